What follows belongs to an exercise in optimizing a design on an open flow for small area and a short achievable clock period; a production flow would make more cautious choices. In this exercise RTL edits were held to simulation tests only and were not proved equivalent to the original. The runs stand in the order in which they began. Some may have run side by side, so a run need not build on the results above it, and the first need not be the original design. Not every run is shown, and edits may drop behaviour that the tests do not exercise.

==> flow/design.v <==
module resampler_q15 #(
    parameter TAP_COUNT = 9,
    parameter DATA_WIDTH = 16
)(
    input  logic                  clk,
    input  logic                  rst_n,
    input  logic signed [31:0]    ppm_in,        
    input  logic [TAP_COUNT*DATA_WIDTH-1:0] coeffs,  
    input  logic [DATA_WIDTH-1:0] data_in,
    input  logic                  data_in_valid,
    output logic                  data_in_ready,
    output logic [DATA_WIDTH-1:0] data_out,
    output logic                  data_out_valid
);
    logic signed [31:0] ppm_accum;
    logic overflow;
    logic signed [DATA_WIDTH-1:0] shift_reg [TAP_COUNT];
    logic signed [2*DATA_WIDTH-1:0] products [TAP_COUNT];
    logic signed [31:0] acc_sum;
    assign data_in_ready = 1'b1;  
    always_ff @(posedge clk or negedge rst_n) begin
        if (!rst_n) begin
            ppm_accum <= 32'sd0;
        end else begin
            ppm_accum <= ppm_accum + ppm_in;
        end
    end
    assign overflow = (ppm_accum[31] == 1'b0 && ppm_accum[30] == 1'b1) ||
                      (ppm_accum[31] == 1'b1 && ppm_accum[30] == 1'b0);
    always_ff @(posedge clk or negedge rst_n) begin
        if (!rst_n) begin
            for (int i = 0; i < TAP_COUNT; i++) begin
                shift_reg[i] <= '0;
            end
        end else if (overflow && data_in_valid) begin
            shift_reg[0] <= data_in;
            for (int i = 1; i < TAP_COUNT; i++) begin
                shift_reg[i] <= shift_reg[i-1];
            end
        end
    end
    always_comb begin
        for (int i = 0; i < TAP_COUNT; i++) begin
            products[i] = $signed(shift_reg[i]) * $signed(coeffs[i*DATA_WIDTH +: DATA_WIDTH]);
        end
    end
    always_comb begin
        acc_sum = 0;
        for (int i = 0; i < TAP_COUNT; i++) begin
            acc_sum += $signed(products[i]) >>> 15;  
        end
    end
    assign data_out       = $signed(acc_sum[DATA_WIDTH-1:0]);
    assign data_out_valid = overflow;
endmodule
==> flow/run.sh <==
#!/bin/bash
# synth_recipe.tcl (not shown) runs the flow's synth.tcl, then flattens the netlist and writes it again
# the make line also repeats each setting of config.mk as NAME=value (left out here)
make -C /OpenROAD-flow-scripts/flow DESIGN_CONFIG=/design/flow/config.mk WORK_HOME=/design/flow/orfs CLKGATE_MAP_FILE= SYNTH_SCRIPT=/design/flow/synth_recipe.tcl finish
==> flow/config.mk <==
export PLATFORM = sky130hd
export DESIGN_NAME = resampler_q15
export DESIGN_NICKNAME = resampler_q15
export VERILOG_FILES = /design/flow/design.v
export SDC_FILE = /design/flow/constraint.sdc
export NUM_CORES = 4
export LEC_CHECK = 0
export CAP_MARGIN = 20
export CORE_MARGIN = 2
export CORE_UTILIZATION = 40
export SLEW_MARGIN = 20
==> flow/constraint.sdc <==
create_clock -name core_clock -period 19.0 [get_ports {clk}]
set_input_delay 3.8000 -clock core_clock [delete_from_list [all_inputs] [get_ports {clk}]]
set_output_delay 3.8000 -clock core_clock [all_outputs]
set_load 0.01 [all_outputs]
==> impl_metrics.tcl, run 1 <==
set metrics [dict create \
    min_period_ps 18670 \
    vias 63976 \
    grt_overflow 0 \
    nNetsFinal 13332 \
    crit_end "data_out[15]" \
    place_hpwl_um 207000 \
    start_util_pct 40.1 \
    cts_root_buf "clkbuf_16" \
    cts_sinks 176 \
    die_w_um 486 \
    drv_cap 0 \
    regToRegSetupSlack_ps 15310 \
    dr.pass1.iters 7 \
    reg2reg_from "ppm_accum[8]" \
    yosysWarnings 3 \
    holdWs_ps 474 \
    place_area_um2 99500 \
    crit_path_start "coeffs[53]" \
    hold_viol_final 0 \
    grt_util_all_layers_pct 21.7 \
    clkTransAtPathRegs_ps 80 \
    stdcell_area_um2 101000 \
    crit_path_end_kind "output port" \
    route.detailed.drc 0 \
    ant_nets 0 \
    cts_tree "yes" \
    critical-path-slowest-cell "clkdlybuf4s50_1" \
    clock_latency_ps 590 \
    period_share_pct 98.2 \
    antenna_found_initial 23 \
    wirelength_um 244000 \
    hold-path-cell-count 1 \
    fmax_mhz 53.6 \
    die_y_um 486 \
    numCtsBuffers 17 \
    clock_tree.buffer_depth 2 \
    r2r_cells 14 \
    cp.arrival_ps 14870 \
    grt_start_max_net_pins 73 \
    placementRows 177 \
    grt_first_pass_wirelength_um 402000 \
    dominantRegCellSynth "dfrtp_1" \
    wl_per_cell_um 18.7 \
    timing.slew.headroom_pct 31.4 \
    largest_register_ffs 144 \
    path_max_fanout 11 \
    syn_area_um2 93000 \
    cp-start-kind "input port" \
    status "timing/DRC/antenna clean" \
    cpPeakStageDelay_ps 810 \
    synth_edf_count 0 \
    worst_pin_slew_ps 1020 \
    htreeDepth 4 \
    path_common_cell "fa_1" \
    die-area_um2 236000 \
    synth_cells 9844 \
    worst_clock_skew_ps 23.9 \
    port_buffers 211 \
    yosysSeqAreaShare_pct 4.73 \
    hp-class "register to register" \
    ioPinCount 213 \
    slew_violations 0 \
    fillerInstances 22435 \
    yosysUniqueCellTypes 74 \
    core_um2 232000 \
    syn_area_per_cell_um2 9.45 \
    critical_path_class "input port to output port" \
    rsz0062_at_grt "true" \
    grt_pass1_vias 72165 \
    setup_viol 0 \
    synth-seq-cells 176 \
    drt_iter0_drc 3471 \
    area_growth_syn_to_layout_pct 8.06 \
    finalNonFillerCells 13061 \
    place_inst 13009 \
    gp_congestion 0.907 \
    async_reset_ff_share_pct 100 \
    timing.rr.end "ppm_accum[31]" \
    vias_per_cell 4.90 \
    drive_gt1_share_pct 5.02 \
    cp_data_required_time_ps 15200 \
]
[synthesized netlist by cell type (all sizes together), types with 5 or more instances]
cell | instances | area [um^2]
inv | 2807 | 10500
fa | 2397 | 48000
nand2 | 1183 | 4440
and2 | 1014 | 6340
ha | 740 | 9260
clkbuf | 316 | 1190
xnor2 | 230 | 2010
dfrtp | 176 | 4400
nor2 | 152 | 576
mux2 | 144 | 1620
nand2b | 115 | 719
a21oi | 108 | 563
o21ai | 73 | 373
xor2 | 62 | 543
a21o | 50 | 375
nor3 | 37 | 185
o21a | 33 | 248
nor2b | 26 | 163
nand4 | 22 | 138
nand3 | 20 | 100
a31oi | 14 | 109
o21bai | 12 | 90.1
a211oi | 11 | 103
or2 | 10 | 62.6
or3 | 8 | 55.1
o211ai | 7 | 57.6
and4 | 6 | 52.6
a2111oi | 5 | 75.1
a211o | 5 | 43.8
a21boi | 5 | 37.5
[area by class of cell]
cell class | instances | area (um^2) | share of cell area, %
Antenna cell | 5 | 12.5 | 0.0124
Clock buffer | 18 | 429 | 0.427
Clock inverter | 14 | 158 | 0.157
Inverter | 2807 | 10500 | 10.5
Multi-Input combinational cell | 6542 | 77100 | 76.7
Sequential cell | 176 | 4400 | 4.38
Tap cell | 3043 | 3810 | 3.79
Timing Repair Buffer | 456 | 4100 | 4.08
[metrics by stage]
step	worst slack, ps	TNS [ps]	util, %
floorplan	1400	0	-
global placement	-25.5	-25.5	42.9
detailed placement	-57.6	-57.6	42.9
CTS	25.2	0	43.2
global route	-42.7	-42.7	43.3
finish	334	0	43.4
[timing repair]
action,4_1_cts,5_1_grt
hold buffers,0,0
setup buffers,0,15
resized for setup,2,79
pin swaps,0,28
endpoints found under the setup margin,1,5
[worst min-delay path by stage]
stage | startpoint | end | slack [ps]
after floorplan | ppm_accum[0] | ppm_accum[0] | 440
after global placement | ppm_accum[0] | ppm_accum[0] | 450
after detailed placement | ppm_accum[0] | ppm_accum[0] | 460
after CTS | ppm_accum[0] | ppm_accum[0] | 480
after global routing | ppm_accum[0] | ppm_accum[0] | 490
final | ppm_accum[0] | ppm_accum[0] | 470
[worst max-delay path: cells and delay by family]
kind / cells / cell delay (ps)
adders and majority gates: 12 / 5460
AOI/OAI and AO/OA: 10 / 1890
buffers and inverters: 10 / 1440
xor gates and xnor gates: 6 / 1140
and+or+nand+nor: 5 / 1100
[logic make-up after synthesis]
family	count (synthesis)	synth area share, %
other	1	0.00403
muxes	144	1.74
xor gates and xnor gates	294	2.80
buffers and inverters	3126	12.6
adders and majority gates	3137	61.5
DFF	176	4.73
AOI/OAI and AO/OA	363	2.68
and+or+nand+nor	2603	13.9
[layer usage]
| layer | vias up | part of all wire (%) | GRT usage [%] |
|---|---|---|---|
| li1 | 28343 | - | - |
| met1 | 33883 | 44 | 29.7 |
| met2 | 1453 | 49 | 36.6 |
| met3 | 273 | 4.5 | 2.51 |
| met4 | 24 | 2.9 | 6.09 |
| met5 | - | 0.069 | 0 |
[cells in the final DEF (no fill, tap or decap), types with 22 or more instances in the layout]
cell             synthesis  routed
nand2b_1               115     115
buf_4                    1     238
a21o_1                  50      50
xnor2_1                230     228
clkdlybuf4s50_1          0     177
fa_1                  2397    2393
ha_1                   740     740
nor2_1                 150     147
nor2b_1                 26      26
a21oi_1                102      94
nand4_1                 22      22
mux2_2                 144     144
dfrtp_1                176     176
o21ai_1                 25      22
o21a_1                  33      33
inv_1                 2807    2805
xor2_1                  62      60
and2_1                1014    1014
nand2_1               1183    1182
o21ai_0                 46      44
dlymetal6s2s_1           0      29
nor3_1                  37      37
Power of run 1 is left out: the tool's default activity adds up to more than one toggle a clock period on the data nets, which glitch-free logic cannot reach.
## Run 2: large edit since run 1, in outline
flow/design.v: 55 -> 8408 lines; modules unchanged: 0
  resampler_q15: edited, 55 -> 8404 lines, shown in part
  fa_cell: new, 4 lines
==> module resampler_q15, changes in run 2, first 57 of 8433 lines <==
@@ -6,4 +6,4 @@
     input  logic                  rst_n,
-    input  logic signed [31:0]    ppm_in,        
-    input  logic [TAP_COUNT*DATA_WIDTH-1:0] coeffs,  
+    input  logic signed [31:0]    ppm_in,
+    input  logic [TAP_COUNT*DATA_WIDTH-1:0] coeffs,
     input  logic [DATA_WIDTH-1:0] data_in,
@@ -15,40 +15,8389 @@
     logic signed [31:0] ppm_accum;
-    logic overflow;
-    logic signed [DATA_WIDTH-1:0] shift_reg [TAP_COUNT];
-    logic signed [2*DATA_WIDTH-1:0] products [TAP_COUNT];
-    logic signed [31:0] acc_sum;
-    assign data_in_ready = 1'b1;  
-    always_ff @(posedge clk or negedge rst_n) begin
+    logic overflow, shift;
+    logic [TAP_COUNT*DATA_WIDTH-1:0] creg;
+    logic [15:0] x;
+    logic [15:0] w0, w1, w2, w3, w4, w5, w6;
+    logic [15:0] q;
+    logic [19:0] ya, yb;
+    logic yc;
+    assign data_in_ready = 1'b1;
+    assign overflow = ppm_accum[31] ^ ppm_accum[30];
+    assign shift = overflow & data_in_valid;
+    always_ff @(posedge clk or negedge rst_n)
+        if (!rst_n) ppm_accum <= '0;
+        else ppm_accum <= ppm_accum + ppm_in;
+    always_ff @(posedge clk)
+        creg <= coeffs;
+    logic bxo0, bxt0, bxn0;
+    logic bxo1, bxt1, bxn1;
+    logic bxo2, bxt2, bxn2;
+    logic bxo3, bxt3, bxn3;
+    logic bxo4, bxt4, bxn4;
+    logic bxo5, bxt5, bxn5;
+    logic bxo6, bxt6, bxn6;
+    logic bxo7, bxt7, bxn7;
+    logic bqo0, bqt0, bqn0;
+    logic bqo1, bqt1, bqn1;
+    logic bqo2, bqt2, bqn2;
+    logic bqo3, bqt3, bqn3;
+    logic bqo4, bqt4, bqn4;
+    logic bqo5, bqt5, bqn5;
+    logic bqo6, bqt6, bqn6;
+    logic bqo7, bqt7, bqn7;
+    logic p1_1;
+    logic p1_2;
+    logic p1_3;
+    logic p1_4;
+    logic p1_5;
+    logic p1_6;
+    logic p1_7;
+    logic p1_8;
+    logic p1_9;
+    logic p1_10;
+    logic p1_11;
==> module fa_cell as of run 2 <==
module fa_cell (input logic a, b, c, output logic s, co);
    assign s = a ^ b ^ c;
    assign co = (a & b) | (c & (a ^ b));
endmodule
--- a/flow/config.mk
+++ b/flow/config.mk
@@ -7,5 +7,8 @@
 export LEC_CHECK = 0
+export ABC_AREA = 1
 export CAP_MARGIN = 20
 export CORE_MARGIN = 2
-export CORE_UTILIZATION = 40
+export CORE_UTILIZATION = 55
 export SLEW_MARGIN = 20
+export SYNTH_HIERARCHICAL = 1
+export SYNTH_MINIMUM_KEEP_SIZE = 0
==> run 2 against run 1 <==
Against the previous run: still clean on timing, DRC and antenna; global-route usage up 14 points; core utilization up 16 points; clock skew up 9.4 ps; critical endpoint is now yb[7].
==> impl_metrics.tcl, run 2 <==
set metrics [dict create \
    wl_met1_um 88200 \
    grt_overflow 0 \
    ys_top_cells_by_area "fa_1 (28%), xor2_1 (16%), o22ai_1 (11%)" \
    slew_violations 0 \
    cts_root_buf "clkbuf_16" \
    fillerInstances 10011 \
    cp.arrival_ps 8960 \
    synth_edf_count 0 \
    synth_top_cell_by_area "fa_1" \
    cts_sinks 345 \
    path_max_fanout 41 \
    synth.top_cell.area_share_pct 28.4 \
    core_um2 112000 \
    wirelength_um 206000 \
    numCtsBuffers 50 \
    place_hpwl_um 140000 \
    cp-start-kind "register" \
    critical_path_class "register to register" \
    crit_path_end_kind "register" \
    route.detailed.drc 0 \
    synth_cells 7265 \
    vias_per_cell 6.25 \
    async_reset_ff_share_pct 58.3 \
    hold-path-cell-count 2 \
    grt_util_all_layers_pct 35.9 \
    dr.pass1.iters 7 \
    met2WireLength_um 91500 \
    syn_area_um2 62000 \
    htreeDepth 2 \
    yosysUniqueCellTypes 46 \
    grt_first_pass_wirelength_um 325000 \
    clock_tree.buffer_depth 3 \
    grt_pass1_vias 55123 \
    die-area_um2 115000 \
    period_share_pct 44.3 \
    ioPinCount 213 \
    yosys-top-cells-count "xor2_1 (1167), o22ai_1 (1064), nand2_1 (1045), fa_1 (879), inv_1 (489)" \
    r2r_cells 24 \
    vias 53680 \
    die_w_um 340 \
    worst_clock_skew_ps 33.3 \
    worst_pin_slew_ps 1020 \
    synth-seq-cells 345 \
    clkTransAtPathRegs_ps 70 \
    dominantRegCellSynth "dfxtp_1" \
    fmax_mhz 119 \
    wl_met3_um 19300 \
    ant_nets 0 \
    postCtsResizedCells 0 \
    yosysWarnings 7 \
    yosysSeqAreaShare_pct 12.9 \
    drt_iter0_drc 4960 \
    maxUsedRoutingLayer "met4" \
    drive_gt1_share_pct 4.82 \
    status "timing/DRC/antenna clean" \
    post-cts-setup-buffer-count 0 \
    die_y_um 340 \
    hold_viol_final 0 \
    cts_hold_buf 0 \
    setup_tns_ps 0 \
    timing.slew.headroom_pct 32.3 \
    hp-class "register to register" \
    final_cell_mix "xor2_1 (1167), o22ai_1 (1064), nand2_1 (1036)" \
    clock_latency_ps 670 \
    wl_per_cell_um 24.0 \
    cp_data_required_time_ps 19530 \
    antenna_found_initial 2 \
    port_buffers 211 \
    drv_cap 0 \
    gp_congestion 0.912 \
    n_antenna_cell 0 \
    start_util_pct 55.3 \
    placementRows 123 \
    grt_start_max_net_pins 106 \
    rsz0062_at_grt "false" \
    cts_tree "yes" \
    final_common_cell "xor2_1" \
    nNetsFinal 8474 \
    post-synth-top-count-cell "xor2_1" \
    area_growth_syn_to_layout_pct 6.87 \
    min_period_ps 8420 \
    largest_register_ffs 144 \
    syn_area_per_cell_um2 8.53 \
    setup_viol 0 \
]
-- run 2: cell types whose count changed after synthesis, sizes merged, moves of 91 or more --
cell and change:
inv -2312, nor2 +217, o22ai +1061, ha -391
and2 -1014, xor2 +1105, nand2b -115, buf +215
fa -1518, nand2 -91, mux2 -144, dfxtp +144
xnor2 -210, nand3 +267
-- run 2: cells by family after synthesis --
kind of cell    synth area share [%]
compound gates                  15.8
xor+xnor                        16.8
fa+ha+maj                       35.4
buf+inv                         7.00
flops                           12.9
other cells                  0.00605
simple gates                    12.1
-- run 2: area by class of cell --
cell class	count	area (um^2)	area share (%)
clock buffers	66	1430	2.16
clock inverters	26	300	0.453
inverters	517	1950	2.94
multi-input cells	5834	49800	75.2
flip-flops and latches	345	8030	12.1
well taps	1500	1880	2.83
repair buffers	303	2870	4.34
-- run 2: path summary, 6_finish.rpt --
| path | from | slack [ps] | end |
|---|---|---|---|
| max in group asynchronous | rst_n | 14400 | ya[3] |
| max | x[7] | 10580 | yb[7] |
| min | w3[13] | 470 | w3[13] |
| max reg2reg | x[7] | 10580 | yb[7] |
| min reg2reg | w3[13] | 470 | w3[13] |
| min in group asynchronous | rst_n | 3090 | w6[0] |
-- run 2: worst max-delay path: stages, from the launching register on --
cell and delay, ps:
dfrtp_4 940, clkinv_1 850, o22ai_1 420, xor2_1 190, ha_1 270, fa_1 450, fa_1 460, fa_1 520
inv_1 60, a21oi_1 180, o21a_1 160, nand2_1 70, a21oi_1 140, nor2_1 70, nand2_1 460, inv_1 120
fa_1 400, xor2_1 350, inv_1 130, fa_1 520, fa_1 450, fa_1 540, fa_1 410, nand2_1 70
nand2_1 60
-- run 2: stage by stage --
stage | hold WS, ps | setup WS [ps] | instance area, um^2 | std cells | utilization (%)
4_1_cts | 471 | 10610 | 66200 | 8591 | 59.1
3_3_place_gp | 453 | 10810 | 64500 | 8499 | 57.5
6_report | 471 | 10580 | 66300 | 8591 | 59.1
5_1_grt | 488 | 10060 | 66300 | 8591 | 59.1
2_1_floorplan | 443 | 11940 | 62000 | 7265 | -
3_5_place_dp | 461 | 10660 | 64500 | 8499 | 57.5
-- run 2: modules after synthesis, one instance, submodules excluded --
module,copies in the design,flip-flops and latches,cells inside
fa_cell,870,0,1
resampler_q15,1,345,6395
-- run 2: layer usage --
layer / vias up / track usage [%]
met5: - / 0
met4: 0 / 12.9
met3: 422 / 7.21
met2: 2674 / 55.1
met1: 26598 / 50.4
li1: 23986 / -
Power of run 2 is left out for the same reason.
==> inputs of run 3 (changes only) <==
==> flow/flow/run.sh (new file) <==
#!/bin/bash
# The standard layout (standard.sh, ORFS synthesis to final), with the
# resizer's setup repair aimed below the clock period so that it buffers and
# sizes the design's long paths. The SDC and every other setting are the standard flow's.
set -euo pipefail
bash standard.sh SETUP_SLACK_MARGIN=11.5 finish > standard_make.log 2>&1
==> flow/standard.sh (new file) <==
#!/bin/bash
# synth_recipe.tcl (not shown) runs the flow's synth.tcl, then flattens the netlist and writes it again
# the make line also repeats each setting of config.mk as NAME=value (left out here)
make -C /OpenROAD-flow-scripts/flow DESIGN_CONFIG=/design/flow/config.mk WORK_HOME=/design/flow/orfs CLKGATE_MAP_FILE= SYNTH_SCRIPT=/design/flow/synth_recipe.tcl "${@:-finish}"
removed: flow/run.sh
==> run 3 against run 2 <==
Against the previous run: critical path type unchanged; core utilization up 0.59 points; non-clock buffer count up 47; via count up 0.99%; synthesized cell count unchanged; die area unchanged; global-route usage up 0.30 points; worst setup slack better by 1200 ps; routed wire length up 1.3%; clock-buffer cell count unchanged; first-iteration DRC count up 4.6%; register-to-register slack better by 1200 ps; sequential share of layout area down 0.11 points.
==> impl_metrics.tcl, run 3 <==
set metrics [dict create \
    dominantRegCellSynth "dfxtp_1" \
    grt_busiest_layer "met2" \
    grtUsageMet1_pct 50.7 \
    setup_viol 0 \
    worst_pin_slew_ps 1020 \
    numCtsBuffers 50 \
    cp_data_required_time_ps 19530 \
    syn_area_um2 62000 \
    hold_viol_final 0 \
    period_share_pct 38.3 \
    clock_tree.buffer_depth 3 \
    grt_first_pass_wirelength_um 327000 \
    start_util_pct 55.3 \
    post-synth-top-count-cell "xor2_1" \
    grt_util_all_layers_pct 36.2 \
    port_buffers 211 \
    synth_edf_count 0 \
    final_common_cell "xor2_1" \
    setup_tns_ps 0 \
    ys_top_cells_by_area "fa_1 (28%), xor2_1 (16%), o22ai_1 (11%)" \
    route.detailed.drc 0 \
    status "timing/DRC/antenna clean" \
    crit_path_end_kind "register" \
    slew_violations 0 \
    synth_cells 7265 \
    path_common_cell "fa_1" \
    yosysUniqueCellTypes 46 \
    path_max_fanout 26 \
    ioPinCount 213 \
    grt_start_max_net_pins 106 \
    die-area_um2 115000 \
    critical-path-slowest-cell "dfrtp_4" \
    min_period_ps 7270 \
    fmax_mhz 138 \
    n_antenna_cell 0 \
    hp-class "register to register" \
    die_w_um 340 \
    synth-seq-cells 345 \
    cp.arrival_ps 7800 \
    cp_top_family "adder cells" \
    rsz0062_at_grt "true" \
    place_area_um2 64500 \
    timing.slew.headroom_pct 32.0 \
    async_reset_ff_share_pct 58.3 \
    yosysWarnings 7 \
    clkTransAtPathRegs_ps 60 \
    cts_tree "yes" \
    cts_sinks 345 \
    vias_per_cell 6.28 \
    die_y_um 340 \
    drive_gt1_share_pct 5.77 \
    drt_iter0_drc 5186 \
    ant_nets 0 \
    drv_cap 0 \
    place_hpwl_um 140000 \
    syn_area_per_cell_um2 8.53 \
    largest_register_ffs 144 \
    area_growth_syn_to_layout_pct 7.93 \
    yosysSeqAreaShare_pct 12.9 \
    placementRows 123 \
    core_um2 112000 \
    cp-start-kind "register" \
    met3_usage_pct 7.47 \
    worst_clock_skew_ps 34.6 \
    wirelength_um 209000 \
    cpPeakStageDelay_ps 710 \
    wl_per_cell_um 24.2 \
    vias 54213 \
    dr.pass1.iters 7 \
    synth.top_cell.area_share_pct 28.4 \
    cts_root_buf "clkbuf_16" \
    final_cell_mix "xor2_1 (1166), o22ai_1 (1063), nand2_1 (1028)" \
    gp_congestion 0.912 \
    antenna_found_initial 2 \
    grtUsageMet2_pct 55.6 \
    stdcell_area_um2 66900 \
    cp_num_buf_inv 3 \
    grt_overflow 0 \
    htreeDepth 2 \
    synth_top_cell_by_area "fa_1" \
    clock_latency_ps 670 \
    nNetsFinal 8521 \
    grt_pass1_vias 55123 \
    path_cells "inv_4 > buf_6 > o22ai_1 > xor2_1 > fa_1 > fa_1 > fa_1 > fa_1 > ha_1 > inv_1 > o21bai_1 > a21oi_1 > a21o_1 > nand2_1 > fa_1 > fa_1 > fa_1 > fa_1 > nand2_1 > nand2_1" \
    yosys-top-cells-count "xor2_1 (1167), o22ai_1 (1064), nand2_1 (1045), fa_1 (879), inv_1 (489)" \
    critical_path_class "register to register" \
]
[run 3: cell count changes in the layout (fill, tap and decap cells not counted), sizes merged]
cell,delta
clkinvlp,+7
buf,+46
inv,-6
clkinv,-1
clkbuf,+1
[run 3: per-stage QoR]
step / cells / hold WS, ps / utilization (%) / worst slack [ps]
floorplan: 7265 / 443 / - / 11940
global placement: 8499 / 453 / 57.5 / 10810
detailed placement: 8499 / 461 / 57.5 / 10660
CTS: 8599 / 471 / 59.2 / 11500
global route: 8638 / 488 / 59.6 / 11450
finish: 8638 / 471 / 59.6 / 11730
[run 3: cell families (layout without fill, tap and decap cells)]
group	Yosys count	after routing	synth area share (%)
AND/OR/NAND/NOR	1821	1821	12.1
AO/OA/AOI/OAI	1596	1596	15.8
adder cells (fa/ha/maj)	1229	1229	35.4
XOR/XNOR	1187	1187	16.8
buffers and inverters	1086	959	7.00
flip-flops	345	345	12.9
other	1	1	0.00605
[run 3: modules after synthesis, one instance, submodules excluded]
module / copies in the design / flip-flops and latches / cells / area [um^2]
fa_cell: 870 / 0 / 1 / 20.0
resampler_q15: 1 / 345 / 6395 / 44600
[run 3: final cells by class]
class | instances | area (um^2)
Multi-Input combinational cell | 5834 | 49900
Fill cell | 9963 | 45300
Sequential cell | 345 | 8030
Timing Repair Buffer | 350 | 3440
Inverter | 517 | 1980
Tap cell | 1500 | 1880
Clock buffer | 66 | 1430
Clock inverter | 26 | 300
[run 3: final timing paths]
path | from | to | slack, ps | cells past startpoint
worst max-delay path | x[15] | yb[10] | 11730 | 20
max in group asynchronous | rst_n | ya[3] | 14400 | 2
worst min-delay path | w3[13] | w3[13] | 470 | 2
worst max register to register | x[15] | yb[10] | 11730 | 20
worst min register to register | w3[13] | w3[13] | 470 | 2
min in group asynchronous | rst_n | w6[0] | 3100 | 1
[run 3: routing by layer]
metal,wire length [um],vias up
li1,-,24084
met1,88300,26917
met2,92600,2803
met3,20600,407
met4,7440,2
met5,13,-
[run 3: worst reg2reg max path, cell delays in order, from the launching register on]
cell,delay [ps]
dfrtp_4,710
inv_4,400
buf_6,360
o22ai_1,190
xor2_1,180
fa_1,570
fa_1,470
fa_1,550
fa_1,460
ha_1,340
inv_1,80
o21bai_1,380
a21oi_1,150
a21o_1,200
nand2_1,190
fa_1,460
fa_1,400
fa_1,530
fa_1,420
nand2_1,90
nand2_1,70
[run 3: timing repair]
action / 4_1_cts / 5_1_grt
setup buffers: 8 / 39
hold buffers: 0 / 0
pin swaps: 0 / 3
setup endpoints to repair: 116 / 83
resized for setup: 14 / 44
Power of run 3 is left out for the same reason.
==> inputs of run 4 (changes only) <==
--- a/flow/design.v
+++ b/flow/design.v
@@ -20,3 +20,3 @@
     logic [15:0] q;
-    logic [19:0] ya, yb;
+    logic [73:0] yr;
     logic yc;
@@ -3893,4 +3893,4 @@
     logic s3839, c3839;
-    logic s3840, c3840;
-    logic s3841, c3841;
+    logic h3840;
+    logic q3841;
     logic s3842, c3842;
@@ -3921,4 +3921,4 @@
     logic s3867, c3867;
-    logic h3868;
-    logic q3869;
+    logic s3868, c3868;
+    logic s3869, c3869;
     logic s3870, c3870;
@@ -3926,9 +3926,9 @@
     logic q3872;
-    logic h3873;
-    logic q3874;
-    logic h3875;
-    logic q3876;
-    logic s3877, c3877;
-    logic s3878, c3878;
-    logic s3879, c3879;
+    logic s3873, c3873;
+    logic h3874;
+    logic q3875;
+    logic h3876;
+    logic q3877;
+    logic h3878;
+    logic q3879;
     logic s3880, c3880;
@@ -3952,31 +3952,31 @@
     logic s3898, c3898;
-    logic h3899;
-    logic q3900;
-    logic h3901;
-    logic q3902;
-    logic h3903;
-    logic q3904;
-    logic s3905, c3905;
-    logic s3906, c3906;
-    logic s3907, c3907;
-    logic s3908, c3908;
-    logic s3909, c3909;
-    logic s3910, c3910;
-    logic s3911, c3911;
-    logic s3912, c3912;
-    logic s3913, c3913;
-    logic s3914, c3914;
-    logic s3915, c3915;
-    logic s3916, c3916;
-    logic s3917, c3917;
-    logic s3918, c3918;
-    logic s3919, c3919;
-    logic s3920, c3920;
-    logic s3921, c3921;
-    logic s3922, c3922;
-    logic s3923, c3923;
-    logic s3924, c3924;
-    logic s3925, c3925;
-    logic s3926, c3926;
-    logic s3927, c3927;
+    logic s3899, c3899;
+    logic s3900, c3900;
+    logic s3901, c3901;
+    logic s3902, c3902;
+    logic s3903, c3903;
+    logic h3904;
+    logic q3905;
+    logic g3906;
+    logic t3907;
+    logic g3908;
+    logic t3909;
+    logic g3910;
+    logic t3911;
+    logic g3912;
+    logic t3913;
+    logic g3914;
+    logic t3915;
+    logic g3916;
+    logic t3917;
+    logic g3918;
+    logic t3919;
+    logic g3920;
+    logic t3921;
+    logic g3922;
+    logic t3923;
+    logic g3924;
+    logic t3925;
+    logic h3926;
+    logic q3927;
     logic s3928, c3928;
@@ -3984,44 +3984,44 @@
     logic s3930, c3930;
-    logic h3931;
-    logic q3932;
-    logic g3933;
-    logic t3934;
-    logic g3935;
-    logic t3936;
-    logic g3937;
-    logic t3938;
-    logic g3939;
-    logic t3940;
-    logic g3941;
-    logic t3942;
-    logic g3943;
-    logic t3944;
-    logic g3945;
-    logic t3946;
-    logic g3947;
-    logic t3948;
-    logic g3949;
-    logic t3950;
-    logic g3951;
-    logic t3952;
+    logic s3931, c3931;
+    logic s3932, c3932;
+    logic s3933, c3933;
+    logic s3934, c3934;
+    logic s3935, c3935;
+    logic s3936, c3936;
+    logic s3937, c3937;
+    logic s3938, c3938;
+    logic s3939, c3939;
+    logic s3940, c3940;
+    logic s3941, c3941;
+    logic s3942, c3942;
+    logic s3943, c3943;
+    logic s3944, c3944;
+    logic s3945, c3945;
+    logic s3946, c3946;
+    logic s3947, c3947;
+    logic s3948, c3948;
+    logic s3949, c3949;
+    logic s3950, c3950;
+    logic h3951;
+    logic q3952;
     logic g3953;
-    logic t3954;
+    logic x3954;
     logic g3955;
-    logic t3956;
+    logic x3956;
     logic g3957;
-    logic t3958;
+    logic x3958;
     logic g3959;
-    logic t3960;
+    logic x3960;
     logic g3961;
-    logic t3962;
+    logic x3962;
     logic g3963;
-    logic t3964;
+    logic x3964;
     logic g3965;
-    logic t3966;
+    logic x3966;
     logic g3967;
-    logic t3968;
+    logic x3968;
     logic g3969;
-    logic t3970;
+    logic x3970;
     logic g3971;
-    logic t3972;
+    logic x3972;
     logic g3973;
@@ -4057,11 +4057,11 @@
     logic g4003;
-    logic x4004;
+    logic t4004;
     logic g4005;
-    logic x4006;
+    logic t4006;
     logic g4007;
-    logic x4008;
+    logic t4008;
     logic g4009;
-    logic x4010;
+    logic t4010;
     logic g4011;
-    logic x4012;
+    logic t4012;
     logic g4013;
@@ -4146,20 +4146,20 @@
     logic t4092;
-    logic k4093;
-    logic o4094;
-    logic k4095;
-    logic o4096;
-    logic k4097;
-    logic o4098;
-    logic k4099;
-    logic o4100;
-    logic k4101;
-    logic o4102;
-    logic k4103;
-    logic o4104;
-    logic k4105;
-    logic o4106;
-    logic k4107;
-    logic o4108;
-    logic k4109;
-    logic o4110;
+    logic g4093;
+    logic t4094;
+    logic g4095;
+    logic t4096;
+    logic g4097;
+    logic t4098;
+    logic g4099;
+    logic t4100;
+    logic g4101;
+    logic t4102;
+    logic g4103;
+    logic t4104;
+    logic g4105;
+    logic t4106;
+    logic g4107;
+    logic t4108;
+    logic g4109;
+    logic t4110;
     logic k4111;
@@ -4178,2 +4178,20 @@
     logic o4124;
+    logic k4125;
+    logic o4126;
+    logic k4127;
+    logic o4128;
+    logic k4129;
+    logic o4130;
+    logic k4131;
+    logic o4132;
+    logic k4133;
+    logic o4134;
+    logic k4135;
+    logic o4136;
+    logic k4137;
+    logic o4138;
+    logic k4139;
+    logic o4140;
+    logic k4141;
+    logic o4142;
     assign bxo0 = x[0] ^ 1'b0;
@@ -8078,186 +8096,186 @@
     assign q3828 = q[7] & p0_3724;
-    assign h3829 = bcn3 ^ p0_3663;
-    assign q3830 = bcn3 & p0_3663;
-    assign h3831 = p0_3664 ^ p0_3679;
-    assign q3832 = p0_3664 & p0_3679;
-    fa_cell u3833 (.a(bcn4), .b(p0_3665), .c(p0_3680), .s(s3833), .co(c3833));
-    assign h3834 = p0_3695 ^ p0_3710;
-    assign q3835 = p0_3695 & p0_3710;
-    fa_cell u3836 (.a(p0_3666), .b(p0_3681), .c(p0_3696), .s(s3836), .co(c3836));
-    assign h3837 = p0_3711 ^ p0_3726;
-    assign q3838 = p0_3711 & p0_3726;
-    fa_cell u3839 (.a(p0_3682), .b(p0_3697), .c(p0_3712), .s(s3839), .co(c3839));
-    fa_cell u3840 (.a(p0_3727), .b(p0_3742), .c(h3795), .s(s3840), .co(c3840));
-    fa_cell u3841 (.a(p0_3698), .b(p0_3713), .c(p0_3728), .s(s3841), .co(c3841));
-    fa_cell u3842 (.a(p0_3743), .b(q3796), .c(h3797), .s(s3842), .co(c3842));
-    fa_cell u3843 (.a(p0_3729), .b(p0_3744), .c(p0_3759), .s(s3843), .co(c3843));
-    fa_cell u3844 (.a(q3798), .b(h3800), .c(s3799), .s(s3844), .co(c3844));
-    fa_cell u3845 (.a(p0_3745), .b(p0_3760), .c(q3801), .s(s3845), .co(c3845));
-    fa_cell u3846 (.a(h3803), .b(c3799), .c(s3802), .s(s3846), .co(c3846));
-    fa_cell u3847 (.a(p0_3776), .b(q3804), .c(h3807), .s(s3847), .co(c3847));
-    fa_cell u3848 (.a(c3802), .b(s3805), .c(s3806), .s(s3848), .co(c3848));
-    fa_cell u3849 (.a(q3808), .b(c3805), .c(c3806), .s(s3849), .co(c3849));
-    fa_cell u3850 (.a(s3809), .b(s3810), .c(s3811), .s(s3850), .co(c3850));
-    fa_cell u3851 (.a(c3809), .b(c3810), .c(c3811), .s(s3851), .co(c3851));
-    fa_cell u3852 (.a(s3812), .b(s3813), .c(s3814), .s(s3852), .co(c3852));
-    fa_cell u3853 (.a(c3812), .b(c3813), .c(c3814), .s(s3853), .co(c3853));
-    fa_cell u3854 (.a(s3815), .b(s3816), .c(s3817), .s(s3854), .co(c3854));
-    fa_cell u3855 (.a(c3815), .b(c3816), .c(c3817), .s(s3855), .co(c3855));
-    fa_cell u3856 (.a(s3818), .b(s3819), .c(s3820), .s(s3856), .co(c3856));
-    fa_cell u3857 (.a(p0_3781), .b(c3818), .c(c3819), .s(s3857), .co(c3857));
-    fa_cell u3858 (.a(c3820), .b(s3821), .c(s3822), .s(s3858), .co(c3858));
-    fa_cell u3859 (.a(p0_3767), .b(p0_3782), .c(h3824), .s(s3859), .co(c3859));
-    fa_cell u3860 (.a(c3821), .b(c3822), .c(s3823), .s(s3860), .co(c3860));
-    fa_cell u3861 (.a(p0_3753), .b(p0_3768), .c(p0_3783), .s(s3861), .co(c3861));
-    fa_cell u3862 (.a(q3825), .b(c3823), .c(s3826), .s(s3862), .co(c3862));
-    fa_cell u3863 (.a(p0_3739), .b(p0_3754), .c(p0_3769), .s(s3863), .co(c3863));
-    fa_cell u3864 (.a(p0_3784), .b(h3827), .c(c3826), .s(s3864), .co(c3864));
-    fa_cell u3865 (.a(q[8]), .b(p0_3740), .c(p0_3755), .s(s3865), .co(c3865));
-    fa_cell u3866 (.a(p0_3770), .b(p0_3785), .c(q3828), .s(s3866), .co(c3866));
-    fa_cell u3867 (.a(q[9]), .b(p0_3741), .c(p0_3756), .s(s3867), .co(c3867));
-    assign h3868 = p0_3771 ^ p0_3786;
-    assign q3869 = p0_3771 & p0_3786;
-    fa_cell u3870 (.a(q[10]), .b(p0_3757), .c(p0_3772), .s(s3870), .co(c3870));
-    assign h3871 = q[11] ^ p0_3758;
-    assign q3872 = q[11] & p0_3758;
-    assign h3873 = bcn2 ^ p0_3661;
-    assign q3874 = bcn2 & p0_3661;
-    assign h3875 = p0_3662 ^ p0_3677;
-    assign q3876 = p0_3662 & p0_3677;
-    fa_cell u3877 (.a(p0_3678), .b(p0_3693), .c(p0_3708), .s(s3877), .co(c3877));
-    fa_cell u3878 (.a(p0_3694), .b(p0_3709), .c(q3830), .s(s3878), .co(c3878));
-    fa_cell u3879 (.a(p0_3725), .b(q3832), .c(h3834), .s(s3879), .co(c3879));
-    fa_cell u3880 (.a(q3835), .b(h3837), .c(c3833), .s(s3880), .co(c3880));
-    fa_cell u3881 (.a(q3838), .b(c3836), .c(s3839), .s(s3881), .co(c3881));
-    fa_cell u3882 (.a(c3839), .b(s3841), .c(c3840), .s(s3882), .co(c3882));
-    fa_cell u3883 (.a(c3841), .b(s3843), .c(c3842), .s(s3883), .co(c3883));
-    fa_cell u3884 (.a(c3843), .b(s3845), .c(c3844), .s(s3884), .co(c3884));
-    fa_cell u3885 (.a(c3845), .b(s3847), .c(c3846), .s(s3885), .co(c3885));
-    fa_cell u3886 (.a(c3847), .b(c3848), .c(s3849), .s(s3886), .co(c3886));
-    fa_cell u3887 (.a(c3849), .b(c3850), .c(s3851), .s(s3887), .co(c3887));
-    fa_cell u3888 (.a(c3851), .b(c3852), .c(s3853), .s(s3888), .co(c3888));
-    fa_cell u3889 (.a(c3853), .b(c3854), .c(s3855), .s(s3889), .co(c3889));
-    fa_cell u3890 (.a(c3855), .b(c3856), .c(s3857), .s(s3890), .co(c3890));
-    fa_cell u3891 (.a(s3859), .b(c3857), .c(c3858), .s(s3891), .co(c3891));
-    fa_cell u3892 (.a(s3861), .b(c3859), .c(c3860), .s(s3892), .co(c3892));
-    fa_cell u3893 (.a(c3861), .b(s3863), .c(c3862), .s(s3893), .co(c3893));
-    fa_cell u3894 (.a(c3863), .b(s3865), .c(s3866), .s(s3894), .co(c3894));
-    fa_cell u3895 (.a(h3868), .b(c3865), .c(s3867), .s(s3895), .co(c3895));
-    fa_cell u3896 (.a(p0_3787), .b(q3869), .c(c3867), .s(s3896), .co(c3896));
-    fa_cell u3897 (.a(p0_3773), .b(p0_3788), .c(h3871), .s(s3897), .co(c3897));
-    fa_cell u3898 (.a(q[12]), .b(p0_3774), .c(p0_3789), .s(s3898), .co(c3898));
-    assign h3899 = q[13] ^ p0_3775;
-    assign q3900 = q[13] & p0_3775;
-    assign h3901 = bcn1 ^ p0_3659;
-    assign q3902 = bcn1 & p0_3659;
-    assign h3903 = p0_3660 ^ p0_3675;
-    assign q3904 = p0_3660 & p0_3675;
-    fa_cell u3905 (.a(p0_3676), .b(p0_3691), .c(h3873), .s(s3905), .co(c3905));
-    fa_cell u3906 (.a(p0_3692), .b(q3874), .c(h3875), .s(s3906), .co(c3906));
-    fa_cell u3907 (.a(q3876), .b(h3829), .c(s3877), .s(s3907), .co(c3907));
-    fa_cell u3908 (.a(h3831), .b(c3877), .c(s3878), .s(s3908), .co(c3908));
-    fa_cell u3909 (.a(s3833), .b(c3878), .c(s3879), .s(s3909), .co(c3909));
-    fa_cell u3910 (.a(s3836), .b(c3879), .c(s3880), .s(s3910), .co(c3910));
-    fa_cell u3911 (.a(s3840), .b(c3880), .c(s3881), .s(s3911), .co(c3911));
-    fa_cell u3912 (.a(s3842), .b(c3881), .c(s3882), .s(s3912), .co(c3912));
-    fa_cell u3913 (.a(s3844), .b(c3882), .c(s3883), .s(s3913), .co(c3913));
-    fa_cell u3914 (.a(s3846), .b(c3883), .c(s3884), .s(s3914), .co(c3914));
-    fa_cell u3915 (.a(s3848), .b(c3884), .c(s3885), .s(s3915), .co(c3915));
-    fa_cell u3916 (.a(s3850), .b(c3885), .c(s3886), .s(s3916), .co(c3916));
-    fa_cell u3917 (.a(s3852), .b(c3886), .c(s3887), .s(s3917), .co(c3917));
-    fa_cell u3918 (.a(s3854), .b(c3887), .c(s3888), .s(s3918), .co(c3918));
-    fa_cell u3919 (.a(s3856), .b(c3888), .c(s3889), .s(s3919), .co(c3919));
-    fa_cell u3920 (.a(s3858), .b(c3889), .c(s3890), .s(s3920), .co(c3920));
-    fa_cell u3921 (.a(s3860), .b(c3890), .c(s3891), .s(s3921), .co(c3921));
-    fa_cell u3922 (.a(s3862), .b(c3891), .c(s3892), .s(s3922), .co(c3922));
-    fa_cell u3923 (.a(s3864), .b(c3892), .c(s3893), .s(s3923), .co(c3923));
-    fa_cell u3924 (.a(c3864), .b(s3894), .c(c3893), .s(s3924), .co(c3924));
-    fa_cell u3925 (.a(c3866), .b(s3895), .c(c3894), .s(s3925), .co(c3925));
-    fa_cell u3926 (.a(s3870), .b(c3895), .c(s3896), .s(s3926), .co(c3926));
-    fa_cell u3927 (.a(c3870), .b(s3897), .c(c3896), .s(s3927), .co(c3927));
-    fa_cell u3928 (.a(q3872), .b(s3898), .c(c3897), .s(s3928), .co(c3928));
-    fa_cell u3929 (.a(p0_3790), .b(h3899), .c(c3898), .s(s3929), .co(c3929));
-    fa_cell u3930 (.a(q[14]), .b(p0_3791), .c(q3900), .s(s3930), .co(c3930));
-    assign h3931 = q[15] ^ p0_3792;
-    assign q3932 = q[15] & p0_3792;
-    assign g3933 = bcn0 & p0_3657;
-    assign t3934 = bcn0 | p0_3657;
-    assign g3935 = h3901 & p0_3674;
-    assign t3936 = h3901 | p0_3674;
-    assign g3937 = q3902 & h3903;
-    assign t3938 = q3902 | h3903;
-    assign g3939 = q3904 & s3905;
-    assign t3940 = q3904 | s3905;
-    assign g3941 = c3905 & s3906;
-    assign t3942 = c3905 | s3906;
-    assign g3943 = c3906 & s3907;
-    assign t3944 = c3906 | s3907;
-    assign g3945 = c3907 & s3908;
-    assign t3946 = c3907 | s3908;
-    assign g3947 = c3908 & s3909;
-    assign t3948 = c3908 | s3909;
-    assign g3949 = c3909 & s3910;
-    assign t3950 = c3909 | s3910;
-    assign g3951 = c3910 & s3911;
-    assign t3952 = c3910 | s3911;
-    assign g3953 = 1'b0 | (p0_3658 & g3933);
-    assign t3954 = p0_3658 & t3934;
-    assign g3955 = g3937 | (t3938 & g3935);
-    assign t3956 = t3938 & t3936;
-    assign g3957 = g3941 | (t3942 & g3939);
-    assign t3958 = t3942 & t3940;
-    assign g3959 = g3945 | (t3946 & g3943);
-    assign t3960 = t3946 & t3944;
-    assign g3961 = g3949 | (t3950 & g3947);
-    assign t3962 = t3950 & t3948;
-    assign g3963 = g3955 | (t3956 & g3953);
-    assign t3964 = t3956 & t3954;
-    assign g3965 = g3959 | (t3960 & g3957);
-    assign t3966 = t3960 & t3958;
-    assign g3967 = g3951 | (t3952 & g3961);
-    assign t3968 = t3952 & t3962;
-    assign g3969 = g3965 | (t3966 & g3963);
-    assign t3970 = t3966 & t3964;
-    assign g3971 = g3967 | (t3968 & g3969);
-    assign t3972 = t3968 & t3970;
-    assign g3973 = ya[0] & yb[0];
-    assign x3974 = ya[0] ^ yb[0];
-    assign g3975 = ya[1] & yb[1];
-    assign x3976 = ya[1] ^ yb[1];
-    assign g3977 = ya[2] & yb[2];
-    assign x3978 = ya[2] ^ yb[2];
-    assign g3979 = ya[3] & yb[3];
-    assign x3980 = ya[3] ^ yb[3];
-    assign g3981 = ya[4] & yb[4];
-    assign x3982 = ya[4] ^ yb[4];
-    assign g3983 = ya[5] & yb[5];
-    assign x3984 = ya[5] ^ yb[5];
-    assign g3985 = ya[6] & yb[6];
-    assign x3986 = ya[6] ^ yb[6];
-    assign g3987 = ya[7] & yb[7];
-    assign x3988 = ya[7] ^ yb[7];
-    assign g3989 = ya[8] & yb[8];
-    assign x3990 = ya[8] ^ yb[8];
-    assign g3991 = ya[9] & yb[9];
-    assign x3992 = ya[9] ^ yb[9];
-    assign g3993 = ya[10] & yb[10];
-    assign x3994 = ya[10] ^ yb[10];
-    assign g3995 = ya[11] & yb[11];
-    assign x3996 = ya[11] ^ yb[11];
-    assign g3997 = ya[12] & yb[12];
-    assign x3998 = ya[12] ^ yb[12];
-    assign g3999 = ya[13] & yb[13];
-    assign x4000 = ya[13] ^ yb[13];
-    assign g4001 = ya[14] & yb[14];
-    assign x4002 = ya[14] ^ yb[14];
-    assign g4003 = ya[15] & yb[15];
-    assign x4004 = ya[15] ^ yb[15];
-    assign g4005 = ya[16] & yb[16];
-    assign x4006 = ya[16] ^ yb[16];
-    assign g4007 = ya[17] & yb[17];
-    assign x4008 = ya[17] ^ yb[17];
-    assign g4009 = ya[18] & yb[18];
-    assign x4010 = ya[18] ^ yb[18];
-    assign g4011 = ya[19] & yb[19];
-    assign x4012 = ya[19] ^ yb[19];
+    assign h3829 = bcn2 ^ p0_3661;
+    assign q3830 = bcn2 & p0_3661;
+    assign h3831 = p0_3662 ^ p0_3677;
+    assign q3832 = p0_3662 & p0_3677;
+    fa_cell u3833 (.a(bcn3), .b(p0_3663), .c(p0_3678), .s(s3833), .co(c3833));
+    assign h3834 = p0_3664 ^ p0_3679;
+    assign q3835 = p0_3664 & p0_3679;
+    fa_cell u3836 (.a(bcn4), .b(p0_3665), .c(p0_3680), .s(s3836), .co(c3836));
+    assign h3837 = p0_3695 ^ p0_3710;
+    assign q3838 = p0_3695 & p0_3710;
+    fa_cell u3839 (.a(p0_3666), .b(p0_3681), .c(p0_3696), .s(s3839), .co(c3839));
+    assign h3840 = p0_3711 ^ p0_3726;
+    assign q3841 = p0_3711 & p0_3726;
+    fa_cell u3842 (.a(p0_3682), .b(p0_3697), .c(p0_3712), .s(s3842), .co(c3842));
+    fa_cell u3843 (.a(p0_3727), .b(p0_3742), .c(h3795), .s(s3843), .co(c3843));
+    fa_cell u3844 (.a(p0_3698), .b(p0_3713), .c(p0_3728), .s(s3844), .co(c3844));
+    fa_cell u3845 (.a(p0_3743), .b(q3796), .c(h3797), .s(s3845), .co(c3845));
+    fa_cell u3846 (.a(p0_3729), .b(p0_3744), .c(p0_3759), .s(s3846), .co(c3846));
+    fa_cell u3847 (.a(q3798), .b(h3800), .c(s3799), .s(s3847), .co(c3847));
+    fa_cell u3848 (.a(p0_3745), .b(p0_3760), .c(q3801), .s(s3848), .co(c3848));
+    fa_cell u3849 (.a(h3803), .b(c3799), .c(s3802), .s(s3849), .co(c3849));
+    fa_cell u3850 (.a(p0_3776), .b(q3804), .c(h3807), .s(s3850), .co(c3850));
+    fa_cell u3851 (.a(c3802), .b(s3805), .c(s3806), .s(s3851), .co(c3851));
+    fa_cell u3852 (.a(q3808), .b(c3805), .c(c3806), .s(s3852), .co(c3852));
+    fa_cell u3853 (.a(s3809), .b(s3810), .c(s3811), .s(s3853), .co(c3853));
+    fa_cell u3854 (.a(c3809), .b(c3810), .c(c3811), .s(s3854), .co(c3854));
+    fa_cell u3855 (.a(s3812), .b(s3813), .c(s3814), .s(s3855), .co(c3855));
+    fa_cell u3856 (.a(c3812), .b(c3813), .c(c3814), .s(s3856), .co(c3856));
+    fa_cell u3857 (.a(s3815), .b(s3816), .c(s3817), .s(s3857), .co(c3857));
+    fa_cell u3858 (.a(c3815), .b(c3816), .c(c3817), .s(s3858), .co(c3858));
+    fa_cell u3859 (.a(s3818), .b(s3819), .c(s3820), .s(s3859), .co(c3859));
+    fa_cell u3860 (.a(p0_3781), .b(c3818), .c(c3819), .s(s3860), .co(c3860));
+    fa_cell u3861 (.a(c3820), .b(s3821), .c(s3822), .s(s3861), .co(c3861));
+    fa_cell u3862 (.a(p0_3767), .b(p0_3782), .c(h3824), .s(s3862), .co(c3862));
+    fa_cell u3863 (.a(c3821), .b(c3822), .c(s3823), .s(s3863), .co(c3863));
+    fa_cell u3864 (.a(p0_3753), .b(p0_3768), .c(p0_3783), .s(s3864), .co(c3864));
+    fa_cell u3865 (.a(q3825), .b(c3823), .c(s3826), .s(s3865), .co(c3865));
+    fa_cell u3866 (.a(p0_3739), .b(p0_3754), .c(p0_3769), .s(s3866), .co(c3866));
+    fa_cell u3867 (.a(p0_3784), .b(h3827), .c(c3826), .s(s3867), .co(c3867));
+    fa_cell u3868 (.a(q[8]), .b(p0_3740), .c(p0_3755), .s(s3868), .co(c3868));
+    fa_cell u3869 (.a(p0_3770), .b(p0_3785), .c(q3828), .s(s3869), .co(c3869));
+    fa_cell u3870 (.a(q[9]), .b(p0_3741), .c(p0_3756), .s(s3870), .co(c3870));
+    assign h3871 = p0_3771 ^ p0_3786;
+    assign q3872 = p0_3771 & p0_3786;
+    fa_cell u3873 (.a(q[10]), .b(p0_3757), .c(p0_3772), .s(s3873), .co(c3873));
+    assign h3874 = q[11] ^ p0_3758;
+    assign q3875 = q[11] & p0_3758;
+    assign h3876 = bcn1 ^ p0_3659;
+    assign q3877 = bcn1 & p0_3659;
+    assign h3878 = p0_3660 ^ p0_3675;
+    assign q3879 = p0_3660 & p0_3675;
+    fa_cell u3880 (.a(p0_3676), .b(p0_3691), .c(h3829), .s(s3880), .co(c3880));
+    fa_cell u3881 (.a(p0_3692), .b(q3830), .c(h3831), .s(s3881), .co(c3881));
+    fa_cell u3882 (.a(p0_3693), .b(p0_3708), .c(q3832), .s(s3882), .co(c3882));
+    fa_cell u3883 (.a(p0_3694), .b(p0_3709), .c(h3834), .s(s3883), .co(c3883));
+    fa_cell u3884 (.a(p0_3725), .b(q3835), .c(h3837), .s(s3884), .co(c3884));
+    fa_cell u3885 (.a(q3838), .b(h3840), .c(c3836), .s(s3885), .co(c3885));
+    fa_cell u3886 (.a(q3841), .b(c3839), .c(s3842), .s(s3886), .co(c3886));
+    fa_cell u3887 (.a(c3842), .b(s3844), .c(c3843), .s(s3887), .co(c3887));
+    fa_cell u3888 (.a(c3844), .b(s3846), .c(c3845), .s(s3888), .co(c3888));
+    fa_cell u3889 (.a(c3846), .b(s3848), .c(c3847), .s(s3889), .co(c3889));
+    fa_cell u3890 (.a(c3848), .b(s3850), .c(c3849), .s(s3890), .co(c3890));
+    fa_cell u3891 (.a(c3850), .b(c3851), .c(s3852), .s(s3891), .co(c3891));
+    fa_cell u3892 (.a(c3852), .b(c3853), .c(s3854), .s(s3892), .co(c3892));
+    fa_cell u3893 (.a(c3854), .b(c3855), .c(s3856), .s(s3893), .co(c3893));
+    fa_cell u3894 (.a(c3856), .b(c3857), .c(s3858), .s(s3894), .co(c3894));
+    fa_cell u3895 (.a(c3858), .b(c3859), .c(s3860), .s(s3895), .co(c3895));
+    fa_cell u3896 (.a(s3862), .b(c3860), .c(c3861), .s(s3896), .co(c3896));
+    fa_cell u3897 (.a(s3864), .b(c3862), .c(c3863), .s(s3897), .co(c3897));
+    fa_cell u3898 (.a(c3864), .b(s3866), .c(c3865), .s(s3898), .co(c3898));
+    fa_cell u3899 (.a(c3866), .b(s3868), .c(s3869), .s(s3899), .co(c3899));
+    fa_cell u3900 (.a(h3871), .b(c3868), .c(s3870), .s(s3900), .co(c3900));
+    fa_cell u3901 (.a(p0_3787), .b(q3872), .c(c3870), .s(s3901), .co(c3901));
+    fa_cell u3902 (.a(p0_3773), .b(p0_3788), .c(h3874), .s(s3902), .co(c3902));
+    fa_cell u3903 (.a(q[12]), .b(p0_3774), .c(p0_3789), .s(s3903), .co(c3903));
+    assign h3904 = q[13] ^ p0_3775;
+    assign q3905 = q[13] & p0_3775;
+    assign g3906 = bcn0 & p0_3657;
+    assign t3907 = bcn0 | p0_3657;
+    assign g3908 = h3876 & p0_3674;
+    assign t3909 = h3876 | p0_3674;
+    assign g3910 = q3877 & h3878;
+    assign t3911 = q3877 | h3878;
+    assign g3912 = q3879 & s3880;
+    assign t3913 = q3879 | s3880;
+    assign g3914 = c3880 & s3881;
+    assign t3915 = c3880 | s3881;
+    assign g3916 = 1'b0 | (p0_3658 & g3906);
+    assign t3917 = p0_3658 & t3907;
+    assign g3918 = g3910 | (t3911 & g3908);
+    assign t3919 = t3911 & t3909;
+    assign g3920 = g3914 | (t3915 & g3912);
+    assign t3921 = t3915 & t3913;
+    assign g3922 = g3918 | (t3919 & g3916);
+    assign t3923 = t3919 & t3917;
+    assign g3924 = g3920 | (t3921 & g3922);
+    assign t3925 = t3921 & t3923;
+    assign h3926 = yr[0] ^ yr[1];
+    assign q3927 = yr[0] & yr[1];
+    fa_cell u3928 (.a(yr[3]), .b(yr[4]), .c(yr[5]), .s(s3928), .co(c3928));
+    fa_cell u3929 (.a(yr[6]), .b(yr[7]), .c(yr[8]), .s(s3929), .co(c3929));
+    fa_cell u3930 (.a(yr[9]), .b(yr[10]), .c(yr[11]), .s(s3930), .co(c3930));
+    fa_cell u3931 (.a(yr[12]), .b(yr[13]), .c(yr[14]), .s(s3931), .co(c3931));
+    fa_cell u3932 (.a(yr[15]), .b(yr[16]), .c(yr[17]), .s(s3932), .co(c3932));
+    fa_cell u3933 (.a(yr[18]), .b(yr[19]), .c(yr[20]), .s(s3933), .co(c3933));
+    fa_cell u3934 (.a(yr[21]), .b(yr[22]), .c(yr[23]), .s(s3934), .co(c3934));
+    fa_cell u3935 (.a(yr[24]), .b(yr[25]), .c(yr[26]), .s(s3935), .co(c3935));
+    fa_cell u3936 (.a(yr[27]), .b(yr[28]), .c(yr[29]), .s(s3936), .co(c3936));
+    fa_cell u3937 (.a(yr[30]), .b(yr[31]), .c(yr[32]), .s(s3937), .co(c3937));
+    fa_cell u3938 (.a(yr[33]), .b(yr[34]), .c(yr[35]), .s(s3938), .co(c3938));
+    fa_cell u3939 (.a(yr[36]), .b(yr[37]), .c(yr[38]), .s(s3939), .co(c3939));
+    fa_cell u3940 (.a(yr[39]), .b(yr[40]), .c(yr[41]), .s(s3940), .co(c3940));
+    fa_cell u3941 (.a(yr[42]), .b(yr[43]), .c(yr[44]), .s(s3941), .co(c3941));
+    fa_cell u3942 (.a(yr[45]), .b(yr[46]), .c(yr[47]), .s(s3942), .co(c3942));
+    fa_cell u3943 (.a(yr[48]), .b(yr[49]), .c(yr[50]), .s(s3943), .co(c3943));
+    fa_cell u3944 (.a(yr[51]), .b(yr[52]), .c(yr[53]), .s(s3944), .co(c3944));
+    fa_cell u3945 (.a(yr[54]), .b(yr[55]), .c(yr[56]), .s(s3945), .co(c3945));
+    fa_cell u3946 (.a(yr[57]), .b(yr[58]), .c(yr[59]), .s(s3946), .co(c3946));
+    fa_cell u3947 (.a(yr[60]), .b(yr[61]), .c(yr[62]), .s(s3947), .co(c3947));
+    fa_cell u3948 (.a(yr[63]), .b(yr[64]), .c(yr[65]), .s(s3948), .co(c3948));
+    fa_cell u3949 (.a(yr[66]), .b(yr[67]), .c(yr[68]), .s(s3949), .co(c3949));
+    fa_cell u3950 (.a(yr[69]), .b(yr[70]), .c(yr[71]), .s(s3950), .co(c3950));
+    assign h3951 = yr[72] ^ yr[73];
+    assign q3952 = yr[72] & yr[73];
+    assign g3953 = h3926 & yr[2];
+    assign x3954 = h3926 ^ yr[2];
+    assign g3955 = q3927 & s3928;
+    assign x3956 = q3927 ^ s3928;
+    assign g3957 = c3928 & s3929;
+    assign x3958 = c3928 ^ s3929;
+    assign g3959 = c3929 & s3930;
+    assign x3960 = c3929 ^ s3930;
+    assign g3961 = c3930 & s3931;
+    assign x3962 = c3930 ^ s3931;
+    assign g3963 = c3931 & s3932;
+    assign x3964 = c3931 ^ s3932;
+    assign g3965 = c3932 & s3933;
+    assign x3966 = c3932 ^ s3933;
+    assign g3967 = c3933 & s3934;
+    assign x3968 = c3933 ^ s3934;
+    assign g3969 = c3934 & s3935;
+    assign x3970 = c3934 ^ s3935;
+    assign g3971 = c3935 & s3936;
+    assign x3972 = c3935 ^ s3936;
+    assign g3973 = c3936 & s3937;
+    assign x3974 = c3936 ^ s3937;
+    assign g3975 = c3937 & s3938;
+    assign x3976 = c3937 ^ s3938;
+    assign g3977 = c3938 & s3939;
+    assign x3978 = c3938 ^ s3939;
+    assign g3979 = c3939 & s3940;
+    assign x3980 = c3939 ^ s3940;
+    assign g3981 = c3940 & s3941;
+    assign x3982 = c3940 ^ s3941;
+    assign g3983 = c3941 & s3942;
+    assign x3984 = c3941 ^ s3942;
+    assign g3985 = c3942 & s3943;
+    assign x3986 = c3942 ^ s3943;
+    assign g3987 = c3943 & s3944;
+    assign x3988 = c3943 ^ s3944;
+    assign g3989 = c3944 & s3945;
+    assign x3990 = c3944 ^ s3945;
+    assign g3991 = c3945 & s3946;
+    assign x3992 = c3945 ^ s3946;
+    assign g3993 = c3946 & s3947;
+    assign x3994 = c3946 ^ s3947;
+    assign g3995 = c3947 & s3948;
+    assign x3996 = c3947 ^ s3948;
+    assign g3997 = c3948 & s3949;
+    assign x3998 = c3948 ^ s3949;
+    assign g3999 = c3949 & s3950;
+    assign x4000 = c3949 ^ s3950;
+    assign g4001 = c3950 & h3951;
+    assign x4002 = c3950 ^ h3951;
+    assign g4003 = g3955 | (x3956 & g3953);
+    assign t4004 = x3956 & x3954;
+    assign g4005 = g3959 | (x3960 & g3957);
+    assign t4006 = x3960 & x3958;
+    assign g4007 = g3963 | (x3964 & g3961);
+    assign t4008 = x3964 & x3962;
+    assign g4009 = g3967 | (x3968 & g3965);
+    assign t4010 = x3968 & x3966;
+    assign g4011 = g3971 | (x3972 & g3969);
+    assign t4012 = x3972 & x3970;
     assign g4013 = g3975 | (x3976 & g3973);
@@ -8276,100 +8294,118 @@
     assign t4026 = x4000 & x3998;
-    assign g4027 = g4003 | (x4004 & g4001);
-    assign t4028 = x4004 & x4002;
-    assign g4029 = g4007 | (x4008 & g4005);
-    assign t4030 = x4008 & x4006;
-    assign g4031 = g4011 | (x4012 & g4009);
-    assign t4032 = x4012 & x4010;
-    assign g4033 = g3977 | (x3978 & g4013);
-    assign t4034 = x3978 & t4014;
-    assign g4035 = g4015 | (t4016 & g4013);
-    assign t4036 = t4016 & t4014;
-    assign g4037 = g3985 | (x3986 & g4017);
-    assign t4038 = x3986 & t4018;
-    assign g4039 = g4019 | (t4020 & g4017);
-    assign t4040 = t4020 & t4018;
-    assign g4041 = g3993 | (x3994 & g4021);
-    assign t4042 = x3994 & t4022;
-    assign g4043 = g4023 | (t4024 & g4021);
-    assign t4044 = t4024 & t4022;
-    assign g4045 = g4001 | (x4002 & g4025);
-    assign t4046 = x4002 & t4026;
-    assign g4047 = g4027 | (t4028 & g4025);
-    assign t4048 = t4028 & t4026;
-    assign g4049 = g4009 | (x4010 & g4029);
-    assign t4050 = x4010 & t4030;
-    assign g4051 = g4031 | (t4032 & g4029);
-    assign t4052 = t4032 & t4030;
-    assign g4053 = g3981 | (x3982 & g4035);
-    assign t4054 = x3982 & t4036;
-    assign g4055 = g4017 | (t4018 & g4035);
-    assign t4056 = t4018 & t4036;
-    assign g4057 = g4037 | (t4038 & g4035);
-    assign t4058 = t4038 & t4036;
-    assign g4059 = g4039 | (t4040 & g4035);
-    assign t4060 = t4040 & t4036;
-    assign g4061 = g3997 | (x3998 & g4043);
-    assign t4062 = x3998 & t4044;
-    assign g4063 = g4025 | (t4026 & g4043);
-    assign t4064 = t4026 & t4044;
-    assign g4065 = g4045 | (t4046 & g4043);
-    assign t4066 = t4046 & t4044;
-    assign g4067 = g4047 | (t4048 & g4043);
-    assign t4068 = t4048 & t4044;
-    assign g4069 = g3989 | (x3990 & g4059);
-    assign t4070 = x3990 & t4060;
-    assign g4071 = g4021 | (t4022 & g4059);
-    assign t4072 = t4022 & t4060;
-    assign g4073 = g4041 | (t4042 & g4059);
-    assign t4074 = t4042 & t4060;
-    assign g4075 = g4043 | (t4044 & g4059);
-    assign t4076 = t4044 & t4060;
-    assign g4077 = g4061 | (t4062 & g4059);
-    assign t4078 = t4062 & t4060;
-    assign g4079 = g4063 | (t4064 & g4059);
-    assign t4080 = t4064 & t4060;
-    assign g4081 = g4065 | (t4066 & g4059);
-    assign t4082 = t4066 & t4060;
-    assign g4083 = g4067 | (t4068 & g4059);
-    assign t4084 = t4068 & t4060;
-    assign g4085 = g4005 | (x4006 & g4083);
-    assign t4086 = x4006 & t4084;
-    assign g4087 = g4029 | (t4030 & g4083);
-    assign t4088 = t4030 & t4084;
-    assign g4089 = g4049 | (t4050 & g4083);
-    assign t4090 = t4050 & t4084;
-    assign g4091 = g4051 | (t4052 & g4083);
-    assign t4092 = t4052 & t4084;
-    assign k4093 = g4035 | (t4036 & yc);
-    assign o4094 = x3982 ^ k4093;
-    assign k4095 = g4053 | (t4054 & yc);
-    assign o4096 = x3984 ^ k4095;
-    assign k4097 = g4055 | (t4056 & yc);
-    assign o4098 = x3986 ^ k4097;
-    assign k4099 = g4057 | (t4058 & yc);
-    assign o4100 = x3988 ^ k4099;
-    assign k4101 = g4059 | (t4060 & yc);
-    assign o4102 = x3990 ^ k4101;
-    assign k4103 = g4069 | (t4070 & yc);
-    assign o4104 = x3992 ^ k4103;
-    assign k4105 = g4071 | (t4072 & yc);
-    assign o4106 = x3994 ^ k4105;
-    assign k4107 = g4073 | (t4074 & yc);
-    assign o4108 = x3996 ^ k4107;
-    assign k4109 = g4075 | (t4076 & yc);
-    assign o4110 = x3998 ^ k4109;
-    assign k4111 = g4077 | (t4078 & yc);
-    assign o4112 = x4000 ^ k4111;
-    assign k4113 = g4079 | (t4080 & yc);
-    assign o4114 = x4002 ^ k4113;
-    assign k4115 = g4081 | (t4082 & yc);
-    assign o4116 = x4004 ^ k4115;
-    assign k4117 = g4083 | (t4084 & yc);
-    assign o4118 = x4006 ^ k4117;
-    assign k4119 = g4085 | (t4086 & yc);
-    assign o4120 = x4008 ^ k4119;
-    assign k4121 = g4087 | (t4088 & yc);
-    assign o4122 = x4010 ^ k4121;
-    assign k4123 = g4089 | (t4090 & yc);
-    assign o4124 = x4012 ^ k4123;
+    assign g4027 = g3957 | (x3958 & g4003);
+    assign t4028 = x3958 & t4004;
+    assign g4029 = g4005 | (t4006 & g4003);
+    assign t4030 = t4006 & t4004;
+    assign g4031 = g3965 | (x3966 & g4007);
+    assign t4032 = x3966 & t4008;
+    assign g4033 = g4009 | (t4010 & g4007);
+    assign t4034 = t4010 & t4008;
+    assign g4035 = g3973 | (x3974 & g4011);
+    assign t4036 = x3974 & t4012;
+    assign g4037 = g4013 | (t4014 & g4011);
+    assign t4038 = t4014 & t4012;
+    assign g4039 = g3981 | (x3982 & g4015);
+    assign t4040 = x3982 & t4016;
+    assign g4041 = g4017 | (t4018 & g4015);
+    assign t4042 = t4018 & t4016;
+    assign g4043 = g3989 | (x3990 & g4019);
+    assign t4044 = x3990 & t4020;
+    assign g4045 = g4021 | (t4022 & g4019);
+    assign t4046 = t4022 & t4020;
+    assign g4047 = g3997 | (x3998 & g4023);
+    assign t4048 = x3998 & t4024;
+    assign g4049 = g4025 | (t4026 & g4023);
+    assign t4050 = t4026 & t4024;
+    assign g4051 = g3961 | (x3962 & g4029);
+    assign t4052 = x3962 & t4030;
+    assign g4053 = g4007 | (t4008 & g4029);
+    assign t4054 = t4008 & t4030;
+    assign g4055 = g4031 | (t4032 & g4029);
+    assign t4056 = t4032 & t4030;
+    assign g4057 = g4033 | (t4034 & g4029);
+    assign t4058 = t4034 & t4030;
+    assign g4059 = g3977 | (x3978 & g4037);
+    assign t4060 = x3978 & t4038;
+    assign g4061 = g4015 | (t4016 & g4037);
+    assign t4062 = t4016 & t4038;
+    assign g4063 = g4039 | (t4040 & g4037);
+    assign t4064 = t4040 & t4038;
+    assign g4065 = g4041 | (t4042 & g4037);
+    assign t4066 = t4042 & t4038;
+    assign g4067 = g3993 | (x3994 & g4045);
+    assign t4068 = x3994 & t4046;
+    assign g4069 = g4023 | (t4024 & g4045);
+    assign t4070 = t4024 & t4046;
+    assign g4071 = g4047 | (t4048 & g4045);
+    assign t4072 = t4048 & t4046;
+    assign g4073 = g4049 | (t4050 & g4045);
+    assign t4074 = t4050 & t4046;
+    assign g4075 = g3969 | (x3970 & g4057);
+    assign t4076 = x3970 & t4058;
+    assign g4077 = g4011 | (t4012 & g4057);
+    assign t4078 = t4012 & t4058;
+    assign g4079 = g4035 | (t4036 & g4057);
+    assign t4080 = t4036 & t4058;
+    assign g4081 = g4037 | (t4038 & g4057);
+    assign t4082 = t4038 & t4058;
+    assign g4083 = g4059 | (t4060 & g4057);
+    assign t4084 = t4060 & t4058;
+    assign g4085 = g4061 | (t4062 & g4057);
+    assign t4086 = t4062 & t4058;
+    assign g4087 = g4063 | (t4064 & g4057);
+    assign t4088 = t4064 & t4058;
+    assign g4089 = g4065 | (t4066 & g4057);
+    assign t4090 = t4066 & t4058;
+    assign g4091 = g4001 | (x4002 & g4073);
+    assign t4092 = x4002 & t4074;
+    assign g4093 = g3985 | (x3986 & g4089);
+    assign t4094 = x3986 & t4090;
+    assign g4095 = g4019 | (t4020 & g4089);
+    assign t4096 = t4020 & t4090;
+    assign g4097 = g4043 | (t4044 & g4089);
+    assign t4098 = t4044 & t4090;
+    assign g4099 = g4045 | (t4046 & g4089);
+    assign t4100 = t4046 & t4090;
+    assign g4101 = g4067 | (t4068 & g4089);
+    assign t4102 = t4068 & t4090;
+    assign g4103 = g4069 | (t4070 & g4089);
+    assign t4104 = t4070 & t4090;
+    assign g4105 = g4071 | (t4072 & g4089);
+    assign t4106 = t4072 & t4090;
+    assign g4107 = g4073 | (t4074 & g4089);
+    assign t4108 = t4074 & t4090;
+    assign g4109 = g4091 | (t4092 & g4089);
+    assign t4110 = t4092 & t4090;
+    assign k4111 = g4075 | (t4076 & yc);
+    assign o4112 = x3972 ^ k4111;
+    assign k4113 = g4077 | (t4078 & yc);
+    assign o4114 = x3974 ^ k4113;
+    assign k4115 = g4079 | (t4080 & yc);
+    assign o4116 = x3976 ^ k4115;
+    assign k4117 = g4081 | (t4082 & yc);
+    assign o4118 = x3978 ^ k4117;
+    assign k4119 = g4083 | (t4084 & yc);
+    assign o4120 = x3980 ^ k4119;
+    assign k4121 = g4085 | (t4086 & yc);
+    assign o4122 = x3982 ^ k4121;
+    assign k4123 = g4087 | (t4088 & yc);
+    assign o4124 = x3984 ^ k4123;
+    assign k4125 = g4089 | (t4090 & yc);
+    assign o4126 = x3986 ^ k4125;
+    assign k4127 = g4093 | (t4094 & yc);
+    assign o4128 = x3988 ^ k4127;
+    assign k4129 = g4095 | (t4096 & yc);
+    assign o4130 = x3990 ^ k4129;
+    assign k4131 = g4097 | (t4098 & yc);
+    assign o4132 = x3992 ^ k4131;
+    assign k4133 = g4099 | (t4100 & yc);
+    assign o4134 = x3994 ^ k4133;
+    assign k4135 = g4101 | (t4102 & yc);
+    assign o4136 = x3996 ^ k4135;
+    assign k4137 = g4103 | (t4104 & yc);
+    assign o4138 = x3998 ^ k4137;
+    assign k4139 = g4105 | (t4106 & yc);
+    assign o4140 = x4000 ^ k4139;
+    assign k4141 = g4107 | (t4108 & yc);
+    assign o4142 = x4002 ^ k4141;
     assign q = {o459, o457, o455, o453, o451, o449, o447, o445, o443, o441, o439, o437, o435, o433, o431, o429};
@@ -8385,4 +8421,3 @@
             w6 <= 16'haaaa;
-            ya <= '0;
-            yb <= '0;
+            yr <= '0;
             yc <= 1'b0;
@@ -8397,7 +8432,6 @@
             w6 <= {o3656, o3654, o3652, o3650, o3648, o3646, o3644, o3642, o3640, o3638, o3636, o3634, o3632, o3630, o3628, o3626};
-            ya <= {c3930, c3929, c3928, c3927, c3926, c3925, c3924, c3923, c3922, c3921, c3920, c3919, c3918, c3917, c3916, c3915, c3914, c3913, c3912, c3911};
-            yb <= {h3931, s3930, s3929, s3928, s3927, s3926, s3925, s3924, s3923, s3922, s3921, s3920, s3919, s3918, s3917, s3916, s3915, s3914, s3913, s3912};
-            yc <= g3971;
+            yr <= {p0_3792, q[15], p0_3791, q[14], q3905, p0_3790, h3904, c3903, q3875, s3903, c3902, c3873, s3902, c3901, s3873, s3901, c3900, c3869, s3900, c3899, c3867, s3899, c3898, s3867, s3898, c3897, s3865, s3897, c3896, s3863, s3896, c3895, s3861, s3895, c3894, s3859, s3894, c3893, s3857, s3893, c3892, s3855, s3892, c3891, s3853, s3891, c3890, s3851, s3890, c3889, s3849, s3889, c3888, s3847, s3888, c3887, s3845, s3887, c3886, s3843, s3886, c3885, s3839, s3885, c3884, s3836, s3884, c3883, c3833, s3883, c3882, s3833, s3882, c3881};
+            yc <= g3924;
         end
-    assign data_out = {o4124, o4122, o4120, o4118, o4116, o4114, o4112, o4110, o4108, o4106, o4104, o4102, o4100, o4098, o4096, o4094};
+    assign data_out = {o4142, o4140, o4138, o4136, o4134, o4132, o4130, o4128, o4126, o4124, o4122, o4120, o4118, o4116, o4114, o4112};
     assign data_out_valid = overflow;
==> run 4 against run 3 <==
Against the previous run: register-to-register slack better by 120 ps; highest routed layer unchanged; synthesized area up 2.1%; clock-buffer cell count up 5; first-iteration DRC count up 4.1%; still clean; final area up 1.8%.
==> impl_metrics.tcl, run 4 <==
set metrics [dict create \
    status "timing/DRC/antenna clean" \
    placementRows 124 \
    nNetsFinal 8662 \
    vias_per_cell 6.25 \
    synth_edf_count 0 \
    path_cells "fa_1 > ha_4 > inv_1 > nor4_2 > nand3_1 > nand3_4 > a21o_2 > nand2_1 > nand2_1 > xor2_1 > dlygate4sd2_1" \
    largest_register_ffs 144 \
    area_growth_syn_to_layout_pct 7.60 \
    synth-seq-cells 379 \
    multi_input_area_um2 50400 \
    fmax_mhz 137 \
    port_buffers 211 \
    start_util_pct 55.4 \
    yosysSeqAreaShare_pct 14.0 \
    cp_num_buf_inv 2 \
    yosys-top-cells-count "nand2_1 (1224), xor2_1 (1160), o22ai_1 (1065), fa_1 (879), inv_1 (500)" \
    wl_per_cell_um 23.9 \
    final_cell_mix "nand2_1 (1210), xor2_1 (1159), o22ai_1 (1065)" \
    cts_hold_buf 0 \
    cp.arrival_ps 3510 \
    die-area_um2 118000 \
    min_period_ps 7310 \
    syn_area_per_cell_um2 8.51 \
    grt_overflow 0 \
    synth.top_cell.area_share_pct 27.8 \
    ioPinCount 213 \
    cp_data_required_time_ps 15200 \
    setup_tns_ps 0 \
    period_share_pct 38.5 \
    cts_tree "yes" \
    seq_area_um2 8880 \
    worst_clock_skew_ps 69.5 \
    cp_top_family "adder cells" \
    drive_gt1_share_pct 5.01 \
    crit_cells 11 \
    antenna_found_initial 5 \
    place_hpwl_um 141000 \
    cpPeakStageDelay_ps 600 \
    critical_path_class "register to output port" \
    cts_sinks 379 \
    clock_latency_ps 720 \
    clock_tree.buffer_depth 3 \
    slew_violations 0 \
    vias 55006 \
    final_common_cell "nand2_1" \
    dominantRegCellSynth "dfrtp_1" \
    hold_viol_final 0 \
    setup_viol 0 \
    wirelength_um 210000 \
    yosysUniqueCellTypes 50 \
    synth_cells 7439 \
    hold-path-cell-count 1 \
    grt_start_max_net_pins 106 \
    syn_area_um2 63300 \
    die_w_um 343 \
    cp-start-kind "register" \
    grt_pass1_vias 55848 \
    cts_root_buf "clkbuf_16" \
    path_max_fanout 4 \
    critical-path-slowest-cell "fa_1" \
    grt_first_pass_wirelength_um 328000 \
    r2r_cells 25 \
    yosysWarnings 7 \
    drt_iter0_drc 5400 \
    timing.slew.headroom_pct 29.5 \
    numCtsBuffers 54 \
    core_um2 114000 \
    dr.pass1.iters 8 \
    die_y_um 343 \
    synth_top_cell_by_area "fa_1" \
    post-synth-top-count-cell "nand2_1" \
    gp_congestion 0.897 \
    ys_top_cells_by_area "fa_1 (28%), xor2_1 (16%), o22ai_1 (11%)" \
    crit_path_end_kind "output port" \
    fillerInstances 10341 \
    route.detailed.drc 0 \
    rsz0062_at_grt "false" \
    clkTransAtPathRegs_ps 60 \
    async_reset_ff_share_pct 62.0 \
    ant_nets 0 \
    path_common_cell "nand2_1" \
    worst_pin_slew_ps 1060 \
    grt_util_all_layers_pct 35.8 \
    hp-class "register to register" \
    drv_cap 0 \
    htreeDepth 2 \
]
## run 4: worst paths after layout
| path | endpoint | slack, ps | startpoint |
|---|---|---|---|
| max in group asynchronous | x[5] | 13930 | rst_n |
| min reg2reg | ppm_accum[0] | 470 | ppm_accum[0] |
| max reg2reg | w6[10] | 11850 | x[1] |
| min | ppm_accum[0] | 470 | ppm_accum[0] |
| max | data_out[12] | 11690 | yr[42] |
| min in group asynchronous | w6[0] | 3090 | rst_n |
## run 4: stage by stage
| step | util (%) | instance area (um^2) | std cells | setup slack (ps) | hold slack (ps) |
|---|---|---|---|---|---|
| after floorplan | - | 63300 | 7439 | 12430 | 443 |
| after global placement | 57.6 | 65800 | 8682 | 11150 | 453 |
| after detailed placement | 57.6 | 65800 | 8682 | 11100 | 461 |
| after CTS | 59.4 | 67900 | 8785 | 11500 | 475 |
| after global routing | 59.6 | 68100 | 8795 | 11480 | 489 |
| final | 59.6 | 68100 | 8795 | 11690 | 470 |
## run 4: logic make-up (layout without fill, tap and decap cells)
| family | count (synthesis) | after routing | synth area share (%) |
|---|---|---|---|
| simple gates | 1925 | 1925 | 12.3 |
| compound gates | 1608 | 1609 | 15.5 |
| other cells | 1 | 4 | 0.00593 |
| buf+inv | 1107 | 947 | 6.99 |
| flops | 379 | 379 | 14.0 |
| xor+xnor | 1184 | 1184 | 16.4 |
| fa+ha+maj | 1235 | 1235 | 34.8 |
## run 4: final cells by class
cell class	instances	share of cell area, %
multi-input cells	5954	73.9
flip-flops and latches	379	13.0
repair buffers	315	4.40
inverters	530	2.95
well taps	1512	2.78
clock buffers	71	2.24
clock inverters	31	0.628
diodes	3	0.0110
## run 4: repair_timing
item | in CTS | in global routing
gates resized for setup | 35 | 42
buffers inserted | 0 | 7
gates cloned | 1 | 0
pin swaps | 3 | 2
setup endpoints to repair | 99 | 97
## run 4: routing by layer
| layer | global-route usage [%] | routed length, um | share of wire, % | vias to the layer above |
|---|---|---|---|---|
| li1 | - | - | - | 24525 |
| met1 | 49.3 | 88300 | 42 | 27251 |
| met5 | 0.681 | 126 | 0.060 | - |
| met4 | 13.3 | 7870 | 3.7 | 4 |
| met2 | 55.9 | 94500 | 45 | 2747 |
| met3 | 7.03 | 19500 | 9.3 | 479 |
## run 4: per-module statistics from Yosys, one instance, submodules excluded
module,cell area [um^2],cells inside,times used,flops+latches
fa_cell,20.0,1,870,0
resampler_q15,45900,6569,1,379
Power of run 4 is left out for the same reason.
==> inputs of run 5 (changes only) <==
==> flow/design.v: back to that of run 2 <==
--- a/flow/flow/run.sh
+++ b/flow/flow/run.sh
@@ -5,2 +5,2 @@
 set -euo pipefail
-bash standard.sh SETUP_SLACK_MARGIN=11.5 finish > standard_make.log 2>&1
+bash standard.sh SETUP_SLACK_MARGIN=12.5 finish > standard_make.log 2>&1
==> run 5 against run 4 <==
Against the previous run: synthesized cell count is 2.3% lower; worst setup slack gained 730 ps; cell count hardly changed; still clean on timing, DRC and antenna.
==> impl_metrics.tcl, run 5 <==
set metrics [dict create \
    drt_iter0_drc 5287 \
    ioPinCount 213 \
    synth.top_cell.area_share_pct 28.4 \
    cp_data_required_time_ps 15200 \
    htreeDepth 2 \
    route.detailed.drc 0 \
    vias_per_cell 6.30 \
    utilization_pct 62.5 \
    die_w_um 340 \
    async_reset_ff_share_pct 58.3 \
    period_share_pct 34.6 \
    hp-class "register to register" \
    cts_sinks 345 \
    antenna_found_initial 0 \
    synth-seq-cells 345 \
    grt_first_pass_wirelength_um 335000 \
    cts_root_buf "clkbuf_16" \
    grt_util_all_layers_pct 37.3 \
    port_buffers 211 \
    wirelength_um 221000 \
    largest_register_ffs 144 \
    yosysWarnings 7 \
    nNetsFinal 8674 \
    final_cell_mix "xor2_1 (1152), o22ai_1 (1039), nand2_1 (1000)" \
    rsz0062_at_grt "true" \
    core_um2 112000 \
    hold_viol_final 0 \
    vias 55353 \
    yosys-top-cells-count "xor2_1 (1167), o22ai_1 (1064), nand2_1 (1045), fa_1 (879), inv_1 (489)" \
    post-synth-top-count-cell "xor2_1" \
    numCtsBuffers 50 \
    syn_area_per_cell_um2 8.53 \
    setup_viol 0 \
    r2r_cells 26 \
    ant_nets 0 \
    place_hpwl_um 141000 \
    gp_congestion 0.929 \
    cp-start-kind "register" \
    cts_tree "yes" \
    placementRows 123 \
    synth_cells 7265 \
    synth_edf_count 0 \
    fillerInstances 9691 \
    drv_cap 0 \
    cp.arrival_ps 2780 \
    wl_per_cell_um 25.1 \
    die_y_um 340 \
    ys_top_cells_by_area "fa_1 (28%), xor2_1 (16%), o22ai_1 (11%)" \
    worst_pin_slew_ps 1030 \
    die-area_um2 115000 \
    start_util_pct 55.3 \
    worst_clock_skew_ps 23.3 \
    synth_top_cell_by_area "fa_1" \
    grt_pass1_vias 55530 \
    grt_overflow 0 \
    status "timing/DRC/antenna clean" \
    setup_tns_ps 0 \
    clock_tree.buffer_depth 3 \
    grt_busiest_layer "met2" \
    min_period_ps 6580 \
    hold-path-cell-count 2 \
    fmax_mhz 152 \
    crit_path_end_kind "output port" \
    path_max_fanout 3 \
    dominantRegCellSynth "dfxtp_1" \
    grt_start_max_net_pins 107 \
    final_common_cell "xor2_1" \
    slew_violations 0 \
    met3_usage_pct 8.74 \
    timing.slew.headroom_pct 31.3 \
    clkTransAtPathRegs_ps 60 \
    critical_path_class "register to output port" \
    yosysUniqueCellTypes 46 \
    clock_latency_ps 660 \
    grtUsageMet1_pct 52.4 \
    yosysSeqAreaShare_pct 12.9 \
    syn_area_um2 62000 \
    area_growth_syn_to_layout_pct 13.0 \
    grtUsageMet2_pct 56.9 \
    dr.pass1.iters 8 \
    drive_gt1_share_pct 11.2 \
]
==> run 5: cell count changes in the layout (fill, tap and decap cells not counted), moves of 34 or more <==
| cell | before | now |
|---|---|---|
| nand2_1 | 1210 | 1000 |
| buf_4 | 86 | 208 |
| inv_1 | 498 | 464 |
| fa_1 | 879 | 837 |
| nand2_2 | 20 | 61 |
| dfrtp_1 | 160 | 119 |
| fa_2 | 0 | 42 |
==> run 5: final timing paths <==
path | end | start | slack [ps]
setup / recovery | data_out[11] | yb[3] | 12420
hold / removal | w1[7] | w1[7] | 470
setup reg to reg | yb[6] | creg[21] | 12450
hold reg to reg | w1[7] | w1[7] | 470
max in group asynchronous | x[9] | rst_n | 14280
min in group asynchronous | w6[0] | rst_n | 3090
==> run 5: per-module statistics from Yosys (local to each module, per instance) <==
module,cells inside,flops+latches,cell area (um^2),copies in the design
resampler_q15,6395,345,44600,1
fa_cell,1,0,20.0,870
==> run 5: critical path: stages (launching register included) <==
cell           delay [ps]
dfrtp_1               410
ha_4                  280
nand2_1                60
inv_2                  90
nand3_4               110
nor2_4                190
buf_6                 130
nand3_1                70
nand2_2               120
a21oi_2                80
o21bai_1              150
xor2_1                160
dlygate4sd2_1         280
==> run 5: cell type report <==
type | instances | area, um^2 | area share [%]
Antenna cell | 1 | 2.50 | 0.00357
Sequential cell | 345 | 8070 | 11.5
Multi-Input combinational cell | 5840 | 51200 | 73.0
Clock inverter | 26 | 387 | 0.552
Tap cell | 1500 | 1880 | 2.68
Clock buffer | 67 | 1400 | 1.99
Inverter | 517 | 2090 | 2.99
Timing Repair Buffer | 493 | 5050 | 7.21
Timing Repair inverter | 4 | 23.8 | 0.0339
==> run 5: repair_timing <==
action	CTS	global route
hold buffers	0	0
endpoints found under the setup margin	165	114
gates resized for setup	233	276
setup buffers	92	96
gates cloned	10	11
pin swaps	31	132
==> run 5: through the flow <==
step | cell area [um^2] | hold WS [ps] | std cells | worst slack, ps
2_1_floorplan | 62200 | 443 | 7265 | 12450
3_3_place_gp | 64500 | 453 | 8490 | 11000
3_5_place_dp | 64500 | 461 | 8490 | 10870
4_1_cts | 68100 | 472 | 8685 | 12310
5_1_grt | 70100 | 482 | 8792 | 12250
6_report | 70100 | 471 | 8793 | 12420
==> run 5: per-layer routing <==
layer	up-vias	routed length, um
li1	24409	-
met1	27373	91500
met2	3116	96900
met3	455	24600
met4	0	7620
met5	-	0
==> run 5: kinds of logic (layout without fill, tap and decap cells) <==
group                      count (synthesis)  in the layout  share of synthesized area [%]
DFF                                      345            345                           12.9
other                                      1              2                        0.00605
AOI/OAI and AO/OA                       1596           1597                           15.8
xor gates and xnor gates                1187           1187                           16.8
buffers and inverters                   1086           1107                           7.00
and+or+nand+nor                         1821           1826                           12.1
adders and majority gates               1229           1229                           35.4
Power of run 5 is left out for the same reason.
## Run 6: large edit since run 5, in outline
flow/design.v: 8408 -> 8439 lines; modules unchanged: 1
  resampler_q15: edited, 8404 -> 8435 lines, shown in part
==> module resampler_q15 as of run 6, first 70 of 8435 lines <==
module resampler_q15 #(
    parameter TAP_COUNT = 9,
    parameter DATA_WIDTH = 16
)(
    input  logic                  clk,
    input  logic                  rst_n,
    input  logic signed [31:0]    ppm_in,
    input  logic [TAP_COUNT*DATA_WIDTH-1:0] coeffs,
    input  logic [DATA_WIDTH-1:0] data_in,
    input  logic                  data_in_valid,
    output logic                  data_in_ready,
    output logic [DATA_WIDTH-1:0] data_out,
    output logic                  data_out_valid
);
    logic signed [31:0] ppm_accum;
    logic overflow, shift;
    logic [TAP_COUNT*DATA_WIDTH-1:0] creg;
    logic [15:0] x;
    logic [15:0] w0, w1, w2, w3, w4, w5, w6;
    logic [61:0] p1;
    logic [15:0] q;
    logic [39:0] yr;
    logic yc;
    assign data_in_ready = 1'b1;
    assign overflow = ppm_accum[31] ^ ppm_accum[30];
    assign shift = overflow & data_in_valid;
    always_ff @(posedge clk or negedge rst_n)
        if (!rst_n) ppm_accum <= '0;
        else ppm_accum <= ppm_accum + ppm_in;
    always_ff @(posedge clk)
        creg <= coeffs;
    logic bxo0, bxt0, bxn0;
    logic bxo1, bxt1, bxn1;
    logic bxo2, bxt2, bxn2;
    logic bxo3, bxt3, bxn3;
    logic bxo4, bxt4, bxn4;
    logic bxo5, bxt5, bxn5;
    logic bxo6, bxt6, bxn6;
    logic bxo7, bxt7, bxn7;
    logic p2_1;
    logic p2_2;
    logic p2_3;
    logic p2_4;
    logic p2_5;
    logic p2_6;
    logic p2_7;
    logic p2_8;
    logic p2_9;
    logic p2_10;
    logic p2_11;
    logic p2_12;
    logic p2_13;
    logic p2_14;
    logic p2_15;
    logic p2_16;
    logic p2_17;
    logic p2_18;
    logic p2_19;
    logic p2_20;
    logic p2_21;
    logic p2_22;
    logic p2_23;
    logic p2_24;
    logic p2_25;
    logic p2_26;
    logic p2_27;
    logic p2_28;
    logic p2_29;
    logic p2_30;
    logic p2_31;
==> run 6 against run 5 <==
Against the previous run: critical path type unchanged; still clean; cell count up 1.8%; sequential share of layout area increased by 2.1 points; core utilization is 1.6 points lower; synthesized area rose by 3.7%; critical path depth is 3 lower; synthesized cell count rose by 3.8%; maximum frequency rose by 1.0%; clock skew up 28 ps.
==> impl_metrics.tcl, run 6 <==
set metrics [dict create \
    holdCritStartpoint "ppm_accum[0]" \
    synth-seq-cells 407 \
    cp_num_buf_inv 1 \
    cts_root_buf "clkbuf_16" \
    fmax_mhz 154 \
    ys_top_cells_by_area "fa_1 (27%), xor2_1 (16%), o22ai_1 (10%)" \
    place_hpwl_um 140000 \
    cp_top_family "compound AO/OA/AOI/OAI gates" \
    nNetsFinal 8809 \
    wirelength_um 216000 \
    synth_cells 7538 \
    rsz0062_at_grt "true" \
    post-synth-top-count-cell "nand2_1" \
    antenna_found_initial 2 \
    cts_tree "yes" \
    cp-start-kind "register" \
    cpPeakStageDelay_ps 460 \
    gp_congestion 0.906 \
    hold_viol_final 0 \
    synth_top_cell_by_area "fa_1" \
    timing.slew.headroom_pct 36.3 \
    vias 56157 \
    worst_clock_skew_ps 51.1 \
    die-area_um2 120000 \
    syn_area_um2 64300 \
    yosysSeqAreaShare_pct 14.9 \
    slew_violations 0 \
    wl_per_cell_um 24.2 \
    crit_path_end_kind "output port" \
    final_cell_mix "nand2_1 (1267), xor2_1 (1166), o22ai_1 (1057)" \
    clock_latency_ps 720 \
    clock_tree.buffer_depth 3 \
    ioPinCount 213 \
    fillerInstances 10305 \
    hp-class "register to register" \
    path_common_cell "a21oi_2" \
    route.detailed.drc 0 \
    worst_pin_slew_ps 956 \
    drive_gt1_share_pct 6.83 \
    reg2reg_from "x[1]" \
    clkTransAtPathRegs_ps 70 \
    critical-path-slowest-cell "dfrtp_2" \
    status "timing/DRC/antenna clean" \
    area_growth_syn_to_layout_pct 9.86 \
    period_share_pct 34.3 \
    setup_viol 0 \
    yosysWarnings 7 \
    drt_iter0_drc 5706 \
    setup_tns_ps 0 \
    htreeDepth 2 \
    synth_edf_count 0 \
    grt_start_max_net_pins 106 \
    yosys-top-cells-count "nand2_1 (1288), xor2_1 (1168), o22ai_1 (1064), fa_1 (880), inv_1 (519)" \
    die_w_um 346 \
    place_area_um2 66900 \
    grt_util_all_layers_pct 35.5 \
    start_util_pct 55.4 \
    final_common_cell "nand2_1" \
    grt_first_pass_wirelength_um 334000 \
    grt_overflow 0 \
    multi_input_area_um2 51000 \
    path_max_fanout 4 \
    crit_path_start "yr[18]" \
    core_um2 116000 \
    async_reset_ff_share_pct 64.6 \
    largest_register_ffs 144 \
    die_y_um 346 \
    placementRows 125 \
    cp_data_required_time_ps 15200 \
    grt_pass1_vias 57065 \
    cp.arrival_ps 2710 \
    port_buffers 211 \
    drv_cap 0 \
    vias_per_cell 6.28 \
    numCtsBuffers 54 \
    min_period_ps 6510 \
    ant_nets 0 \
    stdcell_area_um2 70600 \
    dr.pass1.iters 6 \
    syn_area_per_cell_um2 8.53 \
    critical_path_class "register to output port" \
    yosysUniqueCellTypes 48 \
    synth.top_cell.area_share_pct 27.4 \
    seq_area_um2 9590 \
    cts_sinks 407 \
    dominantRegCellSynth "dfrtp_1" \
    path_cells "ha_4 > a21oi_2 > o21ai_2 > a21oi_2 > nand3_4 > a21o_4 > a21oi_2 > xnor2_1 > buf_2" \
]
[run 6: cell types whose count changed after synthesis, sizes merged, moves of 8 or more]
cell    change
a31oi      +13
buf        -15
clkbuf     +36
clkinv     -17
dfrtp      +54
dfstp       +8
ha          +8
inv        +34
nand2     +215
nand3      -47
o21ai      +23
o21bai     -13
[run 6: repair_timing]
item,4_1_cts,5_1_grt
resized for setup,167,133
cloned,1,16
hold buffers,0,0
buffers inserted,14,22
pin swaps,23,31
endpoints found under the setup margin,146,105
[run 6: cells by family after synthesis]
group                      Yosys count  synth area share, %
and+or+nand+nor                   1969                 12.3
AOI/OAI and AO/OA                 1607                 15.2
adders and majority gates         1238                 34.4
xor gates and xnor gates          1192                 16.2
buffers and inverters             1124                 6.99
DFF                                407                 14.9
other                                1              0.00583
[run 6: metal layers]
layer / GRT usage [%] / wire length (um) / vias to the layer above
li1: - / - / 24899
met1: 49.2 / 89400 / 27893
met2: 55.2 / 97000 / 2888
met3: 7.01 / 21600 / 477
met4: 13.1 / 8330 / 0
met5: 0 / 0 / -
[run 6: cell type report]
| type | instances | area share [%] |
|---|---|---|
| Antenna cell | 1 | 0.00354 |
| Clock buffer | 71 | 2.19 |
| Clock inverter | 31 | 0.618 |
| Inverter | 534 | 2.91 |
| Multi-Input combinational cell | 6011 | 72.2 |
| Sequential cell | 407 | 13.6 |
| Tap cell | 1524 | 2.70 |
| Timing Repair Buffer | 369 | 5.80 |
[run 6: per-stage QoR]
| stage | hold slack, ps | setup slack [ps] | util (%) | cells |
|---|---|---|---|---|
| after global routing | 489 | 12390 | 60.8 | 8947 |
| after floorplan | 443 | 12500 | - | 7538 |
| after global placement | 453 | 11430 | 57.7 | 8792 |
| after CTS | 472 | 12450 | 60.0 | 8909 |
| after detailed placement | 461 | 11390 | 57.7 | 8792 |
| final | 471 | 12490 | 60.8 | 8948 |
[run 6: worst reg2reg max path, stage by stage, from the launching register on]
cell	delay, ps
dfrtp_4	600
nand2_4	370
nand2_1	250
nand2_8	350
buf_16	380
o22ai_1	200
xor2_1	200
fa_1	510
fa_1	420
fa_1	470
fa_1	520
inv_1	60
nand2_1	90
nand2_1	60
nand2_1	80
o21a_1	140
nand2_1	70
nor2_1	140
nand2_2	80
nand2_4	180
inv_1	100
fa_1	720
o21ai_0	140
[run 6: path summary, 6_finish.rpt]
check	cells after the start	endpoint	slack, ps
min in group asynchronous	1	ppm_accum[25]	3030
hold / removal	1	ppm_accum[0]	470
hold reg to reg	1	ppm_accum[0]	470
max in group asynchronous	3	w0[4]	13690
setup reg to reg	22	w3[0]	12730
setup / recovery	9	data_out[13]	12490
[run 6: Yosys stat by module, one instance, submodules excluded]
module	cells	area (um^2)	flops+latches
fa_cell	1	20.0	0
resampler_q15	6667	46800	407
Power of run 6 is left out for the same reason.
==> inputs of run 7 (changes only) <==
==> flow/design.v: back to that of run 2 <==
==> flow/flow/run.sh (replaced) <==
#!/bin/bash
# The standard layout (standard.sh, ORFS synthesis to final), with the
# resizer's setup repair aimed below the clock period so that it buffers and
# sizes the design's long paths, and with the synthesis buffers removed at
# floorplan so that the resizer buffers those nets itself. The SDC and every
# other setting are the standard flow's.
set -euo pipefail
bash standard.sh SETUP_SLACK_MARGIN=12.5 REMOVE_ABC_BUFFERS=1 finish > standard_make.log 2>&1
--- a/flow/config.mk
+++ b/flow/config.mk
@@ -10,3 +10,3 @@
 export CORE_MARGIN = 2
-export CORE_UTILIZATION = 55
+export CORE_UTILIZATION = 65
 export SLEW_MARGIN = 20
==> run 7 against run 6 <==
Against the previous run: maximum frequency down 2.6%; routed wire length down 6.1%; non-clock buffer count up 88; flip-flop and latch count down 62; synthesized cell count down 3.6%; core utilization up 12 points; first-iteration DRC count up 10%; cell count down 4.9%; largest cell class unchanged.
==> impl_metrics.tcl, run 7 <==
set metrics [dict create \
    status "timing/DRC/antenna clean" \
    holdWs_ps 469 \
    htreeDepth 2 \
    path_max_fanout 3 \
    clock_tree.buffer_depth 3 \
    grt_first_pass_wirelength_um 316000 \
    syn_area_per_cell_um2 8.53 \
    gp_congestion 0.931 \
    synth.top_cell.area_share_pct 28.4 \
    setup_viol 0 \
    critical_path_class "register to register" \
    post-synth-top-count-cell "xor2_1" \
    drt_iter0_drc 6293 \
    cp_data_required_time_ps 19610 \
    period_share_pct 35.2 \
    grt_overflow 0 \
    numCtsBuffers 48 \
    die-area_um2 97900 \
    crit_path_end_kind "register" \
    drv_cap 0 \
    port_buffers 211 \
    placementRows 113 \
    min_period_ps 6690 \
    cp-start-kind "register" \
    antenna_found_initial 1 \
    hold_viol_final 0 \
    drive_gt1_share_pct 9.91 \
    wl_met1_um 76400 \
    utilization_pct 72.8 \
    cts_root_buf "clkbuf_16" \
    clock_latency_ps 670 \
    r2r_cells 26 \
    yosysUniqueCellTypes 46 \
    dominantRegCellSynth "dfxtp_1" \
    core_um2 94700 \
    ys_top_cells_by_area "fa_1 (28%), xor2_1 (16%), o22ai_1 (11%)" \
    fmax_mhz 150 \
    setup_tns_ps 0 \
    vias_per_cell 6.56 \
    place_hpwl_um 127000 \
    clkTransAtPathRegs_ps 60 \
    nNetsFinal 8632 \
    die_w_um 313 \
    final_common_cell "xor2_1" \
    syn_area_um2 62000 \
    route.detailed.drc 0 \
    yosys-top-cells-count "xor2_1 (1167), o22ai_1 (1064), nand2_1 (1045), fa_1 (879), inv_1 (489)" \
    async_reset_ff_share_pct 58.3 \
    hold-path-cell-count 2 \
    cts_sinks 345 \
    die_y_um 313 \
    synth_top_cell_by_area "fa_1" \
    yosysSeqAreaShare_pct 12.9 \
    dr.pass1.iters 8 \
    rsz0062_at_grt "true" \
    worst_pin_slew_ps 995 \
    slew_violations 0 \
    vias 55826 \
    grt_start_max_net_pins 97 \
    stdcell_area_um2 69000 \
    synth-seq-cells 345 \
    cts_tree "yes" \
    timing.slew.headroom_pct 33.7 \
    synth_cells 7265 \
    start_util_pct 65.4 \
    ant_nets 0 \
    synth_edf_count 0 \
    final_cell_mix "xor2_1 (1160), o22ai_1 (1042), nand2_1 (1004)" \
    wl_met3_um 24300 \
    maxUsedRoutingLayer "met5" \
    area_growth_syn_to_layout_pct 11.3 \
    largest_register_ffs 144 \
    grt_util_all_layers_pct 40.6 \
    hp-class "register to register" \
    cts_hold_buf 0 \
    yosysWarnings 7 \
    wirelength_um 203000 \
    cp.arrival_ps 7300 \
    place_area_um2 64200 \
    grt_pass1_vias 56815 \
    ioPinCount 213 \
    wl_per_cell_um 23.9 \
    n_antenna_cell 0 \
    worst_clock_skew_ps 18.9 \
    met2WireLength_um 92400 \
]
[run 7: path summary, 6_finish.rpt]
check                           startpoint    end  slack (ps)
worst min register to register       w4[7]  w4[7]         470
worst max-delay path                  x[9]  yb[6]       12310
min in group asynchronous            rst_n  w2[0]        3110
worst min-delay path                 w4[7]  w4[7]         470
worst max register to register        x[9]  yb[6]       12310
max in group asynchronous            rst_n  x[11]       13560
[run 7: routing by layer]
metal / GRT usage, % / vias to the layer above
li1: - / 24324
met1: 53.0 / 27225
met2: 64.2 / 3593
met3: 10.3 / 682
met4: 18.2 / 2
met5: 0 / -
[run 7: logic make-up after synthesis]
kind of cell,after synthesis,synth area share [%]
other,1,0.00605
DFF,345,12.9
xor gates and xnor gates,1187,16.8
AOI/OAI and AO/OA,1596,15.8
adders and majority gates,1229,35.4
buffers and inverters,1086,7.00
and+or+nand+nor,1821,12.1
[run 7: per-module statistics from Yosys (local to each module, per instance)]
module,times used,flops+latches
fa_cell,870,0
resampler_q15,1,345
[run 7: metrics by stage]
step	setup WS, ps	std cells
6_report	12310	8513
5_1_grt	12170	8513
4_1_cts	12320	8452
3_5_place_dp	10730	8266
3_3_place_gp	10850	8266
2_1_floorplan	5100	6696
[run 7: layout make-up]
type,count,area [um^2]
clock buffers,65,1390
flip-flops and latches,345,8060
repair inverters,1,5.00
well taps,1265,1580
fillers,7353,25700
repair buffers,457,4670
clock inverters,24,422
inverters,517,2060
multi-input cells,5839,50800
[run 7: worst max-delay path: stages (launching register included)]
cell and delay (ps):
dfrtp_4 440, buf_6 120, inv_8 30, buf_12 120, o22ai_2 190, xor2_1 220, fa_1 490, fa_2 370
fa_1 470, fa_1 570, inv_2 60, a21oi_2 150, o21a_1 180, nand2_2 70, nor2_1 90, nand2_1 100
nand2_4 110, inv_2 40, fa_2 380, xor2_4 210, buf_4 150, fa_2 340, fa_2 550, fa_2 460
fa_2 570, nand2_1 50, nand2_1 100
[run 7: timing repair]
| action | 4_1_cts | 5_1_grt |
|---|---|---|
| setup buffers | 87 | 55 |
| endpoints found under the setup margin | 163 | 109 |
| pin swaps | 60 | 74 |
| resized for setup | 252 | 192 |
| cloned | 10 | 6 |
Power of run 7 is left out for the same reason.
==> inputs of run 8 (changes only) <==
--- a/flow/design.v
+++ b/flow/design.v
@@ -15,2 +15,3 @@
     logic signed [31:0] ppm_accum;
+    logic [31:0] acc_next;       
     logic overflow, shift;
@@ -27,3 +28,3 @@
         if (!rst_n) ppm_accum <= '0;
-        else ppm_accum <= ppm_accum + ppm_in;
+        else ppm_accum <= acc_next;
     always_ff @(posedge clk)
@@ -4178,2 +4179,211 @@
     logic o4124;
+    logic g4125;
+    logic g4126;
+    logic g4127;
+    logic g4128;
+    logic g4129;
+    logic g4130;
+    logic g4131;
+    logic g4132;
+    logic g4133;
+    logic g4134;
+    logic g4135;
+    logic g4136;
+    logic g4137;
+    logic g4138;
+    logic g4139;
+    logic g4140;
+    logic g4141;
+    logic g4142;
+    logic g4143;
+    logic g4144;
+    logic g4145;
+    logic g4146;
+    logic g4147;
+    logic g4148;
+    logic g4149;
+    logic g4150;
+    logic g4151;
+    logic g4152;
+    logic g4153;
+    logic g4154;
+    logic g4155;
+    logic g4156;
+    logic x4157;
+    logic x4158;
+    logic x4159;
+    logic x4160;
+    logic x4161;
+    logic x4162;
+    logic x4163;
+    logic x4164;
+    logic x4165;
+    logic x4166;
+    logic x4167;
+    logic x4168;
+    logic x4169;
+    logic x4170;
+    logic x4171;
+    logic x4172;
+    logic x4173;
+    logic x4174;
+    logic x4175;
+    logic x4176;
+    logic x4177;
+    logic x4178;
+    logic x4179;
+    logic x4180;
+    logic x4181;
+    logic x4182;
+    logic x4183;
+    logic x4184;
+    logic x4185;
+    logic x4186;
+    logic x4187;
+    logic x4188;
+    logic g4189;
+    logic t4190;
+    logic g4191;
+    logic t4192;
+    logic g4193;
+    logic t4194;
+    logic g4195;
+    logic t4196;
+    logic g4197;
+    logic t4198;
+    logic g4199;
+    logic t4200;
+    logic g4201;
+    logic t4202;
+    logic g4203;
+    logic t4204;
+    logic g4205;
+    logic t4206;
+    logic g4207;
+    logic t4208;
+    logic g4209;
+    logic t4210;
+    logic g4211;
+    logic t4212;
+    logic g4213;
+    logic t4214;
+    logic g4215;
+    logic t4216;
+    logic g4217;
+    logic t4218;
+    logic g4219;
+    logic t4220;
+    logic g4221;
+    logic t4222;
+    logic g4223;
+    logic t4224;
+    logic g4225;
+    logic t4226;
+    logic g4227;
+    logic t4228;
+    logic g4229;
+    logic t4230;
+    logic g4231;
+    logic t4232;
+    logic g4233;
+    logic t4234;
+    logic g4235;
+    logic t4236;
+    logic g4237;
+    logic t4238;
+    logic g4239;
+    logic t4240;
+    logic g4241;
+    logic t4242;
+    logic g4243;
+    logic t4244;
+    logic g4245;
+    logic t4246;
+    logic g4247;
+    logic t4248;
+    logic g4249;
+    logic t4250;
+    logic g4251;
+    logic t4252;
+    logic g4253;
+    logic t4254;
+    logic g4255;
+    logic t4256;
+    logic g4257;
+    logic t4258;
+    logic g4259;
+    logic t4260;
+    logic g4261;
+    logic t4262;
+    logic g4263;
+    logic t4264;
+    logic g4265;
+    logic t4266;
+    logic g4267;
+    logic t4268;
+    logic g4269;
+    logic t4270;
+    logic g4271;
+    logic t4272;
+    logic g4273;
+    logic t4274;
+    logic g4275;
+    logic t4276;
+    logic g4277;
+    logic t4278;
+    logic g4279;
+    logic t4280;
+    logic g4281;
+    logic t4282;
+    logic g4283;
+    logic t4284;
+    logic g4285;
+    logic t4286;
+    logic g4287;
+    logic t4288;
+    logic g4289;
+    logic t4290;
+    logic g4291;
+    logic t4292;
+    logic g4293;
+    logic t4294;
+    logic g4295;
+    logic t4296;
+    logic g4297;
+    logic t4298;
+    logic g4299;
+    logic t4300;
+    logic g4301;
+    logic t4302;
+    logic o4303;
+    logic o4304;
+    logic o4305;
+    logic o4306;
+    logic o4307;
+    logic o4308;
+    logic o4309;
+    logic o4310;
+    logic o4311;
+    logic o4312;
+    logic o4313;
+    logic o4314;
+    logic o4315;
+    logic o4316;
+    logic o4317;
+    logic o4318;
+    logic o4319;
+    logic o4320;
+    logic o4321;
+    logic o4322;
+    logic o4323;
+    logic o4324;
+    logic o4325;
+    logic o4326;
+    logic o4327;
+    logic o4328;
+    logic o4329;
+    logic o4330;
+    logic o4331;
+    logic o4332;
+    logic o4333;
     assign bxo0 = x[0] ^ 1'b0;
@@ -8374,3 +8584,213 @@
     assign o4124 = x4012 ^ k4123;
+    assign g4125 = ppm_accum[0] & ppm_in[0];
+    assign g4126 = ppm_accum[1] & ppm_in[1];
+    assign g4127 = ppm_accum[2] & ppm_in[2];
+    assign g4128 = ppm_accum[3] & ppm_in[3];
+    assign g4129 = ppm_accum[4] & ppm_in[4];
+    assign g4130 = ppm_accum[5] & ppm_in[5];
+    assign g4131 = ppm_accum[6] & ppm_in[6];
+    assign g4132 = ppm_accum[7] & ppm_in[7];
+    assign g4133 = ppm_accum[8] & ppm_in[8];
+    assign g4134 = ppm_accum[9] & ppm_in[9];
+    assign g4135 = ppm_accum[10] & ppm_in[10];
+    assign g4136 = ppm_accum[11] & ppm_in[11];
+    assign g4137 = ppm_accum[12] & ppm_in[12];
+    assign g4138 = ppm_accum[13] & ppm_in[13];
+    assign g4139 = ppm_accum[14] & ppm_in[14];
+    assign g4140 = ppm_accum[15] & ppm_in[15];
+    assign g4141 = ppm_accum[16] & ppm_in[16];
+    assign g4142 = ppm_accum[17] & ppm_in[17];
+    assign g4143 = ppm_accum[18] & ppm_in[18];
+    assign g4144 = ppm_accum[19] & ppm_in[19];
+    assign g4145 = ppm_accum[20] & ppm_in[20];
+    assign g4146 = ppm_accum[21] & ppm_in[21];
+    assign g4147 = ppm_accum[22] & ppm_in[22];
+    assign g4148 = ppm_accum[23] & ppm_in[23];
+    assign g4149 = ppm_accum[24] & ppm_in[24];
+    assign g4150 = ppm_accum[25] & ppm_in[25];
+    assign g4151 = ppm_accum[26] & ppm_in[26];
+    assign g4152 = ppm_accum[27] & ppm_in[27];
+    assign g4153 = ppm_accum[28] & ppm_in[28];
+    assign g4154 = ppm_accum[29] & ppm_in[29];
+    assign g4155 = ppm_accum[30] & ppm_in[30];
+    assign g4156 = ppm_accum[31] & ppm_in[31];
+    assign x4157 = ppm_accum[0] ^ ppm_in[0];
+    assign x4158 = ppm_accum[1] ^ ppm_in[1];
+    assign x4159 = ppm_accum[2] ^ ppm_in[2];
+    assign x4160 = ppm_accum[3] ^ ppm_in[3];
+    assign x4161 = ppm_accum[4] ^ ppm_in[4];
+    assign x4162 = ppm_accum[5] ^ ppm_in[5];
+    assign x4163 = ppm_accum[6] ^ ppm_in[6];
+    assign x4164 = ppm_accum[7] ^ ppm_in[7];
+    assign x4165 = ppm_accum[8] ^ ppm_in[8];
+    assign x4166 = ppm_accum[9] ^ ppm_in[9];
+    assign x4167 = ppm_accum[10] ^ ppm_in[10];
+    assign x4168 = ppm_accum[11] ^ ppm_in[11];
+    assign x4169 = ppm_accum[12] ^ ppm_in[12];
+    assign x4170 = ppm_accum[13] ^ ppm_in[13];
+    assign x4171 = ppm_accum[14] ^ ppm_in[14];
+    assign x4172 = ppm_accum[15] ^ ppm_in[15];
+    assign x4173 = ppm_accum[16] ^ ppm_in[16];
+    assign x4174 = ppm_accum[17] ^ ppm_in[17];
+    assign x4175 = ppm_accum[18] ^ ppm_in[18];
+    assign x4176 = ppm_accum[19] ^ ppm_in[19];
+    assign x4177 = ppm_accum[20] ^ ppm_in[20];
+    assign x4178 = ppm_accum[21] ^ ppm_in[21];
+    assign x4179 = ppm_accum[22] ^ ppm_in[22];
+    assign x4180 = ppm_accum[23] ^ ppm_in[23];
+    assign x4181 = ppm_accum[24] ^ ppm_in[24];
+    assign x4182 = ppm_accum[25] ^ ppm_in[25];
+    assign x4183 = ppm_accum[26] ^ ppm_in[26];
+    assign x4184 = ppm_accum[27] ^ ppm_in[27];
+    assign x4185 = ppm_accum[28] ^ ppm_in[28];
+    assign x4186 = ppm_accum[29] ^ ppm_in[29];
+    assign x4187 = ppm_accum[30] ^ ppm_in[30];
+    assign x4188 = ppm_accum[31] ^ ppm_in[31];
+    assign g4189 = g4126 | (x4158 & g4125);
+    assign t4190 = x4158 & x4157;
+    assign g4191 = g4128 | (x4160 & g4127);
+    assign t4192 = x4160 & x4159;
+    assign g4193 = g4130 | (x4162 & g4129);
+    assign t4194 = x4162 & x4161;
+    assign g4195 = g4132 | (x4164 & g4131);
+    assign t4196 = x4164 & x4163;
+    assign g4197 = g4134 | (x4166 & g4133);
+    assign t4198 = x4166 & x4165;
+    assign g4199 = g4136 | (x4168 & g4135);
+    assign t4200 = x4168 & x4167;
+    assign g4201 = g4138 | (x4170 & g4137);
+    assign t4202 = x4170 & x4169;
+    assign g4203 = g4140 | (x4172 & g4139);
+    assign t4204 = x4172 & x4171;
+    assign g4205 = g4142 | (x4174 & g4141);
+    assign t4206 = x4174 & x4173;
+    assign g4207 = g4144 | (x4176 & g4143);
+    assign t4208 = x4176 & x4175;
+    assign g4209 = g4146 | (x4178 & g4145);
+    assign t4210 = x4178 & x4177;
+    assign g4211 = g4148 | (x4180 & g4147);
+    assign t4212 = x4180 & x4179;
+    assign g4213 = g4150 | (x4182 & g4149);
+    assign t4214 = x4182 & x4181;
+    assign g4215 = g4152 | (x4184 & g4151);
+    assign t4216 = x4184 & x4183;
+    assign g4217 = g4154 | (x4186 & g4153);
+    assign t4218 = x4186 & x4185;
+    assign g4219 = g4156 | (x4188 & g4155);
+    assign t4220 = x4188 & x4187;
+    assign g4221 = g4191 | (t4192 & g4189);
+    assign t4222 = t4192 & t4190;
+    assign g4223 = g4195 | (t4196 & g4193);
+    assign t4224 = t4196 & t4194;
+    assign g4225 = g4199 | (t4200 & g4197);
+    assign t4226 = t4200 & t4198;
+    assign g4227 = g4203 | (t4204 & g4201);
+    assign t4228 = t4204 & t4202;
+    assign g4229 = g4207 | (t4208 & g4205);
+    assign t4230 = t4208 & t4206;
+    assign g4231 = g4211 | (t4212 & g4209);
+    assign t4232 = t4212 & t4210;
+    assign g4233 = g4215 | (t4216 & g4213);
+    assign t4234 = t4216 & t4214;
+    assign g4235 = g4219 | (t4220 & g4217);
+    assign t4236 = t4220 & t4218;
+    assign g4237 = g4223 | (t4224 & g4221);
+    assign t4238 = t4224 & t4222;
+    assign g4239 = g4227 | (t4228 & g4225);
+    assign t4240 = t4228 & t4226;
+    assign g4241 = g4231 | (t4232 & g4229);
+    assign t4242 = t4232 & t4230;
+    assign g4243 = g4235 | (t4236 & g4233);
+    assign t4244 = t4236 & t4234;
+    assign g4245 = g4239 | (t4240 & g4237);
+    assign t4246 = t4240 & t4238;
+    assign g4247 = g4243 | (t4244 & g4241);
+    assign t4248 = t4244 & t4242;
+    assign g4249 = g4247 | (t4248 & g4245);
+    assign t4250 = t4248 & t4246;
+    assign g4251 = g4241 | (t4242 & g4245);
+    assign t4252 = t4242 & t4246;
+    assign g4253 = g4225 | (t4226 & g4237);
+    assign t4254 = t4226 & t4238;
+    assign g4255 = g4229 | (t4230 & g4245);
+    assign t4256 = t4230 & t4246;
+    assign g4257 = g4233 | (t4234 & g4251);
+    assign t4258 = t4234 & t4252;
+    assign g4259 = g4193 | (t4194 & g4221);
+    assign t4260 = t4194 & t4222;
+    assign g4261 = g4197 | (t4198 & g4237);
+    assign t4262 = t4198 & t4238;
+    assign g4263 = g4201 | (t4202 & g4253);
+    assign t4264 = t4202 & t4254;
+    assign g4265 = g4205 | (t4206 & g4245);
+    assign t4266 = t4206 & t4246;
+    assign g4267 = g4209 | (t4210 & g4255);
+    assign t4268 = t4210 & t4256;
+    assign g4269 = g4213 | (t4214 & g4251);
+    assign t4270 = t4214 & t4252;
+    assign g4271 = g4217 | (t4218 & g4257);
+    assign t4272 = t4218 & t4258;
+    assign g4273 = g4127 | (x4159 & g4189);
+    assign t4274 = x4159 & t4190;
+    assign g4275 = g4129 | (x4161 & g4221);
+    assign t4276 = x4161 & t4222;
+    assign g4277 = g4131 | (x4163 & g4259);
+    assign t4278 = x4163 & t4260;
+    assign g4279 = g4133 | (x4165 & g4237);
+    assign t4280 = x4165 & t4238;
+    assign g4281 = g4135 | (x4167 & g4261);
+    assign t4282 = x4167 & t4262;
+    assign g4283 = g4137 | (x4169 & g4253);
+    assign t4284 = x4169 & t4254;
+    assign g4285 = g4139 | (x4171 & g4263);
+    assign t4286 = x4171 & t4264;
+    assign g4287 = g4141 | (x4173 & g4245);
+    assign t4288 = x4173 & t4246;
+    assign g4289 = g4143 | (x4175 & g4265);
+    assign t4290 = x4175 & t4266;
+    assign g4291 = g4145 | (x4177 & g4255);
+    assign t4292 = x4177 & t4256;
+    assign g4293 = g4147 | (x4179 & g4267);
+    assign t4294 = x4179 & t4268;
+    assign g4295 = g4149 | (x4181 & g4251);
+    assign t4296 = x4181 & t4252;
+    assign g4297 = g4151 | (x4183 & g4269);
+    assign t4298 = x4183 & t4270;
+    assign g4299 = g4153 | (x4185 & g4257);
+    assign t4300 = x4185 & t4258;
+    assign g4301 = g4155 | (x4187 & g4271);
+    assign t4302 = x4187 & t4272;
+    assign o4303 = x4158 ^ g4125;
+    assign o4304 = x4159 ^ g4189;
+    assign o4305 = x4160 ^ g4273;
+    assign o4306 = x4161 ^ g4221;
+    assign o4307 = x4162 ^ g4275;
+    assign o4308 = x4163 ^ g4259;
+    assign o4309 = x4164 ^ g4277;
+    assign o4310 = x4165 ^ g4237;
+    assign o4311 = x4166 ^ g4279;
+    assign o4312 = x4167 ^ g4261;
+    assign o4313 = x4168 ^ g4281;
+    assign o4314 = x4169 ^ g4253;
+    assign o4315 = x4170 ^ g4283;
+    assign o4316 = x4171 ^ g4263;
+    assign o4317 = x4172 ^ g4285;
+    assign o4318 = x4173 ^ g4245;
+    assign o4319 = x4174 ^ g4287;
+    assign o4320 = x4175 ^ g4265;
+    assign o4321 = x4176 ^ g4289;
+    assign o4322 = x4177 ^ g4255;
+    assign o4323 = x4178 ^ g4291;
+    assign o4324 = x4179 ^ g4267;
+    assign o4325 = x4180 ^ g4293;
+    assign o4326 = x4181 ^ g4251;
+    assign o4327 = x4182 ^ g4295;
+    assign o4328 = x4183 ^ g4269;
+    assign o4329 = x4184 ^ g4297;
+    assign o4330 = x4185 ^ g4257;
+    assign o4331 = x4186 ^ g4299;
+    assign o4332 = x4187 ^ g4271;
+    assign o4333 = x4188 ^ g4301;
     assign q = {o459, o457, o455, o453, o451, o449, o447, o445, o443, o441, o439, o437, o435, o433, o431, o429};
+    assign acc_next = {o4333, o4332, o4331, o4330, o4329, o4328, o4327, o4326, o4325, o4324, o4323, o4322, o4321, o4320, o4319, o4318, o4317, o4316, o4315, o4314, o4313, o4312, o4311, o4310, o4309, o4308, o4307, o4306, o4305, o4304, o4303, x4157};
     always_ff @(posedge clk or negedge rst_n)
==> flow/flow/run.sh (replaced) <==
#!/bin/bash
# The standard layout (standard.sh, ORFS synthesis to final), with:
# - the resizer's setup repair aimed below the clock period, so that it buffers
#   and sizes the design's long paths;
# - the synthesis buffers removed at floorplan, so that the resizer buffers
#   those nets itself;
# - the port buffers made as sky130_fd_sc_hd__buf_1 (the resizer sizes them up
#   where a path needs it).
# The SDC and every other setting are the standard flow's.
set -euo pipefail
bash standard.sh SETUP_SLACK_MARGIN=12.5 REMOVE_ABC_BUFFERS=1 \
  "BUFFER_PORTS_ARGS=-buffer_cell sky130_fd_sc_hd__buf_1" finish > standard_make.log 2>&1
==> run 8 against run 7 <==
Against the previous run: register-to-register slack gained 90 ps; worst setup slack gained 89 ps; clock skew grew 2.8 ps; via count shrank 1.9%; critical path type unchanged; highest routed layer unchanged.
==> impl_metrics.tcl, run 8 <==
set metrics [dict create \
    hp-class "register to register" \
    timing.slew.headroom_pct 31.5 \
    dr.pass1.iters 8 \
    met2WireLength_um 89900 \
    grt_first_pass_wirelength_um 312000 \
    synthMuxAreaShare_pct 0 \
    syn_area_per_cell_um2 8.63 \
    maxUsedRoutingLayer "met5" \
    start_util_pct 65.6 \
    numCtsBuffers 46 \
    cts_tree "yes" \
    ant_nets 0 \
    drive_gt1_share_pct 9.57 \
    regToRegSetupSlack_ps 12400 \
    critical_path_class "register to register" \
    synth_top_cell_by_area "fa_1" \
    slew_violations 0 \
    hold-path-cell-count 2 \
    worst_pin_slew_ps 1030 \
    htreeDepth 2 \
    core_um2 93300 \
    drt_iter0_drc 6008 \
    synth-seq-cells 345 \
    grt_start_max_net_pins 92 \
    wl_met1_um 77300 \
    min_period_ps 6600 \
    wl_met3_um 24000 \
    largest_register_ffs 144 \
    synth_xor_xnor_area_share_pct 16.8 \
    grt_pass1_vias 55709 \
    hold_viol_final 0 \
    synth_top_family_by_area "adder cells" \
    cts_root_buf "clkbuf_16" \
    area_growth_syn_to_layout_pct 9.43 \
    vias_per_cell 6.58 \
    place_hpwl_um 126000 \
    post-synth-top-count-cell "xor2_1" \
    fillerInstances 7321 \
    dominantRegCellSynth "dfxtp_1" \
    setup_viol 0 \
    async_reset_ff_share_pct 58.3 \
    port_buffers 211 \
    status "timing/DRC/antenna clean" \
    synth.top_cell.area_share_pct 29.2 \
    synth_cells 7099 \
    final_common_cell "xor2_1" \
    syn_area_um2 61300 \
    vias 54779 \
    seq_area_um2 8060 \
    holdWs_ps 469 \
    period_share_pct 34.7 \
    crit_path_end_kind "register" \
    yosysWarnings 7 \
    multi_input_area_um2 50100 \
    reg2reg_from "x[3]" \
    nNetsFinal 8475 \
    ioPinCount 213 \
    die-area_um2 96700 \
    drv_cap 0 \
    yosysUniqueCellTypes 46 \
    synth_compound_area_share_pct 15.5 \
    clock_latency_ps 660 \
    r2r_cells 27 \
    grt_overflow 0 \
    worst_clock_skew_ps 21.7 \
    timing.rr.end "yb[7]" \
    rsz0062_at_grt "true" \
    cp-start-kind "register" \
    die_w_um 311 \
    synth_fa_ha_area_share_pct 36.3 \
    wirelength_um 200000 \
    synth_edf_count 0 \
    gp_congestion 0.902 \
    wl_per_cell_um 24.1 \
    holdCritStartpoint "w6[13]" \
    ys_top_cells_by_area "fa_1 (29%), xor2_1 (17%), o22ai_1 (11%)" \
    fmax_mhz 152 \
    place_ws_ps 11010 \
    yosys.area_share.simple_pct 11.3 \
    cp.arrival_ps 7210 \
    clock_tree.buffer_depth 3 \
    yosysSeqAreaShare_pct 13.0 \
    grt_util_all_layers_pct 40.7 \
    n_antenna_cell 0 \
    die_y_um 311 \
    route.detailed.drc 0 \
    antenna_found_initial 2 \
    placementRows 112 \
    yosys-top-cells-count "xor2_1 (1158), o22ai_1 (1066), nand2_1 (1030), fa_1 (894), inv_1 (477)" \
    cts_hold_buf 0 \
    final_cell_mix "xor2_1 (1151), o22ai_1 (1050), nand2_1 (992)" \
    cp_data_required_time_ps 19610 \
    path_max_fanout 21 \
    min_to "w6[13]" \
    setup_tns_ps 0 \
    clkTransAtPathRegs_ps 70 \
    worst_slack_ps 12400 \
    cts_sinks 345 \
]
-- run 8: metrics by stage --
stage                     cell area, um^2  instances  util, %
final                               67000       8331     71.8
after global routing                67000       8331     71.8
after CTS                           65400       8264     70.1
after detailed placement            62200       8094     66.6
after global placement              62200       8094     66.6
after floorplan                     58900       6531        -
-- run 8: logic make-up (layout without fill, tap and decap cells) --
kind of cell               count (synthesis)  in the layout
DFF                                      345            345
xor gates and xnor gates                1176           1176
adders and majority gates               1244           1244
other                                      1              1
and+or+nand+nor                         1715           1717
buffers and inverters                   1074           1050
AOI/OAI and AO/OA                       1544           1544
-- run 8: cell type report --
cell class                 instances  share of cell area [%]
sequential                       345                    12.0
timing repair buffer             457                    5.41
tap                             1254                    2.34
clock buffer                      56                    1.88
inverter                         506                    3.00
timing repair inverter             1                 0.00747
multi-input combinational       5682                    74.7
clock inverter                    30                   0.612
-- run 8: metal layers --
layer  GRT usage (%)  up-vias
met4            18.3        4
li1                -    23759
met2            63.3     3557
met5               0        -
met1            54.3    26826
met3            9.78      633
-- run 8: worst max-delay path by stage --
stage / startpoint / end / slack [ps] / cells past startpoint
4_1_cts: creg[19] / yb[7] / 12460 / 29
3_5_place_dp: creg[17] / yb[7] / 11010 / 29
5_1_grt: creg[17] / yb[7] / 12160 / 30
2_1_floorplan: x[15] / w5[12] / 5080 / 20
3_3_place_gp: creg[17] / yb[7] / 11060 / 29
6_report: x[3] / yb[7] / 12400 / 27
-- run 8: repair_timing --
item,in CTS,in global routing
buffers inserted,74,59
hold endpoints to repair,0,0
gates cloned,10,8
pin swaps,31,102
gates resized for setup,166,274
setup endpoints to repair,154,114
-- run 8: worst max-delay path, cell delays in order (launching register included) --
cell        delay [ps]
dfrtp_4            520
clkinvlp_4         150
buf_12             200
o22ai_1            130
xor2_1             160
ha_1               320
fa_1               520
fa_1               430
fa_1               510
inv_2               50
nand2_2             70
o21a_1             150
o21ai_1             70
inv_1               80
nand2_2             70
nor2_1              90
nand2_1            100
nand2_4            110
inv_2               40
fa_2               370
xor2_4             170
inv_2               60
fa_2               390
fa_2               590
fa_2               450
fa_2               530
nand2_1             60
nand2_1            110
-- run 8: Yosys stat by module, one instance, submodules excluded --
module | cell area [um^2] | copies in the design | cells inside
resampler_q15 | 43800 | 1 | 6229
fa_cell | 20.0 | 870 | 1
Power of run 8 is left out for the same reason.
==> inputs of run 9 (changes only) <==
--- a/flow/config.mk
+++ b/flow/config.mk
@@ -10,3 +10,4 @@
 export CORE_MARGIN = 2
-export CORE_UTILIZATION = 65
+export CORE_UTILIZATION = 68
+export CTS_BUF_LIST = sky130_fd_sc_hd__clkbuf_4 sky130_fd_sc_hd__clkbuf_8
 export SLEW_MARGIN = 20
==> run 9 against run 8 <==
Against the previous run: clock skew is 21 ps higher; core utilization is 3.6 points higher; clock-buffer cell count is 55 higher; register-to-register slack worse by 120 ps; hold slack better by 3.5 ps; non-clock buffer count is 22 higher; flip-flop and latch count stayed put.
==> impl_metrics.tcl, run 9 <==
set metrics [dict create \
    status "timing/DRC/antenna clean" \
    utilization_pct 75.4 \
    cpPeakStageDelay_ps 540 \
    area_growth_syn_to_layout_pct 10.3 \
    clkTransAtPathRegs_ps 60 \
    setup_viol 0 \
    die_w_um 304 \
    grt_pass1_vias 56169 \
    placementRows 110 \
    nNetsFinal 8527 \
    die_y_um 304 \
    setup_tns_ps 0 \
    cts_hold_buf 0 \
    numCtsBuffers 74 \
    port_buffers 211 \
    vias 55960 \
    ys_top_cells_by_area "fa_1 (29%), xor2_1 (17%), o22ai_1 (11%)" \
    place_hpwl_um 123000 \
    timing.rr.end "yb[5]" \
    clock_latency_ps 790 \
    worst_clock_skew_ps 43.1 \
    hold-path-cell-count 1 \
    timing.slew.headroom_pct 28.9 \
    yosysWarnings 7 \
    wirelength_um 205000 \
    synth.top_cell.area_share_pct 29.2 \
    die-area_um2 92500 \
    worst_pin_slew_ps 1070 \
    path_max_fanout 6 \
    final_cell_mix "xor2_1 (1146), o22ai_1 (1040), nand2_1 (980)" \
    grtUsageMet2_pct 66.4 \
    min_to "ppm_accum[0]" \
    core_um2 89600 \
    yosys-top-cells-count "xor2_1 (1158), o22ai_1 (1066), nand2_1 (1030), fa_1 (894), inv_1 (477)" \
    syn_area_per_cell_um2 8.63 \
    grt_util_all_layers_pct 42.4 \
    antenna_found_initial 6 \
    route.detailed.drc 0 \
    critical_path_class "register to register" \
    clock_tree.buffer_depth 3 \
    cts_tree "yes" \
    ant_nets 0 \
    reg2reg_from "creg[19]" \
    stdcell_area_um2 67600 \
    drive_gt1_share_pct 11.3 \
    seq_area_um2 8070 \
    largest_register_ffs 144 \
    regToRegSetupSlack_ps 12280 \
    grt_start_max_net_pins 107 \
    synth_cells 7099 \
    drt_iter0_drc 6715 \
    hp-class "register to register" \
    multi_input_area_um2 50500 \
    cp_data_required_time_ps 19720 \
    drv_cap 0 \
    dr.pass1.iters 7 \
    wl_per_cell_um 24.5 \
    cp.arrival_ps 7440 \
    holdCritStartpoint "ppm_accum[0]" \
    min_period_ps 6720 \
    rsz0062_at_grt "true" \
    cts_root_buf "clkbuf_8" \
    ioPinCount 213 \
    yosysSeqAreaShare_pct 13.0 \
    synth_edf_count 0 \
    grt_first_pass_wirelength_um 310000 \
    fmax_mhz 149 \
    hold_viol_final 0 \
    fillerInstances 6615 \
    post-synth-top-count-cell "xor2_1" \
    gp_congestion 0.925 \
    met3_usage_pct 11.0 \
    critical-path-slowest-cell "fa_2" \
    period_share_pct 35.4 \
    grt_busiest_layer "met2" \
    dominantRegCellSynth "dfxtp_1" \
    vias_per_cell 6.71 \
    place_area_um2 62100 \
    yosysUniqueCellTypes 46 \
    start_util_pct 68.4 \
    async_reset_ff_share_pct 58.3 \
    grtUsageMet1_pct 55.1 \
    cts_sinks 345 \
    r2r_cells 29 \
    synth-seq-cells 345 \
    path_common_cell "fa_2" \
    syn_area_um2 61300 \
    synth_top_cell_by_area "fa_1" \
    cp-start-kind "register" \
    slew_violations 0 \
    crit_path_end_kind "register" \
    final_common_cell "xor2_1" \
    htreeDepth 3 \
    grt_overflow 0 \
]
-- run 9: changes by cell type in the layout (fill, tap and decap cells not counted), sizes merged --
cell	change
clkinv	+10
diode	+6
clkbuf	+50
inv	-10
bufinv	-3
nand2	+2
buf	+27
clkinvlp	-1
-- run 9: cell families (layout without fill, tap and decap cells) --
family,Yosys count,after routing,share of synthesized area (%)
buffers and inverters,1074,1123,6.99
AO/OA/AOI/OAI,1544,1544,15.5
XOR/XNOR,1176,1176,16.8
adder cells (fa/ha/maj),1244,1244,36.3
AND/OR/NAND/NOR,1715,1719,11.3
flip-flops,345,345,13.0
other,1,7,0.00612
-- run 9: worst max-delay path by stage --
| stage | endpoint | start |
|---|---|---|
| floorplan | w5[12] | x[15] |
| global placement | yb[7] | x[5] |
| detailed placement | yb[7] | x[5] |
| CTS | yb[7] | creg[17] |
| global route | yb[8] | creg[27] |
| finish | yb[5] | creg[19] |
-- run 9: layer usage --
metal / vias up / share of wire (%)
li1: 23864 / -
met2: 4025 / 45
met1: 27192 / 37
met4: 2 / 5.7
met3: 877 / 12
met5: - / 0.0088
-- run 9: per-module statistics from Yosys (local to each module, per instance) --
module | flip-flops and latches | copies in the design
fa_cell | 0 | 870
resampler_q15 | 345 | 1
-- run 9: layout make-up --
class	instances	share of cell area (%)
multi-input cells	5684	74.8
flip-flops and latches	345	11.9
repair buffers	479	5.59
inverters	506	2.98
well taps	1176	2.18
clock buffers	111	2.10
clock inverters	26	0.409
diodes	6	0.0222
repair inverters	1	0.00741
-- run 9: critical path, delay by kind of cell (launching register included) --
kind	cells	cell delay (ps)
buffers and inverters	6	500
AO/OA/AOI/OAI	5	540
flip-flops	1	370
adder cells (fa/ha/maj)	9	4300
XOR/XNOR	1	220
AND/OR/NAND/NOR	8	680
-- run 9: timing repair --
item | in CTS | in global routing
buffers inserted | 93 | 69
setup endpoints to repair | 154 | 112
gates resized for setup | 223 | 278
pin swaps | 63 | 133
gates cloned | 8 | 9
endpoints found under the hold margin | 0 | 0
-- run 9: stage by stage --
stage	std cells	worst slack [ps]	hold slack, ps
after floorplan	6531	5080	443
after global placement	8011	11290	454
after detailed placement	8011	11140	461
after CTS	8249	12410	475
after global routing	8331	12090	485
final	8334	12280	472
Power of run 9 is left out for the same reason.
==> inputs of run 10 (changes only) <==
--- a/flow/flow/run.sh
+++ b/flow/flow/run.sh
@@ -10,3 +10,3 @@
 set -euo pipefail
-bash standard.sh SETUP_SLACK_MARGIN=12.5 REMOVE_ABC_BUFFERS=1 \
+bash standard.sh SETUP_SLACK_MARGIN=12.8 REMOVE_ABC_BUFFERS=1 \
   "BUFFER_PORTS_ARGS=-buffer_cell sky130_fd_sc_hd__buf_1" finish > standard_make.log 2>&1
--- a/flow/config.mk
+++ b/flow/config.mk
@@ -10,4 +10,3 @@
 export CORE_MARGIN = 2
-export CORE_UTILIZATION = 68
-export CTS_BUF_LIST = sky130_fd_sc_hd__clkbuf_4 sky130_fd_sc_hd__clkbuf_8
+export CORE_UTILIZATION = 65
 export SLEW_MARGIN = 20
==> run 10 against run 9 <==
Against the previous run: critical path depth down 7; flip-flop and latch count unchanged; maximum frequency increased by 2.9%; synthesized area is the same; still clean on timing, DRC and antenna; register-to-register slack improved by 190 ps; final area rose by 1.5%; critical endpoint is now yb[10]; via count down 0.32%; clock skew fell by 19 ps; largest cell class unchanged.
==> impl_metrics.tcl, run 10 <==
set metrics [dict create \
    yosysWarnings 7 \
    path_max_fanout 12 \
    hold_viol_final 0 \
    cp_data_required_time_ps 19540 \
    multi_input_area_um2 50800 \
    period_share_pct 34.4 \
    wirelength_um 209000 \
    cp-start-kind "register" \
    synth_edf_count 0 \
    nNetsFinal 8534 \
    die-area_um2 96700 \
    grt_pass1_vias 56192 \
    drt_iter0_drc 6123 \
    slew_violations 0 \
    cpPeakStageDelay_ps 540 \
    clock_latency_ps 670 \
    antenna_found_initial 4 \
    synth_compound_area_share_pct 15.5 \
    grt_util_all_layers_pct 41.2 \
    area_growth_syn_to_layout_pct 11.9 \
    async_reset_ff_share_pct 58.3 \
    yosys-top-cells-count "xor2_1 (1158), o22ai_1 (1066), nand2_1 (1030), fa_1 (894), inv_1 (477)" \
    yosysSeqAreaShare_pct 13.0 \
    route.detailed.drc 0 \
    cp_num_buf_inv 4 \
    start_util_pct 65.6 \
    syn_area_per_cell_um2 8.63 \
    setup_tns_ps 0 \
    path_cells "clkinvlp_4 > buf_4 > o22ai_2 > xor2_1 > fa_2 > fa_2 > fa_1 > fa_1 > ha_4 > inv_1 > o21bai_4 > a21oi_4 > inv_4 > a21oi_4 > a21o_1 > nand2_2 > fa_2 > fa_2 > fa_2 > fa_2 > nand2_1 > nand2_1" \
    final_cell_mix "xor2_1 (1148), o22ai_1 (1041), nand2_1 (973)" \
    cts_root_buf "clkbuf_16" \
    worst_pin_slew_ps 1050 \
    status "timing/DRC/antenna clean" \
    post-synth-top-count-cell "xor2_1" \
    clkTransAtPathRegs_ps 60 \
    min_period_ps 6530 \
    vias 55779 \
    place_inst 8094 \
    ys_top_cells_by_area "fa_1 (29%), xor2_1 (17%), o22ai_1 (11%)" \
    finalNonFillerCells 8395 \
    syn_area_um2 61300 \
    htreeDepth 2 \
    wl_per_cell_um 24.9 \
    synth_cells 7099 \
    synth_xor_xnor_area_share_pct 16.8 \
    yosysUniqueCellTypes 46 \
    grt_overflow 0 \
    fmax_mhz 153 \
    place_ws_ps 11010 \
    cp_top_family "adder cells" \
    timing.slew.headroom_pct 30.2 \
    seq_area_um2 8070 \
    placementRows 112 \
    ioPinCount 213 \
    worst_slack_ps 12470 \
    clock_tree.buffer_depth 3 \
    synth_fa_ha_area_share_pct 36.3 \
    grt_first_pass_wirelength_um 316000 \
    core_um2 93300 \
    ant_nets 0 \
    cts_tree "yes" \
    dr.pass1.iters 8 \
    grt_start_max_net_pins 92 \
    place_hpwl_um 126000 \
    die_y_um 311 \
    rsz0062_at_grt "true" \
    critical-path-slowest-cell "fa_2" \
    die_w_um 311 \
    synth_top_cell_by_area "fa_1" \
    dominantRegCellSynth "dfxtp_1" \
    cts_hold_buf 0 \
    synthMuxAreaShare_pct 0 \
    numCtsBuffers 46 \
    path_common_cell "fa_2" \
    largest_register_ffs 144 \
    crit_path_end_kind "register" \
    cp.arrival_ps 7070 \
    worst_clock_skew_ps 23.9 \
    drive_gt1_share_pct 11.7 \
    yosys.area_share.simple_pct 11.3 \
    synth.top_cell.area_share_pct 29.2 \
    setup_viol 0 \
    synth-seq-cells 345 \
    fillerInstances 7078 \
    cts_sinks 345 \
    synth_top_family_by_area "adder cells" \
    hp-class "register to register" \
    critical_path_class "register to register" \
    gp_congestion 0.902 \
    final_common_cell "xor2_1" \
    drv_cap 0 \
    port_buffers 211 \
    vias_per_cell 6.64 \
]
-- run 10: cell types whose count changed in the layout (fill, tap and decap cells not counted), moves of 9 or more --
cell	previous run	this run
buf_16	5	16
buf_4	181	190
buf_6	24	34
clkbuf_16	4	60
clkbuf_4	18	1
clkbuf_8	95	3
fa_1	855	837
fa_2	39	57
inv_4	4	16
nand2_4	23	37
-- run 10: cell families (layout without fill, tap and decap cells) --
family / after synthesis / count (layout)
fa+ha+maj: 1244 / 1244
xor+xnor: 1176 / 1176
compound gates: 1544 / 1544
other cells: 1 / 6
flops: 345 / 345
simple gates: 1715 / 1721
buf+inv: 1074 / 1105
-- run 10: path summary, 6_finish.rpt --
check	start	endpoint	slack, ps	depth (start not counted)
min in group asynchronous	rst_n	ppm_accum[16]	3060	1
max reg2reg	x[12]	yb[10]	12470	22
min reg2reg	w4[7]	w4[7]	470	2
min	w4[7]	w4[7]	470	2
max	x[12]	yb[10]	12470	22
max in group asynchronous	rst_n	x[13]	13890	3
-- run 10: modules after synthesis, one instance, submodules excluded --
module | times used | cells | flops+latches
fa_cell | 870 | 1 | 0
resampler_q15 | 1 | 6229 | 345
-- run 10: worst register-to-register path, cell delays in order, from the launching register on --
cell        delay (ps)
dfrtp_2            500
clkinvlp_4         250
buf_4              260
o22ai_2            200
xor2_1             220
fa_2               490
fa_2               400
fa_1               520
fa_1               460
ha_4               260
inv_1              160
o21bai_4           100
a21oi_4            190
inv_4               90
a21oi_4            130
a21o_1             130
nand2_2             80
fa_2               480
fa_2               360
fa_2               540
fa_2               420
nand2_1            100
nand2_1             70
-- run 10: layout make-up --
| cell class | count | share of cell area (%) |
|---|---|---|
| Tap cell | 1254 | 2.29 |
| Multi-Input combinational cell | 5686 | 74.1 |
| Timing Repair Buffer | 510 | 6.37 |
| Inverter | 506 | 3.02 |
| Clock buffer | 56 | 1.84 |
| Sequential cell | 345 | 11.8 |
| Clock inverter | 30 | 0.598 |
| Antenna cell | 5 | 0.0182 |
| Timing Repair inverter | 3 | 0.0219 |
-- run 10: repair_timing --
item / in CTS / in global routing
resized for setup: 325 / 300
setup endpoints to repair: 163 / 127
cloned: 12 / 19
pin swaps: 97 / 153
buffers inserted: 105 / 74
-- run 10: through the flow --
step                      cell area [um^2]  hold slack (ps)  util (%)
after floorplan                      58900              443         -
after global placement               62200              453      66.6
after detailed placement             62200              461      66.6
after CTS                            66300              471      71.1
after global routing                 68600              488      73.5
final                                68600              471      73.5
-- run 10: per-layer routing --
metal / track usage, % / part of all wire [%]
met5: 0 / 0.017
met2: 63.7 / 44
met3: 10.9 / 13
met1: 54.2 / 38
met4: 19.6 / 5.3
Power of run 10 is left out for the same reason.
==> run 11: too many edits to list; what changed since run 10 <==
flow/design.v: 8828 -> 8879 lines; modules unchanged: 1
  resampler_q15: edited, 8824 -> 8875 lines, shown in part
==> module resampler_q15 as of run 11, first 69 of 8875 lines <==
module resampler_q15 #(
    parameter TAP_COUNT = 9,
    parameter DATA_WIDTH = 16
)(
    input  logic                  clk,
    input  logic                  rst_n,
    input  logic signed [31:0]    ppm_in,
    input  logic [TAP_COUNT*DATA_WIDTH-1:0] coeffs,
    input  logic [DATA_WIDTH-1:0] data_in,
    input  logic                  data_in_valid,
    output logic                  data_in_ready,
    output logic [DATA_WIDTH-1:0] data_out,
    output logic                  data_out_valid
);
    logic signed [31:0] ppm_accum;
    logic [31:0] acc_next;       
    logic overflow, shift;
    logic [TAP_COUNT*DATA_WIDTH-1:0] creg;
    logic [15:0] x;
    logic [15:0] w0, w1, w2, w3, w4, w5, w6;
    logic [61:0] p1;
    logic [15:0] q;
    logic [45:0] yr;
    logic yc;
    assign data_in_ready = 1'b1;
    assign overflow = ppm_accum[31] ^ ppm_accum[30];
    assign shift = overflow & data_in_valid;
    always_ff @(posedge clk or negedge rst_n)
        if (!rst_n) ppm_accum <= '0;
        else ppm_accum <= acc_next;
    always_ff @(posedge clk)
        creg <= coeffs;
    logic bxo0, bxt0, bxn0;
    logic bxo1, bxt1, bxn1;
    logic bxo2, bxt2, bxn2;
    logic bxo3, bxt3, bxn3;
    logic bxo4, bxt4, bxn4;
    logic bxo5, bxt5, bxn5;
    logic bxo6, bxt6, bxn6;
    logic bxo7, bxt7, bxn7;
    logic p2_1;
    logic p2_2;
    logic p2_3;
    logic p2_4;
    logic p2_5;
    logic p2_6;
    logic p2_7;
    logic p2_8;
    logic p2_9;
    logic p2_10;
    logic p2_11;
    logic p2_12;
    logic p2_13;
    logic p2_14;
    logic p2_15;
    logic p2_16;
    logic p2_17;
    logic p2_18;
    logic p2_19;
    logic p2_20;
    logic p2_21;
    logic p2_22;
    logic p2_23;
    logic p2_24;
    logic p2_25;
    logic p2_26;
    logic p2_27;
    logic p2_28;
    logic p2_29;
--- a/flow/flow/run.sh
+++ b/flow/flow/run.sh
@@ -10,3 +10,3 @@
 set -euo pipefail
-bash standard.sh SETUP_SLACK_MARGIN=12.8 REMOVE_ABC_BUFFERS=1 \
+bash standard.sh SETUP_SLACK_MARGIN=12.5 REMOVE_ABC_BUFFERS=1 \
   "BUFFER_PORTS_ARGS=-buffer_cell sky130_fd_sc_hd__buf_1" finish > standard_make.log 2>&1
==> run 11 against run 10 <==
Against the previous run: clock skew is 4.7 ps lower; maximum frequency decreased by 0.27%; first-iteration DRC count fell by 3.9%; register-to-register slack better by 270 ps; via count barely moved; critical path depth down 10; final area fell by 0.72%; non-clock buffer count shrank 170; largest cell class unchanged; highest routed layer unchanged.
==> impl_metrics.tcl, run 11 <==
set metrics [dict create \
    r2r_cells 23 \
    rsz0062_at_grt "true" \
    wirelength_um 200000 \
    clkTransAtPathRegs_ps 60 \
    synth.top_cell.area_share_pct 27.8 \
    clock_tree.buffer_depth 3 \
    worst_slack_ps 12450 \
    status "timing/DRC/antenna clean" \
    timing.slew.headroom_pct 27.3 \
    die_y_um 319 \
    htreeDepth 2 \
    vias 55739 \
    n_antenna_cell 0 \
    dominantRegCellSynth "dfrtp_1" \
    antenna_found_initial 3 \
    cp_data_required_time_ps 15200 \
    ant_nets 0 \
    yosysUniqueCellTypes 51 \
    cts_root_buf "clkbuf_16" \
    grt_pass1_vias 56381 \
    place_ws_ps 11330 \
    synth-seq-cells 413 \
    drv_cap 0 \
    fmax_mhz 153 \
    cp_top_family "simple AND/OR/NAND/NOR gates" \
    met2WireLength_um 90800 \
    min_period_ps 6550 \
    drive_gt1_share_pct 6.41 \
    numCtsBuffers 52 \
    die_w_um 319 \
    final_cell_mix "nand2_1 (1248), xor2_1 (1159), o22ai_1 (1062)" \
    placementRows 115 \
    synth_cells 7454 \
    ys_top_cells_by_area "fa_1 (28%), xor2_1 (16%), o22ai_1 (10%)" \
    nNetsFinal 8709 \
    start_util_pct 65.6 \
    setup_tns_ps 0 \
    vias_per_cell 6.49 \
    grt_util_all_layers_pct 38.7 \
    final_common_cell "nand2_1" \
    cts_tree "yes" \
    fillerInstances 8162 \
    regToRegSetupSlack_ps 12740 \
    grt_first_pass_wirelength_um 313000 \
    post-synth-top-count-cell "nand2_1" \
    wl_per_cell_um 23.3 \
    critical_path_class "register to output port" \
    largest_register_ffs 144 \
    cts_sinks 413 \
    clock_latency_ps 680 \
    period_share_pct 34.5 \
    slew_violations 0 \
    cpPeakStageDelay_ps 420 \
    worst_pin_slew_ps 1090 \
    worst_clock_skew_ps 19.2 \
    yosys-top-cells-count "nand2_1 (1268), xor2_1 (1159), o22ai_1 (1062), fa_1 (895), inv_1 (505)" \
    crit_path_end_kind "output port" \
    area_growth_syn_to_layout_pct 5.66 \
    setup_viol 0 \
    yosysSeqAreaShare_pct 15.1 \
    ioPinCount 213 \
    die-area_um2 102000 \
    hold-path-cell-count 2 \
    cp_num_buf_inv 2 \
    gp_congestion 0.918 \
    core_um2 98300 \
    hp-class "register to register" \
    syn_area_per_cell_um2 8.64 \
    port_buffers 211 \
    path_cells "ha_4 > nand2_2 > inv_2 > nand2_4 > nor3_4 > nand3_2 > nand3_4 > a21o_4 > nand2_4 > nand2_2 > xor2_1 > buf_2" \
    crit_cells 12 \
    maxUsedRoutingLayer "met5" \
    grt_start_max_net_pins 91 \
    hold_viol_final 0 \
    cp.arrival_ps 2750 \
    grt_overflow 0 \
    wl_met1_um 78700 \
    synth_edf_count 0 \
    wl_met3_um 21300 \
    dr.pass1.iters 7 \
    critical-path-slowest-cell "dfrtp_1" \
    drt_iter0_drc 5885 \
    place_hpwl_um 127000 \
    synth_top_cell_by_area "fa_1" \
    yosysWarnings 7 \
    syn_area_um2 64400 \
    route.detailed.drc 0 \
    async_reset_ff_share_pct 65.1 \
    path_max_fanout 7 \
    cp-start-kind "register" \
]
==> run 11: logic make-up after synthesis <==
logic type               share of synthesized area (%)
AO/OA/AOI/OAI                                     14.8
XOR/XNOR                                          16.0
adder cells (fa/ha/maj)                           34.8
buffers and inverters                             6.97
flip-flops                                        15.1
other                                          0.00582
AND/OR/NAND/NOR                                   12.4
==> run 11: layout make-up <==
cell class	count	area, um^2	area share [%]
Inverter	524	2000	2.94
Clock buffer	69	1480	2.17
Clock inverter	28	275	0.404
Timing Repair Buffer	340	2230	3.28
Sequential cell	413	9740	14.3
Tap cell	1287	1610	2.37
Timing Repair inverter	1	5.00	0.00735
Multi-Input combinational cell	5929	50700	74.5
==> run 11: path summary, 6_finish.rpt <==
kind,startpoint,end
worst min register to register,w4[13],w4[13]
min in group asynchronous,rst_n,ppm_accum[6]
worst max register to register,x[7],w6[13]
worst max-delay path,yr[20],data_out[15]
worst min-delay path,w4[13],w4[13]
max in group asynchronous,rst_n,x[15]
==> run 11: worst reg2reg max path: stages (launching register included) <==
cell and delay (ps):
dfrtp_4 600, clkinvlp_4 310, o21ai_4 240, buf_12 350, buf_8 540, o22ai_1 170, xor2_1 290, fa_1 500
fa_1 420, fa_1 540, fa_1 450, ha_1 300, nand2_1 80, nor3_2 260, nand2_1 150, nor2_1 220
nand2_1 140, nor3_2 150, nand2_1 70, nor2_1 80, nand2_1 70, nand3_1 90, nand3_1 80, nand2_1 100
==> run 11: per-stage QoR <==
step	hold WS [ps]	utilization, %	instance area [um^2]	instances
finish	473	69.3	68100	8591
global route	488	69.3	68100	8591
CTS	476	68.6	67400	8566
detailed placement	462	66.4	65200	8460
global placement	453	66.4	65200	8460
floorplan	443	-	61900	6865
==> run 11: modules after synthesis (local to each module, per instance) <==
| module | cell area [um^2] | times used | flops+latches |
|---|---|---|---|
| fa_cell | 20.0 | 871 | 0 |
| resampler_q15 | 47000 | 1 | 413 |
==> run 11: repair_timing <==
action,in CTS,in global routing
buffers inserted,8,20
resized for setup,43,110
setup endpoints to repair,118,96
gates cloned,1,4
pin swaps,3,16
hold buffers,0,0
==> run 11: per-layer routing <==
layer	GRT usage, %	vias to the layer above
li1	-	24541
met1	51.9	27203
met2	61.6	3360
met3	8.19	629
met4	15.7	6
met5	0	-
Power of run 11 is left out for the same reason.
==> inputs of run 12 (changes only) <==
==> flow/design.v: back to that of run 8 <==
--- a/flow/config.mk
+++ b/flow/config.mk
@@ -11,2 +11,4 @@
 export CORE_UTILIZATION = 65
+export CTS_CLUSTER_DIAMETER = 100
+export CTS_CLUSTER_SIZE = 24
 export SLEW_MARGIN = 20
==> run 12 against run 11 <==
Against the previous run: critical path depth fell by 1; synthesized cell count fell by 4.8%; flip-flop and latch count shrank 68; global-route usage up 1.6 points; first-iteration DRC count down 5.3%; cell count is 3.6% lower; sequential share of layout area is 2.2 points lower; via count decreased by 2.4%; worst setup slack lost 18 ps; synthesized area decreased by 4.9%; critical path type is now input port to register; largest cell class unchanged.
==> impl_metrics.tcl, run 12 <==
set metrics [dict create \
    yosysSeqAreaShare_pct 13.0 \
    antenna_found_initial 1 \
    cts_tree "yes" \
    rsz0062_at_grt "true" \
    holdCritStartpoint "w4[7]" \
    cp_data_required_time_ps 19580 \
    met3_usage_pct 9.46 \
    yosys-top-cells-count "xor2_1 (1158), o22ai_1 (1066), nand2_1 (1030), fa_1 (894), inv_1 (477)" \
    clock_tree.buffer_depth 3 \
    timing.slew.headroom_pct 33.3 \
    grt_first_pass_wirelength_um 311000 \
    numCtsBuffers 31 \
    ioPinCount 213 \
    place_ws_ps 11010 \
    min_period_ps 6560 \
    grt_start_max_net_pins 92 \
    vias 54408 \
    nNetsFinal 8443 \
    wl_per_cell_um 24.0 \
    critical_path_class "input port to register" \
    crit_path_start "data_in[15]" \
    timing.rr.end "yb[7]" \
    synth_cells 7099 \
    clkTransAtPathRegs_ps 90 \
    grtUsageMet2_pct 63.2 \
    area_growth_syn_to_layout_pct 8.35 \
    n_antenna_cell 0 \
    worst_clock_skew_ps 25.7 \
    crit_path_end_kind "register" \
    hp-class "register to register" \
    largest_register_ffs 144 \
    cp.arrival_ps 7150 \
    r2r_cells 27 \
    worst_pin_slew_ps 999 \
    fillerInstances 7446 \
    cts_root_buf "clkbuf_16" \
    vias_per_cell 6.57 \
    dr.pass1.iters 8 \
    start_util_pct 65.6 \
    drive_gt1_share_pct 9.31 \
    reg2reg_from "x[3]" \
    grt_busiest_layer "met2" \
    ant_nets 0 \
    place_hpwl_um 126000 \
    clock_latency_ps 690 \
    core_um2 93300 \
    hold_viol_final 0 \
    route.detailed.drc 0 \
    status "timing/DRC/antenna clean" \
    die_y_um 311 \
    wirelength_um 199000 \
    dominantRegCellSynth "dfxtp_1" \
    ys_top_cells_by_area "fa_1 (29%), xor2_1 (17%), o22ai_1 (11%)" \
    cp-start-kind "input port" \
    async_reset_ff_share_pct 58.3 \
    cts_hold_buf 0 \
    synth_edf_count 0 \
    regToRegSetupSlack_ps 12450 \
    synth.top_cell.area_share_pct 29.2 \
    syn_area_um2 61300 \
    grt_overflow 0 \
    hold-path-cell-count 2 \
    syn_area_per_cell_um2 8.63 \
    worst_slack_ps 12440 \
    drv_cap 0 \
    yosysUniqueCellTypes 46 \
    grt_pass1_vias 55380 \
    gp_congestion 0.902 \
    path_max_fanout 10 \
    yosysWarnings 7 \
    final_cell_mix "xor2_1 (1150), o22ai_1 (1048), nand2_1 (988)" \
    cts_sinks 345 \
    synth-seq-cells 345 \
    die-area_um2 96700 \
    drt_iter0_drc 5573 \
    htreeDepth 1 \
    placementRows 112 \
    port_buffers 211 \
    die_w_um 311 \
    period_share_pct 34.5 \
    post-synth-top-count-cell "xor2_1" \
    final_common_cell "xor2_1" \
    grtUsageMet1_pct 54.2 \
    setup_tns_ps 0 \
    min_to "w4[7]" \
    grt_util_all_layers_pct 40.3 \
    slew_violations 0 \
    synth_top_cell_by_area "fa_1" \
    fmax_mhz 152 \
    setup_viol 0 \
]
==> run 12: layer usage <==
metal,vias to the layer above,share of wire [%]
li1,23658,-
met1,26673,39
met2,3458,45
met3,619,12
met4,0,4.4
met5,-,0
==> run 12: worst max-delay path by stage <==
| stage | to | slack (ps) | depth (start not counted) |
|---|---|---|---|
| floorplan | w5[12] | 5080 | 20 |
| global placement | yb[7] | 11060 | 29 |
| detailed placement | yb[7] | 11010 | 29 |
| CTS | yb[7] | 12430 | 30 |
| global route | yb[7] | 12180 | 30 |
| finish | yb[7] | 12440 | 11 |
==> run 12: cell families after synthesis <==
family                   after synthesis  synth area share [%]
buffers and inverters               1074                  6.99
AND/OR/NAND/NOR                     1715                  11.3
XOR/XNOR                            1176                  16.8
other                                  1               0.00612
adder cells (fa/ha/maj)             1244                  36.3
AO/OA/AOI/OAI                       1544                  15.5
flip-flops                           345                  13.0
==> run 12: worst max-delay path, cell delays in order <==
cell        delay [ps]
buf_1              460
clkinvlp_4         170
buf_4              210
o22ai_1            210
xor2_1             280
fa_2               510
fa_2               390
fa_2               560
fa_2               430
nand2_1             70
nand2_1             60
==> run 12: per-stage QoR <==
step | cells | hold WS, ps | instance area, um^2 | util (%)
CTS | 8229 | 475 | 64900 | 69.5
global placement | 8094 | 453 | 62200 | 66.6
global route | 8286 | 490 | 66400 | 71.1
detailed placement | 8094 | 461 | 62200 | 66.6
finish | 8286 | 473 | 66400 | 71.1
floorplan | 6531 | 443 | 58900 | -
==> run 12: per-module statistics from Yosys (local to each module, per instance) <==
module | copies in the design | flops+latches
fa_cell | 870 | 0
resampler_q15 | 1 | 345
==> run 12: area by class of cell <==
cell class	count	area (um^2)	area share, %
Clock inverter	24	314	0.473
Timing Repair Buffer	440	3390	5.11
Inverter	506	1990	3.00
Multi-Input combinational cell	5682	50200	75.6
Clock buffer	34	840	1.26
Tap cell	1254	1570	2.36
Timing Repair inverter	1	7.51	0.0113
Sequential cell	345	8060	12.1
==> run 12: what timing repair did <==
item	CTS	global route
pin swaps	27	82
buffers inserted	69	50
gates resized for setup	168	267
setup endpoints to repair	153	116
gates cloned	8	7
Power of run 12 is left out for the same reason.
==> inputs of run 13 (changes only) <==
--- a/flow/design.v
+++ b/flow/design.v
@@ -16,3 +16,3 @@
     logic [31:0] acc_next;       
-    logic overflow, shift;
+    logic overflow, shift, clr;
     logic [TAP_COUNT*DATA_WIDTH-1:0] creg;
@@ -8796,3 +8796,6 @@
     always_ff @(posedge clk or negedge rst_n)
-        if (!rst_n) begin
+        if (!rst_n) clr <= 1'b1;
+        else clr <= 1'b0;
+    always_ff @(posedge clk)
+        if (clr) begin
             x <= '0;
@@ -8805,5 +8808,2 @@
             w6 <= 16'haaaa;
-            ya <= '0;
-            yb <= '0;
-            yc <= 1'b0;
         end else if (shift) begin
@@ -8817,2 +8817,9 @@
             w6 <= {o3656, o3654, o3652, o3650, o3648, o3646, o3644, o3642, o3640, o3638, o3636, o3634, o3632, o3630, o3628, o3626};
+        end
+    always_ff @(posedge clk or negedge rst_n)
+        if (!rst_n) begin
+            ya <= '0;
+            yb <= '0;
+            yc <= 1'b0;
+        end else if (shift) begin
             ya <= {c3930, c3929, c3928, c3927, c3926, c3925, c3924, c3923, c3922, c3921, c3920, c3919, c3918, c3917, c3916, c3915, c3914, c3913, c3912, c3911};
==> run 13 against run 12 <==
Against the previous run: synthesized area shrank 0.50%; synthesized cell count is 0.17% higher; maximum frequency shrank 2.0%; non-clock buffer count increased by 9; die area down 0.49%; hold slack better by 16 ps; routed wire length is 3.7% higher; flip-flop and latch count up 1; sequential share of layout area decreased by 0.99 points; critical path type is now register to output port.
==> impl_metrics.tcl, run 13 <==
set metrics [dict create \
    nNetsFinal 8451 \
    cts_root_buf "clkbuf_16" \
    ant_nets 0 \
    slew_violations 0 \
    wirelength_um 206000 \
    setup_tns_ps 0 \
    status "timing/DRC/antenna clean" \
    grt_util_all_layers_pct 41.4 \
    place_ws_ps 10700 \
    place_hpwl_um 129000 \
    numCtsBuffers 29 \
    largest_register_ffs 144 \
    path_cells "ha_4 > nand2_4 > inv_2 > nand3_4 > nor3_4 > buf_6 > nand2_4 > nand3_4 > a21o_1 > nand3_1 > nand2_1 > xor2_1 > buf_2" \
    clock_tree.buffer_depth 3 \
    route.detailed.drc 0 \
    placementRows 112 \
    core_um2 93200 \
    die_w_um 310 \
    port_buffers 211 \
    htreeDepth 1 \
    syn_area_per_cell_um2 8.57 \
    reg2reg_from "x[12]" \
    final_cell_mix "xor2_1 (1149), o22ai_1 (1053), fa_1 (855)" \
    hold_viol_final 0 \
    min_to "w3[13]" \
    wl_per_cell_um 24.8 \
    final_common_cell "xor2_1" \
    clkTransAtPathRegs_ps 100 \
    critical_path_class "register to output port" \
    min_period_ps 6690 \
    dominantRegCellSynth "dfxtp_1" \
    critical-path-slowest-cell "dfrtp_1" \
    period_share_pct 35.2 \
    rsz0062_at_grt "true" \
    finalNonFillerCells 8293 \
    drt_iter0_drc 6261 \
    area_growth_syn_to_layout_pct 8.42 \
    grt_overflow 0 \
    yosysSeqAreaShare_pct 12.0 \
    dr.pass1.iters 8 \
    synth_edf_count 0 \
    ioPinCount 213 \
    grt_pass1_vias 54460 \
    synth_cells 7111 \
    path_max_fanout 3 \
    r2r_cells 26 \
    timing.rr.end "yb[6]" \
    vias 55112 \
    setup_viol 0 \
    grt_start_max_net_pins 106 \
    place_inst 8078 \
    cp_data_required_time_ps 15200 \
    fillerInstances 7491 \
    start_util_pct 65.4 \
    holdCritStartpoint "w3[13]" \
    post-synth-top-count-cell "xor2_1" \
    die_y_um 310 \
    place_area_um2 61700 \
    vias_per_cell 6.65 \
    drv_cap 0 \
    cts_hold_buf 0 \
    stdcell_area_um2 66100 \
    timing.slew.headroom_pct 31.5 \
    gp_congestion 0.944 \
    yosysUniqueCellTypes 49 \
    hp-class "register to register" \
    synth.top_cell.area_share_pct 29.4 \
    cts_tree "yes" \
    fmax_mhz 149 \
    cts_sinks 346 \
    worst_slack_ps 12310 \
    ys_top_cells_by_area "fa_1 (29%), xor2_1 (17%), o22ai_1 (11%)" \
    yosys-top-cells-count "xor2_1 (1162), o22ai_1 (1067), fa_1 (894), nand2_1 (858), inv_1 (496)" \
    synth_top_cell_by_area "fa_1" \
    die-area_um2 96200 \
    regToRegSetupSlack_ps 12370 \
    yosysWarnings 7 \
    worst_pin_slew_ps 1030 \
    synth-seq-cells 346 \
    drive_gt1_share_pct 8.38 \
    syn_area_um2 61000 \
    clock_latency_ps 700 \
    async_reset_ff_share_pct 21.4 \
    worst_clock_skew_ps 35.9 \
    cpPeakStageDelay_ps 440 \
    cp.arrival_ps 2890 \
    crit_path_end_kind "output port" \
    cp-start-kind "register" \
    antenna_found_initial 3 \
    grt_first_pass_wirelength_um 310000 \
    hold-path-cell-count 2 \
]
-- run 13: changes by cell type after synthesis, sizes merged, moves of 51 or more --
cell | previous run | this run
dfxtp | 144 | 272
nand3 | 276 | 225
nand2 | 1040 | 870
dfrtp | 135 | 73
dfstp | 66 | 1
a21oi | 176 | 285
-- run 13: cell families after synthesis --
| logic type | synth area share, % |
|---|---|
| AO/OA/AOI/OAI | 17.2 |
| buffers and inverters | 7.20 |
| flip-flops | 12.0 |
| other | 0.0123 |
| AND/OR/NAND/NOR | 10.2 |
| XOR/XNOR | 17.0 |
| adder cells (fa/ha/maj) | 36.5 |
-- run 13: cell type report --
class	instances	area, um^2	area share (%)
multi-input combinational	5668	50500	76.4
sequential	346	7370	11.2
clock inverter	24	408	0.617
timing repair inverter	2	12.5	0.0189
antenna	1	2.50	0.00379
inverter	519	2050	3.10
timing repair buffer	449	3430	5.19
clock buffer	30	729	1.10
tap	1254	1570	2.37
-- run 13: stage by stage --
| stage | utilization [%] | hold WS, ps |
|---|---|---|
| after floorplan | - | 443 |
| after global placement | 66.2 | 453 |
| after detailed placement | 66.2 | 470 |
| after CTS | 69.4 | 492 |
| after global routing | 70.9 | 511 |
| final | 70.9 | 489 |
-- run 13: how the worst max path moves through the flow --
stage / startpoint / end
6_report: yb[11] / data_out[14]
5_1_grt: x[12] / yb[6]
4_1_cts: yb[2] / data_out[14]
3_5_place_dp: x[9] / yb[7]
3_3_place_gp: x[9] / yb[7]
2_1_floorplan: x[9] / w5[15]
-- run 13: worst max-delay path, delay by kind of cell, from the launching register on --
family / cells / cell delay [ps]
fa+ha+maj: 1 / 310
buf+inv: 3 / 370
simple gates: 7 / 710
xor+xnor: 1 / 190
flops: 1 / 440
compound gates: 1 / 190
-- run 13: repair_timing --
item                       in CTS  in global routing
buffers inserted               89                 54
gates cloned                    5                 12
setup endpoints to repair     159                102
gates resized for setup       202                216
pin swaps                      40                 92
-- run 13: Yosys stat by module (local to each module, per instance) --
module,copies in the design,area (um^2)
resampler_q15,1,43500
fa_cell,870,20.0
-- run 13: metal layers --
layer  up-vias  wire [um]  global-route usage, %
li1      23845          -                      -
met1     26976      79800                   55.8
met2      3613      91600                   64.1
met3       672      25400                   10.6
met4         6       8930                   16.1
met5         -         51                      0
Power of run 13 is left out for the same reason.
==> run 14: too many edits to list; what changed since run 13 <==
flow/design.v: 8835 -> 8886 lines; modules unchanged: 1
  resampler_q15: edited, 8831 -> 8882 lines, shown in part
==> module resampler_q15 as of run 14, first 69 of 8882 lines <==
module resampler_q15 #(
    parameter TAP_COUNT = 9,
    parameter DATA_WIDTH = 16
)(
    input  logic                  clk,
    input  logic                  rst_n,
    input  logic signed [31:0]    ppm_in,
    input  logic [TAP_COUNT*DATA_WIDTH-1:0] coeffs,
    input  logic [DATA_WIDTH-1:0] data_in,
    input  logic                  data_in_valid,
    output logic                  data_in_ready,
    output logic [DATA_WIDTH-1:0] data_out,
    output logic                  data_out_valid
);
    logic signed [31:0] ppm_accum;
    logic [31:0] acc_next;       
    logic overflow, shift, clr;
    logic [TAP_COUNT*DATA_WIDTH-1:0] creg;
    logic [15:0] x;
    logic [15:0] w0, w1, w2, w3, w4, w5, w6;
    logic [61:0] p1;
    logic [15:0] q;
    logic [45:0] yr;
    logic yc;
    assign data_in_ready = 1'b1;
    assign overflow = ppm_accum[31] ^ ppm_accum[30];
    assign shift = overflow & data_in_valid;
    always_ff @(posedge clk or negedge rst_n)
        if (!rst_n) ppm_accum <= '0;
        else ppm_accum <= acc_next;
    always_ff @(posedge clk)
        creg <= coeffs;
    logic bxo0, bxt0, bxn0;
    logic bxo1, bxt1, bxn1;
    logic bxo2, bxt2, bxn2;
    logic bxo3, bxt3, bxn3;
    logic bxo4, bxt4, bxn4;
    logic bxo5, bxt5, bxn5;
    logic bxo6, bxt6, bxn6;
    logic bxo7, bxt7, bxn7;
    logic p2_1;
    logic p2_2;
    logic p2_3;
    logic p2_4;
    logic p2_5;
    logic p2_6;
    logic p2_7;
    logic p2_8;
    logic p2_9;
    logic p2_10;
    logic p2_11;
    logic p2_12;
    logic p2_13;
    logic p2_14;
    logic p2_15;
    logic p2_16;
    logic p2_17;
    logic p2_18;
    logic p2_19;
    logic p2_20;
    logic p2_21;
    logic p2_22;
    logic p2_23;
    logic p2_24;
    logic p2_25;
    logic p2_26;
    logic p2_27;
    logic p2_28;
    logic p2_29;
==> run 14 against run 13 <==
Against the previous run: still clean; synthesized cell count up 4.4%; first-iteration DRC count up 1.4%; cell count rose by 2.7%; flip-flop and latch count grew 68.
==> impl_metrics.tcl, run 14 <==
set metrics [dict create \
    critical_path_class "register to output port" \
    fmax_mhz 154 \
    yosysWarnings 7 \
    syn_area_per_cell_um2 8.55 \
    cts_hold_buf 0 \
    dr.pass1.iters 6 \
    final_common_cell "xor2_1" \
    gp_congestion 0.883 \
    vias 55724 \
    wl_per_cell_um 23.0 \
    cts_root_buf "clkbuf_16" \
    grt_pass1_vias 55317 \
    nNetsFinal 8662 \
    die_w_um 316 \
    clock_latency_ps 710 \
    clock_tree.buffer_depth 3 \
    syn_area_um2 63400 \
    critical-path-slowest-cell "dfrtp_1" \
    ys_top_cells_by_area "fa_1 (28%), xor2_1 (16%), dfxtp_1 (11%)" \
    yosys-top-cells-count "xor2_1 (1162), o22ai_1 (1064), nand2_1 (991), fa_1 (895), inv_1 (502)" \
    grt_util_all_layers_pct 38.5 \
    die_y_um 316 \
    die-area_um2 100000 \
    timing.slew.headroom_pct 31.1 \
    dominantRegCellSynth "dfxtp_1" \
    vias_per_cell 6.54 \
    cts_tree "yes" \
    grt_first_pass_wirelength_um 307000 \
    cts_sinks 414 \
    min_period_ps 6490 \
    path_cells "ha_4 > nand4_1 > buf_4 > nor2_4 > nand3_2 > nand3_4 > nand2_2 > nand3_2 > xor2_1 > buf_2" \
    post-synth-top-count-cell "xor2_1" \
    ant_nets 0 \
    path_max_fanout 7 \
    setup_viol 0 \
    core_um2 96700 \
    synth.top_cell.area_share_pct 28.2 \
    synth_cells 7424 \
    port_buffers 211 \
    start_util_pct 65.6 \
    placementRows 114 \
    setup_tns_ps 0 \
    route.detailed.drc 0 \
    n_antenna_cell 0 \
    worst_pin_slew_ps 1030 \
    wirelength_um 196000 \
    stdcell_area_um2 66600 \
    cp_num_buf_inv 2 \
    drt_iter0_drc 6347 \
    htreeDepth 1 \
    cp_top_family "simple AND/OR/NAND/NOR gates" \
    slew_violations 0 \
    crit_path_end_kind "output port" \
    ioPinCount 213 \
    clkTransAtPathRegs_ps 100 \
    antenna_found_initial 3 \
    period_share_pct 34.2 \
    grt_overflow 0 \
    worst_clock_skew_ps 44.7 \
    async_reset_ff_share_pct 19.3 \
    yosysUniqueCellTypes 54 \
    place_inst 8402 \
    cp_data_required_time_ps 15200 \
    rsz0062_at_grt "true" \
    cpPeakStageDelay_ps 420 \
    synth_edf_count 0 \
    drv_cap 0 \
    yosysSeqAreaShare_pct 13.7 \
    synth_top_cell_by_area "fa_1" \
    path_common_cell "nand3_2" \
    area_growth_syn_to_layout_pct 4.93 \
    cp.arrival_ps 2690 \
    hp-class "register to register" \
    synth-seq-cells 414 \
    hold_viol_final 0 \
    drive_gt1_share_pct 4.85 \
    finalNonFillerCells 8515 \
    place_area_um2 64300 \
    numCtsBuffers 31 \
    status "timing/DRC/antenna clean" \
    place_hpwl_um 126000 \
    grt_start_max_net_pins 203 \
    cp-start-kind "register" \
    largest_register_ffs 144 \
    final_cell_mix "xor2_1 (1161), o22ai_1 (1064), nand2_1 (975)" \
]
run 14: cell types whose count changed after synthesis, sizes merged, moves of 7 or more:
| cell | before | now |
|---|---|---|
| inv | 505 | 513 |
| nand2 | 870 | 1008 |
| ha | 347 | 358 |
| nor2 | 329 | 354 |
| a31oi | 67 | 49 |
| dfxtp | 272 | 334 |
| o211ai | 0 | 7 |
| clkbuf | 407 | 428 |
| a21o | 29 | 20 |
| a21oi | 285 | 342 |
run 14: repair_timing:
item	CTS	global route
resized for setup	68	85
endpoints found under the setup margin	133	100
gates cloned	2	2
buffers inserted	23	28
pin swaps	15	27
run 14: path summary, 6_finish.rpt:
check	startpoint	to	slack (ps)	cells after the start
setup / recovery	yr[15]	data_out[14]	12510	10
hold / removal	p1[0]	p1[0]	470	2
setup reg to reg	x[1]	w5[10]	12670	26
hold reg to reg	p1[0]	p1[0]	470	2
max in group asynchronous	rst_n	yr[2]	14850	2
min in group asynchronous	rst_n	ppm_accum[14]	3020	1
run 14: cell type report:
cell class | instances | area (um^2)
repair inverters | 2 | 10.0
multi-input cells | 5880 | 50700
clock buffers | 35 | 801
clock inverters | 23 | 339
well taps | 1276 | 1600
fillers | 8020 | 30100
inverters | 521 | 2010
flip-flops and latches | 414 | 8720
repair buffers | 364 | 2390
run 14: layer usage:
layer	vias up	track usage, %	part of all wire [%]
met2	3418	59.8	44
li1	24595	-	-
met5	-	0	0.0066
met4	2	14.2	4.0
met3	606	7.93	11
met1	27103	53.5	40
run 14: logic make-up after synthesis:
logic type | count (synthesis) | synth area share [%]
fa+ha+maj | 1253 | 35.3
other cells | 2 | 0.0118
flops | 414 | 13.7
compound gates | 1761 | 16.7
buf+inv | 1131 | 7.11
xor+xnor | 1181 | 16.3
simple gates | 1682 | 10.9
run 14: per-module statistics from Yosys, one instance, submodules excluded:
module,copies in the design,flip-flops and latches
fa_cell,871,0
resampler_q15,1,414
run 14: metrics by stage:
step / setup slack (ps) / hold slack (ps) / util (%)
finish: 12510 / 474 / 68.8
detailed placement: 11260 / 460 / 66.5
CTS: 12480 / 476 / 68.2
floorplan: 5330 / 443 / -
global route: 12410 / 492 / 68.8
global placement: 11410 / 454 / 66.5
run 14: tightest hold or removal path: stages, from the launching register on:
cell     delay [ps]
dfxtp_1         320
nand2_1          60
a21oi_1          50
Power of run 14 is left out for the same reason.
==> inputs of run 15 (changes only) <==
--- a/flow/flow/run.sh
+++ b/flow/flow/run.sh
@@ -10,3 +10,3 @@
 set -euo pipefail
-bash standard.sh SETUP_SLACK_MARGIN=12.5 REMOVE_ABC_BUFFERS=1 \
+bash standard.sh SETUP_SLACK_MARGIN=12.8 REMOVE_ABC_BUFFERS=1 \
   "BUFFER_PORTS_ARGS=-buffer_cell sky130_fd_sc_hd__buf_1" finish > standard_make.log 2>&1
==> run 15 against run 14 <==
Against the previous run: still clean on timing, DRC and antenna; synthesized area unchanged; critical path depth decreased by 1; flip-flop and latch count unchanged; maximum frequency decreased by 1.4%; global-route usage increased by 0.24 points; die area unchanged; largest cell class unchanged.
==> impl_metrics.tcl, run 15 <==
set metrics [dict create \
    start_util_pct 65.6 \
    hp-class "register to register" \
    fmax_mhz 152 \
    timing.slew.headroom_pct 29.6 \
    synth_compound_area_share_pct 16.7 \
    ioPinCount 213 \
    drive_gt1_share_pct 5.76 \
    synth-seq-cells 414 \
    drt_iter0_drc 6676 \
    grt_pass1_vias 55559 \
    cts_tree "yes" \
    route.detailed.drc 0 \
    cp_data_required_time_ps 15200 \
    wl_per_cell_um 23.3 \
    die-area_um2 100000 \
    status "timing/DRC/antenna clean" \
    antenna_found_initial 2 \
    path_max_fanout 3 \
    clock_latency_ps 710 \
    gp_congestion 0.883 \
    crit_path_end_kind "output port" \
    n_antenna_cell 0 \
    grt_util_all_layers_pct 38.8 \
    core_um2 96700 \
    drv_cap 0 \
    grt_overflow 0 \
    largest_register_ffs 144 \
    numCtsBuffers 31 \
    cp.arrival_ps 2790 \
    wirelength_um 199000 \
    port_buffers 211 \
    cts_sinks 414 \
    critical_path_class "register to output port" \
    vias 55857 \
    synth_xor_xnor_area_share_pct 16.3 \
    worst_clock_skew_ps 44.1 \
    slew_violations 0 \
    final_common_cell "xor2_1" \
    cts_root_buf "clkbuf_16" \
    placementRows 114 \
    yosysWarnings 7 \
    hold-path-cell-count 2 \
    min_period_ps 6590 \
    dr.pass1.iters 9 \
    synth_top_cell_by_area "fa_1" \
    yosysUniqueCellTypes 54 \
    worst_pin_slew_ps 1060 \
    cp-start-kind "register" \
    grt_start_max_net_pins 203 \
    syn_area_um2 63400 \
    synth_top_family_by_area "adder cells" \
    hold_viol_final 0 \
    period_share_pct 34.7 \
    dominantRegCellSynth "dfxtp_1" \
    ys_top_cells_by_area "fa_1 (28%), xor2_1 (16%), dfxtp_1 (11%)" \
    synthMuxAreaShare_pct 0 \
    setup_viol 0 \
    r2r_cells 23 \
    synth_edf_count 0 \
    die_w_um 316 \
    synth.top_cell.area_share_pct 28.2 \
    grt_first_pass_wirelength_um 308000 \
    die_y_um 316 \
    post-synth-top-count-cell "xor2_1" \
    rsz0062_at_grt "true" \
    setup_tns_ps 0 \
    htreeDepth 1 \
    async_reset_ff_share_pct 19.3 \
    vias_per_cell 6.54 \
    yosys-top-cells-count "xor2_1 (1162), o22ai_1 (1064), nand2_1 (991), fa_1 (895), inv_1 (502)" \
    syn_area_per_cell_um2 8.55 \
    clkTransAtPathRegs_ps 90 \
    area_growth_syn_to_layout_pct 6.12 \
    clock_tree.buffer_depth 3 \
    final_cell_mix "xor2_1 (1157), o22ai_1 (1057), nand2_1 (975)" \
    yosysSeqAreaShare_pct 13.7 \
    synth_fa_ha_area_share_pct 35.3 \
    synth_cells 7424 \
    ant_nets 0 \
    place_hpwl_um 126000 \
    yosys.area_share.simple_pct 10.9 \
    nNetsFinal 8683 \
]
## run 15: changes by cell type in the layout (fill, tap and decap cells not counted), sizes merged
cell	before	now
buf	355	373
clkbuf	44	46
clkinv	8	7
clkinvlp	11	9
inv	526	529
nand2	1009	1010
## run 15: cell families (layout without fill, tap and decap cells)
group | count (synthesis) | in the layout
XOR/XNOR | 1181 | 1181
flip-flops | 414 | 414
buffers and inverters | 1131 | 965
other | 2 | 2
AO/OA/AOI/OAI | 1761 | 1761
AND/OR/NAND/NOR | 1682 | 1684
adder cells (fa/ha/maj) | 1253 | 1253
## run 15: layout make-up
type	count	area, um^2
inverters	521	2010
clock inverters	23	339
flip-flops and latches	414	8720
repair inverters	2	10.0
fillers	7905	29400
clock buffers	35	801
well taps	1276	1600
multi-input cells	5881	51000
repair buffers	384	2890
## run 15: metal layers
layer / part of all wire [%] / wire length, um / track usage [%]
met2: 44 / 88300 / 60.1
met5: 0.042 / 84 / 0
met1: 40 / 80200 / 53.5
met4: 3.8 / 7650 / 14.3
met3: 11 / 22600 / 8.48
## run 15: worst paths after layout
path / start / end / slack [ps]
max: yr[6] / data_out[6] / 12410
min: p1[0] / p1[0] / 480
max reg2reg: x[1] / w5[12] / 12980
min reg2reg: p1[0] / p1[0] / 480
max in group asynchronous: rst_n / yr[2] / 14840
min in group asynchronous: rst_n / ppm_accum[14] / 3030
## run 15: critical path: stages, from the launching register on
cell and delay [ps]:
dfrtp_1 420, ha_4 290, nand4_1 220, nor2_4 290, buf_6 140, buf_4 100
nand4_1 150, nand3_1 150, xor2_1 160, buf_2 170
## run 15: repair_timing
| action | in CTS | in global routing |
|---|---|---|
| pin swaps | 29 | 30 |
| setup buffers | 35 | 30 |
| gates resized for setup | 142 | 131 |
| gates cloned | 2 | 9 |
| hold buffers | 0 | 0 |
| endpoints found under the setup margin | 157 | 118 |
## run 15: stage by stage
step	setup slack (ps)	hold slack [ps]	cell area (um^2)	utilization, %	std cells
after detailed placement	11260	460	64300	66.5	8402
final	12410	477	67300	69.6	8536
after CTS	12550	476	66400	68.6	8497
after global placement	11410	454	64300	66.5	8402
after global routing	12380	492	67300	69.6	8536
after floorplan	5330	443	60900	-	6814
## run 15: Yosys stat by module (local to each module, per instance)
| module | cells inside | area, um^2 | copies in the design | flip-flops and latches |
|---|---|---|---|---|
| fa_cell | 1 | 20.0 | 871 | 0 |
| resampler_q15 | 6553 | 46000 | 1 | 414 |
Power of run 15 is left out for the same reason.
==> inputs of run 16 (changes only) <==
--- a/flow/design.v
+++ b/flow/design.v
@@ -22,3 +22,3 @@
     logic [15:0] q;
-    logic [45:0] yr;
+    logic [37:0] yr;
     logic yc;
@@ -4032,17 +4032,17 @@
     logic g3976;
-    logic x3977;
+    logic t3977;
     logic g3978;
-    logic x3979;
+    logic t3979;
     logic g3980;
-    logic x3981;
+    logic t3981;
     logic g3982;
-    logic x3983;
+    logic t3983;
     logic g3984;
-    logic x3985;
+    logic t3985;
     logic g3986;
-    logic x3987;
+    logic t3987;
     logic g3988;
-    logic x3989;
+    logic t3989;
     logic g3990;
-    logic x3991;
+    logic t3991;
     logic g3992;
@@ -4078,9 +4078,9 @@
     logic g4022;
-    logic t4023;
+    logic x4023;
     logic g4024;
-    logic t4025;
+    logic x4025;
     logic g4026;
-    logic t4027;
+    logic x4027;
     logic g4028;
-    logic t4029;
+    logic x4029;
     logic g4030;
@@ -4159,16 +4159,16 @@
     logic t4103;
-    logic g4104;
-    logic t4105;
-    logic g4106;
-    logic t4107;
-    logic g4108;
-    logic t4109;
-    logic g4110;
-    logic t4111;
-    logic g4112;
-    logic t4113;
-    logic g4114;
-    logic t4115;
-    logic g4116;
-    logic t4117;
+    logic k4104;
+    logic o4105;
+    logic k4106;
+    logic o4107;
+    logic k4108;
+    logic o4109;
+    logic k4110;
+    logic o4111;
+    logic k4112;
+    logic o4113;
+    logic k4114;
+    logic o4115;
+    logic k4116;
+    logic o4117;
     logic k4118;
@@ -4191,16 +4191,16 @@
     logic o4135;
-    logic k4136;
-    logic o4137;
-    logic k4138;
-    logic o4139;
-    logic k4140;
-    logic o4141;
-    logic k4142;
-    logic o4143;
-    logic k4144;
-    logic o4145;
-    logic k4146;
-    logic o4147;
-    logic k4148;
-    logic o4149;
+    logic g4136;
+    logic g4137;
+    logic g4138;
+    logic g4139;
+    logic g4140;
+    logic g4141;
+    logic g4142;
+    logic g4143;
+    logic g4144;
+    logic g4145;
+    logic g4146;
+    logic g4147;
+    logic g4148;
+    logic g4149;
     logic g4150;
@@ -4223,16 +4223,16 @@
     logic g4167;
-    logic g4168;
-    logic g4169;
-    logic g4170;
-    logic g4171;
-    logic g4172;
-    logic g4173;
-    logic g4174;
-    logic g4175;
-    logic g4176;
-    logic g4177;
-    logic g4178;
-    logic g4179;
-    logic g4180;
-    logic g4181;
+    logic x4168;
+    logic x4169;
+    logic x4170;
+    logic x4171;
+    logic x4172;
+    logic x4173;
+    logic x4174;
+    logic x4175;
+    logic x4176;
+    logic x4177;
+    logic x4178;
+    logic x4179;
+    logic x4180;
+    logic x4181;
     logic x4182;
@@ -4255,16 +4255,16 @@
     logic x4199;
-    logic x4200;
-    logic x4201;
-    logic x4202;
-    logic x4203;
-    logic x4204;
-    logic x4205;
-    logic x4206;
-    logic x4207;
-    logic x4208;
-    logic x4209;
-    logic x4210;
-    logic x4211;
-    logic x4212;
-    logic x4213;
+    logic g4200;
+    logic t4201;
+    logic g4202;
+    logic t4203;
+    logic g4204;
+    logic t4205;
+    logic g4206;
+    logic t4207;
+    logic g4208;
+    logic t4209;
+    logic g4210;
+    logic t4211;
+    logic g4212;
+    logic t4213;
     logic g4214;
@@ -4369,16 +4369,16 @@
     logic t4313;
-    logic g4314;
-    logic t4315;
-    logic g4316;
-    logic t4317;
-    logic g4318;
-    logic t4319;
-    logic g4320;
-    logic t4321;
-    logic g4322;
-    logic t4323;
-    logic g4324;
-    logic t4325;
-    logic g4326;
-    logic t4327;
+    logic o4314;
+    logic o4315;
+    logic o4316;
+    logic o4317;
+    logic o4318;
+    logic o4319;
+    logic o4320;
+    logic o4321;
+    logic o4322;
+    logic o4323;
+    logic o4324;
+    logic o4325;
+    logic o4326;
+    logic o4327;
     logic o4328;
@@ -4400,16 +4400,2 @@
     logic o4344;
-    logic o4345;
-    logic o4346;
-    logic o4347;
-    logic o4348;
-    logic o4349;
-    logic o4350;
-    logic o4351;
-    logic o4352;
-    logic o4353;
-    logic o4354;
-    logic o4355;
-    logic o4356;
-    logic o4357;
-    logic o4358;
     assign bxo0 = x[0] ^ 1'b0;
@@ -8447,70 +8433,70 @@
     assign t3961 = c3922 | s3923;
-    assign g3962 = 1'b0 | (p0_3673 & g3948);
-    assign t3963 = p0_3673 & t3949;
-    assign g3964 = g3952 | (t3953 & g3950);
-    assign t3965 = t3953 & t3951;
-    assign g3966 = g3956 | (t3957 & g3954);
-    assign t3967 = t3957 & t3955;
-    assign g3968 = g3960 | (t3961 & g3958);
-    assign t3969 = t3961 & t3959;
-    assign g3970 = g3964 | (t3965 & g3962);
-    assign t3971 = t3965 & t3963;
-    assign g3972 = g3968 | (t3969 & g3966);
-    assign t3973 = t3969 & t3967;
-    assign g3974 = g3972 | (t3973 & g3970);
-    assign t3975 = t3973 & t3971;
-    assign g3976 = yr[0] & yr[1];
-    assign x3977 = yr[0] ^ yr[1];
-    assign g3978 = yr[2] & yr[3];
-    assign x3979 = yr[2] ^ yr[3];
-    assign g3980 = yr[4] & yr[5];
-    assign x3981 = yr[4] ^ yr[5];
-    assign g3982 = yr[6] & yr[7];
-    assign x3983 = yr[6] ^ yr[7];
-    assign g3984 = yr[8] & yr[9];
-    assign x3985 = yr[8] ^ yr[9];
-    assign g3986 = yr[10] & yr[11];
-    assign x3987 = yr[10] ^ yr[11];
-    assign g3988 = yr[12] & yr[13];
-    assign x3989 = yr[12] ^ yr[13];
-    assign g3990 = yr[14] & yr[15];
-    assign x3991 = yr[14] ^ yr[15];
-    assign g3992 = yr[16] & yr[17];
-    assign x3993 = yr[16] ^ yr[17];
-    assign g3994 = yr[18] & yr[19];
-    assign x3995 = yr[18] ^ yr[19];
-    assign g3996 = yr[20] & yr[21];
-    assign x3997 = yr[20] ^ yr[21];
-    assign g3998 = yr[22] & yr[23];
-    assign x3999 = yr[22] ^ yr[23];
-    assign g4000 = yr[24] & yr[25];
-    assign x4001 = yr[24] ^ yr[25];
-    assign g4002 = yr[26] & yr[27];
-    assign x4003 = yr[26] ^ yr[27];
-    assign g4004 = yr[28] & yr[29];
-    assign x4005 = yr[28] ^ yr[29];
-    assign g4006 = yr[30] & yr[31];
-    assign x4007 = yr[30] ^ yr[31];
-    assign g4008 = yr[32] & yr[33];
-    assign x4009 = yr[32] ^ yr[33];
-    assign g4010 = yr[34] & yr[35];
-    assign x4011 = yr[34] ^ yr[35];
-    assign g4012 = yr[36] & yr[37];
-    assign x4013 = yr[36] ^ yr[37];
-    assign g4014 = yr[38] & yr[39];
-    assign x4015 = yr[38] ^ yr[39];
-    assign g4016 = yr[40] & yr[41];
-    assign x4017 = yr[40] ^ yr[41];
-    assign g4018 = yr[42] & yr[43];
-    assign x4019 = yr[42] ^ yr[43];
-    assign g4020 = yr[44] & yr[45];
-    assign x4021 = yr[44] ^ yr[45];
-    assign g4022 = g3978 | (x3979 & g3976);
-    assign t4023 = x3979 & x3977;
-    assign g4024 = g3982 | (x3983 & g3980);
-    assign t4025 = x3983 & x3981;
-    assign g4026 = g3986 | (x3987 & g3984);
-    assign t4027 = x3987 & x3985;
-    assign g4028 = g3990 | (x3991 & g3988);
-    assign t4029 = x3991 & x3989;
+    assign g3962 = c3923 & s3924;
+    assign t3963 = c3923 | s3924;
+    assign g3964 = c3924 & s3925;
+    assign t3965 = c3924 | s3925;
+    assign g3966 = c3925 & s3926;
+    assign t3967 = c3925 | s3926;
+    assign g3968 = c3926 & s3927;
+    assign t3969 = c3926 | s3927;
+    assign g3970 = 1'b0 | (p0_3673 & g3948);
+    assign t3971 = p0_3673 & t3949;
+    assign g3972 = g3952 | (t3953 & g3950);
+    assign t3973 = t3953 & t3951;
+    assign g3974 = g3956 | (t3957 & g3954);
+    assign t3975 = t3957 & t3955;
+    assign g3976 = g3960 | (t3961 & g3958);
+    assign t3977 = t3961 & t3959;
+    assign g3978 = g3964 | (t3965 & g3962);
+    assign t3979 = t3965 & t3963;
+    assign g3980 = g3968 | (t3969 & g3966);
+    assign t3981 = t3969 & t3967;
+    assign g3982 = g3972 | (t3973 & g3970);
+    assign t3983 = t3973 & t3971;
+    assign g3984 = g3976 | (t3977 & g3974);
+    assign t3985 = t3977 & t3975;
+    assign g3986 = g3980 | (t3981 & g3978);
+    assign t3987 = t3981 & t3979;
+    assign g3988 = g3984 | (t3985 & g3982);
+    assign t3989 = t3985 & t3983;
+    assign g3990 = g3986 | (t3987 & g3988);
+    assign t3991 = t3987 & t3989;
+    assign g3992 = yr[0] & yr[1];
+    assign x3993 = yr[0] ^ yr[1];
+    assign g3994 = yr[2] & yr[3];
+    assign x3995 = yr[2] ^ yr[3];
+    assign g3996 = yr[4] & yr[5];
+    assign x3997 = yr[4] ^ yr[5];
+    assign g3998 = yr[6] & yr[7];
+    assign x3999 = yr[6] ^ yr[7];
+    assign g4000 = yr[8] & yr[9];
+    assign x4001 = yr[8] ^ yr[9];
+    assign g4002 = yr[10] & yr[11];
+    assign x4003 = yr[10] ^ yr[11];
+    assign g4004 = yr[12] & yr[13];
+    assign x4005 = yr[12] ^ yr[13];
+    assign g4006 = yr[14] & yr[15];
+    assign x4007 = yr[14] ^ yr[15];
+    assign g4008 = yr[16] & yr[17];
+    assign x4009 = yr[16] ^ yr[17];
+    assign g4010 = yr[18] & yr[19];
+    assign x4011 = yr[18] ^ yr[19];
+    assign g4012 = yr[20] & yr[21];
+    assign x4013 = yr[20] ^ yr[21];
+    assign g4014 = yr[22] & yr[23];
+    assign x4015 = yr[22] ^ yr[23];
+    assign g4016 = yr[24] & yr[25];
+    assign x4017 = yr[24] ^ yr[25];
+    assign g4018 = yr[26] & yr[27];
+    assign x4019 = yr[26] ^ yr[27];
+    assign g4020 = yr[28] & yr[29];
+    assign x4021 = yr[28] ^ yr[29];
+    assign g4022 = yr[30] & yr[31];
+    assign x4023 = yr[30] ^ yr[31];
+    assign g4024 = yr[32] & yr[33];
+    assign x4025 = yr[32] ^ yr[33];
+    assign g4026 = yr[34] & yr[35];
+    assign x4027 = yr[34] ^ yr[35];
+    assign g4028 = yr[36] & yr[37];
+    assign x4029 = yr[36] ^ yr[37];
     assign g4030 = g3994 | (x3995 & g3992);
@@ -8529,172 +8515,172 @@
     assign t4043 = x4019 & x4017;
-    assign g4044 = g3980 | (x3981 & g4022);
-    assign t4045 = x3981 & t4023;
-    assign g4046 = g4024 | (t4025 & g4022);
-    assign t4047 = t4025 & t4023;
-    assign g4048 = g3988 | (x3989 & g4026);
-    assign t4049 = x3989 & t4027;
-    assign g4050 = g4028 | (t4029 & g4026);
-    assign t4051 = t4029 & t4027;
-    assign g4052 = g3996 | (x3997 & g4030);
-    assign t4053 = x3997 & t4031;
-    assign g4054 = g4032 | (t4033 & g4030);
-    assign t4055 = t4033 & t4031;
-    assign g4056 = g4004 | (x4005 & g4034);
-    assign t4057 = x4005 & t4035;
-    assign g4058 = g4036 | (t4037 & g4034);
-    assign t4059 = t4037 & t4035;
-    assign g4060 = g4012 | (x4013 & g4038);
-    assign t4061 = x4013 & t4039;
-    assign g4062 = g4040 | (t4041 & g4038);
-    assign t4063 = t4041 & t4039;
-    assign g4064 = g4020 | (x4021 & g4042);
-    assign t4065 = x4021 & t4043;
-    assign g4066 = g3984 | (x3985 & g4046);
-    assign t4067 = x3985 & t4047;
-    assign g4068 = g4026 | (t4027 & g4046);
-    assign t4069 = t4027 & t4047;
-    assign g4070 = g4048 | (t4049 & g4046);
-    assign t4071 = t4049 & t4047;
-    assign g4072 = g4050 | (t4051 & g4046);
-    assign t4073 = t4051 & t4047;
-    assign g4074 = g4000 | (x4001 & g4054);
-    assign t4075 = x4001 & t4055;
-    assign g4076 = g4034 | (t4035 & g4054);
-    assign t4077 = t4035 & t4055;
-    assign g4078 = g4056 | (t4057 & g4054);
-    assign t4079 = t4057 & t4055;
-    assign g4080 = g4058 | (t4059 & g4054);
-    assign t4081 = t4059 & t4055;
-    assign g4082 = g4016 | (x4017 & g4062);
-    assign t4083 = x4017 & t4063;
-    assign g4084 = g4042 | (t4043 & g4062);
-    assign t4085 = t4043 & t4063;
-    assign g4086 = g4064 | (t4065 & g4062);
-    assign t4087 = t4065 & t4063;
-    assign g4088 = g3992 | (x3993 & g4072);
-    assign t4089 = x3993 & t4073;
-    assign g4090 = g4030 | (t4031 & g4072);
-    assign t4091 = t4031 & t4073;
-    assign g4092 = g4052 | (t4053 & g4072);
-    assign t4093 = t4053 & t4073;
-    assign g4094 = g4054 | (t4055 & g4072);
-    assign t4095 = t4055 & t4073;
-    assign g4096 = g4074 | (t4075 & g4072);
-    assign t4097 = t4075 & t4073;
-    assign g4098 = g4076 | (t4077 & g4072);
-    assign t4099 = t4077 & t4073;
-    assign g4100 = g4078 | (t4079 & g4072);
-    assign t4101 = t4079 & t4073;
-    assign g4102 = g4080 | (t4081 & g4072);
-    assign t4103 = t4081 & t4073;
-    assign g4104 = g4008 | (x4009 & g4102);
-    assign t4105 = x4009 & t4103;
-    assign g4106 = g4038 | (t4039 & g4102);
-    assign t4107 = t4039 & t4103;
-    assign g4108 = g4060 | (t4061 & g4102);
-    assign t4109 = t4061 & t4103;
-    assign g4110 = g4062 | (t4063 & g4102);
-    assign t4111 = t4063 & t4103;
-    assign g4112 = g4082 | (t4083 & g4102);
-    assign t4113 = t4083 & t4103;
-    assign g4114 = g4084 | (t4085 & g4102);
-    assign t4115 = t4085 & t4103;
-    assign g4116 = g4086 | (t4087 & g4102);
-    assign t4117 = t4087 & t4103;
-    assign k4118 = g4070 | (t4071 & yc);
-    assign o4119 = x3991 ^ k4118;
-    assign k4120 = g4072 | (t4073 & yc);
-    assign o4121 = x3993 ^ k4120;
+    assign g4044 = g4022 | (x4023 & g4020);
+    assign t4045 = x4023 & x4021;
+    assign g4046 = g4026 | (x4027 & g4024);
+    assign t4047 = x4027 & x4025;
+    assign g4048 = g3996 | (x3997 & g4030);
+    assign t4049 = x3997 & t4031;
+    assign g4050 = g4032 | (t4033 & g4030);
+    assign t4051 = t4033 & t4031;
+    assign g4052 = g4004 | (x4005 & g4034);
+    assign t4053 = x4005 & t4035;
+    assign g4054 = g4036 | (t4037 & g4034);
+    assign t4055 = t4037 & t4035;
+    assign g4056 = g4012 | (x4013 & g4038);
+    assign t4057 = x4013 & t4039;
+    assign g4058 = g4040 | (t4041 & g4038);
+    assign t4059 = t4041 & t4039;
+    assign g4060 = g4020 | (x4021 & g4042);
+    assign t4061 = x4021 & t4043;
+    assign g4062 = g4044 | (t4045 & g4042);
+    assign t4063 = t4045 & t4043;
+    assign g4064 = g4028 | (x4029 & g4046);
+    assign t4065 = x4029 & t4047;
+    assign g4066 = g4000 | (x4001 & g4050);
+    assign t4067 = x4001 & t4051;
+    assign g4068 = g4034 | (t4035 & g4050);
+    assign t4069 = t4035 & t4051;
+    assign g4070 = g4052 | (t4053 & g4050);
+    assign t4071 = t4053 & t4051;
+    assign g4072 = g4054 | (t4055 & g4050);
+    assign t4073 = t4055 & t4051;
+    assign g4074 = g4016 | (x4017 & g4058);
+    assign t4075 = x4017 & t4059;
+    assign g4076 = g4042 | (t4043 & g4058);
+    assign t4077 = t4043 & t4059;
+    assign g4078 = g4060 | (t4061 & g4058);
+    assign t4079 = t4061 & t4059;
+    assign g4080 = g4062 | (t4063 & g4058);
+    assign t4081 = t4063 & t4059;
+    assign g4082 = g4008 | (x4009 & g4072);
+    assign t4083 = x4009 & t4073;
+    assign g4084 = g4038 | (t4039 & g4072);
+    assign t4085 = t4039 & t4073;
+    assign g4086 = g4056 | (t4057 & g4072);
+    assign t4087 = t4057 & t4073;
+    assign g4088 = g4058 | (t4059 & g4072);
+    assign t4089 = t4059 & t4073;
+    assign g4090 = g4074 | (t4075 & g4072);
+    assign t4091 = t4075 & t4073;
+    assign g4092 = g4076 | (t4077 & g4072);
+    assign t4093 = t4077 & t4073;
+    assign g4094 = g4078 | (t4079 & g4072);
+    assign t4095 = t4079 & t4073;
+    assign g4096 = g4080 | (t4081 & g4072);
+    assign t4097 = t4081 & t4073;
+    assign g4098 = g4024 | (x4025 & g4096);
+    assign t4099 = x4025 & t4097;
+    assign g4100 = g4046 | (t4047 & g4096);
+    assign t4101 = t4047 & t4097;
+    assign g4102 = g4064 | (t4065 & g4096);
+    assign t4103 = t4065 & t4097;
+    assign k4104 = g4048 | (t4049 & yc);
+    assign o4105 = x3999 ^ k4104;
+    assign k4106 = g4050 | (t4051 & yc);
+    assign o4107 = x4001 ^ k4106;
+    assign k4108 = g4066 | (t4067 & yc);
+    assign o4109 = x4003 ^ k4108;
+    assign k4110 = g4068 | (t4069 & yc);
+    assign o4111 = x4005 ^ k4110;
+    assign k4112 = g4070 | (t4071 & yc);
+    assign o4113 = x4007 ^ k4112;
+    assign k4114 = g4072 | (t4073 & yc);
+    assign o4115 = x4009 ^ k4114;
+    assign k4116 = g4082 | (t4083 & yc);
+    assign o4117 = x4011 ^ k4116;
+    assign k4118 = g4084 | (t4085 & yc);
+    assign o4119 = x4013 ^ k4118;
+    assign k4120 = g4086 | (t4087 & yc);
+    assign o4121 = x4015 ^ k4120;
     assign k4122 = g4088 | (t4089 & yc);
-    assign o4123 = x3995 ^ k4122;
+    assign o4123 = x4017 ^ k4122;
     assign k4124 = g4090 | (t4091 & yc);
-    assign o4125 = x3997 ^ k4124;
+    assign o4125 = x4019 ^ k4124;
     assign k4126 = g4092 | (t4093 & yc);
-    assign o4127 = x3999 ^ k4126;
+    assign o4127 = x4021 ^ k4126;
     assign k4128 = g4094 | (t4095 & yc);
-    assign o4129 = x4001 ^ k4128;
+    assign o4129 = x4023 ^ k4128;
     assign k4130 = g4096 | (t4097 & yc);
-    assign o4131 = x4003 ^ k4130;
+    assign o4131 = x4025 ^ k4130;
     assign k4132 = g4098 | (t4099 & yc);
-    assign o4133 = x4005 ^ k4132;
+    assign o4133 = x4027 ^ k4132;
     assign k4134 = g4100 | (t4101 & yc);
-    assign o4135 = x4007 ^ k4134;
-    assign k4136 = g4102 | (t4103 & yc);
-    assign o4137 = x4009 ^ k4136;
-    assign k4138 = g4104 | (t4105 & yc);
-    assign o4139 = x4011 ^ k4138;
-    assign k4140 = g4106 | (t4107 & yc);
-    assign o4141 = x4013 ^ k4140;
-    assign k4142 = g4108 | (t4109 & yc);
-    assign o4143 = x4015 ^ k4142;
-    assign k4144 = g4110 | (t4111 & yc);
-    assign o4145 = x4017 ^ k4144;
-    assign k4146 = g4112 | (t4113 & yc);
-    assign o4147 = x4019 ^ k4146;
-    assign k4148 = g4114 | (t4115 & yc);
-    assign o4149 = x4021 ^ k4148;
-    assign g4150 = ppm_accum[0] & ppm_in[0];
-    assign g4151 = ppm_accum[1] & ppm_in[1];
-    assign g4152 = ppm_accum[2] & ppm_in[2];
-    assign g4153 = ppm_accum[3] & ppm_in[3];
-    assign g4154 = ppm_accum[4] & ppm_in[4];
-    assign g4155 = ppm_accum[5] & ppm_in[5];
-    assign g4156 = ppm_accum[6] & ppm_in[6];
-    assign g4157 = ppm_accum[7] & ppm_in[7];
-    assign g4158 = ppm_accum[8] & ppm_in[8];
-    assign g4159 = ppm_accum[9] & ppm_in[9];
-    assign g4160 = ppm_accum[10] & ppm_in[10];
-    assign g4161 = ppm_accum[11] & ppm_in[11];
-    assign g4162 = ppm_accum[12] & ppm_in[12];
-    assign g4163 = ppm_accum[13] & ppm_in[13];
-    assign g4164 = ppm_accum[14] & ppm_in[14];
-    assign g4165 = ppm_accum[15] & ppm_in[15];
-    assign g4166 = ppm_accum[16] & ppm_in[16];
-    assign g4167 = ppm_accum[17] & ppm_in[17];
-    assign g4168 = ppm_accum[18] & ppm_in[18];
-    assign g4169 = ppm_accum[19] & ppm_in[19];
-    assign g4170 = ppm_accum[20] & ppm_in[20];
-    assign g4171 = ppm_accum[21] & ppm_in[21];
-    assign g4172 = ppm_accum[22] & ppm_in[22];
-    assign g4173 = ppm_accum[23] & ppm_in[23];
-    assign g4174 = ppm_accum[24] & ppm_in[24];
-    assign g4175 = ppm_accum[25] & ppm_in[25];
-    assign g4176 = ppm_accum[26] & ppm_in[26];
-    assign g4177 = ppm_accum[27] & ppm_in[27];
-    assign g4178 = ppm_accum[28] & ppm_in[28];
-    assign g4179 = ppm_accum[29] & ppm_in[29];
-    assign g4180 = ppm_accum[30] & ppm_in[30];
-    assign g4181 = ppm_accum[31] & ppm_in[31];
-    assign x4182 = ppm_accum[0] ^ ppm_in[0];
-    assign x4183 = ppm_accum[1] ^ ppm_in[1];
-    assign x4184 = ppm_accum[2] ^ ppm_in[2];
-    assign x4185 = ppm_accum[3] ^ ppm_in[3];
-    assign x4186 = ppm_accum[4] ^ ppm_in[4];
-    assign x4187 = ppm_accum[5] ^ ppm_in[5];
-    assign x4188 = ppm_accum[6] ^ ppm_in[6];
-    assign x4189 = ppm_accum[7] ^ ppm_in[7];
-    assign x4190 = ppm_accum[8] ^ ppm_in[8];
-    assign x4191 = ppm_accum[9] ^ ppm_in[9];
-    assign x4192 = ppm_accum[10] ^ ppm_in[10];
-    assign x4193 = ppm_accum[11] ^ ppm_in[11];
-    assign x4194 = ppm_accum[12] ^ ppm_in[12];
-    assign x4195 = ppm_accum[13] ^ ppm_in[13];
-    assign x4196 = ppm_accum[14] ^ ppm_in[14];
-    assign x4197 = ppm_accum[15] ^ ppm_in[15];
-    assign x4198 = ppm_accum[16] ^ ppm_in[16];
-    assign x4199 = ppm_accum[17] ^ ppm_in[17];
-    assign x4200 = ppm_accum[18] ^ ppm_in[18];
-    assign x4201 = ppm_accum[19] ^ ppm_in[19];
-    assign x4202 = ppm_accum[20] ^ ppm_in[20];
-    assign x4203 = ppm_accum[21] ^ ppm_in[21];
-    assign x4204 = ppm_accum[22] ^ ppm_in[22];
-    assign x4205 = ppm_accum[23] ^ ppm_in[23];
-    assign x4206 = ppm_accum[24] ^ ppm_in[24];
-    assign x4207 = ppm_accum[25] ^ ppm_in[25];
-    assign x4208 = ppm_accum[26] ^ ppm_in[26];
-    assign x4209 = ppm_accum[27] ^ ppm_in[27];
-    assign x4210 = ppm_accum[28] ^ ppm_in[28];
-    assign x4211 = ppm_accum[29] ^ ppm_in[29];
-    assign x4212 = ppm_accum[30] ^ ppm_in[30];
-    assign x4213 = ppm_accum[31] ^ ppm_in[31];
+    assign o4135 = x4029 ^ k4134;
+    assign g4136 = ppm_accum[0] & ppm_in[0];
+    assign g4137 = ppm_accum[1] & ppm_in[1];
+    assign g4138 = ppm_accum[2] & ppm_in[2];
+    assign g4139 = ppm_accum[3] & ppm_in[3];
+    assign g4140 = ppm_accum[4] & ppm_in[4];
+    assign g4141 = ppm_accum[5] & ppm_in[5];
+    assign g4142 = ppm_accum[6] & ppm_in[6];
+    assign g4143 = ppm_accum[7] & ppm_in[7];
+    assign g4144 = ppm_accum[8] & ppm_in[8];
+    assign g4145 = ppm_accum[9] & ppm_in[9];
+    assign g4146 = ppm_accum[10] & ppm_in[10];
+    assign g4147 = ppm_accum[11] & ppm_in[11];
+    assign g4148 = ppm_accum[12] & ppm_in[12];
+    assign g4149 = ppm_accum[13] & ppm_in[13];
+    assign g4150 = ppm_accum[14] & ppm_in[14];
+    assign g4151 = ppm_accum[15] & ppm_in[15];
+    assign g4152 = ppm_accum[16] & ppm_in[16];
+    assign g4153 = ppm_accum[17] & ppm_in[17];
+    assign g4154 = ppm_accum[18] & ppm_in[18];
+    assign g4155 = ppm_accum[19] & ppm_in[19];
+    assign g4156 = ppm_accum[20] & ppm_in[20];
+    assign g4157 = ppm_accum[21] & ppm_in[21];
+    assign g4158 = ppm_accum[22] & ppm_in[22];
+    assign g4159 = ppm_accum[23] & ppm_in[23];
+    assign g4160 = ppm_accum[24] & ppm_in[24];
+    assign g4161 = ppm_accum[25] & ppm_in[25];
+    assign g4162 = ppm_accum[26] & ppm_in[26];
+    assign g4163 = ppm_accum[27] & ppm_in[27];
+    assign g4164 = ppm_accum[28] & ppm_in[28];
+    assign g4165 = ppm_accum[29] & ppm_in[29];
+    assign g4166 = ppm_accum[30] & ppm_in[30];
+    assign g4167 = ppm_accum[31] & ppm_in[31];
+    assign x4168 = ppm_accum[0] ^ ppm_in[0];
+    assign x4169 = ppm_accum[1] ^ ppm_in[1];
+    assign x4170 = ppm_accum[2] ^ ppm_in[2];
+    assign x4171 = ppm_accum[3] ^ ppm_in[3];
+    assign x4172 = ppm_accum[4] ^ ppm_in[4];
+    assign x4173 = ppm_accum[5] ^ ppm_in[5];
+    assign x4174 = ppm_accum[6] ^ ppm_in[6];
+    assign x4175 = ppm_accum[7] ^ ppm_in[7];
+    assign x4176 = ppm_accum[8] ^ ppm_in[8];
+    assign x4177 = ppm_accum[9] ^ ppm_in[9];
+    assign x4178 = ppm_accum[10] ^ ppm_in[10];
+    assign x4179 = ppm_accum[11] ^ ppm_in[11];
+    assign x4180 = ppm_accum[12] ^ ppm_in[12];
+    assign x4181 = ppm_accum[13] ^ ppm_in[13];
+    assign x4182 = ppm_accum[14] ^ ppm_in[14];
+    assign x4183 = ppm_accum[15] ^ ppm_in[15];
+    assign x4184 = ppm_accum[16] ^ ppm_in[16];
+    assign x4185 = ppm_accum[17] ^ ppm_in[17];
+    assign x4186 = ppm_accum[18] ^ ppm_in[18];
+    assign x4187 = ppm_accum[19] ^ ppm_in[19];
+    assign x4188 = ppm_accum[20] ^ ppm_in[20];
+    assign x4189 = ppm_accum[21] ^ ppm_in[21];
+    assign x4190 = ppm_accum[22] ^ ppm_in[22];
+    assign x4191 = ppm_accum[23] ^ ppm_in[23];
+    assign x4192 = ppm_accum[24] ^ ppm_in[24];
+    assign x4193 = ppm_accum[25] ^ ppm_in[25];
+    assign x4194 = ppm_accum[26] ^ ppm_in[26];
+    assign x4195 = ppm_accum[27] ^ ppm_in[27];
+    assign x4196 = ppm_accum[28] ^ ppm_in[28];
+    assign x4197 = ppm_accum[29] ^ ppm_in[29];
+    assign x4198 = ppm_accum[30] ^ ppm_in[30];
+    assign x4199 = ppm_accum[31] ^ ppm_in[31];
+    assign g4200 = g4137 | (x4169 & g4136);
+    assign t4201 = x4169 & x4168;
+    assign g4202 = g4139 | (x4171 & g4138);
+    assign t4203 = x4171 & x4170;
+    assign g4204 = g4141 | (x4173 & g4140);
+    assign t4205 = x4173 & x4172;
+    assign g4206 = g4143 | (x4175 & g4142);
+    assign t4207 = x4175 & x4174;
+    assign g4208 = g4145 | (x4177 & g4144);
+    assign t4209 = x4177 & x4176;
+    assign g4210 = g4147 | (x4179 & g4146);
+    assign t4211 = x4179 & x4178;
+    assign g4212 = g4149 | (x4181 & g4148);
+    assign t4213 = x4181 & x4180;
     assign g4214 = g4151 | (x4183 & g4150);
@@ -8717,131 +8703,117 @@
     assign t4231 = x4199 & x4198;
-    assign g4232 = g4169 | (x4201 & g4168);
-    assign t4233 = x4201 & x4200;
-    assign g4234 = g4171 | (x4203 & g4170);
-    assign t4235 = x4203 & x4202;
-    assign g4236 = g4173 | (x4205 & g4172);
-    assign t4237 = x4205 & x4204;
-    assign g4238 = g4175 | (x4207 & g4174);
-    assign t4239 = x4207 & x4206;
-    assign g4240 = g4177 | (x4209 & g4176);
-    assign t4241 = x4209 & x4208;
-    assign g4242 = g4179 | (x4211 & g4178);
-    assign t4243 = x4211 & x4210;
-    assign g4244 = g4181 | (x4213 & g4180);
-    assign t4245 = x4213 & x4212;
-    assign g4246 = g4216 | (t4217 & g4214);
-    assign t4247 = t4217 & t4215;
-    assign g4248 = g4220 | (t4221 & g4218);
-    assign t4249 = t4221 & t4219;
-    assign g4250 = g4224 | (t4225 & g4222);
-    assign t4251 = t4225 & t4223;
-    assign g4252 = g4228 | (t4229 & g4226);
-    assign t4253 = t4229 & t4227;
-    assign g4254 = g4232 | (t4233 & g4230);
-    assign t4255 = t4233 & t4231;
-    assign g4256 = g4236 | (t4237 & g4234);
-    assign t4257 = t4237 & t4235;
-    assign g4258 = g4240 | (t4241 & g4238);
-    assign t4259 = t4241 & t4239;
-    assign g4260 = g4244 | (t4245 & g4242);
-    assign t4261 = t4245 & t4243;
-    assign g4262 = g4248 | (t4249 & g4246);
-    assign t4263 = t4249 & t4247;
-    assign g4264 = g4252 | (t4253 & g4250);
-    assign t4265 = t4253 & t4251;
-    assign g4266 = g4256 | (t4257 & g4254);
-    assign t4267 = t4257 & t4255;
-    assign g4268 = g4260 | (t4261 & g4258);
-    assign t4269 = t4261 & t4259;
-    assign g4270 = g4264 | (t4265 & g4262);
-    assign t4271 = t4265 & t4263;
-    assign g4272 = g4268 | (t4269 & g4266);
-    assign t4273 = t4269 & t4267;
-    assign g4274 = g4272 | (t4273 & g4270);
-    assign t4275 = t4273 & t4271;
-    assign g4276 = g4266 | (t4267 & g4270);
-    assign t4277 = t4267 & t4271;
-    assign g4278 = g4250 | (t4251 & g4262);
-    assign t4279 = t4251 & t4263;
-    assign g4280 = g4254 | (t4255 & g4270);
-    assign t4281 = t4255 & t4271;
-    assign g4282 = g4258 | (t4259 & g4276);
-    assign t4283 = t4259 & t4277;
-    assign g4284 = g4218 | (t4219 & g4246);
-    assign t4285 = t4219 & t4247;
-    assign g4286 = g4222 | (t4223 & g4262);
-    assign t4287 = t4223 & t4263;
-    assign g4288 = g4226 | (t4227 & g4278);
-    assign t4289 = t4227 & t4279;
-    assign g4290 = g4230 | (t4231 & g4270);
-    assign t4291 = t4231 & t4271;
-    assign g4292 = g4234 | (t4235 & g4280);
-    assign t4293 = t4235 & t4281;
-    assign g4294 = g4238 | (t4239 & g4276);
-    assign t4295 = t4239 & t4277;
-    assign g4296 = g4242 | (t4243 & g4282);
-    assign t4297 = t4243 & t4283;
-    assign g4298 = g4152 | (x4184 & g4214);
-    assign t4299 = x4184 & t4215;
-    assign g4300 = g4154 | (x4186 & g4246);
-    assign t4301 = x4186 & t4247;
-    assign g4302 = g4156 | (x4188 & g4284);
-    assign t4303 = x4188 & t4285;
-    assign g4304 = g4158 | (x4190 & g4262);
-    assign t4305 = x4190 & t4263;
-    assign g4306 = g4160 | (x4192 & g4286);
-    assign t4307 = x4192 & t4287;
-    assign g4308 = g4162 | (x4194 & g4278);
-    assign t4309 = x4194 & t4279;
-    assign g4310 = g4164 | (x4196 & g4288);
-    assign t4311 = x4196 & t4289;
-    assign g4312 = g4166 | (x4198 & g4270);
-    assign t4313 = x4198 & t4271;
-    assign g4314 = g4168 | (x4200 & g4290);
-    assign t4315 = x4200 & t4291;
-    assign g4316 = g4170 | (x4202 & g4280);
-    assign t4317 = x4202 & t4281;
-    assign g4318 = g4172 | (x4204 & g4292);
-    assign t4319 = x4204 & t4293;
-    assign g4320 = g4174 | (x4206 & g4276);
-    assign t4321 = x4206 & t4277;
-    assign g4322 = g4176 | (x4208 & g4294);
-    assign t4323 = x4208 & t4295;
-    assign g4324 = g4178 | (x4210 & g4282);
-    assign t4325 = x4210 & t4283;
-    assign g4326 = g4180 | (x4212 & g4296);
-    assign t4327 = x4212 & t4297;
-    assign o4328 = x4183 ^ g4150;
-    assign o4329 = x4184 ^ g4214;
+    assign g4232 = g4202 | (t4203 & g4200);
+    assign t4233 = t4203 & t4201;
+    assign g4234 = g4206 | (t4207 & g4204);
+    assign t4235 = t4207 & t4205;
+    assign g4236 = g4210 | (t4211 & g4208);
+    assign t4237 = t4211 & t4209;
+    assign g4238 = g4214 | (t4215 & g4212);
+    assign t4239 = t4215 & t4213;
+    assign g4240 = g4218 | (t4219 & g4216);
+    assign t4241 = t4219 & t4217;
+    assign g4242 = g4222 | (t4223 & g4220);
+    assign t4243 = t4223 & t4221;
+    assign g4244 = g4226 | (t4227 & g4224);
+    assign t4245 = t4227 & t4225;
+    assign g4246 = g4230 | (t4231 & g4228);
+    assign t4247 = t4231 & t4229;
+    assign g4248 = g4234 | (t4235 & g4232);
+    assign t4249 = t4235 & t4233;
+    assign g4250 = g4238 | (t4239 & g4236);
+    assign t4251 = t4239 & t4237;
+    assign g4252 = g4242 | (t4243 & g4240);
+    assign t4253 = t4243 & t4241;
+    assign g4254 = g4246 | (t4247 & g4244);
+    assign t4255 = t4247 & t4245;
+    assign g4256 = g4250 | (t4251 & g4248);
+    assign t4257 = t4251 & t4249;
+    assign g4258 = g4254 | (t4255 & g4252);
+    assign t4259 = t4255 & t4253;
+    assign g4260 = g4258 | (t4259 & g4256);
+    assign t4261 = t4259 & t4257;
+    assign g4262 = g4252 | (t4253 & g4256);
+    assign t4263 = t4253 & t4257;
+    assign g4264 = g4236 | (t4237 & g4248);
+    assign t4265 = t4237 & t4249;
+    assign g4266 = g4240 | (t4241 & g4256);
+    assign t4267 = t4241 & t4257;
+    assign g4268 = g4244 | (t4245 & g4262);
+    assign t4269 = t4245 & t4263;
+    assign g4270 = g4204 | (t4205 & g4232);
+    assign t4271 = t4205 & t4233;
+    assign g4272 = g4208 | (t4209 & g4248);
+    assign t4273 = t4209 & t4249;
+    assign g4274 = g4212 | (t4213 & g4264);
+    assign t4275 = t4213 & t4265;
+    assign g4276 = g4216 | (t4217 & g4256);
+    assign t4277 = t4217 & t4257;
+    assign g4278 = g4220 | (t4221 & g4266);
+    assign t4279 = t4221 & t4267;
+    assign g4280 = g4224 | (t4225 & g4262);
+    assign t4281 = t4225 & t4263;
+    assign g4282 = g4228 | (t4229 & g4268);
+    assign t4283 = t4229 & t4269;
+    assign g4284 = g4138 | (x4170 & g4200);
+    assign t4285 = x4170 & t4201;
+    assign g4286 = g4140 | (x4172 & g4232);
+    assign t4287 = x4172 & t4233;
+    assign g4288 = g4142 | (x4174 & g4270);
+    assign t4289 = x4174 & t4271;
+    assign g4290 = g4144 | (x4176 & g4248);
+    assign t4291 = x4176 & t4249;
+    assign g4292 = g4146 | (x4178 & g4272);
+    assign t4293 = x4178 & t4273;
+    assign g4294 = g4148 | (x4180 & g4264);
+    assign t4295 = x4180 & t4265;
+    assign g4296 = g4150 | (x4182 & g4274);
+    assign t4297 = x4182 & t4275;
+    assign g4298 = g4152 | (x4184 & g4256);
+    assign t4299 = x4184 & t4257;
+    assign g4300 = g4154 | (x4186 & g4276);
+    assign t4301 = x4186 & t4277;
+    assign g4302 = g4156 | (x4188 & g4266);
+    assign t4303 = x4188 & t4267;
+    assign g4304 = g4158 | (x4190 & g4278);
+    assign t4305 = x4190 & t4279;
+    assign g4306 = g4160 | (x4192 & g4262);
+    assign t4307 = x4192 & t4263;
+    assign g4308 = g4162 | (x4194 & g4280);
+    assign t4309 = x4194 & t4281;
+    assign g4310 = g4164 | (x4196 & g4268);
+    assign t4311 = x4196 & t4269;
+    assign g4312 = g4166 | (x4198 & g4282);
+    assign t4313 = x4198 & t4283;
+    assign o4314 = x4169 ^ g4136;
+    assign o4315 = x4170 ^ g4200;
+    assign o4316 = x4171 ^ g4284;
+    assign o4317 = x4172 ^ g4232;
+    assign o4318 = x4173 ^ g4286;
+    assign o4319 = x4174 ^ g4270;
+    assign o4320 = x4175 ^ g4288;
+    assign o4321 = x4176 ^ g4248;
+    assign o4322 = x4177 ^ g4290;
+    assign o4323 = x4178 ^ g4272;
+    assign o4324 = x4179 ^ g4292;
+    assign o4325 = x4180 ^ g4264;
+    assign o4326 = x4181 ^ g4294;
+    assign o4327 = x4182 ^ g4274;
+    assign o4328 = x4183 ^ g4296;
+    assign o4329 = x4184 ^ g4256;
     assign o4330 = x4185 ^ g4298;
-    assign o4331 = x4186 ^ g4246;
+    assign o4331 = x4186 ^ g4276;
     assign o4332 = x4187 ^ g4300;
-    assign o4333 = x4188 ^ g4284;
+    assign o4333 = x4188 ^ g4266;
     assign o4334 = x4189 ^ g4302;
-    assign o4335 = x4190 ^ g4262;
+    assign o4335 = x4190 ^ g4278;
     assign o4336 = x4191 ^ g4304;
-    assign o4337 = x4192 ^ g4286;
+    assign o4337 = x4192 ^ g4262;
     assign o4338 = x4193 ^ g4306;
-    assign o4339 = x4194 ^ g4278;
+    assign o4339 = x4194 ^ g4280;
     assign o4340 = x4195 ^ g4308;
-    assign o4341 = x4196 ^ g4288;
+    assign o4341 = x4196 ^ g4268;
     assign o4342 = x4197 ^ g4310;
-    assign o4343 = x4198 ^ g4270;
+    assign o4343 = x4198 ^ g4282;
     assign o4344 = x4199 ^ g4312;
-    assign o4345 = x4200 ^ g4290;
-    assign o4346 = x4201 ^ g4314;
-    assign o4347 = x4202 ^ g4280;
-    assign o4348 = x4203 ^ g4316;
-    assign o4349 = x4204 ^ g4292;
-    assign o4350 = x4205 ^ g4318;
-    assign o4351 = x4206 ^ g4276;
-    assign o4352 = x4207 ^ g4320;
-    assign o4353 = x4208 ^ g4294;
-    assign o4354 = x4209 ^ g4322;
-    assign o4355 = x4210 ^ g4282;
-    assign o4356 = x4211 ^ g4324;
-    assign o4357 = x4212 ^ g4296;
-    assign o4358 = x4213 ^ g4326;
     assign q = {o3671, o3669, o3667, o3665, o3663, o3661, o3659, o3657, o3655, o3653, o3651, o3649, o3647, o3645, o3643, o3641};
-    assign acc_next = {o4358, o4357, o4356, o4355, o4354, o4353, o4352, o4351, o4350, o4349, o4348, o4347, o4346, o4345, o4344, o4343, o4342, o4341, o4340, o4339, o4338, o4337, o4336, o4335, o4334, o4333, o4332, o4331, o4330, o4329, o4328, x4182};
+    assign acc_next = {o4344, o4343, o4342, o4341, o4340, o4339, o4338, o4337, o4336, o4335, o4334, o4333, o4332, o4331, o4330, o4329, o4328, o4327, o4326, o4325, o4324, o4323, o4322, o4321, o4320, o4319, o4318, o4317, o4316, o4315, o4314, x4168};
     always_ff @(posedge clk or negedge rst_n)
@@ -8876,6 +8848,6 @@
         end else if (shift) begin
-            yr <= {h3946, c3945, s3945, c3944, s3944, c3943, s3943, c3942, s3942, c3941, s3941, c3940, s3940, c3939, s3939, c3938, s3938, c3937, s3937, c3936, s3936, c3935, s3935, c3934, s3934, c3933, s3933, c3932, s3932, c3931, s3931, c3930, s3930, c3929, s3929, c3928, s3928, c3927, s3927, c3926, s3926, c3925, s3925, c3924, s3924, c3923};
-            yc <= g3974;
+            yr <= {h3946, c3945, s3945, c3944, s3944, c3943, s3943, c3942, s3942, c3941, s3941, c3940, s3940, c3939, s3939, c3938, s3938, c3937, s3937, c3936, s3936, c3935, s3935, c3934, s3934, c3933, s3933, c3932, s3932, c3931, s3931, c3930, s3930, c3929, s3929, c3928, s3928, c3927};
+            yc <= g3990;
         end
-    assign data_out = {o4149, o4147, o4145, o4143, o4141, o4139, o4137, o4135, o4133, o4131, o4129, o4127, o4125, o4123, o4121, o4119};
+    assign data_out = {o4135, o4133, o4131, o4129, o4127, o4125, o4123, o4121, o4119, o4117, o4115, o4113, o4111, o4109, o4107, o4105};
     assign data_out_valid = overflow;
--- a/flow/flow/run.sh
+++ b/flow/flow/run.sh
@@ -10,3 +10,3 @@
 set -euo pipefail
-bash standard.sh SETUP_SLACK_MARGIN=12.8 REMOVE_ABC_BUFFERS=1 \
+bash standard.sh SETUP_SLACK_MARGIN=12.5 REMOVE_ABC_BUFFERS=1 \
   "BUFFER_PORTS_ARGS=-buffer_cell sky130_fd_sc_hd__buf_1" finish > standard_make.log 2>&1
==> run 16 against run 15 <==
Against the previous run: register-to-register slack got worse by 210 ps; maximum frequency decreased by 0.36%; first-iteration DRC count shrank 7.3%; highest routed layer unchanged; die area is 0.76% lower.
==> impl_metrics.tcl, run 16 <==
set metrics [dict create \
    htreeDepth 1 \
    met3_usage_pct 7.70 \
    dominantRegCellSynth "dfxtp_1" \
    nNetsFinal 8582 \
    setup_tns_ps 0 \
    wirelength_um 198000 \
    fillerInstances 7895 \
    clock_tree.buffer_depth 3 \
    numCtsBuffers 30 \
    path_max_fanout 3 \
    final_cell_mix "xor2_1 (1163), o22ai_1 (1064), nand2_1 (931)" \
    grt_start_max_net_pins 172 \
    syn_area_per_cell_um2 8.57 \
    fmax_mhz 151 \
    cp_data_required_time_ps 15200 \
    cts_hold_buf 0 \
    min_to "p1[16]" \
    worst_pin_slew_ps 981 \
    grt_first_pass_wirelength_um 308000 \
    min_period_ps 6610 \
    grtUsageMet2_pct 61.8 \
    drv_cap 0 \
    post-synth-top-count-cell "xor2_1" \
    cts_sinks 406 \
    vias 55228 \
    synth_top_cell_by_area "fa_1" \
    worst_clock_skew_ps 39.4 \
    timing.slew.headroom_pct 34.6 \
    core_um2 96300 \
    yosys-top-cells-count "xor2_1 (1163), o22ai_1 (1065), nand2_1 (951), fa_1 (895), inv_1 (480)" \
    status "timing/DRC/antenna clean" \
    cts_root_buf "clkbuf_16" \
    clock_latency_ps 710 \
    synth-seq-cells 406 \
    grt_overflow 0 \
    area_growth_syn_to_layout_pct 5.15 \
    cts_tree "yes" \
    dr.pass1.iters 6 \
    yosysSeqAreaShare_pct 13.5 \
    drive_gt1_share_pct 4.86 \
    cp-start-kind "register" \
    crit_path_end_kind "output port" \
    wl_per_cell_um 23.5 \
    rsz0062_at_grt "true" \
    vias_per_cell 6.55 \
    drt_iter0_drc 6190 \
    hp-class "register to register" \
    synth_edf_count 0 \
    grt_util_all_layers_pct 39.0 \
    placementRows 114 \
    gp_congestion 0.899 \
    seq_area_um2 8520 \
    ys_top_cells_by_area "fa_1 (28%), xor2_1 (16%), dfxtp_1 (11%)" \
    port_buffers 211 \
    ioPinCount 213 \
    slew_violations 0 \
    largest_register_ffs 144 \
    reg2reg_from "x[11]" \
    grt_pass1_vias 56040 \
    syn_area_um2 63000 \
    r2r_cells 24 \
    timing.rr.end "w4[10]" \
    async_reset_ff_share_pct 17.7 \
    route.detailed.drc 0 \
    holdCritStartpoint "p1[16]" \
    place_hpwl_um 126000 \
    grt_busiest_layer "met2" \
    yosysWarnings 7 \
    n_antenna_cell 0 \
    period_share_pct 34.8 \
    grtUsageMet1_pct 52.9 \
    die_w_um 315 \
    die-area_um2 99400 \
    critical_path_class "register to output port" \
    synth.top_cell.area_share_pct 28.5 \
    regToRegSetupSlack_ps 12770 \
    cp.arrival_ps 2810 \
    clkTransAtPathRegs_ps 100 \
    final_common_cell "xor2_1" \
    die_y_um 315 \
    ant_nets 0 \
    start_util_pct 65.4 \
    hold-path-cell-count 2 \
    synth_cells 7345 \
    setup_viol 0 \
    multi_input_area_um2 50600 \
    yosysUniqueCellTypes 56 \
    antenna_found_initial 1 \
    hold_viol_final 0 \
]
## run 16: cell count changes after synthesis, sizes merged, moves of 6 or more
cell   change
dfrtp      -8
inv       -25
nand2     -37
nand4      -7
nor4       +6
## run 16: metal layers
layer / part of all wire, % / vias to the layer above
met5: 0.0056 / -
met4: 4.1 / 2
met3: 12 / 589
met2: 45 / 3377
met1: 39 / 26898
li1: - / 24362
## run 16: modules after synthesis (local to each module, per instance)
module	flip-flops and latches	cell area, um^2	cells inside
fa_cell	0	20.0	1
resampler_q15	406	45500	6474
## run 16: worst max-delay path: stages (launching register included)
cell     delay (ps)
dfrtp_1         430
ha_4            300
nand2_2          60
inv_2            70
nand3_4          70
nor3_4          210
nand4_1         200
nand3_4         160
a21o_1          180
nand3_2         110
nand2_2          80
nand2_2          40
nand2_1          70
buf_2           130
## run 16: kinds of logic (layout without fill, tap and decap cells)
family / Yosys count / after routing / synth area share, %
flops: 406 / 406 / 13.5
fa+ha+maj: 1251 / 1251 / 35.5
buf+inv: 1104 / 917 / 6.99
simple gates: 1638 / 1642 / 10.7
compound gates: 1764 / 1764 / 16.9
xor+xnor: 1180 / 1180 / 16.4
other cells: 2 / 2 / 0.0119
## run 16: worst max-delay path by stage
stage	from	endpoint	slack, ps	cells past startpoint
after detailed placement	x[7]	w6[12]	11360	26
after global placement	data_in[9]	yc	11200	13
after CTS	yr[3]	data_out[14]	12370	13
after global routing	yr[22]	data_out[15]	12280	13
final	yr[22]	data_out[15]	12390	13
after floorplan	x[15]	w3[10]	5320	24
## run 16: layout make-up
type,instances,area share [%]
Clock buffer,40,1.27
Inverter,497,2.89
Tap cell,1276,2.41
Sequential cell,406,12.9
Clock inverter,16,0.340
Multi-Input combinational cell,5839,76.5
Timing Repair Buffer,364,3.73
## run 16: what timing repair did
item                       CTS  global route
setup endpoints to repair  127            97
pin swaps                   23            24
setup buffers               17            27
cloned                       1             5
gates resized for setup     90            90
## run 16: per-stage QoR
| stage | std cells | worst slack [ps] | hold slack (ps) | util [%] | area [um^2] |
|---|---|---|---|---|---|
| CTS | 8405 | 12370 | 478 | 68.0 | 65500 |
| global route | 8438 | 12280 | 502 | 68.8 | 66200 |
| global placement | 8330 | 11200 | 453 | 66.3 | 63800 |
| finish | 8438 | 12390 | 477 | 68.8 | 66200 |
| detailed placement | 8331 | 11360 | 464 | 66.3 | 63800 |
| floorplan | 6738 | 5320 | 443 | - | 60400 |
Power of run 16 is left out for the same reason.
==> inputs of run 17 (changes only) <==
==> flow/design.v: back to that of run 14 <==
--- a/flow/flow/run.sh
+++ b/flow/flow/run.sh
@@ -10,3 +10,3 @@
 set -euo pipefail
-bash standard.sh SETUP_SLACK_MARGIN=12.5 REMOVE_ABC_BUFFERS=1 \
+bash standard.sh SETUP_SLACK_MARGIN=12.2 REMOVE_ABC_BUFFERS=1 \
   "BUFFER_PORTS_ARGS=-buffer_cell sky130_fd_sc_hd__buf_1" finish > standard_make.log 2>&1
==> run 17 against run 16 <==
Against the previous run: still clean on timing, DRC and antenna; global-route usage decreased by 0.71 points; clock skew increased by 4.7 ps; worst setup slack got worse by 39 ps; critical path depth decreased by 2; cell count increased by 0.39%; hold slack got worse by 2.5 ps; critical path type unchanged; largest cell class unchanged; highest routed layer unchanged.
==> impl_metrics.tcl, run 17 <==
set metrics [dict create \
    status "timing/DRC/antenna clean" \
    yosysWarnings 7 \
    synth.top_cell.area_share_pct 28.2 \
    hp-class "register to register" \
    yosys-top-cells-count "xor2_1 (1162), o22ai_1 (1064), nand2_1 (991), fa_1 (895), inv_1 (502)" \
    drt_iter0_drc 5904 \
    die_y_um 316 \
    vias 55227 \
    clkTransAtPathRegs_ps 90 \
    synth_cells 7424 \
    timing.slew.headroom_pct 30.0 \
    cpPeakStageDelay_ps 390 \
    path_common_cell "nand2_1" \
    die-area_um2 100000 \
    grt_start_max_net_pins 203 \
    ant_nets 0 \
    placementRows 114 \
    async_reset_ff_share_pct 19.3 \
    cts_tree "yes" \
    nNetsFinal 8617 \
    final_cell_mix "xor2_1 (1162), o22ai_1 (1064), nand2_1 (984)" \
    cts_root_buf "clkbuf_16" \
    yosysUniqueCellTypes 54 \
    path_cells "ha_1 > a21oi_1 > o21ai_1 > nand2_1 > nand3_2 > nand2_1 > nand3_4 > nand3_1 > nand2_1 > xor2_1 > clkbuf_2" \
    utilization_pct 68.0 \
    drv_cap 0 \
    cp_data_required_time_ps 15200 \
    place_area_um2 64300 \
    synth_edf_count 0 \
    clock_tree.buffer_depth 3 \
    core_um2 96700 \
    period_share_pct 35.0 \
    numCtsBuffers 31 \
    yosysSeqAreaShare_pct 13.7 \
    grt_first_pass_wirelength_um 305000 \
    grt_util_all_layers_pct 38.3 \
    crit_path_end_kind "output port" \
    dominantRegCellSynth "dfxtp_1" \
    worst_clock_skew_ps 44.0 \
    vias_per_cell 6.52 \
    syn_area_um2 63400 \
    route.detailed.drc 0 \
    gp_congestion 0.883 \
    wirelength_um 193000 \
    cts_sinks 414 \
    grt_pass1_vias 55195 \
    antenna_found_initial 2 \
    wl_per_cell_um 22.8 \
    slew_violations 0 \
    syn_area_per_cell_um2 8.55 \
    drive_gt1_share_pct 3.54 \
    start_util_pct 65.6 \
    ioPinCount 213 \
    clock_latency_ps 710 \
    htreeDepth 1 \
    fmax_mhz 150 \
    rsz0062_at_grt "false" \
    stdcell_area_um2 65800 \
    critical_path_class "register to output port" \
    final_common_cell "xor2_1" \
    setup_viol 0 \
    port_buffers 211 \
    cp-start-kind "register" \
    place_hpwl_um 126000 \
    grt_overflow 0 \
    place_inst 8402 \
    worst_pin_slew_ps 1050 \
    path_max_fanout 7 \
    die_w_um 316 \
    hold_viol_final 0 \
    min_period_ps 6650 \
    synth-seq-cells 414 \
    post-synth-top-count-cell "xor2_1" \
    critical-path-slowest-cell "dfrtp_1" \
    cp.arrival_ps 2850 \
    ys_top_cells_by_area "fa_1 (28%), xor2_1 (16%), dfxtp_1 (11%)" \
    synth_top_cell_by_area "fa_1" \
    setup_tns_ps 0 \
    finalNonFillerCells 8471 \
    dr.pass1.iters 6 \
    fillerInstances 8128 \
    largest_register_ffs 144 \
    area_growth_syn_to_layout_pct 3.71 \
]
==> run 17: cell types whose count changed after synthesis, moves of 6 or more <==
cell	previous run	this run
inv_1	480	502
nand2_1	951	991
dfrtp_1	71	79
buf_6	4	10
nor2_1	356	350
o21ai_0	131	138
==> run 17: per-layer routing <==
metal | global-route usage, % | up-vias | part of all wire, %
met4 | 13.6 | 2 | 3.8
met1 | 53.5 | 26897 | 41
li1 | - | 24505 | -
met3 | 7.59 | 540 | 11
met2 | 59.7 | 3283 | 44
met5 | 0 | - | 0.0072
==> run 17: repair_timing <==
item,in CTS,in global routing
gates resized for setup,21,44
gates cloned,0,1
setup buffers,5,4
hold buffers,0,0
setup endpoints to repair,101,84
pin swaps,3,2
==> run 17: stage by stage <==
| step | hold slack (ps) | worst slack, ps |
|---|---|---|
| 2_1_floorplan | 443 | 5330 |
| 3_3_place_gp | 454 | 11410 |
| 3_5_place_dp | 460 | 11260 |
| 4_1_cts | 476 | 12180 |
| 5_1_grt | 492 | 12190 |
| 6_report | 474 | 12350 |
==> run 17: path summary, 6_finish.rpt <==
path / start / to / slack, ps / cells past startpoint
worst max-delay path: yr[2] / data_out[15] / 12350 / 11
max in group asynchronous: rst_n / yr[2] / 14840 / 2
worst max register to register: x[1] / w3[10] / 12450 / 27
min in group asynchronous: rst_n / ppm_accum[14] / 3030 / 1
worst min register to register: p1[0] / p1[0] / 470 / 2
worst min-delay path: p1[0] / p1[0] / 470 / 2
==> run 17: kinds of logic after synthesis <==
kind of cell,Yosys count,share of synthesized area [%]
AO/OA/AOI/OAI,1761,16.7
adder cells (fa/ha/maj),1253,35.3
buffers and inverters,1131,7.11
flip-flops,414,13.7
AND/OR/NAND/NOR,1682,10.9
XOR/XNOR,1181,16.3
other,2,0.0118
==> run 17: per-module statistics from Yosys, one instance, submodules excluded <==
module	cell area, um^2	times used
fa_cell	20.0	871
resampler_q15	46000	1
==> run 17: final cells by class <==
cell class	instances	area, um^2	share of cell area [%]
sequential	414	8720	13.3
timing repair inverter	1	5.00	0.00761
multi-input combinational	5879	50400	76.7
tap	1276	1600	2.43
inverter	521	2000	3.04
clock inverter	23	339	0.515
antenna	1	2.50	0.00380
clock buffer	35	801	1.22
timing repair buffer	321	1880	2.86
==> run 17: critical path: cells and delay by family (launching register included) <==
| family | cells | cell delay [ps] |
|---|---|---|
| flops | 1 | 390 |
| simple gates | 6 | 730 |
| buf+inv | 1 | 180 |
| compound gates | 2 | 310 |
| fa+ha+maj | 1 | 310 |
| xor+xnor | 1 | 220 |
Power of run 17 is left out for the same reason.
==> inputs of run 18 (changes only) <==
--- a/flow/flow/run.sh
+++ b/flow/flow/run.sh
@@ -10,3 +10,3 @@
 set -euo pipefail
-bash standard.sh SETUP_SLACK_MARGIN=12.2 REMOVE_ABC_BUFFERS=1 \
+bash standard.sh SETUP_SLACK_MARGIN=12.5 REMOVE_ABC_BUFFERS=1 \
   "BUFFER_PORTS_ARGS=-buffer_cell sky130_fd_sc_hd__buf_1" finish > standard_make.log 2>&1
--- a/flow/config.mk
+++ b/flow/config.mk
@@ -13,2 +13,3 @@
 export CTS_CLUSTER_SIZE = 24
+export GPL_ROUTABILITY_DRIVEN = 0
 export SLEW_MARGIN = 20
==> run 18 against run 17 <==
Against the previous run: core utilization is 0.80 points higher; non-clock buffer count is 43 higher; flip-flop and latch count stayed put; clock skew is 0.68 ps higher; via count is 0.90% higher; first-iteration DRC count is 7.5% higher; highest routed layer unchanged; critical path depth is 1 lower; critical path type unchanged; maximum frequency is 2.4% higher; critical endpoint is now data_out[14]; synthesized cell count stayed put.
==> impl_metrics.tcl, run 18 <==
set metrics [dict create \
    vias 55724 \
    grt_overflow 0 \
    drv_cap 0 \
    synth_edf_count 0 \
    clkTransAtPathRegs_ps 100 \
    rsz0062_at_grt "true" \
    start_util_pct 65.6 \
    cts_root_buf "clkbuf_16" \
    worst_clock_skew_ps 44.7 \
    fmax_mhz 154 \
    setup_tns_ps 0 \
    cts_hold_buf 0 \
    route.detailed.drc 0 \
    setup_viol 0 \
    yosys-top-cells-count "xor2_1 (1162), o22ai_1 (1064), nand2_1 (991), fa_1 (895), inv_1 (502)" \
    final_common_cell "xor2_1" \
    status "timing/DRC/antenna clean" \
    area_growth_syn_to_layout_pct 4.93 \
    die_y_um 316 \
    dr.pass1.iters 6 \
    syn_area_um2 63400 \
    vias_per_cell 6.54 \
    numCtsBuffers 31 \
    crit_path_end_kind "output port" \
    ant_nets 0 \
    dominantRegCellSynth "dfxtp_1" \
    fillerInstances 8020 \
    hold_viol_final 0 \
    yosysSeqAreaShare_pct 13.7 \
    ioPinCount 213 \
    cp_data_required_time_ps 15200 \
    largest_register_ffs 144 \
    port_buffers 211 \
    critical_path_class "register to output port" \
    period_share_pct 34.2 \
    grt_util_all_layers_pct 38.5 \
    cp.arrival_ps 2690 \
    nNetsFinal 8662 \
    clock_tree.buffer_depth 3 \
    drive_gt1_share_pct 4.85 \
    placementRows 114 \
    final_cell_mix "xor2_1 (1161), o22ai_1 (1064), nand2_1 (975)" \
    htreeDepth 1 \
    cts_tree "yes" \
    yosysWarnings 7 \
    min_period_ps 6490 \
    cp-start-kind "register" \
    worst_pin_slew_ps 1030 \
    grt_start_max_net_pins 203 \
    hp-class "register to register" \
    n_antenna_cell 0 \
    syn_area_per_cell_um2 8.55 \
    timing.slew.headroom_pct 31.1 \
    drt_iter0_drc 6347 \
    core_um2 96700 \
    synth.top_cell.area_share_pct 28.2 \
    post-synth-top-count-cell "xor2_1" \
    cts_sinks 414 \
    grt_first_pass_wirelength_um 307000 \
    wl_per_cell_um 23.0 \
    synth-seq-cells 414 \
    async_reset_ff_share_pct 19.3 \
    path_max_fanout 7 \
    die_w_um 316 \
    ys_top_cells_by_area "fa_1 (28%), xor2_1 (16%), dfxtp_1 (11%)" \
    clock_latency_ps 710 \
    synth_cells 7424 \
    wirelength_um 196000 \
    place_hpwl_um 126000 \
    die-area_um2 100000 \
    grt_pass1_vias 55317 \
    yosysUniqueCellTypes 54 \
    slew_violations 0 \
    synth_top_cell_by_area "fa_1" \
    regToRegSetupSlack_ps 12670 \
    antenna_found_initial 3 \
]
run 18: changes by cell type in the layout (fill, tap and decap cells not counted), sizes merged:
cell      previous run  this run
clkbuf              39        44
diode                1         0
clkinv              10         8
buf                317       355
nand2             1008      1009
clkinvlp             7        11
bufinv               2         1
run 18: stage by stage:
step	cells	utilization, %	hold slack, ps	worst slack (ps)	cell area (um^2)
detailed placement	8402	66.5	460	11260	64300
global route	8515	68.8	492	12410	66600
floorplan	6814	-	443	5330	60900
CTS	8485	68.2	476	12480	66000
global placement	8402	66.5	454	11410	64300
finish	8515	68.8	474	12510	66600
run 18: area by class of cell:
cell class / instances / area, um^2 / share of cell area (%)
Multi-Input combinational cell: 5880 / 50700 / 76.2
Timing Repair inverter: 2 / 10.0 / 0.0150
Clock buffer: 35 / 801 / 1.20
Sequential cell: 414 / 8720 / 13.1
Clock inverter: 23 / 339 / 0.509
Tap cell: 1276 / 1600 / 2.40
Timing Repair Buffer: 364 / 2390 / 3.59
Inverter: 521 / 2010 / 3.02
run 18: path summary, 6_finish.rpt:
path,cells past startpoint,from,end
hold / removal,2,p1[0],p1[0]
max in group asynchronous,2,rst_n,yr[2]
hold reg to reg,2,p1[0],p1[0]
setup / recovery,10,yr[15],data_out[14]
setup reg to reg,26,x[1],w5[10]
min in group asynchronous,1,rst_n,ppm_accum[14]
run 18: per-module statistics from Yosys (local to each module, per instance):
module         area [um^2]  copies in the design
resampler_q15        46000                     1
fa_cell               20.0                   871
run 18: timing repair:
item / CTS / global route
setup endpoints to repair: 133 / 100
resized for setup: 68 / 85
pin swaps: 15 / 27
setup buffers: 23 / 28
endpoints found under the hold margin: 0 / 0
gates cloned: 2 / 2
run 18: worst max-delay path: stages, from the launching register on:
cell	delay, ps
dfrtp_1	420
ha_4	300
nand4_1	130
buf_4	170
nor2_4	180
nand3_2	120
nand3_4	180
nand2_2	80
nand3_2	60
xor2_1	170
buf_2	160
run 18: cells by family (layout without fill, tap and decap cells):
| kind of cell | after synthesis | after routing | share of synthesized area [%] |
|---|---|---|---|
| buffers and inverters | 1131 | 945 | 7.11 |
| AO/OA/AOI/OAI | 1761 | 1761 | 16.7 |
| other | 2 | 2 | 0.0118 |
| XOR/XNOR | 1181 | 1181 | 16.3 |
| flip-flops | 414 | 414 | 13.7 |
| AND/OR/NAND/NOR | 1682 | 1683 | 10.9 |
| adder cells (fa/ha/maj) | 1253 | 1253 | 35.3 |
run 18: metal layers:
layer | part of all wire (%) | global-route usage (%) | vias to the layer above
met5 | 0.0066 | 0 | -
met2 | 44 | 59.8 | 3418
li1 | - | - | 24595
met3 | 11 | 7.93 | 606
met1 | 40 | 53.5 | 27103
met4 | 4.0 | 14.2 | 2
Power of run 18 is left out for the same reason.
==> inputs of run 19 (changes only) <==
--- a/flow/design.v
+++ b/flow/design.v
@@ -20,3 +20,3 @@
     logic [15:0] w0, w1, w2, w3, w4, w5, w6;
-    logic [61:0] p1;
+    logic [45:0] p1;
     logic [15:0] q;
@@ -3388,10 +3388,10 @@
     logic q3340;
-    logic h3341;
-    logic q3342;
-    logic s3343, c3343;
-    logic h3344;
-    logic q3345;
-    logic s3346, c3346;
-    logic h3347;
-    logic q3348;
+    logic s3341, c3341;
+    logic h3342;
+    logic q3343;
+    logic s3344, c3344;
+    logic s3345, c3345;
+    logic h3346;
+    logic q3347;
+    logic s3348, c3348;
     logic s3349, c3349;
@@ -3405,5 +3405,5 @@
     logic s3357, c3357;
-    logic h3358;
-    logic q3359;
-    logic s3360, c3360;
+    logic s3358, c3358;
+    logic h3359;
+    logic q3360;
     logic s3361, c3361;
@@ -3411,14 +3411,14 @@
     logic q3363;
-    logic s3364, c3364;
-    logic s3365, c3365;
-    logic s3366, c3366;
-    logic h3367;
-    logic q3368;
-    logic s3369, c3369;
-    logic h3370;
-    logic q3371;
+    logic h3364;
+    logic q3365;
+    logic h3366;
+    logic q3367;
+    logic s3368, c3368;
+    logic h3369;
+    logic q3370;
+    logic s3371, c3371;
     logic h3372;
     logic q3373;
-    logic h3374;
-    logic q3375;
+    logic s3374, c3374;
+    logic s3375, c3375;
     logic s3376, c3376;
@@ -3427,4 +3427,4 @@
     logic s3379, c3379;
-    logic h3380;
-    logic q3381;
+    logic s3380, c3380;
+    logic s3381, c3381;
     logic s3382, c3382;
@@ -3446,19 +3446,19 @@
     logic s3398, c3398;
-    logic s3399, c3399;
-    logic s3400, c3400;
+    logic h3399;
+    logic q3400;
     logic s3401, c3401;
-    logic s3402, c3402;
-    logic s3403, c3403;
-    logic s3404, c3404;
-    logic s3405, c3405;
-    logic s3406, c3406;
-    logic h3407;
-    logic q3408;
+    logic h3402;
+    logic q3403;
+    logic h3404;
+    logic q3405;
+    logic h3406;
+    logic q3407;
+    logic s3408, c3408;
     logic s3409, c3409;
-    logic h3410;
-    logic q3411;
-    logic h3412;
-    logic q3413;
-    logic h3414;
-    logic q3415;
+    logic s3410, c3410;
+    logic s3411, c3411;
+    logic s3412, c3412;
+    logic s3413, c3413;
+    logic s3414, c3414;
+    logic s3415, c3415;
     logic s3416, c3416;
@@ -3475,8 +3475,8 @@
     logic s3427, c3427;
-    logic s3428, c3428;
-    logic s3429, c3429;
-    logic s3430, c3430;
-    logic s3431, c3431;
-    logic s3432, c3432;
-    logic s3433, c3433;
+    logic h3428;
+    logic q3429;
+    logic h3430;
+    logic q3431;
+    logic h3432;
+    logic q3433;
     logic s3434, c3434;
@@ -3485,24 +3485,24 @@
     logic s3437, c3437;
-    logic h3438;
-    logic q3439;
-    logic g3440;
-    logic t3441;
-    logic g3442;
-    logic t3443;
-    logic g3444;
-    logic t3445;
-    logic g3446;
-    logic t3447;
-    logic g3448;
-    logic t3449;
-    logic g3450;
-    logic t3451;
-    logic g3452;
-    logic t3453;
-    logic g3454;
-    logic t3455;
-    logic g3456;
-    logic t3457;
-    logic g3458;
-    logic t3459;
+    logic s3438, c3438;
+    logic s3439, c3439;
+    logic s3440, c3440;
+    logic s3441, c3441;
+    logic s3442, c3442;
+    logic s3443, c3443;
+    logic s3444, c3444;
+    logic s3445, c3445;
+    logic s3446, c3446;
+    logic s3447, c3447;
+    logic s3448, c3448;
+    logic s3449, c3449;
+    logic s3450, c3450;
+    logic s3451, c3451;
+    logic s3452, c3452;
+    logic s3453, c3453;
+    logic s3454, c3454;
+    logic s3455, c3455;
+    logic s3456, c3456;
+    logic s3457, c3457;
+    logic h3458;
+    logic q3459;
     logic g3460;
@@ -3519,32 +3519,32 @@
     logic t3471;
-    logic h3472;
-    logic q3473;
-    logic h3474;
-    logic q3475;
-    logic h3476;
-    logic q3477;
-    logic h3478;
-    logic q3479;
-    logic h3480;
-    logic q3481;
-    logic h3482;
-    logic q3483;
-    logic s3484, c3484;
-    logic s3485, c3485;
-    logic s3486, c3486;
-    logic s3487, c3487;
-    logic s3488, c3488;
-    logic s3489, c3489;
-    logic s3490, c3490;
-    logic s3491, c3491;
-    logic s3492, c3492;
-    logic s3493, c3493;
-    logic s3494, c3494;
-    logic s3495, c3495;
-    logic s3496, c3496;
-    logic h3497;
-    logic q3498;
-    logic h3499;
-    logic q3500;
-    logic s3501, c3501;
+    logic g3472;
+    logic t3473;
+    logic g3474;
+    logic t3475;
+    logic g3476;
+    logic t3477;
+    logic g3478;
+    logic t3479;
+    logic g3480;
+    logic t3481;
+    logic g3482;
+    logic t3483;
+    logic g3484;
+    logic t3485;
+    logic g3486;
+    logic t3487;
+    logic h3488;
+    logic q3489;
+    logic h3490;
+    logic q3491;
+    logic h3492;
+    logic q3493;
+    logic h3494;
+    logic q3495;
+    logic h3496;
+    logic q3497;
+    logic h3498;
+    logic q3499;
+    logic h3500;
+    logic q3501;
     logic s3502, c3502;
@@ -3564,8 +3564,8 @@
     logic s3516, c3516;
-    logic s3517, c3517;
-    logic s3518, c3518;
-    logic s3519, c3519;
-    logic s3520, c3520;
-    logic h3521;
-    logic q3522;
+    logic h3517;
+    logic q3518;
+    logic g3519;
+    logic t3520;
+    logic g3521;
+    logic t3522;
     logic g3523;
@@ -7795,203 +7795,203 @@
     assign p1_3333 = ~(((data_in[15] & bpo7) | (data_in[15] & bpt7)) ^ bpn7);
-    assign h3334 = bpn3 ^ p1_3204;
-    assign q3335 = bpn3 & p1_3204;
-    assign h3336 = p1_3205 ^ p1_3220;
-    assign q3337 = p1_3205 & p1_3220;
-    fa_cell u3338 (.a(bpn4), .b(p1_3206), .c(p1_3221), .s(s3338), .co(c3338));
-    assign h3339 = p1_3236 ^ p1_3251;
-    assign q3340 = p1_3236 & p1_3251;
-    assign h3341 = p1_3207 ^ p1_3222;
-    assign q3342 = p1_3207 & p1_3222;
-    fa_cell u3343 (.a(bpn5), .b(p1_3208), .c(p1_3223), .s(s3343), .co(c3343));
-    assign h3344 = p1_3209 ^ p1_3224;
-    assign q3345 = p1_3209 & p1_3224;
-    fa_cell u3346 (.a(bpn6), .b(p1_3210), .c(p1_3225), .s(s3346), .co(c3346));
-    assign h3347 = p1_3240 ^ p1_3255;
-    assign q3348 = p1_3240 & p1_3255;
-    fa_cell u3349 (.a(p1_3211), .b(p1_3226), .c(p1_3241), .s(s3349), .co(c3349));
-    assign h3350 = p1_3256 ^ p1_3271;
-    assign q3351 = p1_3256 & p1_3271;
-    fa_cell u3352 (.a(bpn7), .b(p1_3212), .c(p1_3227), .s(s3352), .co(c3352));
-    fa_cell u3353 (.a(p1_3242), .b(p1_3257), .c(p1_3272), .s(s3353), .co(c3353));
-    assign h3354 = p1_3287 ^ p1_3302;
-    assign q3355 = p1_3287 & p1_3302;
-    fa_cell u3356 (.a(p1_3213), .b(p1_3228), .c(p1_3243), .s(s3356), .co(c3356));
-    fa_cell u3357 (.a(p1_3258), .b(p1_3273), .c(p1_3288), .s(s3357), .co(c3357));
-    assign h3358 = p1_3303 ^ p1_3318;
-    assign q3359 = p1_3303 & p1_3318;
-    fa_cell u3360 (.a(p1_3214), .b(p1_3229), .c(p1_3244), .s(s3360), .co(c3360));
-    fa_cell u3361 (.a(p1_3259), .b(p1_3274), .c(p1_3289), .s(s3361), .co(c3361));
-    assign h3362 = p1_3304 ^ p1_3319;
-    assign q3363 = p1_3304 & p1_3319;
-    fa_cell u3364 (.a(p1_3230), .b(p1_3245), .c(p1_3260), .s(s3364), .co(c3364));
-    fa_cell u3365 (.a(p1_3275), .b(p1_3290), .c(p1_3305), .s(s3365), .co(c3365));
-    fa_cell u3366 (.a(p1_3231), .b(p1_3246), .c(p1_3261), .s(s3366), .co(c3366));
-    assign h3367 = p1_3276 ^ p1_3291;
-    assign q3368 = p1_3276 & p1_3291;
-    fa_cell u3369 (.a(p1_3247), .b(p1_3262), .c(p1_3277), .s(s3369), .co(c3369));
-    assign h3370 = p1_3248 ^ p1_3263;
-    assign q3371 = p1_3248 & p1_3263;
-    assign h3372 = bpn2 ^ p1_3202;
-    assign q3373 = bpn2 & p1_3202;
-    assign h3374 = p1_3203 ^ p1_3218;
-    assign q3375 = p1_3203 & p1_3218;
-    fa_cell u3376 (.a(p1_3219), .b(p1_3234), .c(p1_3249), .s(s3376), .co(c3376));
-    fa_cell u3377 (.a(p1_3235), .b(p1_3250), .c(q3335), .s(s3377), .co(c3377));
-    fa_cell u3378 (.a(p1_3266), .b(q3337), .c(h3339), .s(s3378), .co(c3378));
-    fa_cell u3379 (.a(p1_3237), .b(p1_3252), .c(p1_3267), .s(s3379), .co(c3379));
-    assign h3380 = q3340 ^ h3341;
-    assign q3381 = q3340 & h3341;
-    fa_cell u3382 (.a(p1_3238), .b(p1_3253), .c(p1_3268), .s(s3382), .co(c3382));
-    fa_cell u3383 (.a(p1_3283), .b(q3342), .c(s3343), .s(s3383), .co(c3383));
-    fa_cell u3384 (.a(p1_3239), .b(p1_3254), .c(p1_3269), .s(s3384), .co(c3384));
-    fa_cell u3385 (.a(p1_3284), .b(h3344), .c(c3343), .s(s3385), .co(c3385));
-    fa_cell u3386 (.a(p1_3270), .b(p1_3285), .c(p1_3300), .s(s3386), .co(c3386));
-    fa_cell u3387 (.a(q3345), .b(h3347), .c(s3346), .s(s3387), .co(c3387));
-    fa_cell u3388 (.a(p1_3286), .b(p1_3301), .c(q3348), .s(s3388), .co(c3388));
-    fa_cell u3389 (.a(h3350), .b(c3346), .c(s3349), .s(s3389), .co(c3389));
-    fa_cell u3390 (.a(p1_3317), .b(q3351), .c(h3354), .s(s3390), .co(c3390));
-    fa_cell u3391 (.a(c3349), .b(s3352), .c(s3353), .s(s3391), .co(c3391));
-    fa_cell u3392 (.a(q3355), .b(h3358), .c(c3352), .s(s3392), .co(c3392));
-    fa_cell u3393 (.a(c3353), .b(s3356), .c(s3357), .s(s3393), .co(c3393));
-    fa_cell u3394 (.a(q3359), .b(h3362), .c(c3356), .s(s3394), .co(c3394));
-    fa_cell u3395 (.a(c3357), .b(s3360), .c(s3361), .s(s3395), .co(c3395));
-    fa_cell u3396 (.a(p1_3320), .b(q3363), .c(c3360), .s(s3396), .co(c3396));
-    fa_cell u3397 (.a(c3361), .b(s3364), .c(s3365), .s(s3397), .co(c3397));
-    fa_cell u3398 (.a(p1_3306), .b(p1_3321), .c(h3367), .s(s3398), .co(c3398));
-    fa_cell u3399 (.a(c3364), .b(c3365), .c(s3366), .s(s3399), .co(c3399));
-    fa_cell u3400 (.a(p1_3292), .b(p1_3307), .c(p1_3322), .s(s3400), .co(c3400));
-    fa_cell u3401 (.a(q3368), .b(c3366), .c(s3369), .s(s3401), .co(c3401));
-    fa_cell u3402 (.a(p1_3278), .b(p1_3293), .c(p1_3308), .s(s3402), .co(c3402));
-    fa_cell u3403 (.a(p1_3323), .b(h3370), .c(c3369), .s(s3403), .co(c3403));
-    fa_cell u3404 (.a(p1_3264), .b(p1_3279), .c(p1_3294), .s(s3404), .co(c3404));
-    fa_cell u3405 (.a(p1_3309), .b(p1_3324), .c(q3371), .s(s3405), .co(c3405));
-    fa_cell u3406 (.a(p1_3265), .b(p1_3280), .c(p1_3295), .s(s3406), .co(c3406));
-    assign h3407 = p1_3310 ^ p1_3325;
-    assign q3408 = p1_3310 & p1_3325;
-    fa_cell u3409 (.a(p1_3281), .b(p1_3296), .c(p1_3311), .s(s3409), .co(c3409));
-    assign h3410 = p1_3282 ^ p1_3297;
-    assign q3411 = p1_3282 & p1_3297;
-    assign h3412 = bpn1 ^ p1_3200;
-    assign q3413 = bpn1 & p1_3200;
-    assign h3414 = p1_3201 ^ p1_3216;
-    assign q3415 = p1_3201 & p1_3216;
-    fa_cell u3416 (.a(p1_3217), .b(p1_3232), .c(h3372), .s(s3416), .co(c3416));
-    fa_cell u3417 (.a(p1_3233), .b(q3373), .c(h3374), .s(s3417), .co(c3417));
-    fa_cell u3418 (.a(q3375), .b(h3334), .c(s3376), .s(s3418), .co(c3418));
-    fa_cell u3419 (.a(h3336), .b(c3376), .c(s3377), .s(s3419), .co(c3419));
-    fa_cell u3420 (.a(s3338), .b(c3377), .c(s3378), .s(s3420), .co(c3420));
-    fa_cell u3421 (.a(c3338), .b(s3379), .c(h3380), .s(s3421), .co(c3421));
-    fa_cell u3422 (.a(c3379), .b(s3382), .c(q3381), .s(s3422), .co(c3422));
-    fa_cell u3423 (.a(c3382), .b(s3384), .c(c3383), .s(s3423), .co(c3423));
-    fa_cell u3424 (.a(c3384), .b(s3386), .c(c3385), .s(s3424), .co(c3424));
-    fa_cell u3425 (.a(c3386), .b(s3388), .c(c3387), .s(s3425), .co(c3425));
-    fa_cell u3426 (.a(c3388), .b(s3390), .c(c3389), .s(s3426), .co(c3426));
-    fa_cell u3427 (.a(c3390), .b(c3391), .c(s3392), .s(s3427), .co(c3427));
-    fa_cell u3428 (.a(c3392), .b(c3393), .c(s3394), .s(s3428), .co(c3428));
-    fa_cell u3429 (.a(c3394), .b(c3395), .c(s3396), .s(s3429), .co(c3429));
-    fa_cell u3430 (.a(s3398), .b(c3396), .c(c3397), .s(s3430), .co(c3430));
-    fa_cell u3431 (.a(s3400), .b(c3398), .c(c3399), .s(s3431), .co(c3431));
-    fa_cell u3432 (.a(c3400), .b(s3402), .c(c3401), .s(s3432), .co(c3432));
-    fa_cell u3433 (.a(c3402), .b(s3404), .c(s3405), .s(s3433), .co(c3433));
-    fa_cell u3434 (.a(h3407), .b(c3404), .c(s3406), .s(s3434), .co(c3434));
-    fa_cell u3435 (.a(p1_3326), .b(q3408), .c(c3406), .s(s3435), .co(c3435));
-    fa_cell u3436 (.a(p1_3312), .b(p1_3327), .c(h3410), .s(s3436), .co(c3436));
-    fa_cell u3437 (.a(p1_3298), .b(p1_3313), .c(p1_3328), .s(s3437), .co(c3437));
-    assign h3438 = p1_3299 ^ p1_3314;
-    assign q3439 = p1_3299 & p1_3314;
-    assign g3440 = bpn0 & p1_3198;
-    assign t3441 = bpn0 | p1_3198;
-    assign g3442 = h3412 & p1_3215;
-    assign t3443 = h3412 | p1_3215;
-    assign g3444 = q3413 & h3414;
-    assign t3445 = q3413 | h3414;
-    assign g3446 = q3415 & s3416;
-    assign t3447 = q3415 | s3416;
-    assign g3448 = c3416 & s3417;
-    assign t3449 = c3416 | s3417;
-    assign g3450 = c3417 & s3418;
-    assign t3451 = c3417 | s3418;
-    assign g3452 = c3418 & s3419;
-    assign t3453 = c3418 | s3419;
-    assign g3454 = c3419 & s3420;
-    assign t3455 = c3419 | s3420;
-    assign g3456 = 1'b0 | (p1_3199 & g3440);
-    assign t3457 = p1_3199 & t3441;
-    assign g3458 = g3444 | (t3445 & g3442);
-    assign t3459 = t3445 & t3443;
-    assign g3460 = g3448 | (t3449 & g3446);
-    assign t3461 = t3449 & t3447;
-    assign g3462 = g3452 | (t3453 & g3450);
-    assign t3463 = t3453 & t3451;
-    assign g3464 = g3458 | (t3459 & g3456);
-    assign t3465 = t3459 & t3457;
-    assign g3466 = g3462 | (t3463 & g3460);
-    assign t3467 = t3463 & t3461;
-    assign g3468 = g3466 | (t3467 & g3464);
-    assign t3469 = t3467 & t3465;
-    assign g3470 = g3454 | (t3455 & g3468);
-    assign t3471 = t3455 & t3469;
-    assign h3472 = p1[0] ^ p1[1];
-    assign q3473 = p1[0] & p1[1];
-    assign h3474 = p1[3] ^ p1[4];
-    assign q3475 = p1[3] & p1[4];
-    assign h3476 = p1[6] ^ p1[7];
-    assign q3477 = p1[6] & p1[7];
-    assign h3478 = p1[9] ^ p1[10];
-    assign q3479 = p1[9] & p1[10];
-    assign h3480 = p1[12] ^ p1[13];
-    assign q3481 = p1[12] & p1[13];
-    assign h3482 = p1[15] ^ p1[16];
-    assign q3483 = p1[15] & p1[16];
-    fa_cell u3484 (.a(p1[18]), .b(p1[19]), .c(p1[20]), .s(s3484), .co(c3484));
-    fa_cell u3485 (.a(p1[21]), .b(p1[22]), .c(p1[23]), .s(s3485), .co(c3485));
-    fa_cell u3486 (.a(p1[24]), .b(p1[25]), .c(p1[26]), .s(s3486), .co(c3486));
-    fa_cell u3487 (.a(p1[27]), .b(p1[28]), .c(p1[29]), .s(s3487), .co(c3487));
-    fa_cell u3488 (.a(p1[30]), .b(p1[31]), .c(p1[32]), .s(s3488), .co(c3488));
-    fa_cell u3489 (.a(p1[33]), .b(p1[34]), .c(p1[35]), .s(s3489), .co(c3489));
-    fa_cell u3490 (.a(p1[36]), .b(p1[37]), .c(p1[38]), .s(s3490), .co(c3490));
-    fa_cell u3491 (.a(p1[39]), .b(p1[40]), .c(p1[41]), .s(s3491), .co(c3491));
-    fa_cell u3492 (.a(p1[42]), .b(p1[43]), .c(p1[44]), .s(s3492), .co(c3492));
-    fa_cell u3493 (.a(p1[45]), .b(p1[46]), .c(p1[47]), .s(s3493), .co(c3493));
-    fa_cell u3494 (.a(p1[48]), .b(p1[49]), .c(p1[50]), .s(s3494), .co(c3494));
-    fa_cell u3495 (.a(p1[51]), .b(p1[52]), .c(p1[53]), .s(s3495), .co(c3495));
-    fa_cell u3496 (.a(p1[54]), .b(p1[55]), .c(p1[56]), .s(s3496), .co(c3496));
-    assign h3497 = p1[57] ^ p1[58];
-    assign q3498 = p1[57] & p1[58];
-    assign h3499 = p1[2] ^ p1[61];
-    assign q3500 = p1[2] & p1[61];
-    fa_cell u3501 (.a(p1[5]), .b(q3473), .c(h3474), .s(s3501), .co(c3501));
-    fa_cell u3502 (.a(p1[8]), .b(q3475), .c(h3476), .s(s3502), .co(c3502));
-    fa_cell u3503 (.a(p1[11]), .b(q3477), .c(h3478), .s(s3503), .co(c3503));
-    fa_cell u3504 (.a(p1[14]), .b(q3479), .c(h3480), .s(s3504), .co(c3504));
-    fa_cell u3505 (.a(p1[17]), .b(q3481), .c(h3482), .s(s3505), .co(c3505));
-    fa_cell u3506 (.a(w0[0]), .b(q3483), .c(s3484), .s(s3506), .co(c3506));
-    fa_cell u3507 (.a(w0[1]), .b(c3484), .c(s3485), .s(s3507), .co(c3507));
-    fa_cell u3508 (.a(w0[2]), .b(c3485), .c(s3486), .s(s3508), .co(c3508));
-    fa_cell u3509 (.a(w0[3]), .b(c3486), .c(s3487), .s(s3509), .co(c3509));
-    fa_cell u3510 (.a(w0[4]), .b(c3487), .c(s3488), .s(s3510), .co(c3510));
-    fa_cell u3511 (.a(w0[5]), .b(c3488), .c(s3489), .s(s3511), .co(c3511));
-    fa_cell u3512 (.a(w0[6]), .b(c3489), .c(s3490), .s(s3512), .co(c3512));
-    fa_cell u3513 (.a(w0[7]), .b(c3490), .c(s3491), .s(s3513), .co(c3513));
-    fa_cell u3514 (.a(w0[8]), .b(c3491), .c(s3492), .s(s3514), .co(c3514));
-    fa_cell u3515 (.a(w0[9]), .b(c3492), .c(s3493), .s(s3515), .co(c3515));
-    fa_cell u3516 (.a(w0[10]), .b(c3493), .c(s3494), .s(s3516), .co(c3516));
-    fa_cell u3517 (.a(w0[11]), .b(c3494), .c(s3495), .s(s3517), .co(c3517));
-    fa_cell u3518 (.a(w0[12]), .b(c3495), .c(s3496), .s(s3518), .co(c3518));
-    fa_cell u3519 (.a(w0[13]), .b(h3497), .c(c3496), .s(s3519), .co(c3519));
-    fa_cell u3520 (.a(p1[59]), .b(w0[14]), .c(q3498), .s(s3520), .co(c3520));
-    assign h3521 = p1[60] ^ w0[15];
-    assign q3522 = p1[60] & w0[15];
-    assign g3523 = h3499 & h3472;
-    assign t3524 = h3499 | h3472;
-    assign g3525 = q3500 & s3501;
-    assign t3526 = q3500 | s3501;
-    assign g3527 = c3501 & s3502;
-    assign t3528 = c3501 | s3502;
-    assign g3529 = c3502 & s3503;
-    assign t3530 = c3502 | s3503;
-    assign g3531 = c3503 & s3504;
-    assign t3532 = c3503 | s3504;
-    assign g3533 = c3504 & s3505;
-    assign t3534 = c3504 | s3505;
+    assign h3334 = bpn5 ^ p1_3208;
+    assign q3335 = bpn5 & p1_3208;
+    assign h3336 = p1_3209 ^ p1_3224;
+    assign q3337 = p1_3209 & p1_3224;
+    fa_cell u3338 (.a(bpn6), .b(p1_3210), .c(p1_3225), .s(s3338), .co(c3338));
+    assign h3339 = p1_3240 ^ p1_3255;
+    assign q3340 = p1_3240 & p1_3255;
+    fa_cell u3341 (.a(p1_3211), .b(p1_3226), .c(p1_3241), .s(s3341), .co(c3341));
+    assign h3342 = p1_3256 ^ p1_3271;
+    assign q3343 = p1_3256 & p1_3271;
+    fa_cell u3344 (.a(bpn7), .b(p1_3212), .c(p1_3227), .s(s3344), .co(c3344));
+    fa_cell u3345 (.a(p1_3242), .b(p1_3257), .c(p1_3272), .s(s3345), .co(c3345));
+    assign h3346 = p1_3287 ^ p1_3302;
+    assign q3347 = p1_3287 & p1_3302;
+    fa_cell u3348 (.a(p1_3213), .b(p1_3228), .c(p1_3243), .s(s3348), .co(c3348));
+    fa_cell u3349 (.a(p1_3258), .b(p1_3273), .c(p1_3288), .s(s3349), .co(c3349));
+    assign h3350 = p1_3303 ^ p1_3318;
+    assign q3351 = p1_3303 & p1_3318;
+    fa_cell u3352 (.a(p1_3214), .b(p1_3229), .c(p1_3244), .s(s3352), .co(c3352));
+    fa_cell u3353 (.a(p1_3259), .b(p1_3274), .c(p1_3289), .s(s3353), .co(c3353));
+    assign h3354 = p1_3304 ^ p1_3319;
+    assign q3355 = p1_3304 & p1_3319;
+    fa_cell u3356 (.a(p1_3230), .b(p1_3245), .c(p1_3260), .s(s3356), .co(c3356));
+    fa_cell u3357 (.a(p1_3275), .b(p1_3290), .c(p1_3305), .s(s3357), .co(c3357));
+    fa_cell u3358 (.a(p1_3231), .b(p1_3246), .c(p1_3261), .s(s3358), .co(c3358));
+    assign h3359 = p1_3276 ^ p1_3291;
+    assign q3360 = p1_3276 & p1_3291;
+    fa_cell u3361 (.a(p1_3247), .b(p1_3262), .c(p1_3277), .s(s3361), .co(c3361));
+    assign h3362 = p1_3248 ^ p1_3263;
+    assign q3363 = p1_3248 & p1_3263;
+    assign h3364 = bpn3 ^ p1_3204;
+    assign q3365 = bpn3 & p1_3204;
+    assign h3366 = p1_3205 ^ p1_3220;
+    assign q3367 = p1_3205 & p1_3220;
+    fa_cell u3368 (.a(bpn4), .b(p1_3206), .c(p1_3221), .s(s3368), .co(c3368));
+    assign h3369 = p1_3236 ^ p1_3251;
+    assign q3370 = p1_3236 & p1_3251;
+    fa_cell u3371 (.a(p1_3207), .b(p1_3222), .c(p1_3237), .s(s3371), .co(c3371));
+    assign h3372 = p1_3252 ^ p1_3267;
+    assign q3373 = p1_3252 & p1_3267;
+    fa_cell u3374 (.a(p1_3223), .b(p1_3238), .c(p1_3253), .s(s3374), .co(c3374));
+    fa_cell u3375 (.a(p1_3268), .b(p1_3283), .c(h3334), .s(s3375), .co(c3375));
+    fa_cell u3376 (.a(p1_3239), .b(p1_3254), .c(p1_3269), .s(s3376), .co(c3376));
+    fa_cell u3377 (.a(p1_3284), .b(q3335), .c(h3336), .s(s3377), .co(c3377));
+    fa_cell u3378 (.a(p1_3270), .b(p1_3285), .c(p1_3300), .s(s3378), .co(c3378));
+    fa_cell u3379 (.a(q3337), .b(h3339), .c(s3338), .s(s3379), .co(c3379));
+    fa_cell u3380 (.a(p1_3286), .b(p1_3301), .c(q3340), .s(s3380), .co(c3380));
+    fa_cell u3381 (.a(h3342), .b(c3338), .c(s3341), .s(s3381), .co(c3381));
+    fa_cell u3382 (.a(p1_3317), .b(q3343), .c(h3346), .s(s3382), .co(c3382));
+    fa_cell u3383 (.a(c3341), .b(s3344), .c(s3345), .s(s3383), .co(c3383));
+    fa_cell u3384 (.a(q3347), .b(h3350), .c(c3344), .s(s3384), .co(c3384));
+    fa_cell u3385 (.a(c3345), .b(s3348), .c(s3349), .s(s3385), .co(c3385));
+    fa_cell u3386 (.a(q3351), .b(h3354), .c(c3348), .s(s3386), .co(c3386));
+    fa_cell u3387 (.a(c3349), .b(s3352), .c(s3353), .s(s3387), .co(c3387));
+    fa_cell u3388 (.a(p1_3320), .b(q3355), .c(c3352), .s(s3388), .co(c3388));
+    fa_cell u3389 (.a(c3353), .b(s3356), .c(s3357), .s(s3389), .co(c3389));
+    fa_cell u3390 (.a(p1_3306), .b(p1_3321), .c(h3359), .s(s3390), .co(c3390));
+    fa_cell u3391 (.a(c3356), .b(c3357), .c(s3358), .s(s3391), .co(c3391));
+    fa_cell u3392 (.a(p1_3292), .b(p1_3307), .c(p1_3322), .s(s3392), .co(c3392));
+    fa_cell u3393 (.a(q3360), .b(c3358), .c(s3361), .s(s3393), .co(c3393));
+    fa_cell u3394 (.a(p1_3278), .b(p1_3293), .c(p1_3308), .s(s3394), .co(c3394));
+    fa_cell u3395 (.a(p1_3323), .b(h3362), .c(c3361), .s(s3395), .co(c3395));
+    fa_cell u3396 (.a(p1_3264), .b(p1_3279), .c(p1_3294), .s(s3396), .co(c3396));
+    fa_cell u3397 (.a(p1_3309), .b(p1_3324), .c(q3363), .s(s3397), .co(c3397));
+    fa_cell u3398 (.a(p1_3265), .b(p1_3280), .c(p1_3295), .s(s3398), .co(c3398));
+    assign h3399 = p1_3310 ^ p1_3325;
+    assign q3400 = p1_3310 & p1_3325;
+    fa_cell u3401 (.a(p1_3281), .b(p1_3296), .c(p1_3311), .s(s3401), .co(c3401));
+    assign h3402 = p1_3282 ^ p1_3297;
+    assign q3403 = p1_3282 & p1_3297;
+    assign h3404 = bpn2 ^ p1_3202;
+    assign q3405 = bpn2 & p1_3202;
+    assign h3406 = p1_3203 ^ p1_3218;
+    assign q3407 = p1_3203 & p1_3218;
+    fa_cell u3408 (.a(p1_3219), .b(p1_3234), .c(p1_3249), .s(s3408), .co(c3408));
+    fa_cell u3409 (.a(p1_3235), .b(p1_3250), .c(q3365), .s(s3409), .co(c3409));
+    fa_cell u3410 (.a(p1_3266), .b(q3367), .c(h3369), .s(s3410), .co(c3410));
+    fa_cell u3411 (.a(q3370), .b(h3372), .c(c3368), .s(s3411), .co(c3411));
+    fa_cell u3412 (.a(q3373), .b(c3371), .c(s3374), .s(s3412), .co(c3412));
+    fa_cell u3413 (.a(c3374), .b(s3376), .c(c3375), .s(s3413), .co(c3413));
+    fa_cell u3414 (.a(c3376), .b(s3378), .c(c3377), .s(s3414), .co(c3414));
+    fa_cell u3415 (.a(c3378), .b(s3380), .c(c3379), .s(s3415), .co(c3415));
+    fa_cell u3416 (.a(c3380), .b(s3382), .c(c3381), .s(s3416), .co(c3416));
+    fa_cell u3417 (.a(c3382), .b(c3383), .c(s3384), .s(s3417), .co(c3417));
+    fa_cell u3418 (.a(c3384), .b(c3385), .c(s3386), .s(s3418), .co(c3418));
+    fa_cell u3419 (.a(c3386), .b(c3387), .c(s3388), .s(s3419), .co(c3419));
+    fa_cell u3420 (.a(s3390), .b(c3388), .c(c3389), .s(s3420), .co(c3420));
+    fa_cell u3421 (.a(s3392), .b(c3390), .c(c3391), .s(s3421), .co(c3421));
+    fa_cell u3422 (.a(c3392), .b(s3394), .c(c3393), .s(s3422), .co(c3422));
+    fa_cell u3423 (.a(c3394), .b(s3396), .c(s3397), .s(s3423), .co(c3423));
+    fa_cell u3424 (.a(h3399), .b(c3396), .c(s3398), .s(s3424), .co(c3424));
+    fa_cell u3425 (.a(p1_3326), .b(q3400), .c(c3398), .s(s3425), .co(c3425));
+    fa_cell u3426 (.a(p1_3312), .b(p1_3327), .c(h3402), .s(s3426), .co(c3426));
+    fa_cell u3427 (.a(p1_3298), .b(p1_3313), .c(p1_3328), .s(s3427), .co(c3427));
+    assign h3428 = p1_3299 ^ p1_3314;
+    assign q3429 = p1_3299 & p1_3314;
+    assign h3430 = bpn1 ^ p1_3200;
+    assign q3431 = bpn1 & p1_3200;
+    assign h3432 = p1_3201 ^ p1_3216;
+    assign q3433 = p1_3201 & p1_3216;
+    fa_cell u3434 (.a(p1_3217), .b(p1_3232), .c(h3404), .s(s3434), .co(c3434));
+    fa_cell u3435 (.a(p1_3233), .b(q3405), .c(h3406), .s(s3435), .co(c3435));
+    fa_cell u3436 (.a(q3407), .b(h3364), .c(s3408), .s(s3436), .co(c3436));
+    fa_cell u3437 (.a(h3366), .b(c3408), .c(s3409), .s(s3437), .co(c3437));
+    fa_cell u3438 (.a(s3368), .b(c3409), .c(s3410), .s(s3438), .co(c3438));
+    fa_cell u3439 (.a(s3371), .b(c3410), .c(s3411), .s(s3439), .co(c3439));
+    fa_cell u3440 (.a(s3375), .b(c3411), .c(s3412), .s(s3440), .co(c3440));
+    fa_cell u3441 (.a(s3377), .b(c3412), .c(s3413), .s(s3441), .co(c3441));
+    fa_cell u3442 (.a(s3379), .b(c3413), .c(s3414), .s(s3442), .co(c3442));
+    fa_cell u3443 (.a(s3381), .b(c3414), .c(s3415), .s(s3443), .co(c3443));
+    fa_cell u3444 (.a(s3383), .b(c3415), .c(s3416), .s(s3444), .co(c3444));
+    fa_cell u3445 (.a(s3385), .b(c3416), .c(s3417), .s(s3445), .co(c3445));
+    fa_cell u3446 (.a(s3387), .b(c3417), .c(s3418), .s(s3446), .co(c3446));
+    fa_cell u3447 (.a(s3389), .b(c3418), .c(s3419), .s(s3447), .co(c3447));
+    fa_cell u3448 (.a(s3391), .b(c3419), .c(s3420), .s(s3448), .co(c3448));
+    fa_cell u3449 (.a(s3393), .b(c3420), .c(s3421), .s(s3449), .co(c3449));
+    fa_cell u3450 (.a(s3395), .b(c3421), .c(s3422), .s(s3450), .co(c3450));
+    fa_cell u3451 (.a(c3395), .b(s3423), .c(c3422), .s(s3451), .co(c3451));
+    fa_cell u3452 (.a(c3397), .b(s3424), .c(c3423), .s(s3452), .co(c3452));
+    fa_cell u3453 (.a(s3401), .b(c3424), .c(s3425), .s(s3453), .co(c3453));
+    fa_cell u3454 (.a(c3401), .b(s3426), .c(c3425), .s(s3454), .co(c3454));
+    fa_cell u3455 (.a(q3403), .b(s3427), .c(c3426), .s(s3455), .co(c3455));
+    fa_cell u3456 (.a(p1_3329), .b(h3428), .c(c3427), .s(s3456), .co(c3456));
+    fa_cell u3457 (.a(p1_3315), .b(p1_3330), .c(q3429), .s(s3457), .co(c3457));
+    assign h3458 = p1_3316 ^ p1_3331;
+    assign q3459 = p1_3316 & p1_3331;
+    assign g3460 = bpn0 & p1_3198;
+    assign t3461 = bpn0 | p1_3198;
+    assign g3462 = h3430 & p1_3215;
+    assign t3463 = h3430 | p1_3215;
+    assign g3464 = q3431 & h3432;
+    assign t3465 = q3431 | h3432;
+    assign g3466 = q3433 & s3434;
+    assign t3467 = q3433 | s3434;
+    assign g3468 = c3434 & s3435;
+    assign t3469 = c3434 | s3435;
+    assign g3470 = c3435 & s3436;
+    assign t3471 = c3435 | s3436;
+    assign g3472 = c3436 & s3437;
+    assign t3473 = c3436 | s3437;
+    assign g3474 = 1'b0 | (p1_3199 & g3460);
+    assign t3475 = p1_3199 & t3461;
+    assign g3476 = g3464 | (t3465 & g3462);
+    assign t3477 = t3465 & t3463;
+    assign g3478 = g3468 | (t3469 & g3466);
+    assign t3479 = t3469 & t3467;
+    assign g3480 = g3472 | (t3473 & g3470);
+    assign t3481 = t3473 & t3471;
+    assign g3482 = g3476 | (t3477 & g3474);
+    assign t3483 = t3477 & t3475;
+    assign g3484 = g3480 | (t3481 & g3478);
+    assign t3485 = t3481 & t3479;
+    assign g3486 = g3484 | (t3485 & g3482);
+    assign t3487 = t3485 & t3483;
+    assign h3488 = p1[0] ^ p1[1];
+    assign q3489 = p1[0] & p1[1];
+    assign h3490 = p1[2] ^ p1[3];
+    assign q3491 = p1[2] & p1[3];
+    assign h3492 = p1[4] ^ p1[5];
+    assign q3493 = p1[4] & p1[5];
+    assign h3494 = p1[6] ^ p1[7];
+    assign q3495 = p1[6] & p1[7];
+    assign h3496 = p1[8] ^ p1[9];
+    assign q3497 = p1[8] & p1[9];
+    assign h3498 = p1[10] ^ p1[11];
+    assign q3499 = p1[10] & p1[11];
+    assign h3500 = p1[12] ^ p1[13];
+    assign q3501 = p1[12] & p1[13];
+    fa_cell u3502 (.a(p1[14]), .b(p1[15]), .c(w0[0]), .s(s3502), .co(c3502));
+    fa_cell u3503 (.a(p1[16]), .b(p1[17]), .c(w0[1]), .s(s3503), .co(c3503));
+    fa_cell u3504 (.a(p1[18]), .b(p1[19]), .c(w0[2]), .s(s3504), .co(c3504));
+    fa_cell u3505 (.a(p1[20]), .b(p1[21]), .c(w0[3]), .s(s3505), .co(c3505));
+    fa_cell u3506 (.a(p1[22]), .b(p1[23]), .c(w0[4]), .s(s3506), .co(c3506));
+    fa_cell u3507 (.a(p1[24]), .b(p1[25]), .c(w0[5]), .s(s3507), .co(c3507));
+    fa_cell u3508 (.a(p1[26]), .b(p1[27]), .c(w0[6]), .s(s3508), .co(c3508));
+    fa_cell u3509 (.a(p1[28]), .b(p1[29]), .c(w0[7]), .s(s3509), .co(c3509));
+    fa_cell u3510 (.a(p1[30]), .b(p1[31]), .c(w0[8]), .s(s3510), .co(c3510));
+    fa_cell u3511 (.a(p1[32]), .b(p1[33]), .c(w0[9]), .s(s3511), .co(c3511));
+    fa_cell u3512 (.a(p1[34]), .b(p1[35]), .c(w0[10]), .s(s3512), .co(c3512));
+    fa_cell u3513 (.a(p1[36]), .b(p1[37]), .c(w0[11]), .s(s3513), .co(c3513));
+    fa_cell u3514 (.a(p1[38]), .b(p1[39]), .c(w0[12]), .s(s3514), .co(c3514));
+    fa_cell u3515 (.a(p1[40]), .b(p1[41]), .c(w0[13]), .s(s3515), .co(c3515));
+    fa_cell u3516 (.a(p1[42]), .b(p1[43]), .c(w0[14]), .s(s3516), .co(c3516));
+    assign h3517 = p1[44] ^ w0[15];
+    assign q3518 = p1[44] & w0[15];
+    assign g3519 = h3488 & p1[45];
+    assign t3520 = h3488 | p1[45];
+    assign g3521 = q3489 & h3490;
+    assign t3522 = q3489 | h3490;
+    assign g3523 = q3491 & h3492;
+    assign t3524 = q3491 | h3492;
+    assign g3525 = q3493 & h3494;
+    assign t3526 = q3493 | h3494;
+    assign g3527 = q3495 & h3496;
+    assign t3528 = q3495 | h3496;
+    assign g3529 = q3497 & h3498;
+    assign t3530 = q3497 | h3498;
+    assign g3531 = q3499 & h3500;
+    assign t3532 = q3499 | h3500;
+    assign g3533 = g3521 | (t3522 & g3519);
+    assign t3534 = t3522 & t3520;
     assign g3535 = g3525 | (t3526 & g3523);
@@ -8000,40 +8000,40 @@
     assign t3538 = t3530 & t3528;
-    assign g3539 = g3533 | (t3534 & g3531);
-    assign t3540 = t3534 & t3532;
-    assign g3541 = g3537 | (t3538 & g3535);
-    assign t3542 = t3538 & t3536;
-    assign g3543 = g3539 | (t3540 & g3541);
-    assign t3544 = t3540 & t3542;
-    assign g3545 = c3505 & s3506;
-    assign x3546 = c3505 ^ s3506;
-    assign g3547 = c3506 & s3507;
-    assign x3548 = c3506 ^ s3507;
-    assign g3549 = c3507 & s3508;
-    assign x3550 = c3507 ^ s3508;
-    assign g3551 = c3508 & s3509;
-    assign x3552 = c3508 ^ s3509;
-    assign g3553 = c3509 & s3510;
-    assign x3554 = c3509 ^ s3510;
-    assign g3555 = c3510 & s3511;
-    assign x3556 = c3510 ^ s3511;
-    assign g3557 = c3511 & s3512;
-    assign x3558 = c3511 ^ s3512;
-    assign g3559 = c3512 & s3513;
-    assign x3560 = c3512 ^ s3513;
-    assign g3561 = c3513 & s3514;
-    assign x3562 = c3513 ^ s3514;
-    assign g3563 = c3514 & s3515;
-    assign x3564 = c3514 ^ s3515;
-    assign g3565 = c3515 & s3516;
-    assign x3566 = c3515 ^ s3516;
-    assign g3567 = c3516 & s3517;
-    assign x3568 = c3516 ^ s3517;
-    assign g3569 = c3517 & s3518;
-    assign x3570 = c3517 ^ s3518;
-    assign g3571 = c3518 & s3519;
-    assign x3572 = c3518 ^ s3519;
-    assign g3573 = c3519 & s3520;
-    assign x3574 = c3519 ^ s3520;
-    assign g3575 = c3520 & h3521;
-    assign x3576 = c3520 ^ h3521;
+    assign g3539 = g3535 | (t3536 & g3533);
+    assign t3540 = t3536 & t3534;
+    assign g3541 = g3531 | (t3532 & g3537);
+    assign t3542 = t3532 & t3538;
+    assign g3543 = g3541 | (t3542 & g3539);
+    assign t3544 = t3542 & t3540;
+    assign g3545 = q3501 & s3502;
+    assign x3546 = q3501 ^ s3502;
+    assign g3547 = c3502 & s3503;
+    assign x3548 = c3502 ^ s3503;
+    assign g3549 = c3503 & s3504;
+    assign x3550 = c3503 ^ s3504;
+    assign g3551 = c3504 & s3505;
+    assign x3552 = c3504 ^ s3505;
+    assign g3553 = c3505 & s3506;
+    assign x3554 = c3505 ^ s3506;
+    assign g3555 = c3506 & s3507;
+    assign x3556 = c3506 ^ s3507;
+    assign g3557 = c3507 & s3508;
+    assign x3558 = c3507 ^ s3508;
+    assign g3559 = c3508 & s3509;
+    assign x3560 = c3508 ^ s3509;
+    assign g3561 = c3509 & s3510;
+    assign x3562 = c3509 ^ s3510;
+    assign g3563 = c3510 & s3511;
+    assign x3564 = c3510 ^ s3511;
+    assign g3565 = c3511 & s3512;
+    assign x3566 = c3511 ^ s3512;
+    assign g3567 = c3512 & s3513;
+    assign x3568 = c3512 ^ s3513;
+    assign g3569 = c3513 & s3514;
+    assign x3570 = c3513 ^ s3514;
+    assign g3571 = c3514 & s3515;
+    assign x3572 = c3514 ^ s3515;
+    assign g3573 = c3515 & s3516;
+    assign x3574 = c3515 ^ s3516;
+    assign g3575 = c3516 & h3517;
+    assign x3576 = c3516 ^ h3517;
     assign g3577 = g3547 | (x3548 & g3545);
@@ -8859,3 +8859,3 @@
             w6 <= 16'haaaa;
-            p1 <= {62'b01001000001000001000001000001000001000001000000000000000000000};
+            p1 <= {46'b0100010001000100010001000100010000000000000000};
         end else if (shift) begin
@@ -8869,3 +8869,3 @@
             w6 <= {o3197, o3195, o3193, o3191, o3189, o3187, o3185, o3183, o3181, o3179, o3177, o3175, o3173, o3171, o3169, o3167};
-            p1 <= {g3470, p1_3333, p1_3332, p1_3331, p1_3316, p1_3330, p1_3315, q3439, p1_3329, h3438, c3437, q3411, s3437, c3436, c3409, s3436, c3435, s3409, s3435, c3434, c3405, s3434, c3433, c3403, s3433, c3432, s3403, s3432, c3431, s3401, s3431, c3430, s3399, s3430, c3429, s3397, s3429, c3428, s3395, s3428, c3427, s3393, s3427, c3426, s3391, s3426, c3425, s3389, s3425, c3424, s3387, s3424, c3423, s3385, s3423, c3422, s3383, s3422, c3421, c3378, s3421, c3420};
+            p1 <= {g3486, p1_3333, p1_3332, q3459, h3458, c3457, s3457, c3456, s3456, c3455, s3455, c3454, s3454, c3453, s3453, c3452, s3452, c3451, s3451, c3450, s3450, c3449, s3449, c3448, s3448, c3447, s3447, c3446, s3446, c3445, s3445, c3444, s3444, c3443, s3443, c3442, s3442, c3441, s3441, c3440, s3440, c3439, s3439, c3438, s3438, c3437};
         end
--- a/flow/config.mk
+++ b/flow/config.mk
@@ -13,3 +13,2 @@
 export CTS_CLUSTER_SIZE = 24
-export GPL_ROUTABILITY_DRIVEN = 0
 export SLEW_MARGIN = 20
==> run 19 against run 18 <==
Against the previous run: global-route usage rose by 1.1 points; clock skew fell by 14 ps; flip-flop and latch count fell by 16; sequential share of layout area fell by 0.33 points; synthesized cell count fell by 1.5%; still clean on timing, DRC and antenna; critical endpoint unchanged; worst setup slack got worse by 16 ps; via count fell by 1.2%; highest routed layer unchanged; register-to-register slack improved by 70 ps.
==> impl_metrics.tcl, run 19 <==
set metrics [dict create \
    synth_top_family_by_area "adder cells" \
    worst_pin_slew_ps 1070 \
    synth_xor_xnor_area_share_pct 16.6 \
    drive_gt1_share_pct 4.81 \
    yosysUniqueCellTypes 53 \
    synth-seq-cells 398 \
    path_cells "ha_1 > a21o_1 > a21oi_2 > o21bai_1 > nand2b_4 > nand2_4 > nand3_4 > nand3_4 > nand3_4 > xor2_2 > buf_2" \
    synth_top_cell_by_area "fa_1" \
    grt_pass1_vias 55970 \
    hold_viol_final 0 \
    setup_tns_ps 0 \
    syn_area_per_cell_um2 8.58 \
    synth.top_cell.area_share_pct 28.6 \
    place_hpwl_um 126000 \
    synth_compound_area_share_pct 16.6 \
    cts_sinks 398 \
    cp.arrival_ps 2710 \
    worst_clock_skew_ps 30.9 \
    area_growth_syn_to_layout_pct 4.89 \
    slew_violations 0 \
    yosys-top-cells-count "xor2_1 (1165), o22ai_1 (1067), nand2_1 (916), fa_1 (895), inv_1 (480)" \
    syn_area_um2 62700 \
    hold-path-cell-count 2 \
    multi_input_area_um2 50500 \
    timing.slew.headroom_pct 28.8 \
    antenna_found_initial 2 \
    synthMuxAreaShare_pct 0 \
    yosys.area_share.simple_pct 10.8 \
    nNetsFinal 8554 \
    final_common_cell "xor2_1" \
    async_reset_ff_share_pct 20.1 \
    fillerInstances 7922 \
    crit_path_end_kind "output port" \
    setup_viol 0 \
    numCtsBuffers 34 \
    clock_latency_ps 630 \
    largest_register_ffs 144 \
    htreeDepth 2 \
    cts_hold_buf 0 \
    clock_tree.buffer_depth 3 \
    dominantRegCellSynth "dfxtp_1" \
    ant_nets 0 \
    clkTransAtPathRegs_ps 90 \
    yosysWarnings 7 \
    drt_iter0_drc 5910 \
    start_util_pct 65.8 \
    fmax_mhz 154 \
    rsz0062_at_grt "true" \
    synth_fa_ha_area_share_pct 35.8 \
    yosysSeqAreaShare_pct 13.3 \
    r2r_cells 23 \
    die_y_um 315 \
    cts_tree "yes" \
    cts_root_buf "clkbuf_16" \
    hp-class "register to register" \
    critical_path_class "register to output port" \
    die-area_um2 99000 \
    cp_data_required_time_ps 15200 \
    seq_area_um2 8400 \
    grt_util_all_layers_pct 39.6 \
    vias_per_cell 6.56 \
    final_cell_mix "xor2_1 (1164), o22ai_1 (1067), nand2_1 (899)" \
    route.detailed.drc 0 \
    path_max_fanout 7 \
    synth_cells 7313 \
    wl_per_cell_um 23.5 \
    port_buffers 211 \
    synth_edf_count 0 \
    grt_overflow 0 \
    grt_start_max_net_pins 109 \
    min_period_ps 6510 \
    cpPeakStageDelay_ps 390 \
    vias 55071 \
    wirelength_um 197000 \
    status "timing/DRC/antenna clean" \
    placementRows 113 \
    drv_cap 0 \
    post-synth-top-count-cell "xor2_1" \
    period_share_pct 34.3 \
    ys_top_cells_by_area "fa_1 (29%), xor2_1 (16%), o22ai_1 (11%)" \
    critical-path-slowest-cell "dfrtp_1" \
    core_um2 95300 \
    cp-start-kind "register" \
    path_common_cell "nand3_4" \
    grt_first_pass_wirelength_um 310000 \
    ioPinCount 213 \
    die_w_um 315 \
    gp_congestion 0.902 \
    dr.pass1.iters 6 \
]
## run 19: changes by cell type in the layout (fill, tap and decap cells not counted), moves of 6 or more
| cell | change |
|---|---|
| a21oi_1 | -11 |
| clkinvlp_4 | -7 |
| nand2_8 | +6 |
| nand2_1 | -76 |
| inv_1 | -22 |
| a31oi_1 | +6 |
| nand2_2 | +8 |
| nand3_1 | +24 |
| dfxtp_1 | -16 |
| a21o_1 | -8 |
| o211ai_1 | +7 |
| a221oi_1 | -6 |
## run 19: per-module statistics from Yosys (local to each module, per instance)
module         area [um^2]  flops+latches  cells inside  copies in the design
fa_cell               20.0              0             1                   871
resampler_q15        45300            398          6442                     1
## run 19: path summary, 6_finish.rpt
check	start	to	slack, ps
worst max-delay path	yr[11]	data_out[14]	12490
worst min-delay path	p1[2]	p1[2]	470
worst max register to register	x[5]	w5[15]	12740
worst min register to register	p1[2]	p1[2]	470
max in group asynchronous	rst_n	yr[0]	14820
min in group asynchronous	rst_n	ppm_accum[15]	3050
## run 19: what timing repair did
action,CTS,global route
endpoints found under the setup margin,137,95
setup buffers,25,11
hold endpoints to repair,0,0
cloned,6,2
pin swaps,12,10
resized for setup,65,76
## run 19: cells by family (layout without fill, tap and decap cells)
logic type,count (synthesis),after routing
AND/OR/NAND/NOR,1637,1642
AO/OA/AOI/OAI,1732,1734
XOR/XNOR,1186,1186
buffers and inverters,1102,913
flip-flops,398,398
adder cells (fa/ha/maj),1256,1256
other,2,4
## run 19: cell type report
class,count,share of cell area (%)
repair buffers,354,3.41
clock inverters,22,0.424
repair inverters,1,0.00761
inverters,497,2.91
well taps,1265,2.41
clock buffers,39,1.37
flip-flops and latches,398,12.8
multi-input cells,5820,76.7
diodes,2,0.00761
## run 19: critical path: cells and delay by family, from the launching register on
| kind | cells | cell delay [ps] |
|---|---|---|
| buffers and inverters | 1 | 140 |
| adder cells (fa/ha/maj) | 1 | 310 |
| AND/OR/NAND/NOR | 5 | 610 |
| AO/OA/AOI/OAI | 3 | 470 |
| flip-flops | 1 | 390 |
| XOR/XNOR | 1 | 150 |
## run 19: metrics by stage
step | utilization, % | area (um^2) | setup slack, ps | hold slack [ps] | std cells
after floorplan | - | 60200 | 5350 | 443 | 6708
after global placement | 66.7 | 63600 | 11320 | 454 | 8291
after detailed placement | 66.7 | 63600 | 11260 | 462 | 8291
after CTS | 68.6 | 65400 | 12480 | 475 | 8383
after global routing | 69.0 | 65800 | 12360 | 494 | 8396
final | 69.1 | 65800 | 12490 | 475 | 8398
## run 19: metal layers
metal	wire length (um)	global-route usage [%]	part of all wire, %
met5	10	0	0.0051
met4	9090	17.7	4.6
met3	22100	9.76	11
met2	88300	61.8	45
met1	77900	52.5	39
Power of run 19 is left out for the same reason.
==> inputs of run 20 (changes only) <==
--- a/flow/config.mk
+++ b/flow/config.mk
@@ -11,4 +11,4 @@
 export CORE_UTILIZATION = 65
-export CTS_CLUSTER_DIAMETER = 100
-export CTS_CLUSTER_SIZE = 24
+export CTS_CLUSTER_DIAMETER = 110
+export CTS_CLUSTER_SIZE = 28
 export SLEW_MARGIN = 20
==> run 20 against run 19 <==
Against the previous run: still clean; clock skew grew 3.7 ps; maximum frequency is 1.4% lower; register-to-register slack about the same; die area did not move; synthesized area did not move; synthesized cell count unchanged; first-iteration DRC count is 2.7% higher; non-clock buffer count is 8 higher; largest cell class unchanged.
==> impl_metrics.tcl, run 20 <==
set metrics [dict create \
    drt_iter0_drc 6070 \
    placementRows 113 \
    grtUsageMet2_pct 62.0 \
    drv_cap 0 \
    wl_per_cell_um 23.6 \
    dr.pass1.iters 8 \
    clkTransAtPathRegs_ps 110 \
    fmax_mhz 151 \
    vias 55313 \
    yosys-top-cells-count "xor2_1 (1165), o22ai_1 (1067), nand2_1 (916), fa_1 (895), inv_1 (480)" \
    path_max_fanout 7 \
    critical_path_class "register to output port" \
    nNetsFinal 8557 \
    seq_area_um2 8400 \
    route.detailed.drc 0 \
    yosysWarnings 7 \
    crit_path_end_kind "output port" \
    syn_area_um2 62700 \
    final_common_cell "xor2_1" \
    clock_tree.buffer_depth 3 \
    synth_edf_count 0 \
    timing.slew.headroom_pct 28.2 \
    worst_clock_skew_ps 34.6 \
    multi_input_area_um2 50500 \
    critical-path-slowest-cell "dfrtp_1" \
    ioPinCount 213 \
    cts_sinks 398 \
    largest_register_ffs 144 \
    min_period_ps 6600 \
    grt_overflow 0 \
    cp-start-kind "register" \
    setup_tns_ps 0 \
    async_reset_ff_share_pct 20.1 \
    cpPeakStageDelay_ps 390 \
    die-area_um2 99000 \
    grt_busiest_layer "met2" \
    cp.arrival_ps 2800 \
    clock_latency_ps 690 \
    status "timing/DRC/antenna clean" \
    yosysSeqAreaShare_pct 13.3 \
    core_um2 95300 \
    synth_cells 7313 \
    ys_top_cells_by_area "fa_1 (29%), xor2_1 (16%), o22ai_1 (11%)" \
    holdCritStartpoint "p1[12]" \
    cts_hold_buf 0 \
    crit_path_start "yr[11]" \
    synth.top_cell.area_share_pct 28.6 \
    synth-seq-cells 398 \
    worst_pin_slew_ps 1080 \
    reg2reg_from "x[9]" \
    grt_start_max_net_pins 109 \
    final_cell_mix "xor2_1 (1164), o22ai_1 (1067), nand2_1 (897)" \
    slew_violations 0 \
    antenna_found_initial 2 \
    setup_viol 0 \
    grt_util_all_layers_pct 39.4 \
    place_hpwl_um 126000 \
    dominantRegCellSynth "dfxtp_1" \
    path_common_cell "nand3_4" \
    start_util_pct 65.8 \
    post-synth-top-count-cell "xor2_1" \
    hp-class "register to register" \
    grt_first_pass_wirelength_um 309000 \
    hold_viol_final 0 \
    yosysUniqueCellTypes 53 \
    fillerInstances 7976 \
    period_share_pct 34.8 \
    vias_per_cell 6.59 \
    area_growth_syn_to_layout_pct 4.77 \
    die_y_um 315 \
    numCtsBuffers 28 \
    syn_area_per_cell_um2 8.58 \
    ant_nets 0 \
    die_w_um 315 \
    port_buffers 211 \
    gp_congestion 0.902 \
    cts_root_buf "clkbuf_16" \
    synth_top_cell_by_area "fa_1" \
    grtUsageMet1_pct 52.7 \
    cp_data_required_time_ps 15200 \
    cts_tree "yes" \
    wirelength_um 198000 \
    drive_gt1_share_pct 4.89 \
    rsz0062_at_grt "true" \
    htreeDepth 1 \
    grt_pass1_vias 55845 \
    met3_usage_pct 8.38 \
    path_cells "ha_1 > a21o_1 > a21oi_2 > o21bai_1 > nand2b_4 > nand2_4 > nand3_4 > nand3_4 > nand3_4 > xor2_2 > buf_2" \
]
run 20: cell counts after synthesis:
Identical to the previous run, type by type.
run 20: cell type report:
type,count,share of cell area [%]
Timing Repair Buffer,362,3.49
Clock buffer,32,1.12
Timing Repair inverter,1,0.00761
Clock inverter,20,0.440
Inverter,497,2.91
Antenna cell,3,0.0114
Sequential cell,398,12.8
Tap cell,1265,2.41
Multi-Input combinational cell,5821,76.8
run 20: stage by stage:
step	utilization, %	hold WS, ps	area [um^2]	setup slack [ps]	cells
CTS	68.5	479	65300	12450	8372
floorplan	-	443	60200	5350	6708
global route	69.0	501	65700	12290	8396
global placement	66.7	454	63600	11320	8291
detailed placement	66.7	462	63600	11260	8291
finish	69.0	481	65700	12400	8399
run 20: repair_timing:
| item | in CTS | in global routing |
|---|---|---|
| cloned | 5 | 4 |
| pin swaps | 11 | 19 |
| gates resized for setup | 71 | 81 |
| endpoints found under the setup margin | 137 | 91 |
| setup buffers | 24 | 20 |
run 20: worst paths after layout:
path / end / slack (ps) / cells past startpoint
worst max-delay path: data_out[14] / 12400 / 11
worst min-delay path: p1[12] / 480 / 2
worst max register to register: w5[15] / 12750 / 22
worst min register to register: p1[12] / 480 / 2
max in group asynchronous: yr[0] / 14880 / 2
min in group asynchronous: ppm_accum[14] / 2980 / 1
run 20: logic make-up (layout without fill, tap and decap cells):
family | Yosys count | after routing | share of synthesized area (%)
adder cells (fa/ha/maj) | 1256 | 1256 | 35.8
AO/OA/AOI/OAI | 1732 | 1734 | 16.6
flip-flops | 398 | 398 | 13.3
XOR/XNOR | 1186 | 1186 | 16.6
buffers and inverters | 1102 | 912 | 7.01
AND/OR/NAND/NOR | 1637 | 1643 | 10.8
other | 2 | 5 | 0.0120
run 20: Yosys stat by module (local to each module, per instance):
| module | times used | cell area (um^2) | flip-flops and latches |
|---|---|---|---|
| fa_cell | 871 | 20.0 | 0 |
| resampler_q15 | 1 | 45300 | 398 |
run 20: critical path: cells and delay by family (launching register included):
kind                       cells  cell delay [ps]
DFF                            1              390
AOI/OAI and AO/OA              3              500
xor gates and xnor gates       1              150
adders and majority gates      1              310
and+or+nand+nor                5              620
buffers and inverters          1              150
run 20: routing by layer:
metal | up-vias | part of all wire (%)
li1 | 24271 | -
met1 | 27017 | 39
met2 | 3408 | 45
met3 | 615 | 11
met4 | 2 | 4.6
met5 | - | 0.0051
Power of run 20 is left out for the same reason.
==> inputs of run 21 (changes only) <==
--- a/flow/flow/run.sh
+++ b/flow/flow/run.sh
@@ -10,3 +10,3 @@
 set -euo pipefail
-bash standard.sh SETUP_SLACK_MARGIN=12.5 REMOVE_ABC_BUFFERS=1 \
+bash standard.sh SETUP_SLACK_MARGIN=12.65 REMOVE_ABC_BUFFERS=1 \
   "BUFFER_PORTS_ARGS=-buffer_cell sky130_fd_sc_hd__buf_1" finish > standard_make.log 2>&1
--- a/flow/config.mk
+++ b/flow/config.mk
@@ -11,4 +11,4 @@
 export CORE_UTILIZATION = 65
-export CTS_CLUSTER_DIAMETER = 110
-export CTS_CLUSTER_SIZE = 28
+export CTS_CLUSTER_DIAMETER = 100
+export CTS_CLUSTER_SIZE = 24
 export SLEW_MARGIN = 20
==> run 21 against run 20 <==
Against the previous run: via count barely moved; core utilization rose by 0.49 points; flip-flop and latch count did not move; routed wire length rose by 0.61%; worst setup slack improved by 150 ps; first-iteration DRC count fell by 4.6%; maximum frequency rose by 2.4%; non-clock buffer count rose by 9; register-to-register slack improved by 140 ps; final area rose by 0.71%; synthesized area did not move; global-route usage rose by 0.49 points; critical endpoint is now data_out[15]; largest cell class unchanged.
==> impl_metrics.tcl, run 21 <==
set metrics [dict create \
    grt_overflow 0 \
    gp_congestion 0.902 \
    dominantRegCellSynth "dfxtp_1" \
    clock_latency_ps 640 \
    timing.rr.end "w5[15]" \
    grt_first_pass_wirelength_um 312000 \
    ioPinCount 213 \
    dr.pass1.iters 9 \
    area_growth_syn_to_layout_pct 5.51 \
    hp-class "register to register" \
    die_y_um 315 \
    route.detailed.drc 0 \
    vias 55273 \
    cts_sinks 398 \
    timing.slew.headroom_pct 27.9 \
    final_common_cell "xor2_1" \
    hold_viol_final 0 \
    synth_top_cell_by_area "fa_1" \
    htreeDepth 2 \
    placementRows 113 \
    setup_tns_ps 0 \
    cts_tree "yes" \
    yosysWarnings 7 \
    synth_cells 7313 \
    async_reset_ff_share_pct 20.1 \
    die-area_um2 99000 \
    numCtsBuffers 34 \
    port_buffers 211 \
    worst_pin_slew_ps 1080 \
    core_um2 95300 \
    cts_hold_buf 0 \
    synth_edf_count 0 \
    clkTransAtPathRegs_ps 90 \
    finalNonFillerCells 8415 \
    drive_gt1_share_pct 5.48 \
    ant_nets 0 \
    crit_path_end_kind "output port" \
    post-synth-top-count-cell "xor2_1" \
    syn_area_per_cell_um2 8.58 \
    fmax_mhz 155 \
    grt_pass1_vias 56166 \
    vias_per_cell 6.57 \
    hold-path-cell-count 1 \
    slew_violations 0 \
    min_period_ps 6450 \
    worst_clock_skew_ps 30.4 \
    place_ws_ps 11260 \
    worst_slack_ps 12550 \
    rsz0062_at_grt "true" \
    grt_start_max_net_pins 109 \
    antenna_found_initial 3 \
    nNetsFinal 8571 \
    cp-start-kind "register" \
    setup_viol 0 \
    path_max_fanout 7 \
    min_to "ppm_accum[0]" \
    synth.top_cell.area_share_pct 28.6 \
    die_w_um 315 \
    synth-seq-cells 398 \
    ys_top_cells_by_area "fa_1 (29%), xor2_1 (16%), o22ai_1 (11%)" \
    largest_register_ffs 144 \
    syn_area_um2 62700 \
    yosysSeqAreaShare_pct 13.3 \
    holdWs_ps 476 \
    place_inst 8291 \
    drv_cap 0 \
    wl_per_cell_um 23.7 \
    cp.arrival_ps 2650 \
    r2r_cells 23 \
    critical_path_class "register to output port" \
    wirelength_um 199000 \
    final_cell_mix "xor2_1 (1164), o22ai_1 (1066), fa_1 (895)" \
    grt_util_all_layers_pct 39.8 \
    start_util_pct 65.8 \
    drt_iter0_drc 5788 \
    regToRegSetupSlack_ps 12890 \
    yosys-top-cells-count "xor2_1 (1165), o22ai_1 (1067), nand2_1 (916), fa_1 (895), inv_1 (480)" \
    clock_tree.buffer_depth 3 \
    status "timing/DRC/antenna clean" \
    cp_data_required_time_ps 15200 \
    cts_root_buf "clkbuf_16" \
    fillerInstances 7852 \
    yosysUniqueCellTypes 53 \
    period_share_pct 33.9 \
    place_hpwl_um 126000 \
    holdCritStartpoint "ppm_accum[0]" \
    reg2reg_from "x[9]" \
    crit_path_start "yr[11]" \
]
[run 21: cell counts after synthesis]
No cell type changed its count.
[run 21: worst max-delay path by stage]
stage | end
after floorplan | w0[12]
after global placement | w5[15]
after detailed placement | w5[15]
after CTS | data_out[14]
after global routing | data_out[15]
final | data_out[15]
[run 21: repair_timing]
action,CTS,global route
gates resized for setup,108,97
cloned,6,3
endpoints found under the setup margin,155,111
setup buffers,38,14
pin swaps,23,23
[run 21: final cells by class]
type	count	area, um^2	share of cell area (%)
Multi-Input combinational cell	5820	50600	76.5
Inverter	497	1920	2.90
Timing Repair Buffer	371	2460	3.72
Clock buffer	39	901	1.36
Clock inverter	22	279	0.422
Tap cell	1265	1580	2.39
Sequential cell	398	8400	12.7
Timing Repair inverter	1	5.00	0.00756
Antenna cell	2	5.00	0.00756
[run 21: kinds of logic (layout without fill, tap and decap cells)]
group | Yosys count | after routing | synth area share [%]
AOI/OAI and AO/OA | 1732 | 1734 | 16.6
xor gates and xnor gates | 1186 | 1186 | 16.6
adders and majority gates | 1256 | 1256 | 35.8
buffers and inverters | 1102 | 930 | 7.01
DFF | 398 | 398 | 13.3
other | 2 | 4 | 0.0120
and+or+nand+nor | 1637 | 1642 | 10.8
[run 21: through the flow]
step | util, % | area [um^2]
2_1_floorplan | - | 60200
3_3_place_gp | 66.7 | 63600
3_5_place_dp | 66.7 | 63600
4_1_cts | 68.9 | 65600
5_1_grt | 69.5 | 66200
6_report | 69.5 | 66200
[run 21: Yosys stat by module (local to each module, per instance)]
module	copies in the design	flops+latches	area (um^2)	cells
resampler_q15	1	398	45300	6442
fa_cell	871	0	20.0	1
[run 21: critical path: stages (launching register included)]
cell	delay [ps]
dfrtp_1	430
ha_4	300
nand2_4	60
nor3_4	250
nand2_2	120
inv_4	110
nand3_4	80
nand3_4	160
nand4_1	120
nand2_1	90
nand2_1	50
nand2_1	100
buf_2	140
[run 21: per-layer routing]
metal	GRT usage, %	up-vias	wire length (um)
li1	-	24309	-
met1	52.8	26923	78300
met2	62.1	3381	88600
met3	9.78	658	22600
met4	17.7	2	9810
met5	0	-	10
Power of run 21 is left out for the same reason.
==> inputs of run 22 (changes only) <==
--- a/flow/design.v
+++ b/flow/design.v
@@ -22,3 +22,3 @@
     logic [15:0] q;
-    logic [45:0] yr;
+    logic [41:0] yr;
     logic yc;
@@ -4032,9 +4032,9 @@
     logic g3976;
-    logic x3977;
+    logic t3977;
     logic g3978;
-    logic x3979;
+    logic t3979;
     logic g3980;
-    logic x3981;
+    logic t3981;
     logic g3982;
-    logic x3983;
+    logic t3983;
     logic g3984;
@@ -4078,5 +4078,5 @@
     logic g4022;
-    logic t4023;
+    logic x4023;
     logic g4024;
-    logic t4025;
+    logic x4025;
     logic g4026;
@@ -4165,10 +4165,10 @@
     logic t4109;
-    logic g4110;
-    logic t4111;
-    logic g4112;
-    logic t4113;
-    logic g4114;
-    logic t4115;
-    logic g4116;
-    logic t4117;
+    logic k4110;
+    logic o4111;
+    logic k4112;
+    logic o4113;
+    logic k4114;
+    logic o4115;
+    logic k4116;
+    logic o4117;
     logic k4118;
@@ -4197,10 +4197,10 @@
     logic o4141;
-    logic k4142;
-    logic o4143;
-    logic k4144;
-    logic o4145;
-    logic k4146;
-    logic o4147;
-    logic k4148;
-    logic o4149;
+    logic g4142;
+    logic g4143;
+    logic g4144;
+    logic g4145;
+    logic g4146;
+    logic g4147;
+    logic g4148;
+    logic g4149;
     logic g4150;
@@ -4229,10 +4229,10 @@
     logic g4173;
-    logic g4174;
-    logic g4175;
-    logic g4176;
-    logic g4177;
-    logic g4178;
-    logic g4179;
-    logic g4180;
-    logic g4181;
+    logic x4174;
+    logic x4175;
+    logic x4176;
+    logic x4177;
+    logic x4178;
+    logic x4179;
+    logic x4180;
+    logic x4181;
     logic x4182;
@@ -4261,10 +4261,10 @@
     logic x4205;
-    logic x4206;
-    logic x4207;
-    logic x4208;
-    logic x4209;
-    logic x4210;
-    logic x4211;
-    logic x4212;
-    logic x4213;
+    logic g4206;
+    logic t4207;
+    logic g4208;
+    logic t4209;
+    logic g4210;
+    logic t4211;
+    logic g4212;
+    logic t4213;
     logic g4214;
@@ -4375,10 +4375,10 @@
     logic t4319;
-    logic g4320;
-    logic t4321;
-    logic g4322;
-    logic t4323;
-    logic g4324;
-    logic t4325;
-    logic g4326;
-    logic t4327;
+    logic o4320;
+    logic o4321;
+    logic o4322;
+    logic o4323;
+    logic o4324;
+    logic o4325;
+    logic o4326;
+    logic o4327;
     logic o4328;
@@ -4406,10 +4406,2 @@
     logic o4350;
-    logic o4351;
-    logic o4352;
-    logic o4353;
-    logic o4354;
-    logic o4355;
-    logic o4356;
-    logic o4357;
-    logic o4358;
     assign bxo0 = x[0] ^ 1'b0;
@@ -8447,66 +8439,66 @@
     assign t3961 = c3922 | s3923;
-    assign g3962 = 1'b0 | (p0_3673 & g3948);
-    assign t3963 = p0_3673 & t3949;
-    assign g3964 = g3952 | (t3953 & g3950);
-    assign t3965 = t3953 & t3951;
-    assign g3966 = g3956 | (t3957 & g3954);
-    assign t3967 = t3957 & t3955;
-    assign g3968 = g3960 | (t3961 & g3958);
-    assign t3969 = t3961 & t3959;
-    assign g3970 = g3964 | (t3965 & g3962);
-    assign t3971 = t3965 & t3963;
-    assign g3972 = g3968 | (t3969 & g3966);
-    assign t3973 = t3969 & t3967;
-    assign g3974 = g3972 | (t3973 & g3970);
-    assign t3975 = t3973 & t3971;
-    assign g3976 = yr[0] & yr[1];
-    assign x3977 = yr[0] ^ yr[1];
-    assign g3978 = yr[2] & yr[3];
-    assign x3979 = yr[2] ^ yr[3];
-    assign g3980 = yr[4] & yr[5];
-    assign x3981 = yr[4] ^ yr[5];
-    assign g3982 = yr[6] & yr[7];
-    assign x3983 = yr[6] ^ yr[7];
-    assign g3984 = yr[8] & yr[9];
-    assign x3985 = yr[8] ^ yr[9];
-    assign g3986 = yr[10] & yr[11];
-    assign x3987 = yr[10] ^ yr[11];
-    assign g3988 = yr[12] & yr[13];
-    assign x3989 = yr[12] ^ yr[13];
-    assign g3990 = yr[14] & yr[15];
-    assign x3991 = yr[14] ^ yr[15];
-    assign g3992 = yr[16] & yr[17];
-    assign x3993 = yr[16] ^ yr[17];
-    assign g3994 = yr[18] & yr[19];
-    assign x3995 = yr[18] ^ yr[19];
-    assign g3996 = yr[20] & yr[21];
-    assign x3997 = yr[20] ^ yr[21];
-    assign g3998 = yr[22] & yr[23];
-    assign x3999 = yr[22] ^ yr[23];
-    assign g4000 = yr[24] & yr[25];
-    assign x4001 = yr[24] ^ yr[25];
-    assign g4002 = yr[26] & yr[27];
-    assign x4003 = yr[26] ^ yr[27];
-    assign g4004 = yr[28] & yr[29];
-    assign x4005 = yr[28] ^ yr[29];
-    assign g4006 = yr[30] & yr[31];
-    assign x4007 = yr[30] ^ yr[31];
-    assign g4008 = yr[32] & yr[33];
-    assign x4009 = yr[32] ^ yr[33];
-    assign g4010 = yr[34] & yr[35];
-    assign x4011 = yr[34] ^ yr[35];
-    assign g4012 = yr[36] & yr[37];
-    assign x4013 = yr[36] ^ yr[37];
-    assign g4014 = yr[38] & yr[39];
-    assign x4015 = yr[38] ^ yr[39];
-    assign g4016 = yr[40] & yr[41];
-    assign x4017 = yr[40] ^ yr[41];
-    assign g4018 = yr[42] & yr[43];
-    assign x4019 = yr[42] ^ yr[43];
-    assign g4020 = yr[44] & yr[45];
-    assign x4021 = yr[44] ^ yr[45];
-    assign g4022 = g3978 | (x3979 & g3976);
-    assign t4023 = x3979 & x3977;
-    assign g4024 = g3982 | (x3983 & g3980);
-    assign t4025 = x3983 & x3981;
+    assign g3962 = c3923 & s3924;
+    assign t3963 = c3923 | s3924;
+    assign g3964 = c3924 & s3925;
+    assign t3965 = c3924 | s3925;
+    assign g3966 = 1'b0 | (p0_3673 & g3948);
+    assign t3967 = p0_3673 & t3949;
+    assign g3968 = g3952 | (t3953 & g3950);
+    assign t3969 = t3953 & t3951;
+    assign g3970 = g3956 | (t3957 & g3954);
+    assign t3971 = t3957 & t3955;
+    assign g3972 = g3960 | (t3961 & g3958);
+    assign t3973 = t3961 & t3959;
+    assign g3974 = g3964 | (t3965 & g3962);
+    assign t3975 = t3965 & t3963;
+    assign g3976 = g3968 | (t3969 & g3966);
+    assign t3977 = t3969 & t3967;
+    assign g3978 = g3972 | (t3973 & g3970);
+    assign t3979 = t3973 & t3971;
+    assign g3980 = g3978 | (t3979 & g3976);
+    assign t3981 = t3979 & t3977;
+    assign g3982 = g3974 | (t3975 & g3980);
+    assign t3983 = t3975 & t3981;
+    assign g3984 = yr[0] & yr[1];
+    assign x3985 = yr[0] ^ yr[1];
+    assign g3986 = yr[2] & yr[3];
+    assign x3987 = yr[2] ^ yr[3];
+    assign g3988 = yr[4] & yr[5];
+    assign x3989 = yr[4] ^ yr[5];
+    assign g3990 = yr[6] & yr[7];
+    assign x3991 = yr[6] ^ yr[7];
+    assign g3992 = yr[8] & yr[9];
+    assign x3993 = yr[8] ^ yr[9];
+    assign g3994 = yr[10] & yr[11];
+    assign x3995 = yr[10] ^ yr[11];
+    assign g3996 = yr[12] & yr[13];
+    assign x3997 = yr[12] ^ yr[13];
+    assign g3998 = yr[14] & yr[15];
+    assign x3999 = yr[14] ^ yr[15];
+    assign g4000 = yr[16] & yr[17];
+    assign x4001 = yr[16] ^ yr[17];
+    assign g4002 = yr[18] & yr[19];
+    assign x4003 = yr[18] ^ yr[19];
+    assign g4004 = yr[20] & yr[21];
+    assign x4005 = yr[20] ^ yr[21];
+    assign g4006 = yr[22] & yr[23];
+    assign x4007 = yr[22] ^ yr[23];
+    assign g4008 = yr[24] & yr[25];
+    assign x4009 = yr[24] ^ yr[25];
+    assign g4010 = yr[26] & yr[27];
+    assign x4011 = yr[26] ^ yr[27];
+    assign g4012 = yr[28] & yr[29];
+    assign x4013 = yr[28] ^ yr[29];
+    assign g4014 = yr[30] & yr[31];
+    assign x4015 = yr[30] ^ yr[31];
+    assign g4016 = yr[32] & yr[33];
+    assign x4017 = yr[32] ^ yr[33];
+    assign g4018 = yr[34] & yr[35];
+    assign x4019 = yr[34] ^ yr[35];
+    assign g4020 = yr[36] & yr[37];
+    assign x4021 = yr[36] ^ yr[37];
+    assign g4022 = yr[38] & yr[39];
+    assign x4023 = yr[38] ^ yr[39];
+    assign g4024 = yr[40] & yr[41];
+    assign x4025 = yr[40] ^ yr[41];
     assign g4026 = g3986 | (x3987 & g3984);
@@ -8529,172 +8521,172 @@
     assign t4043 = x4019 & x4017;
-    assign g4044 = g3980 | (x3981 & g4022);
-    assign t4045 = x3981 & t4023;
-    assign g4046 = g4024 | (t4025 & g4022);
-    assign t4047 = t4025 & t4023;
-    assign g4048 = g3988 | (x3989 & g4026);
-    assign t4049 = x3989 & t4027;
-    assign g4050 = g4028 | (t4029 & g4026);
-    assign t4051 = t4029 & t4027;
-    assign g4052 = g3996 | (x3997 & g4030);
-    assign t4053 = x3997 & t4031;
-    assign g4054 = g4032 | (t4033 & g4030);
-    assign t4055 = t4033 & t4031;
-    assign g4056 = g4004 | (x4005 & g4034);
-    assign t4057 = x4005 & t4035;
-    assign g4058 = g4036 | (t4037 & g4034);
-    assign t4059 = t4037 & t4035;
-    assign g4060 = g4012 | (x4013 & g4038);
-    assign t4061 = x4013 & t4039;
-    assign g4062 = g4040 | (t4041 & g4038);
-    assign t4063 = t4041 & t4039;
-    assign g4064 = g4020 | (x4021 & g4042);
-    assign t4065 = x4021 & t4043;
-    assign g4066 = g3984 | (x3985 & g4046);
-    assign t4067 = x3985 & t4047;
-    assign g4068 = g4026 | (t4027 & g4046);
-    assign t4069 = t4027 & t4047;
-    assign g4070 = g4048 | (t4049 & g4046);
-    assign t4071 = t4049 & t4047;
-    assign g4072 = g4050 | (t4051 & g4046);
-    assign t4073 = t4051 & t4047;
-    assign g4074 = g4000 | (x4001 & g4054);
-    assign t4075 = x4001 & t4055;
-    assign g4076 = g4034 | (t4035 & g4054);
-    assign t4077 = t4035 & t4055;
-    assign g4078 = g4056 | (t4057 & g4054);
-    assign t4079 = t4057 & t4055;
-    assign g4080 = g4058 | (t4059 & g4054);
-    assign t4081 = t4059 & t4055;
-    assign g4082 = g4016 | (x4017 & g4062);
-    assign t4083 = x4017 & t4063;
-    assign g4084 = g4042 | (t4043 & g4062);
-    assign t4085 = t4043 & t4063;
-    assign g4086 = g4064 | (t4065 & g4062);
-    assign t4087 = t4065 & t4063;
-    assign g4088 = g3992 | (x3993 & g4072);
-    assign t4089 = x3993 & t4073;
-    assign g4090 = g4030 | (t4031 & g4072);
-    assign t4091 = t4031 & t4073;
-    assign g4092 = g4052 | (t4053 & g4072);
-    assign t4093 = t4053 & t4073;
-    assign g4094 = g4054 | (t4055 & g4072);
-    assign t4095 = t4055 & t4073;
-    assign g4096 = g4074 | (t4075 & g4072);
-    assign t4097 = t4075 & t4073;
-    assign g4098 = g4076 | (t4077 & g4072);
-    assign t4099 = t4077 & t4073;
-    assign g4100 = g4078 | (t4079 & g4072);
-    assign t4101 = t4079 & t4073;
-    assign g4102 = g4080 | (t4081 & g4072);
-    assign t4103 = t4081 & t4073;
-    assign g4104 = g4008 | (x4009 & g4102);
-    assign t4105 = x4009 & t4103;
-    assign g4106 = g4038 | (t4039 & g4102);
-    assign t4107 = t4039 & t4103;
-    assign g4108 = g4060 | (t4061 & g4102);
-    assign t4109 = t4061 & t4103;
-    assign g4110 = g4062 | (t4063 & g4102);
-    assign t4111 = t4063 & t4103;
-    assign g4112 = g4082 | (t4083 & g4102);
-    assign t4113 = t4083 & t4103;
-    assign g4114 = g4084 | (t4085 & g4102);
-    assign t4115 = t4085 & t4103;
-    assign g4116 = g4086 | (t4087 & g4102);
-    assign t4117 = t4087 & t4103;
-    assign k4118 = g4070 | (t4071 & yc);
-    assign o4119 = x3991 ^ k4118;
-    assign k4120 = g4072 | (t4073 & yc);
-    assign o4121 = x3993 ^ k4120;
+    assign g4044 = g4022 | (x4023 & g4020);
+    assign t4045 = x4023 & x4021;
+    assign g4046 = g3988 | (x3989 & g4026);
+    assign t4047 = x3989 & t4027;
+    assign g4048 = g4028 | (t4029 & g4026);
+    assign t4049 = t4029 & t4027;
+    assign g4050 = g3996 | (x3997 & g4030);
+    assign t4051 = x3997 & t4031;
+    assign g4052 = g4032 | (t4033 & g4030);
+    assign t4053 = t4033 & t4031;
+    assign g4054 = g4004 | (x4005 & g4034);
+    assign t4055 = x4005 & t4035;
+    assign g4056 = g4036 | (t4037 & g4034);
+    assign t4057 = t4037 & t4035;
+    assign g4058 = g4012 | (x4013 & g4038);
+    assign t4059 = x4013 & t4039;
+    assign g4060 = g4040 | (t4041 & g4038);
+    assign t4061 = t4041 & t4039;
+    assign g4062 = g4020 | (x4021 & g4042);
+    assign t4063 = x4021 & t4043;
+    assign g4064 = g4044 | (t4045 & g4042);
+    assign t4065 = t4045 & t4043;
+    assign g4066 = g3992 | (x3993 & g4048);
+    assign t4067 = x3993 & t4049;
+    assign g4068 = g4030 | (t4031 & g4048);
+    assign t4069 = t4031 & t4049;
+    assign g4070 = g4050 | (t4051 & g4048);
+    assign t4071 = t4051 & t4049;
+    assign g4072 = g4052 | (t4053 & g4048);
+    assign t4073 = t4053 & t4049;
+    assign g4074 = g4008 | (x4009 & g4056);
+    assign t4075 = x4009 & t4057;
+    assign g4076 = g4038 | (t4039 & g4056);
+    assign t4077 = t4039 & t4057;
+    assign g4078 = g4058 | (t4059 & g4056);
+    assign t4079 = t4059 & t4057;
+    assign g4080 = g4060 | (t4061 & g4056);
+    assign t4081 = t4061 & t4057;
+    assign g4082 = g4024 | (x4025 & g4064);
+    assign t4083 = x4025 & t4065;
+    assign g4084 = g4000 | (x4001 & g4072);
+    assign t4085 = x4001 & t4073;
+    assign g4086 = g4034 | (t4035 & g4072);
+    assign t4087 = t4035 & t4073;
+    assign g4088 = g4054 | (t4055 & g4072);
+    assign t4089 = t4055 & t4073;
+    assign g4090 = g4056 | (t4057 & g4072);
+    assign t4091 = t4057 & t4073;
+    assign g4092 = g4074 | (t4075 & g4072);
+    assign t4093 = t4075 & t4073;
+    assign g4094 = g4076 | (t4077 & g4072);
+    assign t4095 = t4077 & t4073;
+    assign g4096 = g4078 | (t4079 & g4072);
+    assign t4097 = t4079 & t4073;
+    assign g4098 = g4080 | (t4081 & g4072);
+    assign t4099 = t4081 & t4073;
+    assign g4100 = g4016 | (x4017 & g4098);
+    assign t4101 = x4017 & t4099;
+    assign g4102 = g4042 | (t4043 & g4098);
+    assign t4103 = t4043 & t4099;
+    assign g4104 = g4062 | (t4063 & g4098);
+    assign t4105 = t4063 & t4099;
+    assign g4106 = g4064 | (t4065 & g4098);
+    assign t4107 = t4065 & t4099;
+    assign g4108 = g4082 | (t4083 & g4098);
+    assign t4109 = t4083 & t4099;
+    assign k4110 = g4066 | (t4067 & yc);
+    assign o4111 = x3995 ^ k4110;
+    assign k4112 = g4068 | (t4069 & yc);
+    assign o4113 = x3997 ^ k4112;
+    assign k4114 = g4070 | (t4071 & yc);
+    assign o4115 = x3999 ^ k4114;
+    assign k4116 = g4072 | (t4073 & yc);
+    assign o4117 = x4001 ^ k4116;
+    assign k4118 = g4084 | (t4085 & yc);
+    assign o4119 = x4003 ^ k4118;
+    assign k4120 = g4086 | (t4087 & yc);
+    assign o4121 = x4005 ^ k4120;
     assign k4122 = g4088 | (t4089 & yc);
-    assign o4123 = x3995 ^ k4122;
+    assign o4123 = x4007 ^ k4122;
     assign k4124 = g4090 | (t4091 & yc);
-    assign o4125 = x3997 ^ k4124;
+    assign o4125 = x4009 ^ k4124;
     assign k4126 = g4092 | (t4093 & yc);
-    assign o4127 = x3999 ^ k4126;
+    assign o4127 = x4011 ^ k4126;
     assign k4128 = g4094 | (t4095 & yc);
-    assign o4129 = x4001 ^ k4128;
+    assign o4129 = x4013 ^ k4128;
     assign k4130 = g4096 | (t4097 & yc);
-    assign o4131 = x4003 ^ k4130;
+    assign o4131 = x4015 ^ k4130;
     assign k4132 = g4098 | (t4099 & yc);
-    assign o4133 = x4005 ^ k4132;
+    assign o4133 = x4017 ^ k4132;
     assign k4134 = g4100 | (t4101 & yc);
-    assign o4135 = x4007 ^ k4134;
+    assign o4135 = x4019 ^ k4134;
     assign k4136 = g4102 | (t4103 & yc);
-    assign o4137 = x4009 ^ k4136;
+    assign o4137 = x4021 ^ k4136;
     assign k4138 = g4104 | (t4105 & yc);
-    assign o4139 = x4011 ^ k4138;
+    assign o4139 = x4023 ^ k4138;
     assign k4140 = g4106 | (t4107 & yc);
-    assign o4141 = x4013 ^ k4140;
-    assign k4142 = g4108 | (t4109 & yc);
-    assign o4143 = x4015 ^ k4142;
-    assign k4144 = g4110 | (t4111 & yc);
-    assign o4145 = x4017 ^ k4144;
-    assign k4146 = g4112 | (t4113 & yc);
-    assign o4147 = x4019 ^ k4146;
-    assign k4148 = g4114 | (t4115 & yc);
-    assign o4149 = x4021 ^ k4148;
-    assign g4150 = ppm_accum[0] & ppm_in[0];
-    assign g4151 = ppm_accum[1] & ppm_in[1];
-    assign g4152 = ppm_accum[2] & ppm_in[2];
-    assign g4153 = ppm_accum[3] & ppm_in[3];
-    assign g4154 = ppm_accum[4] & ppm_in[4];
-    assign g4155 = ppm_accum[5] & ppm_in[5];
-    assign g4156 = ppm_accum[6] & ppm_in[6];
-    assign g4157 = ppm_accum[7] & ppm_in[7];
-    assign g4158 = ppm_accum[8] & ppm_in[8];
-    assign g4159 = ppm_accum[9] & ppm_in[9];
-    assign g4160 = ppm_accum[10] & ppm_in[10];
-    assign g4161 = ppm_accum[11] & ppm_in[11];
-    assign g4162 = ppm_accum[12] & ppm_in[12];
-    assign g4163 = ppm_accum[13] & ppm_in[13];
-    assign g4164 = ppm_accum[14] & ppm_in[14];
-    assign g4165 = ppm_accum[15] & ppm_in[15];
-    assign g4166 = ppm_accum[16] & ppm_in[16];
-    assign g4167 = ppm_accum[17] & ppm_in[17];
-    assign g4168 = ppm_accum[18] & ppm_in[18];
-    assign g4169 = ppm_accum[19] & ppm_in[19];
-    assign g4170 = ppm_accum[20] & ppm_in[20];
-    assign g4171 = ppm_accum[21] & ppm_in[21];
-    assign g4172 = ppm_accum[22] & ppm_in[22];
-    assign g4173 = ppm_accum[23] & ppm_in[23];
-    assign g4174 = ppm_accum[24] & ppm_in[24];
-    assign g4175 = ppm_accum[25] & ppm_in[25];
-    assign g4176 = ppm_accum[26] & ppm_in[26];
-    assign g4177 = ppm_accum[27] & ppm_in[27];
-    assign g4178 = ppm_accum[28] & ppm_in[28];
-    assign g4179 = ppm_accum[29] & ppm_in[29];
-    assign g4180 = ppm_accum[30] & ppm_in[30];
-    assign g4181 = ppm_accum[31] & ppm_in[31];
-    assign x4182 = ppm_accum[0] ^ ppm_in[0];
-    assign x4183 = ppm_accum[1] ^ ppm_in[1];
-    assign x4184 = ppm_accum[2] ^ ppm_in[2];
-    assign x4185 = ppm_accum[3] ^ ppm_in[3];
-    assign x4186 = ppm_accum[4] ^ ppm_in[4];
-    assign x4187 = ppm_accum[5] ^ ppm_in[5];
-    assign x4188 = ppm_accum[6] ^ ppm_in[6];
-    assign x4189 = ppm_accum[7] ^ ppm_in[7];
-    assign x4190 = ppm_accum[8] ^ ppm_in[8];
-    assign x4191 = ppm_accum[9] ^ ppm_in[9];
-    assign x4192 = ppm_accum[10] ^ ppm_in[10];
-    assign x4193 = ppm_accum[11] ^ ppm_in[11];
-    assign x4194 = ppm_accum[12] ^ ppm_in[12];
-    assign x4195 = ppm_accum[13] ^ ppm_in[13];
-    assign x4196 = ppm_accum[14] ^ ppm_in[14];
-    assign x4197 = ppm_accum[15] ^ ppm_in[15];
-    assign x4198 = ppm_accum[16] ^ ppm_in[16];
-    assign x4199 = ppm_accum[17] ^ ppm_in[17];
-    assign x4200 = ppm_accum[18] ^ ppm_in[18];
-    assign x4201 = ppm_accum[19] ^ ppm_in[19];
-    assign x4202 = ppm_accum[20] ^ ppm_in[20];
-    assign x4203 = ppm_accum[21] ^ ppm_in[21];
-    assign x4204 = ppm_accum[22] ^ ppm_in[22];
-    assign x4205 = ppm_accum[23] ^ ppm_in[23];
-    assign x4206 = ppm_accum[24] ^ ppm_in[24];
-    assign x4207 = ppm_accum[25] ^ ppm_in[25];
-    assign x4208 = ppm_accum[26] ^ ppm_in[26];
-    assign x4209 = ppm_accum[27] ^ ppm_in[27];
-    assign x4210 = ppm_accum[28] ^ ppm_in[28];
-    assign x4211 = ppm_accum[29] ^ ppm_in[29];
-    assign x4212 = ppm_accum[30] ^ ppm_in[30];
-    assign x4213 = ppm_accum[31] ^ ppm_in[31];
+    assign o4141 = x4025 ^ k4140;
+    assign g4142 = ppm_accum[0] & ppm_in[0];
+    assign g4143 = ppm_accum[1] & ppm_in[1];
+    assign g4144 = ppm_accum[2] & ppm_in[2];
+    assign g4145 = ppm_accum[3] & ppm_in[3];
+    assign g4146 = ppm_accum[4] & ppm_in[4];
+    assign g4147 = ppm_accum[5] & ppm_in[5];
+    assign g4148 = ppm_accum[6] & ppm_in[6];
+    assign g4149 = ppm_accum[7] & ppm_in[7];
+    assign g4150 = ppm_accum[8] & ppm_in[8];
+    assign g4151 = ppm_accum[9] & ppm_in[9];
+    assign g4152 = ppm_accum[10] & ppm_in[10];
+    assign g4153 = ppm_accum[11] & ppm_in[11];
+    assign g4154 = ppm_accum[12] & ppm_in[12];
+    assign g4155 = ppm_accum[13] & ppm_in[13];
+    assign g4156 = ppm_accum[14] & ppm_in[14];
+    assign g4157 = ppm_accum[15] & ppm_in[15];
+    assign g4158 = ppm_accum[16] & ppm_in[16];
+    assign g4159 = ppm_accum[17] & ppm_in[17];
+    assign g4160 = ppm_accum[18] & ppm_in[18];
+    assign g4161 = ppm_accum[19] & ppm_in[19];
+    assign g4162 = ppm_accum[20] & ppm_in[20];
+    assign g4163 = ppm_accum[21] & ppm_in[21];
+    assign g4164 = ppm_accum[22] & ppm_in[22];
+    assign g4165 = ppm_accum[23] & ppm_in[23];
+    assign g4166 = ppm_accum[24] & ppm_in[24];
+    assign g4167 = ppm_accum[25] & ppm_in[25];
+    assign g4168 = ppm_accum[26] & ppm_in[26];
+    assign g4169 = ppm_accum[27] & ppm_in[27];
+    assign g4170 = ppm_accum[28] & ppm_in[28];
+    assign g4171 = ppm_accum[29] & ppm_in[29];
+    assign g4172 = ppm_accum[30] & ppm_in[30];
+    assign g4173 = ppm_accum[31] & ppm_in[31];
+    assign x4174 = ppm_accum[0] ^ ppm_in[0];
+    assign x4175 = ppm_accum[1] ^ ppm_in[1];
+    assign x4176 = ppm_accum[2] ^ ppm_in[2];
+    assign x4177 = ppm_accum[3] ^ ppm_in[3];
+    assign x4178 = ppm_accum[4] ^ ppm_in[4];
+    assign x4179 = ppm_accum[5] ^ ppm_in[5];
+    assign x4180 = ppm_accum[6] ^ ppm_in[6];
+    assign x4181 = ppm_accum[7] ^ ppm_in[7];
+    assign x4182 = ppm_accum[8] ^ ppm_in[8];
+    assign x4183 = ppm_accum[9] ^ ppm_in[9];
+    assign x4184 = ppm_accum[10] ^ ppm_in[10];
+    assign x4185 = ppm_accum[11] ^ ppm_in[11];
+    assign x4186 = ppm_accum[12] ^ ppm_in[12];
+    assign x4187 = ppm_accum[13] ^ ppm_in[13];
+    assign x4188 = ppm_accum[14] ^ ppm_in[14];
+    assign x4189 = ppm_accum[15] ^ ppm_in[15];
+    assign x4190 = ppm_accum[16] ^ ppm_in[16];
+    assign x4191 = ppm_accum[17] ^ ppm_in[17];
+    assign x4192 = ppm_accum[18] ^ ppm_in[18];
+    assign x4193 = ppm_accum[19] ^ ppm_in[19];
+    assign x4194 = ppm_accum[20] ^ ppm_in[20];
+    assign x4195 = ppm_accum[21] ^ ppm_in[21];
+    assign x4196 = ppm_accum[22] ^ ppm_in[22];
+    assign x4197 = ppm_accum[23] ^ ppm_in[23];
+    assign x4198 = ppm_accum[24] ^ ppm_in[24];
+    assign x4199 = ppm_accum[25] ^ ppm_in[25];
+    assign x4200 = ppm_accum[26] ^ ppm_in[26];
+    assign x4201 = ppm_accum[27] ^ ppm_in[27];
+    assign x4202 = ppm_accum[28] ^ ppm_in[28];
+    assign x4203 = ppm_accum[29] ^ ppm_in[29];
+    assign x4204 = ppm_accum[30] ^ ppm_in[30];
+    assign x4205 = ppm_accum[31] ^ ppm_in[31];
+    assign g4206 = g4143 | (x4175 & g4142);
+    assign t4207 = x4175 & x4174;
+    assign g4208 = g4145 | (x4177 & g4144);
+    assign t4209 = x4177 & x4176;
+    assign g4210 = g4147 | (x4179 & g4146);
+    assign t4211 = x4179 & x4178;
+    assign g4212 = g4149 | (x4181 & g4148);
+    assign t4213 = x4181 & x4180;
     assign g4214 = g4151 | (x4183 & g4150);
@@ -8723,98 +8715,98 @@
     assign t4237 = x4205 & x4204;
-    assign g4238 = g4175 | (x4207 & g4174);
-    assign t4239 = x4207 & x4206;
-    assign g4240 = g4177 | (x4209 & g4176);
-    assign t4241 = x4209 & x4208;
-    assign g4242 = g4179 | (x4211 & g4178);
-    assign t4243 = x4211 & x4210;
-    assign g4244 = g4181 | (x4213 & g4180);
-    assign t4245 = x4213 & x4212;
-    assign g4246 = g4216 | (t4217 & g4214);
-    assign t4247 = t4217 & t4215;
-    assign g4248 = g4220 | (t4221 & g4218);
-    assign t4249 = t4221 & t4219;
-    assign g4250 = g4224 | (t4225 & g4222);
-    assign t4251 = t4225 & t4223;
-    assign g4252 = g4228 | (t4229 & g4226);
-    assign t4253 = t4229 & t4227;
-    assign g4254 = g4232 | (t4233 & g4230);
-    assign t4255 = t4233 & t4231;
-    assign g4256 = g4236 | (t4237 & g4234);
-    assign t4257 = t4237 & t4235;
-    assign g4258 = g4240 | (t4241 & g4238);
-    assign t4259 = t4241 & t4239;
-    assign g4260 = g4244 | (t4245 & g4242);
-    assign t4261 = t4245 & t4243;
-    assign g4262 = g4248 | (t4249 & g4246);
-    assign t4263 = t4249 & t4247;
-    assign g4264 = g4252 | (t4253 & g4250);
-    assign t4265 = t4253 & t4251;
-    assign g4266 = g4256 | (t4257 & g4254);
-    assign t4267 = t4257 & t4255;
-    assign g4268 = g4260 | (t4261 & g4258);
-    assign t4269 = t4261 & t4259;
-    assign g4270 = g4264 | (t4265 & g4262);
-    assign t4271 = t4265 & t4263;
-    assign g4272 = g4268 | (t4269 & g4266);
-    assign t4273 = t4269 & t4267;
-    assign g4274 = g4272 | (t4273 & g4270);
-    assign t4275 = t4273 & t4271;
-    assign g4276 = g4266 | (t4267 & g4270);
-    assign t4277 = t4267 & t4271;
-    assign g4278 = g4250 | (t4251 & g4262);
-    assign t4279 = t4251 & t4263;
-    assign g4280 = g4254 | (t4255 & g4270);
-    assign t4281 = t4255 & t4271;
-    assign g4282 = g4258 | (t4259 & g4276);
-    assign t4283 = t4259 & t4277;
-    assign g4284 = g4218 | (t4219 & g4246);
-    assign t4285 = t4219 & t4247;
-    assign g4286 = g4222 | (t4223 & g4262);
-    assign t4287 = t4223 & t4263;
-    assign g4288 = g4226 | (t4227 & g4278);
-    assign t4289 = t4227 & t4279;
-    assign g4290 = g4230 | (t4231 & g4270);
-    assign t4291 = t4231 & t4271;
-    assign g4292 = g4234 | (t4235 & g4280);
-    assign t4293 = t4235 & t4281;
-    assign g4294 = g4238 | (t4239 & g4276);
-    assign t4295 = t4239 & t4277;
-    assign g4296 = g4242 | (t4243 & g4282);
-    assign t4297 = t4243 & t4283;
-    assign g4298 = g4152 | (x4184 & g4214);
-    assign t4299 = x4184 & t4215;
-    assign g4300 = g4154 | (x4186 & g4246);
-    assign t4301 = x4186 & t4247;
-    assign g4302 = g4156 | (x4188 & g4284);
-    assign t4303 = x4188 & t4285;
+    assign g4238 = g4208 | (t4209 & g4206);
+    assign t4239 = t4209 & t4207;
+    assign g4240 = g4212 | (t4213 & g4210);
+    assign t4241 = t4213 & t4211;
+    assign g4242 = g4216 | (t4217 & g4214);
+    assign t4243 = t4217 & t4215;
+    assign g4244 = g4220 | (t4221 & g4218);
+    assign t4245 = t4221 & t4219;
+    assign g4246 = g4224 | (t4225 & g4222);
+    assign t4247 = t4225 & t4223;
+    assign g4248 = g4228 | (t4229 & g4226);
+    assign t4249 = t4229 & t4227;
+    assign g4250 = g4232 | (t4233 & g4230);
+    assign t4251 = t4233 & t4231;
+    assign g4252 = g4236 | (t4237 & g4234);
+    assign t4253 = t4237 & t4235;
+    assign g4254 = g4240 | (t4241 & g4238);
+    assign t4255 = t4241 & t4239;
+    assign g4256 = g4244 | (t4245 & g4242);
+    assign t4257 = t4245 & t4243;
+    assign g4258 = g4248 | (t4249 & g4246);
+    assign t4259 = t4249 & t4247;
+    assign g4260 = g4252 | (t4253 & g4250);
+    assign t4261 = t4253 & t4251;
+    assign g4262 = g4256 | (t4257 & g4254);
+    assign t4263 = t4257 & t4255;
+    assign g4264 = g4260 | (t4261 & g4258);
+    assign t4265 = t4261 & t4259;
+    assign g4266 = g4264 | (t4265 & g4262);
+    assign t4267 = t4265 & t4263;
+    assign g4268 = g4258 | (t4259 & g4262);
+    assign t4269 = t4259 & t4263;
+    assign g4270 = g4242 | (t4243 & g4254);
+    assign t4271 = t4243 & t4255;
+    assign g4272 = g4246 | (t4247 & g4262);
+    assign t4273 = t4247 & t4263;
+    assign g4274 = g4250 | (t4251 & g4268);
+    assign t4275 = t4251 & t4269;
+    assign g4276 = g4210 | (t4211 & g4238);
+    assign t4277 = t4211 & t4239;
+    assign g4278 = g4214 | (t4215 & g4254);
+    assign t4279 = t4215 & t4255;
+    assign g4280 = g4218 | (t4219 & g4270);
+    assign t4281 = t4219 & t4271;
+    assign g4282 = g4222 | (t4223 & g4262);
+    assign t4283 = t4223 & t4263;
+    assign g4284 = g4226 | (t4227 & g4272);
+    assign t4285 = t4227 & t4273;
+    assign g4286 = g4230 | (t4231 & g4268);
+    assign t4287 = t4231 & t4269;
+    assign g4288 = g4234 | (t4235 & g4274);
+    assign t4289 = t4235 & t4275;
+    assign g4290 = g4144 | (x4176 & g4206);
+    assign t4291 = x4176 & t4207;
+    assign g4292 = g4146 | (x4178 & g4238);
+    assign t4293 = x4178 & t4239;
+    assign g4294 = g4148 | (x4180 & g4276);
+    assign t4295 = x4180 & t4277;
+    assign g4296 = g4150 | (x4182 & g4254);
+    assign t4297 = x4182 & t4255;
+    assign g4298 = g4152 | (x4184 & g4278);
+    assign t4299 = x4184 & t4279;
+    assign g4300 = g4154 | (x4186 & g4270);
+    assign t4301 = x4186 & t4271;
+    assign g4302 = g4156 | (x4188 & g4280);
+    assign t4303 = x4188 & t4281;
     assign g4304 = g4158 | (x4190 & g4262);
     assign t4305 = x4190 & t4263;
-    assign g4306 = g4160 | (x4192 & g4286);
-    assign t4307 = x4192 & t4287;
-    assign g4308 = g4162 | (x4194 & g4278);
-    assign t4309 = x4194 & t4279;
-    assign g4310 = g4164 | (x4196 & g4288);
-    assign t4311 = x4196 & t4289;
-    assign g4312 = g4166 | (x4198 & g4270);
-    assign t4313 = x4198 & t4271;
-    assign g4314 = g4168 | (x4200 & g4290);
-    assign t4315 = x4200 & t4291;
-    assign g4316 = g4170 | (x4202 & g4280);
-    assign t4317 = x4202 & t4281;
-    assign g4318 = g4172 | (x4204 & g4292);
-    assign t4319 = x4204 & t4293;
-    assign g4320 = g4174 | (x4206 & g4276);
-    assign t4321 = x4206 & t4277;
-    assign g4322 = g4176 | (x4208 & g4294);
-    assign t4323 = x4208 & t4295;
-    assign g4324 = g4178 | (x4210 & g4282);
-    assign t4325 = x4210 & t4283;
-    assign g4326 = g4180 | (x4212 & g4296);
-    assign t4327 = x4212 & t4297;
-    assign o4328 = x4183 ^ g4150;
-    assign o4329 = x4184 ^ g4214;
+    assign g4306 = g4160 | (x4192 & g4282);
+    assign t4307 = x4192 & t4283;
+    assign g4308 = g4162 | (x4194 & g4272);
+    assign t4309 = x4194 & t4273;
+    assign g4310 = g4164 | (x4196 & g4284);
+    assign t4311 = x4196 & t4285;
+    assign g4312 = g4166 | (x4198 & g4268);
+    assign t4313 = x4198 & t4269;
+    assign g4314 = g4168 | (x4200 & g4286);
+    assign t4315 = x4200 & t4287;
+    assign g4316 = g4170 | (x4202 & g4274);
+    assign t4317 = x4202 & t4275;
+    assign g4318 = g4172 | (x4204 & g4288);
+    assign t4319 = x4204 & t4289;
+    assign o4320 = x4175 ^ g4142;
+    assign o4321 = x4176 ^ g4206;
+    assign o4322 = x4177 ^ g4290;
+    assign o4323 = x4178 ^ g4238;
+    assign o4324 = x4179 ^ g4292;
+    assign o4325 = x4180 ^ g4276;
+    assign o4326 = x4181 ^ g4294;
+    assign o4327 = x4182 ^ g4254;
+    assign o4328 = x4183 ^ g4296;
+    assign o4329 = x4184 ^ g4278;
     assign o4330 = x4185 ^ g4298;
-    assign o4331 = x4186 ^ g4246;
+    assign o4331 = x4186 ^ g4270;
     assign o4332 = x4187 ^ g4300;
-    assign o4333 = x4188 ^ g4284;
+    assign o4333 = x4188 ^ g4280;
     assign o4334 = x4189 ^ g4302;
@@ -8822,26 +8814,18 @@
     assign o4336 = x4191 ^ g4304;
-    assign o4337 = x4192 ^ g4286;
+    assign o4337 = x4192 ^ g4282;
     assign o4338 = x4193 ^ g4306;
-    assign o4339 = x4194 ^ g4278;
+    assign o4339 = x4194 ^ g4272;
     assign o4340 = x4195 ^ g4308;
-    assign o4341 = x4196 ^ g4288;
+    assign o4341 = x4196 ^ g4284;
     assign o4342 = x4197 ^ g4310;
-    assign o4343 = x4198 ^ g4270;
+    assign o4343 = x4198 ^ g4268;
     assign o4344 = x4199 ^ g4312;
-    assign o4345 = x4200 ^ g4290;
+    assign o4345 = x4200 ^ g4286;
     assign o4346 = x4201 ^ g4314;
-    assign o4347 = x4202 ^ g4280;
+    assign o4347 = x4202 ^ g4274;
     assign o4348 = x4203 ^ g4316;
-    assign o4349 = x4204 ^ g4292;
+    assign o4349 = x4204 ^ g4288;
     assign o4350 = x4205 ^ g4318;
-    assign o4351 = x4206 ^ g4276;
-    assign o4352 = x4207 ^ g4320;
-    assign o4353 = x4208 ^ g4294;
-    assign o4354 = x4209 ^ g4322;
-    assign o4355 = x4210 ^ g4282;
-    assign o4356 = x4211 ^ g4324;
-    assign o4357 = x4212 ^ g4296;
-    assign o4358 = x4213 ^ g4326;
     assign q = {o3671, o3669, o3667, o3665, o3663, o3661, o3659, o3657, o3655, o3653, o3651, o3649, o3647, o3645, o3643, o3641};
-    assign acc_next = {o4358, o4357, o4356, o4355, o4354, o4353, o4352, o4351, o4350, o4349, o4348, o4347, o4346, o4345, o4344, o4343, o4342, o4341, o4340, o4339, o4338, o4337, o4336, o4335, o4334, o4333, o4332, o4331, o4330, o4329, o4328, x4182};
+    assign acc_next = {o4350, o4349, o4348, o4347, o4346, o4345, o4344, o4343, o4342, o4341, o4340, o4339, o4338, o4337, o4336, o4335, o4334, o4333, o4332, o4331, o4330, o4329, o4328, o4327, o4326, o4325, o4324, o4323, o4322, o4321, o4320, x4174};
     always_ff @(posedge clk or negedge rst_n)
@@ -8876,6 +8860,6 @@
         end else if (shift) begin
-            yr <= {h3946, c3945, s3945, c3944, s3944, c3943, s3943, c3942, s3942, c3941, s3941, c3940, s3940, c3939, s3939, c3938, s3938, c3937, s3937, c3936, s3936, c3935, s3935, c3934, s3934, c3933, s3933, c3932, s3932, c3931, s3931, c3930, s3930, c3929, s3929, c3928, s3928, c3927, s3927, c3926, s3926, c3925, s3925, c3924, s3924, c3923};
-            yc <= g3974;
+            yr <= {h3946, c3945, s3945, c3944, s3944, c3943, s3943, c3942, s3942, c3941, s3941, c3940, s3940, c3939, s3939, c3938, s3938, c3937, s3937, c3936, s3936, c3935, s3935, c3934, s3934, c3933, s3933, c3932, s3932, c3931, s3931, c3930, s3930, c3929, s3929, c3928, s3928, c3927, s3927, c3926, s3926, c3925};
+            yc <= g3982;
         end
-    assign data_out = {o4149, o4147, o4145, o4143, o4141, o4139, o4137, o4135, o4133, o4131, o4129, o4127, o4125, o4123, o4121, o4119};
+    assign data_out = {o4141, o4139, o4137, o4135, o4133, o4131, o4129, o4127, o4125, o4123, o4121, o4119, o4117, o4115, o4113, o4111};
     assign data_out_valid = overflow;
--- a/flow/flow/run.sh
+++ b/flow/flow/run.sh
@@ -10,3 +10,3 @@
 set -euo pipefail
-bash standard.sh SETUP_SLACK_MARGIN=12.65 REMOVE_ABC_BUFFERS=1 \
+bash standard.sh SETUP_SLACK_MARGIN=12.5 REMOVE_ABC_BUFFERS=1 \
   "BUFFER_PORTS_ARGS=-buffer_cell sky130_fd_sc_hd__buf_1" finish > standard_make.log 2>&1
==> run 22 against run 21 <==
Against the previous run: worst setup slack got worse by 70 ps; final area fell by 0.80%; die area shrank 0.31%; maximum frequency decreased by 1.1%; critical path depth unchanged; still clean on timing, DRC and antenna; via count shrank 1.1%; sequential share of layout area barely moved; global-route usage decreased by 1.4 points; hold slack worse by 2.1 ps.
==> impl_metrics.tcl, run 22 <==
set metrics [dict create \
    holdCritStartpoint "p1[7]" \
    status "timing/DRC/antenna clean" \
    vias 54663 \
    ant_nets 0 \
    place_inst 8255 \
    cts_tree "yes" \
    die_y_um 314 \
    hold_viol_final 0 \
    cp_data_required_time_ps 15200 \
    cts_hold_buf 0 \
    syn_area_um2 62500 \
    ioPinCount 213 \
    yosysSeqAreaShare_pct 13.2 \
    holdWs_ps 474 \
    clock_latency_ps 640 \
    gp_congestion 0.912 \
    die_w_um 314 \
    drt_iter0_drc 5744 \
    die-area_um2 98700 \
    synth_top_cell_by_area "fa_1" \
    cp_num_buf_inv 1 \
    drive_gt1_share_pct 4.45 \
    dominantRegCellSynth "dfxtp_1" \
    slew_violations 0 \
    clock_tree.buffer_depth 3 \
    critical_path_class "register to output port" \
    reg2reg_from "x[11]" \
    route.detailed.drc 0 \
    core_um2 95200 \
    cp_top_family "compound AO/OA/AOI/OAI gates" \
    path_common_cell "nand2_1" \
    area_growth_syn_to_layout_pct 4.99 \
    setup_tns_ps 0 \
    synth-seq-cells 394 \
    finalNonFillerCells 8351 \
    worst_clock_skew_ps 26.1 \
    crit_path_start "yr[2]" \
    synth.top_cell.area_share_pct 28.7 \
    critical-path-slowest-cell "dfrtp_1" \
    period_share_pct 34.3 \
    drv_cap 0 \
    antenna_found_initial 0 \
    cts_sinks 394 \
    async_reset_ff_share_pct 19.3 \
    hp-class "register to register" \
    grt_pass1_vias 54841 \
    worst_pin_slew_ps 1130 \
    numCtsBuffers 34 \
    largest_register_ffs 144 \
    synth_cells 7284 \
    final_common_cell "xor2_1" \
    grt_overflow 0 \
    wirelength_um 193000 \
    wl_per_cell_um 23.1 \
    path_max_fanout 2 \
    yosysWarnings 7 \
    port_buffers 211 \
    n_antenna_cell 0 \
    placementRows 113 \
    dr.pass1.iters 8 \
    grt_first_pass_wirelength_um 302000 \
    yosys-top-cells-count "xor2_1 (1167), o22ai_1 (1067), nand2_1 (912), fa_1 (895), inv_1 (485)" \
    min_period_ps 6520 \
    nNetsFinal 8507 \
    crit_path_end_kind "output port" \
    start_util_pct 65.7 \
    final_cell_mix "xor2_1 (1167), o22ai_1 (1067), nand2_1 (902)" \
    cp-start-kind "register" \
    clkTransAtPathRegs_ps 90 \
    cts_root_buf "clkbuf_16" \
    fmax_mhz 153 \
    path_cells "ha_4 > a21oi_2 > o21ai_2 > a21oi_2 > nand2_1 > nand2_1 > nand2_1 > nand2_1 > nand2_1 > a21oi_1 > xnor2_1 > clkbuf_2" \
    timing.slew.headroom_pct 24.9 \
    cpPeakStageDelay_ps 420 \
    stdcell_area_um2 65700 \
    syn_area_per_cell_um2 8.58 \
    grt_start_max_net_pins 124 \
    yosysUniqueCellTypes 52 \
    grt_util_all_layers_pct 38.5 \
    cp.arrival_ps 2720 \
    post-synth-top-count-cell "xor2_1" \
    rsz0062_at_grt "true" \
    synth_edf_count 0 \
    place_hpwl_um 123000 \
    vias_per_cell 6.55 \
    htreeDepth 2 \
    place_area_um2 63400 \
    setup_viol 0 \
    ys_top_cells_by_area "fa_1 (29%), xor2_1 (16%), o22ai_1 (11%)" \
]
## run 22: kinds of logic after synthesis
family          Yosys count  synth area share (%)
flops                   394                  13.2
other cells               2                0.0120
simple gates           1580                  10.4
fa+ha+maj              1251                  35.8
buf+inv                1107                  7.05
xor+xnor               1186                  16.6
compound gates         1764                  17.0
## run 22: area by class of cell
class,instances,area [um^2]
fillers,7881,29500
well taps,1265,1580
repair buffers,342,2310
clock inverters,25,362
inverters,505,1950
multi-input cells,5784,50300
clock buffers,36,880
flip-flops and latches,394,8310
## run 22: per-layer routing
metal | up-vias | track usage [%] | wire length (um)
met2 | 3290 | 60.1 | 86700
met1 | 26696 | 52.2 | 77600
met3 | 535 | 7.96 | 20900
met4 | 0 | 16.2 | 7580
li1 | 24142 | - | -
met5 | - | 0 | 0
## run 22: worst paths after layout
kind | depth (start not counted) | slack, ps | end
setup / recovery | 12 | 12480 | data_out[6]
hold / removal | 2 | 470 | p1[7]
setup reg to reg | 23 | 12700 | w3[13]
hold reg to reg | 2 | 470 | p1[7]
max in group asynchronous | 2 | 14840 | yr[0]
min in group asynchronous | 1 | 3060 | ppm_accum[0]
## run 22: through the flow
step	worst slack, ps	utilization, %
final	12480	69.0
after global placement	11520	66.6
after detailed placement	11390	66.6
after CTS	12420	68.4
after global routing	12330	69.0
after floorplan	5330	-
## run 22: tightest hold or removal path, delay by kind of cell, from the launching register on
family,cells,cell delay [ps]
DFF,1,320
AOI/OAI and AO/OA,1,50
and+or+nand+nor,1,60
## run 22: per-module statistics from Yosys, one instance, submodules excluded
module | flops+latches | copies in the design | cells
resampler_q15 | 394 | 1 | 6413
fa_cell | 0 | 871 | 1
## run 22: repair_timing
item                       CTS  global route
buffers inserted            10            22
gates resized for setup     56            98
cloned                       1             2
pin swaps                   10            11
setup endpoints to repair  138           109
Power of run 22 is left out for the same reason.
==> inputs of run 23 (changes only) <==
--- a/flow/flow/run.sh
+++ b/flow/flow/run.sh
@@ -10,3 +10,3 @@
 set -euo pipefail
-bash standard.sh SETUP_SLACK_MARGIN=12.5 REMOVE_ABC_BUFFERS=1 \
+bash standard.sh SETUP_SLACK_MARGIN=12.65 REMOVE_ABC_BUFFERS=1 \
   "BUFFER_PORTS_ARGS=-buffer_cell sky130_fd_sc_hd__buf_1" finish > standard_make.log 2>&1
==> run 23 against run 22 <==
Against the previous run: die area is the same; clock skew grew 1.9 ps; hold slack is essentially flat; maximum frequency is essentially flat; core utilization grew 0.53 points; synthesized area is the same; cell count grew 0.23%; global-route usage grew 0.082 points; flip-flop and latch count is the same; non-clock buffer count grew 19; critical path type unchanged.
==> impl_metrics.tcl, run 23 <==
set metrics [dict create \
    route.detailed.drc 0 \
    timing.slew.headroom_pct 25.9 \
    synth_top_cell_by_area "fa_1" \
    start_util_pct 65.7 \
    hp-class "register to register" \
    path_max_fanout 5 \
    cp-start-kind "register" \
    status "timing/DRC/antenna clean" \
    vias_per_cell 6.56 \
    die_y_um 314 \
    place_hpwl_um 123000 \
    port_buffers 211 \
    synth.top_cell.area_share_pct 28.7 \
    yosysWarnings 7 \
    min_period_ps 6510 \
    syn_area_um2 62500 \
    cp_num_buf_inv 2 \
    async_reset_ff_share_pct 19.3 \
    core_um2 95200 \
    fillerInstances 7813 \
    final_common_cell "xor2_1" \
    die_w_um 314 \
    ioPinCount 213 \
    syn_area_per_cell_um2 8.58 \
    gp_congestion 0.912 \
    dr.pass1.iters 8 \
    synth_edf_count 0 \
    numCtsBuffers 34 \
    largest_register_ffs 144 \
    path_common_cell "nand2_1" \
    yosysSeqAreaShare_pct 13.2 \
    grt_pass1_vias 54920 \
    vias 54916 \
    critical_path_class "register to output port" \
    final_cell_mix "xor2_1 (1165), o22ai_1 (1061), nand2_1 (899)" \
    antenna_found_initial 0 \
    drv_cap 0 \
    crit_path_end_kind "output port" \
    cp_top_family "compound AO/OA/AOI/OAI gates" \
    period_share_pct 34.3 \
    ant_nets 0 \
    post-synth-top-count-cell "xor2_1" \
    cp.arrival_ps 2710 \
    hold_viol_final 0 \
    rsz0062_at_grt "true" \
    ys_top_cells_by_area "fa_1 (29%), xor2_1 (16%), o22ai_1 (11%)" \
    cts_hold_buf 0 \
    worst_clock_skew_ps 28.0 \
    clock_latency_ps 650 \
    yosys-top-cells-count "xor2_1 (1167), o22ai_1 (1067), nand2_1 (912), fa_1 (895), inv_1 (485)" \
    synth-seq-cells 394 \
    yosysUniqueCellTypes 52 \
    fmax_mhz 154 \
    cts_root_buf "clkbuf_16" \
    clock_tree.buffer_depth 3 \
    wl_per_cell_um 23.3 \
    slew_violations 0 \
    path_cells "ha_4 > a21oi_4 > o21ai_2 > a21oi_2 > inv_1 > nand2_2 > nand3_4 > a21o_4 > nand2_1 > nand2_1 > xor2_1 > buf_2" \
    critical-path-slowest-cell "dfrtp_1" \
    cp_data_required_time_ps 15200 \
    placementRows 113 \
    grt_overflow 0 \
    grt_start_max_net_pins 124 \
    setup_tns_ps 0 \
    n_antenna_cell 0 \
    synth_cells 7284 \
    setup_viol 0 \
    grt_first_pass_wirelength_um 303000 \
    worst_pin_slew_ps 1110 \
    dominantRegCellSynth "dfxtp_1" \
    cts_tree "yes" \
    nNetsFinal 8526 \
    cpPeakStageDelay_ps 420 \
    drive_gt1_share_pct 5.12 \
    area_growth_syn_to_layout_pct 5.80 \
    die-area_um2 98700 \
    grt_util_all_layers_pct 38.6 \
    htreeDepth 2 \
    cts_sinks 394 \
    clkTransAtPathRegs_ps 90 \
    wirelength_um 195000 \
    drt_iter0_drc 6170 \
]
[run 23: cell counts after synthesis]
Identical to the previous run, type by type.
[run 23: area by class of cell]
cell class              instances  area [um^2]  share of cell area [%]
clock inverters                25          362                   0.547
flip-flops and latches        394         8310                    12.6
inverters                     505         1960                    2.96
well taps                    1265         1580                    2.39
clock buffers                  36          880                    1.33
multi-input cells            5784        50400                    76.2
repair buffers                361         2650                    4.01
[run 23: logic make-up after synthesis]
| family | Yosys count | synth area share, % |
|---|---|---|
| other cells | 2 | 0.0120 |
| fa+ha+maj | 1251 | 35.8 |
| xor+xnor | 1186 | 16.6 |
| flops | 394 | 13.2 |
| compound gates | 1764 | 17.0 |
| simple gates | 1580 | 10.4 |
| buf+inv | 1107 | 7.05 |
[run 23: per-module statistics from Yosys, one instance, submodules excluded]
module | times used | cell area, um^2 | cells
resampler_q15 | 1 | 45100 | 6413
fa_cell | 871 | 20.0 | 1
[run 23: layer usage]
metal / GRT usage [%] / up-vias / share of wire [%]
li1: - / 24204 / -
met1: 52.3 / 26809 / 40
met2: 60.2 / 3358 / 45
met3: 7.99 / 545 / 11
met4: 16.3 / 0 / 4.1
met5: 0 / - / 0
[run 23: repair_timing]
| action | 4_1_cts | 5_1_grt |
|---|---|---|
| resized for setup | 83 | 141 |
| gates cloned | 1 | 5 |
| buffers inserted | 17 | 31 |
| endpoints found under the hold margin | 0 | 0 |
| setup endpoints to repair | 157 | 121 |
| pin swaps | 11 | 16 |
[run 23: worst min-delay path: cells and delay by family (launching register included)]
| family | cells | cell delay (ps) |
|---|---|---|
| flops | 1 | 320 |
| compound gates | 1 | 50 |
| simple gates | 1 | 60 |
[run 23: worst paths after layout]
kind / from / endpoint / slack, ps / cells past startpoint
worst max-delay path: yr[2] / data_out[14] / 12490 / 12
worst min register to register: p1[7] / p1[7] / 470 / 2
max in group asynchronous: rst_n / yr[0] / 14840 / 2
worst min-delay path: p1[7] / p1[7] / 470 / 2
min in group asynchronous: rst_n / ppm_accum[0] / 3050 / 1
worst max register to register: x[11] / w0[10] / 12950 / 23
[run 23: through the flow]
| step | hold slack, ps | utilization [%] | instance area [um^2] | worst slack (ps) | std cells |
|---|---|---|---|---|---|
| floorplan | 443 | - | 60000 | 5330 | 6682 |
| global placement | 453 | 66.6 | 63400 | 11520 | 8255 |
| detailed placement | 460 | 66.6 | 63400 | 11390 | 8255 |
| CTS | 476 | 68.5 | 65200 | 12440 | 8334 |
| global route | 487 | 69.5 | 66200 | 12350 | 8370 |
| finish | 475 | 69.5 | 66200 | 12490 | 8370 |
Power of run 23 is left out for the same reason.

[separate check: timing with driven ports]
In the flow no input, the clock included, has a driving cell. The finished layouts below were timed again as built, in two steps. Step 1: set_driving_cell puts a clkbuf_16 on clk and a buf_2 on each other input, an assumption about the parent block. Step 2 also shifts input and output timing later by t, the mid clock arrival at the registers, as if the neighbouring blocks saw the same clock. Slacks: ideal / step 1 / step 2; pairs: ideal / step 1.
run | shift t [ns] | slack for setup (ns) | clock arrival spread, ns | worst register clock-pin slew, ns
run 1 | 0.657 | 0.334 / 0.310 / 0.310 | 0.030 / 0.030 | 0.10 / 0.10
run 2 | 0.730 | 10.577 / 10.577 / 10.577 | 0.034 / 0.034 | 0.07 / 0.07
run 3 | 0.732 | 11.730 / 11.730 / 11.219 | 0.036 / 0.035 | 0.07 / 0.07
run 4 | 0.759 | 11.686 / 11.612 / 11.736 | 0.071 / 0.070 | 0.07 / 0.07
run 5 | 0.730 | 12.420 / 12.339 / 11.811 | 0.027 / 0.027 | 0.07 / 0.07
run 6 | 0.777 | 12.488 / 12.408 / 11.820 | 0.052 / 0.052 | 0.07 / 0.07
run 7 | 0.743 | 12.311 / 12.311 / 11.790 | 0.021 / 0.020 | 0.07 / 0.07
run 8 | 0.729 | 12.401 / 12.386 / 11.921 | 0.022 / 0.022 | 0.07 / 0.07
run 9 | 0.848 | 12.280 / 12.280 / 11.716 | 0.057 / 0.058 | 0.08 / 0.08
run 10 | 0.729 | 12.472 / 12.437 / 12.002 | 0.025 / 0.024 | 0.08 / 0.08
run 11 | 0.748 | 12.454 / 12.378 / 11.878 | 0.023 / 0.023 | 0.07 / 0.07
run 12 | 0.760 | 12.436 / 12.449 / 11.721 | 0.037 / 0.036 | 0.10 / 0.10
run 13 | 0.766 | 12.305 / 12.226 / 11.695 | 0.038 / 0.038 | 0.10 / 0.10
run 14 | 0.764 | 12.506 / 12.429 / 11.826 | 0.045 / 0.045 | 0.11 / 0.11
run 15 | 0.760 | 12.413 / 12.337 / 12.126 | 0.045 / 0.045 | 0.11 / 0.11
run 16 | 0.762 | 12.389 / 12.317 / 11.849 | 0.041 / 0.041 | 0.11 / 0.11
run 17 | 0.760 | 12.350 / 12.274 / 11.642 | 0.044 / 0.044 | 0.10 / 0.10
run 18 | 0.764 | 12.506 / 12.429 / 11.826 | 0.045 / 0.045 | 0.11 / 0.11
run 19 | 0.704 | 12.490 / 12.409 / 11.888 | 0.044 / 0.045 | 0.10 / 0.10
run 20 | 0.750 | 12.396 / 12.321 / 11.843 | 0.042 / 0.042 | 0.12 / 0.12
run 21 | 0.702 | 12.550 / 12.472 / 12.057 | 0.040 / 0.040 | 0.10 / 0.10
run 22 | 0.705 | 12.480 / 12.402 / 12.007 | 0.030 / 0.030 | 0.10 / 0.10
run 23 | 0.713 | 12.486 / 12.406 / 12.105 | 0.031 / 0.032 | 0.10 / 0.10
After both steps setup and hold are still met in every run listed. For run 12, which loses most, drivers alone change the setup slack by +0.013 ns; drivers and shift together by -0.715 ns.
